Background: an optimization exercise with open tools, aiming at small area. Do not read the settings as production practice.
At most, simulation tests tie the RTL to the original design; equivalence was not proved.
Runs are listed by start time; runs that overlapped did not see each other's results, and the first one shown may already differ from the original design.
Not every run is shown, and edits may drop behaviour that the tests do not exercise.
For runs 6 to 9, 23, 33, 34, 36 and 37, only the layout was checked, not whether the RTL still works.
Power and IR drop assume default switching activity.

==> design/flow/design.v <==
module reset_synch(rst_n, RST_n, clk);
   input RST_n, clk;  
   output reg rst_n; 
   reg q;
   always @(negedge clk, negedge RST_n)begin
          if(!RST_n)begin
            q<=0;
            rst_n<=0;
          end  
          else begin
            q<=1;
            rst_n<=q;
          end  
   end        
endmodule              
module pwm(PWM_sig, duty, rst_n, clk);
    output reg PWM_sig;
    input clk, rst_n;
    input [9:0] duty;
    reg [9:0] cntr;  
    wire set_PWM, clr_PWM; 
   always @(posedge clk, negedge rst_n)begin
         if (!rst_n) cntr <= 10'h3ff;
         else cntr <= cntr+1;
   end
   always @(posedge clk, negedge rst_n)begin
         if(!rst_n) PWM_sig <= 1'b0;
	 else if(clr_PWM) PWM_sig <=1'b0;
	 else if(set_PWM) PWM_sig <=1'b1;  
   end   
   assign set_PWM = &cntr;
   assign clr_PWM = (cntr == duty) ? 1'b1 : 1'b0;
 endmodule
module pwm1(PWM_sig, rst_n, clk);
    output reg PWM_sig;
    input clk, rst_n;
    localparam DUTY = 8'h8c;
    reg [7:0] cntr;  
    wire set_PWM, clr_PWM; 
   always @(posedge clk, negedge rst_n)begin
         if (!rst_n) cntr<=8'hff;
         else cntr<=cntr+1;
   end
   always @(posedge clk, negedge rst_n)begin
         if(!rst_n) PWM_sig <= 1'b0;
	 else if(clr_PWM) PWM_sig <=1'b0;
	 else if(set_PWM) PWM_sig <=1'b1;  
   end   
   assign set_PWM = &cntr;
   assign clr_PWM = (cntr == DUTY) ? 1'b1 : 1'b0;
 endmodule
module motor_cntrl(clk, rst_n, rht, lft, fwd_rht, fwd_lft, rev_rht, rev_lft);
input clk, rst_n;
input [10:0] rht, lft;
output logic fwd_rht, fwd_lft, rev_rht, rev_lft;
logic [9:0] in_right, in_left; 
logic out_right, out_left;
pwm left_pwm(.PWM_sig(out_right), .duty(in_right), .rst_n(rst_n), .clk(clk));
pwm right_pwm(.PWM_sig(out_left), .duty(in_left), .rst_n(rst_n), .clk(clk));
assign in_right = (rht[10]) ?  ((~rht[9:0])+1) : rht[9:0];  
assign in_left = (lft[10]) ?  ((~lft[9:0])+1) : lft[9:0];  
assign fwd_lft = (lft == 11'h000) ? 1'b1 : 
		 (lft[10] == 1'b0) ? out_left: 1'b0;  
assign rev_lft = (lft == 11'h000) ? 1'b1 : 
		 (lft[10]) ?  out_left : 1'b0;   
assign fwd_rht = (rht == 11'h000) ? 1'b1 : 
		 (rht[10] == 1'b0) ?  out_right : 1'b0;  
assign rev_rht = (rht == 11'h000) ? 1'b1 : 
		(rht[10]) ?  out_right : 1'b0;  
endmodule
module barcode(ID_vld, ID, BC, clr_ID_vld, clk, rst_n);
input logic BC, clr_ID_vld, clk, rst_n;
output logic[7:0] ID;
output logic ID_vld;
typedef enum reg[2:0] {idle, get_time_info, wait_start, smpl, wait_high} state_t;
	state_t state, next_state;
logic BC_filtered, BC_FF0, BC_FF1, BC_FF2, BC_FF3, set, clr, start_timing_cnt, start_smpl_cnt, hold_cnt, shift, vld_en, start_bit;
logic[21:0] timing_cnt, smpl_cnt;
logic [3:0] bit_cnt;
always @(posedge clk, negedge rst_n)begin
	if(!rst_n)begin
		BC_FF0<=1;
		BC_FF1<=1;
		BC_FF2<=1;
		BC_FF3<=1;
	end
	else begin
		BC_FF0<=BC;
		BC_FF1<=BC_FF0;
		BC_FF2<=BC_FF1;
		BC_FF3<=BC_FF2;
	end
end
assign set = BC_FF1&BC_FF2&BC_FF3;
assign clr = ~(BC_FF1|BC_FF2|BC_FF3);
always @(posedge clk, negedge rst_n)begin
	if(!rst_n)
		BC_filtered<=1'b1;
	else if(set)
		BC_filtered<=1'b1;
	else if(clr)
		BC_filtered<=1'b0;
end 
always @(posedge clk, negedge rst_n)
		if(!rst_n)
			timing_cnt<=21'h000000;
		else if(start_timing_cnt)
			timing_cnt<=21'h000000;
		else if(!hold_cnt)
			timing_cnt<=timing_cnt+1;
always @(posedge clk, negedge rst_n)
		if(!rst_n)
			smpl_cnt<=21'h000000;
		else if(start_smpl_cnt)
			smpl_cnt<=21'h000000;
		else
			smpl_cnt<=smpl_cnt+1;
always @(posedge clk, negedge rst_n)
		if(!rst_n)
			bit_cnt<=3'h0;
		else if(start_bit)
			bit_cnt<=3'h0;
		else if(shift)
			bit_cnt<=bit_cnt+1;
always @(posedge clk, negedge rst_n)
	if(!rst_n)
		state<=idle;
	else
		state<=next_state;
always_comb begin
	next_state=idle;
	start_timing_cnt=0;
	hold_cnt=1;
	start_smpl_cnt=0;
	shift=0;
	vld_en=1'b1;
        start_bit =0;
	case(state)
		idle:
			if(~BC_filtered) begin
				next_state=get_time_info;
				start_timing_cnt=1;
				hold_cnt=0;
			end
		get_time_info:
			if(BC_filtered)begin
				next_state=wait_start;
				start_smpl_cnt=1;
				start_bit=1;
			end
			else begin
				next_state=get_time_info;
				hold_cnt=0;
			end
		wait_start:
			if(bit_cnt==8)begin
				next_state=idle;
				vld_en=1'b1;
			end
			else if(&smpl_cnt)  
				next_state=idle;
			else if(BC_filtered)
				next_state=wait_start;
			else begin
				next_state=smpl;
				start_smpl_cnt=1;
			end
		smpl:
			if(smpl_cnt==timing_cnt)begin
				next_state=wait_high;
				shift=1;
			end
			else
				next_state=smpl;
		default:
			if(BC_filtered)
				next_state=wait_start;
			else  
				next_state=wait_high;
	endcase
end
always @(posedge clk, negedge rst_n)
	if(!rst_n)
		ID<= 8'hFF;
	else if(clr_ID_vld)
		ID<= 8'hFF;
	else if(shift)
		ID<= {ID[6:0],BC_filtered};
always @(posedge clk, negedge rst_n)
	if(!rst_n)
		ID_vld<=0;
	else if(clr_ID_vld)
		ID_vld<=0;
	else if((~|ID[7:6]) & vld_en)
		ID_vld<=1;
endmodule
module uart_rcv(rx_rdy, rx_data, clk, rst_n, RX, clr_rx_rdy);
	output [7:0] rx_data;
	output reg rx_rdy;
	input clk, rst_n, RX, clr_rx_rdy;
	logic load, shift, transmitting, set_ready, rx_nr, rx_rd;
	reg [11:0] baud_cnt;
	reg [3:0] bit_cnt;
	reg [9:0] rx_shft;
	typedef enum reg[1:0] {idle, first, rest} state_t;
	state_t state, next_state;
	always @(posedge clk, negedge rst_n)
		if(!rst_n)begin
			rx_nr<=1;
			rx_rd<=1;
		end
		else begin
			rx_nr<=RX;
			rx_rd<=rx_nr;
		end
	always @(posedge clk)
		if(load)
			bit_cnt<=1'h0;
		else if(shift)
			bit_cnt<=bit_cnt+1;
   	 always @(posedge clk)
		if(load)
			baud_cnt<=3'h0;
		else if(shift)
			baud_cnt<=3'h0;
		else if(transmitting)
			baud_cnt<=baud_cnt+1;
	always @(posedge clk, negedge rst_n)
		if(!rst_n)
			rx_shft<=10'h000;
		else if(shift)
			rx_shft<= {rx_rd,rx_shft[9:1]};  
		else if(load)
			rx_shft<=10'h000;
	assign rx_data = rx_shft[8:1];
	always_ff @(posedge clk, negedge rst_n)
		if(!rst_n)
			state<=idle;
		else
			state<=next_state;  	
	always_comb begin
		load=0;
		shift=0;
		transmitting=0;
		set_ready=0;
		next_state=idle;
		case(state)
			idle: if(!rx_rd)begin  
				next_state=first;
				load=1;
			end
			first: if(baud_cnt==1302)begin  
					next_state=rest;
					shift=1;
				end
				else begin
					transmitting=1;  
					next_state=first;  
				end
			default: if(bit_cnt==10)  
					set_ready=1;
				 else if(baud_cnt==2604) begin   
					shift=1;
					next_state=rest;
				 end
				 else begin
					transmitting=1;  
					next_state=rest;
				 end
		endcase
	end
	always @(posedge clk, negedge rst_n)
		if(!rst_n)
			rx_rdy<=0;
		else if(set_ready)
			rx_rdy<=1;
		else if(clr_rx_rdy)
			rx_rdy<=0;
endmodule
module A2D_intf(cnv_cmplt, res, a2d_SS_n, SCLK, MOSI, clk, rst_n, strt_cnv, chnnl, MISO);
output logic cnv_cmplt, a2d_SS_n, SCLK, MOSI;
output logic [11:0] res;
input logic clk,rst_n, strt_cnv, MISO;
input logic [2:0] chnnl;
logic [4:0] SCLK_cnt;
logic [5:0] trans_cnt;
logic shift, clr_cnt, load, set_cnv_cmplt, ready_shift;
logic[15:0] shft_reg, shft_reg_inpt, cmd;
typedef enum reg[1:0] {idle, send, last} state_t;
state_t state, next_state;
always @(posedge clk, negedge rst_n)
	if(!rst_n)
		SCLK_cnt<=5'b11111;
	else if(a2d_SS_n)
		SCLK_cnt<=5'b11111;
	else if(!a2d_SS_n)	
		SCLK_cnt<=SCLK_cnt+1;
assign cmd = {2'b00, chnnl, 11'h000};
assign SCLK = SCLK_cnt[4];
assign shift = &SCLK_cnt[4:1] & !SCLK_cnt[0];
assign shft_reg_inpt = (load)	? cmd[15:0] :
		       (shift)	? {shft_reg[14:0],MISO} :
				shft_reg;
assign res = ~shft_reg[11:0];
always @(posedge clk, negedge rst_n)
	if(!rst_n)
		trans_cnt<=0;
	else if(clr_cnt)
		trans_cnt<=0;
	else if(shift)	
		trans_cnt<=trans_cnt+1;
always@(posedge clk, negedge rst_n)
	if(!rst_n)
		shft_reg<=16'h0000;
	else
		shft_reg<= shft_reg_inpt;
assign MOSI = shft_reg[15];
always @(posedge clk, negedge rst_n)
	if(!rst_n)
		state<=idle;
	else
		state<=next_state;
always@(posedge clk, negedge rst_n)
	if(!rst_n)
		cnv_cmplt<=0;
	else if(strt_cnv)
		cnv_cmplt<=0;
	else if(set_cnv_cmplt)
		cnv_cmplt<=1;
always_comb begin
	next_state=idle;
	clr_cnt=0;
	a2d_SS_n=1;
	load=0;
	set_cnv_cmplt=0;
	ready_shift=0;
	case(state)
		idle: if(strt_cnv)begin
				next_state= send;
				clr_cnt=1;  
				a2d_SS_n=0;
				load=1;
			end
		send: if(trans_cnt[5])begin   
				next_state = last;
				a2d_SS_n=0;   
    			end
     		        else begin
				next_state=send; 
				a2d_SS_n=0;
      		      	end
		default: 
			if(SCLK_cnt==3)
				set_cnv_cmplt=1;
			else begin   
				a2d_SS_n=0;
				next_state=last;
			end	
	endcase
end
endmodule
module alu(dst,src1sel, accum, iterm, error, fwd,
               src0sel, a2d_res, intgrl, icomp, pcomp, pterm,
               mult2, mult4, sub, saturate, multiply);
		output [15:0]dst;
    input [2:0]src1sel;
    input [15:0] accum;
    input [11:0] iterm, error, fwd; 
    input [2:0] src0sel;
    input [11:0] a2d_res, intgrl, icomp;
    input [15:0] pcomp;
    input [13:0] pterm;
    input mult2, mult4, sub, saturate, multiply;
    localparam ACCUM = 3'b000;
    localparam ITERM = 3'b001;
    localparam ERROR0 = 3'b010;
    localparam ERROR1 = 3'b011;
    localparam FWD = 3'b100;    
    localparam ADRES = 3'b000;
    localparam INTG = 3'b001;
    localparam ICOM = 3'b010;
    localparam PCOM = 3'b011;
    localparam PTER = 3'b100;
	wire [15:0] src1, pre_src0, scaled_src0, src0;
	wire [15:0] add_o, add_o_s;
    	wire signed  [14:0] op1, op0;
    	wire signed  [29:0] mult_o;
    	wire [15:0] mult_o_s; 
    	assign {src1} = (src1sel==ACCUM)  ? accum:
                    (src1sel==ITERM)  ? {4'b0000,iterm}:
                    (src1sel==ERROR0) ? {{4{error[11]}}, error}:
                    (src1sel==ERROR1) ? {{8{error[11]}}, error[11:4]}:
                    (src1sel==FWD)    ? {4'b0000, fwd}:
                                        16'h0000;    
    	assign {pre_src0} = (src0sel==ADRES)  ? {4'b0000,a2d_res}:
                        (src0sel==INTG)   ? {{4{intgrl[11]}}, intgrl}:
                        (src0sel==ICOM)   ? {{4{icomp[11]}}, icomp}:
                        (src0sel==PCOM)   ? pcomp:
                        (src0sel==PTER)   ? {2'b00, pterm}:
                                          16'h0000;                                        
    	assign {scaled_src0} = (mult4) ? pre_src0<<2:
                           (mult2) ? pre_src0<<1: pre_src0;
  	assign {src0} = (sub) ?  ~scaled_src0 : scaled_src0;                   
  	assign{add_o} = src1+src0+sub;  
  	assign op1 = src1[14:0];
  	assign op0 = src0[14:0];
  	assign mult_o = op1*op0;
    	assign{add_o_s} = (saturate) ?
		      ((add_o[15])     ? 
                      ((&add_o[14:11]) ? add_o : 16'hf800) :
                      ((|add_o[14:11]) ? 16'h07ff : add_o)): add_o;
     	assign{mult_o_s} = (mult_o[29])    ? 
                        ((&mult_o[27:26]) ? mult_o[27:12] : 16'h c000) :
                        ((|mult_o[27:26]) ? 16'h 3fff : mult_o[27:12]);   
	assign{dst}  = (multiply) ? mult_o_s : add_o_s;                              
endmodule                                        
module motion(addr, strt_cnv, lft, rht, IR_out_en, IR_mid_en, IR_in_en, res, cnv_cmplt, go, clk, rst_n);
output reg[10:0] lft, rht;
output reg[2:0] addr;
output reg strt_cnv, IR_out_en, IR_mid_en, IR_in_en;
input[11:0] res;
input cnv_cmplt, go, clk, rst_n;
logic[12:0] tmr;
logic[2:0] chnnl;
logic[1:0] itg_cnt;
logic rst_chnnl, inc_chnnl, clr_tmr, inc_itg_cnt, wrt_en_Intgrl, wrt_en_Icomp, wrt_en_Pcomp,
			wrt_en_Accum, wrt_en_rht, wrt_en_lft, wrt_en_Error, clr_accum, intg_en;
localparam Pterm = 14'h37e0;
localparam Iterm = 12'h380;
logic[15:0] dst;
logic[15:0] Accum, Pcomp;
logic[11:0] Fwd, Error, Intgrl, Icomp;
logic multiply, sub, mult2, mult4, saturate, PWM_sig, IR_en;
typedef enum reg[3:0] {IDLE, RDY, STRT_CNV_1, RHT_ACCUM, STRT_CNV_2, CALC_INTGRL, 
				CALC_ICOMP, CALC_PCOMP, CALC_ACCUM_1, CALC_RHT, CALC_ACCUM_2, CALC_LFT} state_t;
state_t state, nxt_state;
typedef enum reg[2:0] {ACCUM, ITERM, ERROR0, ERROR1, FWD} src1_sel_sig;
src1_sel_sig src1_sel;
typedef enum reg[2:0] {A2D_RES, INTGRL, ICOMP, PCOMP, PTERM} src0_sel_sig;
src0_sel_sig src0_sel;
pwm1 ir_pwm(.PWM_sig(PWM_sig), .rst_n(rst_n), .clk(clk));
alu my_ALU(.dst(dst), .src1sel(src1_sel), .src0sel(src0_sel), .accum(Accum), .pcomp(Pcomp), .pterm(Pterm), 
		   .fwd(Fwd), .a2d_res(res), .error(Error), .intgrl(Intgrl), .icomp(Icomp), .iterm(Iterm), .multiply(multiply),
		   .sub(sub), .mult2(mult2), .mult4(mult4), .saturate(saturate));
always @(posedge clk, negedge rst_n)
	if(!rst_n)
		tmr<=0;
	else if(clr_tmr)
		tmr<=0;
	else
		tmr<=tmr+1;
always @(posedge clk, negedge rst_n)
	if(!rst_n)
		chnnl<=3'h0;
	else if(rst_chnnl)
		chnnl<=3'h0;
	else if(inc_chnnl)
		chnnl<=chnnl+1;
always @(posedge clk, negedge rst_n)
	if(!rst_n)
		 itg_cnt <= 2'b00;
	else if(inc_itg_cnt)
		 itg_cnt <= itg_cnt + 1'b1;
assign wrt_en_Intgrl = (&itg_cnt) & intg_en ;
always_ff @(posedge clk, negedge rst_n)
	if (!rst_n)
		Fwd <= 12'h000;
	else if (~go)  
		Fwd <= 12'b000;  
	else if (wrt_en_Intgrl & ~&Fwd[10:8])  
		Fwd <= Fwd + 1'b1;  
always @(posedge clk, negedge rst_n)
	if(!rst_n)
		Accum <= 16'h0000;
	else if(clr_accum)
		Accum <= 16'h0000;
	else if(wrt_en_Accum)
		Accum <= dst;
always @(posedge clk, negedge rst_n)
	if(!rst_n)
		Error <= 12'h000;
	else if(wrt_en_Error)
		Error <= dst[11:0];
always @(posedge clk, negedge rst_n)
	if(!rst_n)
		Intgrl <= 12'h000;
	else if(wrt_en_Intgrl)  
		Intgrl <= dst[11:0];
always @(posedge clk, negedge rst_n)
	if(!rst_n)
		Icomp <= 12'h000;
	else if(wrt_en_Icomp)
		Icomp <= dst[11:0];
always @(posedge clk, negedge rst_n)
	if(!rst_n)
		Pcomp <= 16'h0000;
	else if(wrt_en_Pcomp)
		Pcomp <= dst;
always_ff @(posedge clk, negedge rst_n)
	if (!rst_n)
		lft <= 12'h000;
	else if (!go)
		lft <= 12'h000;
	else if (wrt_en_lft)
		lft <= dst[11:1];
always_ff @(posedge clk, negedge rst_n)
	if (!rst_n)
		rht <= 12'h000;
	else if (!go)
		rht <= 12'h000;
	else if (wrt_en_rht)
		rht <= dst[11:1];
assign addr = 	(chnnl == 3'b000) ? 3'b001:
		(chnnl == 3'b001) ? 3'b000:
		(chnnl == 3'b010) ? 3'b100:
		(chnnl == 3'b011) ? 3'b010:
		(chnnl == 3'b100) ? 3'b011:
		3'b111;
always @(posedge clk, negedge rst_n)
	if(!rst_n)
		state <= IDLE;
	else
		state <= nxt_state;
always_comb begin
	nxt_state = IDLE;
	strt_cnv = 1'b0;
	clr_tmr = 1'b0;
	rst_chnnl =1'b0;
	inc_chnnl = 1'b0;
	mult2 = 1'b0;
	mult4 = 1'b0;
	multiply = 1'b0;
	sub = 1'b0;
	inc_itg_cnt = 1'b0;
	wrt_en_Accum = 1'b0;
	wrt_en_Error = 1'b0;
	wrt_en_Icomp = 1'b0;
	wrt_en_Pcomp = 1'b0;
	wrt_en_rht = 1'b0;
	wrt_en_lft = 1'b0;
	IR_en = 1'b0;
	src0_sel =A2D_RES;
	src1_sel = ACCUM;
	clr_accum = 1'b0;
	saturate = 1'b0;	
	intg_en =1'b0;
	case(state)
		IDLE:		if(go) begin
					nxt_state = RDY;
					rst_chnnl = 1'b1;
					clr_tmr = 1'b1;
					clr_accum=1'b1;
				        IR_en = 1'b1;
				end
		RDY:	begin
				IR_en = 1'b1;
				if(tmr == 4096) begin
					nxt_state = STRT_CNV_1;
					strt_cnv = 1'b1;
				end
				else begin
					nxt_state = RDY;			
				end
			end
		STRT_CNV_1:	begin
				IR_en = 1'b1;
				if(cnv_cmplt)begin
					wrt_en_Accum = 1'b1;
					inc_chnnl = 1'b1;
					nxt_state = RHT_ACCUM;
					clr_tmr = 1'b1;
					if(chnnl == 2)
						mult2 = 1'b1;
					else if(chnnl == 4)
						mult4 = 1'b1;
				end				
				else
					nxt_state = STRT_CNV_1;
			end
		RHT_ACCUM:	begin
				IR_en = 1'b1;
				if(tmr == 32)begin	
					nxt_state = STRT_CNV_2;
					strt_cnv = 1'b1;		
				end
				else
					nxt_state = RHT_ACCUM;
			end
		STRT_CNV_2:	if(cnv_cmplt)begin
					if(chnnl == 1) begin
						inc_chnnl=1'b1;
						wrt_en_Accum = 1'b1;
						sub = 1'b1;
						nxt_state=RDY;
					end
					else if(chnnl == 3) begin
						inc_chnnl=1'b1;
						wrt_en_Accum = 1'b1;
						mult2 = 1'b1;
						sub = 1'b1;
						nxt_state=RDY;
					end
					else if(chnnl == 5) begin
						wrt_en_Error = 1'b1;
						mult4 = 1'b1;
						sub = 1'b1;
						saturate = 1'b1;
						nxt_state=CALC_INTGRL;
					end
				end
				else begin
					nxt_state = STRT_CNV_2;
					IR_en = 1'b1;
				end	
		CALC_INTGRL:	begin
					nxt_state = CALC_ICOMP;
					saturate = 1'b1;
					src0_sel = INTGRL;
					src1_sel = ERROR1;
					intg_en =1'b1;
					clr_tmr = 1'b1;
				end
		CALC_ICOMP:	begin
					multiply = 1'b1;
					src0_sel = INTGRL;
					src1_sel = ITERM;
					if(tmr[0]) begin
						nxt_state = CALC_PCOMP;
						wrt_en_Icomp = 1'b1;
					end
					else
					nxt_state= CALC_ICOMP;
				end
		CALC_PCOMP:	begin
					multiply = 1'b1;
					src0_sel = PTERM;
					src1_sel = ERROR0;
					if(tmr[0]) begin
						nxt_state = CALC_ACCUM_1;
						wrt_en_Pcomp = 1'b1;
					end
					else
					nxt_state=CALC_PCOMP;
				end
		CALC_ACCUM_1:	begin
					nxt_state = CALC_RHT;
					wrt_en_Accum = 1'b1;
					sub = 1'b1;
					src0_sel = PCOMP;
					src1_sel = FWD;
				end
		CALC_RHT:	begin
					nxt_state = CALC_ACCUM_2;
					wrt_en_rht = 1'b1;
					saturate = 1'b1;
					sub = 1'b1;
					src0_sel = ICOMP;
					src1_sel = ACCUM;
				end
		CALC_ACCUM_2:	begin
					nxt_state = CALC_LFT;
					wrt_en_Accum = 1'b1;
					src0_sel = PCOMP;
					src1_sel = FWD;
				end
		default:	begin
					wrt_en_lft = 1'b1;
					saturate = 1;
					src0_sel = ICOMP;
					src1_sel = ACCUM;
					inc_itg_cnt = 1'b1;
				end
	endcase
end
  assign IR_in_en = (IR_en && ~|chnnl[2:1]) ? PWM_sig : 1'b0; 
  assign IR_mid_en = (IR_en && ~chnnl[2] && chnnl[1]) ? PWM_sig : 1'b0; 
  assign IR_out_en = (IR_en && chnnl[2]) ? PWM_sig : 1'b0; 
endmodule	
module cmd_intf(buzz, buzz_n, clr_cmd_rdy, go, in_transit, clr_ID_vld, ID, ID_vld, cmd_rdy, OK2Move, cmd, clk, rst_n);
output logic clr_cmd_rdy, go, in_transit, clr_ID_vld, buzz, buzz_n;
input[7:0] cmd, ID;
input ID_vld, cmd_rdy, OK2Move, clk, rst_n;
typedef enum reg {IDLE, CMD_CNTRL} state_t;
state_t state, nxt_state;
logic[12:0]count;
logic[5:0] dest_ID, dest_ID_inp;
logic buzz_en, inv_buzz, capture_ID, clr_in_transit, set_in_transit;
always @(posedge clk, negedge rst_n)
	if(!rst_n) 
		count <= 13'h0000;
	else if(buzz_en && count < 6250) 
		count <= count + 1;
	else if(buzz_en &&  count == 6250)
		count <= 13'h0000;
assign inv_buzz = (count == 6249) ? 1'b1: 1'b0;   
always @(posedge clk, negedge rst_n)
	if(!rst_n) begin
		buzz <= 1'b0;
		buzz_n <= 1'b1;
	end
	else if(!buzz_en)begin
		buzz <=1'b0;
		buzz_n <=1'b1;
	end
	else if(inv_buzz) begin
		buzz <= ~buzz;
		buzz_n <= ~buzz_n;
	end
	else begin
		buzz <= buzz;
		buzz_n <= buzz_n;
	end
always @(posedge clk, negedge rst_n)
	if(!rst_n)
		in_transit <= 1'b0;
	else if(clr_in_transit)
		in_transit <= 1'b0;
	else if(set_in_transit)
		in_transit <= 1'b1;
	else
		in_transit <= in_transit;
assign buzz_en = in_transit & ~OK2Move;
assign dest_ID_inp = (capture_ID) ? cmd[5:0] : dest_ID;
always @(posedge clk, negedge rst_n)
	if(!rst_n)
		dest_ID <= 6'h00;
	else if(capture_ID)
		dest_ID <= dest_ID_inp;
assign go = in_transit & OK2Move;
always @(posedge clk, negedge rst_n)
	if(!rst_n)
		state <= IDLE;
	else
		state <= nxt_state;
always_comb begin
	nxt_state = IDLE;
	set_in_transit = 1'b0;
	clr_in_transit = 1'b0;
	capture_ID = 1'b0;
	clr_cmd_rdy = 1'b0;
	clr_ID_vld = 1'b0;
	case(state)
		IDLE: 		if(cmd_rdy && cmd[7:6] == 2'b01) begin  
					nxt_state = CMD_CNTRL;  
					set_in_transit = 1'b1;
					capture_ID = 1'b1;
					clr_cmd_rdy = 1'b1;	
				end
		  		else if(cmd_rdy)
						clr_cmd_rdy = 1'b1;  
		default:	if(cmd_rdy && cmd[7:6] == 2'b01) begin  
					nxt_state = CMD_CNTRL;
					set_in_transit = 1'b1;
					capture_ID = 1'b1;
					clr_cmd_rdy = 1'b1;
				end
				else if((!cmd_rdy && !ID_vld) || (cmd_rdy && cmd[7:6] != 2'b01 && 
						cmd[7:6] != 2'b00 && !ID_vld)) begin
					nxt_state = CMD_CNTRL;
					if(cmd_rdy)
						clr_cmd_rdy = 1'b1;  
				end
				else if((!cmd_rdy && ID_vld && ID[5:0] != dest_ID) || (cmd_rdy && cmd[7:6] != 2'b01 &&
						cmd[7:6] != 2'b00 && ID_vld && ID[5:0] != dest_ID)) begin
					nxt_state = CMD_CNTRL;
					clr_ID_vld = 1'b1;
					if(cmd_rdy)
						clr_cmd_rdy = 1'b1;  
				end
				else if(cmd_rdy && cmd[7:6] == 2'b00) begin
					clr_in_transit = 1'b1;
					clr_cmd_rdy = 1'b1;
				end
				else begin
					clr_ID_vld = 1'b1;
					clr_in_transit = 1'b1;
					if(cmd_rdy)
						clr_cmd_rdy = 1'b1;  
				end
	endcase
end
endmodule
module dig_core(clk,rst_n,cmd_rdy,cmd,clr_cmd_rdy,lft,rht,buzz,buzz_n,
                in_transit,OK2Move,ID,clr_ID_vld,ID_vld,cnv_cmplt,strt_cnv,
				chnnl,A2D_res,IR_in_en, IR_mid_en, go,IR_out_en,led);
  input clk,rst_n;			 
  input cmd_rdy;			 
  input [7:0] cmd;			 
  input OK2Move;			 
  input [7:0] ID;			 
  input ID_vld;				 
  input cnv_cmplt;			 
  input [11:0] A2D_res;		 
  output clr_cmd_rdy;					 
  output [10:0] lft,rht;				 
  output buzz,buzz_n;					 
  output in_transit;					 
  output clr_ID_vld;					 
  output strt_cnv;						 
  output [2:0] chnnl;					 
  output IR_in_en,IR_mid_en,IR_out_en;	 
  output [7:0] led;						 
  output go;							 
  assign led = 8'h00;
  cmd_intf cmd_cntrl(.buzz(buzz), .buzz_n(buzz_n), .clr_cmd_rdy(clr_cmd_rdy), .go(go), .in_transit(in_transit), .clr_ID_vld(clr_ID_vld), 
		.ID(ID), .ID_vld(ID_vld), .cmd_rdy(cmd_rdy), .OK2Move(OK2Move), .cmd(cmd), .clk(clk), .rst_n(rst_n));
  motion motion_cntrl(.addr(chnnl), .strt_cnv(strt_cnv), .lft(lft), .rht(rht), .IR_out_en(IR_out_en), 
		.IR_mid_en(IR_mid_en), .IR_in_en(IR_in_en), .res(A2D_res), .cnv_cmplt(cnv_cmplt), .go(go), .clk(clk), .rst_n(rst_n));			
endmodule
module Follower(clk,RST_n,led,a2d_SS_n,SCLK,MISO,MOSI,rev_rht,
                rev_lft,fwd_rht,fwd_lft,IR_in_en,IR_mid_en,IR_out_en,
				in_transit,OK2Move,buzz,buzz_n,BC,RX);
  input clk,RST_n;			 
  input MISO;				 
  input BC;					 
  input OK2Move;			 
  input RX;					 
  output [7:0] led;				 
  output a2d_SS_n,SCLK,MOSI;	 
  output rev_rht,fwd_rht;		 
  output rev_lft,fwd_lft;		 
  output IR_in_en,IR_mid_en,IR_out_en;	 
  output buzz,buzz_n;			 
  output in_transit;			 
  wire [10:0] lft, rht;			 
  wire [7:0] cmd;				 
  wire [7:0] ID;				 
  wire [11:0] A2D_res;			 
  wire [2:0] chnnl;				 
  wire cmd_rdy, clr_cmd_rdy, clr_ID_vld, ID_vld;
  wire cnv_cmplt, strt_cnv; 
  wire rst_n;
  reset_synch iRST(.clk(clk), .RST_n(RST_n), .rst_n(rst_n));
  dig_core iCORE(.clk(clk),.rst_n(rst_n),.cmd_rdy(cmd_rdy),.cmd(cmd),.led(led),
			     .clr_cmd_rdy(clr_cmd_rdy),.lft(lft),.rht(rht),.buzz(buzz),
				 .buzz_n(buzz_n),.in_transit(in_transit),.OK2Move(OK2Move),.ID(ID),
				 .clr_ID_vld(clr_ID_vld),.ID_vld(ID_vld),.strt_cnv(strt_cnv),
				 .cnv_cmplt(cnv_cmplt),.chnnl(chnnl),.A2D_res(A2D_res),.go(go),
				 .IR_in_en(IR_in_en),.IR_mid_en(IR_mid_en),.IR_out_en(IR_out_en));
  uart_rcv iCMD(.clk(clk),.rst_n(rst_n),.RX(RX),.rx_rdy(cmd_rdy),.rx_data(cmd),
             .clr_rx_rdy(clr_cmd_rdy));
  motor_cntrl iMTR(.clk(clk), .rst_n(rst_n), .lft(lft), .rht(rht), .fwd_lft(fwd_lft),
                   .rev_lft(rev_lft), .fwd_rht(fwd_rht), .rev_rht(rev_rht));
  barcode iBC(.clk(clk),.rst_n(rst_n),.BC(BC),.ID_vld(ID_vld),.clr_ID_vld(clr_ID_vld),
              .ID(ID));
  A2D_intf iA2D(.clk(clk),.rst_n(rst_n),.strt_cnv(strt_cnv),.cnv_cmplt(cnv_cmplt),.chnnl(chnnl),
                .res(A2D_res),.a2d_SS_n(a2d_SS_n),.SCLK(SCLK),.MOSI(MOSI),.MISO(MISO));
endmodule
==> design/flow/run.sh <==
#!/bin/bash
# synth_recipe.tcl (not shown) runs the flow's synth.tcl, then flattens the netlist and writes it again
# the make line also repeats each setting of config.mk as NAME=value (left out here)
make -C /OpenROAD-flow-scripts/flow DESIGN_CONFIG=/design/flow/config.mk WORK_HOME=/design/flow/orfs CLKGATE_MAP_FILE= SYNTH_SCRIPT=/design/flow/synth_recipe.tcl finish
==> design/flow/config.mk <==
export PLATFORM = sky130hd
export DESIGN_NAME = Follower
export DESIGN_NICKNAME = Follower
export VERILOG_FILES = /design/flow/design.v
export SDC_FILE = /design/flow/constraint.sdc
export NUM_CORES = 4
export LEC_CHECK = 0
export CAP_MARGIN = 20
export CORE_MARGIN = 2
export CORE_UTILIZATION = 40
export SLEW_MARGIN = 20
==> design/flow/constraint.sdc <==
create_clock -name core_clock -period 20.0 [get_ports {clk}]
set_input_delay 4.0000 -clock core_clock [delete_from_list [all_inputs] [get_ports {clk}]]
set_output_delay 4.0000 -clock core_clock [all_outputs]
set_load 0.01 [all_outputs]
==> results.ini, run 1 <==
[floorplan]
core_area_um2 = 62850
io_pins = 27
initial_utilization_pct = 40.32
die_w_um = 255.7
fp-row-count = 92
die_area_um2 = 65390
die_h_um = 255.7

[clock_network]
cts_resized = 0
clock_sinks = 305
tritoncts = built
path_clk_slew_ps = 40
clock_latency_ps = 530
cts.path.max_buffers = 3
cts_max_level = 2
cts_root_buf = clkbuf_16
holdBufCountCts = 0
numCtsBuffers = 36
post_cts_buffers = 0

[global_routing]
first_global_vias = 19960
overflow = 0
grt_max_degree = 84
grt_pass1_wl_um = 105700
grt_antenna_before_repair = 1
grt_use_total_pct = 19.82

[logic_synthesis]
syn-cell-area_um2 = 25340
synth.avg_cell_area_um2 = 8.843
synth.distinct_cells = 94
synth_top_cell_by_area = dfrtp_1
synth_fa_ha_area_share_pct = 23.60
synth_seq_cells = 305
synthSimpleGateAreaFrac_pct = 18.31
synth-xor-area-share_pct = 7.687
synth-main-ff-cell = dfrtp_1
ys_async_sr_fraction_pct = 94.75
yosysWarnings = 13
synthTopCellsByArea = dfrtp_1, fa_1, ha_1
synth_top_family_by_area = adder cells
synthCells = 2866
synth-edff-count = 0
synth_compound_area_share_pct = 11.59
synth_mux_area_share_pct = 1.585
ys_seq_area_share_pct = 30.04
synth_top_area_share_pct = 23.50

[placement]
numPortBuffers = 18
dp_hpwl_um = 48040
placed_cell_area_um2 = 26500
gp_congestion = 0.9229

[final_layout]
antennaDiodeCount = 0
layout_commonest_cell = nand2_1
stdcell_area_um2 = 27850
top_regs = iBC.smpl_cnt (22), iBC.timing_cnt (22)
drive_gt1_share_pct = 7.301
multiInputGateArea_um2 = 16020
num-fill-cells = 6152
layout_common_cells = nand2_1, inv_1, nor2_1
fin_nets = 3212
ff_latch_area_um2 = 7614
area_delta_synth_final_pct = 9.899

[setup_path]
r2r-start = iRST.rst_n$_DFF_NN0_
worstSetupEndpointType = async pin
cp_top_family = buffers and inverters
critical_path.max_fanout = 2
critical_path_class = in2async
cp_slowest_cell = clkdlybuf4s50_1
critical_path.startpoint = RST_n
critPathMaxStageDelay_ps = 500
crit_chain = clkdlybuf4s50_1
arrival_ps = 4500
cp-start-kind = input pin
r2r_slack_ps = 7450
worst-path-buf-inv = 1
worstPathRequired_ps = 10820

[timing]
setup_viol = 0
maxSlewViolCount = 0
worst_slew_pin_slew_ps = 1040
skew_ps = 14.39
hold_violations = 0
rsz0062_at_grt = false
max_slew_margin_pct = 30.47
setup_tns_ps = 0

[route]
post_drt_wl_per_cell_um = 17.06
via_count = 19730
detail-route-antenna-nets = 0
first_iter_violations = 1450
vias_per_cell = 5.281
drc_errors = 0
wl_um = 63720
dr.pass1.iters = 5

[hold_path]
hold_class = reg2reg
worstHoldStart = iRST.q$_DFF_NN0_

[run]
cap_viol_max_count = 0

[pwr]
power_mw = 1.474
leakagePower_nw = 13.16
ir_worst_vdd_mv = 0.04892
powerDensity_nw_per_um2 = 52.92

[run_status]
status = timing/DRC/antenna clean

## metal layers
layer	up-vias	routed length, um	GRT usage [%]
li1	9325	-	-
met1	9807	27610	26.30
met2	494	30570	33.09
met3	105	3816	3.585
met4	0	1722	5.815
met5	-	0	0
## final cells by class
type / instances / area share (%)
multi-input cells: 2098 / 57.52
flip-flops and latches: 305 / 27.34
inverters: 363 / 4.892
clock buffers: 50 / 3.827
well taps: 846 / 3.801
repair buffers: 58 / 1.837
clock inverters: 16 / 0.7817
## worst paths after layout
kind / endpoint / depth (start not counted)
worst max-delay path: iRST.q$_DFF_NN0_ / 1
worst min-delay path: iRST.rst_n$_DFF_NN0_ / 0
worst max register to register: iCORE.motion_cntrl.Fwd[5]$_DFFE_PN0P_ / 3
worst min register to register: iRST.rst_n$_DFF_NN0_ / 0
max in group core_clock: iCORE.motion_cntrl.Pcomp[3]$_DFFE_PN0P_ / 27
min in group asynchronous: iBC.state[1]$_DFF_PN0_ / 1
## cells by family after synthesis
family | Yosys count
other | 2
xor gates and xnor gates | 220
adders and majority gates | 345
muxes | 38
DFF | 305
buffers and inverters | 470
and+or+nand+nor | 1030
AOI/OAI and AO/OA | 456
## metrics by stage
step	hold WS [ps]	util (%)	cells	worst slack [ps]
2_1_floorplan	291.7	-	2873	1349
3_3_place_gp	307.7	42.16	3668	5780
3_5_place_dp	298.5	42.17	3668	5781
4_1_cts	299.1	44.21	3734	6335
5_1_grt	312.9	44.31	3736	6297
6_report	294.8	44.31	3736	6321
## synthesized netlist by cell type (21+ instances only)
master	n
ha_1	122
o31ai_1	23
fa_1	222
dfrtp_1	238
o21ai_0	123
clkbuf_1	82
nand2b_1	22
nand2_1	396
xor2_1	81
nor2b_1	24
dfstp_2	49
inv_1	351
nand3_1	84
a21oi_1	121
nor3_1	29
nand4_1	25
xnor2_1	137
and3_1	34
mux2i_1	23
nor2_1	312
and2_1	29
o21a_1	21
## report_power, final
group	internal (mW)	switching, mW	total, mW	leakage (nW)
clock	0.438	0.266	0.704	0.635
sequential	0.642	0.0268	0.669	3.76
combinational	0.0403	0.0606	0.101	8.77
total	1.12	0.354	1.47	13.2
==> inputs of run 2 (changes only) <==
==> design/flow/design.v (replaced) <==
module reset_synch(rst_n, RST_n, clk);
   input RST_n, clk;  
   output reg rst_n; 
   reg q;
   always @(negedge clk, negedge RST_n)begin
          if(!RST_n)begin
            q<=0;
            rst_n<=0;
          end  
          else begin
            q<=1;
            rst_n<=q;
          end  
   end        
endmodule              
module pwm(PWM_sig, duty, cntr, rst_n, clk);
  output reg PWM_sig;
  input clk, rst_n;
  input [9:0] duty;
  input [9:0] cntr;
  always @(posedge clk, negedge rst_n)
    if (!rst_n) PWM_sig <= 1'b0;
    else if (cntr == duty) PWM_sig <= 1'b0;
    else if (&cntr) PWM_sig <= 1'b1;
endmodule
module pwm_cntr(cntr, rst_n, clk);
  output reg [9:0] cntr;
  input clk, rst_n;
  always @(posedge clk, negedge rst_n)
    if (!rst_n) cntr <= 10'h3ff;
    else cntr <= cntr + 1'b1;
endmodule
module motor_cntrl(clk, rst_n, rht, lft, pwm_cnt, fwd_rht, fwd_lft, rev_rht, rev_lft);
input clk, rst_n;
input [10:0] rht, lft;
output [9:0] pwm_cnt;
output logic fwd_rht, fwd_lft, rev_rht, rev_lft;
logic [9:0] in_right, in_left;
logic out_right, out_left;
pwm_cntr iCNT(.cntr(pwm_cnt), .rst_n(rst_n), .clk(clk));
pwm left_pwm(.PWM_sig(out_right), .duty(in_right), .cntr(pwm_cnt), .rst_n(rst_n), .clk(clk));
pwm right_pwm(.PWM_sig(out_left), .duty(in_left), .cntr(pwm_cnt), .rst_n(rst_n), .clk(clk));
assign in_right = (rht[10]) ? ((~rht[9:0])+1'b1) : rht[9:0];
assign in_left  = (lft[10]) ? ((~lft[9:0])+1'b1) : lft[9:0];
wire lz = ~|lft;
wire rz = ~|rht;
assign fwd_lft = lz | (~lft[10] & out_left);
assign rev_lft = lz | ( lft[10] & out_left);
assign fwd_rht = rz | (~rht[10] & out_right);
assign rev_rht = rz | ( rht[10] & out_right);
endmodule
module barcode(ID_vld, ID, BC, clr_ID_vld, clk, rst_n);
input logic BC, clr_ID_vld, clk, rst_n;
output logic [7:0] ID;
output logic ID_vld;
localparam IDLE = 3'd0, GTI = 3'd1, WS = 3'd2, SMPL = 3'd3, WH = 3'd4;
logic [2:0] state;
logic BC_filtered, BC_FF0, BC_FF1, BC_FF2, BC_FF3;
logic [21:0] timing_cnt, smpl_cnt;
logic [3:0] bit_cnt;
always @(posedge clk, negedge rst_n)
	if (!rst_n) {BC_FF0, BC_FF1, BC_FF2, BC_FF3} <= 4'hf;
	else {BC_FF0, BC_FF1, BC_FF2, BC_FF3} <= {BC, BC_FF0, BC_FF1, BC_FF2};
always @(posedge clk, negedge rst_n)
	if (!rst_n)
		BC_filtered <= 1'b1;
	else if (BC_FF1 & BC_FF2 & BC_FF3)
		BC_filtered <= 1'b1;
	else if (~(BC_FF1 | BC_FF2 | BC_FF3))
		BC_filtered <= 1'b0;
wire s_idle = (state == IDLE);
wire s_gti  = (state == GTI);
wire s_ws   = (state == WS);
wire s_smpl = (state == SMPL);
wire s_wh   = state[2];
wire match = (smpl_cnt == timing_cnt);
wire shift = s_smpl & match;
wire tmo   = &smpl_cnt;
always @(posedge clk)
	if (s_idle) timing_cnt <= 22'h0;
	else if (s_gti & ~BC_filtered) timing_cnt <= timing_cnt + 1'b1;
always @(posedge clk)
	if (s_idle | s_gti | (s_ws & ~BC_filtered)) smpl_cnt <= 22'h0;
	else smpl_cnt <= smpl_cnt + 1'b1;
always @(posedge clk)
	if (s_idle | s_gti) bit_cnt <= 4'h0;
	else if (shift) bit_cnt <= bit_cnt + 1'b1;
always @(posedge clk, negedge rst_n)
	if (!rst_n)
		state <= IDLE;
	else case (state)
		IDLE: if (~BC_filtered) state <= GTI;
		GTI:  if (BC_filtered) state <= WS;
		WS:   if (bit_cnt[3] | tmo) state <= IDLE;
		      else if (~BC_filtered) state <= SMPL;
		SMPL: if (match) state <= WH;
		default: if (BC_filtered) state <= WS;
	endcase
always @(posedge clk, negedge rst_n)
	if (!rst_n)
		ID <= 8'hFF;
	else if (clr_ID_vld)
		ID <= 8'hFF;
	else if (shift)
		ID <= {ID[6:0], BC_filtered};
always @(posedge clk, negedge rst_n)
	if (!rst_n)
		ID_vld <= 1'b0;
	else if (clr_ID_vld)
		ID_vld <= 1'b0;
	else if (~|ID[7:6])
		ID_vld <= 1'b1;
endmodule
module uart_rcv(rx_rdy, rx_data, clk, rst_n, RX);
	output reg [7:0] rx_data;
	output reg rx_rdy;
	input clk, rst_n, RX;
	reg rx_nr, rx_rd;
	reg [11:0] baud_cnt;
	reg [3:0] bit_cnt;
	reg [1:0] state;		 
	wire idle  = ~state[0] & ~state[1];
	wire first = state[0];
	wire rest  = state[1];
	wire half = &{baud_cnt[10], baud_cnt[8], baud_cnt[4], baud_cnt[2], baud_cnt[1]};	 
	wire full = &{baud_cnt[11], baud_cnt[9], baud_cnt[5], baud_cnt[3], baud_cnt[2]};	 
	wire done = bit_cnt[3] & bit_cnt[1];	 
	wire shift = (first & half) | (rest & ~done & full);
	always @(posedge clk, negedge rst_n)
		if (!rst_n) begin
			rx_nr <= 1'b1;
			rx_rd <= 1'b1;
		end else begin
			rx_nr <= RX;
			rx_rd <= rx_nr;
		end
	always @(posedge clk)
		if (idle) bit_cnt <= 4'h0;
		else if (shift) bit_cnt <= bit_cnt + 1'b1;
	always @(posedge clk)
		if (idle | shift) baud_cnt <= 12'h000;
		else baud_cnt <= baud_cnt + 1'b1;
	always @(posedge clk)
		if (shift & ~(bit_cnt[3] & bit_cnt[0]))
			rx_data <= {rx_rd, rx_data[7:1]};
	always @(posedge clk, negedge rst_n)
		if (!rst_n) state <= 2'b00;
		else if (idle) state <= {1'b0, ~rx_rd};
		else if (first) state <= {half, ~half};
		else state <= {~done, 1'b0};
	always @(posedge clk, negedge rst_n)
		if (!rst_n) rx_rdy <= 1'b0;
		else rx_rdy <= rest & done;
endmodule
module A2D_intf(cnv_cmplt, res, a2d_SS_n, SCLK, MOSI, clk, rst_n, strt_cnv, chnnl, MISO);
output logic cnv_cmplt, a2d_SS_n, SCLK, MOSI;
output logic [11:0] res;
input logic clk, rst_n, strt_cnv, MISO;
input logic [2:0] chnnl;
logic [10:0] cnt;
logic [15:0] shft_reg;
wire idle = cnt[10] & cnt[9];
wire last = cnt[10] & ~cnt[9];
wire fin  = last & cnt[1] & cnt[0];
wire start = idle & strt_cnv;
wire shift = (cnt[4:0] == 5'd30);
assign a2d_SS_n = idle ? ~strt_cnv : fin;
assign SCLK = cnt[4];
assign MOSI = shft_reg[15];
assign res = ~shft_reg[11:0];
always @(posedge clk, negedge rst_n)
	if (!rst_n)
		cnt <= 11'h7ff;
	else if (a2d_SS_n)
		cnt <= 11'h7ff;
	else
		cnt <= cnt + 1'b1;
always @(posedge clk, negedge rst_n)
	if (!rst_n)
		shft_reg <= 16'h0000;
	else if (start)
		shft_reg <= {2'b00, chnnl, 11'h000};
	else if (shift)
		shft_reg <= {shft_reg[14:0], MISO};
always @(posedge clk, negedge rst_n)
	if (!rst_n)
		cnv_cmplt <= 1'b0;
	else if (strt_cnv)
		cnv_cmplt <= 1'b0;
	else if (fin)
		cnv_cmplt <= 1'b1;
endmodule
module alu(sum, sat, pi, a, b, sub, error, intgrl);
  output [15:0] sum;		 
  output [11:0] sat;		 
  output [15:0] pi;		 
  input [15:0] a, b;
  input sub;
  input [11:0] error, intgrl;
  assign sum = a + (b ^ {16{sub}}) + sub;
  assign sat = (~sum[15] & |sum[14:11]) ? 12'h7ff :
               ( sum[15] & ~&sum[14:11]) ? 12'h800 : sum[11:0];
  wire [20:0] e = {{9{error[11]}}, error};
  wire [20:0] p447 = (e << 9) - (e << 6) - e;
  wire [14:0] i = {{3{intgrl[11]}}, intgrl};
  wire [14:0] i7 = (i << 3) - i;
  assign pi = {{2{p447[20]}}, p447[20:7]} + {{6{i7[14]}}, i7[14:5]};
endmodule
module motion(addr, strt_cnv, lft, rht, IR_out_en, IR_mid_en, IR_in_en, res, cnv_cmplt, go, pwm_cnt, clk, rst_n);
output reg [10:0] lft, rht;
output [2:0] addr;
output strt_cnv, IR_out_en, IR_mid_en, IR_in_en;
input [11:0] res;
input [9:0] pwm_cnt;
input cnv_cmplt, go, clk, rst_n;
localparam IDLE = 3'd0, TW = 3'd1, CW = 3'd2, CI = 3'd3, CALC = 3'd4;
reg [2:0] state;
reg [12:0] tmr;
reg [2:0] chnnl;
reg [1:0] itg_cnt;
reg [10:0] Fwd;
reg [15:0] Accum;
reg [11:0] Error, Intgrl;
wire s_idle = (state == IDLE);
wire s_tw   = (state == TW);
wire s_cw   = (state == CW);
wire s_ci   = (state == CI);
wire s_calc = state[2];
wire ch5 = chnnl[2] & chnnl[0];
wire cnv_done = s_cw & cnv_cmplt;
wire itg = s_ci & (&itg_cnt);
assign strt_cnv = s_tw & (chnnl[0] ? tmr[5] : tmr[12]);
wire [15:0] sum, pi;
wire [11:0] sat;
wire selA_acc = s_cw | (s_calc & tmr[0]);
wire selA_fwd = s_calc & ~tmr[0];
wire [15:0] opA = ({16{selA_acc}} & Accum) |
                  ({16{s_ci}} & {{4{Intgrl[11]}}, Intgrl}) |
                  ({16{selA_fwd}} & {5'b0, Fwd});
wire [13:0] res_sc = chnnl[2] ? {res, 2'b00} : chnnl[1] ? {1'b0, res, 1'b0} : {2'b00, res};
wire [15:0] opB = ({16{s_cw}} & {2'b00, res_sc}) |
                  ({16{s_ci}} & {{8{Error[11]}}, Error[11:4]}) |
                  ({16{selA_fwd}} & pi);
wire sub = (s_cw & chnnl[0]) | (s_calc & ~tmr[1] & ~tmr[0]);
alu iALU(.sum(sum), .sat(sat), .pi(pi), .a(opA), .b(opB), .sub(sub), .error(Error), .intgrl(Intgrl));
wire PWM_sig = ~pwm_cnt[7] | (~|pwm_cnt[6:4] & ~(pwm_cnt[3] & pwm_cnt[2] & (pwm_cnt[1] | pwm_cnt[0])));
always @(posedge clk, negedge rst_n)
	if (!rst_n)
		state <= IDLE;
	else case (state)
		IDLE: if (go) state <= TW;
		TW:   if (strt_cnv) state <= CW;
		CW:   if (cnv_cmplt) state <= ch5 ? CI : TW;
		CI:   state <= CALC;
		default: if (&tmr[2:0]) state <= IDLE;
	endcase
always @(posedge clk)
	if (s_idle | s_ci | (cnv_done & ~chnnl[0]))
		tmr <= 13'h0;
	else
		tmr <= tmr + 1'b1;
always @(posedge clk, negedge rst_n)
	if (!rst_n)
		chnnl <= 3'h0;
	else if (s_idle & go)
		chnnl <= 3'h0;
	else if (cnv_done & ~ch5)
		chnnl <= chnnl + 1'b1;
always @(posedge clk, negedge rst_n)
	if (!rst_n)
		itg_cnt <= 2'b00;
	else if (s_calc & (&tmr[2:0]))
		itg_cnt <= itg_cnt + 1'b1;
always @(posedge clk)
	if (~go)
		Fwd <= 11'h000;
	else if (itg & ~&Fwd[10:8])
		Fwd <= Fwd + 1'b1;
always @(posedge clk)
	if (s_idle | cnv_done | selA_fwd)
		Accum <= sum;
always @(posedge clk)
	if (cnv_done & ch5)
		Error <= sat;
always @(posedge clk, negedge rst_n)
	if (!rst_n)
		Intgrl <= 12'h000;
	else if (itg)
		Intgrl <= sat;
always @(posedge clk, negedge rst_n)
	if (!rst_n)
		rht <= 11'h000;
	else if (!go)
		rht <= 11'h000;
	else if (s_calc & tmr[2] & ~tmr[1] & tmr[0])
		rht <= sat[11:1];
always @(posedge clk, negedge rst_n)
	if (!rst_n)
		lft <= 11'h000;
	else if (!go)
		lft <= 11'h000;
	else if (s_calc & (&tmr[2:0]))
		lft <= sat[11:1];
assign addr = (chnnl == 3'b000) ? 3'b001:
              (chnnl == 3'b001) ? 3'b000:
              (chnnl == 3'b010) ? 3'b100:
              (chnnl == 3'b011) ? 3'b010:
              (chnnl == 3'b100) ? 3'b011:
              3'b111;
wire IR_en = (s_idle & go) | s_tw | (s_cw & ~(chnnl[0] & cnv_cmplt));
assign IR_in_en  = IR_en & ~chnnl[2] & ~chnnl[1] & PWM_sig;
assign IR_mid_en = IR_en & ~chnnl[2] &  chnnl[1] & PWM_sig;
assign IR_out_en = IR_en &  chnnl[2] & PWM_sig;
endmodule
module cmd_intf(buzz, buzz_n, go, in_transit, clr_ID_vld, ID, ID_vld, cmd_rdy, OK2Move, cmd, clk, rst_n);
output logic go, in_transit, clr_ID_vld, buzz, buzz_n;
input [7:0] cmd, ID;
input ID_vld, cmd_rdy, OK2Move, clk, rst_n;
logic [12:0] count;
logic [5:0] dest_ID;
wire buzz_en = in_transit & ~OK2Move;
wire c6250 = &{count[12], count[11], count[6], count[5], count[3], count[1]};
wire c6249 = &{count[12], count[11], count[6], count[5], count[3], count[0]};
always @(posedge clk, negedge rst_n)
	if (!rst_n)
		count <= 13'h0000;
	else if (buzz_en)
		count <= c6250 ? 13'h0000 : count + 1'b1;
always @(posedge clk, negedge rst_n)
	if (!rst_n)
		buzz <= 1'b0;
	else
		buzz <= buzz_en & (buzz ^ c6249);
assign buzz_n = ~buzz;
wire go_cmd   = cmd_rdy & ~cmd[7] &  cmd[6];
wire stop_cmd = cmd_rdy & ~cmd[7] & ~cmd[6];
wire at_dest  = ID_vld & (ID[5:0] == dest_ID);
always @(posedge clk, negedge rst_n)
	if (!rst_n)
		in_transit <= 1'b0;
	else
		in_transit <= go_cmd | (in_transit & ~stop_cmd & ~at_dest);
always @(posedge clk)
	if (go_cmd)
		dest_ID <= cmd[5:0];
assign clr_ID_vld = in_transit & ID_vld & (~cmd_rdy | cmd[7]);
assign go = in_transit & OK2Move;
endmodule
module dig_core(clk,rst_n,cmd_rdy,cmd,lft,rht,buzz,buzz_n,
                in_transit,OK2Move,ID,clr_ID_vld,ID_vld,cnv_cmplt,strt_cnv,
                chnnl,A2D_res,IR_in_en,IR_mid_en,go,IR_out_en,led,pwm_cnt);
  input clk,rst_n;
  input cmd_rdy;
  input [7:0] cmd;
  input OK2Move;
  input [7:0] ID;
  input ID_vld;
  input cnv_cmplt;
  input [11:0] A2D_res;
  input [9:0] pwm_cnt;
  output [10:0] lft,rht;
  output buzz,buzz_n;
  output in_transit;
  output clr_ID_vld;
  output strt_cnv;
  output [2:0] chnnl;
  output IR_in_en,IR_mid_en,IR_out_en;
  output [7:0] led;
  output go;
  assign led = 8'h00;
  cmd_intf cmd_cntrl(.buzz(buzz), .buzz_n(buzz_n), .go(go), .in_transit(in_transit),
                     .clr_ID_vld(clr_ID_vld), .ID(ID), .ID_vld(ID_vld), .cmd_rdy(cmd_rdy),
                     .OK2Move(OK2Move), .cmd(cmd), .clk(clk), .rst_n(rst_n));
  motion motion_cntrl(.addr(chnnl), .strt_cnv(strt_cnv), .lft(lft), .rht(rht),
                      .IR_out_en(IR_out_en), .IR_mid_en(IR_mid_en), .IR_in_en(IR_in_en),
                      .res(A2D_res), .cnv_cmplt(cnv_cmplt), .go(go), .pwm_cnt(pwm_cnt),
                      .clk(clk), .rst_n(rst_n));
endmodule
module Follower(clk,RST_n,led,a2d_SS_n,SCLK,MISO,MOSI,rev_rht,
                rev_lft,fwd_rht,fwd_lft,IR_in_en,IR_mid_en,IR_out_en,
				in_transit,OK2Move,buzz,buzz_n,BC,RX);
  input clk,RST_n;			 
  input MISO;				 
  input BC;					 
  input OK2Move;			 
  input RX;					 
  output [7:0] led;				 
  output a2d_SS_n,SCLK,MOSI;	 
  output rev_rht,fwd_rht;		 
  output rev_lft,fwd_lft;		 
  output IR_in_en,IR_mid_en,IR_out_en;	 
  output buzz,buzz_n;			 
  output in_transit;			 
  wire [10:0] lft, rht;
  wire [7:0] cmd;
  wire [7:0] ID;
  wire [11:0] A2D_res;
  wire [2:0] chnnl;
  wire [9:0] pwm_cnt;
  wire cmd_rdy, ID_vld, clr_ID_vld;
  wire cnv_cmplt, strt_cnv, go;
  wire rst_n;
  reset_synch iRST(.clk(clk), .RST_n(RST_n), .rst_n(rst_n));
  dig_core iCORE(.clk(clk),.rst_n(rst_n),.cmd_rdy(cmd_rdy),.cmd(cmd),.led(led),
                 .lft(lft),.rht(rht),.buzz(buzz),.buzz_n(buzz_n),.in_transit(in_transit),
                 .OK2Move(OK2Move),.ID(ID),.clr_ID_vld(clr_ID_vld),.ID_vld(ID_vld),
                 .strt_cnv(strt_cnv),.cnv_cmplt(cnv_cmplt),.chnnl(chnnl),.A2D_res(A2D_res),
                 .go(go),.pwm_cnt(pwm_cnt),
                 .IR_in_en(IR_in_en),.IR_mid_en(IR_mid_en),.IR_out_en(IR_out_en));
  uart_rcv iCMD(.clk(clk),.rst_n(rst_n),.RX(RX),.rx_rdy(cmd_rdy),.rx_data(cmd));
  motor_cntrl iMTR(.clk(clk), .rst_n(rst_n), .lft(lft), .rht(rht), .pwm_cnt(pwm_cnt),
                   .fwd_lft(fwd_lft), .rev_lft(rev_lft), .fwd_rht(fwd_rht), .rev_rht(rev_rht));
  barcode iBC(.clk(clk),.rst_n(rst_n),.BC(BC),.ID_vld(ID_vld),.clr_ID_vld(clr_ID_vld),
              .ID(ID));
  A2D_intf iA2D(.clk(clk),.rst_n(rst_n),.strt_cnv(strt_cnv),.cnv_cmplt(cnv_cmplt),.chnnl(chnnl),
                .res(A2D_res),.a2d_SS_n(a2d_SS_n),.SCLK(SCLK),.MOSI(MOSI),.MISO(MISO));
endmodule
==> run 2 against run 1 <==
Effect of this change:
- wire length down 48%
- first-iteration DRC count down 54%
- critical path depth unchanged
- worst setup slack better by 26 ps
==> results.ini, run 2 <==
[setup_path]
cp_top_family = buffers and inverters
worstPathRequired_ps = 10840  ; +20 ps
worstSetupEndpointType = async pin
crit_chain = clkdlybuf4s50_1
worst-path-buf-inv = 1  ; unchanged
critical_path_class = in2async
cp-start-kind = input pin
arrival_ps = 4490  ; about the same
critical_path.max_fanout = 2  ; unchanged
cp_slowest_cell = clkdlybuf4s50_1
critPathMaxStageDelay_ps = 490  ; about the same

[logic_synthesis]
yosysWarnings = 8  ; -5
synth_top_area_share_pct = 13.93  ; -9.6 points
synth-main-ff-cell = dfxtp_1
yosysMostFrequentCell = nand2_1
synth_commonest_cells = nand2_1, nor2_1, xor2_1, a21oi_1, xnor2_1
synthCells = 1621  ; -43%
ys_seq_area_share_pct = 40.88  ; +11 points
synth_seq_cells = 251  ; -18%
ys_async_sr_fraction_pct = 48.21  ; -47 points
synth.avg_cell_area_um2 = 9.198  ; +4.0%
synth_top_cell_by_area = dfrtp_1
synthTopCellsByArea = dfrtp_1, dfxtp_1, edfxtp_1
synth-edff-count = 42  ; +42
syn-cell-area_um2 = 14910  ; -41%
synth.distinct_cells = 82  ; -13%

[clock_network]
clock_latency_ps = 540  ; about the same
numCtsBuffers = 27  ; -25%
clock_sinks = 251  ; -18%
cts.path.max_buffers = 3  ; unchanged
tritoncts = built
cts_root_buf = clkbuf_16
post_cts_buffers = 0  ; unchanged
cts_max_level = 1  ; -1
path_clk_slew_ps = 40  ; about the same
holdBufCountCts = 0  ; unchanged
cts_resized = 0  ; unchanged

[floorplan]
initial_utilization_pct = 40.63  ; +0.31 points
die_area_um2 = 38840  ; -41%
io_pins = 27  ; unchanged
die_h_um = 197.1  ; -23%
core_area_um2 = 36700  ; -42%
die_w_um = 197.1  ; -23%
fp-row-count = 70  ; -24%

[final_layout]
drive_gt1_share_pct = 7.130  ; -0.17 points
layout_commonest_cell = nand2_1
top_regs = iBC.smpl_cnt (22), iBC.timing_cnt (22)
num-fill-cells = 3485  ; -43%
area_delta_synth_final_pct = 9.659
fin_cells = 2109  ; -44%
stdcell_area_um2 = 16350  ; -41%
fin_nets = 1719  ; -46%
antennaDiodeCount = 0  ; unchanged
layout_common_cells = nand2_1, nor2_1, xor2_1
final_core_util_pct = 44.56  ; +0.24 points

[pwr]
power_frac_clock_pct = 41.7  ; -6.1 points
seq_power_share_pct = 49.6  ; +4.2 points
switching_power_mw = 0.2889  ; -18%
combPwrFrac_pct = 8.8  ; +1.9 points
netSwitchingFraction_pct = 25.14  ; +1.2 points
p_int_mw = 0.8601  ; -23%
powerDensity_nw_per_um2 = 70.27  ; +33%
leakagePower_nw = 7.200  ; -45%
ir_worst_vdd_mv = 0.08018  ; +64%

[global_routing]
grt_use_total_pct = 17.32  ; -2.5 points
met2_usage_pct = 28.46  ; -4.6 points
first_global_vias = 10840  ; -46%
grtUsageMet3_pct = 2.083  ; -1.5 points
overflow = 0  ; unchanged
grt_antenna_before_repair = 0  ; -1
grt_max_degree = 61  ; -27%
grtUsageMet1_pct = 24.30  ; -2.0 points
busiest_layer = met2
grt_pass1_wl_um = 55230  ; -48%

[placement]
place_inst = 2059  ; -44%
numPortBuffers = 18  ; unchanged
dp_hpwl_um = 23860  ; -50%
placed_cell_area_um2 = 15500  ; -42%
gp_congestion = 0.8525  ; -7.6%

[route]
vias_per_cell = 5.337  ; +1.0%
detail-route-antenna-nets = 0  ; unchanged
drc_errors = 0  ; unchanged
first_iter_violations = 672  ; -54%
dr.pass1.iters = 7  ; +2
via_count = 11260  ; -43%
post_drt_wl_per_cell_um = 15.79  ; -7.4%
wl_um = 33300  ; -48%

[timing]
worst_slew_pin_slew_ps = 1035  ; -4.994 ps
skew_ps = 14.23  ; -0.1623 ps
hold_violations = 0  ; unchanged
setup_viol = 0  ; unchanged
holdWs_ps = 309.4  ; +14.56 ps
rsz0062_at_grt = false
maxSlewViolCount = 0  ; unchanged
max_slew_margin_pct = 30.27  ; -0.20 points
setup_tns_ps = 0  ; unchanged

[run]
cap_viol_max_count = 0  ; unchanged

[hold_path]
hold_class = reg2reg

[run_status]
status = timing/DRC/antenna clean

## run 2: changes by cell type after synthesis, moves of 39 or more
cell | previous run | this run
dfrtp_1 | 238 | 83
dfxtp_1 | 16 | 88
edfxtp_1 | 0 | 42
fa_1 | 222 | 10
ha_1 | 122 | 83
inv_1 | 351 | 77
nand2_1 | 396 | 170
nor2_1 | 312 | 169
xnor2_1 | 137 | 91
xor2_1 | 81 | 120
## run 2: area by class of cell
class,instances,area (um2),share of cell area (%)
clock buffers,40,795.8,4.867
flip-flops and latches,251,6096,37.28
inverters,77,289.0,1.768
clock inverters,10,56.30,0.3444
multi-input cells,1233,8258,50.50
well taps,468,585.6,3.581
repair buffers,30,270.3,1.653
## run 2: worst paths after layout
check | from | to | slack [ps] | depth (start not counted)
max | RST_n | iRST.rst_n$_DFF_NN0_ | 6350 | 1
min | iRST.q$_DFF_NN0_ | iRST.rst_n$_DFF_NN0_ | 310 | 0
max reg2reg | iRST.rst_n$_DFF_NN0_ | iCORE.motion_cntrl.chnnl[2]$_DFFE_PN0P_ | 8970 | 1
min reg2reg | iRST.q$_DFF_NN0_ | iRST.rst_n$_DFF_NN0_ | 310 | 0
max in group core_clock | OK2Move | IR_in_en | 9800 | 7
min in group asynchronous | iRST.rst_n$_DFF_NN0_ | iMTR.left_pwm.PWM_sig$_DFFE_PN0P_ | 10500 | 1
## run 2: cells by family after synthesis
group / share of synthesized area, %
multiplexers: 2.685
XOR/XNOR: 12.55
adder cells (fa/ha/maj): 8.307
other: 0.05037
AO/OA/AOI/OAI: 13.47
flip-flops: 40.88
buffers and inverters: 4.028
AND/OR/NAND/NOR: 18.02
## run 2: metrics by stage
step / power [mW] / setup WS, ps
2_1_floorplan: 0.6550 / 6304
3_3_place_gp: 0.6792 / 5788
3_5_place_dp: 0.6812 / 5781
4_1_cts: 1.166 / 6360
5_1_grt: 1.201 / 6334
6_report: 1.149 / 6346
## run 2: power groups by stage
stage               combinational (mW)  clock [mW]  sequential (mW)
floorplan                       0.0838           0            0.571
global placement                 0.101           0            0.579
detailed placement               0.102           0            0.579
CTS                              0.103       0.493            0.570
global route                     0.116       0.512            0.573
finish                           0.101       0.479            0.569
## run 2: layer usage
layer	wire length (um)	vias to the layer above
met4	576	0
met5	0	-
met3	1486	41
met1	15950	5390
li1	-	5619
met2	15280	205
==> inputs of run 3 (changes only) <==
--- a/design/flow/config.mk
+++ b/design/flow/config.mk
@@ -5,6 +5,7 @@
 export SDC_FILE = /design/flow/constraint.sdc
 export NUM_CORES = 4
 export LEC_CHECK = 0
+export ABC_AREA = 1
 export CAP_MARGIN = 20
 export CORE_MARGIN = 2
 export CORE_UTILIZATION = 40
==> run 3 against run 2 <==
Effect of this change:
- cell count rose by 22%
- critical endpoint unchanged
- worst setup slack improved by 4.9 ps
- sequential share of layout area fell by 1.8 points
==> results.ini, run 3 <==
[timing]
max_slew_margin_pct = 39.43  ; +9.2 points
fin_ws_ps = 6351  ; +4.930 ps
skew_ps = 16.85  ; +2.619 ps
hold_violations = 0  ; unchanged
setup_viol = 0  ; unchanged
maxSlewViolCount = 0  ; unchanged
rsz0062_at_grt = false
worst_slew_pin_slew_ps = 908.6  ; -126.5 ps
setup_tns_ps = 0  ; unchanged

[floorplan]
die_w_um = 201.0  ; +2.0%
io_pins = 27  ; unchanged
initial_utilization_pct = 40.35  ; -0.28 points
die_h_um = 201.0  ; +2.0%
fp-row-count = 72  ; +2.9%
die_area_um2 = 40400  ; +4.0%
core_area_um2 = 38470  ; +4.8%

[global_routing]
grt_antenna_before_repair = 0  ; unchanged
overflow = 0  ; unchanged
grt_use_total_pct = 17.93  ; +0.61 points
first_global_vias = 12250  ; +13%
grt_pass1_wl_um = 60520  ; +9.6%
grt_max_degree = 69  ; +13%

[clock_network]
path_clk_slew_ps = 40  ; about the same
holdBufCountCts = 0  ; unchanged
tritoncts = built
clock_latency_ps = 560  ; +20 ps
cts_root_buf = clkbuf_16
post_cts_buffers = 0  ; unchanged
numCtsBuffers = 28  ; +3.7%
clock_sinks = 251  ; unchanged
cts_resized = 0  ; unchanged
cts_max_level = 1  ; unchanged
cts.path.max_buffers = 3  ; unchanged

[logic_synthesis]
yosysWarnings = 8  ; unchanged
synthTopCellsByArea = dfrtp_1, dfxtp_1, nand2_1
synth-xor-area-share_pct = 5.417  ; -7.1 points
synthSimpleGateAreaFrac_pct = 24.93  ; +6.9 points
synth_fa_ha_area_share_pct = 7.980  ; -0.33 points
syn-cell-area_um2 = 15520  ; +4.1%
ys_async_sr_fraction_pct = 48.21  ; unchanged
synth_mux_area_share_pct = 0  ; -2.7 points
synth-main-ff-cell = dfxtp_1
synthCells = 2012  ; +24%
synth_seq_cells = 251  ; unchanged
synth.distinct_cells = 60  ; -27%
synth_compound_area_share_pct = 13.47  ; about the same
synth_top_area_share_pct = 13.38  ; -0.55 points
ys_seq_area_share_pct = 39.27  ; -1.6 points
synth_commonest_cells = nand2_1, inv_1, nor2_1, a21oi_1, o21ai_0
synth_top_cell_by_area = dfrtp_1
synth-edff-count = 42  ; unchanged
synth.avg_cell_area_um2 = 7.715  ; -16%
yosysMostFrequentCell = nand2_1
synth_top_family_by_area = simple AND/OR/NAND/NOR gates

[setup_path]
worstPathRequired_ps = 10840  ; about the same
crit_chain = clkdlybuf4s50_1
worst-path-buf-inv = 1  ; unchanged
critPathMaxStageDelay_ps = 490  ; about the same
critical_path.max_fanout = 2  ; unchanged
cp_top_family = buffers and inverters
worstSetupEndpointType = async pin
arrival_ps = 4490  ; about the same
cp_slowest_cell = clkdlybuf4s50_1
critical_path_class = in2async
cp-start-kind = input pin

[placement]
numPortBuffers = 18  ; unchanged
dp_hpwl_um = 26940  ; +13%
gp_congestion = 0.8921  ; +4.6%
dpl_worst_slack_ps = 5782  ; +0.9000 ps

[route]
first_iter_violations = 811  ; +21%
wl_um = 36070  ; +8.3%
dr.pass1.iters = 5  ; -2
via_count = 12970  ; +15%
drc_errors = 0  ; unchanged
vias_per_cell = 5.047  ; -5.4%
post_drt_wl_per_cell_um = 14.04  ; -11%
detail-route-antenna-nets = 0  ; unchanged

[pwr]
seq_power_share_pct = 45.9  ; -3.7 points
leakagePower_nw = 7.804  ; +8.4%
power_frac_clock_pct = 44.5  ; +2.8 points
switching_power_mw = 0.3108  ; +7.6%
ir_worst_vdd_mv = 0.07631  ; -4.8%
combPwrFrac_pct = 9.6  ; +0.8 points
p_int_mw = 0.9130  ; +6.1%
powerDensity_nw_per_um2 = 71.23  ; +1.4%
netSwitchingFraction_pct = 25.40  ; +0.25 points

[hold_path]
hold_class = reg2reg

[run_status]
status = timing/DRC/antenna clean

[final_layout]
layout_commonest_cell = nand2_1
fin_nets = 2128  ; +24%
area_delta_synth_final_pct = 10.68
num-fill-cells = 3830  ; +9.9%
antennaDiodeCount = 0  ; unchanged
drive_gt1_share_pct = 7.167  ; +0.037 points
layout_common_cells = nand2_1, inv_1, nor2_1
ff_latch_area_um2 = 6096  ; unchanged
top_regs = iBC.smpl_cnt (22), iBC.timing_cnt (22)
multiInputGateArea_um2 = 8074  ; -2.2%

[run]
cap_viol_max_count = 0  ; unchanged

[run 3: cell types whose count changed after synthesis, moves of 37 or more]
cell	change
a21oi_1	+53
xnor2_1	-64
o21ai_0	+37
nand2_1	+222
nor3_1	+46
xor2_1	-51
nand3_1	+53
inv_1	+217
[run 3: final timing paths]
path                       cells after the start                                   endpoint                 start  slack [ps]
min                                            0                       iRST.rst_n$_DFF_NN0_      iRST.q$_DFF_NN0_         300
max in group core_clock                        8                                  IR_mid_en               OK2Move       10170
min reg2reg                                    0                       iRST.rst_n$_DFF_NN0_      iRST.q$_DFF_NN0_         300
min in group asynchronous                      0      iCORE.motion_cntrl.lft[9]$_DFFE_PN0P_  iRST.rst_n$_DFF_NN0_       10300
max reg2reg                                    2  iCORE.motion_cntrl.Intgrl[11]$_DFFE_PN0P_  iRST.rst_n$_DFF_NN0_        7850
max                                            1                       iRST.rst_n$_DFF_NN0_                 RST_n        6350
[run 3: power groups by stage]
stage | Clock (mW) | Combinational, mW | Sequential [mW]
global route | 0.579 | 0.139 | 0.564
CTS | 0.560 | 0.119 | 0.561
floorplan | 0 | 0.0882 | 0.570
finish | 0.545 | 0.118 | 0.561
detailed placement | 0 | 0.118 | 0.571
global placement | 0 | 0.116 | 0.570
[run 3: cell type report]
type                            instances  share of cell area, %
Multi-Input combinational cell       1418                  47.00
Sequential cell                       251                  35.48
Inverter                              306                  6.686
Clock buffer                           41                  4.894
Tap cell                              518                  3.772
Timing Repair Buffer                   24                  1.311
Clock inverter                         11                 0.8594
[run 3: per-stage QoR]
step | instances | power [mW] | hold WS, ps | area, um2 | utilization, %
floorplan | 2019 | 0.6579 | 291.7 | 15550 | -
global placement | 2517 | 0.6867 | 303.6 | 16190 | 42.09
detailed placement | 2517 | 0.6895 | 299.0 | 16190 | 42.09
CTS | 2569 | 1.240 | 307.1 | 17180 | 44.66
global route | 2569 | 1.283 | 311.1 | 17180 | 44.66
finish | 2569 | 1.224 | 301.1 | 17180 | 44.66
[run 3: cells by family (layout without fill, tap and decap cells)]
group / Yosys count / count (layout)
simple gates: 850 / 850
compound gates: 370 / 370
buf+inv: 350 / 382
flops: 251 / 251
xor+xnor: 96 / 96
fa+ha+maj: 93 / 93
other cells: 2 / 9
[run 3: per-layer routing]
metal / part of all wire (%) / wire, um / track usage [%] / vias to the layer above
met5: 0 / 0 / 0 / -
met4: 2.1 / 745 / 4.815 / 0
met3: 4.0 / 1460 / 2.013 / 51
met2: 46 / 16450 / 29.56 / 193
met1: 48 / 17410 / 25.00 / 6036
li1: - / - / - / 6685
==> inputs of run 4 (changes only) <==
--- a/design/flow/design.v
+++ b/design/flow/design.v
@@ -73,15 +73,16 @@
 wire s_ws   = (state == WS);
 wire s_smpl = (state == SMPL);
 wire s_wh   = state[2];
+wire smpl_z = ~|smpl_cnt[20:0];
+wire [21:0] smpl_nxt = {smpl_cnt[20:0], smpl_cnt[21] ^ smpl_cnt[20] ^ smpl_z};
 wire match = (smpl_cnt == timing_cnt);
 wire shift = s_smpl & match;
-wire tmo   = &smpl_cnt;
+wire tmo   = smpl_cnt[21] & smpl_z;
 always @(posedge clk)
-	if (s_idle) timing_cnt <= 22'h0;
-	else if (s_gti & ~BC_filtered) timing_cnt <= timing_cnt + 1'b1;
+	if (s_gti & BC_filtered) timing_cnt <= smpl_cnt;
 always @(posedge clk)
-	if (s_idle | s_gti | (s_ws & ~BC_filtered)) smpl_cnt <= 22'h0;
-	else smpl_cnt <= smpl_cnt + 1'b1;
+	if (s_idle | (s_gti & BC_filtered) | (s_ws & ~BC_filtered)) smpl_cnt <= 22'h0;
+	else smpl_cnt <= smpl_nxt;
 always @(posedge clk)
 	if (s_idle | s_gti) bit_cnt <= 4'h0;
 	else if (shift) bit_cnt <= bit_cnt + 1'b1;
@@ -177,34 +178,35 @@
 		cnt <= cnt + 1'b1;
 always @(posedge clk, negedge rst_n)
 	if (!rst_n)
-		shft_reg <= 16'h0000;
+		shft_reg[15] <= 1'b0;
 	else if (start)
-		shft_reg <= {2'b00, chnnl, 11'h000};
+		shft_reg[15] <= 1'b0;
 	else if (shift)
-		shft_reg <= {shft_reg[14:0], MISO};
-always @(posedge clk, negedge rst_n)
-	if (!rst_n)
-		cnv_cmplt <= 1'b0;
-	else if (strt_cnv)
+		shft_reg[15] <= shft_reg[14];
+always @(posedge clk)
+	if (start)
+		shft_reg[14:0] <= {1'b0, chnnl, 11'h000};
+	else if (shift)
+		shft_reg[14:0] <= {shft_reg[13:0], MISO};
+always @(posedge clk)
+	if (strt_cnv)
 		cnv_cmplt <= 1'b0;
 	else if (fin)
 		cnv_cmplt <= 1'b1;
 endmodule
-module alu(sum, sat, pi, a, b, sub, error, intgrl);
+module alu(sum, sat, ic, a, b, inv, cin, intgrl);
   output [15:0] sum;		 
   output [11:0] sat;		 
-  output [15:0] pi;		 
+  output [9:0] ic;
   input [15:0] a, b;
-  input sub;
-  input [11:0] error, intgrl;
-  assign sum = a + (b ^ {16{sub}}) + sub;
+  input inv, cin;
+  input [11:0] intgrl;
+  assign sum = a + (b ^ {16{inv}}) + cin;
   assign sat = (~sum[15] & |sum[14:11]) ? 12'h7ff :
                ( sum[15] & ~&sum[14:11]) ? 12'h800 : sum[11:0];
-  wire [20:0] e = {{9{error[11]}}, error};
-  wire [20:0] p447 = (e << 9) - (e << 6) - e;
   wire [14:0] i = {{3{intgrl[11]}}, intgrl};
   wire [14:0] i7 = (i << 3) - i;
-  assign pi = {{2{p447[20]}}, p447[20:7]} + {{6{i7[14]}}, i7[14:5]};
+  assign ic = i7[14:5];
 endmodule
 module motion(addr, strt_cnv, lft, rht, IR_out_en, IR_mid_en, IR_in_en, res, cnv_cmplt, go, pwm_cnt, clk, rst_n);
 output reg [10:0] lft, rht;
@@ -220,7 +222,8 @@
 reg [1:0] itg_cnt;
 reg [10:0] Fwd;
 reg [15:0] Accum;
-reg [11:0] Error, Intgrl;
+reg [11:0] Intgrl;
+reg [13:0] Error;
 wire s_idle = (state == IDLE);
 wire s_tw   = (state == TW);
 wire s_cw   = (state == CW);
@@ -230,19 +233,28 @@
 wire cnv_done = s_cw & cnv_cmplt;
 wire itg = s_ci & (&itg_cnt);
 assign strt_cnv = s_tw & (chnnl[0] ? tmr[5] : tmr[12]);
-wire [15:0] sum, pi;
+wire [15:0] sum;
 wire [11:0] sat;
-wire selA_acc = s_cw | (s_calc & tmr[0]);
-wire selA_fwd = s_calc & ~tmr[0];
-wire [15:0] opA = ({16{selA_acc}} & Accum) |
+wire [9:0] ic;
+wire t0 = s_calc & (tmr[2:0] == 3'd0);
+wire t1 = s_calc & (tmr[2:0] == 3'd1);
+wire tF = s_calc & tmr[2] & ~tmr[0];	 
+wire tR = s_calc & tmr[2] &  tmr[0];	 
+wire [11:0] E = Error[11:0];
+wire [15:0] opA = ({16{s_cw | t1 | tR}} & Accum) |
                   ({16{s_ci}} & {{4{Intgrl[11]}}, Intgrl}) |
-                  ({16{selA_fwd}} & {5'b0, Fwd});
+                  ({16{tF}} & {5'b0, Fwd}) |
+                  ({16{t0}} & {{1{E[11]}}, E, 3'b000});
 wire [13:0] res_sc = chnnl[2] ? {res, 2'b00} : chnnl[1] ? {1'b0, res, 1'b0} : {2'b00, res};
 wire [15:0] opB = ({16{s_cw}} & {2'b00, res_sc}) |
-                  ({16{s_ci}} & {{8{Error[11]}}, Error[11:4]}) |
-                  ({16{selA_fwd}} & pi);
-wire sub = (s_cw & chnnl[0]) | (s_calc & ~tmr[1] & ~tmr[0]);
-alu iALU(.sum(sum), .sat(sat), .pi(pi), .a(opA), .b(opB), .sub(sub), .error(Error), .intgrl(Intgrl));
+                  ({16{s_ci}} & {{8{E[11]}}, E[11:4]}) |
+                  ({16{t0}} & {{4{E[11]}}, E}) |
+                  ({16{t1}} & {{10{E[11]}}, E[11:6]}) |
+                  ({16{tF}} & {{2{Error[13]}}, Error}) |
+                  ({16{tR}} & {{6{ic[9]}}, ic});
+wire inv = (s_cw & chnnl[0]) | t0 | t1 | (s_calc & tmr[2] & ~tmr[1]);
+wire cin = (s_cw & chnnl[0]) | t0 | (t1 & ~|E[5:0]) | (s_calc & tmr[2] & ~tmr[1]);
+alu iALU(.sum(sum), .sat(sat), .ic(ic), .a(opA), .b(opB), .inv(inv), .cin(cin), .intgrl(Intgrl));
 wire PWM_sig = ~pwm_cnt[7] | (~|pwm_cnt[6:4] & ~(pwm_cnt[3] & pwm_cnt[2] & (pwm_cnt[1] | pwm_cnt[0])));
 always @(posedge clk, negedge rst_n)
 	if (!rst_n)
@@ -277,11 +289,13 @@
 	else if (itg & ~&Fwd[10:8])
 		Fwd <= Fwd + 1'b1;
 always @(posedge clk)
-	if (s_idle | cnv_done | selA_fwd)
+	if (s_idle | cnv_done | t0 | tF)
 		Accum <= sum;
 always @(posedge clk)
 	if (cnv_done & ch5)
-		Error <= sat;
+		Error <= {{2{sat[11]}}, sat};
+	else if (t1)
+		Error <= sum[14:1];
 always @(posedge clk, negedge rst_n)
 	if (!rst_n)
 		Intgrl <= 12'h000;
@@ -292,14 +306,14 @@
 		rht <= 11'h000;
 	else if (!go)
 		rht <= 11'h000;
-	else if (s_calc & tmr[2] & ~tmr[1] & tmr[0])
+	else if (tR & ~tmr[1])
 		rht <= sat[11:1];
 always @(posedge clk, negedge rst_n)
 	if (!rst_n)
 		lft <= 11'h000;
 	else if (!go)
 		lft <= 11'h000;
-	else if (s_calc & (&tmr[2:0]))
+	else if (tR & tmr[1])
 		lft <= sat[11:1];
 assign addr = (chnnl == 3'b000) ? 3'b001:
               (chnnl == 3'b001) ? 3'b000:
--- a/design/flow/config.mk
+++ b/design/flow/config.mk
@@ -5,7 +5,6 @@
 export SDC_FILE = /design/flow/constraint.sdc
 export NUM_CORES = 4
 export LEC_CHECK = 0
-export ABC_AREA = 1
 export CAP_MARGIN = 20
 export CORE_MARGIN = 2
 export CORE_UTILIZATION = 40
==> run 4 against run 3 <==
Effect of this change:
- worst hold slack better by 3.5 ps
- clock skew fell by 1.7 ps
- wire length down 19%
- global-route usage shrank 1.1 points
- sequential cell count up 2
- largest cell class unchanged
- total power shrank 10%
- via count decreased by 25%
- utilization increased by 0.25 points
- design area decreased by 15%
- combinational power shrank about 50%
- still clean on timing, DRC and antenna
==> results.ini, run 4 <==
[run_status]
status = timing/DRC/antenna clean

[clock_network]
post_cts_buffers = 0  ; unchanged
cts.path.max_buffers = 3  ; unchanged
clock_latency_ps = 540  ; -20 ps
path_clk_slew_ps = 40  ; about the same
numCtsBuffers = 27  ; -3.6%
cts_resized = 0  ; unchanged
holdBufCountCts = 0  ; unchanged
tritoncts = built
cts_root_buf = clkbuf_16
clock_sinks = 253  ; +0.80%
cts_max_level = 1  ; unchanged

[setup_path]
cp_slowest_cell = clkdlybuf4s50_1
r2r_end = iCORE.cmd_cntrl.count[1]$_DFFE_PN0P_
worst-path-buf-inv = 1  ; unchanged
arrival_ps = 4490  ; about the same
critical_path.max_fanout = 2  ; unchanged
r2r-start = iRST.rst_n$_DFF_NN0_
worstPathRequired_ps = 10830  ; about the same
critPathMaxStageDelay_ps = 490  ; about the same
cp_top_family = buffers and inverters
crit_chain = clkdlybuf4s50_1
critical_path_class = in2async
rr_worst_depth = 2  ; unchanged
r2r_slack_ps = 8000  ; +150 ps
worstSetupEndpointType = async pin
cp-start-kind = input pin

[timing]
hold_violations = 0  ; unchanged
setup_viol = 0  ; unchanged
worst_slew_pin_slew_ps = 991.2  ; +82.58 ps
rsz0062_at_grt = false
skew_ps = 15.17  ; -1.676 ps
holdWs_ps = 304.6  ; +3.517 ps
max_slew_margin_pct = 33.06  ; -6.4 points
maxSlewViolCount = 0  ; unchanged
setup_tns_ps = 0  ; unchanged
fin_ws_ps = 6342  ; -8.670 ps

[logic_synthesis]
synth-edff-count = 69  ; +64%
synth.avg_cell_area_um2 = 9.815  ; +27%
synthTopCellsByArea = edfxtp_1, dfrtp_1, dfxtp_1
yosysWarnings = 8  ; unchanged
synthCells = 1357  ; -33%
ys_seq_area_share_pct = 47.50  ; +8.2 points
syn-cell-area_um2 = 13320  ; -14%
synth.distinct_cells = 85  ; +42%
synth_seq_cells = 253  ; +0.80%
synth_top_cell_by_area = edfxtp_1
ys_async_sr_fraction_pct = 41.50  ; -6.7 points
synth_top_area_share_pct = 15.56  ; +2.2 points
synth_commonest_cells = nand2_1, nor2_1, a21oi_1, dfxtp_1, xor2_1
synth-main-ff-cell = dfxtp_1
yosysMostFrequentCell = nand2_1

[route]
vias_per_cell = 5.377  ; +6.6%
drc_errors = 0  ; unchanged
detail-route-antenna-nets = 0  ; unchanged
dr.pass1.iters = 7  ; +2
via_count = 9776  ; -25%
wl_um = 29390  ; -19%
first_iter_violations = 837  ; +3.2%
post_drt_wl_per_cell_um = 16.17  ; +15%

[floorplan]
die_w_um = 186.5  ; -7.2%
initial_utilization_pct = 40.73  ; +0.38 points
die_h_um = 186.5  ; -7.2%
fp-row-count = 66  ; -8.3%
io_pins = 27  ; unchanged
die_area_um2 = 34770  ; -14%
core_area_um2 = 32700  ; -15%

[final_layout]
top_regs = iBC.smpl_cnt (22), iBC.timing_cnt (22)
fin_nets = 1409  ; -34%
ff_latch_area_um2 = 6326  ; +3.8%
layout_common_cells = nand2_1, nor2_1, a21oi_1
stdcell_area_um2 = 14690  ; -15%
layout_commonest_cell = nand2_1
num-fill-cells = 3164  ; -17%
multiInputGateArea_um2 = 6568  ; -19%
area_delta_synth_final_pct = 10.28
drive_gt1_share_pct = 8.648  ; +1.5 points
antennaDiodeCount = 0  ; unchanged
fin_cells = 1818  ; -29%
final_core_util_pct = 44.92  ; +0.25 points

[placement]
placed_cell_area_um2 = 13850  ; -14%
gp_congestion = 0.9042  ; +1.4%
dp_hpwl_um = 20730  ; -23%
place_inst = 1768  ; -30%
numPortBuffers = 18  ; unchanged
dpl_worst_slack_ps = 5780  ; -2.110 ps

[global_routing]
first_global_vias = 9412  ; -23%
overflow = 0  ; unchanged
grt_max_degree = 64  ; -7.2%
grt_pass1_wl_um = 49250  ; -19%
grt_antenna_before_repair = 0  ; unchanged
grt_use_total_pct = 16.85  ; -1.1 points

[pwr]
power_mw = 1.096  ; -10%
ir_worst_vdd_mv = 0.08071  ; +5.8%
powerDensity_nw_per_um2 = 74.63  ; +4.8%
leakagePower_nw = 6.180  ; -21%

[hold_path]
holdPathStages = 0  ; unchanged
worstHoldStart = iRST.q$_DFF_NN0_
min_to = iRST.rst_n$_DFF_NN0_
hold_class = reg2reg

[run]
cap_viol_max_count = 0  ; unchanged

==> run 4: layer usage <==
| layer | track usage, % | share of wire (%) | up-vias |
|---|---|---|---|
| met4 | 4.915 | 2.1 | 0 |
| met5 | 0 | 0 | - |
| met1 | 25.01 | 50 | 4736 |
| met3 | 2.163 | 4.1 | 39 |
| li1 | - | - | 4803 |
| met2 | 25.70 | 44 | 198 |
==> run 4: layout make-up <==
| cell class | instances | area share, % |
|---|---|---|
| multi-input cells | 1005 | 44.71 |
| flip-flops and latches | 253 | 43.07 |
| clock buffers | 35 | 5.035 |
| well taps | 442 | 3.765 |
| repair buffers | 28 | 1.738 |
| inverters | 40 | 1.022 |
| clock inverters | 15 | 0.6559 |
==> run 4: worst max path at each step <==
stage / from / endpoint / slack, ps / depth (start not counted)
detailed placement: RST_n / iRST.rst_n$_DFF_NN0_ / 5780 / 1
global route: RST_n / iRST.q$_DFF_NN0_ / 6330 / 1
global placement: RST_n / iRST.q$_DFF_NN0_ / 5790 / 1
floorplan: RST_n / iRST.q$_DFF_NN0_ / 6300 / 0
CTS: RST_n / iRST.q$_DFF_NN0_ / 6350 / 1
finish: RST_n / iRST.q$_DFF_NN0_ / 6340 / 1
==> run 4: logic make-up after synthesis <==
| family | after synthesis | synth area share [%] |
|---|---|---|
| fa+ha+maj | 48 | 4.622 |
| mux | 35 | 2.715 |
| buf+inv | 106 | 3.438 |
| xor+xnor | 147 | 9.864 |
| compound gates | 291 | 14.86 |
| flops | 253 | 47.50 |
| other cells | 2 | 0.05639 |
| simple gates | 475 | 16.95 |
==> run 4: power breakdown <==
| group | internal, mW | switching, mW | leakage [nW] | total, mW |
|---|---|---|---|---|
| registers | 0.552 | 0.0161 | 2.58 | 0.568 |
| clock network | 0.262 | 0.207 | 0.408 | 0.469 |
| logic | 0.0227 | 0.0358 | 3.19 | 0.0586 |
| total | 0.837 | 0.259 | 6.18 | 1.10 |
==> inputs of run 5 (changes only) <==
--- a/design/flow/config.mk
+++ b/design/flow/config.mk
@@ -7,5 +7,5 @@
 export LEC_CHECK = 0
 export CAP_MARGIN = 20
 export CORE_MARGIN = 2
-export CORE_UTILIZATION = 40
+export CORE_UTILIZATION = 65
 export SLEW_MARGIN = 20
==> run 5 against run 4 <==
Effect of this change:
- clock skew increased by 0.56 ps
- register-to-register slack better by 130 ps
- clock power is 11% higher
- design area is 0.80% lower
- synthesized cell count did not move
- sequential cell count did not move
- die area shrank 38%
- total power grew 4.7%
- cell count is 9.5% lower
- via count grew 0.47%
- largest power group unchanged
==> results.ini, run 5 <==
[placement]
dp_hpwl_um = 20230  ; -2.4%
place_inst = 1593  ; -9.9%
dpl_worst_slack_ps = 5786  ; +6.050 ps
numPortBuffers = 18  ; unchanged
gp_congestion = 0.9518  ; +5.3%
placed_cell_area_um2 = 13610  ; -1.7%

[clock_network]
cts_max_level = 1  ; unchanged
clock_latency_ps = 540  ; about the same
cts_resized = 0  ; unchanged
cts_root_buf = clkbuf_16
holdBufCountCts = 0  ; unchanged
numCtsBuffers = 28  ; +3.7%
path_clk_slew_ps = 40  ; about the same
cts.path.max_buffers = 3  ; unchanged
post_cts_buffers = 0  ; unchanged
clock_sinks = 253  ; unchanged
tritoncts = built

[setup_path]
worstSetupEndpointType = async pin
cp_slowest_cell = clkdlybuf4s50_1
critPathMaxStageDelay_ps = 490  ; about the same
critical_path.max_fanout = 2  ; unchanged
cp-start-kind = input pin
cp_top_family = buffers and inverters
arrival_ps = 4490  ; about the same
crit_chain = clkdlybuf4s50_1
critical_path_class = in2async
worstPathRequired_ps = 10830  ; about the same
worst-path-buf-inv = 1  ; unchanged

[logic_synthesis]
synth_top_cell_by_area = edfxtp_1
synth_mux_area_share_pct = 2.715  ; unchanged
yosysMostFrequentCell = nand2_1
synth_seq_cells = 253  ; unchanged
syn-cell-area_um2 = 13320  ; unchanged
synth_fa_ha_area_share_pct = 4.622  ; unchanged
synth.distinct_cells = 85  ; unchanged
synthSimpleGateAreaFrac_pct = 16.95  ; unchanged
synth_top_area_share_pct = 15.56  ; unchanged
synth.avg_cell_area_um2 = 9.815  ; unchanged
ys_seq_area_share_pct = 47.50  ; unchanged
synth_compound_area_share_pct = 14.86  ; unchanged
synth-edff-count = 69  ; unchanged
synthCells = 1357  ; unchanged
ys_async_sr_fraction_pct = 41.50  ; unchanged
yosysWarnings = 8  ; unchanged
synth-xor-area-share_pct = 9.864  ; unchanged
synth-main-ff-cell = dfxtp_1
synthTopCellsByArea = edfxtp_1, dfrtp_1, dfxtp_1
synth_top_family_by_area = simple AND/OR/NAND/NOR gates
synth_commonest_cells = nand2_1, nor2_1, a21oi_1, dfxtp_1, xor2_1

[floorplan]
die_h_um = 147.1  ; -21%
initial_utilization_pct = 66.04  ; +25 points
fp-row-count = 52  ; -21%
die_area_um2 = 21650  ; -38%
io_pins = 27  ; unchanged
die_w_um = 147.1  ; -21%
core_area_um2 = 20170  ; -38%

[pwr]
seq_power_share_pct = 49.5  ; -2.3 points
combPwrFrac_pct = 5.0  ; -0.3 points
powerDensity_nw_per_um2 = 78.75  ; +5.5%
netSwitchingFraction_pct = 22.83  ; -0.77 points
p_int_mw = 0.8854  ; +5.7%
leakagePower_nw = 6.229  ; +0.80%
power_frac_clock_pct = 45.5  ; +2.7 points
switching_power_mw = 0.2620  ; +1.3%
ir_worst_vdd_mv = 0.09389  ; +16%

[hold_path]
hold_class = reg2reg

[run]
cap_viol_max_count = 0  ; unchanged

[timing]
hold_violations = 0  ; unchanged
maxSlewViolCount = 0  ; unchanged
max_slew_margin_pct = 31.28  ; -1.8 points
fin_ws_ps = 6344  ; +1.520 ps
skew_ps = 15.73  ; +0.5602 ps
rsz0062_at_grt = false
setup_tns_ps = 0  ; unchanged
setup_viol = 0  ; unchanged
worst_slew_pin_slew_ps = 1031  ; +39.65 ps

[final_layout]
layout_common_cells = nand2_1, nor2_1, a21oi_1
top_regs = iBC.smpl_cnt (22), iBC.timing_cnt (22)
drive_gt1_share_pct = 8.582  ; -0.066 points
fin_nets = 1407  ; -0.14%
area_delta_synth_final_pct = 9.394
layout_commonest_cell = nand2_1
stdcell_area_um2 = 14570  ; -0.80%
fin_cells = 1645  ; -9.5%
num-fill-cells = 1509  ; -52%
antennaDiodeCount = 0  ; unchanged
final_core_util_pct = 72.24  ; +27 points

[global_routing]
grt_max_degree = 54  ; -16%
grtUsageMet3_pct = 5.093  ; +2.9 points
grt_antenna_before_repair = 0  ; unchanged
busiest_layer = met2
met2_usage_pct = 41.99  ; +16 points
overflow = 0  ; unchanged
first_global_vias = 9522  ; +1.2%
grt_use_total_pct = 26.77  ; +9.9 points
grtUsageMet1_pct = 38.76  ; +14 points
grt_pass1_wl_um = 47870  ; -2.8%

[route]
wl_um = 28610  ; -2.7%
via_count = 9822  ; +0.47%
detail-route-antenna-nets = 0  ; unchanged
post_drt_wl_per_cell_um = 17.39  ; +7.6%
dr.pass1.iters = 8  ; +1
first_iter_violations = 884  ; +5.6%
vias_per_cell = 5.971  ; +11%
drc_errors = 0  ; unchanged

[run_status]
status = timing/DRC/antenna clean

==> run 5: final cells by class <==
cell class | instances | area [um2] | share of cell area (%)
Inverter | 40 | 150.1 | 1.030
Sequential cell | 253 | 6326 | 43.42
Clock inverter | 13 | 110.1 | 0.7557
Timing Repair Buffer | 25 | 232.7 | 1.597
Multi-Input combinational cell | 1005 | 6566 | 45.07
Tap cell | 270 | 337.8 | 2.319
Clock buffer | 39 | 847.1 | 5.814
==> run 5: logic make-up after synthesis <==
group,Yosys count
AND/OR/NAND/NOR,475
AO/OA/AOI/OAI,291
flip-flops,253
XOR/XNOR,147
buffers and inverters,106
adder cells (fa/ha/maj),48
multiplexers,35
other,2
==> run 5: worst paths after layout <==
check / from / end / slack, ps / depth (start not counted)
setup / recovery: RST_n / iRST.q$_DFF_NN0_ / 6340 / 1
setup reg to reg: iRST.rst_n$_DFF_NN0_ / iBC.state[2]$_DFFE_PN0P_ / 8130 / 2
min in group asynchronous: iRST.rst_n$_DFF_NN0_ / iCORE.motion_cntrl.chnnl[1]$_DFFE_PN0P_ / 10300 / 0
hold / removal: iRST.q$_DFF_NN0_ / iRST.rst_n$_DFF_NN0_ / 310 / 0
hold reg to reg: iRST.q$_DFF_NN0_ / iRST.rst_n$_DFF_NN0_ / 310 / 0
max in group core_clock: OK2Move / IR_in_en / 9750 / 6
==> run 5: through the flow <==
step	hold WS, ps	power [mW]
after floorplan	291.7	0.6207
after global placement	303.8	0.6354
after detailed placement	300.6	0.6371
after CTS	313.6	1.157
after global routing	320.9	1.188
final	310.2	1.147
==> run 5: power groups by stage <==
stage	sequential [mW]	combinational, mW	clock [mW]
after floorplan	0.576	0.0445	0
after global placement	0.578	0.0578	0
after detailed placement	0.578	0.0588	0
after CTS	0.568	0.0588	0.530
after global routing	0.571	0.0663	0.551
final	0.568	0.0577	0.522
==> run 5: per-layer routing <==
metal	vias up	share of wire (%)
met2	305	45
met1	4661	45
met3	45	7.7
met5	-	0
li1	4811	-
met4	0	2.1
==> inputs of run 6 (changes only) <==
--- a/design/flow/design.v
+++ b/design/flow/design.v
@@ -40,8 +40,8 @@
 pwm_cntr iCNT(.cntr(pwm_cnt), .rst_n(rst_n), .clk(clk));
 pwm left_pwm(.PWM_sig(out_right), .duty(in_right), .cntr(pwm_cnt), .rst_n(rst_n), .clk(clk));
 pwm right_pwm(.PWM_sig(out_left), .duty(in_left), .cntr(pwm_cnt), .rst_n(rst_n), .clk(clk));
-assign in_right = (rht[10]) ? ((~rht[9:0])+1'b1) : rht[9:0];
-assign in_left  = (lft[10]) ? ((~lft[9:0])+1'b1) : lft[9:0];
+assign in_right = rht[9:0];
+assign in_left  = lft[9:0];
 wire lz = ~|lft;
 wire rz = ~|rht;
 assign fwd_lft = lz | (~lft[10] & out_left);
@@ -123,8 +123,9 @@
 	wire idle  = ~state[0] & ~state[1];
 	wire first = state[0];
 	wire rest  = state[1];
-	wire half = &{baud_cnt[10], baud_cnt[8], baud_cnt[4], baud_cnt[2], baud_cnt[1]};	 
-	wire full = &{baud_cnt[11], baud_cnt[9], baud_cnt[5], baud_cnt[3], baud_cnt[2]};	 
+	wire [11:0] baud_nxt = {baud_cnt[10:0], ~(baud_cnt[11] ^ baud_cnt[7] ^ baud_cnt[1] ^ baud_cnt[0])};
+	wire half = ((baud_cnt & 12'h7bf) == 12'h7ad);
+	wire full = ((baud_cnt & 12'hff7) == 12'h586);
 	wire done = bit_cnt[3] & bit_cnt[1];	 
 	wire shift = (first & half) | (rest & ~done & full);
 	always @(posedge clk, negedge rst_n)
@@ -140,7 +141,7 @@
 		else if (shift) bit_cnt <= bit_cnt + 1'b1;
 	always @(posedge clk)
 		if (idle | shift) baud_cnt <= 12'h000;
-		else baud_cnt <= baud_cnt + 1'b1;
+		else baud_cnt <= baud_nxt;
 	always @(posedge clk)
 		if (shift & ~(bit_cnt[3] & bit_cnt[0]))
 			rx_data <= {rx_rd, rx_data[7:1]};
@@ -232,14 +233,20 @@
 wire ch5 = chnnl[2] & chnnl[0];
 wire cnv_done = s_cw & cnv_cmplt;
 wire itg = s_ci & (&itg_cnt);
-assign strt_cnv = s_tw & (chnnl[0] ? tmr[5] : tmr[12]);
+wire [12:0] tmr_nxt = {tmr[11:0], ~(tmr[12] ^ tmr[10] ^ tmr[8] ^ tmr[7])};
+wire tmr32   = ((tmr & 13'h285) == 13'h081);
+wire tmr4096 = ((tmr & 13'hdff) == 13'h05a);
+wire [7:0] tk = {tmr[6] & ~tmr[7], tmr[5] & ~tmr[6], tmr[4] & ~tmr[5], tmr[3] & ~tmr[4],
+                 tmr[2] & ~tmr[3], tmr[1] & ~tmr[2], tmr[0] & ~tmr[1], ~tmr[0]};
+assign strt_cnv = s_tw & (chnnl[0] ? tmr32 : tmr4096);
 wire [15:0] sum;
 wire [11:0] sat;
 wire [9:0] ic;
-wire t0 = s_calc & (tmr[2:0] == 3'd0);
-wire t1 = s_calc & (tmr[2:0] == 3'd1);
-wire tF = s_calc & tmr[2] & ~tmr[0];	 
-wire tR = s_calc & tmr[2] &  tmr[0];	 
+wire t0 = s_calc & tk[0];
+wire t1 = s_calc & tk[1];
+wire tF = s_calc & (tk[4] | tk[6]);	 
+wire tR = s_calc & (tk[5] | tk[7]);	 
+wire t45 = s_calc & tmr[3] & ~tmr[5];	 
 wire [11:0] E = Error[11:0];
 wire [15:0] opA = ({16{s_cw | t1 | tR}} & Accum) |
                   ({16{s_ci}} & {{4{Intgrl[11]}}, Intgrl}) |
@@ -252,8 +259,8 @@
                   ({16{t1}} & {{10{E[11]}}, E[11:6]}) |
                   ({16{tF}} & {{2{Error[13]}}, Error}) |
                   ({16{tR}} & {{6{ic[9]}}, ic});
-wire inv = (s_cw & chnnl[0]) | t0 | t1 | (s_calc & tmr[2] & ~tmr[1]);
-wire cin = (s_cw & chnnl[0]) | t0 | (t1 & ~|E[5:0]) | (s_calc & tmr[2] & ~tmr[1]);
+wire inv = (s_cw & chnnl[0]) | t0 | t1 | t45;
+wire cin = (s_cw & chnnl[0]) | t0 | (t1 & ~|E[5:0]) | t45;
 alu iALU(.sum(sum), .sat(sat), .ic(ic), .a(opA), .b(opB), .inv(inv), .cin(cin), .intgrl(Intgrl));
 wire PWM_sig = ~pwm_cnt[7] | (~|pwm_cnt[6:4] & ~(pwm_cnt[3] & pwm_cnt[2] & (pwm_cnt[1] | pwm_cnt[0])));
 always @(posedge clk, negedge rst_n)
@@ -264,13 +271,13 @@
 		TW:   if (strt_cnv) state <= CW;
 		CW:   if (cnv_cmplt) state <= ch5 ? CI : TW;
 		CI:   state <= CALC;
-		default: if (&tmr[2:0]) state <= IDLE;
+		default: if (tk[7]) state <= IDLE;
 	endcase
 always @(posedge clk)
 	if (s_idle | s_ci | (cnv_done & ~chnnl[0]))
 		tmr <= 13'h0;
 	else
-		tmr <= tmr + 1'b1;
+		tmr <= tmr_nxt;
 always @(posedge clk, negedge rst_n)
 	if (!rst_n)
 		chnnl <= 3'h0;
@@ -281,7 +288,7 @@
 always @(posedge clk, negedge rst_n)
 	if (!rst_n)
 		itg_cnt <= 2'b00;
-	else if (s_calc & (&tmr[2:0]))
+	else if (s_calc & tk[7])
 		itg_cnt <= itg_cnt + 1'b1;
 always @(posedge clk)
 	if (~go)
@@ -301,20 +308,22 @@
 		Intgrl <= 12'h000;
 	else if (itg)
 		Intgrl <= sat;
+wire [10:0] drv = sat[11:1];
+wire [10:0] drv_sm = {drv[10], (drv[9:0] ^ {10{drv[10]}}) + drv[10]};
 always @(posedge clk, negedge rst_n)
 	if (!rst_n)
 		rht <= 11'h000;
 	else if (!go)
 		rht <= 11'h000;
-	else if (tR & ~tmr[1])
-		rht <= sat[11:1];
+	else if (s_calc & tk[5])
+		rht <= drv_sm;
 always @(posedge clk, negedge rst_n)
 	if (!rst_n)
 		lft <= 11'h000;
 	else if (!go)
 		lft <= 11'h000;
-	else if (tR & tmr[1])
-		lft <= sat[11:1];
+	else if (s_calc & tk[7])
+		lft <= drv_sm;
 assign addr = (chnnl == 3'b000) ? 3'b001:
               (chnnl == 3'b001) ? 3'b000:
               (chnnl == 3'b010) ? 3'b100:
--- a/design/flow/config.mk
+++ b/design/flow/config.mk
@@ -7,5 +7,6 @@
 export LEC_CHECK = 0
 export CAP_MARGIN = 20
 export CORE_MARGIN = 2
-export CORE_UTILIZATION = 65
+export CORE_UTILIZATION = 40
+export CTS_BUF_LIST = sky130_fd_sc_hd__clkbuf_4
 export SLEW_MARGIN = 20
==> run 6 against run 5 <==
Effect of this change:
- clock skew increased by 73 ps
- sequential cell count unchanged
- non-clock buffer count is 5 higher
- design area grew 0.92%
- synthesized cell count barely moved
- still clean on timing, DRC and antenna
- combinational power grew 24%
- synthesized area is 1.4% lower
- via count increased by 2.4%
- total power is 1.4% higher
- global-route usage down 8.7 points
==> results.ini, run 6 <==
[global_routing]
grt_antenna_before_repair = 2  ; +2
grt_pass1_wl_um = 49680  ; +3.8%
overflow = 0  ; unchanged
grt_use_total_pct = 18.08  ; -8.7 points
grt_max_degree = 72  ; +33%
first_global_vias = 9811  ; +3.0%

[timing]
setup_tns_ps = 0  ; unchanged
hold_violations = 0  ; unchanged
max_slew_margin_pct = 30.45  ; -0.83 points
rsz0062_at_grt = false
maxSlewViolCount = 0  ; unchanged
skew_ps = 89.10  ; +73.37 ps
worst_slew_pin_slew_ps = 1041  ; +9.952 ps
setup_viol = 0  ; unchanged

[logic_synthesis]
ys_seq_area_share_pct = 48.18  ; +0.68 points
synthTopCellsByArea = edfxtp_1, dfrtp_1, dfxtp_1
synth-edff-count = 69  ; unchanged
synthCells = 1358  ; +0.074%
ys_async_sr_fraction_pct = 41.50  ; unchanged
synth_seq_cells = 253  ; unchanged
synth_commonest_cells = nand2_1, nor2_1, o21ai_0, dfxtp_1, edfxtp_1
synth.avg_cell_area_um2 = 9.669  ; -1.5%
synth-main-ff-cell = dfxtp_1
yosysWarnings = 8  ; unchanged
synth_top_area_share_pct = 15.78  ; +0.22 points
synth_top_cell_by_area = edfxtp_1
syn-cell-area_um2 = 13130  ; -1.4%
yosysMostFrequentCell = nand2_1
synth.distinct_cells = 88  ; +3.5%

[clock_network]
cts_resized = 0  ; unchanged
cts_root_buf = clkbuf_4
cts_max_level = 3  ; +2
cts.path.max_buffers = 3  ; unchanged
post_cts_buffers = 0  ; unchanged
tritoncts = built
path_clk_slew_ps = 50  ; about the same
numCtsBuffers = 72  ; +160%
holdBufCountCts = 0  ; unchanged
clock_sinks = 253  ; unchanged
clock_latency_ps = 720  ; +180 ps

[pwr]
ir_worst_vdd_mv = 0.04022  ; -57%
powerDensity_nw_per_um2 = 79.11  ; +0.45%
power_mw = 1.163  ; +1.4%
leakagePower_nw = 6.080  ; -2.4%

[route]
drc_errors = 0  ; unchanged
dr.pass1.iters = 7  ; -1
via_count = 10050  ; +2.4%
first_iter_violations = 698  ; -21%
detail-route-antenna-nets = 0  ; unchanged
wl_um = 29900  ; +4.5%
vias_per_cell = 5.289  ; -11%
post_drt_wl_per_cell_um = 15.73  ; -9.6%

[setup_path]
cp-start-kind = input pin
cp_slowest_cell = clkdlybuf4s50_1
path_depth = 1  ; unchanged
arrival_ps = 4490  ; about the same
critPathMaxStageDelay_ps = 490  ; about the same
cp_top_family = buffers and inverters
worstSetupEndpointType = async pin
rr_worst_depth = 2  ; unchanged
worstPathRequired_ps = 10930  ; +100 ps
critical_path_class = in2async
worst-path-buf-inv = 1  ; unchanged
critical_path.max_fanout = 2  ; unchanged
crit_chain = clkdlybuf4s50_1

[placement]
placed_cell_area_um2 = 13690  ; +0.59%
place_inst = 1768  ; +11%
gp_congestion = 0.8645  ; -9.2%
numPortBuffers = 18  ; unchanged
dp_hpwl_um = 20820  ; +2.9%

[final_layout]
fin_nets = 1449  ; +3.0%
top_regs = iBC.smpl_cnt (22), iBC.timing_cnt (22)
layout_common_cells = nand2_1, clkbuf_4, nor2_1
area_delta_synth_final_pct = 11.99
stdcell_area_um2 = 14700  ; +0.92%
fin_cells = 1901  ; +16%
layout_commonest_cell = nand2_1
drive_gt1_share_pct = 13.86  ; +5.3 points

[run]
cap_viol_max_count = 0  ; unchanged

[floorplan]
initial_utilization_pct = 40.46  ; -26 points
fp-row-count = 66  ; +27%
die_h_um = 185.2  ; +26%
die_area_um2 = 34290  ; +58%
die_w_um = 185.2  ; +26%
io_pins = 27  ; unchanged
core_area_um2 = 32450  ; +61%

[hold_path]
holdPathStages = 0  ; unchanged
hold_class = reg2reg

[run_status]
status = timing/DRC/antenna clean

run 6: cell types whose count changed after synthesis, moves of 9 or more:
cell and change:
a211oi_1 +9, a21oi_1 -18, nor3_1 +11, clkbuf_1 +14, and2_1 +14, o21ai_0 +9
nor2_1 -23, xor2_1 -18, nand2_1 +27, buf_2 -9
run 6: routing by layer:
metal	track usage (%)	share of wire (%)
met5	0	0
met4	7.079	2.7
met3	3.578	5.0
met2	28.94	46
met1	24.08	46
run 6: worst paths after layout:
check                                startpoint                                endpoint  slack (ps)
min                            iRST.q$_DFF_NN0_                    iRST.rst_n$_DFF_NN0_         300
min in group asynchronous  iRST.rst_n$_DFF_NN0_   iCORE.cmd_cntrl.count[11]$_DFFE_PN0P_       10260
max in group core_clock                 OK2Move                               IR_mid_en        9820
min reg2reg                    iRST.q$_DFF_NN0_                    iRST.rst_n$_DFF_NN0_         300
max reg2reg                iRST.rst_n$_DFF_NN0_  iCORE.motion_cntrl.lft[10]$_DFFE_PN0P_        8440
max                                       RST_n                    iRST.rst_n$_DFF_NN0_        6440
run 6: kinds of logic after synthesis:
| kind of cell | count (synthesis) | share of synthesized area (%) |
|---|---|---|
| compound gates | 287 | 14.47 |
| xor+xnor | 128 | 8.652 |
| fa+ha+maj | 43 | 4.212 |
| buf+inv | 109 | 3.411 |
| flops | 253 | 48.18 |
| mux | 31 | 2.449 |
| other cells | 2 | 0.05720 |
| simple gates | 505 | 18.57 |
run 6: per-stage QoR:
stage,hold WS [ps],utilization (%),setup slack [ps]
detailed placement,307.4,42.19,5779
floorplan,291.7,-,6304
global route,327.0,45.31,6481
finish,304.3,45.31,6442
global placement,305.5,42.19,5785
CTS,307.4,45.26,6483
run 6: area by class of cell:
| cell class | instances | area, um2 |
|---|---|---|
| Antenna cell | 2 | 5.005 |
| Clock buffer | 116 | 870.8 |
| Clock inverter | 15 | 123.9 |
| Fill cell | 3149 | 17750 |
| Inverter | 40 | 151.4 |
| Multi-Input combinational cell | 1003 | 6404 |
| Sequential cell | 253 | 6326 |
| Tap cell | 442 | 553.0 |
| Timing Repair Buffer | 30 | 270.3 |
run 6: report_power, final:
group / internal, mW / switching [mW] / total [mW]
combinational: 0.0320 / 0.0398 / 0.0718
clock: 0.289 / 0.218 / 0.507
sequential: 0.563 / 0.0210 / 0.584
total: 0.884 / 0.279 / 1.16
==> inputs of run 7 (changes only) <==
--- a/design/flow/config.mk
+++ b/design/flow/config.mk
@@ -8,5 +8,4 @@
 export CAP_MARGIN = 20
 export CORE_MARGIN = 2
 export CORE_UTILIZATION = 40
-export CTS_BUF_LIST = sky130_fd_sc_hd__clkbuf_4
 export SLEW_MARGIN = 20
==> run 7 against run 6 <==
Effect of this change:
- via count decreased by 3.1%
- worst setup slack got worse by 87 ps
- cell count decreased by 4.3%
- design area increased by 0.26%
- global-route usage decreased by 0.59 points
- clock skew decreased by 61 ps
- highest routed layer unchanged
- combinational power about the same
- sequential power about the same
- total power increased by 4.5%
- critical endpoint unchanged
==> results.ini, run 7 <==
[timing]
holdWs_ps = 304.2  ; -0.05600 ps
setup_tns_ps = 0  ; unchanged
maxSlewViolCount = 0  ; unchanged
setup_viol = 0  ; unchanged
worst_slew_pin_slew_ps = 1034  ; -6.820 ps
rsz0062_at_grt = false
max_slew_margin_pct = 30.90  ; +0.46 points
skew_ps = 28.02  ; -61.08 ps
hold_violations = 0  ; unchanged

[pwr]
powerDensity_nw_per_um2 = 82.43  ; +4.2%
leakagePower_nw = 5.988  ; -1.5%
ir_worst_vdd_mv = 0.07494  ; +86%

[setup_path]
cp-start-kind = input pin
critPathMaxStageDelay_ps = 490  ; about the same
cp_top_family = buffers and inverters
worst-path-buf-inv = 1  ; unchanged
crit_chain = clkdlybuf4s50_1
arrival_ps = 4490  ; about the same
cp_slowest_cell = clkdlybuf4s50_1
worstPathRequired_ps = 10850  ; -80 ps
critical_path_class = in2async
critical_path.max_fanout = 2  ; unchanged
worstSetupEndpointType = async pin

[clock_network]
clock_latency_ps = 560  ; -160 ps
tritoncts = built
holdBufCountCts = 0  ; unchanged
cts_resized = 0  ; unchanged
clock_sinks = 253  ; unchanged
cts.path.max_buffers = 3  ; unchanged
cts_root_buf = clkbuf_16
numCtsBuffers = 28  ; -61%
post_cts_buffers = 0  ; unchanged
cts_max_level = 1  ; -2
path_clk_slew_ps = 40  ; about the same

[run]
cap_viol_max_count = 0  ; unchanged

[placement]
gp_congestion = 0.8645  ; unchanged
numPortBuffers = 18  ; unchanged
dp_hpwl_um = 20820  ; unchanged

[floorplan]
fp-row-count = 66  ; unchanged
die_h_um = 185.2  ; unchanged
initial_utilization_pct = 40.46  ; unchanged
die_area_um2 = 34290  ; unchanged
io_pins = 27  ; unchanged
core_area_um2 = 32450  ; unchanged
die_w_um = 185.2  ; unchanged

[route]
drc_errors = 0  ; unchanged
vias_per_cell = 5.351  ; +1.2%
first_iter_violations = 744  ; +6.6%
detail-route-antenna-nets = 0  ; unchanged
post_drt_wl_per_cell_um = 16.17  ; +2.8%
via_count = 9739  ; -3.1%
dr.pass1.iters = 9  ; +2
wl_um = 29430  ; -1.5%

[global_routing]
grt_max_degree = 72  ; unchanged
overflow = 0  ; unchanged
grt_use_total_pct = 17.49  ; -0.59 points
first_global_vias = 9375  ; -4.4%
grt_antenna_before_repair = 0  ; -2
grt_pass1_wl_um = 48720  ; -1.9%

[logic_synthesis]
synth_seq_cells = 253  ; unchanged
synthCells = 1358  ; unchanged
synth_commonest_cells = nand2_1, nor2_1, o21ai_0, dfxtp_1, edfxtp_1
synth-main-ff-cell = dfxtp_1
synth.distinct_cells = 88  ; unchanged
yosysMostFrequentCell = nand2_1
synth_top_area_share_pct = 15.78  ; unchanged
synthTopCellsByArea = edfxtp_1, dfrtp_1, dfxtp_1
syn-cell-area_um2 = 13130  ; unchanged
synth-edff-count = 69  ; unchanged
ys_async_sr_fraction_pct = 41.50  ; unchanged
yosysWarnings = 8  ; unchanged
synth_top_cell_by_area = edfxtp_1
synth.avg_cell_area_um2 = 9.669  ; unchanged
ys_seq_area_share_pct = 48.18  ; unchanged

[final_layout]
layout_commonest_cell = nand2_1
antennaDiodeCount = 0  ; -2
area_delta_synth_final_pct = 12.27
num-fill-cells = 3100  ; -1.6%
layout_common_cells = nand2_1, nor2_1, o21ai_0
drive_gt1_share_pct = 9.216  ; -4.6 points
fin_nets = 1405  ; -3.0%
top_regs = iBC.smpl_cnt (22), iBC.timing_cnt (22)

[run_status]
status = timing/DRC/antenna clean

[hold_path]
hold_class = reg2reg

-- run 7: worst paths after layout --
kind / startpoint / to / slack, ps / cells past startpoint
setup / recovery: RST_n / iRST.rst_n$_DFF_NN0_ / 6350 / 1
hold / removal: iRST.q$_DFF_NN0_ / iRST.rst_n$_DFF_NN0_ / 300 / 0
hold reg to reg: iRST.q$_DFF_NN0_ / iRST.rst_n$_DFF_NN0_ / 300 / 0
min in group asynchronous: iRST.rst_n$_DFF_NN0_ / iCORE.cmd_cntrl.count[8]$_DFFE_PN0P_ / 10310 / 1
max in group core_clock: OK2Move / IR_mid_en / 9840 / 7
setup reg to reg: iRST.rst_n$_DFF_NN0_ / iCORE.motion_cntrl.lft[1]$_DFFE_PN0P_ / 8350 / 2
-- run 7: final cells by class --
| class | instances | area, um2 | share of cell area (%) |
|---|---|---|---|
| Clock buffer | 35 | 812.0 | 5.508 |
| Clock inverter | 17 | 225.2 | 1.528 |
| Inverter | 40 | 151.4 | 1.027 |
| Tap cell | 442 | 553.0 | 3.751 |
| Sequential cell | 253 | 6326 | 42.91 |
| Timing Repair Buffer | 30 | 270.3 | 1.833 |
| Multi-Input combinational cell | 1003 | 6404 | 43.44 |
-- run 7: per-stage QoR --
| stage | setup slack (ps) | instance area [um2] | util [%] | std cells | power (mW) |
|---|---|---|---|---|---|
| after floorplan | 6304 | 13160 | - | 1365 | 0.6460 |
| after global placement | 5785 | 13690 | 42.19 | 1768 | 0.6642 |
| after detailed placement | 5779 | 13690 | 42.19 | 1768 | 0.6661 |
| after CTS | 6367 | 14730 | 45.39 | 1820 | 1.231 |
| after global routing | 6353 | 14740 | 45.42 | 1820 | 1.265 |
| final | 6354 | 14740 | 45.42 | 1820 | 1.215 |
-- run 7: power breakdown --
group | internal [mW] | switching (mW)
sequential | 0.563 | 0.0208
clock | 0.343 | 0.217
combinational | 0.0320 | 0.0399
total | 0.938 | 0.277
-- run 7: kinds of logic after synthesis --
group,share of synthesized area (%)
AOI/OAI and AO/OA,14.47
xor gates and xnor gates,8.652
adders and majority gates,4.212
buffers and inverters,3.411
DFF,48.18
muxes,2.449
other,0.05720
and+or+nand+nor,18.57
-- run 7: routing by layer --
layer  vias up  wire length [um]  GRT usage (%)  part of all wire (%)
li1       4804                 -              -                     -
met1      4664             13530          24.28                    46
met2       227             13640          28.51                    46
met3        44              1539          2.595                   5.2
met4         0               720          4.667                   2.4
met5         -                 0              0                     0
==> inputs of run 8 (changes only) <==
--- a/design/flow/design.v
+++ b/design/flow/design.v
@@ -26,9 +26,11 @@
 module pwm_cntr(cntr, rst_n, clk);
   output reg [9:0] cntr;
   input clk, rst_n;
+  wire [9:0] nxt;
+  inc #(10) iINC(.s(nxt), .a(cntr), .ci(1'b1));
   always @(posedge clk, negedge rst_n)
     if (!rst_n) cntr <= 10'h3ff;
-    else cntr <= cntr + 1'b1;
+    else cntr <= nxt;
 endmodule
 module motor_cntrl(clk, rst_n, rht, lft, pwm_cnt, fwd_rht, fwd_lft, rev_rht, rev_lft);
 input clk, rst_n;
@@ -83,9 +85,11 @@
 always @(posedge clk)
 	if (s_idle | (s_gti & BC_filtered) | (s_ws & ~BC_filtered)) smpl_cnt <= 22'h0;
 	else smpl_cnt <= smpl_nxt;
+wire [3:0] bit_inc;
+inc #(4) iINC(.s(bit_inc), .a(bit_cnt), .ci(shift));
 always @(posedge clk)
 	if (s_idle | s_gti) bit_cnt <= 4'h0;
-	else if (shift) bit_cnt <= bit_cnt + 1'b1;
+	else bit_cnt <= bit_inc;
 always @(posedge clk, negedge rst_n)
 	if (!rst_n)
 		state <= IDLE;
@@ -136,9 +140,11 @@
 			rx_nr <= RX;
 			rx_rd <= rx_nr;
 		end
+	wire [3:0] bit_inc;
+	inc #(4) iINC(.s(bit_inc), .a(bit_cnt), .ci(shift));
 	always @(posedge clk)
 		if (idle) bit_cnt <= 4'h0;
-		else if (shift) bit_cnt <= bit_cnt + 1'b1;
+		else bit_cnt <= bit_inc;
 	always @(posedge clk)
 		if (idle | shift) baud_cnt <= 12'h000;
 		else baud_cnt <= baud_nxt;
@@ -166,6 +172,8 @@
 wire fin  = last & cnt[1] & cnt[0];
 wire start = idle & strt_cnv;
 wire shift = (cnt[4:0] == 5'd30);
+wire [10:0] cnt_inc;
+inc #(11) iINC(.s(cnt_inc), .a(cnt), .ci(1'b1));
 assign a2d_SS_n = idle ? ~strt_cnv : fin;
 assign SCLK = cnt[4];
 assign MOSI = shft_reg[15];
@@ -176,7 +184,7 @@
 	else if (a2d_SS_n)
 		cnt <= 11'h7ff;
 	else
-		cnt <= cnt + 1'b1;
+		cnt <= cnt_inc;
 always @(posedge clk, negedge rst_n)
 	if (!rst_n)
 		shft_reg[15] <= 1'b0;
@@ -202,13 +210,37 @@
   input [15:0] a, b;
   input inv, cin;
   input [11:0] intgrl;
-  assign sum = a + (b ^ {16{inv}}) + cin;
+  rca #(16) iADD(.s(sum), .a(a), .b(b ^ {16{inv}}), .ci(cin));
   assign sat = (~sum[15] & |sum[14:11]) ? 12'h7ff :
                ( sum[15] & ~&sum[14:11]) ? 12'h800 : sum[11:0];
-  wire [14:0] i = {{3{intgrl[11]}}, intgrl};
-  wire [14:0] i7 = (i << 3) - i;
+  wire [14:0] i7;
+  rca #(15) iIC(.s(i7), .a({intgrl, 3'b000}), .b(~{{3{intgrl[11]}}, intgrl}), .ci(1'b1));
   assign ic = i7[14:5];
 endmodule
+module rca #(parameter W = 16) (s, a, b, ci);
+  output [W-1:0] s;
+  input [W-1:0] a, b;
+  input ci;
+  wire [W:0] c;
+  assign c[0] = ci;
+  genvar k;
+  generate for (k = 0; k < W; k = k + 1) begin : fa
+    assign s[k] = a[k] ^ b[k] ^ c[k];
+    assign c[k+1] = (a[k] & b[k]) | (c[k] & (a[k] ^ b[k]));
+  end endgenerate
+endmodule
+module inc #(parameter W = 8) (s, a, ci);
+  output [W-1:0] s;
+  input [W-1:0] a;
+  input ci;
+  wire [W:0] c;
+  assign c[0] = ci;
+  genvar k;
+  generate for (k = 0; k < W; k = k + 1) begin : ha
+    assign s[k] = a[k] ^ c[k];
+    assign c[k+1] = a[k] & c[k];
+  end endgenerate
+endmodule
 module motion(addr, strt_cnv, lft, rht, IR_out_en, IR_mid_en, IR_in_en, res, cnv_cmplt, go, pwm_cnt, clk, rst_n);
 output reg [10:0] lft, rht;
 output [2:0] addr;
@@ -290,11 +322,13 @@
 		itg_cnt <= 2'b00;
 	else if (s_calc & tk[7])
 		itg_cnt <= itg_cnt + 1'b1;
+wire [10:0] Fwd_inc;
+inc #(11) iFWD(.s(Fwd_inc), .a(Fwd), .ci(itg & ~&Fwd[10:8]));
 always @(posedge clk)
 	if (~go)
 		Fwd <= 11'h000;
-	else if (itg & ~&Fwd[10:8])
-		Fwd <= Fwd + 1'b1;
+	else
+		Fwd <= Fwd_inc;
 always @(posedge clk)
 	if (s_idle | cnv_done | t0 | tF)
 		Accum <= sum;
@@ -309,7 +343,9 @@
 	else if (itg)
 		Intgrl <= sat;
 wire [10:0] drv = sat[11:1];
-wire [10:0] drv_sm = {drv[10], (drv[9:0] ^ {10{drv[10]}}) + drv[10]};
+wire [9:0] drv_mag;
+inc #(10) iMAG(.s(drv_mag), .a(drv[9:0] ^ {10{drv[10]}}), .ci(drv[10]));
+wire [10:0] drv_sm = {drv[10], drv_mag};
 always @(posedge clk, negedge rst_n)
 	if (!rst_n)
 		rht <= 11'h000;
@@ -344,11 +380,15 @@
 wire buzz_en = in_transit & ~OK2Move;
 wire c6250 = &{count[12], count[11], count[6], count[5], count[3], count[1]};
 wire c6249 = &{count[12], count[11], count[6], count[5], count[3], count[0]};
+wire [12:0] count_inc;
+inc #(13) iINC(.s(count_inc), .a(count), .ci(buzz_en));
 always @(posedge clk, negedge rst_n)
 	if (!rst_n)
 		count <= 13'h0000;
-	else if (buzz_en)
-		count <= c6250 ? 13'h0000 : count + 1'b1;
+	else if (buzz_en & c6250)
+		count <= 13'h0000;
+	else
+		count <= count_inc;
 always @(posedge clk, negedge rst_n)
 	if (!rst_n)
 		buzz <= 1'b0;
--- a/design/flow/config.mk
+++ b/design/flow/config.mk
@@ -8,4 +8,6 @@
 export CAP_MARGIN = 20
 export CORE_MARGIN = 2
 export CORE_UTILIZATION = 40
+export CTS_CLUSTER_DIAMETER = 100
+export CTS_CLUSTER_SIZE = 20
 export SLEW_MARGIN = 20
==> run 8 against run 7 <==
Effect of this change:
- global-route usage down 1.2 points
- first-iteration DRC count up 2.8%
- synthesized area down 6.9%
- critical path type unchanged
- largest cell class is now sequential cells
- critical endpoint is now iRST.q$_DFF_NN0_
==> results.ini, run 8 <==
[run_status]
status = timing/DRC/antenna clean

[logic_synthesis]
synth.distinct_cells = 65  ; -26%
synthTopCellsByArea = edfxtp_1, dfrtp_1, dfxtp_1
synth_fa_ha_area_share_pct = 10.37  ; +6.2 points
yosysWarnings = 8  ; unchanged
synthSimpleGateAreaFrac_pct = 15.74  ; -2.8 points
ys_seq_area_share_pct = 51.73  ; +3.5 points
syn-cell-area_um2 = 12230  ; -6.9%
synth_top_cell_by_area = edfxtp_1
synth_compound_area_share_pct = 11.40  ; -3.1 points
synth-main-ff-cell = dfxtp_1
synthCells = 1124  ; -17%
synth_mux_area_share_pct = 1.473  ; -0.98 points
synth_top_family_by_area = simple AND/OR/NAND/NOR gates
synth-edff-count = 69  ; unchanged
synth_top_area_share_pct = 16.94  ; +1.2 points
yosysMostFrequentCell = nand2_1
synth.avg_cell_area_um2 = 10.88  ; +13%
synth_seq_cells = 253  ; unchanged
synth-xor-area-share_pct = 5.781  ; -2.9 points
synth_commonest_cells = nand2_1, dfxtp_1, edfxtp_1, dfrtp_1, ha_1
ys_async_sr_fraction_pct = 41.50  ; unchanged

[pwr]
power_mw = 0.9986  ; -18%
ir_worst_vdd_mv = 0.06284  ; -16%
powerDensity_nw_per_um2 = 75.45  ; -8.5%
leakagePower_nw = 5.584  ; -6.8%

[clock_network]
post_cts_buffers = 0  ; unchanged
clock_sinks = 253  ; unchanged
cts_root_buf = clkbuf_16
cts.path.max_buffers = 3  ; unchanged
tritoncts = built
numCtsBuffers = 17  ; -39%
cts_resized = 0  ; unchanged
path_clk_slew_ps = 50  ; about the same
cts_max_level = 1  ; unchanged
holdBufCountCts = 0  ; unchanged
clock_latency_ps = 500  ; -60 ps

[placement]
dp_hpwl_um = 17690  ; -15%
placed_cell_area_um2 = 12740  ; -7.0%
place_inst = 1495  ; -15%
numPortBuffers = 18  ; unchanged
gp_congestion = 0.8591  ; -0.62%

[global_routing]
first_global_vias = 7729  ; -18%
grt_use_total_pct = 16.27  ; -1.2 points
overflow = 0  ; unchanged
grt_pass1_wl_um = 41680  ; -14%
grt_max_degree = 59  ; -18%
grt_antenna_before_repair = 0  ; unchanged

[floorplan]
io_pins = 27  ; unchanged
die_area_um2 = 31990  ; -6.7%
die_w_um = 178.9  ; -3.4%
initial_utilization_pct = 40.30  ; -0.16 points
die_h_um = 178.9  ; -3.4%
fp-row-count = 64  ; -3.0%
core_area_um2 = 30350  ; -6.5%

[route]
detail-route-antenna-nets = 0  ; unchanged
vias_per_cell = 5.331  ; -0.38%
first_iter_violations = 765  ; +2.8%
dr.pass1.iters = 6  ; -3
post_drt_wl_per_cell_um = 16.75  ; +3.6%
drc_errors = 0  ; unchanged
wl_um = 25530  ; -13%
via_count = 8124  ; -17%

[timing]
rsz0062_at_grt = false
setup_tns_ps = 0  ; unchanged
hold_violations = 0  ; unchanged
maxSlewViolCount = 0  ; unchanged
skew_ps = 26.17  ; -1.849 ps
max_slew_margin_pct = 29.29  ; -1.6 points
worst_slew_pin_slew_ps = 1061  ; +26.70 ps
setup_viol = 0  ; unchanged

[final_layout]
area_delta_synth_final_pct = 8.226
num-fill-cells = 2854  ; -7.9%
fin_nets = 1211  ; -14%
antennaDiodeCount = 0  ; unchanged
drive_gt1_share_pct = 7.358  ; -1.9 points
ff_latch_area_um2 = 6326  ; unchanged
stdcell_area_um2 = 13240  ; -10%
fin_cells = 1524  ; -16%
top_regs = iBC.smpl_cnt (22), iBC.timing_cnt (22)
layout_common_cells = nand2_1, dfxtp_1, edfxtp_1
final_core_util_pct = 43.61  ; -1.8 points
multiInputGateArea_um2 = 5513  ; -14%
layout_commonest_cell = nand2_1

[setup_path]
cp_top_family = buffers and inverters
arrival_ps = 4490  ; about the same
cp-start-kind = input pin
critical_path.max_fanout = 2  ; unchanged
r2r-start = iCORE.motion_cntrl.Intgrl[3]$_DFFE_PN0P_
worstPathRequired_ps = 10800  ; -50 ps
r2r_end = iCORE.motion_cntrl.lft[9]$_DFFE_PN0P_
rr_worst_depth = 39  ; +37
cp_slowest_cell = clkdlybuf4s50_1
worstSetupEndpointType = async pin
crit_chain = clkdlybuf4s50_1
critPathMaxStageDelay_ps = 490  ; about the same
r2r_slack_ps = 8370  ; +20 ps
critical_path_class = in2async
worst-path-buf-inv = 1  ; unchanged

[hold_path]
min_to = iRST.rst_n$_DFF_NN0_
holdPathStages = 0  ; unchanged
worstHoldStart = iRST.q$_DFF_NN0_
hold_class = reg2reg

[run]
cap_viol_max_count = 0  ; unchanged

==> run 8: logic make-up (layout without fill, tap and decap cells) <==
logic type	after synthesis	after routing
flops	253	253
xor+xnor	79	79
simple gates	378	378
compound gates	208	208
other cells	2	9
buf+inv	99	96
fa+ha+maj	87	87
mux	18	18
==> run 8: worst max-delay path by stage <==
stage | end | from | slack, ps | depth (start not counted)
floorplan | iRST.q$_DFF_NN0_ | RST_n | 6300 | 0
global placement | iRST.q$_DFF_NN0_ | RST_n | 5790 | 1
detailed placement | iRST.q$_DFF_NN0_ | RST_n | 5790 | 1
CTS | iRST.q$_DFF_NN0_ | RST_n | 6320 | 1
global route | iRST.q$_DFF_NN0_ | RST_n | 6270 | 1
finish | iRST.q$_DFF_NN0_ | RST_n | 6310 | 1
==> run 8: per-layer routing <==
layer  GRT usage, %  vias to the layer above  share of wire [%]
met2          24.29                      212                 43
met5              0                        -                  0
met4          4.336                        0                2.4
met3          1.993                       40                5.2
met1          24.83                     3943                 49
li1               -                     3929                  -
==> run 8: through the flow <==
| stage | worst slack [ps] | hold WS [ps] |
|---|---|---|
| 2_1_floorplan | 6304 | 291.7 |
| 3_3_place_gp | 5790 | 304.2 |
| 3_5_place_dp | 5786 | 307.3 |
| 4_1_cts | 6317 | 307.2 |
| 5_1_grt | 6273 | 311.9 |
| 6_report | 6306 | 307.2 |
==> run 8: final cells by class <==
| type | instances | area share (%) |
|---|---|---|
| sequential | 253 | 47.80 |
| multi-input combinational | 779 | 41.65 |
| tap | 396 | 3.744 |
| clock buffer | 26 | 3.469 |
| timing repair buffer | 29 | 1.985 |
| inverter | 38 | 1.078 |
| clock inverter | 3 | 0.2742 |
==> run 8: report_power, final <==
part | internal, mW | switching [mW] | total [mW]
combinational | 0.0324 | 0.0406 | 0.0731
sequential | 0.562 | 0.0219 | 0.584
clock | 0.163 | 0.179 | 0.342
==> inputs of run 9 (changes only) <==
--- a/design/flow/config.mk
+++ b/design/flow/config.mk
@@ -8,6 +8,6 @@
 export CAP_MARGIN = 20
 export CORE_MARGIN = 2
 export CORE_UTILIZATION = 40
-export CTS_CLUSTER_DIAMETER = 100
-export CTS_CLUSTER_SIZE = 20
+export CTS_CLUSTER_DIAMETER = 60
+export CTS_CLUSTER_SIZE = 28
 export SLEW_MARGIN = 20
==> run 9 against run 8 <==
Effect of this change:
- still clean on timing, DRC and antenna
- register-to-register slack about the same
- synthesized cell count unchanged
- critical path depth unchanged
- utilization increased by 1.3 points
- die area unchanged
- critical path type unchanged
- largest cell class unchanged
==> results.ini, run 9 <==
[pwr]
power_frac_clock_pct = 43.1  ; +8.9 points
powerDensity_nw_per_um2 = 84.81  ; +12%
ir_worst_vdd_mv = 0.07172  ; +14%
leakagePower_nw = 5.765  ; +3.3%
power_mw = 1.155  ; +16%
netSwitchingFraction_pct = 25.33  ; +1.2 points
p_int_mw = 0.8626  ; +14%
seq_power_share_pct = 50.6  ; -7.9 points
switching_power_mw = 0.2927  ; +21%
combPwrFrac_pct = 6.3  ; -1.0 points

[setup_path]
rr_worst_depth = 39  ; unchanged
arrival_ps = 4490  ; about the same
cp-start-kind = input pin
path_depth = 1  ; unchanged
critPathMaxStageDelay_ps = 490  ; about the same
worstSetupEndpointType = async pin
worstPathRequired_ps = 10840  ; +40 ps
crit_end = iRST.q$_DFF_NN0_
cp_slowest_cell = clkdlybuf4s50_1
critical_path.max_fanout = 2  ; unchanged
cp_top_family = buffers and inverters
crit_chain = clkdlybuf4s50_1
r2r_slack_ps = 8380  ; about the same
critical_path.startpoint = RST_n
r2r-start = iCORE.motion_cntrl.Intgrl[3]$_DFFE_PN0P_
r2r_end = iCORE.motion_cntrl.rht[9]$_DFFE_PN0P_
worst-path-buf-inv = 1  ; unchanged
critical_path_class = in2async

[final_layout]
num-fill-cells = 2814  ; -1.4%
layout_commonest_cell = nand2_1
layout_common_cells = nand2_1, dfxtp_1, edfxtp_1
drive_gt1_share_pct = 9.202  ; +1.8 points
fin_nets = 1217  ; +0.50%
antennaDiodeCount = 0  ; unchanged
top_regs = iBC.smpl_cnt (22), iBC.timing_cnt (22)
stdcell_area_um2 = 13620  ; +2.9%
area_delta_synth_final_pct = 11.39

[logic_synthesis]
ys_async_sr_fraction_pct = 41.50  ; unchanged
synthCells = 1124  ; unchanged
synth_compound_area_share_pct = 11.40  ; unchanged
synth_commonest_cells = nand2_1, dfxtp_1, edfxtp_1, dfrtp_1, ha_1
synth_seq_cells = 253  ; unchanged
synth-main-ff-cell = dfxtp_1
synth.distinct_cells = 65  ; unchanged
synth_fa_ha_area_share_pct = 10.37  ; unchanged
syn-cell-area_um2 = 12230  ; unchanged
synthSimpleGateAreaFrac_pct = 15.74  ; unchanged
synth_top_area_share_pct = 16.94  ; unchanged
synth-xor-area-share_pct = 5.781  ; unchanged
synth_top_family_by_area = simple AND/OR/NAND/NOR gates
synthTopCellsByArea = edfxtp_1, dfrtp_1, dfxtp_1
synth_top_cell_by_area = edfxtp_1
yosysWarnings = 8  ; unchanged
synth-edff-count = 69  ; unchanged
synth.avg_cell_area_um2 = 10.88  ; unchanged
synth_mux_area_share_pct = 1.473  ; unchanged
yosysMostFrequentCell = nand2_1
ys_seq_area_share_pct = 51.73  ; unchanged

[floorplan]
die_area_um2 = 31990  ; unchanged
io_pins = 27  ; unchanged
initial_utilization_pct = 40.30  ; unchanged
die_h_um = 178.9  ; unchanged
core_area_um2 = 30350  ; unchanged
fp-row-count = 64  ; unchanged
die_w_um = 178.9  ; unchanged

[placement]
numPortBuffers = 18  ; unchanged
gp_congestion = 0.8591  ; unchanged
placed_cell_area_um2 = 12740  ; unchanged
dp_hpwl_um = 17690  ; unchanged
dpl_worst_slack_ps = 5786  ; unchanged

[clock_network]
cts.path.max_buffers = 3  ; unchanged
cts_max_level = 1  ; unchanged
tritoncts = built
holdBufCountCts = 0  ; unchanged
clock_sinks = 253  ; unchanged
cts_root_buf = clkbuf_16
post_cts_buffers = 0  ; unchanged
clock_latency_ps = 540  ; +40 ps
numCtsBuffers = 23  ; +6
path_clk_slew_ps = 50  ; about the same
cts_resized = 0  ; unchanged

[route]
vias_per_cell = 5.340  ; +0.18%
post_drt_wl_per_cell_um = 16.65  ; -0.61%
wl_um = 25590  ; +0.24%
drc_errors = 0  ; unchanged
detail-route-antenna-nets = 0  ; unchanged
via_count = 8208  ; +1.0%
first_iter_violations = 838  ; +9.5%
dr.pass1.iters = 7  ; +1

[timing]
setup_tns_ps = 0  ; unchanged
fin_ws_ps = 6345  ; +39.03 ps
rsz0062_at_grt = false
setup_viol = 0  ; unchanged
skew_ps = 18.49  ; -7.685 ps
maxSlewViolCount = 0  ; unchanged
hold_violations = 0  ; unchanged
max_slew_margin_pct = 29.53  ; +0.25 points
worst_slew_pin_slew_ps = 1057  ; -3.676 ps
holdWs_ps = 305.6  ; -1.605 ps

[global_routing]
grt_pass1_wl_um = 41820  ; +0.35%
grt_use_total_pct = 16.29  ; +0.017 points
grt_antenna_before_repair = 0  ; unchanged
overflow = 0  ; unchanged
grt_max_degree = 59  ; unchanged
first_global_vias = 7785  ; +0.72%

[run]
cap_viol_max_count = 0  ; unchanged

[hold_path]
hold_class = reg2reg

[run_status]
status = timing/DRC/antenna clean

[run 9: cell families after synthesis]
group,after synthesis
simple gates,378
flops,253
compound gates,208
buf+inv,99
fa+ha+maj,87
xor+xnor,79
mux,18
other cells,2
[run 9: stage by stage]
| step | instances | util (%) |
|---|---|---|
| after floorplan | 1131 | - |
| after global placement | 1495 | 41.98 |
| after detailed placement | 1495 | 41.98 |
| after CTS | 1537 | 44.88 |
| after global routing | 1537 | 44.88 |
| final | 1537 | 44.88 |
[run 9: how the worst min path moves through the flow]
stage                startpoint              endpoint  slack, ps  cells after the start
4_1_cts        iRST.q$_DFF_NN0_  iRST.rst_n$_DFF_NN0_        310                      0
2_1_floorplan  iRST.q$_DFF_NN0_  iRST.rst_n$_DFF_NN0_        290                      0
6_report       iRST.q$_DFF_NN0_  iRST.rst_n$_DFF_NN0_        310                      0
5_1_grt        iRST.q$_DFF_NN0_  iRST.rst_n$_DFF_NN0_        310                      0
3_5_place_dp   iRST.q$_DFF_NN0_  iRST.rst_n$_DFF_NN0_        310                      0
3_3_place_gp   iRST.q$_DFF_NN0_  iRST.rst_n$_DFF_NN0_        300                      0
[run 9: routing by layer]
metal  wire (um)  track usage, %  up-vias
li1            -               -     3958
met1       12680           24.89     3973
met2       10860           23.88      234
met3        1352           2.226       43
met4         687           4.810        0
met5           0               0        -
[run 9: cell type report]
| cell class | instances | area, um2 | area share [%] |
|---|---|---|---|
| Sequential cell | 253 | 6326 | 46.44 |
| Clock buffer | 23 | 575.6 | 4.225 |
| Tap cell | 396 | 495.5 | 3.637 |
| Clock inverter | 19 | 306.5 | 2.250 |
| Inverter | 38 | 142.6 | 1.047 |
| Multi-Input combinational cell | 779 | 5513 | 40.47 |
| Timing Repair Buffer | 29 | 262.8 | 1.929 |
[run 9: power groups by stage]
| stage | registers (mW) | logic [mW] | clock network (mW) |
|---|---|---|---|
| after floorplan | 0.590 | 0.0569 | 0 |
| after global placement | 0.594 | 0.0723 | 0 |
| after detailed placement | 0.595 | 0.0738 | 0 |
| after CTS | 0.584 | 0.0743 | 0.513 |
| after global routing | 0.589 | 0.0829 | 0.531 |
| final | 0.584 | 0.0731 | 0.498 |
==> inputs of run 10 (changes only) <==
--- a/design/flow/design.v
+++ b/design/flow/design.v
@@ -280,16 +280,15 @@
 wire tR = s_calc & (tk[5] | tk[7]);	 
 wire t45 = s_calc & tmr[3] & ~tmr[5];	 
 wire [11:0] E = Error[11:0];
-wire [15:0] opA = ({16{s_cw | t1 | tR}} & Accum) |
+wire [15:0] opA = ({16{s_tw | s_cw | t1 | tR}} & Accum) |
                   ({16{s_ci}} & {{4{Intgrl[11]}}, Intgrl}) |
                   ({16{tF}} & {5'b0, Fwd}) |
                   ({16{t0}} & {{1{E[11]}}, E, 3'b000});
 wire [13:0] res_sc = chnnl[2] ? {res, 2'b00} : chnnl[1] ? {1'b0, res, 1'b0} : {2'b00, res};
-wire [15:0] opB = ({16{s_cw}} & {2'b00, res_sc}) |
+wire [15:0] opB = ({16{cnv_done}} & {2'b00, res_sc}) |
                   ({16{s_ci}} & {{8{E[11]}}, E[11:4]}) |
-                  ({16{t0}} & {{4{E[11]}}, E}) |
                   ({16{t1}} & {{10{E[11]}}, E[11:6]}) |
-                  ({16{tF}} & {{2{Error[13]}}, Error}) |
+                  ({16{t0 | tF}} & {{2{Error[13]}}, Error}) |	 
                   ({16{tR}} & {{6{ic[9]}}, ic});
 wire inv = (s_cw & chnnl[0]) | t0 | t1 | t45;
 wire cin = (s_cw & chnnl[0]) | t0 | (t1 & ~|E[5:0]) | t45;
@@ -330,8 +329,7 @@
 	else
 		Fwd <= Fwd_inc;
 always @(posedge clk)
-	if (s_idle | cnv_done | t0 | tF)
-		Accum <= sum;
+	Accum <= sum;
 always @(posedge clk)
 	if (cnv_done & ch5)
 		Error <= {{2{sat[11]}}, sat};
--- a/design/flow/config.mk
+++ b/design/flow/config.mk
@@ -8,6 +8,6 @@
 export CAP_MARGIN = 20
 export CORE_MARGIN = 2
 export CORE_UTILIZATION = 40
-export CTS_CLUSTER_DIAMETER = 60
-export CTS_CLUSTER_SIZE = 28
+export CTS_CLUSTER_DIAMETER = 100
+export CTS_CLUSTER_SIZE = 20
 export SLEW_MARGIN = 20
==> run 10 against run 9 <==
Effect of this change:
- via count fell by 4.5%
- first-iteration DRC count down 31%
- non-clock buffer count is 5 higher
- combinational power fell by 2%
- worst hold slack hardly changed
- sequential share of layout area rose by 0.67 points
- utilization decreased by 0.73 points
- critical path depth unchanged
- largest power group unchanged
- total power fell by 14%
- clock power down 32%
==> results.ini, run 10 <==
[run_status]
status = timing/DRC/antenna clean

[logic_synthesis]
yosysMostFrequentCell = nand2_1
synthTopCellsByArea = dfxtp_1, dfrtp_1, edfxtp_1
synth_top_area_share_pct = 15.76  ; -1.2 points
synth-xor-area-share_pct = 6.046  ; +0.27 points
synth.avg_cell_area_um2 = 10.96  ; +0.72%
synth-edff-count = 53  ; -23%
yosysWarnings = 8  ; unchanged
synthCells = 1101  ; -2.0%
synth_top_family_by_area = simple AND/OR/NAND/NOR gates
synth_fa_ha_area_share_pct = 10.52  ; +0.14 points
synth_compound_area_share_pct = 11.29  ; -0.10 points
syn-cell-area_um2 = 12070  ; -1.3%
ys_async_sr_fraction_pct = 41.50  ; unchanged
synthSimpleGateAreaFrac_pct = 15.02  ; -0.72 points
synth_top_cell_by_area = dfxtp_1
synth.distinct_cells = 68  ; +4.6%
synth_commonest_cells = nand2_1, dfxtp_1, dfrtp_1, ha_1, a21oi_1
ys_seq_area_share_pct = 51.10  ; -0.62 points
synth-main-ff-cell = dfxtp_1
synth_seq_cells = 253  ; unchanged
synth_mux_area_share_pct = 2.240  ; +0.77 points

[setup_path]
r2r-start = iCORE.motion_cntrl.Intgrl[3]$_DFFE_PN0P_
arrival_ps = 4490  ; about the same
worstSetupEndpointType = async pin
cp-start-kind = input pin
rr_worst_depth = 39  ; unchanged
worst-path-buf-inv = 1  ; unchanged
critPathMaxStageDelay_ps = 490  ; about the same
worstPathRequired_ps = 10800  ; -40 ps
r2r_end = iCORE.motion_cntrl.lft[9]$_DFFE_PN0P_
cp_slowest_cell = clkdlybuf4s50_1
crit_chain = clkdlybuf4s50_1
critical_path.max_fanout = 2  ; unchanged
critical_path_class = in2async
r2r_slack_ps = 8110  ; -270 ps
cp_top_family = buffers and inverters

[pwr]
powerDensity_nw_per_um2 = 75.72  ; -11%
leakagePower_nw = 5.504  ; -4.5%
combPwrFrac_pct = 7.2  ; +0.9 points
ir_worst_vdd_mv = 0.04466  ; -38%
power_frac_clock_pct = 34.4  ; -8.7 points
seq_power_share_pct = 58.4  ; +7.8 points
p_int_mw = 0.7600  ; -12%
switching_power_mw = 0.2310  ; -21%
netSwitchingFraction_pct = 23.31  ; -2.0 points

[timing]
rsz0062_at_grt = false
setup_viol = 0  ; unchanged
setup_tns_ps = 0  ; unchanged
skew_ps = 25.00  ; +6.511 ps
maxSlewViolCount = 0  ; unchanged
worst_slew_pin_slew_ps = 1010  ; -46.55 ps
hold_violations = 0  ; unchanged
holdWs_ps = 305.7  ; +0.1340 ps
max_slew_margin_pct = 32.64  ; +3.1 points

[final_layout]
layout_commonest_cell = nand2_1
final_core_util_pct = 44.16  ; -0.73 points
top_regs = iBC.smpl_cnt (22), iBC.timing_cnt (22)
drive_gt1_share_pct = 7.374  ; -1.8 points
num-fill-cells = 2843  ; +1.0%
layout_common_cells = nand2_1, dfxtp_1, dfrtp_1
antennaDiodeCount = 0  ; unchanged
fin_nets = 1195  ; -1.8%
area_delta_synth_final_pct = 8.473

[route]
via_count = 7839  ; -4.5%
first_iter_violations = 579  ; -31%
post_drt_wl_per_cell_um = 16.31  ; -2.0%
wl_um = 24500  ; -4.3%
drc_errors = 0  ; unchanged
detail-route-antenna-nets = 0  ; unchanged
vias_per_cell = 5.219  ; -2.3%
dr.pass1.iters = 6  ; -1

[clock_network]
tritoncts = built
holdBufCountCts = 0  ; unchanged
path_clk_slew_ps = 60  ; about the same
numCtsBuffers = 16  ; -30%
cts_root_buf = clkbuf_16
cts_max_level = 1  ; unchanged
cts_resized = 0  ; unchanged
clock_sinks = 253  ; unchanged
cts.path.max_buffers = 3  ; unchanged
post_cts_buffers = 0  ; unchanged
clock_latency_ps = 500  ; -40 ps

[global_routing]
overflow = 0  ; unchanged
grt_antenna_before_repair = 0  ; unchanged
first_global_vias = 7646  ; -1.8%
grt_max_degree = 67  ; +14%
grt_pass1_wl_um = 41060  ; -1.8%
grt_use_total_pct = 16.04  ; -0.26 points

[floorplan]
die_area_um2 = 31570  ; -1.3%
initial_utilization_pct = 40.71  ; +0.41 points
die_w_um = 177.7  ; -0.66%
fp-row-count = 63  ; -1.6%
core_area_um2 = 29640  ; -2.3%
die_h_um = 177.7  ; -0.66%
io_pins = 27  ; unchanged

[placement]
numPortBuffers = 18  ; unchanged
gp_congestion = 0.8590  ; about the same
dp_hpwl_um = 17240  ; -2.5%

[run]
cap_viol_max_count = 0  ; unchanged

[hold_path]
min_to = iRST.rst_n$_DFF_NN0_
holdPathStages = 0  ; unchanged
worstHoldStart = iRST.q$_DFF_NN0_
hold_class = reg2reg

-- run 10: through the flow --
stage                     power (mW)  setup WS, ps  std cells  instance area [um2]
final                         0.9910          6309       1502                13090
after global routing           1.038          6293       1502                13090
after CTS                      1.006          6321       1502                13090
after detailed placement      0.6628          5782       1474                12590
after global placement        0.6604          5787       1474                12590
after floorplan               0.6416          6304       1108                12090
-- run 10: worst max-delay path by stage --
| stage | startpoint | end | slack, ps | cells past startpoint |
|---|---|---|---|---|
| 2_1_floorplan | RST_n | iRST.q$_DFF_NN0_ | 6300 | 0 |
| 3_3_place_gp | RST_n | iRST.q$_DFF_NN0_ | 5790 | 1 |
| 3_5_place_dp | RST_n | iRST.q$_DFF_NN0_ | 5780 | 1 |
| 4_1_cts | RST_n | iRST.q$_DFF_NN0_ | 6320 | 1 |
| 5_1_grt | RST_n | iRST.q$_DFF_NN0_ | 6290 | 1 |
| 6_report | RST_n | iRST.q$_DFF_NN0_ | 6310 | 1 |
-- run 10: layout make-up --
type | instances | area, um2 | share of cell area, %
tap | 390 | 488.0 | 3.728
timing repair buffer | 34 | 300.3 | 2.294
clock buffer | 28 | 498.0 | 3.805
inverter | 41 | 153.9 | 1.176
sequential | 253 | 6166 | 47.11
multi-input combinational | 756 | 5482 | 41.88
-- run 10: kinds of logic (layout without fill, tap and decap cells) --
| family | after synthesis | after routing |
|---|---|---|
| and+or+nand+nor | 352 | 352 |
| buffers and inverters | 99 | 103 |
| xor gates and xnor gates | 79 | 79 |
| other | 2 | 9 |
| AOI/OAI and AO/OA | 202 | 202 |
| adders and majority gates | 87 | 87 |
| muxes | 27 | 27 |
| DFF | 253 | 253 |
-- run 10: routing by layer --
metal	track usage [%]	share of wire [%]	up-vias
met2	24.94	45	189
li1	-	-	3839
met1	23.78	48	3778
met3	2.121	5.4	33
met5	0	0	-
met4	3.586	1.8	0
-- run 10: power by group through the flow --
stage,logic (mW),registers (mW),clock network (mW)
after detailed placement,0.0730,0.590,0
after floorplan,0.0562,0.585,0
after global routing,0.0810,0.583,0.374
after CTS,0.0733,0.579,0.354
after global placement,0.0716,0.589,0
final,0.0713,0.579,0.341
==> inputs of run 11 (changes only) <==
--- a/design/flow/config.mk
+++ b/design/flow/config.mk
@@ -5,9 +5,9 @@
 export SDC_FILE = /design/flow/constraint.sdc
 export NUM_CORES = 4
 export LEC_CHECK = 0
-export CAP_MARGIN = 20
+export CAP_MARGIN = 0
 export CORE_MARGIN = 2
 export CORE_UTILIZATION = 40
 export CTS_CLUSTER_DIAMETER = 100
 export CTS_CLUSTER_SIZE = 20
-export SLEW_MARGIN = 20
+export SLEW_MARGIN = 0
==> run 11 against run 10 <==
Effect of this change:
- sequential share of layout area stayed put
- combinational power hardly changed
- cell count stayed put
- non-clock buffer count stayed put
- still clean
- sequential cell count stayed put
- total power hardly changed
- critical path depth stayed put
- clock power hardly changed
==> results.ini, run 11 <==
[run_status]
status = timing/DRC/antenna clean

[logic_synthesis]
synth_commonest_cells = nand2_1, dfxtp_1, dfrtp_1, ha_1, a21oi_1
yosysMostFrequentCell = nand2_1
synthCells = 1101  ; unchanged
synth_top_cell_by_area = dfxtp_1
synth-edff-count = 53  ; unchanged
yosysWarnings = 8  ; unchanged
synth.distinct_cells = 68  ; unchanged
synth_seq_cells = 253  ; unchanged
synth_top_area_share_pct = 15.76  ; unchanged
syn-cell-area_um2 = 12070  ; unchanged
synthTopCellsByArea = dfxtp_1, dfrtp_1, edfxtp_1
synth.avg_cell_area_um2 = 10.96  ; unchanged
ys_seq_area_share_pct = 51.10  ; unchanged
ys_async_sr_fraction_pct = 41.50  ; unchanged
synth-main-ff-cell = dfxtp_1

[route]
drc_errors = 0  ; unchanged
wl_um = 24510  ; about the same
dr.pass1.iters = 7  ; +1
vias_per_cell = 5.211  ; -0.15%
first_iter_violations = 583  ; +0.69%
detail-route-antenna-nets = 0  ; unchanged
via_count = 7827  ; -0.15%
post_drt_wl_per_cell_um = 16.32  ; about the same

[setup_path]
rr_worst_depth = 39  ; unchanged
r2r_end = iCORE.motion_cntrl.lft[9]$_DFFE_PN0P_
worstSetupEndpointType = async pin
cp_top_family = buffers and inverters
crit_chain = clkdlybuf4s50_1
arrival_ps = 4490  ; about the same
worstPathRequired_ps = 10800  ; about the same
r2r_slack_ps = 8100  ; about the same
critical_path_class = in2async
worst-path-buf-inv = 1  ; unchanged
cp_slowest_cell = clkdlybuf4s50_1
critical_path.startpoint = RST_n
critPathMaxStageDelay_ps = 490  ; about the same
critical_path.max_fanout = 2  ; unchanged
r2r-start = iCORE.motion_cntrl.Intgrl[3]$_DFFE_PN0P_
crit_end = iRST.q$_DFF_NN0_
path_depth = 1  ; unchanged
cp-start-kind = input pin

[timing]
max_slew_margin_pct = 27.46  ; -5.2 points
worst_slew_pin_slew_ps = 1078  ; +67.94 ps
setup_tns_ps = 0  ; unchanged
rsz0062_at_grt = false
skew_ps = 26.22  ; +1.217 ps
setup_viol = 0  ; unchanged
maxSlewViolCount = 0  ; unchanged
hold_violations = 0  ; unchanged

[floorplan]
fp-row-count = 63  ; unchanged
die_h_um = 177.7  ; unchanged
die_w_um = 177.7  ; unchanged
core_area_um2 = 29640  ; unchanged
io_pins = 27  ; unchanged
die_area_um2 = 31570  ; unchanged
initial_utilization_pct = 40.71  ; unchanged

[placement]
placed_cell_area_um2 = 12590  ; unchanged
dp_hpwl_um = 17240  ; unchanged
numPortBuffers = 18  ; unchanged
gp_congestion = 0.8590  ; unchanged

[global_routing]
grt_use_total_pct = 16.04  ; unchanged
grt_antenna_before_repair = 0  ; unchanged
grt_pass1_wl_um = 41060  ; unchanged
first_global_vias = 7646  ; unchanged
overflow = 0  ; unchanged
grt_max_degree = 67  ; unchanged

[clock_network]
cts_resized = 0  ; unchanged
cts_max_level = 1  ; unchanged
post_cts_buffers = 0  ; unchanged
cts.path.max_buffers = 3  ; unchanged
cts_root_buf = clkbuf_16
clock_sinks = 253  ; unchanged
tritoncts = built
path_clk_slew_ps = 60  ; about the same
holdBufCountCts = 0  ; unchanged
numCtsBuffers = 16  ; unchanged
clock_latency_ps = 500  ; about the same

[final_layout]
stdcell_area_um2 = 13090  ; unchanged
area_delta_synth_final_pct = 8.473  ; unchanged
layout_common_cells = nand2_1, dfxtp_1, dfrtp_1
final_core_util_pct = 44.16  ; unchanged
drive_gt1_share_pct = 7.374  ; unchanged
fin_nets = 1195  ; unchanged
layout_commonest_cell = nand2_1
top_regs = iBC.smpl_cnt (22), iBC.timing_cnt (22)
antennaDiodeCount = 0  ; unchanged

[pwr]
powerDensity_nw_per_um2 = 75.69  ; about the same
power_mw = 0.9906  ; about the same
leakagePower_nw = 5.503  ; about the same
ir_worst_vdd_mv = 0.04466  ; about the same

[hold_path]
hold_class = reg2reg

[run]
cap_viol_max_count = 0  ; unchanged

-- run 11: cell types whose count changed in the layout (fill, tap and decap cells not counted) --
cell	previous run	this run
a21boi_0	10	11
a21boi_1	3	2
-- run 11: area by class of cell --
class                           count  area (um2)
Fill cell                        2843       16550
Sequential cell                   253        6166
Multi-Input combinational cell    756        5482
Clock buffer                       28       498.0
Tap cell                          390       488.0
Timing Repair Buffer               34       300.3
Inverter                           41       153.9
-- run 11: metrics by stage --
step | worst slack [ps] | instances | hold slack, ps
4_1_cts | 6321 | 1502 | 310.9
3_3_place_gp | 5787 | 1474 | 303.3
6_report | 6308 | 1502 | 305.7
5_1_grt | 6293 | 1502 | 321.6
2_1_floorplan | 6304 | 1108 | 291.7
3_5_place_dp | 5782 | 1474 | 310.6
-- run 11: report_power, final --
| part | internal (mW) | total [mW] | switching (mW) |
|---|---|---|---|
| logic | 0.0318 | 0.0710 | 0.0391 |
| registers | 0.558 | 0.579 | 0.0212 |
| clock network | 0.171 | 0.341 | 0.170 |
-- run 11: worst min-delay path by stage --
stage	start	endpoint	depth (start not counted)
floorplan	iRST.q$_DFF_NN0_	iRST.rst_n$_DFF_NN0_	0
finish	iRST.q$_DFF_NN0_	iRST.rst_n$_DFF_NN0_	0
CTS	iRST.q$_DFF_NN0_	iRST.rst_n$_DFF_NN0_	0
global route	iRST.q$_DFF_NN0_	iRST.rst_n$_DFF_NN0_	0
detailed placement	iRST.q$_DFF_NN0_	iRST.rst_n$_DFF_NN0_	0
global placement	iRST.q$_DFF_NN0_	iRST.rst_n$_DFF_NN0_	0
-- run 11: kinds of logic after synthesis --
| kind of cell | synth area share, % |
|---|---|
| and+or+nand+nor | 15.02 |
| DFF | 51.10 |
| AOI/OAI and AO/OA | 11.29 |
| buffers and inverters | 3.723 |
| adders and majority gates | 10.52 |
| xor gates and xnor gates | 6.046 |
| muxes | 2.240 |
| other | 0.06224 |
-- run 11: worst reg2reg max path, delay by kind of cell (launching register included) --
family	cells	cell delay [ps]
AOI/OAI and AO/OA	4	790
xor gates and xnor gates	1	220
adders and majority gates	25	8320
buffers and inverters	2	120
DFF	1	400
muxes	1	150
and+or+nand+nor	6	1830
-- run 11: metal layers --
| metal | routed length [um] | global-route usage, % | share of wire, % | vias up |
|---|---|---|---|---|
| met5 | 0 | 0 | 0 | - |
| met4 | 394 | 3.586 | 1.6 | 0 |
| met3 | 1211 | 2.121 | 4.9 | 27 |
| met2 | 10960 | 24.94 | 45 | 176 |
| met1 | 11950 | 23.78 | 49 | 3783 |
| li1 | - | - | - | 3841 |
==> inputs of run 12 (changes only) <==
==> design/flow/config.mk (replaced) <==
export PLATFORM = sky130hd
export DESIGN_NAME = Follower
export DESIGN_NICKNAME = Follower
export VERILOG_FILES = /design/flow/design.v
export SDC_FILE = /design/flow/constraint.sdc
export NUM_CORES = 4
export LEC_CHECK = 0
export CAP_MARGIN = 20
export CORE_MARGIN = 2
export CORE_UTILIZATION = 40
export CTS_BUF_LIST = sky130_fd_sc_hd__clkbuf_8
export CTS_CLUSTER_DIAMETER = 80
export CTS_CLUSTER_SIZE = 14
export SLEW_MARGIN = 20
==> run 12 against run 11 <==
Effect of this change:
- wire length is 0.57% higher
- sequential share of layout area grew 0.29 points
- global-route usage hardly changed
==> results.ini, run 12 <==
[run_status]
status = timing/DRC/antenna clean

[final_layout]
area_delta_synth_final_pct = 7.798
layout_commonest_cell = nand2_1
drive_gt1_share_pct = 7.918  ; +0.54 points
fin_nets = 1201  ; +0.50%
layout_common_cells = nand2_1, dfxtp_1, dfrtp_1
stdcell_area_um2 = 13010  ; -0.62%
top_regs = iBC.smpl_cnt (22), iBC.timing_cnt (22)
num-fill-cells = 2871  ; +0.98%
antennaDiodeCount = 0  ; unchanged
fin_cells = 1514  ; +0.80%

[timing]
skew_ps = 47.55  ; +21.34 ps
hold_violations = 0  ; unchanged
max_slew_margin_pct = 31.74  ; +4.3 points
setup_viol = 0  ; unchanged
setup_tns_ps = 0  ; unchanged
worst_slew_pin_slew_ps = 1024  ; -54.44 ps
rsz0062_at_grt = false
maxSlewViolCount = 0  ; unchanged

[setup_path]
r2r_end = iCORE.motion_cntrl.lft[9]$_DFFE_PN0P_
worst-path-buf-inv = 1  ; unchanged
cp-start-kind = input pin
critical_path.max_fanout = 2  ; unchanged
critical_path_class = in2async
critical_path.startpoint = RST_n
crit_chain = clkdlybuf4s50_1
critPathMaxStageDelay_ps = 490  ; about the same
rr_worst_depth = 39  ; unchanged
worstPathRequired_ps = 10820  ; +20 ps
worstSetupEndpointType = async pin
path_depth = 1  ; unchanged
r2r-start = iCORE.motion_cntrl.Intgrl[3]$_DFFE_PN0P_
arrival_ps = 4490  ; about the same
cp_top_family = buffers and inverters
r2r_slack_ps = 8120  ; +20 ps
cp_slowest_cell = clkdlybuf4s50_1

[global_routing]
grt_antenna_before_repair = 0  ; unchanged
first_global_vias = 7719  ; +0.95%
grt_max_degree = 67  ; unchanged
grt_pass1_wl_um = 41130  ; +0.17%
overflow = 0  ; unchanged
grt_use_total_pct = 16.08  ; +0.048 points

[clock_network]
holdBufCountCts = 0  ; unchanged
cts_root_buf = clkbuf_8
clock_latency_ps = 560  ; +60 ps
path_clk_slew_ps = 60  ; about the same
post_cts_buffers = 0  ; unchanged
cts_max_level = 1  ; unchanged
tritoncts = built
numCtsBuffers = 22  ; +6
cts.path.max_buffers = 3  ; unchanged
cts_resized = 0  ; unchanged
clock_sinks = 253  ; unchanged

[logic_synthesis]
synth_top_area_share_pct = 15.76  ; unchanged
synth-main-ff-cell = dfxtp_1
ys_async_sr_fraction_pct = 41.50  ; unchanged
synthCells = 1101  ; unchanged
synth-edff-count = 53  ; unchanged
synth_top_cell_by_area = dfxtp_1
synth.avg_cell_area_um2 = 10.96  ; unchanged
ys_seq_area_share_pct = 51.10  ; unchanged
synthTopCellsByArea = dfxtp_1, dfrtp_1, edfxtp_1
synth.distinct_cells = 68  ; unchanged
syn-cell-area_um2 = 12070  ; unchanged
yosysMostFrequentCell = nand2_1
synth_commonest_cells = nand2_1, dfxtp_1, dfrtp_1, ha_1, a21oi_1
synth_seq_cells = 253  ; unchanged
yosysWarnings = 8  ; unchanged

[floorplan]
core_area_um2 = 29640  ; unchanged
die_area_um2 = 31570  ; unchanged
fp-row-count = 63  ; unchanged
die_h_um = 177.7  ; unchanged
initial_utilization_pct = 40.71  ; unchanged
die_w_um = 177.7  ; unchanged
io_pins = 27  ; unchanged

[route]
top_layer_used = met4
dr.pass1.iters = 6  ; -1
post_drt_wl_per_cell_um = 16.28  ; -0.23%
first_iter_violations = 491  ; -16%
via_count = 7861  ; +0.43%
dr_wl_met3_um = 1264  ; +4.4%
vias_per_cell = 5.192  ; -0.36%
detail-route-antenna-nets = 0  ; unchanged
wl_met1_um = 11990  ; +0.33%
wl_um = 24650  ; +0.57%
wl_met2_um = 11000  ; +0.44%
drc_errors = 0  ; unchanged

[placement]
gp_congestion = 0.8590  ; unchanged
placed_cell_area_um2 = 12590  ; unchanged
dp_hpwl_um = 17240  ; unchanged
numPortBuffers = 18  ; unchanged
place_inst = 1474  ; unchanged

[hold_path]
holdPathStages = 0  ; unchanged
min_to = iRST.rst_n$_DFF_NN0_
worstHoldStart = iRST.q$_DFF_NN0_
hold_class = reg2reg

[pwr]
leakagePower_nw = 5.528  ; +0.45%
powerDensity_nw_per_um2 = 72.67  ; -4.0%
ir_worst_vdd_mv = 0.04226  ; -5.4%

[run]
cap_viol_max_count = 0  ; unchanged

-- run 12: cell counts after synthesis --
No cell type changed its count.
-- run 12: layout make-up --
type | instances | area, um2 | share of cell area (%)
Sequential cell | 253 | 6166 | 47.41
Tap cell | 390 | 488.0 | 3.752
Clock inverter | 17 | 100.1 | 0.7696
Multi-Input combinational cell | 756 | 5482 | 42.15
Clock buffer | 23 | 316.6 | 2.434
Timing Repair Buffer | 34 | 300.3 | 2.309
Inverter | 41 | 153.9 | 1.183
-- run 12: per-layer routing --
layer / track usage [%] / vias up
met5: 0 / -
met4: 3.757 / 0
met3: 2.292 / 33
met2: 25.23 / 173
met1: 23.49 / 3805
li1: - / 3850
-- run 12: through the flow --
stage,hold slack [ps],power (mW),util (%),worst slack [ps]
after floorplan,291.7,0.6416,-,6304
after global placement,303.3,0.6604,42.48,5787
after detailed placement,310.6,0.6628,42.48,5782
after CTS,311.1,0.9612,43.88,6355
after global routing,322.2,0.9929,43.88,6329
final,306.1,0.9451,43.88,6329
-- run 12: cell families (layout without fill, tap and decap cells) --
group,count (synthesis),in the layout,synth area share (%)
buffers and inverters,99,115,3.723
XOR/XNOR,79,79,6.046
AO/OA/AOI/OAI,202,202,11.29
other,2,9,0.06224
flip-flops,253,253,51.10
AND/OR/NAND/NOR,352,352,15.02
multiplexers,27,27,2.240
adder cells (fa/ha/maj),87,87,10.52
-- run 12: worst max path at each step --
stage | slack, ps | end
after CTS | 6360 | iRST.q$_DFF_NN0_
final | 6330 | iRST.rst_n$_DFF_NN0_
after floorplan | 6300 | iRST.q$_DFF_NN0_
after global routing | 6330 | iRST.rst_n$_DFF_NN0_
after global placement | 5790 | iRST.q$_DFF_NN0_
after detailed placement | 5780 | iRST.q$_DFF_NN0_
-- run 12: power breakdown --
part           internal, mW  leakage [nW]  switching [mW]  total, mW
Combinational        0.0318          2.75          0.0396     0.0714
Sequential            0.558          2.51          0.0212      0.579
Clock                 0.122         0.263           0.173      0.295
Total                 0.711          5.53           0.234      0.945
==> inputs of run 13 (changes only) <==
--- a/design/flow/config.mk
+++ b/design/flow/config.mk
@@ -8,7 +8,7 @@
 export CAP_MARGIN = 20
 export CORE_MARGIN = 2
 export CORE_UTILIZATION = 40
-export CTS_BUF_LIST = sky130_fd_sc_hd__clkbuf_8
-export CTS_CLUSTER_DIAMETER = 80
-export CTS_CLUSTER_SIZE = 14
+export CTS_CLUSTER_DIAMETER = 100
+export CTS_CLUSTER_SIZE = 20
+export GPL_TIMING_DRIVEN = 0
 export SLEW_MARGIN = 20
==> run 13 against run 12 <==
Effect of this change:
- clock-buffer cell count increased by 4
- worst hold slack got worse by 1.9 ps
- sequential power hardly changed
- critical path type unchanged
- clock power increased by 13%
- die area is the same
- design area increased by 2.8%
- cell count is 2.5% higher
- sequential cell count is the same
- still clean
- clock skew shrank 21 ps
- sequential share of layout area down 1.3 points
==> results.ini, run 13 <==
[setup_path]
cp_slowest_cell = clkdlybuf4s50_1
r2r_slack_ps = 8070  ; -50 ps
worst-path-buf-inv = 1  ; unchanged
critical_path.startpoint = RST_n
cp_top_family = buffers and inverters
path_depth = 1  ; unchanged
critPathMaxStageDelay_ps = 490  ; about the same
crit_end = iRST.rst_n$_DFF_NN0_
rr_worst_depth = 41  ; +5.1%
crit_chain = clkdlybuf4s50_1
critical_path_class = in2async
worstPathRequired_ps = 10810  ; about the same
cp-start-kind = input pin
worstSetupEndpointType = async pin
arrival_ps = 4490  ; about the same
r2r_end = iCORE.motion_cntrl.rht[9]$_DFFE_PN0P_
critical_path.max_fanout = 2  ; unchanged
r2r-start = iCORE.motion_cntrl.Intgrl[3]$_DFFE_PN0P_

[pwr]
ir_worst_vdd_mv = 0.04436  ; +5.0%
power_mw = 0.9865  ; +4.4%
power_frac_clock_pct = 33.8  ; +2.6 points
p_int_mw = 0.7523  ; +5.8%
leakagePower_nw = 5.623  ; +1.7%
seq_power_share_pct = 58.6  ; -2.6 points
switching_power_mw = 0.2342  ; +0.13%
combPwrFrac_pct = 7.6  ; about the same
netSwitchingFraction_pct = 23.74  ; -1.0 points
powerDensity_nw_per_um2 = 73.79  ; +1.5%

[placement]
place_inst = 1524  ; +3.4%
dpl_worst_slack_ps = 5783  ; +1.040 ps
dp_hpwl_um = 18650  ; +8.2%
numPortBuffers = 18  ; unchanged
placed_cell_area_um2 = 12900  ; +2.4%
gp_congestion = 0.8554  ; -0.42%

[logic_synthesis]
synth_top_area_share_pct = 15.76  ; unchanged
ys_async_sr_fraction_pct = 41.50  ; unchanged
synth-main-ff-cell = dfxtp_1
synth_seq_cells = 253  ; unchanged
yosysWarnings = 8  ; unchanged
synth.avg_cell_area_um2 = 10.96  ; unchanged
synthCells = 1101  ; unchanged
synth.distinct_cells = 68  ; unchanged
syn-cell-area_um2 = 12070  ; unchanged
synthTopCellsByArea = dfxtp_1, dfrtp_1, edfxtp_1
yosysMostFrequentCell = nand2_1
synth_commonest_cells = nand2_1, dfxtp_1, dfrtp_1, ha_1, a21oi_1
synth-edff-count = 53  ; unchanged
ys_seq_area_share_pct = 51.10  ; unchanged
synth_top_cell_by_area = dfxtp_1

[timing]
rsz0062_at_grt = false
skew_ps = 26.19  ; -21.36 ps
setup_tns_ps = 0  ; unchanged
holdWs_ps = 304.2  ; -1.919 ps
max_slew_margin_pct = 33.97  ; +2.2 points
setup_viol = 0  ; unchanged
maxSlewViolCount = 0  ; unchanged
fin_ws_ps = 6320  ; -8.440 ps
hold_violations = 0  ; unchanged
worst_slew_pin_slew_ps = 990.5  ; -33.49 ps

[route]
detail-route-antenna-nets = 0  ; unchanged
dr.pass1.iters = 5  ; -1
wl_um = 25390  ; +3.0%
post_drt_wl_per_cell_um = 16.36  ; +0.50%
first_iter_violations = 507  ; +3.3%
vias_per_cell = 5.206  ; +0.27%
drc_errors = 0  ; unchanged
via_count = 8080  ; +2.8%

[final_layout]
fin_nets = 1245  ; +3.7%
stdcell_area_um2 = 13370  ; +2.8%
area_delta_synth_final_pct = 10.81
top_regs = iBC.smpl_cnt (22), iBC.timing_cnt (22)
layout_commonest_cell = nand2_1
antennaDiodeCount = 0  ; unchanged
final_core_util_pct = 45.11  ; +1.2 points
layout_common_cells = nand2_1, dfxtp_1, dfrtp_1
fin_cells = 1552  ; +2.5%
ff_latch_area_um2 = 6166  ; unchanged
num-fill-cells = 2820  ; -1.8%
multiInputGateArea_um2 = 5477  ; about the same
drive_gt1_share_pct = 7.831  ; -0.087 points

[clock_network]
cts_max_level = 1  ; unchanged
post_cts_buffers = 0  ; unchanged
path_clk_slew_ps = 60  ; about the same
tritoncts = built
cts.path.max_buffers = 3  ; unchanged
clock_sinks = 253  ; unchanged
cts_root_buf = clkbuf_16
cts_resized = 0  ; unchanged
numCtsBuffers = 16  ; -27%
holdBufCountCts = 0  ; unchanged
clock_latency_ps = 510  ; -50 ps

[global_routing]
grt_antenna_before_repair = 0  ; unchanged
grt_max_degree = 23  ; -66%
grt_use_total_pct = 16.48  ; +0.40 points
first_global_vias = 8063  ; +4.5%
overflow = 0  ; unchanged
grt_pass1_wl_um = 42310  ; +2.9%

[floorplan]
die_area_um2 = 31570  ; unchanged
die_w_um = 177.7  ; unchanged
fp-row-count = 63  ; unchanged
die_h_um = 177.7  ; unchanged
io_pins = 27  ; unchanged
core_area_um2 = 29640  ; unchanged
initial_utilization_pct = 40.71  ; unchanged

[run_status]
status = timing/DRC/antenna clean

[hold_path]
hold_class = reg2reg
holdPathStages = 0  ; unchanged

[run]
cap_viol_max_count = 0  ; unchanged

run 13: area by class of cell:
class	instances	share of cell area (%)
inverters	41	1.151
flip-flops and latches	253	46.12
repair buffers	26	2.377
plain buffers	58	2.209
multi-input cells	756	40.96
well taps	390	3.650
clock inverters	1	0.06551
clock buffers	27	3.463
run 13: power by group through the flow:
stage               Sequential (mW)  Combinational [mW]  Clock [mW]
finish                        0.578              0.0747       0.333
global route                  0.583              0.0852       0.364
CTS                           0.579              0.0768       0.346
detailed placement            0.590              0.0762           0
global placement              0.592              0.0677           0
floorplan                     0.585              0.0562           0
run 13: per-layer routing:
| metal | wire length [um] | GRT usage, % | vias up |
|---|---|---|---|
| li1 | - | - | 3950 |
| met1 | 12560 | 24.17 | 3944 |
| met2 | 11380 | 25.66 | 157 |
| met3 | 1057 | 2.335 | 29 |
| met4 | 393 | 4.030 | 0 |
| met5 | 0 | 0 | - |
run 13: worst min path at each step:
stage / from / to / slack, ps
detailed placement: iRST.q$_DFF_NN0_ / iRST.rst_n$_DFF_NN0_ / 310
global placement: iRST.q$_DFF_NN0_ / iRST.rst_n$_DFF_NN0_ / 300
CTS: iRST.q$_DFF_NN0_ / iRST.rst_n$_DFF_NN0_ / 310
finish: iRST.q$_DFF_NN0_ / iRST.rst_n$_DFF_NN0_ / 300
floorplan: iRST.q$_DFF_NN0_ / iRST.rst_n$_DFF_NN0_ / 290
global route: iRST.q$_DFF_NN0_ / iRST.rst_n$_DFF_NN0_ / 320
run 13: cells by family (layout without fill, tap and decap cells):
group           after synthesis  after routing  synth area share [%]
other cells                   2              9               0.06224
simple gates                352            352                 15.02
mux                          27             27                 2.240
compound gates              202            202                 11.29
flops                       253            253                 51.10
xor+xnor                     79             79                 6.046
fa+ha+maj                    87             87                 10.52
buf+inv                      99            153                 3.723
==> inputs of run 14 (changes only) <==
--- a/design/flow/config.mk
+++ b/design/flow/config.mk
@@ -8,7 +8,7 @@
 export CAP_MARGIN = 20
 export CORE_MARGIN = 2
 export CORE_UTILIZATION = 40
+export CTS_BUF_LIST = sky130_fd_sc_hd__clkbuf_8
 export CTS_CLUSTER_DIAMETER = 100
-export CTS_CLUSTER_SIZE = 20
-export GPL_TIMING_DRIVEN = 0
+export CTS_CLUSTER_SIZE = 16
 export SLEW_MARGIN = 20
==> run 14 against run 13 <==
Effect of this change:
- still clean
- sequential share of layout area is 1.6 points higher
- total power fell by 7.8%
- sequential power hardly changed
- worst setup slack worse by 3.6 ps
- synthesized area did not move
- synthesized cell count unchanged
- critical path depth stayed put
- die area did not move
- critical path type unchanged
- critical endpoint is now iRST.q$_DFF_NN0_
- largest cell class unchanged
- highest routed layer unchanged
==> results.ini, run 14 <==
[route]
wl_um = 24610  ; -3.1%
drc_errors = 0  ; unchanged
first_iter_violations = 588  ; +16%
detail-route-antenna-nets = 0  ; unchanged
via_count = 7874  ; -2.5%
dr.pass1.iters = 5  ; unchanged
post_drt_wl_per_cell_um = 16.32  ; -0.25%
vias_per_cell = 5.221  ; +0.29%

[logic_synthesis]
synth_top_cell_by_area = dfxtp_1
synth-edff-count = 53  ; unchanged
synthCells = 1101  ; unchanged
ys_seq_area_share_pct = 51.10  ; unchanged
synth-main-ff-cell = dfxtp_1
synth.distinct_cells = 68  ; unchanged
synth_commonest_cells = nand2_1, dfxtp_1, dfrtp_1, ha_1, a21oi_1
synthTopCellsByArea = dfxtp_1, dfrtp_1, edfxtp_1
synth_seq_cells = 253  ; unchanged
yosysMostFrequentCell = nand2_1
synth.avg_cell_area_um2 = 10.96  ; unchanged
ys_async_sr_fraction_pct = 41.50  ; unchanged
syn-cell-area_um2 = 12070  ; unchanged
synth_top_area_share_pct = 15.76  ; unchanged
yosysWarnings = 8  ; unchanged

[final_layout]
ff_latch_area_um2 = 6166  ; unchanged
num-fill-cells = 2867  ; +1.7%
layout_common_cells = nand2_1, dfxtp_1, dfrtp_1
stdcell_area_um2 = 12920  ; -3.4%
multiInputGateArea_um2 = 5482  ; about the same
area_delta_synth_final_pct = 7.093
fin_nets = 1198  ; -3.8%
fin_cells = 1508  ; -2.8%
top_regs = iBC.smpl_cnt (22), iBC.timing_cnt (22)
antennaDiodeCount = 0  ; unchanged
drive_gt1_share_pct = 7.513  ; -0.32 points
layout_commonest_cell = nand2_1
final_core_util_pct = 43.60  ; -1.5 points

[pwr]
ir_worst_vdd_mv = 0.03652  ; -18%
powerDensity_nw_per_um2 = 70.40  ; -4.6%
power_mw = 0.9096  ; -7.8%
leakagePower_nw = 5.478  ; -2.6%

[clock_network]
cts.path.max_buffers = 3  ; unchanged
numCtsBuffers = 19  ; +3
path_clk_slew_ps = 60  ; about the same
tritoncts = built
clock_sinks = 253  ; unchanged
clock_latency_ps = 550  ; +40 ps
cts_root_buf = clkbuf_8
cts_max_level = 1  ; unchanged
post_cts_buffers = 0  ; unchanged
holdBufCountCts = 0  ; unchanged
cts_resized = 0  ; unchanged

[setup_path]
crit_chain = clkdlybuf4s50_1
worstSetupEndpointType = async pin
critPathMaxStageDelay_ps = 490  ; about the same
cp_top_family = buffers and inverters
cp_slowest_cell = clkdlybuf4s50_1
worst-path-buf-inv = 1  ; unchanged
critical_path.max_fanout = 2  ; unchanged
arrival_ps = 4490  ; about the same
worstPathRequired_ps = 10810  ; about the same
cp-start-kind = input pin
critical_path_class = in2async

[placement]
dpl_worst_slack_ps = 5782  ; -1.040 ps
gp_congestion = 0.8590  ; +0.42%
place_inst = 1474  ; -3.3%
dp_hpwl_um = 17240  ; -7.6%
placed_cell_area_um2 = 12590  ; -2.4%
numPortBuffers = 18  ; unchanged

[floorplan]
die_area_um2 = 31570  ; unchanged
die_w_um = 177.7  ; unchanged
fp-row-count = 63  ; unchanged
core_area_um2 = 29640  ; unchanged
initial_utilization_pct = 40.71  ; unchanged
die_h_um = 177.7  ; unchanged
io_pins = 27  ; unchanged

[timing]
hold_violations = 0  ; unchanged
setup_viol = 0  ; unchanged
worst_slew_pin_slew_ps = 1053  ; +62.80 ps
fin_ws_ps = 6317  ; -3.560 ps
skew_ps = 48.71  ; +22.52 ps
setup_tns_ps = 0  ; unchanged
max_slew_margin_pct = 29.78  ; -4.2 points
maxSlewViolCount = 0  ; unchanged
rsz0062_at_grt = false
holdWs_ps = 306.1  ; +1.922 ps

[global_routing]
grtUsageMet1_pct = 23.73  ; -0.44 points
grt_max_degree = 67  ; +190%
overflow = 0  ; unchanged
met2_usage_pct = 24.73  ; -0.94 points
busiest_layer = met2
grtUsageMet3_pct = 2.421  ; +0.086 points
first_global_vias = 7667  ; -4.9%
grt_use_total_pct = 16.06  ; -0.42 points
grt_pass1_wl_um = 41080  ; -2.9%
grt_antenna_before_repair = 0  ; unchanged

[run]
cap_viol_max_count = 0  ; unchanged

[run_status]
status = timing/DRC/antenna clean

[hold_path]
hold_class = reg2reg

run 14: cell counts after synthesis:
Identical to the previous run, type by type.
run 14: path summary, 6_finish.rpt:
check | cells after the start | endpoint | startpoint | slack [ps]
worst max-delay path | 1 | iRST.q$_DFF_NN0_ | RST_n | 6320
worst min-delay path | 0 | iRST.rst_n$_DFF_NN0_ | iRST.q$_DFF_NN0_ | 310
worst max register to register | 39 | iCORE.motion_cntrl.rht[9]$_DFFE_PN0P_ | iCORE.motion_cntrl.Intgrl[3]$_DFFE_PN0P_ | 8140
worst min register to register | 0 | iRST.rst_n$_DFF_NN0_ | iRST.q$_DFF_NN0_ | 310
max in group core_clock | 39 | iCORE.motion_cntrl.rht[9]$_DFFE_PN0P_ | iCORE.motion_cntrl.Intgrl[3]$_DFFE_PN0P_ | 8140
min in group asynchronous | 1 | iCMD.state[0]$_DFF_PN0_ | iRST.rst_n$_DFF_NN0_ | 10320
run 14: cell type report:
class | instances | share of cell area (%)
well taps | 390 | 3.777
repair buffers | 34 | 2.324
inverters | 41 | 1.191
clock buffers | 20 | 2.130
flip-flops and latches | 253 | 47.72
multi-input cells | 756 | 42.42
clock inverters | 14 | 0.4358
run 14: metal layers:
layer  part of all wire [%]  up-vias  wire length, um
li1                       -     3844                -
met1                     49     3806            11980
met2                     44      192            10870
met3                    5.5       32             1351
met4                    1.7        0              410
met5                      0        -                0
run 14: power by group:
group	leakage, nW	internal, mW	switching [mW]
clock network	0.213	0.0939	0.165
logic	2.75	0.0318	0.0401
registers	2.51	0.558	0.0212
total	5.48	0.683	0.226
run 14: cells by family (layout without fill, tap and decap cells):
logic type | count (synthesis) | in the layout | synth area share (%)
and+or+nand+nor | 352 | 352 | 15.02
adders and majority gates | 87 | 87 | 10.52
xor gates and xnor gates | 79 | 79 | 6.046
muxes | 27 | 27 | 2.240
AOI/OAI and AO/OA | 202 | 202 | 11.29
other | 2 | 9 | 0.06224
buffers and inverters | 99 | 109 | 3.723
DFF | 253 | 253 | 51.10
==> inputs of run 15 (changes only) <==
--- a/design/flow/config.mk
+++ b/design/flow/config.mk
@@ -8,7 +8,7 @@
 export CAP_MARGIN = 20
 export CORE_MARGIN = 2
 export CORE_UTILIZATION = 40
-export CTS_BUF_LIST = sky130_fd_sc_hd__clkbuf_8
-export CTS_CLUSTER_DIAMETER = 100
-export CTS_CLUSTER_SIZE = 16
+export CTS_BUF_LIST = sky130_fd_sc_hd__clkbuf_4 sky130_fd_sc_hd__clkbuf_8
+export CTS_CLUSTER_DIAMETER = 60
+export CTS_CLUSTER_SIZE = 10
 export SLEW_MARGIN = 20
==> run 15 against run 14 <==
Effect of this change:
- still clean on timing, DRC and antenna
- die area did not move
- critical path depth did not move
- clock-buffer cell count rose by 32
- clock power rose by about 40%
- global-route usage rose by 0.089 points
- worst setup slack improved by 20 ps
- non-clock buffer count did not move
- via count rose by 0.95%
- largest cell class unchanged
- largest power group unchanged
- highest routed layer unchanged
==> results.ini, run 15 <==
[logic_synthesis]
synth.avg_cell_area_um2 = 10.96  ; unchanged
synth_top_area_share_pct = 15.76  ; unchanged
ys_seq_area_share_pct = 51.10  ; unchanged
synth_top_cell_by_area = dfxtp_1
synth-main-ff-cell = dfxtp_1
ys_async_sr_fraction_pct = 41.50  ; unchanged
synth_commonest_cells = nand2_1, dfxtp_1, dfrtp_1, ha_1, a21oi_1
synth-edff-count = 53  ; unchanged
synth_seq_cells = 253  ; unchanged
syn-cell-area_um2 = 12070  ; unchanged
synthCells = 1101  ; unchanged
synthTopCellsByArea = dfxtp_1, dfrtp_1, edfxtp_1
yosysMostFrequentCell = nand2_1
synth.distinct_cells = 68  ; unchanged
yosysWarnings = 8  ; unchanged

[setup_path]
r2r-start = iCORE.motion_cntrl.Intgrl[3]$_DFFE_PN0P_
worstSetupEndpointType = async pin
r2r_end = iCORE.motion_cntrl.lft[9]$_DFFE_PN0P_
worstPathRequired_ps = 10830  ; +20 ps
r2r_slack_ps = 8140  ; about the same
critical_path_class = in2async
crit_chain = clkdlybuf4s50_1
arrival_ps = 4490  ; about the same
cp_slowest_cell = clkdlybuf4s50_1
rr_worst_depth = 39  ; unchanged
worst-path-buf-inv = 1  ; unchanged
cp_top_family = buffers and inverters
critPathMaxStageDelay_ps = 490  ; about the same
cp-start-kind = input pin
critical_path.max_fanout = 2  ; unchanged

[pwr]
powerDensity_nw_per_um2 = 76.76  ; +9.0%
netSwitchingFraction_pct = 24.01  ; -0.87 points
ir_worst_vdd_mv = 0.04745  ; +30%
switching_power_mw = 0.2429  ; +7.4%
combPwrFrac_pct = 7.0  ; -0.9 points
p_int_mw = 0.7689  ; +13%
power_frac_clock_pct = 35.7  ; +7.3 points
seq_power_share_pct = 57.2  ; -6.4 points
leakagePower_nw = 5.589  ; +2.0%

[global_routing]
grt_use_total_pct = 16.15  ; +0.089 points
grt_antenna_before_repair = 0  ; unchanged
first_global_vias = 7786  ; +1.6%
grt_max_degree = 67  ; unchanged
grt_pass1_wl_um = 41350  ; +0.67%
overflow = 0  ; unchanged

[final_layout]
area_delta_synth_final_pct = 9.250
layout_common_cells = nand2_1, dfxtp_1, dfrtp_1
fin_cells = 1528  ; +1.3%
drive_gt1_share_pct = 10.28  ; +2.8 points
final_core_util_pct = 44.47  ; +0.88 points
ff_latch_area_um2 = 6166  ; unchanged
multiInputGateArea_um2 = 5482  ; unchanged
top_regs = iBC.smpl_cnt (22), iBC.timing_cnt (22)
fin_nets = 1208  ; +0.83%
antennaDiodeCount = 0  ; unchanged
layout_commonest_cell = nand2_1
num-fill-cells = 2856  ; -0.38%

[placement]
gp_congestion = 0.8590  ; unchanged
numPortBuffers = 18  ; unchanged
dp_hpwl_um = 17240  ; unchanged
place_inst = 1474  ; unchanged

[floorplan]
core_area_um2 = 29640  ; unchanged
io_pins = 27  ; unchanged
die_h_um = 177.7  ; unchanged
fp-row-count = 63  ; unchanged
initial_utilization_pct = 40.71  ; unchanged
die_w_um = 177.7  ; unchanged
die_area_um2 = 31570  ; unchanged

[route]
wl_um = 24900  ; +1.2%
drc_errors = 0  ; unchanged
dr.pass1.iters = 7  ; +2
vias_per_cell = 5.202  ; -0.37%
first_iter_violations = 571  ; -2.9%
via_count = 7949  ; +0.95%
post_drt_wl_per_cell_um = 16.30  ; -0.14%
detail-route-antenna-nets = 0  ; unchanged

[timing]
setup_tns_ps = 0  ; unchanged
maxSlewViolCount = 0  ; unchanged
skew_ps = 72.15  ; +23.44 ps
hold_violations = 0  ; unchanged
max_slew_margin_pct = 31.33  ; +1.6 points
rsz0062_at_grt = false
setup_viol = 0  ; unchanged
worst_slew_pin_slew_ps = 1030  ; -23.28 ps

[hold_path]
min_to = iRST.rst_n$_DFF_NN0_
holdPathStages = 0  ; unchanged
worstHoldStart = iRST.q$_DFF_NN0_
hold_class = reg2reg

[clock_network]
cts_resized = 0  ; unchanged
clock_sinks = 253  ; unchanged
holdBufCountCts = 0  ; unchanged
path_clk_slew_ps = 50  ; about the same
clock_latency_ps = 600  ; +50 ps
numCtsBuffers = 29  ; +10
cts_max_level = 1  ; unchanged
cts.path.max_buffers = 3  ; unchanged
cts_root_buf = clkbuf_8
post_cts_buffers = 0  ; unchanged
tritoncts = built

[run_status]
status = timing/DRC/antenna clean

[run]
cap_viol_max_count = 0  ; unchanged

-- run 15: cell types whose count changed in the layout (fill, tap and decap cells not counted) --
cell,before,now
clkbuf_4,0,23
clkbuf_8,20,29
inv_8,0,1
inv_1,54,41
clkinv_4,0,1
clkinvlp_4,1,0
-- run 15: how the worst max path moves through the flow --
stage / from / end / cells past startpoint
2_1_floorplan: RST_n / iRST.q$_DFF_NN0_ / 0
3_3_place_gp: RST_n / iRST.q$_DFF_NN0_ / 1
3_5_place_dp: RST_n / iRST.q$_DFF_NN0_ / 1
4_1_cts: RST_n / iRST.q$_DFF_NN0_ / 1
5_1_grt: RST_n / iRST.rst_n$_DFF_NN0_ / 1
6_report: RST_n / iRST.q$_DFF_NN0_ / 1
-- run 15: cell type report --
type                    count  area share, %
clock inverters             2         0.1519
multi-input cells         756          41.59
repair buffers             34          2.278
flip-flops and latches    253          46.78
clock buffers              52          4.338
inverters                  41          1.168
well taps                 390          3.702
-- run 15: worst register-to-register path, delay by kind of cell (launching register included) --
kind / cells / cell delay (ps)
adder cells (fa/ha/maj): 25 / 8330
AO/OA/AOI/OAI: 4 / 800
flip-flops: 1 / 390
AND/OR/NAND/NOR: 6 / 1810
multiplexers: 1 / 140
buffers and inverters: 2 / 130
XOR/XNOR: 1 / 220
-- run 15: layer usage --
layer / share of wire (%) / global-route usage, %
met2: 44 / 25.11
met3: 5.7 / 2.399
met5: 0 / 0
met1: 48 / 23.53
met4: 2.0 / 4.235
-- run 15: power groups by stage --
stage / logic (mW) / registers, mW / clock network [mW]
3_5_place_dp: 0.0730 / 0.590 / 0
5_1_grt: 0.0811 / 0.583 / 0.396
4_1_cts: 0.0734 / 0.579 / 0.377
2_1_floorplan: 0.0562 / 0.585 / 0
3_3_place_gp: 0.0716 / 0.589 / 0
6_report: 0.0712 / 0.579 / 0.362
-- run 15: stage by stage --
step / instance area, um2 / power (mW) / hold WS [ps] / setup WS, ps
final: 13180 / 1.012 / 305.6 / 6337
after global routing: 13180 / 1.061 / 321.4 / 6336
after CTS: 13180 / 1.030 / 310.5 / 6362
after detailed placement: 12590 / 0.6628 / 310.6 / 5782
after global placement: 12590 / 0.6604 / 303.3 / 5787
after floorplan: 12090 / 0.6416 / 291.7 / 6304
-- run 15: kinds of logic after synthesis --
family / share of synthesized area, %
xor gates and xnor gates: 6.046
adders and majority gates: 10.52
and+or+nand+nor: 15.02
other: 0.06224
DFF: 51.10
buffers and inverters: 3.723
AOI/OAI and AO/OA: 11.29
muxes: 2.240
==> inputs of run 16 (changes only) <==
==> design/flow/flow/run.sh (new file) <==
#!/bin/bash
# Layout flow: the standard flow (standard synthesis unchanged), with
#  - the port buffers made with the smallest buffer (buf_1) instead of the default,
#  - clock tree synthesis with clkbuf_8 leaf clusters of at most 14 sinks and no
#    dummy loads.
# Every tool's output goes to standard.log in this folder (ORFS also keeps its own
# per-step logs under orfs/logs).
set -o pipefail
CTS="-sink_clustering_enable -repair_clock_nets -sink_clustering_size 14 -sink_clustering_max_diameter 80 -buf_list sky130_fd_sc_hd__clkbuf_8 -dont_use_dummy_load"
bash standard.sh "BUFFER_PORTS_ARGS=-buffer_cell sky130_fd_sc_hd__buf_1" "CTS_ARGS=$CTS" finish > standard.log 2>&1
==> design/flow/standard.sh (new file) <==
#!/bin/bash
# synth_recipe.tcl (not shown) runs the flow's synth.tcl, then flattens the netlist and writes it again
# the make line also repeats each setting of config.mk as NAME=value (left out here)
make -C /OpenROAD-flow-scripts/flow DESIGN_CONFIG=/design/flow/config.mk WORK_HOME=/design/flow/orfs CLKGATE_MAP_FILE= SYNTH_SCRIPT=/design/flow/synth_recipe.tcl "${@:-finish}"
--- a/design/flow/config.mk
+++ b/design/flow/config.mk
@@ -8,7 +8,4 @@
 export CAP_MARGIN = 20
 export CORE_MARGIN = 2
 export CORE_UTILIZATION = 40
-export CTS_BUF_LIST = sky130_fd_sc_hd__clkbuf_4 sky130_fd_sc_hd__clkbuf_8
-export CTS_CLUSTER_DIAMETER = 60
-export CTS_CLUSTER_SIZE = 10
 export SLEW_MARGIN = 20
removed: design/flow/run.sh
==> run 16 against run 15 <==
Effect of this change:
- critical path depth stayed put
- worst setup slack better by 370 ps
- global-route usage hardly changed
- still clean
- largest power group unchanged
- via count is 2.0% lower
- clock-buffer cell count is 30 lower
- largest cell class unchanged
==> results.ini, run 16 <==
[setup_path]
crit_chain = buf_1
cp_slowest_cell = buf_1
arrival_ps = 4110  ; -380 ps
cp-start-kind = input pin
worst-path-buf-inv = 1  ; unchanged
worstSetupEndpointType = async pin
critical_path_class = in2async
critPathMaxStageDelay_ps = 110  ; -380 ps
worstPathRequired_ps = 10820  ; about the same
cp_top_family = buffers and inverters
critical_path.max_fanout = 2  ; unchanged

[global_routing]
grt_pass1_wl_um = 41350  ; unchanged
grt_use_total_pct = 16.20  ; +0.047 points
grt_antenna_before_repair = 0  ; unchanged
grtUsageMet3_pct = 2.399  ; unchanged
overflow = 0  ; unchanged
grtUsageMet1_pct = 23.68  ; +0.15 points
first_global_vias = 7833  ; +0.60%
met2_usage_pct = 25.13  ; about the same
busiest_layer = met2
grt_max_degree = 67  ; unchanged

[final_layout]
drive_gt1_share_pct = 7.685  ; -2.6 points
layout_commonest_cell = nand2_1
top_regs = iBC.smpl_cnt (22), iBC.timing_cnt (22)
fin_nets = 1201  ; -0.58%
area_delta_synth_final_pct = 5.922
stdcell_area_um2 = 12780  ; -3.0%
final_core_util_pct = 43.12  ; -1.4 points
antennaDiodeCount = 0  ; unchanged
layout_common_cells = nand2_1, dfxtp_1, dfrtp_1

[logic_synthesis]
synthTopCellsByArea = dfxtp_1, dfrtp_1, edfxtp_1
ys_seq_area_share_pct = 51.10  ; unchanged
ys_async_sr_fraction_pct = 41.50  ; unchanged
synth_commonest_cells = nand2_1, dfxtp_1, dfrtp_1, ha_1, a21oi_1
yosysMostFrequentCell = nand2_1
yosysWarnings = 8  ; unchanged
synth_top_area_share_pct = 15.76  ; unchanged
synth_seq_cells = 253  ; unchanged
synth-main-ff-cell = dfxtp_1
syn-cell-area_um2 = 12070  ; unchanged
synthCells = 1101  ; unchanged
synth.avg_cell_area_um2 = 10.96  ; unchanged
synth.distinct_cells = 68  ; unchanged
synth-edff-count = 53  ; unchanged
synth_top_cell_by_area = dfxtp_1

[clock_network]
numCtsBuffers = 22  ; -24%
clock_latency_ps = 530  ; -70 ps
cts_resized = 0  ; unchanged
holdBufCountCts = 0  ; unchanged
cts.path.max_buffers = 3  ; unchanged
cts_root_buf = clkbuf_8
clock_sinks = 253  ; unchanged
path_clk_slew_ps = 60  ; about the same
cts_max_level = 1  ; unchanged
post_cts_buffers = 0  ; unchanged
tritoncts = built

[placement]
gp_congestion = 0.8199  ; -4.6%
dp_hpwl_um = 17200  ; -0.23%
placed_cell_area_um2 = 12480  ; -0.89%
numPortBuffers = 18  ; unchanged

[timing]
setup_viol = 0  ; unchanged
worst_slew_pin_slew_ps = 1007  ; -23.26 ps
max_slew_margin_pct = 32.88  ; +1.6 points
setup_tns_ps = 0  ; unchanged
rsz0062_at_grt = false
skew_ps = 55.41  ; -16.74 ps
hold_violations = 0  ; unchanged
maxSlewViolCount = 0  ; unchanged

[run_status]
status = timing/DRC/antenna clean

[pwr]
leakagePower_nw = 5.375  ; -3.8%
powerDensity_nw_per_um2 = 71.20  ; -7.2%
ir_worst_vdd_mv = 0.04796  ; +1.1%

[hold_path]
hold_class = reg2reg

[floorplan]
io_pins = 27  ; unchanged
fp-row-count = 63  ; unchanged
die_area_um2 = 31570  ; unchanged
core_area_um2 = 29640  ; unchanged
die_h_um = 177.7  ; unchanged
die_w_um = 177.7  ; unchanged
initial_utilization_pct = 40.71  ; unchanged

[route]
first_iter_violations = 748  ; +31%
drc_errors = 0  ; unchanged
wl_um = 24490  ; -1.6%
post_drt_wl_per_cell_um = 16.37  ; +0.46%
dr.pass1.iters = 7  ; unchanged
detail-route-antenna-nets = 0  ; unchanged
vias_per_cell = 5.209  ; +0.12%
via_count = 7792  ; -2.0%

[run]
cap_viol_max_count = 0  ; unchanged

==> run 16: changes by cell type in the layout (fill, tap and decap cells not counted) <==
cell             delta
clkbuf_8            -7
clkinv_4            -1
buf_1              +18
inv_8               -1
clkbuf_4           -23
clkdlybuf4s50_1    -18
==> run 16: kinds of logic after synthesis <==
family	Yosys count	synth area share [%]
XOR/XNOR	79	6.046
flip-flops	253	51.10
other	2	0.06224
adder cells (fa/ha/maj)	87	10.52
AND/OR/NAND/NOR	352	15.02
AO/OA/AOI/OAI	202	11.29
buffers and inverters	99	3.723
multiplexers	27	2.240
==> run 16: worst paths after layout <==
kind                       slack, ps                                      from  cells after the start                                     to
setup / recovery                6710                                     RST_n                      1                       iRST.q$_DFF_NN0_
hold / removal                   310                          iRST.q$_DFF_NN0_                      0                   iRST.rst_n$_DFF_NN0_
setup reg to reg                8130  iCORE.motion_cntrl.Intgrl[3]$_DFFE_PN0P_                     39  iCORE.motion_cntrl.lft[9]$_DFFE_PN0P_
hold reg to reg                  310                          iRST.q$_DFF_NN0_                      0                   iRST.rst_n$_DFF_NN0_
max in group core_clock         8130  iCORE.motion_cntrl.Intgrl[3]$_DFFE_PN0P_                     39  iCORE.motion_cntrl.lft[9]$_DFFE_PN0P_
min in group asynchronous      10320                      iRST.rst_n$_DFF_NN0_                      1                iCMD.state[0]$_DFF_PN0_
==> run 16: per-stage QoR <==
stage / std cells / power (mW) / setup WS (ps) / hold slack (ps)
2_1_floorplan: 1108 / 0.6416 / 6304 / 291.7
3_3_place_gp: 1474 / 0.6598 / 6167 / 303.5
3_5_place_dp: 1474 / 0.6610 / 6163 / 307.4
4_1_cts: 1496 / 0.9253 / 6736 / 308.0
5_1_grt: 1496 / 0.9582 / 6723 / 324.2
6_report: 1496 / 0.9099 / 6711 / 305.0
==> run 16: power breakdown <==
part,internal [mW],switching [mW],total [mW]
Clock,0.0984,0.162,0.261
Combinational,0.0312,0.0398,0.0711
Sequential,0.558,0.0207,0.578
Total,0.687,0.223,0.910
==> run 16: per-layer routing <==
metal	wire length (um)	share of wire (%)
met1	12190	50
met2	10590	43
met3	1230	5.0
met4	475	1.9
met5	0	0
==> run 16: area by class of cell <==
| type | instances | area (um2) |
|---|---|---|
| Timing Repair Buffer | 34 | 187.7 |
| Fill cell | 2928 | 16860 |
| Tap cell | 390 | 488.0 |
| Multi-Input combinational cell | 756 | 5482 |
| Clock buffer | 22 | 302.8 |
| Inverter | 41 | 153.9 |
| Sequential cell | 253 | 6166 |
==> inputs of run 17 (changes only) <==
==> design/flow/flow/run.sh (replaced) <==
#!/bin/bash
# Layout flow: the standard flow (standard synthesis unchanged), with
#  - the port buffers made with the smallest buffer (buf_1) instead of the default,
#  - clock tree synthesis with clkbuf_8 leaf clusters of at most 14 sinks and no
#    dummy loads,
#  - after global routing, gates off the critical paths downsized (RECOVER_POWER).
# Every tool's output goes to standard.log in this folder (ORFS also keeps its own
# per-step logs under orfs/logs).
set -o pipefail
CTS="-sink_clustering_enable -repair_clock_nets -sink_clustering_size 14 -sink_clustering_max_diameter 80 -buf_list sky130_fd_sc_hd__clkbuf_8 -dont_use_dummy_load"
bash standard.sh "BUFFER_PORTS_ARGS=-buffer_cell sky130_fd_sc_hd__buf_1" "CTS_ARGS=$CTS" RECOVER_POWER=100 finish > standard.log 2>&1
==> run 17 against run 16 <==
Effect of this change:
- utilization is 0.29 points lower
- synthesized area stayed put
- sequential power about the same
- clock-buffer cell count unchanged
- non-clock buffer count did not move
- largest cell class unchanged
- sequential share of layout area rose by 0.33 points
- largest power group unchanged
- highest routed layer unchanged
- die area stayed put
- the layout now fails its checks (capacitance limit, slew limit)
==> results.ini, run 17 <==
[floorplan]
fp-row-count = 63  ; unchanged
core_area_um2 = 29640  ; unchanged
initial_utilization_pct = 40.71  ; unchanged
io_pins = 27  ; unchanged
die_h_um = 177.7  ; unchanged
die_w_um = 177.7  ; unchanged
die_area_um2 = 31570  ; unchanged

[logic_synthesis]
synthTopCellsByArea = dfxtp_1, dfrtp_1, edfxtp_1
synth_top_area_share_pct = 15.76  ; unchanged
synthCells = 1101  ; unchanged
ys_seq_area_share_pct = 51.10  ; unchanged
synth-main-ff-cell = dfxtp_1
yosysWarnings = 8  ; unchanged
yosysMostFrequentCell = nand2_1
synth_top_cell_by_area = dfxtp_1
synth-edff-count = 53  ; unchanged
synth_seq_cells = 253  ; unchanged
synth.distinct_cells = 68  ; unchanged
syn-cell-area_um2 = 12070  ; unchanged
ys_async_sr_fraction_pct = 41.50  ; unchanged
synth_commonest_cells = nand2_1, dfxtp_1, dfrtp_1, ha_1, a21oi_1
synth.avg_cell_area_um2 = 10.96  ; unchanged

[global_routing]
grt_use_total_pct = 16.20  ; unchanged
grt_pass1_wl_um = 41350  ; unchanged
first_global_vias = 7833  ; unchanged
grt_max_degree = 67  ; unchanged
grt_antenna_before_repair = 0  ; unchanged
overflow = 0  ; unchanged

[clock_network]
cts.path.max_buffers = 3  ; unchanged
cts_resized = 0  ; unchanged
holdBufCountCts = 0  ; unchanged
numCtsBuffers = 22  ; unchanged
clock_sinks = 253  ; unchanged
post_cts_buffers = 0  ; unchanged
cts_root_buf = clkbuf_8
tritoncts = built
clock_latency_ps = 540  ; about the same
path_clk_slew_ps = 90  ; +30 ps
cts_max_level = 1  ; unchanged

[final_layout]
antennaDiodeCount = 0  ; unchanged
multiInputGateArea_um2 = 5433  ; -0.89%
num-fill-cells = 2949  ; +0.72%
stdcell_area_um2 = 12690  ; -0.68%
layout_common_cells = nand2_1, dfxtp_1, dfrtp_1
fin_nets = 1201  ; unchanged
top_regs = iBC.smpl_cnt (22), iBC.timing_cnt (22)
fin_cells = 1496  ; unchanged
drive_gt1_share_pct = 5.787  ; -1.9 points
layout_commonest_cell = nand2_1
area_delta_synth_final_pct = 5.206
final_core_util_pct = 42.83  ; -0.29 points
ff_latch_area_um2 = 6166  ; unchanged

[pwr]
leakagePower_nw = 5.307  ; -1.3%
p_int_mw = 0.6854  ; -0.25%
combPwrFrac_pct = 7.6  ; -0.2 points
power_frac_clock_pct = 28.7  ; about the same
switching_power_mw = 0.2224  ; -0.13%
ir_worst_vdd_mv = 0.04765  ; -0.64%
powerDensity_nw_per_um2 = 71.52  ; +0.45%
power_mw = 0.9078  ; -0.22%
seq_power_share_pct = 63.7  ; about the same
netSwitchingFraction_pct = 24.50  ; about the same

[route]
via_count = 7800  ; +0.10%
vias_per_cell = 5.214  ; +0.10%
drc_errors = 0  ; unchanged
detail-route-antenna-nets = 0  ; unchanged
post_drt_wl_per_cell_um = 16.40  ; +0.20%
dr.pass1.iters = 6  ; -1
first_iter_violations = 637  ; -15%
wl_um = 24540  ; +0.20%

[timing]
max_slew_margin_pct = -141.0  ; -170 points
worst_slew_pin_slew_ps = 3615  ; +2608 ps
hold_violations = 0  ; unchanged
rsz0062_at_grt = false
skew_ps = 56.17  ; +0.7646 ps
setup_tns_ps = 0  ; unchanged
maxSlewViolCount = 135  ; +135
setup_viol = 0  ; unchanged

[setup_path]
worstSetupEndpointType = async pin
critical_path.max_fanout = 66  ; +64
crit_chain = clkbuf_1 > clkbuf_1
critPathMaxStageDelay_ps = 2640  ; +2530 ps
cp-start-kind = flip-flop
cp_slowest_cell = clkbuf_1
critical_path_class = reg2async
cp_common_cell = clkbuf_1
worstPathRequired_ps = 19830  ; +9010 ps
arrival_ps = 14980  ; +10870 ps

[placement]
numPortBuffers = 18  ; unchanged
gp_congestion = 0.8199  ; unchanged
placed_cell_area_um2 = 12480  ; unchanged
place_inst = 1474  ; unchanged
dp_hpwl_um = 17200  ; unchanged

[run]
cap_viol_max_count = 3  ; +3

[run_status]
so_faults = capacitance limit, slew limit
status = failed layout checks

[hold_path]
hold_class = reg2reg

==> run 17: cell count changes in the layout (fill, tap and decap cells not counted), sizes merged <==
cell    delta
buf       -11
clkbuf    +11
==> run 17: worst paths after layout <==
check                           slack, ps                               endpoint                                startpoint  depth (start not counted)
worst max-delay path                 4860     iMTR.right_pwm.PWM_sig$_DFFE_PN0P_                      iRST.rst_n$_DFF_NN0_                          2
worst min-delay path                  310                   iRST.rst_n$_DFF_NN0_                          iRST.q$_DFF_NN0_                          0
worst max register to register       4860     iMTR.right_pwm.PWM_sig$_DFFE_PN0P_                      iRST.rst_n$_DFF_NN0_                          2
worst min register to register        310                   iRST.rst_n$_DFF_NN0_                          iRST.q$_DFF_NN0_                          0
max in group core_clock              7020  iCORE.motion_cntrl.lft[9]$_DFFE_PN0P_  iCORE.motion_cntrl.Intgrl[3]$_DFFE_PN0P_                         40
min in group asynchronous           10910     iCORE.cmd_cntrl.count[7]$_DFF_PN0_                      iRST.rst_n$_DFF_NN0_                          1
==> run 17: kinds of logic (layout without fill, tap and decap cells) <==
group,count (synthesis),after routing,share of synthesized area (%)
fa+ha+maj,87,87,10.52
mux,27,27,2.240
xor+xnor,79,79,6.046
flops,253,253,51.10
other cells,2,9,0.06224
compound gates,202,202,11.29
buf+inv,99,97,3.723
simple gates,352,352,15.02
==> run 17: through the flow <==
stage | hold slack [ps] | setup WS, ps
after floorplan | 291.7 | 6304
after global placement | 303.5 | 6167
after detailed placement | 307.4 | 6163
after CTS | 308.0 | 6736
after global routing | 324.2 | 3690
final | 305.0 | 4857
==> run 17: per-layer routing <==
| metal | wire, um | global-route usage [%] | vias to the layer above |
|---|---|---|---|
| met2 | 10600 | 25.13 | 163 |
| met1 | 12200 | 23.68 | 3770 |
| met5 | 0 | 0 | - |
| met4 | 512 | 4.201 | 0 |
| li1 | - | - | 3833 |
| met3 | 1225 | 2.399 | 34 |
==> run 17: worst max-delay path: cells and delay by family (launching register included) <==
| kind | cells | cell delay, ps |
|---|---|---|
| buffers and inverters | 2 | 4030 |
| flip-flops | 1 | 380 |
==> run 17: area by class of cell <==
cell class	count	area share, %
sequential	253	48.58
inverter	41	1.212
multi-input combinational	756	42.80
clock buffer	22	2.385
tap	390	3.844
timing repair buffer	34	1.183
==> run 17: power by group through the flow <==
stage,clock network [mW],registers [mW],logic [mW]
after CTS,0.274,0.578,0.0727
after detailed placement,0,0.589,0.0721
final,0.261,0.578,0.0692
after floorplan,0,0.585,0.0562
after global routing,0.293,0.583,0.0802
after global placement,0,0.589,0.0710
==> inputs of run 18 (changes only) <==
==> design/flow/flow/run.sh (replaced) <==
#!/bin/bash
# Layout flow: the standard flow (standard synthesis unchanged), with
#  - the port buffers made with the smallest buffer (buf_1) instead of the default,
#  - clock tree synthesis with clkbuf_8 leaf clusters of at most 14 sinks and no
#    dummy loads.
# Every tool's output goes to standard.log in this folder (ORFS also keeps its own
# per-step logs under orfs/logs).
set -o pipefail
CTS="-sink_clustering_enable -repair_clock_nets -sink_clustering_size 14 -sink_clustering_max_diameter 80 -buf_list sky130_fd_sc_hd__clkbuf_8 -dont_use_dummy_load"
bash standard.sh "BUFFER_PORTS_ARGS=-buffer_cell sky130_fd_sc_hd__buf_1" "CTS_ARGS=$CTS" finish > standard.log 2>&1
--- a/design/flow/config.mk
+++ b/design/flow/config.mk
@@ -7,5 +7,5 @@
 export LEC_CHECK = 0
 export CAP_MARGIN = 20
 export CORE_MARGIN = 2
-export CORE_UTILIZATION = 40
+export CORE_UTILIZATION = 55
 export SLEW_MARGIN = 20
==> run 18 against run 17 <==
Effect of this change:
- the run now finishes clean
- first-iteration DRC count fell by 15%
- register-to-register slack improved by 3200 ps
- combinational power rose by 2%
- utilization rose by 15 points
- non-clock buffer count rose by 1
- sequential share of layout area rose by 0.17 points
- critical path depth fell by 1
- clock power barely moved
- design area fell by 0.35%
- critical path type is now in2async
- largest cell class unchanged
==> results.ini, run 18 <==
[timing]
max_slew_margin_pct = 37.97  ; +180 points
maxSlewViolCount = 0  ; -100%
skew_ps = 72.00  ; +15.83 ps
rsz0062_at_grt = false
worst_slew_pin_slew_ps = 927.0  ; -2688 ps
setup_viol = 0  ; unchanged
setup_tns_ps = 0  ; unchanged
hold_violations = 0  ; unchanged

[floorplan]
io_pins = 27  ; unchanged
die_w_um = 152.1  ; -14%
die_area_um2 = 23140  ; -27%
die_h_um = 152.1  ; -14%
fp-row-count = 54  ; -14%
core_area_um2 = 21690  ; -27%
initial_utilization_pct = 55.63  ; +15 points

[route]
wl_um = 24520  ; about the same
drc_errors = 0  ; unchanged
detail-route-antenna-nets = 0  ; unchanged
via_count = 7798  ; -0.026%
dr.pass1.iters = 8  ; +2
first_iter_violations = 544  ; -15%
vias_per_cell = 5.622  ; +7.8%
post_drt_wl_per_cell_um = 17.68  ; +7.8%

[final_layout]
fin_nets = 1202  ; +0.083%
layout_commonest_cell = nand2_1
fin_cells = 1387  ; -7.3%
layout_common_cells = nand2_1, dfxtp_1, dfrtp_1
ff_latch_area_um2 = 6166  ; unchanged
antennaDiodeCount = 0  ; unchanged
area_delta_synth_final_pct = 4.833
top_regs = iBC.smpl_cnt (22), iBC.timing_cnt (22)
drive_gt1_share_pct = 7.859  ; +2.1 points
multiInputGateArea_um2 = 5483  ; +0.92%
num-fill-cells = 1872  ; -37%

[pwr]
leakagePower_nw = 5.377  ; +1.3%
powerDensity_nw_per_um2 = 71.68  ; +0.22%
ir_worst_vdd_mv = 0.06964  ; +46%

[placement]
place_inst = 1364  ; -7.5%
numPortBuffers = 18  ; unchanged
dp_hpwl_um = 17220  ; +0.12%
gp_congestion = 0.8651  ; +5.5%

[logic_synthesis]
synth_seq_cells = 253  ; unchanged
synth_commonest_cells = nand2_1, dfxtp_1, dfrtp_1, ha_1, a21oi_1
synth-edff-count = 53  ; unchanged
synthSimpleGateAreaFrac_pct = 15.02  ; unchanged
ys_async_sr_fraction_pct = 41.50  ; unchanged
synth.avg_cell_area_um2 = 10.96  ; unchanged
synth_fa_ha_area_share_pct = 10.52  ; unchanged
synth_compound_area_share_pct = 11.29  ; unchanged
synth-xor-area-share_pct = 6.046  ; unchanged
yosysWarnings = 8  ; unchanged
synth-main-ff-cell = dfxtp_1
synthTopCellsByArea = dfxtp_1, dfrtp_1, edfxtp_1
ys_seq_area_share_pct = 51.10  ; unchanged
synth.distinct_cells = 68  ; unchanged
synth_top_cell_by_area = dfxtp_1
synth_top_area_share_pct = 15.76  ; unchanged
syn-cell-area_um2 = 12070  ; unchanged
synth_mux_area_share_pct = 2.240  ; unchanged
synthCells = 1101  ; unchanged
yosysMostFrequentCell = nand2_1
synth_top_family_by_area = simple AND/OR/NAND/NOR gates

[clock_network]
numCtsBuffers = 22  ; unchanged
holdBufCountCts = 0  ; unchanged
clock_latency_ps = 550  ; about the same
cts_root_buf = clkbuf_8
cts.path.max_buffers = 3  ; unchanged
cts_resized = 0  ; unchanged
post_cts_buffers = 0  ; unchanged
cts_max_level = 1  ; unchanged
path_clk_slew_ps = 90  ; about the same
clock_sinks = 253  ; unchanged
tritoncts = built

[hold_path]
holdPathStages = 0  ; unchanged
min_to = iCMD.rx_rd$_DFF_PN1_
worstHoldStart = iCMD.rx_nr$_DFF_PN1_
hold_class = reg2reg

[setup_path]
critPathMaxStageDelay_ps = 120  ; -2520 ps
r2r_end = iCORE.motion_cntrl.rht[9]$_DFFE_PN0P_
cp_top_family = buffers and inverters
cp-start-kind = input pin
critical_path.max_fanout = 2  ; -97%
arrival_ps = 4120  ; -10860 ps
worst-path-buf-inv = 1  ; -1
critical_path_class = in2async
worstSetupEndpointType = async pin
rr_worst_depth = 39  ; +37
r2r_slack_ps = 8030  ; +3170 ps
worstPathRequired_ps = 10760  ; -9070 ps
r2r-start = iCORE.motion_cntrl.Intgrl[3]$_DFFE_PN0P_
cp_slowest_cell = buf_1
crit_chain = buf_1

[global_routing]
grt_use_total_pct = 21.64  ; +5.4 points
overflow = 0  ; unchanged
grt_antenna_before_repair = 0  ; unchanged
first_global_vias = 7701  ; -1.7%
grt_pass1_wl_um = 41160  ; -0.47%
grt_max_degree = 63  ; -6.0%

[run_status]
status = timing/DRC/antenna clean

[run]
cap_viol_max_count = 0  ; -3

run 18: final cells by class:
type,count,share of cell area (%)
timing repair buffer,35,1.523
sequential,253,48.75
inverter,41,1.217
tap,280,2.770
multi-input combinational,756,43.35
clock buffer,22,2.394
run 18: where the power goes:
group          leakage, nW  switching (mW)  total, mW  internal, mW
logic                 2.71          0.0390     0.0704        0.0314
clock network        0.158           0.159      0.258        0.0985
registers             2.51          0.0209      0.578         0.557
run 18: kinds of logic (layout without fill, tap and decap cells):
family,after synthesis,after routing
compound gates,202,202
xor+xnor,79,79
fa+ha+maj,87,87
buf+inv,99,98
flops,253,253
mux,27,27
other cells,2,9
simple gates,352,352
run 18: routing by layer:
layer,part of all wire (%),GRT usage [%]
met5,0,0
met3,4.9,3.651
met2,43,32.73
met1,49,32.53
met4,2.3,5.785
run 18: how the worst max path moves through the flow:
stage          startpoint                   end  slack (ps)  cells past startpoint
6_report            RST_n  iRST.rst_n$_DFF_NN0_        6640                      1
4_1_cts             RST_n  iRST.rst_n$_DFF_NN0_        6640                      1
5_1_grt             RST_n  iRST.rst_n$_DFF_NN0_        6620                      1
3_5_place_dp        RST_n  iRST.rst_n$_DFF_NN0_        6140                      1
2_1_floorplan       RST_n      iRST.q$_DFF_NN0_        6300                      0
3_3_place_gp        RST_n      iRST.q$_DFF_NN0_        6170                      1
run 18: metrics by stage:
stage	area [um2]	util, %	setup WS [ps]	hold slack, ps	total power, mW
floorplan	12090	-	6304	291.7	0.6416
global placement	12340	56.89	6170	304.5	0.6596
detailed placement	12340	56.89	6138	331.0	0.6615
CTS	12640	58.29	6644	350.5	0.9206
global route	12650	58.32	6623	355.3	0.9529
finish	12650	58.32	6645	349.3	0.9066
==> inputs of run 19 (changes only) <==
--- a/design/flow/design.v
+++ b/design/flow/design.v
@@ -284,14 +284,15 @@
                   ({16{s_ci}} & {{4{Intgrl[11]}}, Intgrl}) |
                   ({16{tF}} & {5'b0, Fwd}) |
                   ({16{t0}} & {{1{E[11]}}, E, 3'b000});
-wire [13:0] res_sc = chnnl[2] ? {res, 2'b00} : chnnl[1] ? {1'b0, res, 1'b0} : {2'b00, res};
-wire [15:0] opB = ({16{cnv_done}} & {2'b00, res_sc}) |
+wire rep = strt_cnv & ((~chnnl[2] & chnnl[1] & chnnl[0]) | (chnnl[2] & ~chnnl[1] & ~chnnl[0]));
+wire [13:0] res_sc = (s_cw & chnnl[2]) ? {res, 2'b00} : {2'b00, res};
+wire [15:0] opB = ({16{cnv_done | rep}} & {2'b00, res_sc}) |
                   ({16{s_ci}} & {{8{E[11]}}, E[11:4]}) |
                   ({16{t1}} & {{10{E[11]}}, E[11:6]}) |
                   ({16{t0 | tF}} & {{2{Error[13]}}, Error}) |	 
                   ({16{tR}} & {{6{ic[9]}}, ic});
-wire inv = (s_cw & chnnl[0]) | t0 | t1 | t45;
-wire cin = (s_cw & chnnl[0]) | t0 | (t1 & ~|E[5:0]) | t45;
+wire inv = (s_cw & chnnl[0]) | (rep & chnnl[2]) | t0 | t1 | t45;
+wire cin = (s_cw & chnnl[0]) | (rep & chnnl[2]) | t0 | (t1 & ~|E[5:0]) | t45;
 alu iALU(.sum(sum), .sat(sat), .ic(ic), .a(opA), .b(opB), .inv(inv), .cin(cin), .intgrl(Intgrl));
 wire PWM_sig = ~pwm_cnt[7] | (~|pwm_cnt[6:4] & ~(pwm_cnt[3] & pwm_cnt[2] & (pwm_cnt[1] | pwm_cnt[0])));
 always @(posedge clk, negedge rst_n)
==> design/flow/flow/run.sh (replaced) <==
#!/bin/bash
# Layout flow: the standard flow (standard synthesis unchanged), with
#  - the port buffers made with the smallest buffer (buf_1) instead of the default,
#  - clock tree synthesis with clkbuf_8 leaf clusters of at most 14 sinks and no
#    dummy loads,
#  - the buffers from synthesis removed at floorplan (placement is not timing driven).
# Every tool's output goes to standard.log in this folder (ORFS also keeps its own
# per-step logs under orfs/logs).
set -o pipefail
CTS="-sink_clustering_enable -repair_clock_nets -sink_clustering_size 14 -sink_clustering_max_diameter 80 -buf_list sky130_fd_sc_hd__clkbuf_8 -dont_use_dummy_load"
bash standard.sh "BUFFER_PORTS_ARGS=-buffer_cell sky130_fd_sc_hd__buf_1" "CTS_ARGS=$CTS" REMOVE_ABC_BUFFERS=1 finish > standard.log 2>&1
--- a/design/flow/config.mk
+++ b/design/flow/config.mk
@@ -7,5 +7,6 @@
 export LEC_CHECK = 0
 export CAP_MARGIN = 20
 export CORE_MARGIN = 2
-export CORE_UTILIZATION = 55
+export CORE_UTILIZATION = 40
+export GPL_TIMING_DRIVEN = 0
 export SLEW_MARGIN = 20
==> run 19 against run 18 <==
Effect of this change:
- still clean
- global-route usage down 5.6 points
- clock power barely moved
- combinational power increased by 12%
- clock skew down 13 ps
- synthesized cell count about the same
- first-iteration DRC count is 26% higher
- total power up 1.0%
- non-clock buffer count fell by 9
- clock-buffer cell count unchanged
- design area rose by 0.85%
- critical endpoint is now iRST.q$_DFF_NN0_
- largest cell class unchanged
==> results.ini, run 19 <==
[placement]
dp_hpwl_um = 17580  ; +2.1%
place_inst = 1471  ; +7.8%
numPortBuffers = 18  ; unchanged
gp_congestion = 0.7930  ; -8.3%

[route]
first_iter_violations = 683  ; +26%
vias_per_cell = 5.262  ; -6.4%
post_drt_wl_per_cell_um = 16.26  ; -8.0%
detail-route-antenna-nets = 0  ; unchanged
drc_errors = 0  ; unchanged
dr.pass1.iters = 5  ; -3
wl_met1_um = 11860  ; -2.0%
via_count = 7862  ; +0.82%
top_layer_used = met4
wl_met2_um = 10850  ; +1.8%
dr_wl_met3_um = 1057  ; -12%
wl_um = 24300  ; -0.93%

[logic_synthesis]
synth-edff-count = 53  ; unchanged
yosysMostFrequentCell = nand2_1
synth_top_area_share_pct = 15.92  ; +0.15 points
synth_commonest_cells = nand2_1, dfxtp_1, dfrtp_1, ha_1, xnor2_1
synth_seq_cells = 253  ; unchanged
synth_top_cell_by_area = dfxtp_1
synth.avg_cell_area_um2 = 10.86  ; -0.87%
synthCells = 1100  ; -0.091%
ys_async_sr_fraction_pct = 41.50  ; unchanged
ys_seq_area_share_pct = 51.60  ; +0.50 points
synth-main-ff-cell = dfxtp_1
synthTopCellsByArea = dfxtp_1, dfrtp_1, edfxtp_1
syn-cell-area_um2 = 11950  ; -0.96%
synth.distinct_cells = 67  ; -1.5%
yosysWarnings = 8  ; unchanged

[setup_path]
worstPathRequired_ps = 10820  ; +60 ps
cp_slowest_cell = buf_1
cp_top_family = buffers and inverters
r2r-start = iCORE.motion_cntrl.Intgrl[3]$_DFFE_PN0P_
r2r_end = iCORE.motion_cntrl.lft[9]$_DFFE_PN0P_
critical_path_class = in2async
worst-path-buf-inv = 1  ; unchanged
critical_path.startpoint = RST_n
critPathMaxStageDelay_ps = 110  ; about the same
rr_worst_depth = 41  ; +5.1%
arrival_ps = 4110  ; about the same
critical_path.max_fanout = 2  ; unchanged
crit_chain = buf_1
cp-start-kind = input pin
r2r_slack_ps = 7810  ; -220 ps
worstSetupEndpointType = async pin

[clock_network]
post_cts_buffers = 0  ; unchanged
holdBufCountCts = 0  ; unchanged
path_clk_slew_ps = 60  ; -30 ps
clock_latency_ps = 560  ; about the same
cts_max_level = 1  ; unchanged
numCtsBuffers = 22  ; unchanged
cts.path.max_buffers = 3  ; unchanged
cts_resized = 0  ; unchanged
clock_sinks = 253  ; unchanged
cts_root_buf = clkbuf_8
tritoncts = built

[timing]
hold_violations = 0  ; unchanged
setup_viol = 0  ; unchanged
max_slew_margin_pct = 21.45  ; -17 points
setup_tns_ps = 0  ; unchanged
skew_ps = 58.86  ; -13.14 ps
maxSlewViolCount = 0  ; unchanged
worst_slew_pin_slew_ps = 1163  ; +236.0 ps
rsz0062_at_grt = false

[hold_path]
hold_class = reg2reg
holdPathStages = 0  ; unchanged
worstHoldStart = iRST.q$_DFF_NN0_
min_to = iRST.rst_n$_DFF_NN0_

[global_routing]
grt_max_degree = 25  ; -60%
grt_pass1_wl_um = 41140  ; about the same
overflow = 0  ; unchanged
grt_antenna_before_repair = 1  ; +1
first_global_vias = 8016  ; +4.1%
grt_use_total_pct = 16.05  ; -5.6 points

[pwr]
leakagePower_nw = 5.255  ; -2.3%
ir_worst_vdd_mv = 0.03244  ; -53%
powerDensity_nw_per_um2 = 71.79  ; +0.17%

[final_layout]
fin_nets = 1198  ; -0.33%
drive_gt1_share_pct = 7.616  ; -0.24 points
layout_commonest_cell = nand2_1
fin_cells = 1494  ; +7.7%
multiInputGateArea_um2 = 5434  ; -0.89%
num-fill-cells = 2817  ; +50%
area_delta_synth_final_pct = 6.754
layout_common_cells = nand2_1, dfxtp_1, dfrtp_1
top_regs = iBC.smpl_cnt (22), iBC.timing_cnt (22)
ff_latch_area_um2 = 6166  ; unchanged

[run]
cap_viol_max_count = 0  ; unchanged

[floorplan]
die_w_um = 176.8  ; +16%
fp-row-count = 63  ; +17%
die_h_um = 176.8  ; +16%
core_area_um2 = 29560  ; +36%
die_area_um2 = 31270  ; +35%
initial_utilization_pct = 40.42  ; -15 points
io_pins = 27  ; unchanged

[run_status]
status = timing/DRC/antenna clean

-- run 19: changes by cell type in the layout (fill, tap and decap cells not counted), sizes merged, moves of 8 or more --
cell    delta
a221oi    +10
a21boi    -12
xnor2     +14
o21ai      -8
a22o      +27
nor3      +10
nand2     +14
a222oi     -9
buf        -8
a22oi     -17
xor2      -13
mux2i     -12
-- run 19: per-layer routing --
metal | vias up | GRT usage, %
li1 | 3850 | -
met1 | 3825 | 22.94
met2 | 148 | 25.18
met3 | 39 | 2.491
met4 | 0 | 4.787
met5 | - | 0
-- run 19: worst reg2reg max path, delay by kind of cell (launching register included) --
kind            cells  cell delay, ps
fa+ha+maj          25            8150
xor+xnor            4            1200
compound gates      5            1000
buf+inv             3             660
simple gates        3             560
flops               1             440
mux                 1             110
-- run 19: how the worst max path moves through the flow --
stage	cells after the start	slack, ps	endpoint
6_report	1	6710	iRST.q$_DFF_NN0_
5_1_grt	1	6710	iRST.q$_DFF_NN0_
2_1_floorplan	0	6300	iRST.q$_DFF_NN0_
3_5_place_dp	1	6160	iRST.rst_n$_DFF_NN0_
3_3_place_gp	0	5350	iCORE.motion_cntrl.rht[1]$_DFFE_PN0P_
4_1_cts	1	6740	iRST.rst_n$_DFF_NN0_
-- run 19: metrics by stage --
step | worst slack [ps] | cell area, um2 | utilization, % | hold slack [ps] | total power [mW]
5_1_grt | 6706 | 12750 | 43.15 | 311.0 | 0.9605
4_1_cts | 6737 | 12750 | 43.15 | 307.8 | 0.9295
3_5_place_dp | 6159 | 12450 | 42.12 | 296.7 | 0.6695
2_1_floorplan | 6304 | 11740 | - | 291.7 | 0.6409
6_report | 6711 | 12760 | 43.15 | 297.7 | 0.9158
3_3_place_gp | 5348 | 12290 | 41.59 | 296.1 | 0.6598
-- run 19: cells by family (layout without fill, tap and decap cells) --
group	count (synthesis)	in the layout	synth area share [%]
XOR/XNOR	80	80	5.989
adder cells (fa/ha/maj)	87	87	10.62
flip-flops	253	253	51.60
AND/OR/NAND/NOR	372	372	15.81
AO/OA/AOI/OAI	194	194	11.25
multiplexers	15	15	1.257
buffers and inverters	97	93	3.414
other	2	10	0.06285
-- run 19: area by class of cell --
type                       count  area share [%]
sequential                   253           48.34
tap                          390           3.825
clock buffer                  22           2.374
inverter                      45           1.334
antenna                        1         0.01962
multi-input combinational    757           42.60
timing repair buffer          26           1.511
-- run 19: where the power goes --
group | switching (mW) | leakage [nW] | internal [mW]
Combinational | 0.0419 | 2.54 | 0.0366
Clock | 0.160 | 0.158 | 0.0986
Sequential | 0.0213 | 2.56 | 0.557
==> inputs of run 20 (changes only) <==
==> design/flow/flow/run.sh (replaced) <==
#!/bin/bash
# Layout flow: the standard flow (standard synthesis unchanged), with
#  - the port buffers made with the smallest buffer (buf_1) instead of the default,
#  - clock tree synthesis with clkbuf_8 leaf clusters of at most 14 sinks and no
#    dummy loads.
# Every tool's output goes to standard.log in this folder (ORFS also keeps its own
# per-step logs under orfs/logs).
set -o pipefail
CTS="-sink_clustering_enable -repair_clock_nets -sink_clustering_size 14 -sink_clustering_max_diameter 80 -buf_list sky130_fd_sc_hd__clkbuf_8 -dont_use_dummy_load"
bash standard.sh "BUFFER_PORTS_ARGS=-buffer_cell sky130_fd_sc_hd__buf_1" "CTS_ARGS=$CTS" finish > standard.log 2>&1
--- a/design/flow/config.mk
+++ b/design/flow/config.mk
@@ -8,5 +8,4 @@
 export CAP_MARGIN = 20
 export CORE_MARGIN = 2
 export CORE_UTILIZATION = 40
-export GPL_TIMING_DRIVEN = 0
 export SLEW_MARGIN = 20
==> run 20 against run 19 <==
Effect of this change:
- sequential power barely moved
- utilization fell by 0.11 points
- clock skew fell by 4.5 ps
- largest cell class unchanged
- first-iteration DRC count fell by 14%
- cell count rose by 0.47%
- sequential share of layout area rose by 0.12 points
- non-clock buffer count rose by 8
- design area fell by 0.25%
- register-to-register slack improved by 350 ps
- largest power group unchanged
==> results.ini, run 20 <==
[final_layout]
antennaDiodeCount = 0  ; -1
num-fill-cells = 2823  ; +0.21%
stdcell_area_um2 = 12720  ; -0.25%
final_core_util_pct = 43.05  ; -0.11 points
drive_gt1_share_pct = 8.011  ; +0.40 points
area_delta_synth_final_pct = 6.492
layout_common_cells = nand2_1, dfxtp_1, dfrtp_1
layout_commonest_cell = nand2_1
fin_nets = 1206  ; +0.67%
top_regs = iBC.smpl_cnt (22), iBC.timing_cnt (22)

[floorplan]
die_area_um2 = 31270  ; unchanged
initial_utilization_pct = 40.42  ; unchanged
fp-row-count = 63  ; unchanged
die_h_um = 176.8  ; unchanged
core_area_um2 = 29560  ; unchanged
die_w_um = 176.8  ; unchanged
io_pins = 27  ; unchanged

[setup_path]
cp-start-kind = input pin
worstSetupEndpointType = async pin
cp_slowest_cell = buf_1
critical_path.max_fanout = 2  ; unchanged
arrival_ps = 4110  ; about the same
worst-path-buf-inv = 1  ; unchanged
worstPathRequired_ps = 10820  ; about the same
crit_chain = buf_1
critical_path_class = in2async
critPathMaxStageDelay_ps = 110  ; about the same
cp_top_family = buffers and inverters

[logic_synthesis]
synth-edff-count = 53  ; unchanged
yosysMostFrequentCell = nand2_1
ys_async_sr_fraction_pct = 41.50  ; unchanged
yosysWarnings = 8  ; unchanged
synth_commonest_cells = nand2_1, dfxtp_1, dfrtp_1, ha_1, xnor2_1
synth_top_cell_by_area = dfxtp_1
ys_seq_area_share_pct = 51.60  ; unchanged
synth.distinct_cells = 67  ; unchanged
synthTopCellsByArea = dfxtp_1, dfrtp_1, edfxtp_1
synth_seq_cells = 253  ; unchanged
synthCells = 1100  ; unchanged
synth.avg_cell_area_um2 = 10.86  ; unchanged
syn-cell-area_um2 = 11950  ; unchanged
synth_top_area_share_pct = 15.92  ; unchanged
synth-main-ff-cell = dfxtp_1

[placement]
placed_cell_area_um2 = 12420  ; -0.23%
gp_congestion = 0.8695  ; +9.6%
dp_hpwl_um = 17320  ; -1.5%
numPortBuffers = 18  ; unchanged

[run]
cap_viol_max_count = 0  ; unchanged

[clock_network]
clock_latency_ps = 560  ; about the same
cts_root_buf = clkbuf_8
clock_sinks = 253  ; unchanged
cts_resized = 0  ; unchanged
path_clk_slew_ps = 60  ; about the same
cts_max_level = 1  ; unchanged
cts.path.max_buffers = 3  ; unchanged
numCtsBuffers = 22  ; unchanged
holdBufCountCts = 0  ; unchanged
post_cts_buffers = 0  ; unchanged
tritoncts = built

[run_status]
status = timing/DRC/antenna clean

[timing]
rsz0062_at_grt = false
skew_ps = 54.38  ; -4.485 ps
maxSlewViolCount = 0  ; unchanged
hold_violations = 0  ; unchanged
setup_tns_ps = 0  ; unchanged
holdWs_ps = 306.5  ; +8.808 ps
setup_viol = 0  ; unchanged
worst_slew_pin_slew_ps = 1039  ; -123.8 ps
max_slew_margin_pct = 30.72  ; +9.3 points

[route]
detail-route-antenna-nets = 0  ; unchanged
dr.pass1.iters = 6  ; +1
via_count = 7860  ; -0.025%
first_iter_violations = 586  ; -14%
vias_per_cell = 5.237  ; -0.49%
drc_errors = 0  ; unchanged
wl_um = 24650  ; +1.4%
post_drt_wl_per_cell_um = 16.42  ; +0.97%

[pwr]
leakagePower_nw = 5.268  ; +0.24%
powerDensity_nw_per_um2 = 71.49  ; -0.42%
ir_worst_vdd_mv = 0.04690  ; +45%

[hold_path]
hold_class = reg2reg

[global_routing]
grt_antenna_before_repair = 0  ; -1
first_global_vias = 7708  ; -3.8%
grt_use_total_pct = 16.30  ; +0.25 points
grt_pass1_wl_um = 40990  ; -0.38%
overflow = 0  ; unchanged
grt_max_degree = 75  ; +200%

==> run 20: cell types whose count changed in the layout (fill, tap and decap cells not counted), sizes merged <==
cell   delta
diode     -1
buf       +8
==> run 20: worst paths after layout <==
kind | startpoint | to | slack, ps | cells after the start
setup / recovery | RST_n | iRST.rst_n$_DFF_NN0_ | 6710 | 1
hold / removal | iRST.q$_DFF_NN0_ | iRST.rst_n$_DFF_NN0_ | 310 | 0
setup reg to reg | iCORE.motion_cntrl.Intgrl[3]$_DFFE_PN0P_ | iCORE.motion_cntrl.lft[9]$_DFFE_PN0P_ | 8160 | 41
hold reg to reg | iRST.q$_DFF_NN0_ | iRST.rst_n$_DFF_NN0_ | 310 | 0
max in group core_clock | iCORE.motion_cntrl.Intgrl[3]$_DFFE_PN0P_ | iCORE.motion_cntrl.lft[9]$_DFFE_PN0P_ | 8160 | 41
min in group asynchronous | iRST.rst_n$_DFF_NN0_ | iCORE.cmd_cntrl.in_transit$_DFF_PN0_ | 10280 | 1
==> run 20: cell families (layout without fill, tap and decap cells) <==
group           Yosys count  after routing  synth area share, %
fa+ha+maj                87             87                10.62
xor+xnor                 80             80                5.989
mux                      15             15                1.257
simple gates            372            372                15.81
flops                   253            253                51.60
buf+inv                  97            101                3.414
other cells               2              9              0.06285
compound gates          194            194                11.25
==> run 20: worst reg2reg max path, delay by kind of cell, from the launching register on <==
| kind | cells | cell delay [ps] |
|---|---|---|
| adder cells (fa/ha/maj) | 25 | 8060 |
| XOR/XNOR | 4 | 1070 |
| AO/OA/AOI/OAI | 5 | 970 |
| buffers and inverters | 3 | 600 |
| AND/OR/NAND/NOR | 3 | 520 |
| flip-flops | 1 | 450 |
| multiplexers | 1 | 110 |
==> run 20: power breakdown <==
group	internal (mW)	switching (mW)
Combinational	0.0333	0.0406
Clock	0.0985	0.160
Sequential	0.557	0.0202
==> run 20: metal layers <==
layer	track usage (%)	wire length [um]
met5	0	0
met3	2.405	1288
met1	24.26	12230
met2	24.80	10610
met4	4.304	517
==> run 20: layout make-up <==
type	instances	area, um2	area share, %
sequential	253	6166	48.46
multi-input combinational	757	5410	42.52
tap	390	488.0	3.835
clock buffer	22	302.8	2.380
timing repair buffer	34	187.7	1.475
inverter	45	170.2	1.337
==> run 20: stage by stage <==
step / worst slack [ps] / total power [mW] / instances
floorplan: 6304 / 0.6435 / 1107
global placement: 6162 / 0.6630 / 1479
detailed placement: 6153 / 0.6641 / 1479
CTS: 6739 / 0.9261 / 1501
global route: 6723 / 0.9566 / 1501
finish: 6711 / 0.9097 / 1501
==> inputs of run 21 (changes only) <==
==> design/flow/flow/run.sh (replaced) <==
#!/bin/bash
# Layout flow: the standard flow (standard synthesis unchanged), with
#  - the port buffers made with the smallest buffer (buf_1) instead of the default,
#  - clock tree synthesis with clkbuf_4 or clkbuf_8 leaf clusters of at most 10 sinks and no
#    dummy loads.
# Every tool's output goes to standard.log in this folder (ORFS also keeps its own
# per-step logs under orfs/logs).
set -o pipefail
CTS="-sink_clustering_enable -repair_clock_nets -sink_clustering_size 10 -sink_clustering_max_diameter 60 -buf_list {sky130_fd_sc_hd__clkbuf_4 sky130_fd_sc_hd__clkbuf_8} -dont_use_dummy_load"
bash standard.sh "BUFFER_PORTS_ARGS=-buffer_cell sky130_fd_sc_hd__buf_1" "CTS_ARGS=$CTS" finish > standard.log 2>&1
==> run 21 against run 20 <==
Effect of this change:
- via count increased by 1.1%
- register-to-register slack got worse by 60 ps
- utilization increased by 0.42 points
- worst setup slack about the same
- clock power increased by 19%
- clock skew about the same
- first-iteration DRC count decreased by 6.7%
- synthesized area unchanged
- worst hold slack got worse by 0.84 ps
- design area increased by 0.97%
- global-route usage increased by 0.11 points
- critical path type unchanged
==> results.ini, run 21 <==
[route]
dr.pass1.iters = 6  ; unchanged
post_drt_wl_per_cell_um = 16.45  ; +0.17%
drc_errors = 0  ; unchanged
first_iter_violations = 547  ; -6.7%
wl_um = 24840  ; +0.77%
vias_per_cell = 5.263  ; +0.50%
via_count = 7947  ; +1.1%
detail-route-antenna-nets = 0  ; unchanged

[setup_path]
r2r-start = iCORE.motion_cntrl.Intgrl[3]$_DFFE_PN0P_
worstSetupEndpointType = async pin
r2r_slack_ps = 8100  ; -60 ps
critical_path_class = in2async
arrival_ps = 4110  ; about the same
path_depth = 1  ; unchanged
r2r_end = iCORE.motion_cntrl.lft[9]$_DFFE_PN0P_
crit_end = iRST.rst_n$_DFF_NN0_
cp_top_family = buffers and inverters
crit_chain = buf_1
worstPathRequired_ps = 10820  ; about the same
worst-path-buf-inv = 1  ; unchanged
critical_path.max_fanout = 2  ; unchanged
critPathMaxStageDelay_ps = 110  ; about the same
cp-start-kind = input pin
rr_worst_depth = 41  ; unchanged
critical_path.startpoint = RST_n
cp_slowest_cell = buf_1

[timing]
setup_viol = 0  ; unchanged
maxSlewViolCount = 0  ; unchanged
worst_slew_pin_slew_ps = 1042  ; +2.695 ps
max_slew_margin_pct = 30.54  ; -0.18 points
skew_ps = 54.54  ; +0.1650 ps
holdWs_ps = 305.6  ; -0.8420 ps
hold_violations = 0  ; unchanged
setup_tns_ps = 0  ; unchanged
rsz0062_at_grt = false

[final_layout]
fin_nets = 1215  ; +0.75%
layout_common_cells = nand2_1, dfxtp_1, dfrtp_1
top_regs = iBC.smpl_cnt (22), iBC.timing_cnt (22)
layout_commonest_cell = nand2_1
drive_gt1_share_pct = 8.750  ; +0.74 points
fin_cells = 1510  ; +0.60%
final_core_util_pct = 43.47  ; +0.42 points
antennaDiodeCount = 0  ; unchanged
area_delta_synth_final_pct = 7.529

[clock_network]
cts.path.max_buffers = 3  ; unchanged
cts_root_buf = clkbuf_8
cts_resized = 0  ; unchanged
holdBufCountCts = 0  ; unchanged
cts_max_level = 1  ; unchanged
numCtsBuffers = 31  ; +41%
clock_latency_ps = 580  ; +20 ps
path_clk_slew_ps = 40  ; -20 ps
clock_sinks = 253  ; unchanged
tritoncts = built
post_cts_buffers = 0  ; unchanged

[logic_synthesis]
synth_fa_ha_area_share_pct = 10.62  ; unchanged
synth_top_family_by_area = simple AND/OR/NAND/NOR gates
ys_seq_area_share_pct = 51.60  ; unchanged
synthTopCellsByArea = dfxtp_1, dfrtp_1, edfxtp_1
synth_mux_area_share_pct = 1.257  ; unchanged
synth_commonest_cells = nand2_1, dfxtp_1, dfrtp_1, ha_1, xnor2_1
synth-main-ff-cell = dfxtp_1
synthCells = 1100  ; unchanged
synthSimpleGateAreaFrac_pct = 15.81  ; unchanged
synth-xor-area-share_pct = 5.990  ; unchanged
synth-edff-count = 53  ; unchanged
yosysMostFrequentCell = nand2_1
synth.avg_cell_area_um2 = 10.86  ; unchanged
synth_compound_area_share_pct = 11.25  ; unchanged
synth.distinct_cells = 67  ; unchanged
syn-cell-area_um2 = 11950  ; unchanged
ys_async_sr_fraction_pct = 41.50  ; unchanged
synth_top_cell_by_area = dfxtp_1
synth_seq_cells = 253  ; unchanged
yosysWarnings = 8  ; unchanged
synth_top_area_share_pct = 15.92  ; unchanged

[hold_path]
hold_class = reg2reg

[pwr]
power_frac_clock_pct = 32.0  ; +3.6 points
switching_power_mw = 0.2319  ; +5.1%
leakagePower_nw = 5.332  ; +1.2%
combPwrFrac_pct = 7.7  ; -0.4 points
netSwitchingFraction_pct = 24.18  ; -0.083 points
seq_power_share_pct = 60.3  ; -3.2 points
powerDensity_nw_per_um2 = 74.65  ; +4.4%
p_int_mw = 0.7272  ; +5.5%
ir_worst_vdd_mv = 0.03895  ; -17%

[global_routing]
first_global_vias = 7824  ; +1.5%
overflow = 0  ; unchanged
grt_max_degree = 75  ; unchanged
grt_use_total_pct = 16.41  ; +0.11 points
grt_antenna_before_repair = 0  ; unchanged
grt_pass1_wl_um = 41230  ; +0.59%

[placement]
gp_congestion = 0.8695  ; unchanged
dp_hpwl_um = 17320  ; unchanged
place_inst = 1479  ; unchanged
numPortBuffers = 18  ; unchanged

[floorplan]
die_w_um = 176.8  ; unchanged
initial_utilization_pct = 40.42  ; unchanged
die_h_um = 176.8  ; unchanged
fp-row-count = 63  ; unchanged
io_pins = 27  ; unchanged
die_area_um2 = 31270  ; unchanged
core_area_um2 = 29560  ; unchanged

[run]
cap_viol_max_count = 0  ; unchanged

[run_status]
status = timing/DRC/antenna clean

-- run 21: cell counts after synthesis --
Identical to the previous run, type by type.
-- run 21: power groups by stage --
stage / sequential [mW] / combinational (mW) / clock, mW
after floorplan: 0.585 / 0.0587 / 0
after detailed placement: 0.588 / 0.0759 / 0
after global routing: 0.582 / 0.0844 / 0.338
final: 0.578 / 0.0740 / 0.307
after CTS: 0.578 / 0.0762 / 0.321
after global placement: 0.588 / 0.0749 / 0
-- run 21: cells by family (layout without fill, tap and decap cells) --
| group | count (synthesis) | count (layout) |
|---|---|---|
| buffers and inverters | 97 | 110 |
| and+or+nand+nor | 372 | 372 |
| xor gates and xnor gates | 80 | 80 |
| DFF | 253 | 253 |
| other | 2 | 9 |
| AOI/OAI and AO/OA | 194 | 194 |
| adders and majority gates | 87 | 87 |
| muxes | 15 | 15 |
-- run 21: how the worst min path moves through the flow --
stage | start | endpoint | slack, ps | depth (start not counted)
floorplan | iRST.q$_DFF_NN0_ | iRST.rst_n$_DFF_NN0_ | 290 | 0
finish | iRST.q$_DFF_NN0_ | iRST.rst_n$_DFF_NN0_ | 310 | 0
detailed placement | iRST.q$_DFF_NN0_ | iRST.rst_n$_DFF_NN0_ | 300 | 0
global route | iRST.q$_DFF_NN0_ | iRST.rst_n$_DFF_NN0_ | 320 | 0
CTS | iRST.q$_DFF_NN0_ | iRST.rst_n$_DFF_NN0_ | 310 | 0
global placement | iRST.q$_DFF_NN0_ | iRST.rst_n$_DFF_NN0_ | 300 | 0
-- run 21: worst register-to-register path: cells and delay by family (launching register included) --
kind / cells / cell delay (ps)
simple gates: 3 / 520
mux: 1 / 110
buf+inv: 3 / 600
xor+xnor: 4 / 1080
compound gates: 5 / 970
flops: 1 / 440
fa+ha+maj: 25 / 8070
-- run 21: stage by stage --
stage	cell area [um2]	power (mW)	setup WS, ps
after floorplan	11980	0.6435	6304
after global placement	12420	0.6630	6162
after detailed placement	12420	0.6641	6153
after CTS	12850	0.9758	6730
after global routing	12850	1.004	6710
final	12850	0.9591	6711
-- run 21: layout make-up --
type                       instances  area [um2]
clock buffer                      31       426.7
fill                            2810       16710
inverter                          45       170.2
multi-input combinational        757        5410
sequential                       253        6166
tap                              390       488.0
timing repair buffer              34       187.7
-- run 21: routing by layer --
layer  up-vias  global-route usage [%]  wire length, um  share of wire (%)
li1       3866                       -                -                  -
met1      3851                   24.01            12180                 49
met2       182                   25.02            10730                 43
met3        48                   2.577             1242                5.0
met4         0                   4.993              686                2.8
met5         -                       0                0                  0
==> inputs of run 22 (changes only) <==
==> design/flow/flow/run.sh (replaced) <==
#!/bin/bash
# Layout flow: the standard flow (standard synthesis unchanged), with
#  - the port buffers made with the smallest buffer (buf_1) instead of the default,
#  - clock tree synthesis with clkbuf_8 leaf clusters of at most 18 sinks and no
#    dummy loads.
# Every tool's output goes to standard.log in this folder (ORFS also keeps its own
# per-step logs under orfs/logs).
set -o pipefail
CTS="-sink_clustering_enable -repair_clock_nets -sink_clustering_size 18 -sink_clustering_max_diameter 100 -buf_list sky130_fd_sc_hd__clkbuf_8 -dont_use_dummy_load"
bash standard.sh "BUFFER_PORTS_ARGS=-buffer_cell sky130_fd_sc_hd__buf_1" "CTS_ARGS=$CTS" finish > standard.log 2>&1
==> run 22 against run 21 <==
Effect of this change:
- utilization fell by 0.61 points
- die area unchanged
- sequential power about the same
- clock-buffer cell count is 13 lower
- register-to-register slack improved by 70 ps
- worst hold slack barely moved
- clock power down 22%
- wire length shrank 0.88%
- cell count fell by 0.86%
- non-clock buffer count is the same
- critical endpoint is now iRST.q$_DFF_NN0_
- largest cell class unchanged
- largest power group unchanged
==> results.ini, run 22 <==
[run_status]
status = timing/DRC/antenna clean

[clock_network]
clock_sinks = 253  ; unchanged
cts_root_buf = clkbuf_8
cts_max_level = 1  ; unchanged
cts_resized = 0  ; unchanged
holdBufCountCts = 0  ; unchanged
post_cts_buffers = 0  ; unchanged
cts.path.max_buffers = 3  ; unchanged
clock_latency_ps = 550  ; -30 ps
numCtsBuffers = 18  ; -42%
path_clk_slew_ps = 40  ; about the same
tritoncts = built

[pwr]
combPwrFrac_pct = 8.3  ; +0.6 points
seq_power_share_pct = 64.9  ; +4.6 points
power_frac_clock_pct = 26.7  ; -5.3 points
ir_worst_vdd_mv = 0.04022  ; +3.3%
p_int_mw = 0.6722  ; -7.6%
powerDensity_nw_per_um2 = 70.20  ; -6.0%
switching_power_mw = 0.2173  ; -6.3%
netSwitchingFraction_pct = 24.43  ; +0.25 points
leakagePower_nw = 5.239  ; -1.8%

[global_routing]
overflow = 0  ; unchanged
grt_max_degree = 75  ; unchanged
grt_use_total_pct = 16.24  ; -0.17 points
grt_pass1_wl_um = 40870  ; -0.87%
first_global_vias = 7726  ; -1.3%
grt_antenna_before_repair = 0  ; unchanged

[logic_synthesis]
synth_top_cell_by_area = dfxtp_1
synth.avg_cell_area_um2 = 10.86  ; unchanged
synth_top_family_by_area = simple AND/OR/NAND/NOR gates
synth-main-ff-cell = dfxtp_1
synthCells = 1100  ; unchanged
synth_top_area_share_pct = 15.92  ; unchanged
synth_commonest_cells = nand2_1, dfxtp_1, dfrtp_1, ha_1, xnor2_1
synth_seq_cells = 253  ; unchanged
synth_mux_area_share_pct = 1.257  ; unchanged
synthTopCellsByArea = dfxtp_1, dfrtp_1, edfxtp_1
ys_seq_area_share_pct = 51.60  ; unchanged
synth.distinct_cells = 67  ; unchanged
synth_compound_area_share_pct = 11.25  ; unchanged
synth-xor-area-share_pct = 5.990  ; unchanged
synthSimpleGateAreaFrac_pct = 15.81  ; unchanged
synth_fa_ha_area_share_pct = 10.62  ; unchanged
yosysWarnings = 8  ; unchanged
syn-cell-area_um2 = 11950  ; unchanged
ys_async_sr_fraction_pct = 41.50  ; unchanged
yosysMostFrequentCell = nand2_1
synth-edff-count = 53  ; unchanged

[final_layout]
fin_nets = 1202  ; -1.1%
drive_gt1_share_pct = 7.678  ; -1.1 points
layout_common_cells = nand2_1, dfxtp_1, dfrtp_1
top_regs = iBC.smpl_cnt (22), iBC.timing_cnt (22)
antennaDiodeCount = 0  ; unchanged
stdcell_area_um2 = 12670  ; -1.4%
num-fill-cells = 2835  ; +0.89%
area_delta_synth_final_pct = 6.032
layout_commonest_cell = nand2_1

[floorplan]
die_w_um = 176.8  ; unchanged
core_area_um2 = 29560  ; unchanged
die_h_um = 176.8  ; unchanged
die_area_um2 = 31270  ; unchanged
initial_utilization_pct = 40.42  ; unchanged
fp-row-count = 63  ; unchanged
io_pins = 27  ; unchanged

[route]
wl_um = 24620  ; -0.88%
first_iter_violations = 604  ; +10%
detail-route-antenna-nets = 0  ; unchanged
via_count = 7861  ; -1.1%
drc_errors = 0  ; unchanged
post_drt_wl_per_cell_um = 16.45  ; about the same
dr.pass1.iters = 7  ; +1
vias_per_cell = 5.251  ; -0.22%

[setup_path]
critical_path_class = in2async
r2r-start = iCORE.motion_cntrl.Intgrl[3]$_DFFE_PN0P_
r2r_slack_ps = 8170  ; +70 ps
cp_slowest_cell = buf_1
path_depth = 1  ; unchanged
worstPathRequired_ps = 10780  ; -40 ps
worst-path-buf-inv = 1  ; unchanged
r2r_end = iCORE.motion_cntrl.lft[9]$_DFFE_PN0P_
crit_end = iRST.q$_DFF_NN0_
crit_chain = buf_1
cp-start-kind = input pin
worstSetupEndpointType = async pin
arrival_ps = 4110  ; about the same
critical_path.max_fanout = 2  ; unchanged
critical_path.startpoint = RST_n
critPathMaxStageDelay_ps = 110  ; about the same
rr_worst_depth = 41  ; unchanged
cp_top_family = buffers and inverters

[timing]
setup_tns_ps = 0  ; unchanged
max_slew_margin_pct = 30.32  ; -0.21 points
fin_ws_ps = 6673  ; -38.25 ps
setup_viol = 0  ; unchanged
maxSlewViolCount = 0  ; unchanged
hold_violations = 0  ; unchanged
skew_ps = 62.08  ; +7.539 ps
worst_slew_pin_slew_ps = 1045  ; +3.222 ps
rsz0062_at_grt = false

[placement]
gp_congestion = 0.8695  ; unchanged
dp_hpwl_um = 17320  ; unchanged
dpl_worst_slack_ps = 6153  ; unchanged
numPortBuffers = 18  ; unchanged
placed_cell_area_um2 = 12420  ; unchanged

[hold_path]
hold_class = reg2reg

[run]
cap_viol_max_count = 0  ; unchanged

==> run 22: changes by cell type in the layout (fill, tap and decap cells not counted), sizes merged <==
cell    change
clkbuf     -13
==> run 22: cells by family (layout without fill, tap and decap cells) <==
group / count (synthesis) / in the layout
AOI/OAI and AO/OA: 194 / 194
DFF: 253 / 253
and+or+nand+nor: 372 / 372
adders and majority gates: 87 / 87
xor gates and xnor gates: 80 / 80
muxes: 15 / 15
buffers and inverters: 97 / 97
other: 2 / 9
==> run 22: final cells by class <==
| cell class | instances | area, um2 | area share (%) |
|---|---|---|---|
| Multi-Input combinational cell | 757 | 5410 | 42.70 |
| Sequential cell | 253 | 6166 | 48.67 |
| Timing Repair Buffer | 34 | 187.7 | 1.481 |
| Clock buffer | 18 | 247.7 | 1.955 |
| Tap cell | 390 | 488.0 | 3.851 |
| Inverter | 45 | 170.2 | 1.343 |
==> run 22: how the worst min path moves through the flow <==
| stage | start | cells after the start | slack [ps] | end |
|---|---|---|---|---|
| after floorplan | iRST.q$_DFF_NN0_ | 0 | 290 | iRST.rst_n$_DFF_NN0_ |
| after global placement | iRST.q$_DFF_NN0_ | 0 | 300 | iRST.rst_n$_DFF_NN0_ |
| after detailed placement | iRST.q$_DFF_NN0_ | 0 | 300 | iRST.rst_n$_DFF_NN0_ |
| after CTS | iRST.q$_DFF_NN0_ | 0 | 310 | iRST.rst_n$_DFF_NN0_ |
| after global routing | iRST.q$_DFF_NN0_ | 0 | 320 | iRST.rst_n$_DFF_NN0_ |
| final | iRST.q$_DFF_NN0_ | 0 | 310 | iRST.rst_n$_DFF_NN0_ |
==> run 22: worst reg2reg max path: cells and delay by family, from the launching register on <==
| family | cells | cell delay (ps) |
|---|---|---|
| AND/OR/NAND/NOR | 3 | 520 |
| multiplexers | 1 | 110 |
| adder cells (fa/ha/maj) | 25 | 8080 |
| XOR/XNOR | 4 | 1090 |
| AO/OA/AOI/OAI | 5 | 970 |
| buffers and inverters | 3 | 600 |
| flip-flops | 1 | 450 |
==> run 22: power by group through the flow <==
stage          clock network (mW)  logic, mW  registers [mW]
2_1_floorplan                   0     0.0587           0.585
3_3_place_gp                    0     0.0749           0.588
3_5_place_dp                    0     0.0759           0.588
4_1_cts                     0.250     0.0762           0.578
5_1_grt                     0.266     0.0844           0.582
6_report                    0.238     0.0741           0.578
==> run 22: metal layers <==
metal  track usage, %  part of all wire [%]  vias up  wire length [um]
met5                0                     0        -                 0
met4            4.201                   2.1        0               525
met3            2.212                   5.0       43              1243
met2            24.93                    43      171             10660
met1            24.12                    50     3806             12190
li1                 -                     -     3841                 -
==> run 22: through the flow <==
stage	hold WS (ps)	util (%)	instances	total power [mW]
floorplan	291.7	-	1107	0.6435
global placement	304.2	42.02	1479	0.6630
detailed placement	298.3	42.02	1479	0.6641
CTS	307.7	42.86	1497	0.9038
global route	317.5	42.86	1497	0.9318
finish	305.6	42.86	1497	0.8894
==> inputs of run 23 (changes only) <==
--- a/design/flow/design.v
+++ b/design/flow/design.v
@@ -203,19 +203,14 @@
 	else if (fin)
 		cnv_cmplt <= 1'b1;
 endmodule
-module alu(sum, sat, ic, a, b, inv, cin, intgrl);
+module alu(sum, sat, a, b, inv, cin);
   output [15:0] sum;		 
   output [11:0] sat;		 
-  output [9:0] ic;
   input [15:0] a, b;
   input inv, cin;
-  input [11:0] intgrl;
   rca #(16) iADD(.s(sum), .a(a), .b(b ^ {16{inv}}), .ci(cin));
   assign sat = (~sum[15] & |sum[14:11]) ? 12'h7ff :
                ( sum[15] & ~&sum[14:11]) ? 12'h800 : sum[11:0];
-  wire [14:0] i7;
-  rca #(15) iIC(.s(i7), .a({intgrl, 3'b000}), .b(~{{3{intgrl[11]}}, intgrl}), .ci(1'b1));
-  assign ic = i7[14:5];
 endmodule
 module rca #(parameter W = 16) (s, a, b, ci);
   output [W-1:0] s;
@@ -273,27 +268,34 @@
 assign strt_cnv = s_tw & (chnnl[0] ? tmr32 : tmr4096);
 wire [15:0] sum;
 wire [11:0] sat;
-wire [9:0] ic;
 wire t0 = s_calc & tk[0];
 wire t1 = s_calc & tk[1];
+wire t2 = s_calc & tk[2];
+wire t3 = s_calc & tk[3];
 wire tF = s_calc & (tk[4] | tk[6]);	 
 wire tR = s_calc & (tk[5] | tk[7]);	 
+wire tRn = tR & Accum[15];		 
 wire t45 = s_calc & tmr[3] & ~tmr[5];	 
 wire [11:0] E = Error[11:0];
-wire [15:0] opA = ({16{s_tw | s_cw | t1 | tR}} & Accum) |
+wire [11:0] I = Intgrl;
+wire [15:0] opA = ({16{s_tw | s_cw | t1 | (tR & ~Accum[15])}} & Accum) |
+                  {15'b0, tRn} |
                   ({16{s_ci}} & {{4{Intgrl[11]}}, Intgrl}) |
                   ({16{tF}} & {5'b0, Fwd}) |
-                  ({16{t0}} & {{1{E[11]}}, E, 3'b000});
+                  ({16{t0}} & {{1{E[11]}}, E, 3'b000}) |
+                  ({16{t2}} & {{1{I[11]}}, I, 3'b000}) |
+                  ({16{t3}} & {{6{Accum[15]}}, Accum[14:5]});
 wire rep = strt_cnv & ((~chnnl[2] & chnnl[1] & chnnl[0]) | (chnnl[2] & ~chnnl[1] & ~chnnl[0]));
 wire [13:0] res_sc = (s_cw & chnnl[2]) ? {res, 2'b00} : {2'b00, res};
 wire [15:0] opB = ({16{cnv_done | rep}} & {2'b00, res_sc}) |
                   ({16{s_ci}} & {{8{E[11]}}, E[11:4]}) |
                   ({16{t1}} & {{10{E[11]}}, E[11:6]}) |
-                  ({16{t0 | tF}} & {{2{Error[13]}}, Error}) |	 
-                  ({16{tR}} & {{6{ic[9]}}, ic});
-wire inv = (s_cw & chnnl[0]) | (rep & chnnl[2]) | t0 | t1 | t45;
-wire cin = (s_cw & chnnl[0]) | (rep & chnnl[2]) | t0 | (t1 & ~|E[5:0]) | t45;
-alu iALU(.sum(sum), .sat(sat), .ic(ic), .a(opA), .b(opB), .inv(inv), .cin(cin), .intgrl(Intgrl));
+                  ({16{t2}} & {{4{I[11]}}, I}) |
+                  ({16{tRn}} & Accum) |
+                  ({16{t0 | t3 | tF}} & {{2{Error[13]}}, Error});	 
+wire inv = (s_cw & chnnl[0]) | (rep & chnnl[2]) | t0 | t1 | t2 | t45 | tRn;
+wire cin = (s_cw & chnnl[0]) | (rep & chnnl[2]) | t0 | (t1 & ~|E[5:0]) | t2 | t45 | tRn;
+alu iALU(.sum(sum), .sat(sat), .a(opA), .b(opB), .inv(inv), .cin(cin));
 wire PWM_sig = ~pwm_cnt[7] | (~|pwm_cnt[6:4] & ~(pwm_cnt[3] & pwm_cnt[2] & (pwm_cnt[1] | pwm_cnt[0])));
 always @(posedge clk, negedge rst_n)
 	if (!rst_n)
@@ -336,15 +338,17 @@
 		Error <= {{2{sat[11]}}, sat};
 	else if (t1)
 		Error <= sum[14:1];
+	else if (t3)
+		Error <= sum[13:0];
 always @(posedge clk, negedge rst_n)
 	if (!rst_n)
 		Intgrl <= 12'h000;
 	else if (itg)
 		Intgrl <= sat;
-wire [10:0] drv = sat[11:1];
-wire [9:0] drv_mag;
-inc #(10) iMAG(.s(drv_mag), .a(drv[9:0] ^ {10{drv[10]}}), .ci(drv[10]));
-wire [10:0] drv_sm = {drv[10], drv_mag};
+wire v_neg = Accum[15];
+wire [9:0] drv_mag = v_neg ? (((|sum[14:12]) | (sum[11] & |sum[10:1])) ? 10'h000 : sum[10:1])
+                           : ((|sum[14:11]) ? 10'h3ff : sum[10:1]);
+wire [10:0] drv_sm = {v_neg, drv_mag};
 always @(posedge clk, negedge rst_n)
 	if (!rst_n)
 		rht <= 11'h000;
==> design/flow/flow/run.sh (replaced) <==
#!/bin/bash
# Layout flow: the standard flow (standard synthesis unchanged), with
#  - the port buffers made with the smallest buffer (buf_1) instead of the default,
#  - clock tree synthesis with clkbuf_8 leaf clusters of at most 14 sinks and no
#    dummy loads.
# Every tool's output goes to standard.log in this folder (ORFS also keeps its own
# per-step logs under orfs/logs).
set -o pipefail
CTS="-sink_clustering_enable -repair_clock_nets -sink_clustering_size 14 -sink_clustering_max_diameter 80 -buf_list sky130_fd_sc_hd__clkbuf_8 -dont_use_dummy_load"
bash standard.sh "BUFFER_PORTS_ARGS=-buffer_cell sky130_fd_sc_hd__buf_1" "CTS_ARGS=$CTS" finish > standard.log 2>&1
==> run 23 against run 22 <==
Effect of this change:
- largest cell class unchanged
- largest power group unchanged
- still clean
- synthesized area about the same
- critical path type unchanged
- sequential power about the same
- clock-buffer cell count increased by 4
- non-clock buffer count fell by 2
- synthesized cell count rose by 3.3%
- highest routed layer unchanged
==> results.ini, run 23 <==
[route]
wl_met2_um = 11150  ; +4.6%
top_layer_used = met4
detail-route-antenna-nets = 0  ; unchanged
vias_per_cell = 5.332  ; +1.5%
dr_wl_met3_um = 1479  ; +19%
wl_met1_um = 12330  ; +1.1%
via_count = 8132  ; +3.4%
post_drt_wl_per_cell_um = 16.89  ; +2.7%
dr.pass1.iters = 9  ; +2
first_iter_violations = 718  ; +19%
wl_um = 25750  ; +4.6%
drc_errors = 0  ; unchanged

[setup_path]
path_depth = 1  ; unchanged
rr_worst_depth = 1  ; -98%
worstSetupEndpointType = async pin
critical_path.max_fanout = 2  ; unchanged
crit_chain = buf_1
critPathMaxStageDelay_ps = 120  ; about the same
worst-path-buf-inv = 1  ; unchanged
arrival_ps = 4120  ; about the same
cp_top_family = buffers and inverters
cp-start-kind = input pin
worstPathRequired_ps = 10800  ; +20 ps
cp_slowest_cell = buf_1
critical_path_class = in2async

[global_routing]
overflow = 0  ; unchanged
first_global_vias = 7937  ; +2.7%
grt_use_total_pct = 16.91  ; +0.67 points
grt_antenna_before_repair = 0  ; unchanged
grt_max_degree = 53  ; -29%
grt_pass1_wl_um = 42490  ; +4.0%

[clock_network]
path_clk_slew_ps = 50  ; about the same
cts_max_level = 1  ; unchanged
tritoncts = built
cts_root_buf = clkbuf_8
cts_resized = 0  ; unchanged
clock_sinks = 253  ; unchanged
numCtsBuffers = 22  ; +4
clock_latency_ps = 540  ; about the same
cts.path.max_buffers = 3  ; unchanged
post_cts_buffers = 0  ; unchanged
holdBufCountCts = 0  ; unchanged

[timing]
setup_tns_ps = 0  ; unchanged
setup_viol = 0  ; unchanged
maxSlewViolCount = 0  ; unchanged
skew_ps = 64.55  ; +2.467 ps
worst_slew_pin_slew_ps = 1013  ; -32.06 ps
rsz0062_at_grt = false
hold_violations = 0  ; unchanged
max_slew_margin_pct = 32.46  ; +2.1 points

[floorplan]
die_w_um = 176.8  ; about the same
fp-row-count = 63  ; unchanged
core_area_um2 = 29560  ; unchanged
io_pins = 27  ; unchanged
die_area_um2 = 31270  ; about the same
initial_utilization_pct = 40.41  ; about the same
die_h_um = 176.8  ; about the same

[placement]
placed_cell_area_um2 = 12370  ; -0.39%
place_inst = 1503  ; +1.6%
numPortBuffers = 18  ; unchanged
dp_hpwl_um = 18510  ; +6.9%
gp_congestion = 0.9157  ; +5.3%

[run]
cap_viol_max_count = 0  ; unchanged

[final_layout]
fin_nets = 1211  ; +0.75%
num-fill-cells = 2835  ; unchanged
fin_cells = 1525  ; +1.9%
drive_gt1_share_pct = 7.930  ; +0.25 points
top_regs = iBC.smpl_cnt (22), iBC.timing_cnt (22)
stdcell_area_um2 = 12680  ; about the same
area_delta_synth_final_pct = 6.106  ; about the same
antennaDiodeCount = 0  ; unchanged
layout_common_cells = nand2_1, dfxtp_1, dfrtp_1
layout_commonest_cell = nand2_1

[pwr]
switching_power_mw = 0.2214  ; +1.9%
power_frac_clock_pct = 28.7  ; +2.0 points
powerDensity_nw_per_um2 = 71.54  ; +1.9%
leakagePower_nw = 5.394  ; +3.0%
netSwitchingFraction_pct = 24.41  ; about the same
combPwrFrac_pct = 7.5  ; -0.8 points
ir_worst_vdd_mv = 0.04476  ; +11%
power_mw = 0.9069  ; +2.0%
p_int_mw = 0.6855  ; +2.0%
seq_power_share_pct = 63.7  ; -1.2 points

[logic_synthesis]
synthCells = 1136  ; +3.3%
ys_seq_area_share_pct = 51.61  ; about the same
synth_top_area_share_pct = 15.92  ; about the same
synth.avg_cell_area_um2 = 10.52  ; -3.2%
yosysWarnings = 8  ; unchanged
synth-main-ff-cell = dfxtp_1
yosysMostFrequentCell = nand2_1
syn-cell-area_um2 = 11950  ; about the same
ys_async_sr_fraction_pct = 41.50  ; unchanged
synth_top_cell_by_area = dfxtp_1
synth_seq_cells = 253  ; unchanged
synth.distinct_cells = 78  ; +16%
synth-edff-count = 53  ; unchanged
synthTopCellsByArea = dfxtp_1, dfrtp_1, edfxtp_1
synth_commonest_cells = nand2_1, dfxtp_1, dfrtp_1, edfxtp_1, ha_1

[hold_path]
hold_class = reg2reg
holdPathStages = 0  ; unchanged

[run_status]
status = timing/DRC/antenna clean

## run 23: changes by cell type after synthesis, sizes merged, moves of 12 or more
cell	previous run	this run
xor2	22	38
xnor2	58	43
o31ai	2	14
nand2	133	150
a22o	29	1
nand3	20	47
a21oi	57	30
## run 23: metrics by stage
stage,setup slack [ps],hold slack [ps],utilization (%)
global route,6676,303.4,42.88
detailed placement,6147,301.5,41.86
finish,6686,300.4,42.88
global placement,6158,303.8,41.86
CTS,6699,301.8,42.88
floorplan,6304,291.7,-
## run 23: worst paths after layout
check / start / to / slack (ps)
setup / recovery: RST_n / iRST.q$_DFF_NN0_ / 6690
hold / removal: iRST.q$_DFF_NN0_ / iRST.rst_n$_DFF_NN0_ / 300
setup reg to reg: iRST.rst_n$_DFF_NN0_ / iCORE.motion_cntrl.lft[0]$_DFFE_PN0P_ / 9060
hold reg to reg: iRST.q$_DFF_NN0_ / iRST.rst_n$_DFF_NN0_ / 300
max in group core_clock: iCORE.motion_cntrl.state[2]$_DFFE_PN0P_ / iCORE.motion_cntrl.Error[3]$_DFFE_PP_ / 10020
min in group asynchronous: iRST.rst_n$_DFF_NN0_ / iCMD.state[1]$_DFF_PN0_ / 10410
## run 23: power groups by stage
stage	registers [mW]	clock network (mW)	logic, mW
2_1_floorplan	0.584	0	0.0559
4_1_cts	0.578	0.270	0.0708
3_3_place_gp	0.588	0	0.0683
5_1_grt	0.582	0.288	0.0786
6_report	0.578	0.261	0.0684
3_5_place_dp	0.589	0	0.0698
## run 23: area by class of cell
cell class	instances	area [um2]	area share, %
Clock buffer	22	302.8	2.389
Timing Repair Buffer	32	172.7	1.362
Multi-Input combinational cell	795	5423	42.78
Tap cell	390	488.0	3.850
Inverter	33	123.9	0.9772
Sequential cell	253	6166	48.64
## run 23: cell families (layout without fill, tap and decap cells)
family	after synthesis	in the layout	share of synthesized area [%]
AND/OR/NAND/NOR	435	435	18.73
AO/OA/AOI/OAI	190	190	11.28
adder cells (fa/ha/maj)	68	68	8.065
buffers and inverters	95	87	3.299
XOR/XNOR	81	81	5.938
multiplexers	12	12	1.016
other	2	9	0.06286
flip-flops	253	253	51.61
## run 23: per-layer routing
layer / global-route usage (%) / vias up
li1: - / 4015
met1: 24.26 / 3865
met2: 25.76 / 204
met3: 3.286 / 48
met4: 5.337 / 0
met5: 0 / -
==> inputs of run 24 (changes only) <==
--- a/design/flow/design.v
+++ b/design/flow/design.v
@@ -274,12 +274,10 @@
 wire t3 = s_calc & tk[3];
 wire tF = s_calc & (tk[4] | tk[6]);	 
 wire tR = s_calc & (tk[5] | tk[7]);	 
-wire tRn = tR & Accum[15];		 
 wire t45 = s_calc & tmr[3] & ~tmr[5];	 
 wire [11:0] E = Error[11:0];
 wire [11:0] I = Intgrl;
-wire [15:0] opA = ({16{s_tw | s_cw | t1 | (tR & ~Accum[15])}} & Accum) |
-                  {15'b0, tRn} |
+wire [15:0] opA = ({16{s_tw | s_cw | t1 | tR}} & Accum) |
                   ({16{s_ci}} & {{4{Intgrl[11]}}, Intgrl}) |
                   ({16{tF}} & {5'b0, Fwd}) |
                   ({16{t0}} & {{1{E[11]}}, E, 3'b000}) |
@@ -291,10 +289,9 @@
                   ({16{s_ci}} & {{8{E[11]}}, E[11:4]}) |
                   ({16{t1}} & {{10{E[11]}}, E[11:6]}) |
                   ({16{t2}} & {{4{I[11]}}, I}) |
-                  ({16{tRn}} & Accum) |
                   ({16{t0 | t3 | tF}} & {{2{Error[13]}}, Error});	 
-wire inv = (s_cw & chnnl[0]) | (rep & chnnl[2]) | t0 | t1 | t2 | t45 | tRn;
-wire cin = (s_cw & chnnl[0]) | (rep & chnnl[2]) | t0 | (t1 & ~|E[5:0]) | t2 | t45 | tRn;
+wire inv = (s_cw & chnnl[0]) | (rep & chnnl[2]) | t0 | t1 | t2 | t45;
+wire cin = (s_cw & chnnl[0]) | (rep & chnnl[2]) | t0 | (t1 & ~|E[5:0]) | t2 | t45;
 alu iALU(.sum(sum), .sat(sat), .a(opA), .b(opB), .inv(inv), .cin(cin));
 wire PWM_sig = ~pwm_cnt[7] | (~|pwm_cnt[6:4] & ~(pwm_cnt[3] & pwm_cnt[2] & (pwm_cnt[1] | pwm_cnt[0])));
 always @(posedge clk, negedge rst_n)
@@ -345,10 +342,10 @@
 		Intgrl <= 12'h000;
 	else if (itg)
 		Intgrl <= sat;
-wire v_neg = Accum[15];
-wire [9:0] drv_mag = v_neg ? (((|sum[14:12]) | (sum[11] & |sum[10:1])) ? 10'h000 : sum[10:1])
-                           : ((|sum[14:11]) ? 10'h3ff : sum[10:1]);
-wire [10:0] drv_sm = {v_neg, drv_mag};
+wire [10:0] drv = sat[11:1];
+wire [9:0] drv_mag;
+inc #(10) iMAG(.s(drv_mag), .a(drv[9:0] ^ {10{drv[10]}}), .ci(drv[10]));
+wire [10:0] drv_sm = {drv[10], drv_mag};
 always @(posedge clk, negedge rst_n)
 	if (!rst_n)
 		rht <= 11'h000;
==> run 24 against run 23 <==
Effect of this change:
- utilization grew 0.58 points
- total power shrank 0.11%
- sequential cell count is the same
- sequential power is essentially flat
- register-to-register slack lost 640 ps
- highest routed layer unchanged
==> results.ini, run 24 <==
[hold_path]
holdPathStages = 0  ; unchanged
min_to = iRST.rst_n$_DFF_NN0_
worstHoldStart = iRST.q$_DFF_NN0_
hold_class = reg2reg

[final_layout]
antennaDiodeCount = 0  ; unchanged
area_delta_synth_final_pct = 6.209  ; about the same
fin_nets = 1198  ; -1.1%
ff_latch_area_um2 = 6166  ; unchanged
multiInputGateArea_um2 = 5306  ; -2.1%
top_regs = iBC.smpl_cnt (22), iBC.timing_cnt (22)
drive_gt1_share_pct = 7.451  ; -0.48 points
layout_common_cells = nand2_1, dfxtp_1, a21oi_1
layout_commonest_cell = nand2_1
num-fill-cells = 2817  ; -0.63%

[floorplan]
die_area_um2 = 30910  ; -1.1%
core_area_um2 = 28860  ; -2.4%
fp-row-count = 62  ; -1.6%
die_w_um = 175.8  ; -0.57%
die_h_um = 175.8  ; -0.57%
io_pins = 27  ; unchanged
initial_utilization_pct = 40.92  ; +0.51 points

[route]
post_drt_wl_per_cell_um = 16.53  ; -2.1%
drc_errors = 0  ; unchanged
vias_per_cell = 5.276  ; -1.1%
detail-route-antenna-nets = 0  ; unchanged
first_iter_violations = 688  ; -4.2%
via_count = 7904  ; -2.8%
dr.pass1.iters = 10  ; +1
wl_um = 24760  ; -3.9%

[timing]
worst_slew_pin_slew_ps = 1052  ; +38.75 ps
holdWs_ps = 305.7  ; +5.243 ps
maxSlewViolCount = 0  ; unchanged
skew_ps = 68.08  ; +3.532 ps
setup_viol = 0  ; unchanged
hold_violations = 0  ; unchanged
setup_tns_ps = 0  ; unchanged
max_slew_margin_pct = 29.88  ; -2.6 points
rsz0062_at_grt = false

[logic_synthesis]
ys_async_sr_fraction_pct = 41.50  ; unchanged
synth.avg_cell_area_um2 = 10.63  ; +1.1%
synthCells = 1111  ; -2.2%
synth-main-ff-cell = dfxtp_1
synth_seq_cells = 253  ; unchanged
yosysMostFrequentCell = nand2_1
synth_top_cell_by_area = dfxtp_1
yosysWarnings = 8  ; unchanged
synth.distinct_cells = 66  ; -15%
synth_commonest_cells = nand2_1, dfxtp_1, a21oi_1, dfrtp_1, ha_1
synthTopCellsByArea = dfxtp_1, dfrtp_1, edfxtp_1
ys_seq_area_share_pct = 52.21  ; +0.60 points
syn-cell-area_um2 = 11810  ; -1.2%
synth-edff-count = 53  ; unchanged
synth_top_area_share_pct = 16.11  ; +0.19 points

[setup_path]
cp-start-kind = input pin
worstSetupEndpointType = async pin
crit_chain = buf_1
rr_worst_depth = 2  ; +1
critical_path_class = in2async
r2r_slack_ps = 8420  ; -640 ps
arrival_ps = 4110  ; about the same
worst-path-buf-inv = 1  ; unchanged
r2r_end = iCORE.motion_cntrl.Intgrl[2]$_DFFE_PN0P_
cp_slowest_cell = buf_1
critical_path.max_fanout = 2  ; unchanged
worstPathRequired_ps = 10830  ; +30 ps
r2r-start = iRST.rst_n$_DFF_NN0_
critPathMaxStageDelay_ps = 110  ; about the same
cp_top_family = buffers and inverters

[clock_network]
path_clk_slew_ps = 60  ; about the same
holdBufCountCts = 0  ; unchanged
cts_root_buf = clkbuf_8
clock_sinks = 253  ; unchanged
numCtsBuffers = 22  ; unchanged
cts_max_level = 1  ; unchanged
cts_resized = 0  ; unchanged
tritoncts = built
clock_latency_ps = 560  ; +20 ps
post_cts_buffers = 0  ; unchanged
cts.path.max_buffers = 3  ; unchanged

[global_routing]
first_global_vias = 7830  ; -1.3%
grt_pass1_wl_um = 41080  ; -3.3%
grt_use_total_pct = 16.28  ; -0.63 points
grt_max_degree = 55  ; +3.8%
overflow = 0  ; unchanged
grt_antenna_before_repair = 0  ; unchanged

[pwr]
leakagePower_nw = 5.355  ; -0.72%
power_frac_clock_pct = 28.5  ; -0.2 points
seq_power_share_pct = 63.9  ; +0.2 points
netSwitchingFraction_pct = 24.34  ; -0.067 points
ir_worst_vdd_mv = 0.03965  ; -11%
switching_power_mw = 0.2205  ; -0.39%
combPwrFrac_pct = 7.6  ; about the same
p_int_mw = 0.6853  ; about the same
powerDensity_nw_per_um2 = 72.23  ; +0.95%

[run_status]
status = timing/DRC/antenna clean

[run]
cap_viol_max_count = 0  ; unchanged

[placement]
numPortBuffers = 18  ; unchanged
gp_congestion = 0.8768  ; -4.2%
dp_hpwl_um = 17610  ; -4.9%

## run 24: cell types whose count changed in the layout (fill, tap and decap cells not counted), sizes merged, moves of 10 or more
cell,previous run,this run
a21o,1,13
a21oi,30,71
a31oi,18,7
nand3,47,16
nor3,22,12
o21ai,42,25
o31ai,14,2
## run 24: routing by layer
metal	up-vias	part of all wire, %	GRT usage, %
met3	53	5.5	3.052
met1	3810	48	23.38
met5	-	0	0.1603
met4	0	2.6	5.303
met2	177	44	24.82
li1	3864	-	-
## run 24: area by class of cell
class | count | share of cell area [%]
sequential | 253 | 49.16
multi-input combinational | 776 | 42.31
timing repair buffer | 31 | 1.317
inverter | 32 | 0.9677
clock buffer | 22 | 2.414
tap | 384 | 3.831
## run 24: worst max-delay path by stage
stage	depth (start not counted)	slack, ps	start	endpoint
CTS	1	6740	RST_n	iRST.rst_n$_DFF_NN0_
finish	1	6720	RST_n	iRST.rst_n$_DFF_NN0_
floorplan	0	6300	RST_n	iRST.q$_DFF_NN0_
global route	1	6710	RST_n	iRST.rst_n$_DFF_NN0_
detailed placement	1	6160	RST_n	iRST.rst_n$_DFF_NN0_
global placement	1	6160	RST_n	iRST.q$_DFF_NN0_
## run 24: logic make-up after synthesis
logic type | after synthesis | synth area share (%)
DFF | 253 | 52.21
AOI/OAI and AO/OA | 196 | 11.23
other | 2 | 0.06360
xor gates and xnor gates | 79 | 6.050
muxes | 20 | 1.695
adders and majority gates | 76 | 9.006
and+or+nand+nor | 396 | 16.58
buffers and inverters | 89 | 3.157
## run 24: power groups by stage
stage | clock network, mW | registers, mW | logic (mW)
3_3_place_gp | 0 | 0.588 | 0.0696
5_1_grt | 0.287 | 0.583 | 0.0776
4_1_cts | 0.271 | 0.579 | 0.0703
6_report | 0.259 | 0.579 | 0.0684
3_5_place_dp | 0 | 0.589 | 0.0699
2_1_floorplan | 0 | 0.584 | 0.0559
## run 24: stage by stage
stage / cell area [um2] / util (%) / std cells / setup WS (ps) / power [mW]
floorplan: 11840 / - / 1118 / 6304 / 0.6395
global placement: 12240 / 42.41 / 1476 / 6163 / 0.6580
detailed placement: 12240 / 42.41 / 1476 / 6162 / 0.6591
CTS: 12540 / 43.46 / 1498 / 6741 / 0.9201
global route: 12540 / 43.46 / 1498 / 6707 / 0.9482
finish: 12540 / 43.46 / 1498 / 6719 / 0.9059
==> inputs of run 25 (changes only) <==
==> design/flow/flow/run.sh (replaced) <==
#!/bin/bash
# Layout flow: the standard flow (standard synthesis unchanged), with
#  - the port buffers made with the smallest buffer (buf_1) instead of the default,
#  - clock tree synthesis with clkbuf_8 leaf clusters of at most 16 sinks and no
#    dummy loads.
# Every tool's output goes to standard.log in this folder (ORFS also keeps its own
# per-step logs under orfs/logs).
set -o pipefail
CTS="-sink_clustering_enable -repair_clock_nets -sink_clustering_size 16 -sink_clustering_max_diameter 90 -buf_list sky130_fd_sc_hd__clkbuf_8 -dont_use_dummy_load"
bash standard.sh "BUFFER_PORTS_ARGS=-buffer_cell sky130_fd_sc_hd__buf_1" "CTS_ARGS=$CTS" finish > standard.log 2>&1
==> run 25 against run 24 <==
Effect of this change:
- still clean
- non-clock buffer count is the same
- cell count shrank 0.20%
- via count is essentially flat
- combinational power is essentially flat
- critical path depth is the same
- sequential power is essentially flat
- wire length shrank 0.45%
- critical path type unchanged
- critical endpoint unchanged
==> results.ini, run 25 <==
[run_status]
status = timing/DRC/antenna clean

[clock_network]
numCtsBuffers = 19  ; -14%
cts_max_level = 1  ; unchanged
cts_root_buf = clkbuf_8
post_cts_buffers = 0  ; unchanged
clock_sinks = 253  ; unchanged
holdBufCountCts = 0  ; unchanged
tritoncts = built
clock_latency_ps = 550  ; about the same
cts_resized = 0  ; unchanged
cts.path.max_buffers = 3  ; unchanged
path_clk_slew_ps = 70  ; about the same

[route]
drc_errors = 0  ; unchanged
dr_wl_met3_um = 1500  ; +11%
via_count = 7909  ; +0.063%
wl_um = 24640  ; -0.45%
post_drt_wl_per_cell_um = 16.48  ; -0.25%
wl_met2_um = 10870  ; about the same
detail-route-antenna-nets = 0  ; unchanged
first_iter_violations = 655  ; -4.8%
top_layer_used = met4
dr.pass1.iters = 8  ; -2
wl_met1_um = 11700  ; -1.5%
vias_per_cell = 5.290  ; +0.26%

[logic_synthesis]
synthCells = 1111  ; unchanged
yosysMostFrequentCell = nand2_1
synth_seq_cells = 253  ; unchanged
synth.avg_cell_area_um2 = 10.63  ; unchanged
yosysWarnings = 8  ; unchanged
synth.distinct_cells = 66  ; unchanged
synth_top_area_share_pct = 16.11  ; unchanged
synth_commonest_cells = nand2_1, dfxtp_1, a21oi_1, dfrtp_1, ha_1
syn-cell-area_um2 = 11810  ; unchanged
synth-main-ff-cell = dfxtp_1
synth-edff-count = 53  ; unchanged
synth_top_cell_by_area = dfxtp_1
ys_seq_area_share_pct = 52.21  ; unchanged
ys_async_sr_fraction_pct = 41.50  ; unchanged
synthTopCellsByArea = dfxtp_1, dfrtp_1, edfxtp_1

[timing]
hold_violations = 0  ; unchanged
rsz0062_at_grt = false
setup_tns_ps = 0  ; unchanged
worst_slew_pin_slew_ps = 1023  ; -28.93 ps
max_slew_margin_pct = 31.81  ; +1.9 points
setup_viol = 0  ; unchanged
skew_ps = 43.31  ; -24.77 ps
maxSlewViolCount = 0  ; unchanged

[setup_path]
arrival_ps = 4110  ; about the same
worst-path-buf-inv = 1  ; unchanged
cp_top_family = buffers and inverters
worstPathRequired_ps = 10840  ; about the same
worstSetupEndpointType = async pin
critPathMaxStageDelay_ps = 110  ; about the same
crit_chain = buf_1
critical_path_class = in2async
critical_path.max_fanout = 2  ; unchanged
cp_slowest_cell = buf_1
cp-start-kind = input pin

[hold_path]
hold_class = reg2reg

[final_layout]
antennaDiodeCount = 0  ; unchanged
ff_latch_area_um2 = 6166  ; unchanged
top_regs = iBC.smpl_cnt (22), iBC.timing_cnt (22)
num-fill-cells = 2811  ; -0.21%
multiInputGateArea_um2 = 5306  ; unchanged
area_delta_synth_final_pct = 5.859
layout_commonest_cell = nand2_1
fin_nets = 1195  ; -0.25%
layout_common_cells = nand2_1, dfxtp_1, a21oi_1
drive_gt1_share_pct = 7.201  ; -0.25 points
stdcell_area_um2 = 12500  ; -0.33%

[global_routing]
grt_use_total_pct = 16.21  ; -0.070 points
grt_antenna_before_repair = 0  ; unchanged
grt_max_degree = 55  ; unchanged
first_global_vias = 7794  ; -0.46%
grt_pass1_wl_um = 40850  ; -0.55%
overflow = 0  ; unchanged

[pwr]
ir_worst_vdd_mv = 0.03799  ; -4.2%
powerDensity_nw_per_um2 = 71.15  ; -1.5%
leakagePower_nw = 5.333  ; -0.40%

[placement]
dp_hpwl_um = 17610  ; unchanged
numPortBuffers = 18  ; unchanged
placed_cell_area_um2 = 12240  ; unchanged
gp_congestion = 0.8768  ; unchanged

[floorplan]
die_h_um = 175.8  ; unchanged
fp-row-count = 62  ; unchanged
initial_utilization_pct = 40.92  ; unchanged
core_area_um2 = 28860  ; unchanged
io_pins = 27  ; unchanged
die_area_um2 = 30910  ; unchanged
die_w_um = 175.8  ; unchanged

[run]
cap_viol_max_count = 0  ; unchanged

==> run 25: cell counts after synthesis <==
No cell type changed its count.
==> run 25: cells by family after synthesis <==
| kind of cell | after synthesis | synth area share [%] |
|---|---|---|
| XOR/XNOR | 79 | 6.050 |
| AO/OA/AOI/OAI | 196 | 11.23 |
| buffers and inverters | 89 | 3.157 |
| AND/OR/NAND/NOR | 396 | 16.58 |
| multiplexers | 20 | 1.695 |
| adder cells (fa/ha/maj) | 76 | 9.006 |
| flip-flops | 253 | 52.21 |
| other | 2 | 0.06360 |
==> run 25: worst paths after layout <==
kind | end | depth (start not counted) | slack, ps | start
worst max-delay path | iRST.rst_n$_DFF_NN0_ | 1 | 6730 | RST_n
worst min-delay path | iRST.rst_n$_DFF_NN0_ | 0 | 310 | iRST.q$_DFF_NN0_
worst max register to register | iCORE.motion_cntrl.Intgrl[3]$_DFFE_PN0P_ | 2 | 8460 | iRST.rst_n$_DFF_NN0_
worst min register to register | iRST.rst_n$_DFF_NN0_ | 0 | 310 | iRST.q$_DFF_NN0_
max in group core_clock | iCORE.motion_cntrl.lft[9]$_DFFE_PN0P_ | 36 | 8560 | iCORE.motion_cntrl.chnnl[0]$_DFFE_PN0P_
min in group asynchronous | iCORE.cmd_cntrl.buzz$_DFF_PN0_ | 1 | 10370 | iRST.rst_n$_DFF_NN0_
==> run 25: routing by layer <==
layer | vias up | GRT usage [%]
met5 | - | 0.1603
met4 | 0 | 4.959
met3 | 49 | 3.182
met2 | 186 | 24.75
met1 | 3815 | 23.28
li1 | 3859 | -
==> run 25: stage by stage <==
step / utilization (%) / worst slack [ps] / power [mW] / hold WS (ps) / instances
after detailed placement: 42.41 / 6162 / 0.6591 / 307.3 / 1476
after global placement: 42.41 / 6163 / 0.6580 / 303.5 / 1476
final: 43.32 / 6728 / 0.8894 / 307.0 / 1495
after CTS: 43.32 / 6747 / 0.9057 / 308.3 / 1495
after floorplan: - / 6304 / 0.6395 / 291.7 / 1118
after global routing: 43.32 / 6723 / 0.9326 / 312.3 / 1495
==> run 25: area by class of cell <==
cell class	instances	area share [%]
Inverter	32	0.9709
Tap cell	384	3.843
Sequential cell	253	49.32
Timing Repair Buffer	31	1.321
Multi-Input combinational cell	776	42.45
Clock buffer	19	2.092
==> run 25: power by group <==
group / switching, mW / internal [mW] / total, mW
Clock: 0.157 / 0.0857 / 0.243
Combinational: 0.0384 / 0.0297 / 0.0681
Sequential: 0.0215 / 0.557 / 0.579
Total: 0.217 / 0.673 / 0.889
==> inputs of run 26 (changes only) <==
--- a/design/flow/config.mk
+++ b/design/flow/config.mk
@@ -8,4 +8,5 @@
 export CAP_MARGIN = 20
 export CORE_MARGIN = 2
 export CORE_UTILIZATION = 40
+export PLACE_DENSITY = 0.75
 export SLEW_MARGIN = 20
==> run 26 against run 25 <==
Effect of this change:
- sequential power about the same
- cell count fell by 0.40%
- critical path depth unchanged
- via count increased by 2.6%
- sequential share of layout area rose by 0.13 points
- die area unchanged
- global-route usage decreased by 0.22 points
- total power about the same
- synthesized cell count did not move
- register-to-register slack got worse by 110 ps
- non-clock buffer count decreased by 6
- largest cell class unchanged
- highest routed layer unchanged
==> results.ini, run 26 <==
[logic_synthesis]
synth_seq_cells = 253  ; unchanged
synth-main-ff-cell = dfxtp_1
syn-cell-area_um2 = 11810  ; unchanged
synth_commonest_cells = nand2_1, dfxtp_1, a21oi_1, dfrtp_1, ha_1
synth-edff-count = 53  ; unchanged
ys_seq_area_share_pct = 52.21  ; unchanged
synthTopCellsByArea = dfxtp_1, dfrtp_1, edfxtp_1
yosysMostFrequentCell = nand2_1
synth.avg_cell_area_um2 = 10.63  ; unchanged
synth.distinct_cells = 66  ; unchanged
ys_async_sr_fraction_pct = 41.50  ; unchanged
synth_top_cell_by_area = dfxtp_1
yosysWarnings = 8  ; unchanged
synthCells = 1111  ; unchanged
synth_top_area_share_pct = 16.11  ; unchanged

[setup_path]
cp_top_family = buffers and inverters
worstSetupEndpointType = async pin
cp_slowest_cell = buf_1
critical_path_class = in2async
cp-start-kind = input pin
crit_chain = buf_1
critical_path.max_fanout = 2  ; unchanged
worstPathRequired_ps = 10810  ; -30 ps
arrival_ps = 4110  ; about the same
worst-path-buf-inv = 1  ; unchanged
critPathMaxStageDelay_ps = 110  ; about the same

[pwr]
leakagePower_nw = 5.302  ; -0.58%
powerDensity_nw_per_um2 = 71.34  ; +0.27%
power_mw = 0.8894  ; about the same
ir_worst_vdd_mv = 0.05956  ; +57%

[timing]
worst_slew_pin_slew_ps = 1013  ; -10.13 ps
hold_violations = 0  ; unchanged
skew_ps = 26.64  ; -16.67 ps
holdWs_ps = 310.5  ; +3.489 ps
fin_ws_ps = 6708  ; -20.43 ps
rsz0062_at_grt = false
max_slew_margin_pct = 32.48  ; +0.68 points
maxSlewViolCount = 0  ; unchanged
setup_viol = 0  ; unchanged
setup_tns_ps = 0  ; unchanged

[route]
wl_um = 24610  ; -0.12%
detail-route-antenna-nets = 0  ; unchanged
first_iter_violations = 620  ; -5.3%
drc_errors = 0  ; unchanged
via_count = 8111  ; +2.6%
vias_per_cell = 5.447  ; +3.0%
post_drt_wl_per_cell_um = 16.53  ; +0.28%
dr.pass1.iters = 7  ; -1

[clock_network]
clock_sinks = 253  ; unchanged
post_cts_buffers = 0  ; unchanged
cts_max_level = 1  ; unchanged
path_clk_slew_ps = 60  ; about the same
numCtsBuffers = 19  ; unchanged
holdBufCountCts = 0  ; unchanged
cts_root_buf = clkbuf_8
cts_resized = 0  ; unchanged
clock_latency_ps = 540  ; about the same
cts.path.max_buffers = 3  ; unchanged
tritoncts = built

[floorplan]
die_area_um2 = 30910  ; unchanged
die_w_um = 175.8  ; unchanged
fp-row-count = 62  ; unchanged
io_pins = 27  ; unchanged
core_area_um2 = 28860  ; unchanged
die_h_um = 175.8  ; unchanged
initial_utilization_pct = 40.92  ; unchanged

[global_routing]
grt_antenna_before_repair = 0  ; unchanged
grt_max_degree = 60  ; +9.1%
grt_use_total_pct = 15.98  ; -0.22 points
overflow = 0  ; unchanged
grt_pass1_wl_um = 40430  ; -1.0%
first_global_vias = 7855  ; +0.78%

[placement]
gp_congestion = 0.9411  ; +7.3%
dp_hpwl_um = 17620  ; +0.11%
dpl_worst_slack_ps = 6164  ; +1.060 ps
placed_cell_area_um2 = 12190  ; -0.37%
numPortBuffers = 18  ; unchanged

[final_layout]
drive_gt1_share_pct = 6.878  ; -0.32 points
layout_commonest_cell = nand2_1
top_regs = iBC.smpl_cnt (22), iBC.timing_cnt (22)
antennaDiodeCount = 0  ; unchanged
fin_nets = 1189  ; -0.50%
stdcell_area_um2 = 12470  ; -0.27%
area_delta_synth_final_pct = 5.574
layout_common_cells = nand2_1, dfxtp_1, a21oi_1

[run]
cap_viol_max_count = 0  ; unchanged

[hold_path]
hold_class = reg2reg

[run_status]
status = timing/DRC/antenna clean

-- run 26: layout make-up --
cell class	count	area (um2)
Timing Repair Buffer	25	120.1
Sequential cell	253	6166
Clock buffer	19	261.5
Multi-Input combinational cell	776	5318
Tap cell	384	480.5
Inverter	32	121.4
Fill cell	2722	16390
-- run 26: through the flow --
stage | instances | utilization [%]
2_1_floorplan | 1118 | -
3_3_place_gp | 1470 | 42.26
3_5_place_dp | 1470 | 42.26
4_1_cts | 1489 | 43.16
5_1_grt | 1489 | 43.20
6_report | 1489 | 43.20
-- run 26: cells by family (layout without fill, tap and decap cells) --
group	count (synthesis)	after routing	synth area share (%)
AOI/OAI and AO/OA	196	196	11.23
xor gates and xnor gates	79	79	6.050
adders and majority gates	76	76	9.006
buffers and inverters	89	76	3.157
DFF	253	253	52.21
muxes	20	20	1.695
other	2	9	0.06360
and+or+nand+nor	396	396	16.58
-- run 26: worst paths after layout --
path | from | to | slack, ps | depth (start not counted)
worst max-delay path | RST_n | iRST.rst_n$_DFF_NN0_ | 6710 | 1
worst min-delay path | iRST.q$_DFF_NN0_ | iRST.rst_n$_DFF_NN0_ | 310 | 0
worst max register to register | iCORE.motion_cntrl.chnnl[0]$_DFFE_PN0P_ | iCORE.motion_cntrl.lft[9]$_DFFE_PN0P_ | 8350 | 36
worst min register to register | iRST.q$_DFF_NN0_ | iRST.rst_n$_DFF_NN0_ | 310 | 0
max in group core_clock | iCORE.motion_cntrl.chnnl[0]$_DFFE_PN0P_ | iCORE.motion_cntrl.lft[9]$_DFFE_PN0P_ | 8350 | 36
min in group asynchronous | iRST.rst_n$_DFF_NN0_ | iCMD.state[1]$_DFF_PN0_ | 10360 | 1
-- run 26: routing by layer --
layer / GRT usage, % / wire length, um / vias up
li1: - / - / 3840
met1: 21.87 / 11030 / 3952
met2: 26.08 / 11500 / 266
met3: 2.078 / 1348 / 53
met4: 5.785 / 739 / 0
met5: 0 / 0 / -
-- run 26: where the power goes --
group          switching [mW]  internal (mW)
Combinational          0.0392         0.0298
Clock                   0.156         0.0860
Sequential             0.0215          0.557
==> inputs of run 27 (changes only) <==
--- a/design/flow/config.mk
+++ b/design/flow/config.mk
@@ -7,6 +7,5 @@
 export LEC_CHECK = 0
 export CAP_MARGIN = 20
 export CORE_MARGIN = 2
-export CORE_UTILIZATION = 40
-export PLACE_DENSITY = 0.75
+export CORE_UTILIZATION = 50
 export SLEW_MARGIN = 20
==> run 27 against run 26 <==
Effect of this change:
- sequential share of layout area increased by 0.39 points
- synthesized area unchanged
- wire length increased by 1.7%
- worst hold slack got worse by 2.8 ps
- still clean on timing, DRC and antenna
- total power about the same
- largest cell class unchanged
==> results.ini, run 27 <==
[run_status]
status = timing/DRC/antenna clean

[hold_path]
min_to = iRST.rst_n$_DFF_NN0_
hold_class = reg2reg
worstHoldStart = iRST.q$_DFF_NN0_
holdPathStages = 0  ; unchanged

[final_layout]
stdcell_area_um2 = 12370  ; -0.77%
layout_common_cells = nand2_1, dfxtp_1, a21oi_1
fin_nets = 1188  ; -0.084%
area_delta_synth_final_pct = 4.757
antennaDiodeCount = 0  ; unchanged
top_regs = iBC.smpl_cnt (22), iBC.timing_cnt (22)
drive_gt1_share_pct = 6.703  ; -0.17 points
final_core_util_pct = 53.02  ; +9.8 points
layout_commonest_cell = nand2_1

[setup_path]
crit_chain = buf_1
worstSetupEndpointType = async pin
critPathMaxStageDelay_ps = 110  ; about the same
r2r-start = iRST.rst_n$_DFF_NN0_
worst-path-buf-inv = 1  ; unchanged
path_depth = 1  ; unchanged
rr_worst_depth = 2  ; -94%
critical_path.max_fanout = 2  ; unchanged
critical_path_class = in2async
cp_top_family = buffers and inverters
worstPathRequired_ps = 10810  ; about the same
r2r_slack_ps = 8450  ; +100 ps
arrival_ps = 4110  ; about the same
r2r_end = iCORE.motion_cntrl.Intgrl[8]$_DFFE_PN0P_
cp_slowest_cell = buf_1
cp-start-kind = input pin

[floorplan]
die_w_um = 157.7  ; -10%
io_pins = 27  ; unchanged
initial_utilization_pct = 50.61  ; +9.7 points
fp-row-count = 56  ; -9.7%
die_h_um = 157.7  ; -10%
core_area_um2 = 23330  ; -19%
die_area_um2 = 24860  ; -20%

[clock_network]
cts_max_level = 1  ; unchanged
holdBufCountCts = 0  ; unchanged
post_cts_buffers = 0  ; unchanged
cts_resized = 0  ; unchanged
numCtsBuffers = 19  ; unchanged
path_clk_slew_ps = 60  ; about the same
cts_root_buf = clkbuf_8
tritoncts = built
clock_sinks = 253  ; unchanged
cts.path.max_buffers = 3  ; unchanged
clock_latency_ps = 520  ; -20 ps

[global_routing]
overflow = 0  ; unchanged
first_global_vias = 7616  ; -3.0%
grt_pass1_wl_um = 40630  ; +0.51%
grt_antenna_before_repair = 0  ; unchanged
grt_use_total_pct = 20.59  ; +4.6 points
grt_max_degree = 62  ; +3.3%

[logic_synthesis]
synth.avg_cell_area_um2 = 10.63  ; unchanged
synth-edff-count = 53  ; unchanged
synth_top_area_share_pct = 16.11  ; unchanged
synth_seq_cells = 253  ; unchanged
synth_commonest_cells = nand2_1, dfxtp_1, a21oi_1, dfrtp_1, ha_1
ys_async_sr_fraction_pct = 41.50  ; unchanged
synth-main-ff-cell = dfxtp_1
ys_seq_area_share_pct = 52.21  ; unchanged
synthCells = 1111  ; unchanged
synth.distinct_cells = 66  ; unchanged
synthTopCellsByArea = dfxtp_1, dfrtp_1, edfxtp_1
yosysWarnings = 8  ; unchanged
yosysMostFrequentCell = nand2_1
synth_top_cell_by_area = dfxtp_1
syn-cell-area_um2 = 11810  ; unchanged

[timing]
maxSlewViolCount = 0  ; unchanged
setup_viol = 0  ; unchanged
fin_ws_ps = 6703  ; -4.770 ps
skew_ps = 21.66  ; -4.980 ps
setup_tns_ps = 0  ; unchanged
worst_slew_pin_slew_ps = 1025  ; +12.12 ps
max_slew_margin_pct = 31.67  ; -0.81 points
rsz0062_at_grt = false
hold_violations = 0  ; unchanged

[route]
dr.pass1.iters = 7  ; unchanged
vias_per_cell = 5.562  ; +2.1%
first_iter_violations = 579  ; -6.6%
detail-route-antenna-nets = 0  ; unchanged
post_drt_wl_per_cell_um = 17.59  ; +6.4%
wl_um = 25030  ; +1.7%
drc_errors = 0  ; unchanged
via_count = 7915  ; -2.4%

[placement]
dpl_worst_slack_ps = 6163  ; -0.5100 ps
placed_cell_area_um2 = 12110  ; -0.73%
numPortBuffers = 18  ; unchanged
gp_congestion = 0.8826  ; -6.2%
dp_hpwl_um = 17690  ; +0.39%

[run]
cap_viol_max_count = 0  ; unchanged

[pwr]
power_mw = 0.8899  ; about the same
ir_worst_vdd_mv = 0.09848  ; +65%
leakagePower_nw = 5.298  ; about the same
powerDensity_nw_per_um2 = 71.94  ; +0.84%

==> run 27: kinds of logic after synthesis <==
family,synth area share (%)
other,0.06360
xor gates and xnor gates,6.050
adders and majority gates,9.006
and+or+nand+nor,16.58
muxes,1.695
AOI/OAI and AO/OA,11.23
buffers and inverters,3.157
DFF,52.21
==> run 27: per-stage QoR <==
| step | std cells | hold slack [ps] |
|---|---|---|
| final | 1423 | 307.6 |
| after global routing | 1423 | 322.1 |
| after CTS | 1423 | 309.4 |
| after detailed placement | 1404 | 308.6 |
| after global placement | 1404 | 304.1 |
| after floorplan | 1118 | 291.7 |
==> run 27: cell type report <==
class	count	area [um2]
fill	2106	10960
timing repair buffer	24	112.6
clock buffer	19	261.5
sequential	253	6166
inverter	32	121.4
multi-input combinational	776	5310
tap	319	399.1
==> run 27: routing by layer <==
layer | track usage (%) | wire (um)
met1 | 30.21 | 11900
met2 | 31.59 | 11130
met3 | 3.312 | 1397
met4 | 5.887 | 605
met5 | 0 | 0
==> run 27: how the worst max path moves through the flow <==
stage,slack (ps),from,endpoint
after floorplan,6300,RST_n,iRST.q$_DFF_NN0_
after global placement,6170,RST_n,iRST.q$_DFF_NN0_
after detailed placement,6160,RST_n,iRST.rst_n$_DFF_NN0_
after CTS,6710,RST_n,iRST.rst_n$_DFF_NN0_
after global routing,6680,RST_n,iRST.q$_DFF_NN0_
final,6700,RST_n,iRST.rst_n$_DFF_NN0_
==> run 27: power breakdown <==
| group | switching (mW) | internal [mW] | total, mW |
|---|---|---|---|
| logic | 0.0388 | 0.0297 | 0.0685 |
| clock network | 0.157 | 0.0861 | 0.243 |
| registers | 0.0213 | 0.557 | 0.579 |
| total | 0.217 | 0.673 | 0.890 |
==> inputs of run 28 (changes only) <==
--- a/design/flow/config.mk
+++ b/design/flow/config.mk
@@ -8,4 +8,5 @@
 export CAP_MARGIN = 20
 export CORE_MARGIN = 2
 export CORE_UTILIZATION = 50
+export PLACE_DENSITY = 0.75
 export SLEW_MARGIN = 20
==> run 28 against run 27 <==
Effect of this change:
- first-iteration DRC count increased by 1.6%
- critical path depth is the same
- synthesized cell count stayed put
- worst hold slack improved by 0.67 ps
- clock power about the same
- sequential power barely moved
- die area stayed put
==> results.ini, run 28 <==
[logic_synthesis]
synth_top_area_share_pct = 16.11  ; unchanged
synth-main-ff-cell = dfxtp_1
synthTopCellsByArea = dfxtp_1, dfrtp_1, edfxtp_1
synth_seq_cells = 253  ; unchanged
syn-cell-area_um2 = 11810  ; unchanged
synth-edff-count = 53  ; unchanged
synth.avg_cell_area_um2 = 10.63  ; unchanged
synthCells = 1111  ; unchanged
synth_commonest_cells = nand2_1, dfxtp_1, a21oi_1, dfrtp_1, ha_1
ys_async_sr_fraction_pct = 41.50  ; unchanged
synth.distinct_cells = 66  ; unchanged
synth_top_cell_by_area = dfxtp_1
ys_seq_area_share_pct = 52.21  ; unchanged
yosysMostFrequentCell = nand2_1
yosysWarnings = 8  ; unchanged

[timing]
maxSlewViolCount = 0  ; unchanged
worst_slew_pin_slew_ps = 1024  ; -1.254 ps
setup_viol = 0  ; unchanged
setup_tns_ps = 0  ; unchanged
rsz0062_at_grt = false
max_slew_margin_pct = 31.76  ; +0.084 points
skew_ps = 25.74  ; +4.079 ps
hold_violations = 0  ; unchanged

[placement]
numPortBuffers = 18  ; unchanged
gp_congestion = 0.9759  ; +11%
dp_hpwl_um = 17120  ; -3.2%

[clock_network]
clock_latency_ps = 530  ; about the same
clock_sinks = 253  ; unchanged
path_clk_slew_ps = 60  ; about the same
cts.path.max_buffers = 3  ; unchanged
numCtsBuffers = 19  ; unchanged
cts_root_buf = clkbuf_8
cts_resized = 0  ; unchanged
tritoncts = built
holdBufCountCts = 0  ; unchanged
cts_max_level = 1  ; unchanged
post_cts_buffers = 0  ; unchanged

[pwr]
power_mw = 0.8910  ; +0.12%
powerDensity_nw_per_um2 = 71.96  ; about the same
leakagePower_nw = 5.307  ; +0.17%
ir_worst_vdd_mv = 0.06879  ; -30%

[run]
cap_viol_max_count = 0  ; unchanged

[floorplan]
fp-row-count = 56  ; unchanged
io_pins = 27  ; unchanged
core_area_um2 = 23330  ; unchanged
die_w_um = 157.7  ; unchanged
die_h_um = 157.7  ; unchanged
initial_utilization_pct = 50.61  ; unchanged
die_area_um2 = 24860  ; unchanged

[setup_path]
worstSetupEndpointType = async pin
critical_path.max_fanout = 2  ; unchanged
crit_chain = buf_1
arrival_ps = 4110  ; about the same
critical_path_class = in2async
worstPathRequired_ps = 10810  ; about the same
cp-start-kind = input pin
critPathMaxStageDelay_ps = 110  ; about the same
cp_slowest_cell = buf_1
worst-path-buf-inv = 1  ; unchanged
cp_top_family = buffers and inverters

[global_routing]
overflow = 0  ; unchanged
grt_pass1_wl_um = 40210  ; -1.0%
grt_use_total_pct = 20.14  ; -0.46 points
grt_max_degree = 53  ; -15%
first_global_vias = 7880  ; +3.5%
grt_antenna_before_repair = 0  ; unchanged

[route]
via_count = 8003  ; +1.1%
vias_per_cell = 5.616  ; +0.97%
dr.pass1.iters = 7  ; unchanged
post_drt_wl_per_cell_um = 17.03  ; -3.2%
drc_errors = 0  ; unchanged
detail-route-antenna-nets = 0  ; unchanged
first_iter_violations = 588  ; +1.6%
wl_um = 24270  ; -3.1%

[final_layout]
fin_nets = 1190  ; +0.17%
layout_common_cells = nand2_1, dfxtp_1, a21oi_1
antennaDiodeCount = 0  ; unchanged
layout_commonest_cell = nand2_1
top_regs = iBC.smpl_cnt (22), iBC.timing_cnt (22)
drive_gt1_share_pct = 6.781  ; +0.078 points
area_delta_synth_final_pct = 4.853  ; about the same
final_core_util_pct = 53.07  ; about the same

[run_status]
status = timing/DRC/antenna clean

[hold_path]
hold_class = reg2reg

## run 28: metal layers
metal  track usage [%]  vias up  share of wire, %
met5                 0        -                 0
met4             6.883        0               2.8
met3             3.340       52               6.6
met2             30.72      249                44
met1             29.17     3856                47
li1                  -     3846                 -
## run 28: path summary, 6_finish.rpt
check / start / cells past startpoint / slack [ps] / to
setup / recovery: RST_n / 1 / 6700 / iRST.rst_n$_DFF_NN0_
hold / removal: iRST.q$_DFF_NN0_ / 0 / 310 / iRST.rst_n$_DFF_NN0_
setup reg to reg: iCORE.motion_cntrl.chnnl[0]$_DFFE_PN0P_ / 37 / 8380 / iCORE.motion_cntrl.lft[9]$_DFFE_PN0P_
hold reg to reg: iRST.q$_DFF_NN0_ / 0 / 310 / iRST.rst_n$_DFF_NN0_
max in group core_clock: iCORE.motion_cntrl.chnnl[0]$_DFFE_PN0P_ / 37 / 8380 / iCORE.motion_cntrl.lft[9]$_DFFE_PN0P_
min in group asynchronous: iRST.rst_n$_DFF_NN0_ / 1 / 10430 / iCORE.cmd_cntrl.buzz$_DFF_PN0_
## run 28: area by class of cell
class | instances | area, um2
multi-input cells | 776 | 5306
well taps | 319 | 399.1
fillers | 2028 | 10950
repair buffers | 26 | 127.6
clock buffers | 19 | 261.5
flip-flops and latches | 253 | 6166
inverters | 32 | 121.4
## run 28: power breakdown
part,internal (mW),switching [mW],total [mW],leakage [nW]
logic,0.0297,0.0384,0.0681,2.61
registers,0.557,0.0219,0.579,2.56
clock network,0.0859,0.158,0.244,0.137
## run 28: through the flow
stage | hold WS, ps | cell area [um2] | worst slack (ps) | cells
4_1_cts | 309.4 | 12380 | 6716 | 1425
3_3_place_gp | 304.6 | 12120 | 6156 | 1406
5_1_grt | 310.1 | 12380 | 6695 | 1425
6_report | 308.3 | 12380 | 6698 | 1425
3_5_place_dp | 297.7 | 12120 | 6153 | 1406
2_1_floorplan | 291.7 | 11840 | 6304 | 1118
## run 28: cells by family after synthesis
group                      count (synthesis)  share of synthesized area (%)
adders and majority gates                 76                          9.006
buffers and inverters                     89                          3.157
DFF                                      253                          52.21
and+or+nand+nor                          396                          16.58
AOI/OAI and AO/OA                        196                          11.23
other                                      2                        0.06360
xor gates and xnor gates                  79                          6.050
muxes                                     20                          1.695
==> inputs of run 29 (changes only) <==
--- a/design/flow/config.mk
+++ b/design/flow/config.mk
@@ -8,5 +8,5 @@
 export CAP_MARGIN = 20
 export CORE_MARGIN = 2
 export CORE_UTILIZATION = 50
-export PLACE_DENSITY = 0.75
+export GPL_ROUTABILITY_DRIVEN = 0
 export SLEW_MARGIN = 20
==> run 29 against run 28 <==
Effect of this change:
- critical path depth stayed put
- cell count is 0.14% lower
- synthesized cell count stayed put
- clock power hardly changed
- worst hold slack worse by 0.67 ps
- clock skew is 4.1 ps lower
==> results.ini, run 29 <==
[clock_network]
cts_resized = 0  ; unchanged
path_clk_slew_ps = 60  ; about the same
holdBufCountCts = 0  ; unchanged
clock_sinks = 253  ; unchanged
tritoncts = built
clock_latency_ps = 520  ; about the same
numCtsBuffers = 19  ; unchanged
cts.path.max_buffers = 3  ; unchanged
cts_root_buf = clkbuf_8
cts_max_level = 1  ; unchanged
post_cts_buffers = 0  ; unchanged

[setup_path]
cp-start-kind = input pin
worstPathRequired_ps = 10810  ; about the same
cp_top_family = buffers and inverters
critical_path.max_fanout = 2  ; unchanged
crit_chain = buf_1
critPathMaxStageDelay_ps = 110  ; about the same
worst-path-buf-inv = 1  ; unchanged
critical_path_class = in2async
cp_slowest_cell = buf_1
arrival_ps = 4110  ; about the same
worstSetupEndpointType = async pin

[logic_synthesis]
synth_seq_cells = 253  ; unchanged
synthCells = 1111  ; unchanged
synth.distinct_cells = 66  ; unchanged
synth-main-ff-cell = dfxtp_1
synth_commonest_cells = nand2_1, dfxtp_1, a21oi_1, dfrtp_1, ha_1
synth_top_area_share_pct = 16.11  ; unchanged
synthTopCellsByArea = dfxtp_1, dfrtp_1, edfxtp_1
synth-edff-count = 53  ; unchanged
ys_seq_area_share_pct = 52.21  ; unchanged
syn-cell-area_um2 = 11810  ; unchanged
yosysMostFrequentCell = nand2_1
synth.avg_cell_area_um2 = 10.63  ; unchanged
yosysWarnings = 8  ; unchanged
synth_top_cell_by_area = dfxtp_1
ys_async_sr_fraction_pct = 41.50  ; unchanged

[global_routing]
grt_use_total_pct = 20.59  ; +0.46 points
grt_antenna_before_repair = 0  ; unchanged
overflow = 0  ; unchanged
grt_max_degree = 62  ; +17%
first_global_vias = 7616  ; -3.4%
grt_pass1_wl_um = 40630  ; +1.0%

[final_layout]
ff_latch_area_um2 = 6166  ; unchanged
fin_nets = 1188  ; -0.17%
multiInputGateArea_um2 = 5310  ; about the same
antennaDiodeCount = 0  ; unchanged
stdcell_area_um2 = 12370  ; about the same
num-fill-cells = 2106  ; +3.8%
layout_common_cells = nand2_1, dfxtp_1, a21oi_1
top_regs = iBC.smpl_cnt (22), iBC.timing_cnt (22)
layout_commonest_cell = nand2_1
drive_gt1_share_pct = 6.703  ; -0.078 points
area_delta_synth_final_pct = 4.757  ; about the same

[pwr]
powerDensity_nw_per_um2 = 71.94  ; about the same
power_mw = 0.8899  ; -0.12%
ir_worst_vdd_mv = 0.09848  ; +43%
leakagePower_nw = 5.298  ; -0.17%

[route]
wl_um = 25030  ; +3.2%
detail-route-antenna-nets = 0  ; unchanged
vias_per_cell = 5.562  ; -0.96%
drc_errors = 0  ; unchanged
dr.pass1.iters = 7  ; unchanged
post_drt_wl_per_cell_um = 17.59  ; +3.3%
via_count = 7915  ; -1.1%
first_iter_violations = 579  ; -1.5%

[run_status]
status = timing/DRC/antenna clean

[placement]
placed_cell_area_um2 = 12110  ; -0.12%
dp_hpwl_um = 17690  ; +3.4%
numPortBuffers = 18  ; unchanged
dpl_worst_slack_ps = 6163  ; +10.47 ps

[floorplan]
initial_utilization_pct = 50.61  ; unchanged
io_pins = 27  ; unchanged
die_area_um2 = 24860  ; unchanged
die_h_um = 157.7  ; unchanged
core_area_um2 = 23330  ; unchanged
die_w_um = 157.7  ; unchanged
fp-row-count = 56  ; unchanged

[timing]
max_slew_margin_pct = 31.67  ; -0.084 points
holdWs_ps = 307.6  ; -0.6740 ps
maxSlewViolCount = 0  ; unchanged
fin_ws_ps = 6703  ; +5.150 ps
rsz0062_at_grt = false
setup_viol = 0  ; unchanged
hold_violations = 0  ; unchanged
setup_tns_ps = 0  ; unchanged
worst_slew_pin_slew_ps = 1025  ; +1.254 ps
skew_ps = 21.66  ; -4.079 ps

[run]
cap_viol_max_count = 0  ; unchanged

[hold_path]
hold_class = reg2reg

run 29: stage by stage:
stage	util, %	std cells
after global placement	51.88	1404
final	53.02	1423
after detailed placement	51.88	1404
after global routing	53.02	1423
after floorplan	-	1118
after CTS	53.00	1423
run 29: area by class of cell:
cell class | count | share of cell area, %
Inverter | 32 | 0.9811
Tap cell | 319 | 3.226
Timing Repair Buffer | 24 | 0.9103
Sequential cell | 253 | 49.84
Multi-Input combinational cell | 776 | 42.93
Clock buffer | 19 | 2.114
run 29: final timing paths:
check / start / to / slack [ps] / depth (start not counted)
max: RST_n / iRST.rst_n$_DFF_NN0_ / 6700 / 1
min: iRST.q$_DFF_NN0_ / iRST.rst_n$_DFF_NN0_ / 310 / 0
max reg2reg: iRST.rst_n$_DFF_NN0_ / iCORE.motion_cntrl.Intgrl[8]$_DFFE_PN0P_ / 8450 / 2
min reg2reg: iRST.q$_DFF_NN0_ / iRST.rst_n$_DFF_NN0_ / 310 / 0
max in group core_clock: iCORE.motion_cntrl.chnnl[0]$_DFFE_PN0P_ / iCORE.motion_cntrl.lft[9]$_DFFE_PN0P_ / 8520 / 36
min in group asynchronous: iRST.rst_n$_DFF_NN0_ / iCMD.state[0]$_DFF_PN0_ / 10360 / 1
run 29: per-layer routing:
layer	up-vias	global-route usage, %	part of all wire, %
met1	3827	30.21	48
met3	46	3.312	5.6
met2	196	31.59	44
li1	3846	-	-
met4	0	5.887	2.4
met5	-	0	0
run 29: cells by family after synthesis:
kind of cell               Yosys count  synth area share [%]
DFF                                253                 52.21
and+or+nand+nor                    396                 16.58
adders and majority gates           76                 9.006
muxes                               20                 1.695
buffers and inverters               89                 3.157
AOI/OAI and AO/OA                  196                 11.23
other                                2               0.06360
xor gates and xnor gates            79                 6.050
run 29: where the power goes:
part / internal, mW / switching, mW / leakage (nW)
registers: 0.557 / 0.0213 / 2.56
clock network: 0.0861 / 0.157 / 0.137
logic: 0.0297 / 0.0388 / 2.60
total: 0.673 / 0.217 / 5.30
run 29: worst register-to-register path, cell delays in order (launching register included):
cell	delay, ps
dfrtn_1	390
buf_4	460
buf_4	730
==> inputs of run 30 (changes only) <==
==> design/flow/flow/run.sh (replaced) <==
#!/bin/bash
# Layout flow: the standard flow (standard synthesis unchanged), with
#  - the port buffers made with the smallest buffer (buf_1) instead of the default,
#  - clock tree synthesis with clkbuf_16 leaf clusters of at most 24 sinks and no
#    dummy loads.
# Every tool's output goes to standard.log in this folder (ORFS also keeps its own
# per-step logs under orfs/logs).
set -o pipefail
CTS="-sink_clustering_enable -repair_clock_nets -sink_clustering_size 24 -sink_clustering_max_diameter 90 -buf_list sky130_fd_sc_hd__clkbuf_16 -dont_use_dummy_load"
bash standard.sh "BUFFER_PORTS_ARGS=-buffer_cell sky130_fd_sc_hd__buf_1" "CTS_ARGS=$CTS" finish > standard.log 2>&1
--- a/design/flow/config.mk
+++ b/design/flow/config.mk
@@ -8,5 +8,4 @@
 export CAP_MARGIN = 20
 export CORE_MARGIN = 2
 export CORE_UTILIZATION = 50
-export GPL_ROUTABILITY_DRIVEN = 0
 export SLEW_MARGIN = 20
==> run 30 against run 29 <==
Effect of this change:
- register-to-register slack worse by 50 ps
- critical path depth unchanged
- total power increased by 6.0%
- highest routed layer unchanged
- sequential power about the same
- largest power group unchanged
- worst hold slack about the same
- first-iteration DRC count increased by 13%
- clock power is 22% higher
- critical endpoint is now iRST.q$_DFF_NN0_
- cell count fell by 0.28%
==> results.ini, run 30 <==
[run_status]
status = timing/DRC/antenna clean

[pwr]
seq_power_share_pct = 61.4  ; -3.6 points
switching_power_mw = 0.2217  ; +2.2%
power_mw = 0.9431  ; +6.0%
ir_worst_vdd_mv = 0.06868  ; -30%
powerDensity_nw_per_um2 = 75.54  ; +5.0%
leakagePower_nw = 5.346  ; +0.91%
p_int_mw = 0.7215  ; +7.2%
netSwitchingFraction_pct = 23.50  ; -0.87 points
power_frac_clock_pct = 31.4  ; +4.1 points
combPwrFrac_pct = 7.3  ; -0.4 points

[setup_path]
critical_path.startpoint = RST_n
r2r-start = iRST.rst_n$_DFF_NN0_
critical_path.max_fanout = 2  ; unchanged
worst-path-buf-inv = 1  ; unchanged
critical_path_class = in2async
cp_top_family = buffers and inverters
crit_end = iRST.q$_DFF_NN0_
worstPathRequired_ps = 10800  ; about the same
cp_slowest_cell = buf_1
path_depth = 1  ; unchanged
arrival_ps = 4110  ; about the same
cp-start-kind = input pin
rr_worst_depth = 2  ; unchanged
r2r_end = iMTR.left_pwm.PWM_sig$_DFFE_PN0P_
critPathMaxStageDelay_ps = 110  ; about the same
worstSetupEndpointType = async pin
r2r_slack_ps = 8400  ; -50 ps
crit_chain = buf_1

[timing]
holdWs_ps = 307.4  ; -0.2000 ps
worst_slew_pin_slew_ps = 1040  ; +15.15 ps
setup_tns_ps = 0  ; unchanged
hold_violations = 0  ; unchanged
max_slew_margin_pct = 30.66  ; -1.0 points
skew_ps = 43.25  ; +21.58 ps
maxSlewViolCount = 0  ; unchanged
rsz0062_at_grt = false
setup_viol = 0  ; unchanged

[route]
detail-route-antenna-nets = 0  ; unchanged
vias_per_cell = 5.555  ; -0.14%
wl_um = 24970  ; -0.26%
drc_errors = 0  ; unchanged
via_count = 7882  ; -0.42%
first_iter_violations = 654  ; +13%
dr.pass1.iters = 5  ; -2
post_drt_wl_per_cell_um = 17.59  ; about the same

[logic_synthesis]
synthTopCellsByArea = dfxtp_1, dfrtp_1, edfxtp_1
synth.avg_cell_area_um2 = 10.63  ; unchanged
synthCells = 1111  ; unchanged
synth_seq_cells = 253  ; unchanged
synth-main-ff-cell = dfxtp_1
yosysMostFrequentCell = nand2_1
ys_seq_area_share_pct = 52.21  ; unchanged
ys_async_sr_fraction_pct = 41.50  ; unchanged
syn-cell-area_um2 = 11810  ; unchanged
synth.distinct_cells = 66  ; unchanged
synth_top_cell_by_area = dfxtp_1
synth_commonest_cells = nand2_1, dfxtp_1, a21oi_1, dfrtp_1, ha_1
synth_top_area_share_pct = 16.11  ; unchanged
yosysWarnings = 8  ; unchanged
synth-edff-count = 53  ; unchanged

[floorplan]
die_w_um = 157.7  ; unchanged
io_pins = 27  ; unchanged
die_h_um = 157.7  ; unchanged
initial_utilization_pct = 50.61  ; unchanged
fp-row-count = 56  ; unchanged
die_area_um2 = 24860  ; unchanged
core_area_um2 = 23330  ; unchanged

[placement]
numPortBuffers = 18  ; unchanged
gp_congestion = 0.8826
placed_cell_area_um2 = 12110  ; unchanged
dp_hpwl_um = 17690  ; unchanged

[clock_network]
clock_sinks = 253  ; unchanged
clock_latency_ps = 500  ; -20 ps
post_cts_buffers = 0  ; unchanged
tritoncts = built
path_clk_slew_ps = 60  ; about the same
cts.path.max_buffers = 3  ; unchanged
numCtsBuffers = 15  ; -4
holdBufCountCts = 0  ; unchanged
cts_resized = 0  ; unchanged
cts_max_level = 1  ; unchanged
cts_root_buf = clkbuf_16

[global_routing]
grt_antenna_before_repair = 0  ; unchanged
first_global_vias = 7553  ; -0.83%
grt_pass1_wl_um = 40540  ; -0.22%
grt_use_total_pct = 20.55  ; -0.041 points
grt_max_degree = 62  ; unchanged
overflow = 0  ; unchanged

[final_layout]
layout_commonest_cell = nand2_1
area_delta_synth_final_pct = 5.722
stdcell_area_um2 = 12480  ; +0.92%
top_regs = iBC.smpl_cnt (22), iBC.timing_cnt (22)
drive_gt1_share_pct = 6.364  ; -0.34 points
antennaDiodeCount = 0  ; unchanged
fin_nets = 1184  ; -0.34%
layout_common_cells = nand2_1, dfxtp_1, a21oi_1

[hold_path]
hold_class = reg2reg

[run]
cap_viol_max_count = 0  ; unchanged

## run 30: cell counts after synthesis
Identical to the previous run, type by type.
## run 30: how the worst min path moves through the flow
stage,cells past startpoint,from,to
final,0,iRST.q$_DFF_NN0_,iRST.rst_n$_DFF_NN0_
after detailed placement,0,iRST.q$_DFF_NN0_,iRST.rst_n$_DFF_NN0_
after CTS,0,iRST.q$_DFF_NN0_,iRST.rst_n$_DFF_NN0_
after global placement,0,iRST.q$_DFF_NN0_,iRST.rst_n$_DFF_NN0_
after floorplan,0,iRST.q$_DFF_NN0_,iRST.rst_n$_DFF_NN0_
after global routing,0,iRST.q$_DFF_NN0_,iRST.rst_n$_DFF_NN0_
## run 30: power by group through the flow
stage                     sequential [mW]  clock [mW]  combinational, mW
after global routing                0.583       0.322             0.0779
after floorplan                     0.584           0             0.0559
after global placement              0.588           0             0.0696
after CTS                           0.579       0.307             0.0701
final                               0.579       0.296             0.0685
after detailed placement            0.589           0             0.0696
## run 30: area by class of cell
cell class,instances,area [um2]
fill,2080,10850
sequential,253,6166
multi-input combinational,776,5310
tap,319,399.1
clock buffer,15,375.4
inverter,32,121.4
timing repair buffer,24,112.6
## run 30: cells by family (layout without fill, tap and decap cells)
group,Yosys count,count (layout),synth area share (%)
and+or+nand+nor,396,396,16.58
DFF,253,253,52.21
AOI/OAI and AO/OA,196,196,11.23
buffers and inverters,89,71,3.157
xor gates and xnor gates,79,79,6.050
adders and majority gates,76,76,9.006
muxes,20,20,1.695
other,2,9,0.06360
## run 30: per-layer routing
metal | global-route usage, % | routed length [um] | vias up
met5 | 0 | 0 | -
met4 | 5.801 | 619 | 0
met3 | 3.285 | 1293 | 50
met2 | 31.74 | 11170 | 191
met1 | 30.01 | 11890 | 3796
li1 | - | - | 3845
## run 30: per-stage QoR
step / worst slack, ps / util, % / cells
2_1_floorplan: 6304 / - / 1118
3_3_place_gp: 6171 / 51.88 / 1404
3_5_place_dp: 6163 / 51.88 / 1404
4_1_cts: 6701 / 53.49 / 1419
5_1_grt: 6663 / 53.51 / 1419
6_report: 6691 / 53.51 / 1419
==> inputs of run 31 (changes only) <==
==> design/flow/flow/run.sh (replaced) <==
#!/bin/bash
# Layout flow: the standard flow (standard synthesis unchanged), with
#  - the port buffers made with the smallest buffer (buf_1) instead of the default,
#  - clock tree synthesis with clkbuf_8 leaf clusters of at most 16 sinks and no
#    dummy loads.
# Every tool's output goes to standard.log in this folder (ORFS also keeps its own
# per-step logs under orfs/logs).
set -o pipefail
CTS="-sink_clustering_enable -repair_clock_nets -sink_clustering_size 16 -sink_clustering_max_diameter 90 -buf_list sky130_fd_sc_hd__clkbuf_8 -dont_use_dummy_load"
bash standard.sh "BUFFER_PORTS_ARGS=-buffer_cell sky130_fd_sc_hd__buf_1" "CTS_ARGS=$CTS" finish > standard.log 2>&1
--- a/design/flow/config.mk
+++ b/design/flow/config.mk
@@ -7,5 +7,6 @@
 export LEC_CHECK = 0
 export CAP_MARGIN = 20
 export CORE_MARGIN = 2
-export CORE_UTILIZATION = 50
+export CORE_UTILIZATION = 60
+export PLACE_DENSITY = 0.8
 export SLEW_MARGIN = 20
==> run 31 against run 30 <==
Effect of this change:
- sequential share of layout area rose by 0.73 points
- worst setup slack got worse by 7.2 ps
- synthesized cell count stayed put
- sequential cell count unchanged
- clock skew shrank 16 ps
- critical path type unchanged
- global-route usage increased by 4.0 points
- total power decreased by 6.4%
- critical path depth stayed put
- utilization grew 9.9 points
- synthesized area is the same
==> results.ini, run 31 <==
[run_status]
status = timing/DRC/antenna clean

[pwr]
powerDensity_nw_per_um2 = 71.78  ; -5.0%
ir_worst_vdd_mv = 0.07941  ; +16%
leakagePower_nw = 5.293  ; -0.99%

[global_routing]
grt_max_degree = 65  ; +4.8%
grt_antenna_before_repair = 0  ; unchanged
grt_pass1_wl_um = 40610  ; +0.15%
grt_use_total_pct = 24.55  ; +4.0 points
overflow = 0  ; unchanged
first_global_vias = 8021  ; +6.2%

[logic_synthesis]
synthCells = 1111  ; unchanged
yosysWarnings = 8  ; unchanged
synth-edff-count = 53  ; unchanged
yosysMostFrequentCell = nand2_1
synth_fa_ha_area_share_pct = 9.006  ; unchanged
synth.avg_cell_area_um2 = 10.63  ; unchanged
synth_commonest_cells = nand2_1, dfxtp_1, a21oi_1, dfrtp_1, ha_1
synth_top_cell_by_area = dfxtp_1
synth_top_family_by_area = simple AND/OR/NAND/NOR gates
synth_compound_area_share_pct = 11.23  ; unchanged
ys_async_sr_fraction_pct = 41.50  ; unchanged
synth-main-ff-cell = dfxtp_1
syn-cell-area_um2 = 11810  ; unchanged
synth.distinct_cells = 66  ; unchanged
synth-xor-area-share_pct = 6.050  ; unchanged
ys_seq_area_share_pct = 52.21  ; unchanged
synthSimpleGateAreaFrac_pct = 16.58  ; unchanged
synthTopCellsByArea = dfxtp_1, dfrtp_1, edfxtp_1
synth_mux_area_share_pct = 1.695  ; unchanged
synth_seq_cells = 253  ; unchanged
synth_top_area_share_pct = 16.11  ; unchanged

[final_layout]
antennaDiodeCount = 0  ; unchanged
stdcell_area_um2 = 12300  ; -1.5%
final_core_util_pct = 63.42  ; +9.9 points
layout_common_cells = nand2_1, dfxtp_1, a21oi_1
area_delta_synth_final_pct = 4.185
fin_nets = 1187  ; +0.25%
drive_gt1_share_pct = 6.709  ; +0.35 points
layout_commonest_cell = nand2_1
top_regs = iBC.smpl_cnt (22), iBC.timing_cnt (22)

[floorplan]
die_w_um = 144.3  ; -8.5%
io_pins = 27  ; unchanged
die_area_um2 = 20820  ; -16%
fp-row-count = 51  ; -8.9%
core_area_um2 = 19400  ; -17%
die_h_um = 144.3  ; -8.5%
initial_utilization_pct = 60.87  ; +10 points

[hold_path]
hold_class = reg2reg

[timing]
setup_viol = 0  ; unchanged
worst_slew_pin_slew_ps = 1020  ; -19.89 ps
maxSlewViolCount = 0  ; unchanged
rsz0062_at_grt = false
max_slew_margin_pct = 31.99  ; +1.3 points
skew_ps = 27.62  ; -15.63 ps
setup_tns_ps = 0  ; unchanged
hold_violations = 0  ; unchanged

[setup_path]
critical_path_class = in2async
worstPathRequired_ps = 10800  ; about the same
critical_path.max_fanout = 2  ; unchanged
worst-path-buf-inv = 1  ; unchanged
arrival_ps = 4110  ; about the same
critPathMaxStageDelay_ps = 110  ; about the same
cp_top_family = buffers and inverters
cp-start-kind = input pin
crit_chain = buf_1
cp_slowest_cell = buf_1
worstSetupEndpointType = async pin

[clock_network]
cts_root_buf = clkbuf_8
post_cts_buffers = 0  ; unchanged
numCtsBuffers = 19  ; +4
holdBufCountCts = 0  ; unchanged
tritoncts = built
clock_latency_ps = 520  ; +20 ps
cts.path.max_buffers = 3  ; unchanged
cts_resized = 0  ; unchanged
path_clk_slew_ps = 60  ; about the same
cts_max_level = 1  ; unchanged
clock_sinks = 253  ; unchanged

[route]
dr.pass1.iters = 10  ; +5
first_iter_violations = 748  ; +14%
via_count = 8157  ; +3.5%
detail-route-antenna-nets = 0  ; unchanged
vias_per_cell = 5.963  ; +7.3%
wl_um = 24450  ; -2.1%
drc_errors = 0  ; unchanged
post_drt_wl_per_cell_um = 17.87  ; +1.6%

[placement]
dp_hpwl_um = 17570  ; -0.71%
gp_congestion = 0.9267  ; +5.0%
placed_cell_area_um2 = 12030  ; -0.62%
numPortBuffers = 18  ; unchanged

[run]
cap_viol_max_count = 0  ; unchanged

## run 31: through the flow
step	instances	hold slack (ps)	total power, mW	setup WS [ps]
4_1_cts	1367	310.1	0.8922	6705
5_1_grt	1368	316.2	0.9251	6690
3_3_place_gp	1348	304.4	0.6553	6170
6_report	1368	307.3	0.8830	6683
3_5_place_dp	1348	309.8	0.6583	6156
2_1_floorplan	1118	291.7	0.6395	6304
## run 31: cell type report
class	count	area (um2)
inverters	32	121.4
well taps	265	331.6
repair buffers	23	105.1
clock buffers	19	261.5
fillers	1622	7096
flip-flops and latches	253	6166
multi-input cells	776	5318
## run 31: report_power, final
group / internal [mW] / switching [mW] / leakage [nW]
combinational: 0.0297 / 0.0389 / 2.59
sequential: 0.557 / 0.0211 / 2.56
clock: 0.0858 / 0.150 / 0.137
total: 0.673 / 0.210 / 5.29
## run 31: path summary, 6_finish.rpt
| path | depth (start not counted) | slack, ps | end | start |
|---|---|---|---|---|
| worst min-delay path | 0 | 310 | iRST.rst_n$_DFF_NN0_ | iRST.q$_DFF_NN0_ |
| worst max register to register | 37 | 8380 | iCORE.motion_cntrl.lft[9]$_DFFE_PN0P_ | iCORE.motion_cntrl.tmr[3]$_SDFF_PP0_ |
| max in group core_clock | 37 | 8380 | iCORE.motion_cntrl.lft[9]$_DFFE_PN0P_ | iCORE.motion_cntrl.tmr[3]$_SDFF_PP0_ |
| worst min register to register | 0 | 310 | iRST.rst_n$_DFF_NN0_ | iRST.q$_DFF_NN0_ |
| worst max-delay path | 1 | 6680 | iRST.q$_DFF_NN0_ | RST_n |
| min in group asynchronous | 1 | 10350 | iBC.state[0]$_DFFE_PN0P_ | iRST.rst_n$_DFF_NN0_ |
## run 31: kinds of logic after synthesis
family	count (synthesis)
compound gates	196
xor+xnor	79
fa+ha+maj	76
buf+inv	89
flops	253
mux	20
other cells	2
simple gates	396
## run 31: per-layer routing
metal  track usage (%)  part of all wire (%)
met3             3.841                   6.6
met4             8.074                   2.9
met1             34.76                    43
met2             39.09                    47
met5                 0                     0
==> inputs of run 32 (changes only) <==
==> design/flow/flow/run.sh (replaced) <==
#!/bin/bash
# Layout flow: the standard flow (standard synthesis unchanged), with
#  - the port buffers made with the smallest buffer (buf_1) instead of the default,
#  - clock tree synthesis with clkbuf_8 leaf clusters of at most 14 sinks and no
#    dummy loads.
# Every tool's output goes to standard.log in this folder (ORFS also keeps its own
# per-step logs under orfs/logs).
set -o pipefail
CTS="-sink_clustering_enable -repair_clock_nets -sink_clustering_size 14 -sink_clustering_max_diameter 80 -buf_list sky130_fd_sc_hd__clkbuf_8 -dont_use_dummy_load"
bash standard.sh "BUFFER_PORTS_ARGS=-buffer_cell sky130_fd_sc_hd__buf_1" "CTS_ARGS=$CTS" finish > standard.log 2>&1
==> run 32 against run 31 <==
Effect of this change:
- first-iteration DRC count rose by 15%
- register-to-register slack lost 40 ps
- cell count up 0.22%
- utilization up 0.21 points
- clock-buffer cell count up 3
- worst setup slack improved by 6.9 ps
- synthesized cell count did not move
- clock skew increased by 11 ps
- highest routed layer unchanged
- non-clock buffer count stayed put
==> results.ini, run 32 <==
[logic_synthesis]
ys_async_sr_fraction_pct = 41.50  ; unchanged
synthCells = 1111  ; unchanged
yosysMostFrequentCell = nand2_1
synthTopCellsByArea = dfxtp_1, dfrtp_1, edfxtp_1
ys_seq_area_share_pct = 52.21  ; unchanged
synth.avg_cell_area_um2 = 10.63  ; unchanged
synth_top_cell_by_area = dfxtp_1
yosysWarnings = 8  ; unchanged
syn-cell-area_um2 = 11810  ; unchanged
synth-edff-count = 53  ; unchanged
synth.distinct_cells = 66  ; unchanged
synth_seq_cells = 253  ; unchanged
synth_top_area_share_pct = 16.11  ; unchanged
synth-main-ff-cell = dfxtp_1
synth_commonest_cells = nand2_1, dfxtp_1, a21oi_1, dfrtp_1, ha_1

[pwr]
leakagePower_nw = 5.314  ; +0.41%
ir_worst_vdd_mv = 0.06612  ; -17%
power_mw = 0.9025  ; +2.2%
power_frac_clock_pct = 28.3  ; +1.6 points
seq_power_share_pct = 64.1  ; -1.4 points
combPwrFrac_pct = 7.6  ; -0.2 points
netSwitchingFraction_pct = 24.05  ; +0.23 points
switching_power_mw = 0.2170  ; +3.2%
powerDensity_nw_per_um2 = 73.11  ; +1.9%
p_int_mw = 0.6854  ; +1.9%

[global_routing]
grt_pass1_wl_um = 40870  ; +0.65%
grt_use_total_pct = 24.74  ; +0.18 points
first_global_vias = 8079  ; +0.72%
grt_max_degree = 65  ; unchanged
overflow = 0  ; unchanged
grt_antenna_before_repair = 0  ; unchanged

[floorplan]
fp-row-count = 51  ; unchanged
die_h_um = 144.3  ; unchanged
core_area_um2 = 19400  ; unchanged
die_w_um = 144.3  ; unchanged
die_area_um2 = 20820  ; unchanged
initial_utilization_pct = 60.87  ; unchanged
io_pins = 27  ; unchanged

[placement]
gp_congestion = 0.9267  ; unchanged
numPortBuffers = 18  ; unchanged
dp_hpwl_um = 17570  ; unchanged

[setup_path]
r2r_end = iCORE.motion_cntrl.lft[9]$_DFFE_PN0P_
crit_chain = buf_1
critical_path_class = in2async
critical_path.max_fanout = 2  ; unchanged
cp_slowest_cell = buf_1
r2r-start = iCORE.motion_cntrl.tmr[3]$_SDFF_PP0_
r2r_slack_ps = 8340  ; -40 ps
cp_top_family = buffers and inverters
rr_worst_depth = 37  ; unchanged
cp-start-kind = input pin
arrival_ps = 4110  ; about the same
critPathMaxStageDelay_ps = 110  ; about the same
worstPathRequired_ps = 10810  ; about the same
worstSetupEndpointType = async pin
worst-path-buf-inv = 1  ; unchanged

[timing]
worst_slew_pin_slew_ps = 996.3  ; -23.85 ps
setup_viol = 0  ; unchanged
maxSlewViolCount = 0  ; unchanged
setup_tns_ps = 0  ; unchanged
max_slew_margin_pct = 33.58  ; +1.6 points
hold_violations = 0  ; unchanged
rsz0062_at_grt = false
skew_ps = 38.50  ; +10.88 ps

[clock_network]
clock_sinks = 253  ; unchanged
cts_resized = 0  ; unchanged
numCtsBuffers = 22  ; +3
cts_root_buf = clkbuf_8
holdBufCountCts = 0  ; unchanged
cts_max_level = 1  ; unchanged
tritoncts = built
path_clk_slew_ps = 50  ; about the same
cts.path.max_buffers = 3  ; unchanged
clock_latency_ps = 540  ; +20 ps
post_cts_buffers = 0  ; unchanged

[final_layout]
multiInputGateArea_um2 = 5318  ; unchanged
ff_latch_area_um2 = 6166  ; unchanged
drive_gt1_share_pct = 6.962  ; +0.25 points
fin_nets = 1190  ; +0.25%
area_delta_synth_final_pct = 4.535
layout_commonest_cell = nand2_1
num-fill-cells = 1618  ; -0.25%
antennaDiodeCount = 0  ; unchanged
top_regs = iBC.smpl_cnt (22), iBC.timing_cnt (22)
layout_common_cells = nand2_1, dfxtp_1, a21oi_1

[route]
vias_per_cell = 5.964  ; about the same
post_drt_wl_per_cell_um = 18.02  ; +0.80%
drc_errors = 0  ; unchanged
first_iter_violations = 857  ; +15%
dr.pass1.iters = 12  ; +2
detail-route-antenna-nets = 0  ; unchanged
via_count = 8177  ; +0.25%
wl_um = 24700  ; +1.0%

[run]
cap_viol_max_count = 0  ; unchanged

[hold_path]
worstHoldStart = iRST.q$_DFF_NN0_
hold_class = reg2reg
holdPathStages = 0  ; unchanged
min_to = iRST.rst_n$_DFF_NN0_

[run_status]
status = timing/DRC/antenna clean

run 32: cell counts after synthesis:
Identical to the previous run, type by type.
run 32: area by class of cell:
type | instances | area share [%]
Tap cell | 265 | 2.686
Multi-Input combinational cell | 776 | 43.08
Clock buffer | 22 | 2.453
Timing Repair Buffer | 23 | 0.8514
Sequential cell | 253 | 49.95
Inverter | 32 | 0.9832
run 32: cells by family after synthesis:
kind of cell               share of synthesized area, %
AOI/OAI and AO/OA                                 11.23
xor gates and xnor gates                          6.050
adders and majority gates                         9.006
buffers and inverters                             3.157
DFF                                               52.21
muxes                                             1.695
other                                           0.06360
and+or+nand+nor                                   16.58
run 32: how the worst max path moves through the flow:
stage | start | end | slack [ps] | depth (start not counted)
after global routing | RST_n | iRST.q$_DFF_NN0_ | 6690 | 1
final | RST_n | iRST.q$_DFF_NN0_ | 6690 | 1
after floorplan | RST_n | iRST.q$_DFF_NN0_ | 6300 | 0
after CTS | RST_n | iRST.q$_DFF_NN0_ | 6710 | 1
after detailed placement | RST_n | iRST.q$_DFF_NN0_ | 6160 | 1
after global placement | RST_n | iRST.q$_DFF_NN0_ | 6170 | 1
run 32: metrics by stage:
step                util (%)  setup slack, ps  cell area (um2)  cells  hold slack, ps
detailed placement     62.02             6156            12030   1348           309.8
finish                 63.64             6690            12340   1371           307.3
CTS                    63.58             6713            12330   1370           309.8
global route           63.64             6694            12340   1371           316.0
floorplan                  -             6304            11840   1118           291.7
global placement       61.98             6170            12020   1348           304.4
run 32: metal layers:
layer	vias to the layer above	global-route usage (%)	share of wire, %
li1	3852	-	-
met1	3971	34.42	44
met2	287	39.34	47
met3	67	4.139	5.9
met4	0	9.198	3.0
met5	-	0	0
run 32: worst register-to-register path, delay by kind of cell, from the launching register on:
family,cells,cell delay (ps)
xor+xnor,2,360
compound gates,6,1280
fa+ha+maj,23,7430
flops,1,420
simple gates,5,1920
buf+inv,1,80
run 32: power groups by stage:
stage / Sequential [mW] / Combinational (mW) / Clock, mW
finish: 0.578 / 0.0687 / 0.255
global route: 0.583 / 0.0788 / 0.280
CTS: 0.578 / 0.0700 / 0.262
detailed placement: 0.589 / 0.0696 / 0
global placement: 0.588 / 0.0675 / 0
floorplan: 0.584 / 0.0559 / 0
==> inputs of run 33 (changes only) <==
--- a/design/flow/design.v
+++ b/design/flow/design.v
@@ -170,13 +170,15 @@
 wire idle = cnt[10] & cnt[9];
 wire last = cnt[10] & ~cnt[9];
 wire fin  = last & cnt[1] & cnt[0];
-wire start = idle & strt_cnv;
 wire shift = (cnt[4:0] == 5'd30);
 wire [10:0] cnt_inc;
 inc #(11) iINC(.s(cnt_inc), .a(cnt), .ci(1'b1));
 assign a2d_SS_n = idle ? ~strt_cnv : fin;
 assign SCLK = cnt[4];
-assign MOSI = shft_reg[15];
+wire [3:0] nsh = cnt_inc[8:5];	 
+wire cmd_phase = ~idle & ~cnt_inc[10] & ~cnt_inc[9];
+wire cmd_bit = ((nsh == 4'd2) & chnnl[2]) | ((nsh == 4'd3) & chnnl[1]) | ((nsh == 4'd4) & chnnl[0]);
+assign MOSI = cmd_phase ? cmd_bit : shft_reg[15];
 assign res = ~shft_reg[11:0];
 always @(posedge clk, negedge rst_n)
 	if (!rst_n)
@@ -188,14 +190,10 @@
 always @(posedge clk, negedge rst_n)
 	if (!rst_n)
 		shft_reg[15] <= 1'b0;
-	else if (start)
-		shft_reg[15] <= 1'b0;
 	else if (shift)
 		shft_reg[15] <= shft_reg[14];
 always @(posedge clk)
-	if (start)
-		shft_reg[14:0] <= {1'b0, chnnl, 11'h000};
-	else if (shift)
+	if (shift)
 		shft_reg[14:0] <= {shft_reg[13:0], MISO};
 always @(posedge clk)
 	if (strt_cnv)
==> design/flow/flow/run.sh (replaced) <==
#!/bin/bash
# Layout flow: the standard flow (standard synthesis unchanged), with
#  - the port buffers made with the smallest buffer (buf_1) instead of the default,
#  - clock tree synthesis with clkbuf_8 leaf clusters of at most 16 sinks and no
#    dummy loads.
# Every tool's output goes to standard.log in this folder (ORFS also keeps its own
# per-step logs under orfs/logs).
set -o pipefail
CTS="-sink_clustering_enable -repair_clock_nets -sink_clustering_size 16 -sink_clustering_max_diameter 90 -buf_list sky130_fd_sc_hd__clkbuf_8 -dont_use_dummy_load"
bash standard.sh "BUFFER_PORTS_ARGS=-buffer_cell sky130_fd_sc_hd__buf_1" "CTS_ARGS=$CTS" finish > standard.log 2>&1
==> run 33 against run 32 <==
Effect of this change:
- critical path depth unchanged
- register-to-register slack improved by 70 ps
- worst hold slack got worse by 0.60 ps
- synthesized area about the same
==> results.ini, run 33 <==
[final_layout]
antennaDiodeCount = 0  ; unchanged
top_regs = iBC.smpl_cnt (22), iBC.timing_cnt (22)
fin_nets = 1147  ; -3.6%
layout_common_cells = nand2_1, dfxtp_1, dfrtp_1
stdcell_area_um2 = 12350  ; about the same
layout_commonest_cell = nand2_1
area_delta_synth_final_pct = 4.488  ; about the same
drive_gt1_share_pct = 8.373  ; +1.4 points

[placement]
gp_congestion = 0.9273  ; about the same
dp_hpwl_um = 16450  ; -6.3%
numPortBuffers = 18  ; unchanged
placed_cell_area_um2 = 12090  ; +0.49%
dpl_worst_slack_ps = 6154  ; -2.680 ps

[clock_network]
numCtsBuffers = 19  ; -14%
path_clk_slew_ps = 60  ; about the same
holdBufCountCts = 0  ; unchanged
cts.path.max_buffers = 3  ; unchanged
cts_root_buf = clkbuf_8
clock_sinks = 253  ; unchanged
cts_max_level = 1  ; unchanged
post_cts_buffers = 0  ; unchanged
cts_resized = 0  ; unchanged
tritoncts = built
clock_latency_ps = 520  ; -20 ps

[timing]
rsz0062_at_grt = false
setup_viol = 0  ; unchanged
max_slew_margin_pct = 24.49  ; -9.1 points
maxSlewViolCount = 0  ; unchanged
setup_tns_ps = 0  ; unchanged
worst_slew_pin_slew_ps = 1130  ; +134.0 ps
hold_violations = 0  ; unchanged
holdWs_ps = 306.7  ; -0.5970 ps
fin_ws_ps = 6693  ; +2.580 ps
skew_ps = 21.03  ; -17.47 ps

[logic_synthesis]
synth_mux_area_share_pct = 1.874  ; +0.18 points
synth.avg_cell_area_um2 = 11.11  ; +4.5%
synthSimpleGateAreaFrac_pct = 15.75  ; -0.83 points
synth_commonest_cells = nand2_1, dfxtp_1, dfrtp_1, edfxtp_1, xnor2_1
synth_top_cell_by_area = edfxtp_1
synth.distinct_cells = 68  ; +3.0%
synth-xor-area-share_pct = 6.118  ; +0.068 points
synth-main-ff-cell = dfxtp_1
syn-cell-area_um2 = 11820  ; about the same
synthCells = 1064  ; -4.2%
synth_top_family_by_area = simple AND/OR/NAND/NOR gates
yosysWarnings = 8  ; unchanged
synth_seq_cells = 253  ; unchanged
synth_fa_ha_area_share_pct = 8.998  ; about the same
synthTopCellsByArea = edfxtp_1, dfrtp_1, dfxtp_1
yosysMostFrequentCell = nand2_1
synth-edff-count = 65  ; +23%
ys_seq_area_share_pct = 53.18  ; +0.97 points
ys_async_sr_fraction_pct = 41.50  ; unchanged
synth_top_area_share_pct = 16.51  ; +0.41 points
synth_compound_area_share_pct = 10.88  ; -0.35 points

[floorplan]
die_w_um = 144.4  ; about the same
fp-row-count = 51  ; unchanged
die_area_um2 = 20840  ; about the same
initial_utilization_pct = 60.93  ; about the same
io_pins = 27  ; unchanged
core_area_um2 = 19400  ; unchanged
die_h_um = 144.4  ; about the same

[setup_path]
worst-path-buf-inv = 1  ; unchanged
critical_path_class = in2async
cp_slowest_cell = buf_1
cp-start-kind = input pin
crit_chain = buf_1
cp_top_family = buffers and inverters
worstSetupEndpointType = async pin
arrival_ps = 4110  ; about the same
critPathMaxStageDelay_ps = 110  ; about the same
r2r-start = iRST.rst_n$_DFF_NN0_
worstPathRequired_ps = 10800  ; about the same
critical_path.startpoint = RST_n
critical_path.max_fanout = 2  ; unchanged

[global_routing]
grt_pass1_wl_um = 38210  ; -6.5%
overflow = 0  ; unchanged
grt_max_degree = 67  ; +3.1%
grt_use_total_pct = 22.87  ; -1.9 points
first_global_vias = 7653  ; -5.3%
grt_antenna_before_repair = 0  ; unchanged

[run]
cap_viol_max_count = 0  ; unchanged

[route]
vias_per_cell = 5.828  ; -2.3%
post_drt_wl_per_cell_um = 17.23  ; -4.4%
via_count = 7739  ; -5.4%
wl_um = 22890  ; -7.4%
dr.pass1.iters = 9  ; -3
drc_errors = 0  ; unchanged
detail-route-antenna-nets = 0  ; unchanged
first_iter_violations = 821  ; -4.2%

[pwr]
powerDensity_nw_per_um2 = 69.09  ; -5.5%
leakagePower_nw = 5.119  ; -3.7%
power_mw = 0.8533  ; -5.4%
ir_worst_vdd_mv = 0.08033  ; +21%

[hold_path]
worstHoldStart = iRST.q$_DFF_NN0_
hold_class = reg2reg

[run_status]
status = timing/DRC/antenna clean

-- run 33: cell count changes in the layout (fill, tap and decap cells not counted), sizes merged, moves of 12 or more --
| cell | before | now |
|---|---|---|
| edfxtp | 53 | 65 |
| xnor2 | 41 | 63 |
| nand2 | 157 | 123 |
| dfxtp | 95 | 83 |
| o221ai | 12 | 0 |
| xor2 | 37 | 17 |
-- run 33: logic make-up after synthesis --
family	Yosys count
flip-flops	253
AND/OR/NAND/NOR	365
XOR/XNOR	81
multiplexers	22
buffers and inverters	88
other	2
adder cells (fa/ha/maj)	76
AO/OA/AOI/OAI	177
-- run 33: where the power goes --
part / switching (mW) / internal [mW]
Sequential: 0.0173 / 0.549
Combinational: 0.0252 / 0.0260
Clock: 0.150 / 0.0858
-- run 33: path summary, 6_finish.rpt --
check                      cells after the start  slack [ps]                               endpoint
min                                            0         310                   iRST.rst_n$_DFF_NN0_
min reg2reg                                    0         310                   iRST.rst_n$_DFF_NN0_
max                                            1        6690                       iRST.q$_DFF_NN0_
max in group core_clock                       33        8620  iCORE.motion_cntrl.lft[9]$_DFFE_PN0P_
min in group asynchronous                      1       10320  iCORE.motion_cntrl.lft[4]$_DFFE_PN0P_
max reg2reg                                    2        8410         iCORE.cmd_cntrl.buzz$_DFF_PN0_
-- run 33: area by class of cell --
type / count / area [um2]
Clock buffer: 19 / 261.5
Fill cell: 1530 / 7048
Inverter: 33 / 123.9
Multi-Input combinational cell: 730 / 5205
Sequential cell: 253 / 6286
Tap cell: 265 / 331.6
Timing Repair Buffer: 28 / 142.6
-- run 33: metal layers --
layer | track usage, % | share of wire [%] | vias up
met5 | 0 | 0 | -
met4 | 7.511 | 2.9 | 0
met3 | 3.742 | 6.2 | 49
met2 | 36.44 | 46 | 258
met1 | 32.24 | 45 | 3701
li1 | - | - | 3731
-- run 33: per-stage QoR --
| stage | cells | util, % |
|---|---|---|
| after global routing | 1328 | 63.67 |
| after floorplan | 1071 | - |
| after global placement | 1309 | 62.32 |
| final | 1328 | 63.67 |
| after CTS | 1328 | 63.67 |
| after detailed placement | 1309 | 62.32 |
==> inputs of run 34 (changes only) <==
--- a/design/flow/design.v
+++ b/design/flow/design.v
@@ -118,7 +118,7 @@
 endmodule
 module uart_rcv(rx_rdy, rx_data, clk, rst_n, RX);
 	output reg [7:0] rx_data;
-	output reg rx_rdy;
+	output rx_rdy;
 	input clk, rst_n, RX;
 	reg rx_nr, rx_rd;
 	reg [11:0] baud_cnt;
@@ -156,9 +156,7 @@
 		else if (idle) state <= {1'b0, ~rx_rd};
 		else if (first) state <= {half, ~half};
 		else state <= {~done, 1'b0};
-	always @(posedge clk, negedge rst_n)
-		if (!rst_n) rx_rdy <= 1'b0;
-		else rx_rdy <= rest & done;
+	assign rx_rdy = idle & done;
 endmodule
 module A2D_intf(cnv_cmplt, res, a2d_SS_n, SCLK, MOSI, clk, rst_n, strt_cnv, chnnl, MISO);
 output logic cnv_cmplt, a2d_SS_n, SCLK, MOSI;
@@ -195,11 +193,7 @@
 always @(posedge clk)
 	if (shift)
 		shft_reg[14:0] <= {shft_reg[13:0], MISO};
-always @(posedge clk)
-	if (strt_cnv)
-		cnv_cmplt <= 1'b0;
-	else if (fin)
-		cnv_cmplt <= 1'b1;
+assign cnv_cmplt = idle;
 endmodule
 module alu(sum, sat, a, b, inv, cin);
   output [15:0] sum;		 
==> run 34 against run 33 <==
Effect of this change:
- combinational power rose by 62%
- cell count fell by 1.3%
- highest routed layer unchanged
- clock-buffer cell count stayed put
- worst hold slack lost 6.2 ps
- critical endpoint is now iRST.rst_n$_DFF_NN0_
- global-route usage decreased by 0.52 points
- clock skew is 7.5 ps higher
- non-clock buffer count shrank 1
- first-iteration DRC count decreased by 18%
- design area fell by 1.1%
- largest cell class unchanged
- sequential cell count fell by 2
==> results.ini, run 34 <==
[logic_synthesis]
synth_commonest_cells = nand2_1, dfxtp_1, dfrtp_1, edfxtp_1, xnor2_1
ys_async_sr_fraction_pct = 41.43  ; -0.068 points
synth.avg_cell_area_um2 = 11.18  ; +0.60%
yosysWarnings = 8  ; unchanged
ys_seq_area_share_pct = 53.34  ; +0.16 points
synth_top_area_share_pct = 16.68  ; +0.17 points
synthCells = 1047  ; -1.6%
syn-cell-area_um2 = 11700  ; -1.0%
yosysMostFrequentCell = nand2_1
synth-main-ff-cell = dfxtp_1
synth_seq_cells = 251  ; -0.79%
synth.distinct_cells = 64  ; -5.9%
synth-edff-count = 65  ; unchanged
synthTopCellsByArea = edfxtp_1, dfrtp_1, dfxtp_1
synth_top_cell_by_area = edfxtp_1

[route]
detail-route-antenna-nets = 0  ; unchanged
post_drt_wl_per_cell_um = 16.86  ; -2.2%
vias_per_cell = 5.869  ; +0.71%
first_iter_violations = 677  ; -18%
via_count = 7694  ; -0.58%
drc_errors = 0  ; unchanged
dr.pass1.iters = 7  ; -2
wl_um = 22100  ; -3.4%

[floorplan]
die_w_um = 143.7  ; -0.49%
io_pins = 27  ; unchanged
die_h_um = 143.7  ; -0.49%
fp-row-count = 51  ; unchanged
die_area_um2 = 20640  ; -0.97%
initial_utilization_pct = 60.72  ; -0.21 points
core_area_um2 = 19270  ; -0.66%

[final_layout]
area_delta_synth_final_pct = 4.384  ; about the same
fin_nets = 1130  ; -1.5%
final_core_util_pct = 63.38  ; -0.29 points
drive_gt1_share_pct = 7.457  ; -0.92 points
layout_common_cells = nand2_1, dfxtp_1, dfrtp_1
antennaDiodeCount = 0  ; unchanged
top_regs = iBC.smpl_cnt (22), iBC.timing_cnt (22)
layout_commonest_cell = nand2_1

[clock_network]
cts_root_buf = clkbuf_8
clock_latency_ps = 520  ; about the same
numCtsBuffers = 19  ; unchanged
tritoncts = built
cts_resized = 0  ; unchanged
clock_sinks = 251  ; -0.79%
path_clk_slew_ps = 60  ; about the same
post_cts_buffers = 0  ; unchanged
cts_max_level = 1  ; unchanged
holdBufCountCts = 0  ; unchanged
cts.path.max_buffers = 3  ; unchanged

[global_routing]
grt_antenna_before_repair = 0  ; unchanged
grt_pass1_wl_um = 37230  ; -2.6%
first_global_vias = 7244  ; -5.3%
grt_use_total_pct = 22.34  ; -0.52 points
grt_max_degree = 57  ; -15%
overflow = 0  ; unchanged

[setup_path]
arrival_ps = 4110  ; about the same
cp_top_family = buffers and inverters
critical_path_class = in2async
worstSetupEndpointType = async pin
cp_slowest_cell = buf_1
cp-start-kind = input pin
critical_path.max_fanout = 2  ; unchanged
crit_chain = buf_1
worstPathRequired_ps = 10790  ; about the same
worst-path-buf-inv = 1  ; unchanged
critPathMaxStageDelay_ps = 110  ; about the same

[pwr]
leakagePower_nw = 5.056  ; -1.2%
ir_worst_vdd_mv = 0.08959  ; +12%
switching_power_mw = 0.2150  ; +12%
powerDensity_nw_per_um2 = 72.76  ; +5.3%
seq_power_share_pct = 64.1  ; -2.3 points
power_frac_clock_pct = 26.6  ; -1.0 points
netSwitchingFraction_pct = 24.19  ; +1.7 points
p_int_mw = 0.6737  ; +1.9%
combPwrFrac_pct = 9.3  ; +3.3 points

[timing]
hold_violations = 0  ; unchanged
setup_viol = 0  ; unchanged
setup_tns_ps = 0  ; unchanged
rsz0062_at_grt = false
worst_slew_pin_slew_ps = 996.0  ; -134.2 ps
skew_ps = 28.53  ; +7.507 ps
maxSlewViolCount = 0  ; unchanged
max_slew_margin_pct = 33.60  ; +9.1 points

[run]
cap_viol_max_count = 0  ; unchanged

[placement]
gp_congestion = 0.9033  ; -2.6%
dp_hpwl_um = 15860  ; -3.6%
numPortBuffers = 18  ; unchanged

[run_status]
status = timing/DRC/antenna clean

[hold_path]
hold_class = reg2reg

run 34: changes by cell type after synthesis, sizes merged, moves of 3 or more:
cell	before	now
nand3	20	15
a21oi	60	45
a31oi	6	10
o31ai	2	5
mux2i	21	29
run 34: path summary, 6_finish.rpt:
kind,from,end,slack (ps),cells past startpoint
hold reg to reg,iRST.q$_DFF_NN0_,iRST.rst_n$_DFF_NN0_,300,0
setup reg to reg,iRST.rst_n$_DFF_NN0_,iCORE.motion_cntrl.state[0]$_DFFE_PN0P_,8160,2
hold / removal,iRST.q$_DFF_NN0_,iRST.rst_n$_DFF_NN0_,300,0
setup / recovery,RST_n,iRST.rst_n$_DFF_NN0_,6680,1
min in group asynchronous,iRST.rst_n$_DFF_NN0_,iCORE.motion_cntrl.rht[5]$_DFFE_PN0P_,10260,0
max in group core_clock,iCORE.motion_cntrl.chnnl[0]$_DFFE_PN0P_,iCORE.motion_cntrl.lft[9]$_DFFE_PN0P_,8750,39
run 34: logic make-up (layout without fill, tap and decap cells):
family,after synthesis,after routing,synth area share (%)
buffers and inverters,87,79,3.208
DFF,251,251,53.34
adders and majority gates,76,76,9.089
and+or+nand+nor,357,357,15.67
muxes,29,29,2.481
AOI/OAI and AO/OA,165,165,10.04
xor gates and xnor gates,80,80,6.116
other,2,9,0.06418
run 34: power by group through the flow:
stage          Sequential, mW  Clock, mW  Combinational (mW)
6_report                0.569      0.236              0.0830
5_1_grt                 0.573      0.261              0.0938
3_5_place_dp            0.580          0              0.0828
4_1_cts                 0.569      0.243              0.0840
2_1_floorplan           0.575          0              0.0668
3_3_place_gp            0.579          0              0.0804
run 34: area by class of cell:
class                           count  area, um2
Clock buffer                       19      261.5
Fill cell                        1565       7057
Inverter                           33      123.9
Multi-Input combinational cell    716       5121
Sequential cell                   251       6241
Tap cell                          265      331.6
Timing Repair Buffer               27      135.1
run 34: metal layers:
| layer | part of all wire (%) | global-route usage (%) |
|---|---|---|
| met4 | 1.9 | 5.470 |
| met2 | 45 | 34.39 |
| met5 | 0 | 0 |
| met3 | 6.7 | 2.799 |
| met1 | 46 | 33.96 |
run 34: through the flow:
step                      hold slack (ps)  instances  power [mW]  area (um2)  setup WS [ps]
final                               300.5       1311      0.8887       12210           6685
after CTS                           303.1       1311      0.8967       12210           6695
after global placement              304.5       1292      0.6596       11950           6167
after detailed placement            302.4       1292      0.6628       11950           6156
after global routing                303.3       1311      0.9278       12210           6672
after floorplan                     291.7       1054      0.6415       11730           6304
==> inputs of run 35 (changes only) <==
--- a/design/flow/design.v
+++ b/design/flow/design.v
@@ -123,10 +123,10 @@
 	reg rx_nr, rx_rd;
 	reg [11:0] baud_cnt;
 	reg [3:0] bit_cnt;
-	reg [1:0] state;		 
-	wire idle  = ~state[0] & ~state[1];
-	wire first = state[0];
-	wire rest  = state[1];
+	reg busy;			 
+	wire idle  = ~busy;
+	wire first = busy & ~|bit_cnt;
+	wire rest  = busy & |bit_cnt;
 	wire [11:0] baud_nxt = {baud_cnt[10:0], ~(baud_cnt[11] ^ baud_cnt[7] ^ baud_cnt[1] ^ baud_cnt[0])};
 	wire half = ((baud_cnt & 12'h7bf) == 12'h7ad);
 	wire full = ((baud_cnt & 12'hff7) == 12'h586);
@@ -152,10 +152,9 @@
 		if (shift & ~(bit_cnt[3] & bit_cnt[0]))
 			rx_data <= {rx_rd, rx_data[7:1]};
 	always @(posedge clk, negedge rst_n)
-		if (!rst_n) state <= 2'b00;
-		else if (idle) state <= {1'b0, ~rx_rd};
-		else if (first) state <= {half, ~half};
-		else state <= {~done, 1'b0};
+		if (!rst_n) busy <= 1'b0;
+		else if (idle) busy <= ~rx_rd;
+		else if (rest & done) busy <= 1'b0;
 	assign rx_rdy = idle & done;
 endmodule
 module A2D_intf(cnv_cmplt, res, a2d_SS_n, SCLK, MOSI, clk, rst_n, strt_cnv, chnnl, MISO);
==> run 35 against run 34 <==
Effect of this change:
- wire length fell by 0.89%
- sequential cell count fell by 1
- sequential share of layout area fell by 0.090 points
- worst hold slack improved by 12 ps
- sequential power fell by 1%
- die area fell by 0.23%
- critical endpoint is now iRST.q$_DFF_NN0_
- total power fell by 4.8%
- combinational power fell by 39%
- via count barely moved
- register-to-register slack improved by 630 ps
- synthesized cell count fell by 0.19%
==> results.ini, run 35 <==
[clock_network]
clock_latency_ps = 510  ; about the same
post_cts_buffers = 0  ; unchanged
cts_max_level = 1  ; unchanged
path_clk_slew_ps = 60  ; about the same
cts_root_buf = clkbuf_8
clock_sinks = 250  ; -0.40%
tritoncts = built
holdBufCountCts = 0  ; unchanged
numCtsBuffers = 19  ; unchanged
cts_resized = 0  ; unchanged
cts.path.max_buffers = 3  ; unchanged

[setup_path]
cp_top_family = buffers and inverters
worstPathRequired_ps = 10800  ; about the same
critical_path.max_fanout = 2  ; unchanged
critical_path_class = in2async
cp-start-kind = input pin
worst-path-buf-inv = 1  ; unchanged
arrival_ps = 4110  ; about the same
cp_slowest_cell = buf_1
critPathMaxStageDelay_ps = 110  ; about the same
r2r_slack_ps = 8790  ; +630 ps
crit_chain = buf_1
worstSetupEndpointType = async pin

[logic_synthesis]
yosysWarnings = 8  ; unchanged
synth_top_family_by_area = simple AND/OR/NAND/NOR gates
synthTopCellsByArea = edfxtp_1, dfxtp_1, dfrtp_1
synth_commonest_cells = nand2_1, dfxtp_1, dfrtp_1, edfxtp_1, xnor2_1
synth-xor-area-share_pct = 6.131  ; +0.014 points
ys_seq_area_share_pct = 53.25  ; -0.089 points
synth.avg_cell_area_um2 = 11.17  ; about the same
synth_top_area_share_pct = 16.72  ; +0.039 points
synth.distinct_cells = 65  ; +1.6%
synth_seq_cells = 250  ; -0.40%
synth_compound_area_share_pct = 9.989  ; -0.051 points
synth_top_cell_by_area = edfxtp_1
synthSimpleGateAreaFrac_pct = 15.63  ; -0.038 points
synth_fa_ha_area_share_pct = 9.110  ; +0.021 points
synth-main-ff-cell = dfxtp_1
synthCells = 1045  ; -0.19%
synth-edff-count = 65  ; unchanged
synth_mux_area_share_pct = 2.487  ; +0.0058 points
yosysMostFrequentCell = nand2_1
ys_async_sr_fraction_pct = 41.20  ; -0.23 points
syn-cell-area_um2 = 11670  ; -0.24%

[final_layout]
multiInputGateArea_um2 = 5104  ; -0.34%
num-fill-cells = 1556  ; -0.58%
ff_latch_area_um2 = 6216  ; -0.40%
top_regs = iBC.smpl_cnt (22), iBC.timing_cnt (22)
area_delta_synth_final_pct = 4.395  ; about the same
layout_common_cells = nand2_1, dfxtp_1, edfxtp_1, dfrtp_1, xnor2_1
drive_gt1_share_pct = 7.383  ; -0.074 points
fin_nets = 1127  ; -0.27%
layout_commonest_cell = nand2_1
final_core_util_pct = 63.24  ; -0.14 points
antennaDiodeCount = 0  ; unchanged

[timing]
rsz0062_at_grt = false
skew_ps = 32.48  ; +3.945 ps
worst_slew_pin_slew_ps = 1030  ; +34.16 ps
setup_tns_ps = 0  ; unchanged
setup_viol = 0  ; unchanged
max_slew_margin_pct = 31.32  ; -2.3 points
hold_violations = 0  ; unchanged
holdWs_ps = 312.9  ; +12.45 ps
maxSlewViolCount = 0  ; unchanged

[route]
dr.pass1.iters = 11  ; +4
drc_errors = 0  ; unchanged
wl_um = 21900  ; -0.89%
first_iter_violations = 711  ; +5.0%
detail-route-antenna-nets = 0  ; unchanged
post_drt_wl_per_cell_um = 16.74  ; -0.66%
vias_per_cell = 5.885  ; +0.28%
via_count = 7698  ; +0.052%

[placement]
dp_hpwl_um = 15640  ; -1.4%
numPortBuffers = 18  ; unchanged
gp_congestion = 0.8866  ; -1.8%

[global_routing]
first_global_vias = 7288  ; +0.61%
grt_antenna_before_repair = 0  ; unchanged
grt_use_total_pct = 21.81  ; -0.53 points
overflow = 0  ; unchanged
grt_pass1_wl_um = 36340  ; -2.4%
grt_max_degree = 71  ; +25%

[hold_path]
hold_class = reg2reg

[floorplan]
die_h_um = 143.5  ; -0.11%
io_pins = 27  ; unchanged
die_area_um2 = 20590  ; -0.23%
core_area_um2 = 19270  ; unchanged
initial_utilization_pct = 60.58  ; -0.14 points
die_w_um = 143.5  ; -0.11%
fp-row-count = 51  ; unchanged

[pwr]
powerDensity_nw_per_um2 = 69.45  ; -4.5%
leakagePower_nw = 5.103  ; +0.92%
ir_worst_vdd_mv = 0.06851  ; -24%

[run_status]
status = timing/DRC/antenna clean

[run]
cap_viol_max_count = 0  ; unchanged

-- run 35: where the power goes --
group	internal (mW)	switching [mW]	total [mW]
combinational	0.0276	0.0227	0.0503
sequential	0.543	0.0183	0.562
clock	0.0858	0.148	0.234
total	0.657	0.189	0.846
-- run 35: worst paths after layout --
check	start	endpoint	depth (start not counted)
worst min-delay path	iRST.q$_DFF_NN0_	iRST.rst_n$_DFF_NN0_	0
worst max register to register	iCORE.motion_cntrl.chnnl[0]$_DFFE_PN0P_	iCORE.motion_cntrl.lft[9]$_DFFE_PN0P_	39
max in group core_clock	iCORE.motion_cntrl.chnnl[0]$_DFFE_PN0P_	iCORE.motion_cntrl.lft[9]$_DFFE_PN0P_	39
worst max-delay path	RST_n	iRST.q$_DFF_NN0_	1
min in group asynchronous	iRST.rst_n$_DFF_NN0_	iCMD.busy$_DFF_PN0_	1
worst min register to register	iRST.q$_DFF_NN0_	iRST.rst_n$_DFF_NN0_	0
-- run 35: cells by family (layout without fill, tap and decap cells) --
family / Yosys count / count (layout)
AO/OA/AOI/OAI: 164 / 164
XOR/XNOR: 80 / 80
adder cells (fa/ha/maj): 76 / 76
buffers and inverters: 91 / 82
flip-flops: 250 / 250
multiplexers: 29 / 29
other: 2 / 9
AND/OR/NAND/NOR: 353 / 353
-- run 35: final cells by class --
cell class | instances | area share, %
repair buffers | 28 | 1.170
multi-input cells | 711 | 41.88
well taps | 265 | 2.721
flip-flops and latches | 250 | 51.01
inverters | 35 | 1.078
clock buffers | 19 | 2.146
-- run 35: metrics by stage --
stage / instance area, um2 / power, mW / std cells / setup slack, ps
2_1_floorplan: 11700 / 0.6106 / 1052 / 6304
3_3_place_gp: 11930 / 0.6208 / 1289 / 6169
3_5_place_dp: 11930 / 0.6234 / 1289 / 6149
4_1_cts: 12190 / 0.8568 / 1308 / 6688
5_1_grt: 12190 / 0.8850 / 1308 / 6673
6_report: 12190 / 0.8463 / 1308 / 6684
-- run 35: metal layers --
metal	GRT usage (%)	vias to the layer above	wire length, um
li1	-	3681	-
met1	32.18	3744	9825
met2	34.39	244	10070
met3	3.799	29	1647
met4	4.180	0	354
met5	0	-	0
==> inputs of run 36 (changes only) <==
--- a/design/flow/design.v
+++ b/design/flow/design.v
@@ -127,9 +127,9 @@
 	wire idle  = ~busy;
 	wire first = busy & ~|bit_cnt;
 	wire rest  = busy & |bit_cnt;
-	wire [11:0] baud_nxt = {baud_cnt[10:0], ~(baud_cnt[11] ^ baud_cnt[7] ^ baud_cnt[1] ^ baud_cnt[0])};
-	wire half = ((baud_cnt & 12'h7bf) == 12'h7ad);
-	wire full = ((baud_cnt & 12'hff7) == 12'h586);
+	wire [11:0] baud_nxt = {baud_cnt[10:0], ~(baud_cnt[11] ^ baud_cnt[10] ^ baud_cnt[9] ^ baud_cnt[1])};
+	wire half = ((baud_cnt & 12'h69f) == 12'h689);
+	wire full = ((baud_cnt & 12'hd3f) == 12'h917);
 	wire done = bit_cnt[3] & bit_cnt[1];	 
 	wire shift = (first & half) | (rest & ~done & full);
 	always @(posedge clk, negedge rst_n)
==> run 36 against run 35 <==
Effect of this change:
- design area rose by 0.64%
- cell count is 0.92% higher
- synthesized cell count increased by 0.38%
- die area hardly changed
- clock power about the same
- synthesized area hardly changed
- global-route usage rose by 0.11 points
- combinational power rose by 5.2%
- non-clock buffer count is 6 higher
- wire length increased by 0.17%
- first-iteration DRC count shrank 23%
- sequential power hardly changed
==> results.ini, run 36 <==
[run_status]
status = timing/DRC/antenna clean

[logic_synthesis]
ys_async_sr_fraction_pct = 41.20  ; unchanged
synth_top_cell_by_area = edfxtp_1
synth_top_area_share_pct = 16.71  ; about the same
synth.avg_cell_area_um2 = 11.13  ; -0.33%
syn-cell-area_um2 = 11680  ; about the same
synth_seq_cells = 250  ; unchanged
synth_commonest_cells = nand2_1, dfxtp_1, dfrtp_1, edfxtp_1, xnor2_1
yosysWarnings = 8  ; unchanged
ys_seq_area_share_pct = 53.22  ; about the same
synth-main-ff-cell = dfxtp_1
yosysMostFrequentCell = nand2_1
synth.distinct_cells = 63  ; -3.1%
synthTopCellsByArea = edfxtp_1, dfxtp_1, dfrtp_1
synth-edff-count = 65  ; unchanged
synthCells = 1049  ; +0.38%

[timing]
max_slew_margin_pct = 32.26  ; +0.94 points
maxSlewViolCount = 0  ; unchanged
rsz0062_at_grt = false
setup_viol = 0  ; unchanged
hold_violations = 0  ; unchanged
fin_ws_ps = 6689  ; +4.790 ps
holdWs_ps = 304.4  ; -8.537 ps
setup_tns_ps = 0  ; unchanged
worst_slew_pin_slew_ps = 1016  ; -14.07 ps
skew_ps = 30.09  ; -2.390 ps

[route]
first_iter_violations = 545  ; -23%
post_drt_wl_per_cell_um = 16.62  ; -0.74%
dr.pass1.iters = 6  ; -5
wl_um = 21940  ; +0.17%
vias_per_cell = 5.820  ; -1.1%
via_count = 7683  ; -0.19%
detail-route-antenna-nets = 0  ; unchanged
drc_errors = 0  ; unchanged

[final_layout]
drive_gt1_share_pct = 7.962  ; +0.58 points
top_regs = iBC.smpl_cnt (22), iBC.timing_cnt (22)
stdcell_area_um2 = 12260  ; +0.64%
layout_commonest_cell = nand2_1
antennaDiodeCount = 0  ; unchanged
num-fill-cells = 1582  ; +1.7%
fin_cells = 1320  ; +0.92%
fin_nets = 1139  ; +1.1%
layout_common_cells = nand2_1, dfxtp_1, edfxtp_1, dfrtp_1, xnor2_1
area_delta_synth_final_pct = 5.003

[setup_path]
r2r-start = iRST.rst_n$_DFF_NN0_
arrival_ps = 4110  ; about the same
worstSetupEndpointType = async pin
r2r_end = iCORE.motion_cntrl.lft[5]$_DFFE_PN0P_
cp_top_family = buffers and inverters
critical_path.max_fanout = 2  ; unchanged
worst-path-buf-inv = 1  ; unchanged
critPathMaxStageDelay_ps = 110  ; about the same
worstPathRequired_ps = 10800  ; about the same
cp_slowest_cell = buf_1
rr_worst_depth = 2  ; -95%
cp-start-kind = input pin
crit_chain = buf_1
r2r_slack_ps = 8400  ; -390 ps
critical_path_class = in2async
critical_path.startpoint = RST_n

[global_routing]
first_global_vias = 7282  ; -0.082%
grt_max_degree = 70  ; -1.4%
grt_antenna_before_repair = 0  ; unchanged
grt_pass1_wl_um = 36690  ; +0.97%
grt_use_total_pct = 21.92  ; +0.11 points
overflow = 0  ; unchanged

[floorplan]
die_area_um2 = 20600  ; about the same
initial_utilization_pct = 60.61  ; about the same
io_pins = 27  ; unchanged
core_area_um2 = 19270  ; unchanged
die_w_um = 143.5  ; about the same
die_h_um = 143.5  ; about the same
fp-row-count = 51  ; unchanged

[placement]
placed_cell_area_um2 = 12000  ; +0.65%
dp_hpwl_um = 15820  ; +1.2%
gp_congestion = 0.9237  ; +4.2%
numPortBuffers = 18  ; unchanged
dpl_worst_slack_ps = 6153  ; +4.250 ps
place_inst = 1301  ; +0.93%

[hold_path]
min_to = iRST.rst_n$_DFF_NN0_
hold_class = reg2reg
holdPathStages = 0  ; unchanged
worstHoldStart = iRST.q$_DFF_NN0_

[clock_network]
cts_root_buf = clkbuf_8
clock_latency_ps = 520  ; about the same
tritoncts = built
cts.path.max_buffers = 3  ; unchanged
numCtsBuffers = 19  ; unchanged
post_cts_buffers = 0  ; unchanged
path_clk_slew_ps = 60  ; about the same
cts_max_level = 1  ; unchanged
holdBufCountCts = 0  ; unchanged
clock_sinks = 250  ; unchanged
cts_resized = 0  ; unchanged

[pwr]
ir_worst_vdd_mv = 0.06099  ; -11%
powerDensity_nw_per_um2 = 69.33  ; -0.17%
leakagePower_nw = 5.133  ; +0.59%

[run]
cap_viol_max_count = 0  ; unchanged

==> run 36: cell families after synthesis <==
group	Yosys count	synth area share (%)
AND/OR/NAND/NOR	359	15.83
flip-flops	250	53.22
AO/OA/AOI/OAI	163	9.791
buffers and inverters	88	3.192
XOR/XNOR	80	6.128
adder cells (fa/ha/maj)	76	9.106
multiplexers	31	2.667
other	2	0.06430
==> run 36: cell type report <==
class | count | area (um2) | share of cell area [%]
sequential | 250 | 6216 | 50.68
multi-input combinational | 718 | 5140 | 41.91
tap | 265 | 331.6 | 2.704
clock buffer | 19 | 261.5 | 2.132
timing repair buffer | 34 | 187.7 | 1.530
inverter | 34 | 127.6 | 1.041
==> run 36: worst max path at each step <==
stage | endpoint | slack, ps | depth (start not counted)
final | iRST.q$_DFF_NN0_ | 6690 | 1
after global routing | iRST.q$_DFF_NN0_ | 6660 | 1
after CTS | iRST.q$_DFF_NN0_ | 6700 | 1
after detailed placement | iRST.rst_n$_DFF_NN0_ | 6150 | 1
after global placement | iRST.q$_DFF_NN0_ | 6170 | 1
after floorplan | iRST.q$_DFF_NN0_ | 6300 | 0
==> run 36: routing by layer <==
metal	vias to the layer above	global-route usage, %	routed length (um)
met5	-	0	0
met4	0	4.747	301
met3	26	3.232	1183
met2	187	34.44	10200
met1	3760	32.67	10250
li1	3710	-	-
==> run 36: power by group <==
part           total, mW  leakage (nW)  internal (mW)  switching [mW]
clock              0.235         0.137         0.0858           0.149
combinational     0.0529          2.49         0.0286          0.0243
sequential         0.562          2.50          0.544          0.0184
==> run 36: worst register-to-register path: stages, from the launching register on <==
cell and delay, ps:
dfrtn_1 420, buf_4 370, buf_4 760
==> run 36: per-stage QoR <==
| stage | power [mW] | util, % |
|---|---|---|
| detailed placement | 0.6267 | 62.28 |
| floorplan | 0.6130 | - |
| CTS | 0.8598 | 63.64 |
| finish | 0.8502 | 63.64 |
| global placement | 0.6235 | 62.28 |
| global route | 0.8857 | 63.64 |
==> inputs of run 37 (changes only) <==
--- a/design/flow/design.v
+++ b/design/flow/design.v
@@ -127,9 +127,9 @@
 	wire idle  = ~busy;
 	wire first = busy & ~|bit_cnt;
 	wire rest  = busy & |bit_cnt;
-	wire [11:0] baud_nxt = {baud_cnt[10:0], ~(baud_cnt[11] ^ baud_cnt[10] ^ baud_cnt[9] ^ baud_cnt[1])};
-	wire half = ((baud_cnt & 12'h69f) == 12'h689);
-	wire full = ((baud_cnt & 12'hd3f) == 12'h917);
+	wire [11:0] baud_nxt = {baud_cnt[10:0], ~(baud_cnt[11] ^ baud_cnt[7] ^ baud_cnt[1] ^ baud_cnt[0])};
+	wire half = ((baud_cnt & 12'h7bf) == 12'h7ad);
+	wire full = ((baud_cnt & 12'hff7) == 12'h586);
 	wire done = bit_cnt[3] & bit_cnt[1];	 
 	wire shift = (first & half) | (rest & ~done & full);
 	always @(posedge clk, negedge rst_n)
@@ -251,9 +251,9 @@
 wire ch5 = chnnl[2] & chnnl[0];
 wire cnv_done = s_cw & cnv_cmplt;
 wire itg = s_ci & (&itg_cnt);
-wire [12:0] tmr_nxt = {tmr[11:0], ~(tmr[12] ^ tmr[10] ^ tmr[8] ^ tmr[7])};
-wire tmr32   = ((tmr & 13'h285) == 13'h081);
-wire tmr4096 = ((tmr & 13'hdff) == 13'h05a);
+wire [12:0] tmr_nxt = {tmr[11:0], ~(tmr[12] ^ tmr[11] ^ tmr[10] ^ tmr[7])};
+wire tmr32   = ((tmr & 13'h221) == 13'h200);
+wire tmr4096 = ((tmr & 13'hefb) == 13'h479);
 wire [7:0] tk = {tmr[6] & ~tmr[7], tmr[5] & ~tmr[6], tmr[4] & ~tmr[5], tmr[3] & ~tmr[4],
                  tmr[2] & ~tmr[3], tmr[1] & ~tmr[2], tmr[0] & ~tmr[1], ~tmr[0]};
 assign strt_cnv = s_tw & (chnnl[0] ? tmr32 : tmr4096);
==> run 37 against run 36 <==
Effect of this change:
- still clean
- sequential power up 3%
- worst hold slack worse by 3.9 ps
- die area about the same
- via count up 2.0%
- synthesized cell count is 0.57% higher
- first-iteration DRC count is 19% higher
- largest cell class unchanged
- largest power group unchanged
==> results.ini, run 37 <==
[logic_synthesis]
synth-main-ff-cell = dfxtp_1
synth-xor-area-share_pct = 6.121  ; about the same
synth_seq_cells = 250  ; unchanged
syn-cell-area_um2 = 11670  ; about the same
yosysMostFrequentCell = nand2_1
ys_seq_area_share_pct = 53.26  ; about the same
synth.avg_cell_area_um2 = 11.06  ; -0.64%
synth_mux_area_share_pct = 1.855  ; -0.81 points
synth_top_cell_by_area = edfxtp_1
ys_async_sr_fraction_pct = 41.20  ; unchanged
synth_top_area_share_pct = 16.72  ; about the same
synthSimpleGateAreaFrac_pct = 16.06  ; +0.23 points
yosysWarnings = 8  ; unchanged
synth-edff-count = 65  ; unchanged
synth_commonest_cells = nand2_1, dfxtp_1, dfrtp_1, edfxtp_1, ha_1
synth_top_family_by_area = simple AND/OR/NAND/NOR gates
synth.distinct_cells = 71  ; +13%
synth_compound_area_share_pct = 10.25  ; +0.46 points
synthTopCellsByArea = edfxtp_1, dfxtp_1, dfrtp_1
synth_fa_ha_area_share_pct = 9.112  ; about the same
synthCells = 1055  ; +0.57%

[floorplan]
initial_utilization_pct = 60.56  ; about the same
die_w_um = 143.5  ; about the same
die_h_um = 143.5  ; about the same
core_area_um2 = 19270  ; unchanged
fp-row-count = 51  ; unchanged
die_area_um2 = 20580  ; about the same
io_pins = 27  ; unchanged

[setup_path]
worstPathRequired_ps = 10790  ; about the same
r2r-start = iRST.rst_n$_DFF_NN0_
critical_path.startpoint = RST_n
worst-path-buf-inv = 1  ; unchanged
crit_end = iRST.rst_n$_DFF_NN0_
cp-start-kind = input pin
r2r_end = iA2D.shft_reg[15]$_DFFE_PN0N_
cp_slowest_cell = buf_1
critPathMaxStageDelay_ps = 110  ; about the same
path_depth = 1  ; unchanged
cp_top_family = buffers and inverters
arrival_ps = 4110  ; about the same
critical_path_class = in2async
worstSetupEndpointType = async pin
rr_worst_depth = 1  ; -1
crit_chain = buf_1
critical_path.max_fanout = 2  ; unchanged
r2r_slack_ps = 8380  ; -20 ps

[timing]
max_slew_margin_pct = 30.29  ; -2.0 points
hold_violations = 0  ; unchanged
rsz0062_at_grt = false
worst_slew_pin_slew_ps = 1040  ; +23.90 ps
setup_viol = 0  ; unchanged
maxSlewViolCount = 0  ; unchanged
setup_tns_ps = 0  ; unchanged
skew_ps = 39.31  ; +9.220 ps

[placement]
dp_hpwl_um = 16210  ; +2.4%
numPortBuffers = 18  ; unchanged
gp_congestion = 0.9129  ; -1.2%
placed_cell_area_um2 = 11920  ; -0.66%

[route]
wl_met1_um = 9994  ; -2.5%
dr.pass1.iters = 9  ; +3
via_count = 7839  ; +2.0%
detail-route-antenna-nets = 0  ; unchanged
drc_errors = 0  ; unchanged
vias_per_cell = 5.943  ; +2.1%
top_layer_used = met4
wl_met2_um = 10720  ; +5.1%
first_iter_violations = 649  ; +19%
post_drt_wl_per_cell_um = 17.17  ; +3.3%
dr_wl_met3_um = 1373  ; +16%
wl_um = 22640  ; +3.2%

[final_layout]
stdcell_area_um2 = 12190  ; -0.61%
num-fill-cells = 1549  ; -2.1%
area_delta_synth_final_pct = 4.438
fin_nets = 1138  ; -0.088%
top_regs = iBC.smpl_cnt (22), iBC.timing_cnt (22)
antennaDiodeCount = 0  ; unchanged
drive_gt1_share_pct = 7.590  ; -0.37 points
layout_common_cells = nand2_1, dfxtp_1, edfxtp_1, dfrtp_1, ha_1
layout_commonest_cell = nand2_1

[run_status]
status = timing/DRC/antenna clean

[hold_path]
worstHoldStart = iRST.q$_DFF_NN0_
hold_class = reg2reg
holdPathStages = 0  ; unchanged

[global_routing]
grt_pass1_wl_um = 37160  ; +1.3%
first_global_vias = 7501  ; +3.0%
grt_max_degree = 81  ; +16%
overflow = 0  ; unchanged
grt_antenna_before_repair = 0  ; unchanged
grt_use_total_pct = 22.45  ; +0.53 points

[clock_network]
post_cts_buffers = 0  ; unchanged
path_clk_slew_ps = 60  ; about the same
cts_resized = 0  ; unchanged
cts.path.max_buffers = 3  ; unchanged
clock_sinks = 250  ; unchanged
numCtsBuffers = 19  ; unchanged
holdBufCountCts = 0  ; unchanged
clock_latency_ps = 520  ; about the same
tritoncts = built
cts_root_buf = clkbuf_8
cts_max_level = 1  ; unchanged

[run]
cap_viol_max_count = 0  ; unchanged

[pwr]
powerDensity_nw_per_um2 = 72.59  ; +4.7%
leakagePower_nw = 5.220  ; +1.7%
ir_worst_vdd_mv = 0.07707  ; +26%

run 37: cell types whose count changed after synthesis, sizes merged, moves of 5 or more:
cell and delta:
mux2i -11, xor2 +13, xnor2 -13, a21oi +6, nor3 +5, a22o +5, and2 +5, nand4 -6
o221ai +11, a221oi -9, nor2b -6, nor2 +10
run 37: how the worst min path moves through the flow:
stage,end,slack (ps)
after global routing,iRST.rst_n$_DFF_NN0_,310
after detailed placement,iRST.rst_n$_DFF_NN0_,300
after global placement,iRST.rst_n$_DFF_NN0_,300
after CTS,iRST.rst_n$_DFF_NN0_,300
final,iRST.rst_n$_DFF_NN0_,300
after floorplan,iRST.rst_n$_DFF_NN0_,290
run 37: final cells by class:
cell class	count	area (um2)	area share, %
Clock buffer	19	261.5	2.145
Sequential cell	250	6216	51.00
Tap cell	265	331.6	2.720
Timing Repair Buffer	27	138.9	1.139
Multi-Input combinational cell	724	5114	41.95
Inverter	34	127.6	1.047
run 37: logic make-up (layout without fill, tap and decap cells):
| group | count (synthesis) | after routing |
|---|---|---|
| xor+xnor | 80 | 80 |
| fa+ha+maj | 76 | 76 |
| flops | 250 | 250 |
| buf+inv | 88 | 80 |
| compound gates | 172 | 172 |
| other cells | 2 | 9 |
| simple gates | 366 | 366 |
| mux | 21 | 21 |
run 37: power breakdown:
part	switching [mW]	internal, mW
registers	0.0226	0.555
clock network	0.150	0.0858
logic	0.0391	0.0317
total	0.212	0.673
run 37: metal layers:
| layer | vias to the layer above | track usage [%] |
|---|---|---|
| met4 | 0 | 7.379 |
| li1 | 3724 | - |
| met3 | 43 | 3.199 |
| met1 | 3812 | 31.07 |
| met2 | 260 | 36.77 |
| met5 | - | 0 |
run 37: stage by stage:
step           hold WS, ps  cells  power, mW  util (%)  setup WS (ps)
6_report             300.4   1319     0.8849     63.25           6684
5_1_grt              306.1   1319     0.9246     63.25           6658
4_1_cts              302.6   1319     0.8929     63.23           6685
3_5_place_dp         299.8   1300     0.6602     61.88           6158
3_3_place_gp         304.7   1300     0.6568     61.88           6159
2_1_floorplan        291.7   1062     0.6400         -           6304
